Background: an optimization exercise with open tools, aiming at small area and a short achievable clock period. Do not read the settings as production practice.
RTL that was checked went through simulation tests only; none was proved equivalent to the original.
Runs are listed by start time; runs that overlapped did not see each other's results, and the first one shown may already differ from the original design.
Some runs may be left out. An edit can pass the tests and still lose a function that they never use.
The RTL of runs 2, 3, 6, 7 and 12 was laid out without a check of its function.
Power figures rest on the tool's default switching activity, not on a simulated workload.

==> flow/design.v <==
`timescale 1ns / 10ps
`timescale 1ns / 10ps
module PC1(
       clk,
		 rst,       
		 nextPC,		 
		 currPC);
		 input clk,rst;		 
		 input [5 - 1:0]nextPC;		  
		 output reg [5 - 1:0]currPC;
		always @(posedge clk)
	 begin
    	if (rst) begin
       	 	currPC <= 0;
    	end else begin
        	 currPC <= nextPC+1; 
    end
	end
endmodule	
`timescale 1ns / 10ps
`timescale 1ns / 1ps
module IF_ID_stage(
    clk,
    rst,
    instruction_in,
    instruction_out
    );
    input clk,rst;
    input [32-1:0] instruction_in;
    output reg [32-1:0] instruction_out;
    always @(posedge clk)
    begin
        if(rst)
            begin
                instruction_out<=0;
            end
     else
        begin
            instruction_out<=instruction_in;
        end
     end
endmodule
`timescale 1ns / 10ps
module control(
  input [5:0] inst_cntrl, 
  output reg wen_cntrl,
  output reg alusrc_cntrl,
  output reg regdst_cntrl,
  output reg [2:0] aluop_cntrl
  );
  always@(inst_cntrl)
  begin
    case(inst_cntrl)
			6'b000000: begin
					wen_cntrl=1;
					alusrc_cntrl=0;
					regdst_cntrl=1;
					aluop_cntrl=inst_cntrl[2:0];
			end
        6'b000001: begin
                wen_cntrl=1;
					 alusrc_cntrl=0;
					 regdst_cntrl=1;
                aluop_cntrl=inst_cntrl[2:0];
        end
        6'b000010: begin
                wen_cntrl=1;
					 alusrc_cntrl=0;
					 regdst_cntrl=1;
                aluop_cntrl=inst_cntrl[2:0];
        end
        6'b000011: begin
                wen_cntrl=1;
					 alusrc_cntrl=0;
					 regdst_cntrl=1;
                aluop_cntrl=inst_cntrl[2:0];
        end
        6'b000100: begin
                wen_cntrl=1;
					 alusrc_cntrl=0;
					 regdst_cntrl=1;
                aluop_cntrl=inst_cntrl[2:0];
        end
        6'b000101: begin
                wen_cntrl=1;
					 alusrc_cntrl=0;
					 regdst_cntrl=1;
                aluop_cntrl=inst_cntrl[2:0];
			end
		6'b000110: begin
                wen_cntrl=1;
					 alusrc_cntrl=1;
					 regdst_cntrl=0;
                aluop_cntrl=inst_cntrl[2:0];
        end
		default: begin
				wen_cntrl=1; 
				alusrc_cntrl=0;
				regdst_cntrl=1;
				aluop_cntrl=inst_cntrl[2:0];
		end	
    endcase
  end
endmodule
`timescale 1ns / 10ps
`timescale 1ns / 1ps
module regfile (
	clk,
	rst,
	wen,
	raddr1, 
	raddr2, 
	waddr, 
	wdata, 
	rdata1,
	rdata2
	);
	input clk;
	input rst;
	input wen;
	input [5-1:0] raddr1; 
	input [5-1:0] raddr2; 
	input [5-1:0] waddr; 
	input [32-1:0] wdata; 
	output [32-1:0] rdata1;
	output [32-1:0] rdata2;
	reg [32-1:0] regdata [0:32-1];
integer i;
	always@(posedge clk)
		begin
			if(rst)
				begin
					for (i=0; i<32; i=i+1)
					regdata[i] <=0;
					regdata[8] <=5; 
					regdata[3] <=2;
				end
			else
				regdata[waddr] <= (wen == 1) ? wdata : regdata[waddr]; 
		end
	assign rdata1 = ((wen) && (waddr == raddr1)) ? wdata : regdata[raddr1]; 
	assign rdata2 = ((wen) && (waddr == raddr2)) ? wdata : regdata[raddr2];
endmodule 
`timescale 1ns / 1ps
module signextender(
    input [15:0] input_16,
    output reg [31:0] output_32
);
always @(*) begin
    if (input_16[15] == 1'b1)  
        output_32 = {16'b11111111_11111111, input_16};  
    else  
        output_32 = {16'b00000000_00000000, input_16};  
end
endmodule
`timescale 1ns / 10ps
module ID_EXE_stage (
clk,  rst, aluop_cntrl,rdata1,rdata2,signextender, waddr, aluop_cntrl_out, alusrc_cntrl, 
alusrc_cntrl_out,
rdata1_out , rdata2_out, signextender_out, waddr_out 
);
    input clk, rst;
    input [2:0] aluop_cntrl;
    input [0:0] alusrc_cntrl;
    input [32-1:0] rdata1;
    input [32-1:0] rdata2;
    input [32-1:0] signextender;
    input [5-1:0] waddr;
    output reg [2:0] aluop_cntrl_out;
    output reg [0:0] alusrc_cntrl_out;
    output reg [32-1:0] rdata1_out;
    output reg [32-1:0] rdata2_out;
    output reg [32-1:0] signextender_out; 
    output reg [5-1:0] waddr_out;
always @(posedge clk)
    begin
        if(rst)
            begin
                aluop_cntrl_out <=0;
                alusrc_cntrl_out <=0;
                rdata1_out <=0;
                rdata2_out <=0;
                signextender_out <=0;
                waddr_out <=0;
            end
     else
        begin
            aluop_cntrl_out <=aluop_cntrl;
            alusrc_cntrl_out <=alusrc_cntrl;
            rdata1_out <=rdata1;
            rdata2_out <=rdata2;
            signextender_out <=signextender;
            waddr_out <=waddr;
        end
     end
endmodule
`timescale 1ns / 10ps
module alu(
   a,    
   b,    
   op,    
   out    
   );
   input [32-1:0] a, b;
   input [2:0] op;
   output reg [32-1:0] out;
always @(a or b or op )
begin
   case(op)
       6'b000000: out = a+b;
       6'b000001: out = a - b;
       6'b000010: out = a & b;
       6'b000011:  out = a^b;
       6'b000100: out = a<=b;
       6'b000101: out = a*b;
       6'b000110: out = a+b;
default: out = 0;  
   endcase
end
endmodule
`timescale 1ns / 10ps
`timescale 1ns / 1ps
module ID_IMEM_stage(
    clk,
    rst,
    waddr,
    alures,
    waddr_out,
    alures_out
    );
    input clk,rst;
    input [5-1:0] waddr;
    input [32-1:0] alures;
    output reg [5-1:0] waddr_out;
    output reg [32-1:0] alures_out;
    always @(posedge clk)
    begin
        if(rst)
            begin
                waddr_out<=0;
                alures_out<=0;
            end
     else
        begin
            waddr_out<=waddr;
            alures_out<=alures;
        end
     end
endmodule
`timescale 1ns / 10ps
`timescale 1ns / 1ps
module datapath_mux (
	clk,
	rst,
	inst,
	aluout2
);
input		  clk;
input		  rst;
input  [32-1:0] inst;
output  [32-1:0] aluout2;
wire [2:0]	aluop;
wire alusrc;
wire [2:0]	aluop_output;
wire alusrc_output;
wire regDST;
wire wen;
wire [32-1:0] rdata1;
wire [32-1:0] rdata2;
wire [32-1:0] wdata_out_in;
wire [32-1:0] rdata1_output;
wire [32-1:0] rdata2_output;
wire [32-1:0] wdata_out;
wire [5-1:0] waddr_out;
wire [5-1:0] waddr2_out;
wire [15:0] signextend_input = inst[15:0];
wire [31:0] signextend_output;
wire [31:0] signextend2_output;
wire [32-1:0] aluout;
wire [32-1:0]rdata2_imm=alusrc_output ? signextend2_output : rdata2_output; 
wire [5-1:0]waddr_regDST=regDST ? inst[15:11] : inst[20:16]; 
control C0
(.inst_cntrl(inst[31:26]),.wen_cntrl(wen),.alusrc_cntrl(alusrc),.regdst_cntrl(regDST),.aluop_cntrl(aluop));
regfile RF0
(.clk(clk),.rst(rst),.wen(wen),.raddr1(inst[25:21]),.raddr2(inst[20:16]),.waddr(waddr2_out),.wdata(aluout2),.rdata1(rdata1),.rdata2(rdata2));
signextender S0(
     .input_16(signextend_input),
     .output_32(signextend_output)
);
ID_EXE_stage IE0 (
.clk(clk),  .rst(rst), .aluop_cntrl(aluop),.rdata1(rdata1),.rdata2(rdata2),.signextender(signextend_output), .waddr(waddr_regDST), .aluop_cntrl_out(aluop_output), .alusrc_cntrl(alusrc), 
.alusrc_cntrl_out(alusrc_output),
.rdata1_out(rdata1_output) , .rdata2_out(rdata2_output), .signextender_out(signextend2_output), .waddr_out(waddr_out) 
);
alu ALU0
(.a(rdata1_output),.b(rdata2_imm),.op(aluop_output),.out(aluout));
ID_IMEM_stage IM0(
    .clk(clk),
    .rst(rst),
    .waddr(waddr_out),
    .alures(aluout),
    .waddr_out(waddr2_out),
    .alures_out(aluout2)
    );
endmodule  
`timescale 1ns / 1ps
`timescale 1ns / 10ps
module pipelined_4stage(clk, rst, imem_addr, imem_data, aluout);
input clk;				
input rst;
output [32-1:0] aluout;
output [5-1:0] imem_addr;	 
input  [32-1:0] imem_data;	 
wire [5-1:0] PCount;
wire [32-1:0] Mem_data_output;
wire [32-1:0] IFID_output;
PC1 PC0(
       .clk(clk),
		 .rst(rst),       
		 .nextPC(PCount),		 
		 .currPC(PCount)
		 );
assign imem_addr = PCount;
assign Mem_data_output = imem_data;
IF_ID_stage ID0(
    .clk(clk),
    .rst(rst),
    .instruction_in(Mem_data_output),
    .instruction_out(IFID_output)
    );
datapath_mux D0(
	.clk(clk),
	.rst(rst),
	.inst(IFID_output),
	.aluout2(aluout)
);
endmodule
==> flow/run.sh <==
#!/bin/bash
# synth_recipe.tcl (not shown) runs the flow's synth.tcl, then flattens the netlist and writes it again
# the make line also repeats each setting of config.mk as NAME=value (left out here)
make -C /OpenROAD-flow-scripts/flow DESIGN_CONFIG=/design/flow/config.mk WORK_HOME=/design/flow/orfs CLKGATE_MAP_FILE= SYNTH_SCRIPT=/design/flow/synth_recipe.tcl finish
==> flow/config.mk <==
export PLATFORM = sky130hd
export DESIGN_NAME = pipelined_4stage
export DESIGN_NICKNAME = pipelined_4stage
export VERILOG_FILES = /design/flow/design.v
export SDC_FILE = /design/flow/constraint.sdc
export NUM_CORES = 4
export LEC_CHECK = 0
export CAP_MARGIN = 20
export CORE_MARGIN = 2
export CORE_UTILIZATION = 40
export SLEW_MARGIN = 20
==> flow/constraint.sdc <==
create_clock -name core_clock -period 10.0 [get_ports {clk}]
set_input_delay 2.0000 -clock core_clock [delete_from_list [all_inputs] [get_ports {clk}]]
set_output_delay 2.0000 -clock core_clock [all_outputs]
set_load 0.01 [all_outputs]
==> run_results.csv, run 1 <==
group,metric,value,unit
outcome,outcome,"no timing/DRC/antenna violations",
synthesis,yosysUniqueCellTypes,91,
routing,ant_nets,0,
critical_path,cp-start-kind,"register",
synthesis,synthCells,6070,
critical_path,worst_r2r_path_depth,29,
finish,layout.nets,6574,
synthesis,yosys_warnings,8,
critical_path,r2r-start,"D0.IE0.alusrc_cntrl_out",
timing,final-hold-violation-count,0,
timing,slew_viol_final,0,
timing,max-slew-margin-rel,21.3,%
placement,io_buffers,70,
clock_network,cts_max_level,4,
synthesis,syn_area,76900,um2
finish,fillers,17251,
timing,finalSetupTns,0,ns
timing,finalCritPeriodShare,87.5,%
global_routing,grt_pass1_wl,372000,um
synthesis,synth.yosys.seq_area_share,44.2,%
timing,setup_viol,0,
critical_path,path_class,"reg2reg",
critical_path,crit_path_max_fanout,19,
synthesis,synthArstFlopShare,0,%
routing,dr.pass1.iters,6,
routing,drc,0,
placement,place_hpwl,165000,um
critical_path,cp.arrival,9.44,ns
flow_run,max_cap_viol_count,0,
routing,wl_met1,95000,um
critical_path,cp_common_cell,"fa_1",
clock_network,cts_tree,"yes",
min_path,hp-class,"reg2reg",
clock_network,clockBufferDepth,3,
finish,drive_above_1_share,19.1,%
power_and_ir_drop,vdd_drop_max,0.176,mV
floorplan,row_count,160,
routing,top_layer,"met5",
routing,met2WireLength,125000,um
routing,via_per_inst,6.03,
clock_network,clk_latency,0.78,ns
global_routing,grt_pass1_vias,53129,
floorplan,die_area,196000,um2
clock_network,clkTransAtPathRegs,0.06,ns
placement,globalplace.congestion,0.958,
floorplan,coreArea,191000,um2
global_routing,antenna_found_initial,14,
clock_network,cts_setup_buffers,0,
synthesis,synth_edf_count,1024,
routing,wire_per_inst,30.0,um
critical_path,r2r_end,"D0.IM0.alures_out[31]",
timing,skew,0.0232,ns
timing,max_slew.worst_pin.slew,1.18,ns
finish,design_area,84600,um2
clock_network,cts_hold_repair.buffers,0,
clock_network,cts-root-buf,"clkbuf_16",
floorplan,start_util,40.3,%
floorplan,die_h,442,um
routing,routed-via-count,51594,
clock_network,cts_resized,0,
critical_path,crit_required,10.69,ns
finish,synthToLayoutAreaGrowth,10.0,%
power_and_ir_drop,leakage,30.4,nW
routing,met3_length,26400,um
timing,rsz0062_at_grt,"no",
clock_network,cts_buffers,133,
floorplan,fp.dieW,442,um
global_routing,grt_overflow_total,0,
critical_path,cp-end-kind,"register",
synthesis,syn_nets,6702,
critical_path,crit_slowest_cell,"dfxtp_2",
routing,drt_iter0_drc,6151,
synthesis,synth-main-ff-cell,"edfxtp_1",
critical_path,crit_end,"D0.IM0.alures_out[31]",
clock_network,cts_sinks,1187,
synthesis,synth.avg_cell_area,12.7,um2
critical_path,critPathMaxStageDelay,0.65,ns
timing,worst_hold_slack,0.439,ns
routing,wirelength,257000,um
power_and_ir_drop,powerDensity,174,nW/um2
timing,layout_min_cycle_time,8.75,ns
global_routing,grt_max_degree,111,
global_routing,grt_usage,26.2,%
min_path,hold_path_startpoint,"ID0.instruction_out[7]",
timing,timing.fmax,114,MHz
critical_path,regToRegSetupSlack,1.25,ns
critical_path,cp-startpoint,"D0.IE0.alusrc_cntrl_out",
floorplan,pin_count,71,
placement,placed_cell_area,80200,um2
synthesis,ys_seq_elements,1187,
==> cell families after synthesis <==
| family | after synthesis | share of synthesized area [%] |
|---|---|---|
| buf+inv | 956 | 4.83 |
| simple gates | 2026 | 11.6 |
| xor+xnor | 120 | 1.40 |
| compound gates | 437 | 3.97 |
| fa+ha+maj | 598 | 13.7 |
| mux | 746 | 20.3 |
| flops | 1187 | 44.2 |
==> critical path: cells and delay by family, from the launching register on <==
family,cells,cell delay (ns)
AOI/OAI and AO/OA,8,1.78
xor gates and xnor gates,1,0.17
adders and majority gates,9,3.88
buffers and inverters,8,1.27
DFF,1,0.65
muxes,1,0.36
and+or+nand+nor,2,0.52
==> registers in the layout, summed over array words and instances (netlist names), 16 cells and up <==
| name | cells |
|---|---|
| D0.IE0.signextender_out | 16 |
| D0.IM0.alures_out | 32 |
| ID0.instruction_out | 32 |
| D0.IE0.rdata2_out | 32 |
| D0.IE0.rdata1_out | 32 |
| D0.RF0.regdata | 1024 |
==> through the flow <==
step | std cells | utilization (%) | worst slack (ns) | power (mW)
CTS | 8558 | 44.4 | 1.33 | 14.7
finish | 8562 | 44.4 | 1.25 | 14.7
floorplan | 6070 | - | 2.55 | 8.47
detailed placement | 8318 | 42.1 | 1.39 | 9.81
global route | 8558 | 44.4 | 0.857 | 15.3
global placement | 8318 | 42.1 | 1.51 | 9.79
==> layer usage <==
metal	vias to the layer above	global-route usage, %
li1	21271	-
met1	26750	33.6
met2	2968	43.5
met3	589	5.81
met4	16	9.97
met5	-	0
==> cells in the mapped netlist (8+ instances only) <==
library cell  instances  area, um2
and2_1              282       1760
a21o_1               29        218
o32ai_1               8       70.1
edfxtp_1           1024      30700
nor2_1             1195       4490
mux2i_1              91        911
clkbuf_1            331       1240
fa_1                410       8210
inv_1               437       1640
mux4_2              640      14400
buf_2                61        305
buf_1               100        375
o211ai_1              9       67.6
a21oi_1             101        505
nand4_1              12       75.1
ha_1                188       2350
xor2_1               33        289
nand2b_1             77        482
nor2b_1              70        438
a21oi_4              13        211
dfxtp_1             163       3260
o22ai_1              13       81.3
o21bai_1              9       67.6
nand2_1             313       1170
o21ai_0              63        315
a31oi_1              27        169
a221oi_1             11       96.3
nor3_1               25        125
xnor2_1              85        744
a211oi_1             75        563
inv_2                19       71.3
a22oi_1              10       75.1
nand3_1              18       90.1
==> layout by cell type, fill, tap and decap left out, types with 27 or more instances in the layout <==
cell type | synthesis | final
xnor2_1 | 85 | 85
nand2_2 | 1 | 33
o21ai_0 | 63 | 63
mux4_2 | 640 | 640
clkbuf_16 | 0 | 141
clkdlybuf4s50_1 | 0 | 69
a211oi_1 | 75 | 75
edfxtp_1 | 1024 | 1024
nor2_1 | 1195 | 1194
xor2_1 | 33 | 33
nand2b_1 | 77 | 44
ha_1 | 188 | 188
a31oi_1 | 27 | 27
a21oi_1 | 101 | 101
nor2b_1 | 70 | 69
mux2i_1 | 91 | 91
dfxtp_1 | 163 | 144
buf_4 | 0 | 162
inv_1 | 437 | 436
nand2_1 | 313 | 281
and2_1 | 282 | 282
fa_1 | 410 | 410
a21o_1 | 29 | 29
==> worst min path at each step <==
stage                                  to  slack, ns  cells after the start
2_1_floorplan  D0.IE0.signextender_out[0]       0.41                      1
3_3_place_gp          D0.IM0.waddr_out[2]       0.43                      1
3_5_place_dp          D0.IM0.waddr_out[1]       0.42                      1
4_1_cts        D0.IE0.signextender_out[5]       0.44                      1
5_1_grt               D0.IM0.waddr_out[1]       0.46                      1
6_report       D0.IE0.signextender_out[7]       0.44                      1
==> power breakdown <==
part           internal [mW]  switching (mW)
Sequential              5.60           0.303
Combinational           1.57            2.32
Clock                   2.85            2.06
Total                   10.0            4.68
==> area by class of cell <==
type                       instances  area, um2  share of cell area, %
sequential                      1187      34100                   40.3
clock inverter                    67        617                  0.729
antenna                            4       10.0                 0.0118
clock buffer                     173       3710                   4.38
timing repair buffer             233       1940                   2.29
multi-input combinational       3927      39400                   46.5
inverter                         460       1740                   2.05
tap                             2511       3140                   3.71
==> inputs of run 2 (changes only) <==
==> flow/design.v (replaced) <==
module regfile (clk, rst, waddr, wdata, sel1, sel2, rdata1, rdata2);
  input         clk, rst;
  input  [4:0]  waddr;
  input  [31:0] wdata;
  input  [31:0] sel1, sel2;
  output [31:0] rdata1, rdata2;
  wire [31:0] t1 [0:32];
  wire [31:0] t2 [0:32];
  assign t1[0] = 32'd0;
  assign t2[0] = 32'd0;
  genvar g;
  generate
    for (g = 0; g < 32; g = g + 1) begin : R
      reg [31:0] r;
      wire        we = rst | (waddr == g);
      wire [31:0] d  = rst ? ((g == 3) ? 32'd2 : (g == 8) ? 32'd5 : 32'd0) : wdata;
      always @(posedge clk)
        if (we) r <= d;
      assign t1[g + 1] = t1[g] | ({32{sel1[g]}} & r);
      assign t2[g + 1] = t2[g] | ({32{sel2[g]}} & r);
    end
  endgenerate
  assign rdata1 = t1[32];
  assign rdata2 = t2[32];
endmodule
module exec (a, b, op, prod, y);
  input  [31:0] a, b, prod;
  input  [2:0]  op;
  output reg [31:0] y;
  wire        sub  = (op == 3'd1);
  wire [31:0] sum  = a + (sub ? ~b : b) + {31'd0, sub};
  wire        le   = (a <= b);
  always @(*)
    case (op)
      3'd0, 3'd1, 3'd6: y = sum;
      3'd2: y = a & b;
      3'd3: y = a ^ b;
      3'd4: y = {31'd0, le};
      3'd5: y = prod;
      default: y = 32'd0;
    endcase
endmodule
module mulpipe (clk, a, b, p);
  input         clk;
  input  [31:0] a, b;
  output [31:0] p;
  wire   [31:0] s, c;
  wire pp0_0 = a[0] & b[0];
  wire pp0_1 = a[0] & b[1];
  wire pp0_2 = a[0] & b[2];
  wire pp0_3 = a[0] & b[3];
  wire pp0_4 = a[0] & b[4];
  wire pp0_5 = a[0] & b[5];
  wire pp0_6 = a[0] & b[6];
  wire pp0_7 = a[0] & b[7];
  wire pp0_8 = a[0] & b[8];
  wire pp0_9 = a[0] & b[9];
  wire pp0_10 = a[0] & b[10];
  wire pp0_11 = a[0] & b[11];
  wire pp0_12 = a[0] & b[12];
  wire pp0_13 = a[0] & b[13];
  wire pp0_14 = a[0] & b[14];
  wire pp0_15 = a[0] & b[15];
  wire pp0_16 = a[0] & b[16];
  wire pp0_17 = a[0] & b[17];
  wire pp0_18 = a[0] & b[18];
  wire pp0_19 = a[0] & b[19];
  wire pp0_20 = a[0] & b[20];
  wire pp0_21 = a[0] & b[21];
  wire pp0_22 = a[0] & b[22];
  wire pp0_23 = a[0] & b[23];
  wire pp0_24 = a[0] & b[24];
  wire pp0_25 = a[0] & b[25];
  wire pp0_26 = a[0] & b[26];
  wire pp0_27 = a[0] & b[27];
  wire pp0_28 = a[0] & b[28];
  wire pp0_29 = a[0] & b[29];
  wire pp0_30 = a[0] & b[30];
  wire pp0_31 = a[0] & b[31];
  wire pp1_0 = a[1] & b[0];
  wire pp1_1 = a[1] & b[1];
  wire pp1_2 = a[1] & b[2];
  wire pp1_3 = a[1] & b[3];
  wire pp1_4 = a[1] & b[4];
  wire pp1_5 = a[1] & b[5];
  wire pp1_6 = a[1] & b[6];
  wire pp1_7 = a[1] & b[7];
  wire pp1_8 = a[1] & b[8];
  wire pp1_9 = a[1] & b[9];
  wire pp1_10 = a[1] & b[10];
  wire pp1_11 = a[1] & b[11];
  wire pp1_12 = a[1] & b[12];
  wire pp1_13 = a[1] & b[13];
  wire pp1_14 = a[1] & b[14];
  wire pp1_15 = a[1] & b[15];
  wire pp1_16 = a[1] & b[16];
  wire pp1_17 = a[1] & b[17];
  wire pp1_18 = a[1] & b[18];
  wire pp1_19 = a[1] & b[19];
  wire pp1_20 = a[1] & b[20];
  wire pp1_21 = a[1] & b[21];
  wire pp1_22 = a[1] & b[22];
  wire pp1_23 = a[1] & b[23];
  wire pp1_24 = a[1] & b[24];
  wire pp1_25 = a[1] & b[25];
  wire pp1_26 = a[1] & b[26];
  wire pp1_27 = a[1] & b[27];
  wire pp1_28 = a[1] & b[28];
  wire pp1_29 = a[1] & b[29];
  wire pp1_30 = a[1] & b[30];
  wire pp2_0 = a[2] & b[0];
  wire pp2_1 = a[2] & b[1];
  wire pp2_2 = a[2] & b[2];
  wire pp2_3 = a[2] & b[3];
  wire pp2_4 = a[2] & b[4];
  wire pp2_5 = a[2] & b[5];
  wire pp2_6 = a[2] & b[6];
  wire pp2_7 = a[2] & b[7];
  wire pp2_8 = a[2] & b[8];
  wire pp2_9 = a[2] & b[9];
  wire pp2_10 = a[2] & b[10];
  wire pp2_11 = a[2] & b[11];
  wire pp2_12 = a[2] & b[12];
  wire pp2_13 = a[2] & b[13];
  wire pp2_14 = a[2] & b[14];
  wire pp2_15 = a[2] & b[15];
  wire pp2_16 = a[2] & b[16];
  wire pp2_17 = a[2] & b[17];
  wire pp2_18 = a[2] & b[18];
  wire pp2_19 = a[2] & b[19];
  wire pp2_20 = a[2] & b[20];
  wire pp2_21 = a[2] & b[21];
  wire pp2_22 = a[2] & b[22];
  wire pp2_23 = a[2] & b[23];
  wire pp2_24 = a[2] & b[24];
  wire pp2_25 = a[2] & b[25];
  wire pp2_26 = a[2] & b[26];
  wire pp2_27 = a[2] & b[27];
  wire pp2_28 = a[2] & b[28];
  wire pp2_29 = a[2] & b[29];
  wire pp3_0 = a[3] & b[0];
  wire pp3_1 = a[3] & b[1];
  wire pp3_2 = a[3] & b[2];
  wire pp3_3 = a[3] & b[3];
  wire pp3_4 = a[3] & b[4];
  wire pp3_5 = a[3] & b[5];
  wire pp3_6 = a[3] & b[6];
  wire pp3_7 = a[3] & b[7];
  wire pp3_8 = a[3] & b[8];
  wire pp3_9 = a[3] & b[9];
  wire pp3_10 = a[3] & b[10];
  wire pp3_11 = a[3] & b[11];
  wire pp3_12 = a[3] & b[12];
  wire pp3_13 = a[3] & b[13];
  wire pp3_14 = a[3] & b[14];
  wire pp3_15 = a[3] & b[15];
  wire pp3_16 = a[3] & b[16];
  wire pp3_17 = a[3] & b[17];
  wire pp3_18 = a[3] & b[18];
  wire pp3_19 = a[3] & b[19];
  wire pp3_20 = a[3] & b[20];
  wire pp3_21 = a[3] & b[21];
  wire pp3_22 = a[3] & b[22];
  wire pp3_23 = a[3] & b[23];
  wire pp3_24 = a[3] & b[24];
  wire pp3_25 = a[3] & b[25];
  wire pp3_26 = a[3] & b[26];
  wire pp3_27 = a[3] & b[27];
  wire pp3_28 = a[3] & b[28];
  wire pp4_0 = a[4] & b[0];
  wire pp4_1 = a[4] & b[1];
  wire pp4_2 = a[4] & b[2];
  wire pp4_3 = a[4] & b[3];
  wire pp4_4 = a[4] & b[4];
  wire pp4_5 = a[4] & b[5];
  wire pp4_6 = a[4] & b[6];
  wire pp4_7 = a[4] & b[7];
  wire pp4_8 = a[4] & b[8];
  wire pp4_9 = a[4] & b[9];
  wire pp4_10 = a[4] & b[10];
  wire pp4_11 = a[4] & b[11];
  wire pp4_12 = a[4] & b[12];
  wire pp4_13 = a[4] & b[13];
  wire pp4_14 = a[4] & b[14];
  wire pp4_15 = a[4] & b[15];
  wire pp4_16 = a[4] & b[16];
  wire pp4_17 = a[4] & b[17];
  wire pp4_18 = a[4] & b[18];
  wire pp4_19 = a[4] & b[19];
  wire pp4_20 = a[4] & b[20];
  wire pp4_21 = a[4] & b[21];
  wire pp4_22 = a[4] & b[22];
  wire pp4_23 = a[4] & b[23];
  wire pp4_24 = a[4] & b[24];
  wire pp4_25 = a[4] & b[25];
  wire pp4_26 = a[4] & b[26];
  wire pp4_27 = a[4] & b[27];
  wire pp5_0 = a[5] & b[0];
  wire pp5_1 = a[5] & b[1];
  wire pp5_2 = a[5] & b[2];
  wire pp5_3 = a[5] & b[3];
  wire pp5_4 = a[5] & b[4];
  wire pp5_5 = a[5] & b[5];
  wire pp5_6 = a[5] & b[6];
  wire pp5_7 = a[5] & b[7];
  wire pp5_8 = a[5] & b[8];
  wire pp5_9 = a[5] & b[9];
  wire pp5_10 = a[5] & b[10];
  wire pp5_11 = a[5] & b[11];
  wire pp5_12 = a[5] & b[12];
  wire pp5_13 = a[5] & b[13];
  wire pp5_14 = a[5] & b[14];
  wire pp5_15 = a[5] & b[15];
  wire pp5_16 = a[5] & b[16];
  wire pp5_17 = a[5] & b[17];
  wire pp5_18 = a[5] & b[18];
  wire pp5_19 = a[5] & b[19];
  wire pp5_20 = a[5] & b[20];
  wire pp5_21 = a[5] & b[21];
  wire pp5_22 = a[5] & b[22];
  wire pp5_23 = a[5] & b[23];
  wire pp5_24 = a[5] & b[24];
  wire pp5_25 = a[5] & b[25];
  wire pp5_26 = a[5] & b[26];
  wire pp6_0 = a[6] & b[0];
  wire pp6_1 = a[6] & b[1];
  wire pp6_2 = a[6] & b[2];
  wire pp6_3 = a[6] & b[3];
  wire pp6_4 = a[6] & b[4];
  wire pp6_5 = a[6] & b[5];
  wire pp6_6 = a[6] & b[6];
  wire pp6_7 = a[6] & b[7];
  wire pp6_8 = a[6] & b[8];
  wire pp6_9 = a[6] & b[9];
  wire pp6_10 = a[6] & b[10];
  wire pp6_11 = a[6] & b[11];
  wire pp6_12 = a[6] & b[12];
  wire pp6_13 = a[6] & b[13];
  wire pp6_14 = a[6] & b[14];
  wire pp6_15 = a[6] & b[15];
  wire pp6_16 = a[6] & b[16];
  wire pp6_17 = a[6] & b[17];
  wire pp6_18 = a[6] & b[18];
  wire pp6_19 = a[6] & b[19];
  wire pp6_20 = a[6] & b[20];
  wire pp6_21 = a[6] & b[21];
  wire pp6_22 = a[6] & b[22];
  wire pp6_23 = a[6] & b[23];
  wire pp6_24 = a[6] & b[24];
  wire pp6_25 = a[6] & b[25];
  wire pp7_0 = a[7] & b[0];
  wire pp7_1 = a[7] & b[1];
  wire pp7_2 = a[7] & b[2];
  wire pp7_3 = a[7] & b[3];
  wire pp7_4 = a[7] & b[4];
  wire pp7_5 = a[7] & b[5];
  wire pp7_6 = a[7] & b[6];
  wire pp7_7 = a[7] & b[7];
  wire pp7_8 = a[7] & b[8];
  wire pp7_9 = a[7] & b[9];
  wire pp7_10 = a[7] & b[10];
  wire pp7_11 = a[7] & b[11];
  wire pp7_12 = a[7] & b[12];
  wire pp7_13 = a[7] & b[13];
  wire pp7_14 = a[7] & b[14];
  wire pp7_15 = a[7] & b[15];
  wire pp7_16 = a[7] & b[16];
  wire pp7_17 = a[7] & b[17];
  wire pp7_18 = a[7] & b[18];
  wire pp7_19 = a[7] & b[19];
  wire pp7_20 = a[7] & b[20];
  wire pp7_21 = a[7] & b[21];
  wire pp7_22 = a[7] & b[22];
  wire pp7_23 = a[7] & b[23];
  wire pp7_24 = a[7] & b[24];
  wire pp8_0 = a[8] & b[0];
  wire pp8_1 = a[8] & b[1];
  wire pp8_2 = a[8] & b[2];
  wire pp8_3 = a[8] & b[3];
  wire pp8_4 = a[8] & b[4];
  wire pp8_5 = a[8] & b[5];
  wire pp8_6 = a[8] & b[6];
  wire pp8_7 = a[8] & b[7];
  wire pp8_8 = a[8] & b[8];
  wire pp8_9 = a[8] & b[9];
  wire pp8_10 = a[8] & b[10];
  wire pp8_11 = a[8] & b[11];
  wire pp8_12 = a[8] & b[12];
  wire pp8_13 = a[8] & b[13];
  wire pp8_14 = a[8] & b[14];
  wire pp8_15 = a[8] & b[15];
  wire pp8_16 = a[8] & b[16];
  wire pp8_17 = a[8] & b[17];
  wire pp8_18 = a[8] & b[18];
  wire pp8_19 = a[8] & b[19];
  wire pp8_20 = a[8] & b[20];
  wire pp8_21 = a[8] & b[21];
  wire pp8_22 = a[8] & b[22];
  wire pp8_23 = a[8] & b[23];
  wire pp9_0 = a[9] & b[0];
  wire pp9_1 = a[9] & b[1];
  wire pp9_2 = a[9] & b[2];
  wire pp9_3 = a[9] & b[3];
  wire pp9_4 = a[9] & b[4];
  wire pp9_5 = a[9] & b[5];
  wire pp9_6 = a[9] & b[6];
  wire pp9_7 = a[9] & b[7];
  wire pp9_8 = a[9] & b[8];
  wire pp9_9 = a[9] & b[9];
  wire pp9_10 = a[9] & b[10];
  wire pp9_11 = a[9] & b[11];
  wire pp9_12 = a[9] & b[12];
  wire pp9_13 = a[9] & b[13];
  wire pp9_14 = a[9] & b[14];
  wire pp9_15 = a[9] & b[15];
  wire pp9_16 = a[9] & b[16];
  wire pp9_17 = a[9] & b[17];
  wire pp9_18 = a[9] & b[18];
  wire pp9_19 = a[9] & b[19];
  wire pp9_20 = a[9] & b[20];
  wire pp9_21 = a[9] & b[21];
  wire pp9_22 = a[9] & b[22];
  wire pp10_0 = a[10] & b[0];
  wire pp10_1 = a[10] & b[1];
  wire pp10_2 = a[10] & b[2];
  wire pp10_3 = a[10] & b[3];
  wire pp10_4 = a[10] & b[4];
  wire pp10_5 = a[10] & b[5];
  wire pp10_6 = a[10] & b[6];
  wire pp10_7 = a[10] & b[7];
  wire pp10_8 = a[10] & b[8];
  wire pp10_9 = a[10] & b[9];
  wire pp10_10 = a[10] & b[10];
  wire pp10_11 = a[10] & b[11];
  wire pp10_12 = a[10] & b[12];
  wire pp10_13 = a[10] & b[13];
  wire pp10_14 = a[10] & b[14];
  wire pp10_15 = a[10] & b[15];
  wire pp10_16 = a[10] & b[16];
  wire pp10_17 = a[10] & b[17];
  wire pp10_18 = a[10] & b[18];
  wire pp10_19 = a[10] & b[19];
  wire pp10_20 = a[10] & b[20];
  wire pp10_21 = a[10] & b[21];
  wire pp11_0 = a[11] & b[0];
  wire pp11_1 = a[11] & b[1];
  wire pp11_2 = a[11] & b[2];
  wire pp11_3 = a[11] & b[3];
  wire pp11_4 = a[11] & b[4];
  wire pp11_5 = a[11] & b[5];
  wire pp11_6 = a[11] & b[6];
  wire pp11_7 = a[11] & b[7];
  wire pp11_8 = a[11] & b[8];
  wire pp11_9 = a[11] & b[9];
  wire pp11_10 = a[11] & b[10];
  wire pp11_11 = a[11] & b[11];
  wire pp11_12 = a[11] & b[12];
  wire pp11_13 = a[11] & b[13];
  wire pp11_14 = a[11] & b[14];
  wire pp11_15 = a[11] & b[15];
  wire pp11_16 = a[11] & b[16];
  wire pp11_17 = a[11] & b[17];
  wire pp11_18 = a[11] & b[18];
  wire pp11_19 = a[11] & b[19];
  wire pp11_20 = a[11] & b[20];
  wire pp12_0 = a[12] & b[0];
  wire pp12_1 = a[12] & b[1];
  wire pp12_2 = a[12] & b[2];
  wire pp12_3 = a[12] & b[3];
  wire pp12_4 = a[12] & b[4];
  wire pp12_5 = a[12] & b[5];
  wire pp12_6 = a[12] & b[6];
  wire pp12_7 = a[12] & b[7];
  wire pp12_8 = a[12] & b[8];
  wire pp12_9 = a[12] & b[9];
  wire pp12_10 = a[12] & b[10];
  wire pp12_11 = a[12] & b[11];
  wire pp12_12 = a[12] & b[12];
  wire pp12_13 = a[12] & b[13];
  wire pp12_14 = a[12] & b[14];
  wire pp12_15 = a[12] & b[15];
  wire pp12_16 = a[12] & b[16];
  wire pp12_17 = a[12] & b[17];
  wire pp12_18 = a[12] & b[18];
  wire pp12_19 = a[12] & b[19];
  wire pp13_0 = a[13] & b[0];
  wire pp13_1 = a[13] & b[1];
  wire pp13_2 = a[13] & b[2];
  wire pp13_3 = a[13] & b[3];
  wire pp13_4 = a[13] & b[4];
  wire pp13_5 = a[13] & b[5];
  wire pp13_6 = a[13] & b[6];
  wire pp13_7 = a[13] & b[7];
  wire pp13_8 = a[13] & b[8];
  wire pp13_9 = a[13] & b[9];
  wire pp13_10 = a[13] & b[10];
  wire pp13_11 = a[13] & b[11];
  wire pp13_12 = a[13] & b[12];
  wire pp13_13 = a[13] & b[13];
  wire pp13_14 = a[13] & b[14];
  wire pp13_15 = a[13] & b[15];
  wire pp13_16 = a[13] & b[16];
  wire pp13_17 = a[13] & b[17];
  wire pp13_18 = a[13] & b[18];
  wire pp14_0 = a[14] & b[0];
  wire pp14_1 = a[14] & b[1];
  wire pp14_2 = a[14] & b[2];
  wire pp14_3 = a[14] & b[3];
  wire pp14_4 = a[14] & b[4];
  wire pp14_5 = a[14] & b[5];
  wire pp14_6 = a[14] & b[6];
  wire pp14_7 = a[14] & b[7];
  wire pp14_8 = a[14] & b[8];
  wire pp14_9 = a[14] & b[9];
  wire pp14_10 = a[14] & b[10];
  wire pp14_11 = a[14] & b[11];
  wire pp14_12 = a[14] & b[12];
  wire pp14_13 = a[14] & b[13];
  wire pp14_14 = a[14] & b[14];
  wire pp14_15 = a[14] & b[15];
  wire pp14_16 = a[14] & b[16];
  wire pp14_17 = a[14] & b[17];
  wire pp15_0 = a[15] & b[0];
  wire pp15_1 = a[15] & b[1];
  wire pp15_2 = a[15] & b[2];
  wire pp15_3 = a[15] & b[3];
  wire pp15_4 = a[15] & b[4];
  wire pp15_5 = a[15] & b[5];
  wire pp15_6 = a[15] & b[6];
  wire pp15_7 = a[15] & b[7];
  wire pp15_8 = a[15] & b[8];
  wire pp15_9 = a[15] & b[9];
  wire pp15_10 = a[15] & b[10];
  wire pp15_11 = a[15] & b[11];
  wire pp15_12 = a[15] & b[12];
  wire pp15_13 = a[15] & b[13];
  wire pp15_14 = a[15] & b[14];
  wire pp15_15 = a[15] & b[15];
  wire pp15_16 = a[15] & b[16];
  wire pp16_0 = a[16] & b[0];
  wire pp16_1 = a[16] & b[1];
  wire pp16_2 = a[16] & b[2];
  wire pp16_3 = a[16] & b[3];
  wire pp16_4 = a[16] & b[4];
  wire pp16_5 = a[16] & b[5];
  wire pp16_6 = a[16] & b[6];
  wire pp16_7 = a[16] & b[7];
  wire pp16_8 = a[16] & b[8];
  wire pp16_9 = a[16] & b[9];
  wire pp16_10 = a[16] & b[10];
  wire pp16_11 = a[16] & b[11];
  wire pp16_12 = a[16] & b[12];
  wire pp16_13 = a[16] & b[13];
  wire pp16_14 = a[16] & b[14];
  wire pp16_15 = a[16] & b[15];
  wire pp17_0 = a[17] & b[0];
  wire pp17_1 = a[17] & b[1];
  wire pp17_2 = a[17] & b[2];
  wire pp17_3 = a[17] & b[3];
  wire pp17_4 = a[17] & b[4];
  wire pp17_5 = a[17] & b[5];
  wire pp17_6 = a[17] & b[6];
  wire pp17_7 = a[17] & b[7];
  wire pp17_8 = a[17] & b[8];
  wire pp17_9 = a[17] & b[9];
  wire pp17_10 = a[17] & b[10];
  wire pp17_11 = a[17] & b[11];
  wire pp17_12 = a[17] & b[12];
  wire pp17_13 = a[17] & b[13];
  wire pp17_14 = a[17] & b[14];
  wire pp18_0 = a[18] & b[0];
  wire pp18_1 = a[18] & b[1];
  wire pp18_2 = a[18] & b[2];
  wire pp18_3 = a[18] & b[3];
  wire pp18_4 = a[18] & b[4];
  wire pp18_5 = a[18] & b[5];
  wire pp18_6 = a[18] & b[6];
  wire pp18_7 = a[18] & b[7];
  wire pp18_8 = a[18] & b[8];
  wire pp18_9 = a[18] & b[9];
  wire pp18_10 = a[18] & b[10];
  wire pp18_11 = a[18] & b[11];
  wire pp18_12 = a[18] & b[12];
  wire pp18_13 = a[18] & b[13];
  wire pp19_0 = a[19] & b[0];
  wire pp19_1 = a[19] & b[1];
  wire pp19_2 = a[19] & b[2];
  wire pp19_3 = a[19] & b[3];
  wire pp19_4 = a[19] & b[4];
  wire pp19_5 = a[19] & b[5];
  wire pp19_6 = a[19] & b[6];
  wire pp19_7 = a[19] & b[7];
  wire pp19_8 = a[19] & b[8];
  wire pp19_9 = a[19] & b[9];
  wire pp19_10 = a[19] & b[10];
  wire pp19_11 = a[19] & b[11];
  wire pp19_12 = a[19] & b[12];
  wire pp20_0 = a[20] & b[0];
  wire pp20_1 = a[20] & b[1];
  wire pp20_2 = a[20] & b[2];
  wire pp20_3 = a[20] & b[3];
  wire pp20_4 = a[20] & b[4];
  wire pp20_5 = a[20] & b[5];
  wire pp20_6 = a[20] & b[6];
  wire pp20_7 = a[20] & b[7];
  wire pp20_8 = a[20] & b[8];
  wire pp20_9 = a[20] & b[9];
  wire pp20_10 = a[20] & b[10];
  wire pp20_11 = a[20] & b[11];
  wire pp21_0 = a[21] & b[0];
  wire pp21_1 = a[21] & b[1];
  wire pp21_2 = a[21] & b[2];
  wire pp21_3 = a[21] & b[3];
  wire pp21_4 = a[21] & b[4];
  wire pp21_5 = a[21] & b[5];
  wire pp21_6 = a[21] & b[6];
  wire pp21_7 = a[21] & b[7];
  wire pp21_8 = a[21] & b[8];
  wire pp21_9 = a[21] & b[9];
  wire pp21_10 = a[21] & b[10];
  wire pp22_0 = a[22] & b[0];
  wire pp22_1 = a[22] & b[1];
  wire pp22_2 = a[22] & b[2];
  wire pp22_3 = a[22] & b[3];
  wire pp22_4 = a[22] & b[4];
  wire pp22_5 = a[22] & b[5];
  wire pp22_6 = a[22] & b[6];
  wire pp22_7 = a[22] & b[7];
  wire pp22_8 = a[22] & b[8];
  wire pp22_9 = a[22] & b[9];
  wire pp23_0 = a[23] & b[0];
  wire pp23_1 = a[23] & b[1];
  wire pp23_2 = a[23] & b[2];
  wire pp23_3 = a[23] & b[3];
  wire pp23_4 = a[23] & b[4];
  wire pp23_5 = a[23] & b[5];
  wire pp23_6 = a[23] & b[6];
  wire pp23_7 = a[23] & b[7];
  wire pp23_8 = a[23] & b[8];
  wire pp24_0 = a[24] & b[0];
  wire pp24_1 = a[24] & b[1];
  wire pp24_2 = a[24] & b[2];
  wire pp24_3 = a[24] & b[3];
  wire pp24_4 = a[24] & b[4];
  wire pp24_5 = a[24] & b[5];
  wire pp24_6 = a[24] & b[6];
  wire pp24_7 = a[24] & b[7];
  wire pp25_0 = a[25] & b[0];
  wire pp25_1 = a[25] & b[1];
  wire pp25_2 = a[25] & b[2];
  wire pp25_3 = a[25] & b[3];
  wire pp25_4 = a[25] & b[4];
  wire pp25_5 = a[25] & b[5];
  wire pp25_6 = a[25] & b[6];
  wire pp26_0 = a[26] & b[0];
  wire pp26_1 = a[26] & b[1];
  wire pp26_2 = a[26] & b[2];
  wire pp26_3 = a[26] & b[3];
  wire pp26_4 = a[26] & b[4];
  wire pp26_5 = a[26] & b[5];
  wire pp27_0 = a[27] & b[0];
  wire pp27_1 = a[27] & b[1];
  wire pp27_2 = a[27] & b[2];
  wire pp27_3 = a[27] & b[3];
  wire pp27_4 = a[27] & b[4];
  wire pp28_0 = a[28] & b[0];
  wire pp28_1 = a[28] & b[1];
  wire pp28_2 = a[28] & b[2];
  wire pp28_3 = a[28] & b[3];
  wire pp29_0 = a[29] & b[0];
  wire pp29_1 = a[29] & b[1];
  wire pp29_2 = a[29] & b[2];
  wire pp30_0 = a[30] & b[0];
  wire pp30_1 = a[30] & b[1];
  wire pp31_0 = a[31] & b[0];
  wire hs1, hc2;
  ha uhs1 (.a(pp0_2), .b(pp1_1), .s(hs1), .co(hc2));
  wire fs3, fc4;
  fa ufs3 (.a(pp0_3), .b(pp1_2), .c(pp2_1), .s(fs3), .co(fc4));
  wire hs5, hc6;
  ha uhs5 (.a(pp3_0), .b(hc2), .s(hs5), .co(hc6));
  wire fs7, fc8;
  fa ufs7 (.a(pp0_4), .b(pp1_3), .c(pp2_2), .s(fs7), .co(fc8));
  wire fs9, fc10;
  fa ufs9 (.a(pp3_1), .b(pp4_0), .c(hc6), .s(fs9), .co(fc10));
  wire hs11, hc12;
  ha uhs11 (.a(fc4), .b(fs7), .s(hs11), .co(hc12));
  wire fs13, fc14;
  fa ufs13 (.a(pp0_5), .b(pp1_4), .c(pp2_3), .s(fs13), .co(fc14));
  wire fs15, fc16;
  fa ufs15 (.a(pp3_2), .b(pp4_1), .c(pp5_0), .s(fs15), .co(fc16));
  wire fs17, fc18;
  fa ufs17 (.a(fc8), .b(fs13), .c(fs15), .s(fs17), .co(fc18));
  wire hs19, hc20;
  ha uhs19 (.a(hc12), .b(fc10), .s(hs19), .co(hc20));
  wire fs21, fc22;
  fa ufs21 (.a(pp0_6), .b(pp1_5), .c(pp2_4), .s(fs21), .co(fc22));
  wire fs23, fc24;
  fa ufs23 (.a(pp3_3), .b(pp4_2), .c(pp5_1), .s(fs23), .co(fc24));
  wire fs25, fc26;
  fa ufs25 (.a(pp6_0), .b(fc14), .c(fc16), .s(fs25), .co(fc26));
  wire fs27, fc28;
  fa ufs27 (.a(fs21), .b(fs23), .c(hc20), .s(fs27), .co(fc28));
  wire hs29, hc30;
  ha uhs29 (.a(fc18), .b(fs25), .s(hs29), .co(hc30));
  wire fs31, fc32;
  fa ufs31 (.a(pp0_7), .b(pp1_6), .c(pp2_5), .s(fs31), .co(fc32));
  wire fs33, fc34;
  fa ufs33 (.a(pp3_4), .b(pp4_3), .c(pp5_2), .s(fs33), .co(fc34));
  wire fs35, fc36;
  fa ufs35 (.a(pp6_1), .b(pp7_0), .c(fc22), .s(fs35), .co(fc36));
  wire fs37, fc38;
  fa ufs37 (.a(fc24), .b(fs31), .c(fs33), .s(fs37), .co(fc38));
  wire fs39, fc40;
  fa ufs39 (.a(fc26), .b(fs35), .c(fs37), .s(fs39), .co(fc40));
  wire hs41, hc42;
  ha uhs41 (.a(hc30), .b(fc28), .s(hs41), .co(hc42));
  wire fs43, fc44;
  fa ufs43 (.a(pp0_8), .b(pp1_7), .c(pp2_6), .s(fs43), .co(fc44));
  wire fs45, fc46;
  fa ufs45 (.a(pp3_5), .b(pp4_4), .c(pp5_3), .s(fs45), .co(fc46));
  wire fs47, fc48;
  fa ufs47 (.a(pp6_2), .b(pp7_1), .c(pp8_0), .s(fs47), .co(fc48));
  wire fs49, fc50;
  fa ufs49 (.a(fc32), .b(fc34), .c(fs43), .s(fs49), .co(fc50));
  wire fs51, fc52;
  fa ufs51 (.a(fs45), .b(fs47), .c(fc36), .s(fs51), .co(fc52));
  wire fs53, fc54;
  fa ufs53 (.a(fc38), .b(fs49), .c(fs51), .s(fs53), .co(fc54));
  wire hs55, hc56;
  ha uhs55 (.a(fc40), .b(hc42), .s(hs55), .co(hc56));
  wire fs57, fc58;
  fa ufs57 (.a(pp0_9), .b(pp1_8), .c(pp2_7), .s(fs57), .co(fc58));
  wire fs59, fc60;
  fa ufs59 (.a(pp3_6), .b(pp4_5), .c(pp5_4), .s(fs59), .co(fc60));
  wire fs61, fc62;
  fa ufs61 (.a(pp6_3), .b(pp7_2), .c(pp8_1), .s(fs61), .co(fc62));
  wire fs63, fc64;
  fa ufs63 (.a(pp9_0), .b(fc44), .c(fc46), .s(fs63), .co(fc64));
  wire fs65, fc66;
  fa ufs65 (.a(fc48), .b(fs57), .c(fs59), .s(fs65), .co(fc66));
  wire fs67, fc68;
  fa ufs67 (.a(fs61), .b(fc50), .c(fs63), .s(fs67), .co(fc68));
  wire fs69, fc70;
  fa ufs69 (.a(fs65), .b(fc52), .c(fs67), .s(fs69), .co(fc70));
  wire fs71, fc72;
  fa ufs71 (.a(pp0_10), .b(pp1_9), .c(pp2_8), .s(fs71), .co(fc72));
  wire fs73, fc74;
  fa ufs73 (.a(pp3_7), .b(pp4_6), .c(pp5_5), .s(fs73), .co(fc74));
  wire fs75, fc76;
  fa ufs75 (.a(pp6_4), .b(pp7_3), .c(pp8_2), .s(fs75), .co(fc76));
  wire fs77, fc78;
  fa ufs77 (.a(pp9_1), .b(pp10_0), .c(fc58), .s(fs77), .co(fc78));
  wire fs79, fc80;
  fa ufs79 (.a(fc60), .b(fc62), .c(fs71), .s(fs79), .co(fc80));
  wire fs81, fc82;
  fa ufs81 (.a(fs73), .b(fs75), .c(fc64), .s(fs81), .co(fc82));
  wire fs83, fc84;
  fa ufs83 (.a(fc66), .b(fs77), .c(fs79), .s(fs83), .co(fc84));
  wire fs85, fc86;
  fa ufs85 (.a(fc68), .b(fs81), .c(fs83), .s(fs85), .co(fc86));
  wire fs87, fc88;
  fa ufs87 (.a(pp0_11), .b(pp1_10), .c(pp2_9), .s(fs87), .co(fc88));
  wire fs89, fc90;
  fa ufs89 (.a(pp3_8), .b(pp4_7), .c(pp5_6), .s(fs89), .co(fc90));
  wire fs91, fc92;
  fa ufs91 (.a(pp6_5), .b(pp7_4), .c(pp8_3), .s(fs91), .co(fc92));
  wire fs93, fc94;
  fa ufs93 (.a(pp9_2), .b(pp10_1), .c(pp11_0), .s(fs93), .co(fc94));
  wire fs95, fc96;
  fa ufs95 (.a(fc72), .b(fc74), .c(fc76), .s(fs95), .co(fc96));
  wire fs97, fc98;
  fa ufs97 (.a(fs87), .b(fs89), .c(fs91), .s(fs97), .co(fc98));
  wire fs99, fc100;
  fa ufs99 (.a(fs93), .b(fc78), .c(fc80), .s(fs99), .co(fc100));
  wire fs101, fc102;
  fa ufs101 (.a(fs95), .b(fs97), .c(fc82), .s(fs101), .co(fc102));
  wire fs103, fc104;
  fa ufs103 (.a(pp0_12), .b(pp1_11), .c(pp2_10), .s(fs103), .co(fc104));
  wire fs105, fc106;
  fa ufs105 (.a(pp3_9), .b(pp4_8), .c(pp5_7), .s(fs105), .co(fc106));
  wire fs107, fc108;
  fa ufs107 (.a(pp6_6), .b(pp7_5), .c(pp8_4), .s(fs107), .co(fc108));
  wire fs109, fc110;
  fa ufs109 (.a(pp9_3), .b(pp10_2), .c(pp11_1), .s(fs109), .co(fc110));
  wire fs111, fc112;
  fa ufs111 (.a(pp12_0), .b(fc88), .c(fc90), .s(fs111), .co(fc112));
  wire fs113, fc114;
  fa ufs113 (.a(fc92), .b(fc94), .c(fs103), .s(fs113), .co(fc114));
  wire fs115, fc116;
  fa ufs115 (.a(fs105), .b(fs107), .c(fs109), .s(fs115), .co(fc116));
  wire fs117, fc118;
  fa ufs117 (.a(fc96), .b(fc98), .c(fs111), .s(fs117), .co(fc118));
  wire fs119, fc120;
  fa ufs119 (.a(fs113), .b(fs115), .c(fc100), .s(fs119), .co(fc120));
  wire hs121, hc122;
  ha uhs121 (.a(fs117), .b(fc102), .s(hs121), .co(hc122));
  wire fs123, fc124;
  fa ufs123 (.a(pp0_13), .b(pp1_12), .c(pp2_11), .s(fs123), .co(fc124));
  wire fs125, fc126;
  fa ufs125 (.a(pp3_10), .b(pp4_9), .c(pp5_8), .s(fs125), .co(fc126));
  wire fs127, fc128;
  fa ufs127 (.a(pp6_7), .b(pp7_6), .c(pp8_5), .s(fs127), .co(fc128));
  wire fs129, fc130;
  fa ufs129 (.a(pp9_4), .b(pp10_3), .c(pp11_2), .s(fs129), .co(fc130));
  wire fs131, fc132;
  fa ufs131 (.a(pp12_1), .b(pp13_0), .c(fc104), .s(fs131), .co(fc132));
  wire fs133, fc134;
  fa ufs133 (.a(fc106), .b(fc108), .c(fc110), .s(fs133), .co(fc134));
  wire fs135, fc136;
  fa ufs135 (.a(fs123), .b(fs125), .c(fs127), .s(fs135), .co(fc136));
  wire fs137, fc138;
  fa ufs137 (.a(fs129), .b(fc112), .c(fc114), .s(fs137), .co(fc138));
  wire fs139, fc140;
  fa ufs139 (.a(fc116), .b(fs131), .c(fs133), .s(fs139), .co(fc140));
  wire fs141, fc142;
  fa ufs141 (.a(fs135), .b(fc118), .c(fs137), .s(fs141), .co(fc142));
  wire fs143, fc144;
  fa ufs143 (.a(pp0_14), .b(pp1_13), .c(pp2_12), .s(fs143), .co(fc144));
  wire fs145, fc146;
  fa ufs145 (.a(pp3_11), .b(pp4_10), .c(pp5_9), .s(fs145), .co(fc146));
  wire fs147, fc148;
  fa ufs147 (.a(pp6_8), .b(pp7_7), .c(pp8_6), .s(fs147), .co(fc148));
  wire fs149, fc150;
  fa ufs149 (.a(pp9_5), .b(pp10_4), .c(pp11_3), .s(fs149), .co(fc150));
  wire fs151, fc152;
  fa ufs151 (.a(pp12_2), .b(pp13_1), .c(pp14_0), .s(fs151), .co(fc152));
  wire fs153, fc154;
  fa ufs153 (.a(fc124), .b(fc126), .c(fc128), .s(fs153), .co(fc154));
  wire fs155, fc156;
  fa ufs155 (.a(fc130), .b(fs143), .c(fs145), .s(fs155), .co(fc156));
  wire fs157, fc158;
  fa ufs157 (.a(fs147), .b(fs149), .c(fs151), .s(fs157), .co(fc158));
  wire fs159, fc160;
  fa ufs159 (.a(fc132), .b(fc134), .c(fc136), .s(fs159), .co(fc160));
  wire fs161, fc162;
  fa ufs161 (.a(fs153), .b(fs155), .c(fs157), .s(fs161), .co(fc162));
  wire fs163, fc164;
  fa ufs163 (.a(fc138), .b(fc140), .c(fs159), .s(fs163), .co(fc164));
  wire fs165, fc166;
  fa ufs165 (.a(pp0_15), .b(pp1_14), .c(pp2_13), .s(fs165), .co(fc166));
  wire fs167, fc168;
  fa ufs167 (.a(pp3_12), .b(pp4_11), .c(pp5_10), .s(fs167), .co(fc168));
  wire fs169, fc170;
  fa ufs169 (.a(pp6_9), .b(pp7_8), .c(pp8_7), .s(fs169), .co(fc170));
  wire fs171, fc172;
  fa ufs171 (.a(pp9_6), .b(pp10_5), .c(pp11_4), .s(fs171), .co(fc172));
  wire fs173, fc174;
  fa ufs173 (.a(pp12_3), .b(pp13_2), .c(pp14_1), .s(fs173), .co(fc174));
  wire fs175, fc176;
  fa ufs175 (.a(pp15_0), .b(fc144), .c(fc146), .s(fs175), .co(fc176));
  wire fs177, fc178;
  fa ufs177 (.a(fc148), .b(fc150), .c(fc152), .s(fs177), .co(fc178));
  wire fs179, fc180;
  fa ufs179 (.a(fs165), .b(fs167), .c(fs169), .s(fs179), .co(fc180));
  wire fs181, fc182;
  fa ufs181 (.a(fs171), .b(fs173), .c(fc154), .s(fs181), .co(fc182));
  wire fs183, fc184;
  fa ufs183 (.a(fc156), .b(fc158), .c(fs175), .s(fs183), .co(fc184));
  wire fs185, fc186;
  fa ufs185 (.a(fs177), .b(fs179), .c(fc160), .s(fs185), .co(fc186));
  wire fs187, fc188;
  fa ufs187 (.a(fs181), .b(fc162), .c(fs183), .s(fs187), .co(fc188));
  wire fs189, fc190;
  fa ufs189 (.a(pp0_16), .b(pp1_15), .c(pp2_14), .s(fs189), .co(fc190));
  wire fs191, fc192;
  fa ufs191 (.a(pp3_13), .b(pp4_12), .c(pp5_11), .s(fs191), .co(fc192));
  wire fs193, fc194;
  fa ufs193 (.a(pp6_10), .b(pp7_9), .c(pp8_8), .s(fs193), .co(fc194));
  wire fs195, fc196;
  fa ufs195 (.a(pp9_7), .b(pp10_6), .c(pp11_5), .s(fs195), .co(fc196));
  wire fs197, fc198;
  fa ufs197 (.a(pp12_4), .b(pp13_3), .c(pp14_2), .s(fs197), .co(fc198));
  wire fs199, fc200;
  fa ufs199 (.a(pp15_1), .b(pp16_0), .c(fc166), .s(fs199), .co(fc200));
  wire fs201, fc202;
  fa ufs201 (.a(fc168), .b(fc170), .c(fc172), .s(fs201), .co(fc202));
  wire fs203, fc204;
  fa ufs203 (.a(fc174), .b(fs189), .c(fs191), .s(fs203), .co(fc204));
  wire fs205, fc206;
  fa ufs205 (.a(fs193), .b(fs195), .c(fs197), .s(fs205), .co(fc206));
  wire fs207, fc208;
  fa ufs207 (.a(fc176), .b(fc178), .c(fc180), .s(fs207), .co(fc208));
  wire fs209, fc210;
  fa ufs209 (.a(fs199), .b(fs201), .c(fs203), .s(fs209), .co(fc210));
  wire fs211, fc212;
  fa ufs211 (.a(fs205), .b(fc182), .c(fc184), .s(fs211), .co(fc212));
  wire fs213, fc214;
  fa ufs213 (.a(pp0_17), .b(pp1_16), .c(pp2_15), .s(fs213), .co(fc214));
  wire fs215, fc216;
  fa ufs215 (.a(pp3_14), .b(pp4_13), .c(pp5_12), .s(fs215), .co(fc216));
  wire fs217, fc218;
  fa ufs217 (.a(pp6_11), .b(pp7_10), .c(pp8_9), .s(fs217), .co(fc218));
  wire fs219, fc220;
  fa ufs219 (.a(pp9_8), .b(pp10_7), .c(pp11_6), .s(fs219), .co(fc220));
  wire fs221, fc222;
  fa ufs221 (.a(pp12_5), .b(pp13_4), .c(pp14_3), .s(fs221), .co(fc222));
  wire fs223, fc224;
  fa ufs223 (.a(pp15_2), .b(pp16_1), .c(pp17_0), .s(fs223), .co(fc224));
  wire fs225, fc226;
  fa ufs225 (.a(fc190), .b(fc192), .c(fc194), .s(fs225), .co(fc226));
  wire fs227, fc228;
  fa ufs227 (.a(fc196), .b(fc198), .c(fs213), .s(fs227), .co(fc228));
  wire fs229, fc230;
  fa ufs229 (.a(fs215), .b(fs217), .c(fs219), .s(fs229), .co(fc230));
  wire fs231, fc232;
  fa ufs231 (.a(fs221), .b(fs223), .c(fc200), .s(fs231), .co(fc232));
  wire fs233, fc234;
  fa ufs233 (.a(fc202), .b(fc204), .c(fc206), .s(fs233), .co(fc234));
  wire fs235, fc236;
  fa ufs235 (.a(fs225), .b(fs227), .c(fs229), .s(fs235), .co(fc236));
  wire fs237, fc238;
  fa ufs237 (.a(fc208), .b(fs231), .c(fc210), .s(fs237), .co(fc238));
  wire fs239, fc240;
  fa ufs239 (.a(pp0_18), .b(pp1_17), .c(pp2_16), .s(fs239), .co(fc240));
  wire fs241, fc242;
  fa ufs241 (.a(pp3_15), .b(pp4_14), .c(pp5_13), .s(fs241), .co(fc242));
  wire fs243, fc244;
  fa ufs243 (.a(pp6_12), .b(pp7_11), .c(pp8_10), .s(fs243), .co(fc244));
  wire fs245, fc246;
  fa ufs245 (.a(pp9_9), .b(pp10_8), .c(pp11_7), .s(fs245), .co(fc246));
  wire fs247, fc248;
  fa ufs247 (.a(pp12_6), .b(pp13_5), .c(pp14_4), .s(fs247), .co(fc248));
  wire fs249, fc250;
  fa ufs249 (.a(pp15_3), .b(pp16_2), .c(pp17_1), .s(fs249), .co(fc250));
  wire fs251, fc252;
  fa ufs251 (.a(pp18_0), .b(fc214), .c(fc216), .s(fs251), .co(fc252));
  wire fs253, fc254;
  fa ufs253 (.a(fc218), .b(fc220), .c(fc222), .s(fs253), .co(fc254));
  wire fs255, fc256;
  fa ufs255 (.a(fc224), .b(fs239), .c(fs241), .s(fs255), .co(fc256));
  wire fs257, fc258;
  fa ufs257 (.a(fs243), .b(fs245), .c(fs247), .s(fs257), .co(fc258));
  wire fs259, fc260;
  fa ufs259 (.a(fs249), .b(fc226), .c(fc228), .s(fs259), .co(fc260));
  wire fs261, fc262;
  fa ufs261 (.a(fc230), .b(fs251), .c(fs253), .s(fs261), .co(fc262));
  wire fs263, fc264;
  fa ufs263 (.a(fs255), .b(fs257), .c(fc232), .s(fs263), .co(fc264));
  wire fs265, fc266;
  fa ufs265 (.a(fc234), .b(fc236), .c(fs259), .s(fs265), .co(fc266));
  wire fs267, fc268;
  fa ufs267 (.a(pp0_19), .b(pp1_18), .c(pp2_17), .s(fs267), .co(fc268));
  wire fs269, fc270;
  fa ufs269 (.a(pp3_16), .b(pp4_15), .c(pp5_14), .s(fs269), .co(fc270));
  wire fs271, fc272;
  fa ufs271 (.a(pp6_13), .b(pp7_12), .c(pp8_11), .s(fs271), .co(fc272));
  wire fs273, fc274;
  fa ufs273 (.a(pp9_10), .b(pp10_9), .c(pp11_8), .s(fs273), .co(fc274));
  wire fs275, fc276;
  fa ufs275 (.a(pp12_7), .b(pp13_6), .c(pp14_5), .s(fs275), .co(fc276));
  wire fs277, fc278;
  fa ufs277 (.a(pp15_4), .b(pp16_3), .c(pp17_2), .s(fs277), .co(fc278));
  wire fs279, fc280;
  fa ufs279 (.a(pp18_1), .b(pp19_0), .c(fc240), .s(fs279), .co(fc280));
  wire fs281, fc282;
  fa ufs281 (.a(fc242), .b(fc244), .c(fc246), .s(fs281), .co(fc282));
  wire fs283, fc284;
  fa ufs283 (.a(fc248), .b(fc250), .c(fs267), .s(fs283), .co(fc284));
  wire fs285, fc286;
  fa ufs285 (.a(fs269), .b(fs271), .c(fs273), .s(fs285), .co(fc286));
  wire fs287, fc288;
  fa ufs287 (.a(fs275), .b(fs277), .c(fc252), .s(fs287), .co(fc288));
  wire fs289, fc290;
  fa ufs289 (.a(fc254), .b(fc256), .c(fc258), .s(fs289), .co(fc290));
  wire fs291, fc292;
  fa ufs291 (.a(fs279), .b(fs281), .c(fs283), .s(fs291), .co(fc292));
  wire fs293, fc294;
  fa ufs293 (.a(fs285), .b(fc260), .c(fc262), .s(fs293), .co(fc294));
  wire fs295, fc296;
  fa ufs295 (.a(fs287), .b(fs289), .c(fs291), .s(fs295), .co(fc296));
  wire fs297, fc298;
  fa ufs297 (.a(pp0_20), .b(pp1_19), .c(pp2_18), .s(fs297), .co(fc298));
  wire fs299, fc300;
  fa ufs299 (.a(pp3_17), .b(pp4_16), .c(pp5_15), .s(fs299), .co(fc300));
  wire fs301, fc302;
  fa ufs301 (.a(pp6_14), .b(pp7_13), .c(pp8_12), .s(fs301), .co(fc302));
  wire fs303, fc304;
  fa ufs303 (.a(pp9_11), .b(pp10_10), .c(pp11_9), .s(fs303), .co(fc304));
  wire fs305, fc306;
  fa ufs305 (.a(pp12_8), .b(pp13_7), .c(pp14_6), .s(fs305), .co(fc306));
  wire fs307, fc308;
  fa ufs307 (.a(pp15_5), .b(pp16_4), .c(pp17_3), .s(fs307), .co(fc308));
  wire fs309, fc310;
  fa ufs309 (.a(pp18_2), .b(pp19_1), .c(pp20_0), .s(fs309), .co(fc310));
  wire fs311, fc312;
  fa ufs311 (.a(fc268), .b(fc270), .c(fc272), .s(fs311), .co(fc312));
  wire fs313, fc314;
  fa ufs313 (.a(fc274), .b(fc276), .c(fc278), .s(fs313), .co(fc314));
  wire fs315, fc316;
  fa ufs315 (.a(fs297), .b(fs299), .c(fs301), .s(fs315), .co(fc316));
  wire fs317, fc318;
  fa ufs317 (.a(fs303), .b(fs305), .c(fs307), .s(fs317), .co(fc318));
  wire fs319, fc320;
  fa ufs319 (.a(fs309), .b(fc280), .c(fc282), .s(fs319), .co(fc320));
  wire fs321, fc322;
  fa ufs321 (.a(fc284), .b(fc286), .c(fs311), .s(fs321), .co(fc322));
  wire fs323, fc324;
  fa ufs323 (.a(fs313), .b(fs315), .c(fs317), .s(fs323), .co(fc324));
  wire fs325, fc326;
  fa ufs325 (.a(fc288), .b(fc290), .c(fs319), .s(fs325), .co(fc326));
  wire fs327, fc328;
  fa ufs327 (.a(fc292), .b(fs321), .c(fs323), .s(fs327), .co(fc328));
  wire fs329, fc330;
  fa ufs329 (.a(pp0_21), .b(pp1_20), .c(pp2_19), .s(fs329), .co(fc330));
  wire fs331, fc332;
  fa ufs331 (.a(pp3_18), .b(pp4_17), .c(pp5_16), .s(fs331), .co(fc332));
  wire fs333, fc334;
  fa ufs333 (.a(pp6_15), .b(pp7_14), .c(pp8_13), .s(fs333), .co(fc334));
  wire fs335, fc336;
  fa ufs335 (.a(pp9_12), .b(pp10_11), .c(pp11_10), .s(fs335), .co(fc336));
  wire fs337, fc338;
  fa ufs337 (.a(pp12_9), .b(pp13_8), .c(pp14_7), .s(fs337), .co(fc338));
  wire fs339, fc340;
  fa ufs339 (.a(pp15_6), .b(pp16_5), .c(pp17_4), .s(fs339), .co(fc340));
  wire fs341, fc342;
  fa ufs341 (.a(pp18_3), .b(pp19_2), .c(pp20_1), .s(fs341), .co(fc342));
  wire fs343, fc344;
  fa ufs343 (.a(pp21_0), .b(fc298), .c(fc300), .s(fs343), .co(fc344));
  wire fs345, fc346;
  fa ufs345 (.a(fc302), .b(fc304), .c(fc306), .s(fs345), .co(fc346));
  wire fs347, fc348;
  fa ufs347 (.a(fc308), .b(fc310), .c(fs329), .s(fs347), .co(fc348));
  wire fs349, fc350;
  fa ufs349 (.a(fs331), .b(fs333), .c(fs335), .s(fs349), .co(fc350));
  wire fs351, fc352;
  fa ufs351 (.a(fs337), .b(fs339), .c(fs341), .s(fs351), .co(fc352));
  wire fs353, fc354;
  fa ufs353 (.a(fc312), .b(fc314), .c(fc316), .s(fs353), .co(fc354));
  wire fs355, fc356;
  fa ufs355 (.a(fc318), .b(fs343), .c(fs345), .s(fs355), .co(fc356));
  wire fs357, fc358;
  fa ufs357 (.a(fs347), .b(fs349), .c(fs351), .s(fs357), .co(fc358));
  wire fs359, fc360;
  fa ufs359 (.a(fc320), .b(fc322), .c(fc324), .s(fs359), .co(fc360));
  wire fs361, fc362;
  fa ufs361 (.a(fs353), .b(fs355), .c(fs357), .s(fs361), .co(fc362));
  wire fs363, fc364;
  fa ufs363 (.a(pp0_22), .b(pp1_21), .c(pp2_20), .s(fs363), .co(fc364));
  wire fs365, fc366;
  fa ufs365 (.a(pp3_19), .b(pp4_18), .c(pp5_17), .s(fs365), .co(fc366));
  wire fs367, fc368;
  fa ufs367 (.a(pp6_16), .b(pp7_15), .c(pp8_14), .s(fs367), .co(fc368));
  wire fs369, fc370;
  fa ufs369 (.a(pp9_13), .b(pp10_12), .c(pp11_11), .s(fs369), .co(fc370));
  wire fs371, fc372;
  fa ufs371 (.a(pp12_10), .b(pp13_9), .c(pp14_8), .s(fs371), .co(fc372));
  wire fs373, fc374;
  fa ufs373 (.a(pp15_7), .b(pp16_6), .c(pp17_5), .s(fs373), .co(fc374));
  wire fs375, fc376;
  fa ufs375 (.a(pp18_4), .b(pp19_3), .c(pp20_2), .s(fs375), .co(fc376));
  wire fs377, fc378;
  fa ufs377 (.a(pp21_1), .b(pp22_0), .c(fc330), .s(fs377), .co(fc378));
  wire fs379, fc380;
  fa ufs379 (.a(fc332), .b(fc334), .c(fc336), .s(fs379), .co(fc380));
  wire fs381, fc382;
  fa ufs381 (.a(fc338), .b(fc340), .c(fc342), .s(fs381), .co(fc382));
  wire fs383, fc384;
  fa ufs383 (.a(fs363), .b(fs365), .c(fs367), .s(fs383), .co(fc384));
  wire fs385, fc386;
  fa ufs385 (.a(fs369), .b(fs371), .c(fs373), .s(fs385), .co(fc386));
  wire fs387, fc388;
  fa ufs387 (.a(fs375), .b(fc344), .c(fc346), .s(fs387), .co(fc388));
  wire fs389, fc390;
  fa ufs389 (.a(fc348), .b(fc350), .c(fc352), .s(fs389), .co(fc390));
  wire fs391, fc392;
  fa ufs391 (.a(fs377), .b(fs379), .c(fs381), .s(fs391), .co(fc392));
  wire fs393, fc394;
  fa ufs393 (.a(fs383), .b(fs385), .c(fc354), .s(fs393), .co(fc394));
  wire fs395, fc396;
  fa ufs395 (.a(fc356), .b(fs387), .c(fc358), .s(fs395), .co(fc396));
  wire fs397, fc398;
  fa ufs397 (.a(pp0_23), .b(pp1_22), .c(pp2_21), .s(fs397), .co(fc398));
  wire fs399, fc400;
  fa ufs399 (.a(pp3_20), .b(pp4_19), .c(pp5_18), .s(fs399), .co(fc400));
  wire fs401, fc402;
  fa ufs401 (.a(pp6_17), .b(pp7_16), .c(pp8_15), .s(fs401), .co(fc402));
  wire fs403, fc404;
  fa ufs403 (.a(pp9_14), .b(pp10_13), .c(pp11_12), .s(fs403), .co(fc404));
  wire fs405, fc406;
  fa ufs405 (.a(pp12_11), .b(pp13_10), .c(pp14_9), .s(fs405), .co(fc406));
  wire fs407, fc408;
  fa ufs407 (.a(pp15_8), .b(pp16_7), .c(pp17_6), .s(fs407), .co(fc408));
  wire fs409, fc410;
  fa ufs409 (.a(pp18_5), .b(pp19_4), .c(pp20_3), .s(fs409), .co(fc410));
  wire fs411, fc412;
  fa ufs411 (.a(pp21_2), .b(pp22_1), .c(pp23_0), .s(fs411), .co(fc412));
  wire fs413, fc414;
  fa ufs413 (.a(fc364), .b(fc366), .c(fc368), .s(fs413), .co(fc414));
  wire fs415, fc416;
  fa ufs415 (.a(fc370), .b(fc372), .c(fc374), .s(fs415), .co(fc416));
  wire fs417, fc418;
  fa ufs417 (.a(fc376), .b(fs397), .c(fs399), .s(fs417), .co(fc418));
  wire fs419, fc420;
  fa ufs419 (.a(fs401), .b(fs403), .c(fs405), .s(fs419), .co(fc420));
  wire fs421, fc422;
  fa ufs421 (.a(fs407), .b(fs409), .c(fs411), .s(fs421), .co(fc422));
  wire fs423, fc424;
  fa ufs423 (.a(fc378), .b(fc380), .c(fc382), .s(fs423), .co(fc424));
  wire fs425, fc426;
  fa ufs425 (.a(fc384), .b(fc386), .c(fs413), .s(fs425), .co(fc426));
  wire fs427, fc428;
  fa ufs427 (.a(fs415), .b(fs417), .c(fs419), .s(fs427), .co(fc428));
  wire fs429, fc430;
  fa ufs429 (.a(fs421), .b(fc388), .c(fc390), .s(fs429), .co(fc430));
  wire fs431, fc432;
  fa ufs431 (.a(fc392), .b(fs423), .c(fs425), .s(fs431), .co(fc432));
  wire fs433, fc434;
  fa ufs433 (.a(pp0_24), .b(pp1_23), .c(pp2_22), .s(fs433), .co(fc434));
  wire fs435, fc436;
  fa ufs435 (.a(pp3_21), .b(pp4_20), .c(pp5_19), .s(fs435), .co(fc436));
  wire fs437, fc438;
  fa ufs437 (.a(pp6_18), .b(pp7_17), .c(pp8_16), .s(fs437), .co(fc438));
  wire fs439, fc440;
  fa ufs439 (.a(pp9_15), .b(pp10_14), .c(pp11_13), .s(fs439), .co(fc440));
  wire fs441, fc442;
  fa ufs441 (.a(pp12_12), .b(pp13_11), .c(pp14_10), .s(fs441), .co(fc442));
  wire fs443, fc444;
  fa ufs443 (.a(pp15_9), .b(pp16_8), .c(pp17_7), .s(fs443), .co(fc444));
  wire fs445, fc446;
  fa ufs445 (.a(pp18_6), .b(pp19_5), .c(pp20_4), .s(fs445), .co(fc446));
  wire fs447, fc448;
  fa ufs447 (.a(pp21_3), .b(pp22_2), .c(pp23_1), .s(fs447), .co(fc448));
  wire fs449, fc450;
  fa ufs449 (.a(pp24_0), .b(fc398), .c(fc400), .s(fs449), .co(fc450));
  wire fs451, fc452;
  fa ufs451 (.a(fc402), .b(fc404), .c(fc406), .s(fs451), .co(fc452));
  wire fs453, fc454;
  fa ufs453 (.a(fc408), .b(fc410), .c(fc412), .s(fs453), .co(fc454));
  wire fs455, fc456;
  fa ufs455 (.a(fs433), .b(fs435), .c(fs437), .s(fs455), .co(fc456));
  wire fs457, fc458;
  fa ufs457 (.a(fs439), .b(fs441), .c(fs443), .s(fs457), .co(fc458));
  wire fs459, fc460;
  fa ufs459 (.a(fs445), .b(fs447), .c(fc414), .s(fs459), .co(fc460));
  wire fs461, fc462;
  fa ufs461 (.a(fc416), .b(fc418), .c(fc420), .s(fs461), .co(fc462));
  wire fs463, fc464;
  fa ufs463 (.a(fc422), .b(fs449), .c(fs451), .s(fs463), .co(fc464));
  wire fs465, fc466;
  fa ufs465 (.a(fs453), .b(fs455), .c(fs457), .s(fs465), .co(fc466));
  wire fs467, fc468;
  fa ufs467 (.a(fc424), .b(fc426), .c(fs459), .s(fs467), .co(fc468));
  wire fs469, fc470;
  fa ufs469 (.a(fc428), .b(fs461), .c(fs463), .s(fs469), .co(fc470));
  wire fs471, fc472;
  fa ufs471 (.a(pp0_25), .b(pp1_24), .c(pp2_23), .s(fs471), .co(fc472));
  wire fs473, fc474;
  fa ufs473 (.a(pp3_22), .b(pp4_21), .c(pp5_20), .s(fs473), .co(fc474));
  wire fs475, fc476;
  fa ufs475 (.a(pp6_19), .b(pp7_18), .c(pp8_17), .s(fs475), .co(fc476));
  wire fs477, fc478;
  fa ufs477 (.a(pp9_16), .b(pp10_15), .c(pp11_14), .s(fs477), .co(fc478));
  wire fs479, fc480;
  fa ufs479 (.a(pp12_13), .b(pp13_12), .c(pp14_11), .s(fs479), .co(fc480));
  wire fs481, fc482;
  fa ufs481 (.a(pp15_10), .b(pp16_9), .c(pp17_8), .s(fs481), .co(fc482));
  wire fs483, fc484;
  fa ufs483 (.a(pp18_7), .b(pp19_6), .c(pp20_5), .s(fs483), .co(fc484));
  wire fs485, fc486;
  fa ufs485 (.a(pp21_4), .b(pp22_3), .c(pp23_2), .s(fs485), .co(fc486));
  wire fs487, fc488;
  fa ufs487 (.a(pp24_1), .b(pp25_0), .c(fc434), .s(fs487), .co(fc488));
  wire fs489, fc490;
  fa ufs489 (.a(fc436), .b(fc438), .c(fc440), .s(fs489), .co(fc490));
  wire fs491, fc492;
  fa ufs491 (.a(fc442), .b(fc444), .c(fc446), .s(fs491), .co(fc492));
  wire fs493, fc494;
  fa ufs493 (.a(fc448), .b(fs471), .c(fs473), .s(fs493), .co(fc494));
  wire fs495, fc496;
  fa ufs495 (.a(fs475), .b(fs477), .c(fs479), .s(fs495), .co(fc496));
  wire fs497, fc498;
  fa ufs497 (.a(fs481), .b(fs483), .c(fs485), .s(fs497), .co(fc498));
  wire fs499, fc500;
  fa ufs499 (.a(fc450), .b(fc452), .c(fc454), .s(fs499), .co(fc500));
  wire fs501, fc502;
  fa ufs501 (.a(fc456), .b(fc458), .c(fs487), .s(fs501), .co(fc502));
  wire fs503, fc504;
  fa ufs503 (.a(fs489), .b(fs491), .c(fs493), .s(fs503), .co(fc504));
  wire fs505, fc506;
  fa ufs505 (.a(fs495), .b(fs497), .c(fc460), .s(fs505), .co(fc506));
  wire fs507, fc508;
  fa ufs507 (.a(fc462), .b(fc464), .c(fs499), .s(fs507), .co(fc508));
  wire fs509, fc510;
  fa ufs509 (.a(fc466), .b(fs501), .c(fs503), .s(fs509), .co(fc510));
  wire fs511, fc512;
  fa ufs511 (.a(pp0_26), .b(pp1_25), .c(pp2_24), .s(fs511), .co(fc512));
  wire fs513, fc514;
  fa ufs513 (.a(pp3_23), .b(pp4_22), .c(pp5_21), .s(fs513), .co(fc514));
  wire fs515, fc516;
  fa ufs515 (.a(pp6_20), .b(pp7_19), .c(pp8_18), .s(fs515), .co(fc516));
  wire fs517, fc518;
  fa ufs517 (.a(pp9_17), .b(pp10_16), .c(pp11_15), .s(fs517), .co(fc518));
  wire fs519, fc520;
  fa ufs519 (.a(pp12_14), .b(pp13_13), .c(pp14_12), .s(fs519), .co(fc520));
  wire fs521, fc522;
  fa ufs521 (.a(pp15_11), .b(pp16_10), .c(pp17_9), .s(fs521), .co(fc522));
  wire fs523, fc524;
  fa ufs523 (.a(pp18_8), .b(pp19_7), .c(pp20_6), .s(fs523), .co(fc524));
  wire fs525, fc526;
  fa ufs525 (.a(pp21_5), .b(pp22_4), .c(pp23_3), .s(fs525), .co(fc526));
  wire fs527, fc528;
  fa ufs527 (.a(pp24_2), .b(pp25_1), .c(pp26_0), .s(fs527), .co(fc528));
  wire fs529, fc530;
  fa ufs529 (.a(fc472), .b(fc474), .c(fc476), .s(fs529), .co(fc530));
  wire fs531, fc532;
  fa ufs531 (.a(fc478), .b(fc480), .c(fc482), .s(fs531), .co(fc532));
  wire fs533, fc534;
  fa ufs533 (.a(fc484), .b(fc486), .c(fs511), .s(fs533), .co(fc534));
  wire fs535, fc536;
  fa ufs535 (.a(fs513), .b(fs515), .c(fs517), .s(fs535), .co(fc536));
  wire fs537, fc538;
  fa ufs537 (.a(fs519), .b(fs521), .c(fs523), .s(fs537), .co(fc538));
  wire fs539, fc540;
  fa ufs539 (.a(fs525), .b(fs527), .c(fc488), .s(fs539), .co(fc540));
  wire fs541, fc542;
  fa ufs541 (.a(fc490), .b(fc492), .c(fc494), .s(fs541), .co(fc542));
  wire fs543, fc544;
  fa ufs543 (.a(fc496), .b(fc498), .c(fs529), .s(fs543), .co(fc544));
  wire fs545, fc546;
  fa ufs545 (.a(fs531), .b(fs533), .c(fs535), .s(fs545), .co(fc546));
  wire fs547, fc548;
  fa ufs547 (.a(fs537), .b(fc500), .c(fc502), .s(fs547), .co(fc548));
  wire fs549, fc550;
  fa ufs549 (.a(fs539), .b(fc504), .c(fs541), .s(fs549), .co(fc550));
  wire fs551, fc552;
  fa ufs551 (.a(pp0_27), .b(pp1_26), .c(pp2_25), .s(fs551), .co(fc552));
  wire fs553, fc554;
  fa ufs553 (.a(pp3_24), .b(pp4_23), .c(pp5_22), .s(fs553), .co(fc554));
  wire fs555, fc556;
  fa ufs555 (.a(pp6_21), .b(pp7_20), .c(pp8_19), .s(fs555), .co(fc556));
  wire fs557, fc558;
  fa ufs557 (.a(pp9_18), .b(pp10_17), .c(pp11_16), .s(fs557), .co(fc558));
  wire fs559, fc560;
  fa ufs559 (.a(pp12_15), .b(pp13_14), .c(pp14_13), .s(fs559), .co(fc560));
  wire fs561, fc562;
  fa ufs561 (.a(pp15_12), .b(pp16_11), .c(pp17_10), .s(fs561), .co(fc562));
  wire fs563, fc564;
  fa ufs563 (.a(pp18_9), .b(pp19_8), .c(pp20_7), .s(fs563), .co(fc564));
  wire fs565, fc566;
  fa ufs565 (.a(pp21_6), .b(pp22_5), .c(pp23_4), .s(fs565), .co(fc566));
  wire fs567, fc568;
  fa ufs567 (.a(pp24_3), .b(pp25_2), .c(pp26_1), .s(fs567), .co(fc568));
  wire fs569, fc570;
  fa ufs569 (.a(pp27_0), .b(fc512), .c(fc514), .s(fs569), .co(fc570));
  wire fs571, fc572;
  fa ufs571 (.a(fc516), .b(fc518), .c(fc520), .s(fs571), .co(fc572));
  wire fs573, fc574;
  fa ufs573 (.a(fc522), .b(fc524), .c(fc526), .s(fs573), .co(fc574));
  wire fs575, fc576;
  fa ufs575 (.a(fc528), .b(fs551), .c(fs553), .s(fs575), .co(fc576));
  wire fs577, fc578;
  fa ufs577 (.a(fs555), .b(fs557), .c(fs559), .s(fs577), .co(fc578));
  wire fs579, fc580;
  fa ufs579 (.a(fs561), .b(fs563), .c(fs565), .s(fs579), .co(fc580));
  wire fs581, fc582;
  fa ufs581 (.a(fs567), .b(fc530), .c(fc532), .s(fs581), .co(fc582));
  wire fs583, fc584;
  fa ufs583 (.a(fc534), .b(fc536), .c(fc538), .s(fs583), .co(fc584));
  wire fs585, fc586;
  fa ufs585 (.a(fs569), .b(fs571), .c(fs573), .s(fs585), .co(fc586));
  wire fs587, fc588;
  fa ufs587 (.a(fs575), .b(fs577), .c(fs579), .s(fs587), .co(fc588));
  wire fs589, fc590;
  fa ufs589 (.a(fc540), .b(fc542), .c(fc544), .s(fs589), .co(fc590));
  wire fs591, fc592;
  fa ufs591 (.a(fs581), .b(fc546), .c(fs583), .s(fs591), .co(fc592));
  wire fs593, fc594;
  fa ufs593 (.a(pp0_28), .b(pp1_27), .c(pp2_26), .s(fs593), .co(fc594));
  wire fs595, fc596;
  fa ufs595 (.a(pp3_25), .b(pp4_24), .c(pp5_23), .s(fs595), .co(fc596));
  wire fs597, fc598;
  fa ufs597 (.a(pp6_22), .b(pp7_21), .c(pp8_20), .s(fs597), .co(fc598));
  wire fs599, fc600;
  fa ufs599 (.a(pp9_19), .b(pp10_18), .c(pp11_17), .s(fs599), .co(fc600));
  wire fs601, fc602;
  fa ufs601 (.a(pp12_16), .b(pp13_15), .c(pp14_14), .s(fs601), .co(fc602));
  wire fs603, fc604;
  fa ufs603 (.a(pp15_13), .b(pp16_12), .c(pp17_11), .s(fs603), .co(fc604));
  wire fs605, fc606;
  fa ufs605 (.a(pp18_10), .b(pp19_9), .c(pp20_8), .s(fs605), .co(fc606));
  wire fs607, fc608;
  fa ufs607 (.a(pp21_7), .b(pp22_6), .c(pp23_5), .s(fs607), .co(fc608));
  wire fs609, fc610;
  fa ufs609 (.a(pp24_4), .b(pp25_3), .c(pp26_2), .s(fs609), .co(fc610));
  wire fs611, fc612;
  fa ufs611 (.a(pp27_1), .b(pp28_0), .c(fc552), .s(fs611), .co(fc612));
  wire fs613, fc614;
  fa ufs613 (.a(fc554), .b(fc556), .c(fc558), .s(fs613), .co(fc614));
  wire fs615, fc616;
  fa ufs615 (.a(fc560), .b(fc562), .c(fc564), .s(fs615), .co(fc616));
  wire fs617, fc618;
  fa ufs617 (.a(fc566), .b(fc568), .c(fs593), .s(fs617), .co(fc618));
  wire fs619, fc620;
  fa ufs619 (.a(fs595), .b(fs597), .c(fs599), .s(fs619), .co(fc620));
  wire fs621, fc622;
  fa ufs621 (.a(fs601), .b(fs603), .c(fs605), .s(fs621), .co(fc622));
  wire fs623, fc624;
  fa ufs623 (.a(fs607), .b(fs609), .c(fc570), .s(fs623), .co(fc624));
  wire fs625, fc626;
  fa ufs625 (.a(fc572), .b(fc574), .c(fc576), .s(fs625), .co(fc626));
  wire fs627, fc628;
  fa ufs627 (.a(fc578), .b(fc580), .c(fs611), .s(fs627), .co(fc628));
  wire fs629, fc630;
  fa ufs629 (.a(fs613), .b(fs615), .c(fs617), .s(fs629), .co(fc630));
  wire fs631, fc632;
  fa ufs631 (.a(fs619), .b(fs621), .c(fc582), .s(fs631), .co(fc632));
  wire fs633, fc634;
  fa ufs633 (.a(fc584), .b(fc586), .c(fs623), .s(fs633), .co(fc634));
  wire fs635, fc636;
  fa ufs635 (.a(fc588), .b(fs625), .c(fs627), .s(fs635), .co(fc636));
  wire fs637, fc638;
  fa ufs637 (.a(pp0_29), .b(pp1_28), .c(pp2_27), .s(fs637), .co(fc638));
  wire fs639, fc640;
  fa ufs639 (.a(pp3_26), .b(pp4_25), .c(pp5_24), .s(fs639), .co(fc640));
  wire fs641, fc642;
  fa ufs641 (.a(pp6_23), .b(pp7_22), .c(pp8_21), .s(fs641), .co(fc642));
  wire fs643, fc644;
  fa ufs643 (.a(pp9_20), .b(pp10_19), .c(pp11_18), .s(fs643), .co(fc644));
  wire fs645, fc646;
  fa ufs645 (.a(pp12_17), .b(pp13_16), .c(pp14_15), .s(fs645), .co(fc646));
  wire fs647, fc648;
  fa ufs647 (.a(pp15_14), .b(pp16_13), .c(pp17_12), .s(fs647), .co(fc648));
  wire fs649, fc650;
  fa ufs649 (.a(pp18_11), .b(pp19_10), .c(pp20_9), .s(fs649), .co(fc650));
  wire fs651, fc652;
  fa ufs651 (.a(pp21_8), .b(pp22_7), .c(pp23_6), .s(fs651), .co(fc652));
  wire fs653, fc654;
  fa ufs653 (.a(pp24_5), .b(pp25_4), .c(pp26_3), .s(fs653), .co(fc654));
  wire fs655, fc656;
  fa ufs655 (.a(pp27_2), .b(pp28_1), .c(pp29_0), .s(fs655), .co(fc656));
  wire fs657, fc658;
  fa ufs657 (.a(fc594), .b(fc596), .c(fc598), .s(fs657), .co(fc658));
  wire fs659, fc660;
  fa ufs659 (.a(fc600), .b(fc602), .c(fc604), .s(fs659), .co(fc660));
  wire fs661, fc662;
  fa ufs661 (.a(fc606), .b(fc608), .c(fc610), .s(fs661), .co(fc662));
  wire fs663, fc664;
  fa ufs663 (.a(fs637), .b(fs639), .c(fs641), .s(fs663), .co(fc664));
  wire fs665, fc666;
  fa ufs665 (.a(fs643), .b(fs645), .c(fs647), .s(fs665), .co(fc666));
  wire fs667, fc668;
  fa ufs667 (.a(fs649), .b(fs651), .c(fs653), .s(fs667), .co(fc668));
  wire fs669, fc670;
  fa ufs669 (.a(fs655), .b(fc612), .c(fc614), .s(fs669), .co(fc670));
  wire fs671, fc672;
  fa ufs671 (.a(fc616), .b(fc618), .c(fc620), .s(fs671), .co(fc672));
  wire fs673, fc674;
  fa ufs673 (.a(fc622), .b(fs657), .c(fs659), .s(fs673), .co(fc674));
  wire fs675, fc676;
  fa ufs675 (.a(fs661), .b(fs663), .c(fs665), .s(fs675), .co(fc676));
  wire fs677, fc678;
  fa ufs677 (.a(fs667), .b(fc624), .c(fc626), .s(fs677), .co(fc678));
  wire fs679, fc680;
  fa ufs679 (.a(fc628), .b(fs669), .c(fc630), .s(fs679), .co(fc680));
  wire fs681, fc682;
  fa ufs681 (.a(fs671), .b(fs673), .c(fs675), .s(fs681), .co(fc682));
  wire fs683, fc684;
  fa ufs683 (.a(pp0_30), .b(pp1_29), .c(pp2_28), .s(fs683), .co(fc684));
  wire fs685, fc686;
  fa ufs685 (.a(pp3_27), .b(pp4_26), .c(pp5_25), .s(fs685), .co(fc686));
  wire fs687, fc688;
  fa ufs687 (.a(pp6_24), .b(pp7_23), .c(pp8_22), .s(fs687), .co(fc688));
  wire fs689, fc690;
  fa ufs689 (.a(pp9_21), .b(pp10_20), .c(pp11_19), .s(fs689), .co(fc690));
  wire fs691, fc692;
  fa ufs691 (.a(pp12_18), .b(pp13_17), .c(pp14_16), .s(fs691), .co(fc692));
  wire fs693, fc694;
  fa ufs693 (.a(pp15_15), .b(pp16_14), .c(pp17_13), .s(fs693), .co(fc694));
  wire fs695, fc696;
  fa ufs695 (.a(pp18_12), .b(pp19_11), .c(pp20_10), .s(fs695), .co(fc696));
  wire fs697, fc698;
  fa ufs697 (.a(pp21_9), .b(pp22_8), .c(pp23_7), .s(fs697), .co(fc698));
  wire fs699, fc700;
  fa ufs699 (.a(pp24_6), .b(pp25_5), .c(pp26_4), .s(fs699), .co(fc700));
  wire fs701, fc702;
  fa ufs701 (.a(pp27_3), .b(pp28_2), .c(pp29_1), .s(fs701), .co(fc702));
  wire fs703, fc704;
  fa ufs703 (.a(pp30_0), .b(fc638), .c(fc640), .s(fs703), .co(fc704));
  wire fs705, fc706;
  fa ufs705 (.a(fc642), .b(fc644), .c(fc646), .s(fs705), .co(fc706));
  wire fs707, fc708;
  fa ufs707 (.a(fc648), .b(fc650), .c(fc652), .s(fs707), .co(fc708));
  wire fs709, fc710;
  fa ufs709 (.a(fc654), .b(fc656), .c(fs683), .s(fs709), .co(fc710));
  wire fs711, fc712;
  fa ufs711 (.a(fs685), .b(fs687), .c(fs689), .s(fs711), .co(fc712));
  wire fs713, fc714;
  fa ufs713 (.a(fs691), .b(fs693), .c(fs695), .s(fs713), .co(fc714));
  wire fs715, fc716;
  fa ufs715 (.a(fs697), .b(fs699), .c(fs701), .s(fs715), .co(fc716));
  wire fs717, fc718;
  fa ufs717 (.a(fc658), .b(fc660), .c(fc662), .s(fs717), .co(fc718));
  wire fs719, fc720;
  fa ufs719 (.a(fc664), .b(fc666), .c(fc668), .s(fs719), .co(fc720));
  wire fs721, fc722;
  fa ufs721 (.a(fs703), .b(fs705), .c(fs707), .s(fs721), .co(fc722));
  wire fs723, fc724;
  fa ufs723 (.a(fs709), .b(fs711), .c(fs713), .s(fs723), .co(fc724));
  wire fs725, fc726;
  fa ufs725 (.a(fs715), .b(fc670), .c(fc672), .s(fs725), .co(fc726));
  wire fs727, fc728;
  fa ufs727 (.a(fc674), .b(fs717), .c(fc676), .s(fs727), .co(fc728));
  wire fs729, fc730;
  fa ufs729 (.a(fs719), .b(fs721), .c(fs723), .s(fs729), .co(fc730));
  wire x731 = pp0_31 ^ pp1_30;
  wire x732 = pp2_29 ^ pp3_28;
  wire x733 = pp4_27 ^ pp5_26;
  wire x734 = pp6_25 ^ pp7_24;
  wire x735 = pp8_23 ^ pp9_22;
  wire x736 = pp10_21 ^ pp11_20;
  wire x737 = pp12_19 ^ pp13_18;
  wire x738 = pp14_17 ^ pp15_16;
  wire x739 = pp16_15 ^ pp17_14;
  wire x740 = pp18_13 ^ pp19_12;
  wire x741 = pp20_11 ^ pp21_10;
  wire x742 = pp22_9 ^ pp23_8;
  wire x743 = pp24_7 ^ pp25_6;
  wire x744 = pp26_5 ^ pp27_4;
  wire x745 = pp28_3 ^ pp29_2;
  wire x746 = pp30_1 ^ pp31_0;
  wire x747 = x731 ^ x732;
  wire x748 = x733 ^ x734;
  wire x749 = x735 ^ x736;
  wire x750 = x737 ^ x738;
  wire x751 = x739 ^ x740;
  wire x752 = x741 ^ x742;
  wire x753 = x743 ^ x744;
  wire x754 = x745 ^ x746;
  wire x755 = fc684 ^ fc686;
  wire x756 = fc688 ^ fc690;
  wire x757 = fc692 ^ fc694;
  wire x758 = fc696 ^ fc698;
  wire x759 = fc700 ^ fc702;
  wire x760 = x747 ^ x748;
  wire x761 = x749 ^ x750;
  wire x762 = x751 ^ x752;
  wire x763 = x753 ^ x754;
  wire x764 = x755 ^ x756;
  wire x765 = x757 ^ x758;
  wire x766 = x759 ^ x760;
  wire x767 = x761 ^ x762;
  wire x768 = x763 ^ fc704;
  wire x769 = fc706 ^ fc708;
  wire x770 = x764 ^ x765;
  wire x771 = x766 ^ x767;
  wire x772 = fc710 ^ fc712;
  wire x773 = fc714 ^ fc716;
  wire x774 = x768 ^ x769;
  wire x775 = x770 ^ x771;
  wire x776 = x772 ^ x773;
  wire x777 = fc718 ^ x774;
  wire x778 = fc720 ^ fc722;
  wire x779 = x775 ^ x776;
  wire x780 = fc724 ^ x777;
  wire x781 = x778 ^ x779;
  reg [119:0] q;
  always @(posedge clk) q <= {fc730, fc728, x781, fc726, x780, fs729, fs727, fc682, fs725, fc680, fc678, fs681, fs679, fs677, fc636, fc634, fc632, fs635, fs633, fc592, fs631, fc590, fs629, fs591, fs589, fc550, fc548, fs587, fs585, fs549, fc510, fs547, fc508, fc506, fs545, fs543, fs509, fs507, fc470, fs505, fc468, fs469, fs467, fc432, fc430, fs465, fs431, fs429, fc396, fc394, fs427, fs395, fc362, fs393, fc360, fs391, fs389, fs361, fs359, fc328, fc326, fs327, fc296, fs325, fc294, fs295, fs293, fc266, fc264, fs265, fc238, fs263, fs261, fs237, fc212, fs235, fs233, fs211, fc188, fc186, fs209, fs207, fs187, fs185, fc164, fs163, fc142, fs161, fs141, hc122, fc120, fs139, hs121, fs119, fc86, fs101, fs99, fc84, fs85, fc70, fs69, fc54, hc56, hs55, fs53, hs41, fs39, hs29, fs27, hs19, fs17, hs11, fs9, hs5, fs3, hs1, pp2_0, pp1_0, pp0_1, pp0_0};
  wire hs782, hc783;
  ha uhs782 (.a(q[17]), .b(q[18]), .s(hs782), .co(hc783));
  wire hs784, hc785;
  ha uhs784 (.a(q[20]), .b(q[21]), .s(hs784), .co(hc785));
  wire fs786, fc787;
  fa ufs786 (.a(q[22]), .b(q[23]), .c(q[24]), .s(fs786), .co(fc787));
  wire hs788, hc789;
  ha uhs788 (.a(q[25]), .b(hc785), .s(hs788), .co(hc789));
  wire fs790, fc791;
  fa ufs790 (.a(q[26]), .b(q[27]), .c(hc789), .s(fs790), .co(fc791));
  wire fs792, fc793;
  fa ufs792 (.a(q[28]), .b(q[29]), .c(q[30]), .s(fs792), .co(fc793));
  wire hs794, hc795;
  ha uhs794 (.a(q[31]), .b(fs792), .s(hs794), .co(hc795));
  wire fs796, fc797;
  fa ufs796 (.a(q[32]), .b(q[33]), .c(q[34]), .s(fs796), .co(fc797));
  wire hs798, hc799;
  ha uhs798 (.a(fc793), .b(fs796), .s(hs798), .co(hc799));
  wire fs800, fc801;
  fa ufs800 (.a(q[35]), .b(q[36]), .c(q[37]), .s(fs800), .co(fc801));
  wire hs802, hc803;
  ha uhs802 (.a(fc797), .b(fs800), .s(hs802), .co(hc803));
  wire fs804, fc805;
  fa ufs804 (.a(q[38]), .b(q[39]), .c(q[40]), .s(fs804), .co(fc805));
  wire fs806, fc807;
  fa ufs806 (.a(q[41]), .b(q[42]), .c(fc801), .s(fs806), .co(fc807));
  wire hs808, hc809;
  ha uhs808 (.a(fs804), .b(hc803), .s(hs808), .co(hc809));
  wire fs810, fc811;
  fa ufs810 (.a(q[43]), .b(q[44]), .c(q[45]), .s(fs810), .co(fc811));
  wire fs812, fc813;
  fa ufs812 (.a(q[46]), .b(fc805), .c(fs810), .s(fs812), .co(fc813));
  wire hs814, hc815;
  ha uhs814 (.a(hc809), .b(fc807), .s(hs814), .co(hc815));
  wire fs816, fc817;
  fa ufs816 (.a(q[47]), .b(q[48]), .c(q[49]), .s(fs816), .co(fc817));
  wire fs818, fc819;
  fa ufs818 (.a(q[50]), .b(fc811), .c(fs816), .s(fs818), .co(fc819));
  wire hs820, hc821;
  ha uhs820 (.a(fc813), .b(fs818), .s(hs820), .co(hc821));
  wire fs822, fc823;
  fa ufs822 (.a(q[51]), .b(q[52]), .c(q[53]), .s(fs822), .co(fc823));
  wire fs824, fc825;
  fa ufs824 (.a(q[54]), .b(fc817), .c(fs822), .s(fs824), .co(fc825));
  wire hs826, hc827;
  ha uhs826 (.a(fc819), .b(fs824), .s(hs826), .co(hc827));
  wire fs828, fc829;
  fa ufs828 (.a(q[55]), .b(q[56]), .c(q[57]), .s(fs828), .co(fc829));
  wire fs830, fc831;
  fa ufs830 (.a(q[58]), .b(fc823), .c(fs828), .s(fs830), .co(fc831));
  wire hs832, hc833;
  ha uhs832 (.a(fc825), .b(fs830), .s(hs832), .co(hc833));
  wire fs834, fc835;
  fa ufs834 (.a(q[59]), .b(q[60]), .c(q[61]), .s(fs834), .co(fc835));
  wire fs836, fc837;
  fa ufs836 (.a(q[62]), .b(fc829), .c(fs834), .s(fs836), .co(fc837));
  wire hs838, hc839;
  ha uhs838 (.a(fc831), .b(fs836), .s(hs838), .co(hc839));
  wire fs840, fc841;
  fa ufs840 (.a(q[63]), .b(q[64]), .c(q[65]), .s(fs840), .co(fc841));
  wire fs842, fc843;
  fa ufs842 (.a(q[66]), .b(q[67]), .c(q[68]), .s(fs842), .co(fc843));
  wire fs844, fc845;
  fa ufs844 (.a(fc835), .b(fs840), .c(fs842), .s(fs844), .co(fc845));
  wire hs846, hc847;
  ha uhs846 (.a(fc837), .b(fs844), .s(hs846), .co(hc847));
  wire fs848, fc849;
  fa ufs848 (.a(q[69]), .b(q[70]), .c(q[71]), .s(fs848), .co(fc849));
  wire fs850, fc851;
  fa ufs850 (.a(q[72]), .b(q[73]), .c(fc841), .s(fs850), .co(fc851));
  wire fs852, fc853;
  fa ufs852 (.a(fc843), .b(fs848), .c(fc845), .s(fs852), .co(fc853));
  wire hs854, hc855;
  ha uhs854 (.a(fs850), .b(hc847), .s(hs854), .co(hc855));
  wire fs856, fc857;
  fa ufs856 (.a(q[74]), .b(q[75]), .c(q[76]), .s(fs856), .co(fc857));
  wire fs858, fc859;
  fa ufs858 (.a(q[77]), .b(q[78]), .c(fc849), .s(fs858), .co(fc859));
  wire fs860, fc861;
  fa ufs860 (.a(fs856), .b(fc851), .c(fs858), .s(fs860), .co(fc861));
  wire hs862, hc863;
  ha uhs862 (.a(hc855), .b(fc853), .s(hs862), .co(hc863));
  wire fs864, fc865;
  fa ufs864 (.a(q[79]), .b(q[80]), .c(q[81]), .s(fs864), .co(fc865));
  wire fs866, fc867;
  fa ufs866 (.a(q[82]), .b(q[83]), .c(fc857), .s(fs866), .co(fc867));
  wire fs868, fc869;
  fa ufs868 (.a(fs864), .b(fc859), .c(fs866), .s(fs868), .co(fc869));
  wire hs870, hc871;
  ha uhs870 (.a(fc861), .b(fs868), .s(hs870), .co(hc871));
  wire fs872, fc873;
  fa ufs872 (.a(q[84]), .b(q[85]), .c(q[86]), .s(fs872), .co(fc873));
  wire fs874, fc875;
  fa ufs874 (.a(q[87]), .b(q[88]), .c(q[89]), .s(fs874), .co(fc875));
  wire fs876, fc877;
  fa ufs876 (.a(q[90]), .b(fc865), .c(fs872), .s(fs876), .co(fc877));
  wire fs878, fc879;
  fa ufs878 (.a(fs874), .b(fc867), .c(fs876), .s(fs878), .co(fc879));
  wire hs880, hc881;
  ha uhs880 (.a(fc869), .b(fs878), .s(hs880), .co(hc881));
  wire fs882, fc883;
  fa ufs882 (.a(q[91]), .b(q[92]), .c(q[93]), .s(fs882), .co(fc883));
  wire fs884, fc885;
  fa ufs884 (.a(q[94]), .b(q[95]), .c(q[96]), .s(fs884), .co(fc885));
  wire fs886, fc887;
  fa ufs886 (.a(fc873), .b(fc875), .c(fs882), .s(fs886), .co(fc887));
  wire fs888, fc889;
  fa ufs888 (.a(fs884), .b(fc877), .c(fs886), .s(fs888), .co(fc889));
  wire hs890, hc891;
  ha uhs890 (.a(fc879), .b(fs888), .s(hs890), .co(hc891));
  wire fs892, fc893;
  fa ufs892 (.a(q[97]), .b(q[98]), .c(q[99]), .s(fs892), .co(fc893));
  wire fs894, fc895;
  fa ufs894 (.a(q[100]), .b(q[101]), .c(q[102]), .s(fs894), .co(fc895));
  wire fs896, fc897;
  fa ufs896 (.a(fc883), .b(fc885), .c(fs892), .s(fs896), .co(fc897));
  wire fs898, fc899;
  fa ufs898 (.a(fs894), .b(fc887), .c(fs896), .s(fs898), .co(fc899));
  wire hs900, hc901;
  ha uhs900 (.a(fc889), .b(fs898), .s(hs900), .co(hc901));
  wire fs902, fc903;
  fa ufs902 (.a(q[103]), .b(q[104]), .c(q[105]), .s(fs902), .co(fc903));
  wire fs904, fc905;
  fa ufs904 (.a(q[106]), .b(q[107]), .c(q[108]), .s(fs904), .co(fc905));
  wire fs906, fc907;
  fa ufs906 (.a(fc893), .b(fc895), .c(fs902), .s(fs906), .co(fc907));
  wire fs908, fc909;
  fa ufs908 (.a(fs904), .b(fc897), .c(fs906), .s(fs908), .co(fc909));
  wire hs910, hc911;
  ha uhs910 (.a(fc899), .b(fs908), .s(hs910), .co(hc911));
  wire fs912, fc913;
  fa ufs912 (.a(q[109]), .b(q[110]), .c(q[111]), .s(fs912), .co(fc913));
  wire fs914, fc915;
  fa ufs914 (.a(q[112]), .b(q[113]), .c(q[114]), .s(fs914), .co(fc915));
  wire fs916, fc917;
  fa ufs916 (.a(fc903), .b(fc905), .c(fs912), .s(fs916), .co(fc917));
  wire fs918, fc919;
  fa ufs918 (.a(fs914), .b(fc907), .c(fs916), .s(fs918), .co(fc919));
  wire hs920, hc921;
  ha uhs920 (.a(fc909), .b(fs918), .s(hs920), .co(hc921));
  wire x922 = q[115] ^ q[116];
  wire x923 = q[117] ^ q[118];
  wire x924 = q[119] ^ x922;
  wire x925 = x923 ^ fc913;
  wire x926 = fc915 ^ x924;
  wire x927 = x925 ^ x926;
  wire x928 = x927 ^ fc917;
  wire x929 = x928 ^ fc919;
  assign s[0] = q[0];
  assign c[0] = 1'b0;
  assign s[1] = q[1];
  assign c[1] = q[2];
  assign s[2] = q[3];
  assign c[2] = q[4];
  assign s[3] = q[5];
  assign c[3] = q[6];
  assign s[4] = q[7];
  assign c[4] = q[8];
  assign s[5] = q[9];
  assign c[5] = q[10];
  assign s[6] = q[11];
  assign c[6] = q[12];
  assign s[7] = q[13];
  assign c[7] = q[14];
  assign s[8] = q[15];
  assign c[8] = q[16];
  assign s[9] = q[19];
  assign c[9] = hs782;
  assign s[10] = hc783;
  assign c[10] = hs784;
  assign s[11] = fs786;
  assign c[11] = hs788;
  assign s[12] = fc787;
  assign c[12] = fs790;
  assign s[13] = fc791;
  assign c[13] = hs794;
  assign s[14] = hc795;
  assign c[14] = hs798;
  assign s[15] = hc799;
  assign c[15] = hs802;
  assign s[16] = fs806;
  assign c[16] = hs808;
  assign s[17] = fs812;
  assign c[17] = hs814;
  assign s[18] = hc815;
  assign c[18] = hs820;
  assign s[19] = hc821;
  assign c[19] = hs826;
  assign s[20] = hc827;
  assign c[20] = hs832;
  assign s[21] = hc833;
  assign c[21] = hs838;
  assign s[22] = hc839;
  assign c[22] = hs846;
  assign s[23] = fs852;
  assign c[23] = hs854;
  assign s[24] = fs860;
  assign c[24] = hs862;
  assign s[25] = hc863;
  assign c[25] = hs870;
  assign s[26] = hc871;
  assign c[26] = hs880;
  assign s[27] = hc881;
  assign c[27] = hs890;
  assign s[28] = hc891;
  assign c[28] = hs900;
  assign s[29] = hc901;
  assign c[29] = hs910;
  assign s[30] = hc911;
  assign c[30] = hs920;
  assign s[31] = hc921;
  assign c[31] = x929;
  assign p = s + c;
endmodule
module fa (a, b, c, s, co);
  input a, b, c;
  output s, co;
  assign s  = a ^ b ^ c;
  assign co = (a & b) | (a & c) | (b & c);
endmodule
module ha (a, b, s, co);
  input a, b;
  output s, co;
  assign s  = a ^ b;
  assign co = a & b;
endmodule
module pipelined_4stage(clk, rst, imem_addr, imem_data, aluout);
  input         clk;
  input         rst;
  output [4:0]  imem_addr;
  input  [31:0] imem_data;
  output [31:0] aluout;
  reg rst_q, rst_qq;
  always @(posedge clk) begin
    rst_q  <= rst;
    rst_qq <= rst_q;
  end
  reg [4:0] pc;
  always @(posedge clk)
    if (rst) pc <= 5'd0;
    else     pc <= pc + 5'd1;
  assign imem_addr = pc;
  reg  [4:0] ex_wa;
  wire       f_addi = (imem_data[31:26] == 6'b000110);
  wire [4:0] f_rs   = imem_data[25:21];
  wire [4:0] f_rt   = imem_data[20:16];
  wire [4:0] f_wa   = (rst_q | rst_qq) ? 5'd0 : ex_wa;
  wire       f_fwa  = (f_rs == f_wa);
  wire       f_fwb  = (f_rt == f_wa) & ~f_addi;
  reg [31:0] id_sa, id_sb;
  reg        id_fwa, id_fwb;
  reg        id_addi;
  reg [2:0]  id_op;
  reg [4:0]  id_rt;
  reg [15:0] id_imm;
  integer k;
  always @(posedge clk) begin
    for (k = 0; k < 32; k = k + 1) begin
      id_sa[k] <= (f_rs == k) & (f_wa != k);
      id_sb[k] <= (f_rt == k) & (f_wa != k) & ~f_addi;
    end
    id_fwa  <= f_fwa;
    id_fwb  <= f_fwb;
    id_addi <= f_addi;
    id_op   <= imem_data[28:26];
    id_rt   <= f_rt;
    id_imm  <= imem_data[15:0];
  end
  reg  [31:0] wb_res;
  reg  [4:0]  wb_wa;
  wire [31:0] rf_a, rf_b;
  regfile RF (.clk(clk), .rst(rst_q), .waddr(wb_wa), .wdata(wb_res),
              .sel1(id_sa), .sel2(id_sb), .rdata1(rf_a), .rdata2(rf_b));
  wire [31:0] d_a = rf_a | ({32{id_fwa}} & wb_res);
  wire [31:0] d_b = rf_b | ({32{id_fwb}} & wb_res) | ({32{id_addi}} & {{16{id_imm[15]}}, id_imm});
  wire [4:0]  d_wa = id_addi ? id_rt : id_imm[15:11];
  reg [31:0] ex_a, ex_b;
  reg [2:0]  ex_op;
  always @(posedge clk) begin
    ex_a  <= d_a;
    ex_b  <= d_b;
    ex_op <= id_op;
    ex_wa <= d_wa;
  end
  wire [31:0] prod;
  mulpipe M (.clk(clk), .a(d_a), .b(d_b), .p(prod));
  wire [31:0] x_res;
  exec EX (.a(ex_a), .b(ex_b), .op(ex_op), .prod(prod), .y(x_res));
  wire kill = rst | rst_q | rst_qq;
  always @(posedge clk)
    if (kill) begin
      wb_res <= 32'd0; wb_wa <= 5'd0;
    end else begin
      wb_res <= x_res; wb_wa <= ex_wa;
    end
  assign aluout = wb_res;
endmodule
--- a/flow/config.mk
+++ b/flow/config.mk
@@ -10,2 +10,3 @@
 export CORE_UTILIZATION = 40
 export SLEW_MARGIN = 20
+export SYNTH_HIERARCHICAL = 1
==> run_results.csv, run 2 <==
group,metric,value,unit
outcome,outcome,"no timing/DRC/antenna violations",
power_and_ir_drop,power.share.sequential,38.1,%
timing,final-hold-violation-count,0,
power_and_ir_drop,comb_power_share,33.0,%
power_and_ir_drop,vdd_drop_max,0.258,mV
placement,placed_cell_area,72800,um2
critical_path,cp_top_family,"adder cells",
synthesis,synth_edf_count,1024,
synthesis,synthSimpleGateAreaFrac,11.6,%
critical_path,cp-start-kind,"register",
critical_path,cp-end-kind,"register",
timing,rsz0062_at_grt,"no",
routing,drt_iter0_drc,6679,
synthesis,synth_compound_area_share,15.2,%
routing,wire_per_inst,32.0,um
synthesis,synthTopCellsByCount,"a22oi_1, edfxtp_1, and2_1",
finish,largest_reg_flops,1024,
routing,drc,0,
floorplan,start_util,40.3,%
clock_network,clk_latency,0.80,ns
floorplan,coreArea,172000,um2
critical_path,cp_common_cell,"xnor2_1",
timing,finalSetupTns,0,ns
timing,timing.fmax,184,MHz
clock_network,cts_setup_buffers,0,
synthesis,yosys_warnings,10,
clock_network,cts_max_level,4,
timing,skew,0.0476,ns
synthesis,synth.most_common_cell,"a22oi_1",
critical_path,critPathMaxStageDelay,0.68,ns
finish,mostFrequentLayoutCells,"a22oi_1, edfxtp_1, and2_1",
floorplan,row_count,152,
finish,fillers,15362,
clock_network,cts_resized,0,
placement,globalplace.congestion,0.937,
global_routing,grt_overflow_total,0,
power_and_ir_drop,p_int,12.0,mW
routing,wirelength,248000,um
synthesis,synth.avg_cell_area,13.1,um2
global_routing,grt_pass1_vias,49659,
critical_path,crit_path_max_fanout,19,
synthesis,synth_top_family_by_area,"compound AO/OA/AOI/OAI gates",
floorplan,fp.dieW,420,um
routing,via_per_inst,6.35,
synthesis,synthAdderAreaFrac,14.7,%
global_routing,grt_pass1_wl,353000,um
finish,regMostFlops,"RF.R.r",
critical_path,path_class,"reg2reg",
clock_network,clkTransAtPathRegs,0.07,ns
synthesis,yosysUniqueCellTypes,93,
synthesis,syn_area,69200,um2
finish,layout.nets,5914,
critical_path,path_cells,"buf_4, a22oi_1, nand4_1, or4_1, a221o_1, buf_4, buf_4, and2_1, fa_1, fa_1, fa_1, xnor2_1, xnor2_1, xnor2_1, xnor2_1, xnor2_1, xnor2_1",
min_path,hp-class,"reg2reg",
placement,io_buffers,70,
clock_network,cts_hold_repair.buffers,0,
clock_network,cts_sinks,1351,
critical_path,crit_required,10.67,ns
placement,place_hpwl,158000,um
synthesis,ys_seq_elements,1351,
power_and_ir_drop,leakage,29.1,nW
global_routing,grt_max_degree,69,
global_routing,antenna_found_initial,24,
synthesis,synth-main-ff-cell,"edfxtp_1",
clock_network,cts_buffers,142,
synthesis,synthArstFlopShare,0,%
critical_path,crit_slowest_cell,"or4_1",
synthesis,synth_area_leaders,"edfxtp_1, fa_1, a22oi_1, dfxtp_1, and2_1",
synthesis,synth.yosys.seq_area_share,53.9,%
finish,largest_registers,"RF.R.r: 1024 flops, M.q: 120 flops",
finish,synthToLayoutAreaGrowth,11.9,%
clock_network,clockBufferDepth,3,
timing,max_slew.worst_pin.slew,1.25,ns
global_routing,grt_usage,27.9,%
timing,finalCritPeriodShare,54.2,%
critical_path,critPathBufInv,3,
timing,slew_viol_final,0,
synthesis,synth_top_area_share,44.4,%
synthesis,synthCells,5288,
flow_run,max_cap_viol_count,0,
synthesis,synthXorXnorAreaFrac,1.91,%
synthesis,yosysTopAreaCell,"edfxtp_1",
synthesis,syn_nets,5891,
finish,drive_above_1_share,8.92,%
power_and_ir_drop,p_sw,6.28,mW
floorplan,pin_count,71,
finish,design_area,77500,um2
critical_path,cp.arrival,6.09,ns
power_and_ir_drop,clockPowerShare,28.9,%
floorplan,die_h,420,um
clock_network,cts-root-buf,"clkbuf_16",
routing,dr.pass1.iters,8,
routing,ant_nets,0,
finish,final_common_cell,"a22oi_1",
clock_network,cts_tree,"yes",
power_and_ir_drop,swShare,34.4,%
floorplan,die_area,176000,um2
timing,max-slew-margin-rel,16.3,%
timing,layout_min_cycle_time,5.42,ns
routing,routed-via-count,49125,
synthesis,muxShareOfSynthArea,0.240,%
timing,setup_viol,0,
power_and_ir_drop,powerDensity,236,nW/um2
-- run 2: Yosys stat by module, one instance, submodules excluded --
module / cells / copies in the design / flip-flops and latches
regfile: 2687 / 1 / 1024
fa: 1 / 406 / 0
exec: 607 / 1 / 0
ha: 1 / 29 / 0
pipelined_4stage: 556 / 1 / 207
mulpipe: 1003 / 1 / 120
-- run 2: cell type report --
type / count / area (um2) / share of cell area [%]
diodes: 8 / 20.0 / 0.0258
clock buffers: 185 / 3830 / 4.94
clock inverters: 71 / 767 / 0.990
inverters: 57 / 214 / 0.276
multi-input cells: 3532 / 30600 / 39.4
flip-flops and latches: 1351 / 37300 / 48.2
well taps: 2310 / 2890 / 3.73
repair buffers: 227 / 1880 / 2.43
-- run 2: power by group through the flow --
stage	registers [mW]	clock network, mW	logic [mW]
global route	7.00	5.55	6.58
detailed placement	7.06	0	5.94
finish	6.95	5.28	6.02
CTS	6.95	5.34	6.00
global placement	7.05	0	5.89
floorplan	6.93	0	3.94
-- run 2: metrics by stage --
stage               power, mW  setup slack (ns)  util, %  std cells  hold WS [ns]
global route             19.1              4.41     45.1       7733         0.334
global placement         12.9              4.61     42.4       7477         0.314
floorplan                10.9              5.86        -       5288         0.310
finish                   18.3              4.58     45.1       7741         0.326
detailed placement       13.0              4.73     42.4       7477         0.312
CTS                      18.3              4.70     45.1       7733         0.326
-- run 2: cells by family (layout without fill, tap and decap cells) --
group,count (synthesis),count (layout)
adders and majority gates,569,569
AOI/OAI and AO/OA,1429,1429
xor gates and xnor gates,151,151
muxes,16,16
DFF,1351,1351
buffers and inverters,405,540
other,0,8
and+or+nand+nor,1367,1367
-- run 2: final timing paths --
path	start	end	slack (ns)	depth (start not counted)
setup / recovery	id_sb[30]	M.q[117]	4.58	17
hold / removal	id_op[0]	ex_op[0]	0.33	0
setup reg to reg	id_sb[30]	M.q[117]	4.58	17
hold reg to reg	id_op[0]	ex_op[0]	0.33	0
-- run 2: layer usage --
metal	track usage [%]	part of all wire (%)	vias up
met4	12.1	5.1	12
li1	-	-	20376
met3	7.98	11	733
met1	36.1	39	24987
met5	0	0.030	-
met2	43.7	45	3017
==> inputs of run 3 (changes only) <==
==> flow/design.v (replaced) <==
module regfile (clk, rst, waddr, wdata, sel1, sel2, rdata1, rdata2);
  input         clk, rst;
  input  [4:0]  waddr;
  input  [31:0] wdata;
  input  [31:0] sel1, sel2;
  output [31:0] rdata1, rdata2;
  wire [31:0] t1 [0:32];
  wire [31:0] t2 [0:32];
  assign t1[0] = 32'd0;
  assign t2[0] = 32'd0;
  genvar g;
  generate
    for (g = 0; g < 32; g = g + 1) begin : R
      reg [31:0] r;
      wire        we = rst | (waddr == g);
      wire [31:0] d  = rst ? ((g == 3) ? 32'd2 : (g == 8) ? 32'd5 : 32'd0) : wdata;
      always @(posedge clk)
        if (we) r <= d;
      assign t1[g + 1] = t1[g] | ({32{sel1[g]}} & r);
      assign t2[g + 1] = t2[g] | ({32{sel2[g]}} & r);
    end
  endgenerate
  assign rdata1 = t1[32];
  assign rdata2 = t2[32];
endmodule
module exec (a, b, op, prod, y);
  input  [31:0] a, b, prod;
  input  [2:0]  op;
  output reg [31:0] y;
  wire        sub  = (op == 3'd1);
  wire [31:0] sum  = a + (sub ? ~b : b) + {31'd0, sub};
  wire        le   = (a <= b);
  always @(*)
    case (op)
      3'd0, 3'd1, 3'd6: y = sum;
      3'd2: y = a & b;
      3'd3: y = a ^ b;
      3'd4: y = {31'd0, le};
      3'd5: y = prod;
      default: y = 32'd0;
    endcase
endmodule
module mulpipe (clk, a, b, p);
  input         clk;
  input  [31:0] a, b;
  output [31:0] p;
  wire   [31:0] s, c;
  wire pp0_0 = a[0] & b[0];
  wire pp0_1 = a[0] & b[1];
  wire pp0_2 = a[0] & b[2];
  wire pp0_3 = a[0] & b[3];
  wire pp0_4 = a[0] & b[4];
  wire pp0_5 = a[0] & b[5];
  wire pp0_6 = a[0] & b[6];
  wire pp0_7 = a[0] & b[7];
  wire pp0_8 = a[0] & b[8];
  wire pp0_9 = a[0] & b[9];
  wire pp0_10 = a[0] & b[10];
  wire pp0_11 = a[0] & b[11];
  wire pp0_12 = a[0] & b[12];
  wire pp0_13 = a[0] & b[13];
  wire pp0_14 = a[0] & b[14];
  wire pp0_15 = a[0] & b[15];
  wire pp0_16 = a[0] & b[16];
  wire pp0_17 = a[0] & b[17];
  wire pp0_18 = a[0] & b[18];
  wire pp0_19 = a[0] & b[19];
  wire pp0_20 = a[0] & b[20];
  wire pp0_21 = a[0] & b[21];
  wire pp0_22 = a[0] & b[22];
  wire pp0_23 = a[0] & b[23];
  wire pp0_24 = a[0] & b[24];
  wire pp0_25 = a[0] & b[25];
  wire pp0_26 = a[0] & b[26];
  wire pp0_27 = a[0] & b[27];
  wire pp0_28 = a[0] & b[28];
  wire pp0_29 = a[0] & b[29];
  wire pp0_30 = a[0] & b[30];
  wire pp0_31 = a[0] & b[31];
  wire pp1_0 = a[1] & b[0];
  wire pp1_1 = a[1] & b[1];
  wire pp1_2 = a[1] & b[2];
  wire pp1_3 = a[1] & b[3];
  wire pp1_4 = a[1] & b[4];
  wire pp1_5 = a[1] & b[5];
  wire pp1_6 = a[1] & b[6];
  wire pp1_7 = a[1] & b[7];
  wire pp1_8 = a[1] & b[8];
  wire pp1_9 = a[1] & b[9];
  wire pp1_10 = a[1] & b[10];
  wire pp1_11 = a[1] & b[11];
  wire pp1_12 = a[1] & b[12];
  wire pp1_13 = a[1] & b[13];
  wire pp1_14 = a[1] & b[14];
  wire pp1_15 = a[1] & b[15];
  wire pp1_16 = a[1] & b[16];
  wire pp1_17 = a[1] & b[17];
  wire pp1_18 = a[1] & b[18];
  wire pp1_19 = a[1] & b[19];
  wire pp1_20 = a[1] & b[20];
  wire pp1_21 = a[1] & b[21];
  wire pp1_22 = a[1] & b[22];
  wire pp1_23 = a[1] & b[23];
  wire pp1_24 = a[1] & b[24];
  wire pp1_25 = a[1] & b[25];
  wire pp1_26 = a[1] & b[26];
  wire pp1_27 = a[1] & b[27];
  wire pp1_28 = a[1] & b[28];
  wire pp1_29 = a[1] & b[29];
  wire pp1_30 = a[1] & b[30];
  wire pp2_0 = a[2] & b[0];
  wire pp2_1 = a[2] & b[1];
  wire pp2_2 = a[2] & b[2];
  wire pp2_3 = a[2] & b[3];
  wire pp2_4 = a[2] & b[4];
  wire pp2_5 = a[2] & b[5];
  wire pp2_6 = a[2] & b[6];
  wire pp2_7 = a[2] & b[7];
  wire pp2_8 = a[2] & b[8];
  wire pp2_9 = a[2] & b[9];
  wire pp2_10 = a[2] & b[10];
  wire pp2_11 = a[2] & b[11];
  wire pp2_12 = a[2] & b[12];
  wire pp2_13 = a[2] & b[13];
  wire pp2_14 = a[2] & b[14];
  wire pp2_15 = a[2] & b[15];
  wire pp2_16 = a[2] & b[16];
  wire pp2_17 = a[2] & b[17];
  wire pp2_18 = a[2] & b[18];
  wire pp2_19 = a[2] & b[19];
  wire pp2_20 = a[2] & b[20];
  wire pp2_21 = a[2] & b[21];
  wire pp2_22 = a[2] & b[22];
  wire pp2_23 = a[2] & b[23];
  wire pp2_24 = a[2] & b[24];
  wire pp2_25 = a[2] & b[25];
  wire pp2_26 = a[2] & b[26];
  wire pp2_27 = a[2] & b[27];
  wire pp2_28 = a[2] & b[28];
  wire pp2_29 = a[2] & b[29];
  wire pp3_0 = a[3] & b[0];
  wire pp3_1 = a[3] & b[1];
  wire pp3_2 = a[3] & b[2];
  wire pp3_3 = a[3] & b[3];
  wire pp3_4 = a[3] & b[4];
  wire pp3_5 = a[3] & b[5];
  wire pp3_6 = a[3] & b[6];
  wire pp3_7 = a[3] & b[7];
  wire pp3_8 = a[3] & b[8];
  wire pp3_9 = a[3] & b[9];
  wire pp3_10 = a[3] & b[10];
  wire pp3_11 = a[3] & b[11];
  wire pp3_12 = a[3] & b[12];
  wire pp3_13 = a[3] & b[13];
  wire pp3_14 = a[3] & b[14];
  wire pp3_15 = a[3] & b[15];
  wire pp3_16 = a[3] & b[16];
  wire pp3_17 = a[3] & b[17];
  wire pp3_18 = a[3] & b[18];
  wire pp3_19 = a[3] & b[19];
  wire pp3_20 = a[3] & b[20];
  wire pp3_21 = a[3] & b[21];
  wire pp3_22 = a[3] & b[22];
  wire pp3_23 = a[3] & b[23];
  wire pp3_24 = a[3] & b[24];
  wire pp3_25 = a[3] & b[25];
  wire pp3_26 = a[3] & b[26];
  wire pp3_27 = a[3] & b[27];
  wire pp3_28 = a[3] & b[28];
  wire pp4_0 = a[4] & b[0];
  wire pp4_1 = a[4] & b[1];
  wire pp4_2 = a[4] & b[2];
  wire pp4_3 = a[4] & b[3];
  wire pp4_4 = a[4] & b[4];
  wire pp4_5 = a[4] & b[5];
  wire pp4_6 = a[4] & b[6];
  wire pp4_7 = a[4] & b[7];
  wire pp4_8 = a[4] & b[8];
  wire pp4_9 = a[4] & b[9];
  wire pp4_10 = a[4] & b[10];
  wire pp4_11 = a[4] & b[11];
  wire pp4_12 = a[4] & b[12];
  wire pp4_13 = a[4] & b[13];
  wire pp4_14 = a[4] & b[14];
  wire pp4_15 = a[4] & b[15];
  wire pp4_16 = a[4] & b[16];
  wire pp4_17 = a[4] & b[17];
  wire pp4_18 = a[4] & b[18];
  wire pp4_19 = a[4] & b[19];
  wire pp4_20 = a[4] & b[20];
  wire pp4_21 = a[4] & b[21];
  wire pp4_22 = a[4] & b[22];
  wire pp4_23 = a[4] & b[23];
  wire pp4_24 = a[4] & b[24];
  wire pp4_25 = a[4] & b[25];
  wire pp4_26 = a[4] & b[26];
  wire pp4_27 = a[4] & b[27];
  wire pp5_0 = a[5] & b[0];
  wire pp5_1 = a[5] & b[1];
  wire pp5_2 = a[5] & b[2];
  wire pp5_3 = a[5] & b[3];
  wire pp5_4 = a[5] & b[4];
  wire pp5_5 = a[5] & b[5];
  wire pp5_6 = a[5] & b[6];
  wire pp5_7 = a[5] & b[7];
  wire pp5_8 = a[5] & b[8];
  wire pp5_9 = a[5] & b[9];
  wire pp5_10 = a[5] & b[10];
  wire pp5_11 = a[5] & b[11];
  wire pp5_12 = a[5] & b[12];
  wire pp5_13 = a[5] & b[13];
  wire pp5_14 = a[5] & b[14];
  wire pp5_15 = a[5] & b[15];
  wire pp5_16 = a[5] & b[16];
  wire pp5_17 = a[5] & b[17];
  wire pp5_18 = a[5] & b[18];
  wire pp5_19 = a[5] & b[19];
  wire pp5_20 = a[5] & b[20];
  wire pp5_21 = a[5] & b[21];
  wire pp5_22 = a[5] & b[22];
  wire pp5_23 = a[5] & b[23];
  wire pp5_24 = a[5] & b[24];
  wire pp5_25 = a[5] & b[25];
  wire pp5_26 = a[5] & b[26];
  wire pp6_0 = a[6] & b[0];
  wire pp6_1 = a[6] & b[1];
  wire pp6_2 = a[6] & b[2];
  wire pp6_3 = a[6] & b[3];
  wire pp6_4 = a[6] & b[4];
  wire pp6_5 = a[6] & b[5];
  wire pp6_6 = a[6] & b[6];
  wire pp6_7 = a[6] & b[7];
  wire pp6_8 = a[6] & b[8];
  wire pp6_9 = a[6] & b[9];
  wire pp6_10 = a[6] & b[10];
  wire pp6_11 = a[6] & b[11];
  wire pp6_12 = a[6] & b[12];
  wire pp6_13 = a[6] & b[13];
  wire pp6_14 = a[6] & b[14];
  wire pp6_15 = a[6] & b[15];
  wire pp6_16 = a[6] & b[16];
  wire pp6_17 = a[6] & b[17];
  wire pp6_18 = a[6] & b[18];
  wire pp6_19 = a[6] & b[19];
  wire pp6_20 = a[6] & b[20];
  wire pp6_21 = a[6] & b[21];
  wire pp6_22 = a[6] & b[22];
  wire pp6_23 = a[6] & b[23];
  wire pp6_24 = a[6] & b[24];
  wire pp6_25 = a[6] & b[25];
  wire pp7_0 = a[7] & b[0];
  wire pp7_1 = a[7] & b[1];
  wire pp7_2 = a[7] & b[2];
  wire pp7_3 = a[7] & b[3];
  wire pp7_4 = a[7] & b[4];
  wire pp7_5 = a[7] & b[5];
  wire pp7_6 = a[7] & b[6];
  wire pp7_7 = a[7] & b[7];
  wire pp7_8 = a[7] & b[8];
  wire pp7_9 = a[7] & b[9];
  wire pp7_10 = a[7] & b[10];
  wire pp7_11 = a[7] & b[11];
  wire pp7_12 = a[7] & b[12];
  wire pp7_13 = a[7] & b[13];
  wire pp7_14 = a[7] & b[14];
  wire pp7_15 = a[7] & b[15];
  wire pp7_16 = a[7] & b[16];
  wire pp7_17 = a[7] & b[17];
  wire pp7_18 = a[7] & b[18];
  wire pp7_19 = a[7] & b[19];
  wire pp7_20 = a[7] & b[20];
  wire pp7_21 = a[7] & b[21];
  wire pp7_22 = a[7] & b[22];
  wire pp7_23 = a[7] & b[23];
  wire pp7_24 = a[7] & b[24];
  wire pp8_0 = a[8] & b[0];
  wire pp8_1 = a[8] & b[1];
  wire pp8_2 = a[8] & b[2];
  wire pp8_3 = a[8] & b[3];
  wire pp8_4 = a[8] & b[4];
  wire pp8_5 = a[8] & b[5];
  wire pp8_6 = a[8] & b[6];
  wire pp8_7 = a[8] & b[7];
  wire pp8_8 = a[8] & b[8];
  wire pp8_9 = a[8] & b[9];
  wire pp8_10 = a[8] & b[10];
  wire pp8_11 = a[8] & b[11];
  wire pp8_12 = a[8] & b[12];
  wire pp8_13 = a[8] & b[13];
  wire pp8_14 = a[8] & b[14];
  wire pp8_15 = a[8] & b[15];
  wire pp8_16 = a[8] & b[16];
  wire pp8_17 = a[8] & b[17];
  wire pp8_18 = a[8] & b[18];
  wire pp8_19 = a[8] & b[19];
  wire pp8_20 = a[8] & b[20];
  wire pp8_21 = a[8] & b[21];
  wire pp8_22 = a[8] & b[22];
  wire pp8_23 = a[8] & b[23];
  wire pp9_0 = a[9] & b[0];
  wire pp9_1 = a[9] & b[1];
  wire pp9_2 = a[9] & b[2];
  wire pp9_3 = a[9] & b[3];
  wire pp9_4 = a[9] & b[4];
  wire pp9_5 = a[9] & b[5];
  wire pp9_6 = a[9] & b[6];
  wire pp9_7 = a[9] & b[7];
  wire pp9_8 = a[9] & b[8];
  wire pp9_9 = a[9] & b[9];
  wire pp9_10 = a[9] & b[10];
  wire pp9_11 = a[9] & b[11];
  wire pp9_12 = a[9] & b[12];
  wire pp9_13 = a[9] & b[13];
  wire pp9_14 = a[9] & b[14];
  wire pp9_15 = a[9] & b[15];
  wire pp9_16 = a[9] & b[16];
  wire pp9_17 = a[9] & b[17];
  wire pp9_18 = a[9] & b[18];
  wire pp9_19 = a[9] & b[19];
  wire pp9_20 = a[9] & b[20];
  wire pp9_21 = a[9] & b[21];
  wire pp9_22 = a[9] & b[22];
  wire pp10_0 = a[10] & b[0];
  wire pp10_1 = a[10] & b[1];
  wire pp10_2 = a[10] & b[2];
  wire pp10_3 = a[10] & b[3];
  wire pp10_4 = a[10] & b[4];
  wire pp10_5 = a[10] & b[5];
  wire pp10_6 = a[10] & b[6];
  wire pp10_7 = a[10] & b[7];
  wire pp10_8 = a[10] & b[8];
  wire pp10_9 = a[10] & b[9];
  wire pp10_10 = a[10] & b[10];
  wire pp10_11 = a[10] & b[11];
  wire pp10_12 = a[10] & b[12];
  wire pp10_13 = a[10] & b[13];
  wire pp10_14 = a[10] & b[14];
  wire pp10_15 = a[10] & b[15];
  wire pp10_16 = a[10] & b[16];
  wire pp10_17 = a[10] & b[17];
  wire pp10_18 = a[10] & b[18];
  wire pp10_19 = a[10] & b[19];
  wire pp10_20 = a[10] & b[20];
  wire pp10_21 = a[10] & b[21];
  wire pp11_0 = a[11] & b[0];
  wire pp11_1 = a[11] & b[1];
  wire pp11_2 = a[11] & b[2];
  wire pp11_3 = a[11] & b[3];
  wire pp11_4 = a[11] & b[4];
  wire pp11_5 = a[11] & b[5];
  wire pp11_6 = a[11] & b[6];
  wire pp11_7 = a[11] & b[7];
  wire pp11_8 = a[11] & b[8];
  wire pp11_9 = a[11] & b[9];
  wire pp11_10 = a[11] & b[10];
  wire pp11_11 = a[11] & b[11];
  wire pp11_12 = a[11] & b[12];
  wire pp11_13 = a[11] & b[13];
  wire pp11_14 = a[11] & b[14];
  wire pp11_15 = a[11] & b[15];
  wire pp11_16 = a[11] & b[16];
  wire pp11_17 = a[11] & b[17];
  wire pp11_18 = a[11] & b[18];
  wire pp11_19 = a[11] & b[19];
  wire pp11_20 = a[11] & b[20];
  wire pp12_0 = a[12] & b[0];
  wire pp12_1 = a[12] & b[1];
  wire pp12_2 = a[12] & b[2];
  wire pp12_3 = a[12] & b[3];
  wire pp12_4 = a[12] & b[4];
  wire pp12_5 = a[12] & b[5];
  wire pp12_6 = a[12] & b[6];
  wire pp12_7 = a[12] & b[7];
  wire pp12_8 = a[12] & b[8];
  wire pp12_9 = a[12] & b[9];
  wire pp12_10 = a[12] & b[10];
  wire pp12_11 = a[12] & b[11];
  wire pp12_12 = a[12] & b[12];
  wire pp12_13 = a[12] & b[13];
  wire pp12_14 = a[12] & b[14];
  wire pp12_15 = a[12] & b[15];
  wire pp12_16 = a[12] & b[16];
  wire pp12_17 = a[12] & b[17];
  wire pp12_18 = a[12] & b[18];
  wire pp12_19 = a[12] & b[19];
  wire pp13_0 = a[13] & b[0];
  wire pp13_1 = a[13] & b[1];
  wire pp13_2 = a[13] & b[2];
  wire pp13_3 = a[13] & b[3];
  wire pp13_4 = a[13] & b[4];
  wire pp13_5 = a[13] & b[5];
  wire pp13_6 = a[13] & b[6];
  wire pp13_7 = a[13] & b[7];
  wire pp13_8 = a[13] & b[8];
  wire pp13_9 = a[13] & b[9];
  wire pp13_10 = a[13] & b[10];
  wire pp13_11 = a[13] & b[11];
  wire pp13_12 = a[13] & b[12];
  wire pp13_13 = a[13] & b[13];
  wire pp13_14 = a[13] & b[14];
  wire pp13_15 = a[13] & b[15];
  wire pp13_16 = a[13] & b[16];
  wire pp13_17 = a[13] & b[17];
  wire pp13_18 = a[13] & b[18];
  wire pp14_0 = a[14] & b[0];
  wire pp14_1 = a[14] & b[1];
  wire pp14_2 = a[14] & b[2];
  wire pp14_3 = a[14] & b[3];
  wire pp14_4 = a[14] & b[4];
  wire pp14_5 = a[14] & b[5];
  wire pp14_6 = a[14] & b[6];
  wire pp14_7 = a[14] & b[7];
  wire pp14_8 = a[14] & b[8];
  wire pp14_9 = a[14] & b[9];
  wire pp14_10 = a[14] & b[10];
  wire pp14_11 = a[14] & b[11];
  wire pp14_12 = a[14] & b[12];
  wire pp14_13 = a[14] & b[13];
  wire pp14_14 = a[14] & b[14];
  wire pp14_15 = a[14] & b[15];
  wire pp14_16 = a[14] & b[16];
  wire pp14_17 = a[14] & b[17];
  wire pp15_0 = a[15] & b[0];
  wire pp15_1 = a[15] & b[1];
  wire pp15_2 = a[15] & b[2];
  wire pp15_3 = a[15] & b[3];
  wire pp15_4 = a[15] & b[4];
  wire pp15_5 = a[15] & b[5];
  wire pp15_6 = a[15] & b[6];
  wire pp15_7 = a[15] & b[7];
  wire pp15_8 = a[15] & b[8];
  wire pp15_9 = a[15] & b[9];
  wire pp15_10 = a[15] & b[10];
  wire pp15_11 = a[15] & b[11];
  wire pp15_12 = a[15] & b[12];
  wire pp15_13 = a[15] & b[13];
  wire pp15_14 = a[15] & b[14];
  wire pp15_15 = a[15] & b[15];
  wire pp15_16 = a[15] & b[16];
  wire pp16_0 = a[16] & b[0];
  wire pp16_1 = a[16] & b[1];
  wire pp16_2 = a[16] & b[2];
  wire pp16_3 = a[16] & b[3];
  wire pp16_4 = a[16] & b[4];
  wire pp16_5 = a[16] & b[5];
  wire pp16_6 = a[16] & b[6];
  wire pp16_7 = a[16] & b[7];
  wire pp16_8 = a[16] & b[8];
  wire pp16_9 = a[16] & b[9];
  wire pp16_10 = a[16] & b[10];
  wire pp16_11 = a[16] & b[11];
  wire pp16_12 = a[16] & b[12];
  wire pp16_13 = a[16] & b[13];
  wire pp16_14 = a[16] & b[14];
  wire pp16_15 = a[16] & b[15];
  wire pp17_0 = a[17] & b[0];
  wire pp17_1 = a[17] & b[1];
  wire pp17_2 = a[17] & b[2];
  wire pp17_3 = a[17] & b[3];
  wire pp17_4 = a[17] & b[4];
  wire pp17_5 = a[17] & b[5];
  wire pp17_6 = a[17] & b[6];
  wire pp17_7 = a[17] & b[7];
  wire pp17_8 = a[17] & b[8];
  wire pp17_9 = a[17] & b[9];
  wire pp17_10 = a[17] & b[10];
  wire pp17_11 = a[17] & b[11];
  wire pp17_12 = a[17] & b[12];
  wire pp17_13 = a[17] & b[13];
  wire pp17_14 = a[17] & b[14];
  wire pp18_0 = a[18] & b[0];
  wire pp18_1 = a[18] & b[1];
  wire pp18_2 = a[18] & b[2];
  wire pp18_3 = a[18] & b[3];
  wire pp18_4 = a[18] & b[4];
  wire pp18_5 = a[18] & b[5];
  wire pp18_6 = a[18] & b[6];
  wire pp18_7 = a[18] & b[7];
  wire pp18_8 = a[18] & b[8];
  wire pp18_9 = a[18] & b[9];
  wire pp18_10 = a[18] & b[10];
  wire pp18_11 = a[18] & b[11];
  wire pp18_12 = a[18] & b[12];
  wire pp18_13 = a[18] & b[13];
  wire pp19_0 = a[19] & b[0];
  wire pp19_1 = a[19] & b[1];
  wire pp19_2 = a[19] & b[2];
  wire pp19_3 = a[19] & b[3];
  wire pp19_4 = a[19] & b[4];
  wire pp19_5 = a[19] & b[5];
  wire pp19_6 = a[19] & b[6];
  wire pp19_7 = a[19] & b[7];
  wire pp19_8 = a[19] & b[8];
  wire pp19_9 = a[19] & b[9];
  wire pp19_10 = a[19] & b[10];
  wire pp19_11 = a[19] & b[11];
  wire pp19_12 = a[19] & b[12];
  wire pp20_0 = a[20] & b[0];
  wire pp20_1 = a[20] & b[1];
  wire pp20_2 = a[20] & b[2];
  wire pp20_3 = a[20] & b[3];
  wire pp20_4 = a[20] & b[4];
  wire pp20_5 = a[20] & b[5];
  wire pp20_6 = a[20] & b[6];
  wire pp20_7 = a[20] & b[7];
  wire pp20_8 = a[20] & b[8];
  wire pp20_9 = a[20] & b[9];
  wire pp20_10 = a[20] & b[10];
  wire pp20_11 = a[20] & b[11];
  wire pp21_0 = a[21] & b[0];
  wire pp21_1 = a[21] & b[1];
  wire pp21_2 = a[21] & b[2];
  wire pp21_3 = a[21] & b[3];
  wire pp21_4 = a[21] & b[4];
  wire pp21_5 = a[21] & b[5];
  wire pp21_6 = a[21] & b[6];
  wire pp21_7 = a[21] & b[7];
  wire pp21_8 = a[21] & b[8];
  wire pp21_9 = a[21] & b[9];
  wire pp21_10 = a[21] & b[10];
  wire pp22_0 = a[22] & b[0];
  wire pp22_1 = a[22] & b[1];
  wire pp22_2 = a[22] & b[2];
  wire pp22_3 = a[22] & b[3];
  wire pp22_4 = a[22] & b[4];
  wire pp22_5 = a[22] & b[5];
  wire pp22_6 = a[22] & b[6];
  wire pp22_7 = a[22] & b[7];
  wire pp22_8 = a[22] & b[8];
  wire pp22_9 = a[22] & b[9];
  wire pp23_0 = a[23] & b[0];
  wire pp23_1 = a[23] & b[1];
  wire pp23_2 = a[23] & b[2];
  wire pp23_3 = a[23] & b[3];
  wire pp23_4 = a[23] & b[4];
  wire pp23_5 = a[23] & b[5];
  wire pp23_6 = a[23] & b[6];
  wire pp23_7 = a[23] & b[7];
  wire pp23_8 = a[23] & b[8];
  wire pp24_0 = a[24] & b[0];
  wire pp24_1 = a[24] & b[1];
  wire pp24_2 = a[24] & b[2];
  wire pp24_3 = a[24] & b[3];
  wire pp24_4 = a[24] & b[4];
  wire pp24_5 = a[24] & b[5];
  wire pp24_6 = a[24] & b[6];
  wire pp24_7 = a[24] & b[7];
  wire pp25_0 = a[25] & b[0];
  wire pp25_1 = a[25] & b[1];
  wire pp25_2 = a[25] & b[2];
  wire pp25_3 = a[25] & b[3];
  wire pp25_4 = a[25] & b[4];
  wire pp25_5 = a[25] & b[5];
  wire pp25_6 = a[25] & b[6];
  wire pp26_0 = a[26] & b[0];
  wire pp26_1 = a[26] & b[1];
  wire pp26_2 = a[26] & b[2];
  wire pp26_3 = a[26] & b[3];
  wire pp26_4 = a[26] & b[4];
  wire pp26_5 = a[26] & b[5];
  wire pp27_0 = a[27] & b[0];
  wire pp27_1 = a[27] & b[1];
  wire pp27_2 = a[27] & b[2];
  wire pp27_3 = a[27] & b[3];
  wire pp27_4 = a[27] & b[4];
  wire pp28_0 = a[28] & b[0];
  wire pp28_1 = a[28] & b[1];
  wire pp28_2 = a[28] & b[2];
  wire pp28_3 = a[28] & b[3];
  wire pp29_0 = a[29] & b[0];
  wire pp29_1 = a[29] & b[1];
  wire pp29_2 = a[29] & b[2];
  wire pp30_0 = a[30] & b[0];
  wire pp30_1 = a[30] & b[1];
  wire pp31_0 = a[31] & b[0];
  wire hs1, hc2;
  ha uhs1 (.a(pp0_2), .b(pp1_1), .s(hs1), .co(hc2));
  wire fs3, fc4;
  fa ufs3 (.a(pp0_3), .b(pp1_2), .c(pp2_1), .s(fs3), .co(fc4));
  wire hs5, hc6;
  ha uhs5 (.a(pp3_0), .b(hc2), .s(hs5), .co(hc6));
  wire fs7, fc8;
  fa ufs7 (.a(pp0_4), .b(pp1_3), .c(pp2_2), .s(fs7), .co(fc8));
  wire fs9, fc10;
  fa ufs9 (.a(pp3_1), .b(pp4_0), .c(hc6), .s(fs9), .co(fc10));
  wire hs11, hc12;
  ha uhs11 (.a(fc4), .b(fs7), .s(hs11), .co(hc12));
  wire fs13, fc14;
  fa ufs13 (.a(pp0_5), .b(pp1_4), .c(pp2_3), .s(fs13), .co(fc14));
  wire fs15, fc16;
  fa ufs15 (.a(pp3_2), .b(pp4_1), .c(pp5_0), .s(fs15), .co(fc16));
  wire fs17, fc18;
  fa ufs17 (.a(fc8), .b(fs13), .c(fs15), .s(fs17), .co(fc18));
  wire hs19, hc20;
  ha uhs19 (.a(hc12), .b(fc10), .s(hs19), .co(hc20));
  wire fs21, fc22;
  fa ufs21 (.a(pp0_6), .b(pp1_5), .c(pp2_4), .s(fs21), .co(fc22));
  wire fs23, fc24;
  fa ufs23 (.a(pp3_3), .b(pp4_2), .c(pp5_1), .s(fs23), .co(fc24));
  wire fs25, fc26;
  fa ufs25 (.a(pp6_0), .b(fc14), .c(fc16), .s(fs25), .co(fc26));
  wire fs27, fc28;
  fa ufs27 (.a(fs21), .b(fs23), .c(fc18), .s(fs27), .co(fc28));
  wire hs29, hc30;
  ha uhs29 (.a(fs25), .b(hc20), .s(hs29), .co(hc30));
  wire fs31, fc32;
  fa ufs31 (.a(pp0_7), .b(pp1_6), .c(pp2_5), .s(fs31), .co(fc32));
  wire fs33, fc34;
  fa ufs33 (.a(pp3_4), .b(pp4_3), .c(pp5_2), .s(fs33), .co(fc34));
  wire fs35, fc36;
  fa ufs35 (.a(pp6_1), .b(pp7_0), .c(fc22), .s(fs35), .co(fc36));
  wire fs37, fc38;
  fa ufs37 (.a(fc24), .b(fs31), .c(fs33), .s(fs37), .co(fc38));
  wire fs39, fc40;
  fa ufs39 (.a(fc26), .b(fs35), .c(fs37), .s(fs39), .co(fc40));
  wire hs41, hc42;
  ha uhs41 (.a(hc30), .b(fc28), .s(hs41), .co(hc42));
  wire fs43, fc44;
  fa ufs43 (.a(pp0_8), .b(pp1_7), .c(pp2_6), .s(fs43), .co(fc44));
  wire fs45, fc46;
  fa ufs45 (.a(pp3_5), .b(pp4_4), .c(pp5_3), .s(fs45), .co(fc46));
  wire fs47, fc48;
  fa ufs47 (.a(pp6_2), .b(pp7_1), .c(pp8_0), .s(fs47), .co(fc48));
  wire fs49, fc50;
  fa ufs49 (.a(fc32), .b(fc34), .c(fs43), .s(fs49), .co(fc50));
  wire fs51, fc52;
  fa ufs51 (.a(fs45), .b(fs47), .c(fc36), .s(fs51), .co(fc52));
  wire fs53, fc54;
  fa ufs53 (.a(fc38), .b(fs49), .c(fs51), .s(fs53), .co(fc54));
  wire hs55, hc56;
  ha uhs55 (.a(fc40), .b(hc42), .s(hs55), .co(hc56));
  wire fs57, fc58;
  fa ufs57 (.a(pp0_9), .b(pp1_8), .c(pp2_7), .s(fs57), .co(fc58));
  wire fs59, fc60;
  fa ufs59 (.a(pp3_6), .b(pp4_5), .c(pp5_4), .s(fs59), .co(fc60));
  wire fs61, fc62;
  fa ufs61 (.a(pp6_3), .b(pp7_2), .c(pp8_1), .s(fs61), .co(fc62));
  wire fs63, fc64;
  fa ufs63 (.a(pp9_0), .b(fc44), .c(fc46), .s(fs63), .co(fc64));
  wire fs65, fc66;
  fa ufs65 (.a(fc48), .b(fs57), .c(fs59), .s(fs65), .co(fc66));
  wire fs67, fc68;
  fa ufs67 (.a(fs61), .b(fc50), .c(fs63), .s(fs67), .co(fc68));
  wire fs69, fc70;
  fa ufs69 (.a(fs65), .b(fc52), .c(fs67), .s(fs69), .co(fc70));
  wire hs71, hc72;
  ha uhs71 (.a(hc56), .b(fc54), .s(hs71), .co(hc72));
  wire fs73, fc74;
  fa ufs73 (.a(pp0_10), .b(pp1_9), .c(pp2_8), .s(fs73), .co(fc74));
  wire fs75, fc76;
  fa ufs75 (.a(pp3_7), .b(pp4_6), .c(pp5_5), .s(fs75), .co(fc76));
  wire fs77, fc78;
  fa ufs77 (.a(pp6_4), .b(pp7_3), .c(pp8_2), .s(fs77), .co(fc78));
  wire fs79, fc80;
  fa ufs79 (.a(pp9_1), .b(pp10_0), .c(fc58), .s(fs79), .co(fc80));
  wire fs81, fc82;
  fa ufs81 (.a(fc60), .b(fc62), .c(fs73), .s(fs81), .co(fc82));
  wire fs83, fc84;
  fa ufs83 (.a(fs75), .b(fs77), .c(fc64), .s(fs83), .co(fc84));
  wire fs85, fc86;
  fa ufs85 (.a(fc66), .b(fs79), .c(fs81), .s(fs85), .co(fc86));
  wire fs87, fc88;
  fa ufs87 (.a(fc68), .b(fs83), .c(fs85), .s(fs87), .co(fc88));
  wire fs89, fc90;
  fa ufs89 (.a(pp0_11), .b(pp1_10), .c(pp2_9), .s(fs89), .co(fc90));
  wire fs91, fc92;
  fa ufs91 (.a(pp3_8), .b(pp4_7), .c(pp5_6), .s(fs91), .co(fc92));
  wire fs93, fc94;
  fa ufs93 (.a(pp6_5), .b(pp7_4), .c(pp8_3), .s(fs93), .co(fc94));
  wire fs95, fc96;
  fa ufs95 (.a(pp9_2), .b(pp10_1), .c(pp11_0), .s(fs95), .co(fc96));
  wire fs97, fc98;
  fa ufs97 (.a(fc74), .b(fc76), .c(fc78), .s(fs97), .co(fc98));
  wire fs99, fc100;
  fa ufs99 (.a(fs89), .b(fs91), .c(fs93), .s(fs99), .co(fc100));
  wire fs101, fc102;
  fa ufs101 (.a(fs95), .b(fc80), .c(fc82), .s(fs101), .co(fc102));
  wire fs103, fc104;
  fa ufs103 (.a(fs97), .b(fs99), .c(fc84), .s(fs103), .co(fc104));
  wire fs105, fc106;
  fa ufs105 (.a(pp0_12), .b(pp1_11), .c(pp2_10), .s(fs105), .co(fc106));
  wire fs107, fc108;
  fa ufs107 (.a(pp3_9), .b(pp4_8), .c(pp5_7), .s(fs107), .co(fc108));
  wire fs109, fc110;
  fa ufs109 (.a(pp6_6), .b(pp7_5), .c(pp8_4), .s(fs109), .co(fc110));
  wire fs111, fc112;
  fa ufs111 (.a(pp9_3), .b(pp10_2), .c(pp11_1), .s(fs111), .co(fc112));
  wire fs113, fc114;
  fa ufs113 (.a(pp12_0), .b(fc90), .c(fc92), .s(fs113), .co(fc114));
  wire fs115, fc116;
  fa ufs115 (.a(fc94), .b(fc96), .c(fs105), .s(fs115), .co(fc116));
  wire fs117, fc118;
  fa ufs117 (.a(fs107), .b(fs109), .c(fs111), .s(fs117), .co(fc118));
  wire fs119, fc120;
  fa ufs119 (.a(fc98), .b(fc100), .c(fs113), .s(fs119), .co(fc120));
  wire fs121, fc122;
  fa ufs121 (.a(fs115), .b(fs117), .c(fc102), .s(fs121), .co(fc122));
  wire hs123, hc124;
  ha uhs123 (.a(fs119), .b(fc104), .s(hs123), .co(hc124));
  wire fs125, fc126;
  fa ufs125 (.a(pp0_13), .b(pp1_12), .c(pp2_11), .s(fs125), .co(fc126));
  wire fs127, fc128;
  fa ufs127 (.a(pp3_10), .b(pp4_9), .c(pp5_8), .s(fs127), .co(fc128));
  wire fs129, fc130;
  fa ufs129 (.a(pp6_7), .b(pp7_6), .c(pp8_5), .s(fs129), .co(fc130));
  wire fs131, fc132;
  fa ufs131 (.a(pp9_4), .b(pp10_3), .c(pp11_2), .s(fs131), .co(fc132));
  wire fs133, fc134;
  fa ufs133 (.a(pp12_1), .b(pp13_0), .c(fc106), .s(fs133), .co(fc134));
  wire fs135, fc136;
  fa ufs135 (.a(fc108), .b(fc110), .c(fc112), .s(fs135), .co(fc136));
  wire fs137, fc138;
  fa ufs137 (.a(fs125), .b(fs127), .c(fs129), .s(fs137), .co(fc138));
  wire fs139, fc140;
  fa ufs139 (.a(fs131), .b(fc114), .c(fc116), .s(fs139), .co(fc140));
  wire fs141, fc142;
  fa ufs141 (.a(fc118), .b(fs133), .c(fs135), .s(fs141), .co(fc142));
  wire fs143, fc144;
  fa ufs143 (.a(fs137), .b(fc120), .c(fs139), .s(fs143), .co(fc144));
  wire fs145, fc146;
  fa ufs145 (.a(pp0_14), .b(pp1_13), .c(pp2_12), .s(fs145), .co(fc146));
  wire fs147, fc148;
  fa ufs147 (.a(pp3_11), .b(pp4_10), .c(pp5_9), .s(fs147), .co(fc148));
  wire fs149, fc150;
  fa ufs149 (.a(pp6_8), .b(pp7_7), .c(pp8_6), .s(fs149), .co(fc150));
  wire fs151, fc152;
  fa ufs151 (.a(pp9_5), .b(pp10_4), .c(pp11_3), .s(fs151), .co(fc152));
  wire fs153, fc154;
  fa ufs153 (.a(pp12_2), .b(pp13_1), .c(pp14_0), .s(fs153), .co(fc154));
  wire fs155, fc156;
  fa ufs155 (.a(fc126), .b(fc128), .c(fc130), .s(fs155), .co(fc156));
  wire fs157, fc158;
  fa ufs157 (.a(fc132), .b(fs145), .c(fs147), .s(fs157), .co(fc158));
  wire fs159, fc160;
  fa ufs159 (.a(fs149), .b(fs151), .c(fs153), .s(fs159), .co(fc160));
  wire fs161, fc162;
  fa ufs161 (.a(fc134), .b(fc136), .c(fc138), .s(fs161), .co(fc162));
  wire fs163, fc164;
  fa ufs163 (.a(fs155), .b(fs157), .c(fs159), .s(fs163), .co(fc164));
  wire fs165, fc166;
  fa ufs165 (.a(fc140), .b(fc142), .c(fs161), .s(fs165), .co(fc166));
  wire fs167, fc168;
  fa ufs167 (.a(pp0_15), .b(pp1_14), .c(pp2_13), .s(fs167), .co(fc168));
  wire fs169, fc170;
  fa ufs169 (.a(pp3_12), .b(pp4_11), .c(pp5_10), .s(fs169), .co(fc170));
  wire fs171, fc172;
  fa ufs171 (.a(pp6_9), .b(pp7_8), .c(pp8_7), .s(fs171), .co(fc172));
  wire fs173, fc174;
  fa ufs173 (.a(pp9_6), .b(pp10_5), .c(pp11_4), .s(fs173), .co(fc174));
  wire fs175, fc176;
  fa ufs175 (.a(pp12_3), .b(pp13_2), .c(pp14_1), .s(fs175), .co(fc176));
  wire fs177, fc178;
  fa ufs177 (.a(pp15_0), .b(fc146), .c(fc148), .s(fs177), .co(fc178));
  wire fs179, fc180;
  fa ufs179 (.a(fc150), .b(fc152), .c(fc154), .s(fs179), .co(fc180));
  wire fs181, fc182;
  fa ufs181 (.a(fs167), .b(fs169), .c(fs171), .s(fs181), .co(fc182));
  wire fs183, fc184;
  fa ufs183 (.a(fs173), .b(fs175), .c(fc156), .s(fs183), .co(fc184));
  wire fs185, fc186;
  fa ufs185 (.a(fc158), .b(fc160), .c(fs177), .s(fs185), .co(fc186));
  wire fs187, fc188;
  fa ufs187 (.a(fs179), .b(fs181), .c(fc162), .s(fs187), .co(fc188));
  wire fs189, fc190;
  fa ufs189 (.a(fs183), .b(fc164), .c(fs185), .s(fs189), .co(fc190));
  wire fs191, fc192;
  fa ufs191 (.a(pp0_16), .b(pp1_15), .c(pp2_14), .s(fs191), .co(fc192));
  wire fs193, fc194;
  fa ufs193 (.a(pp3_13), .b(pp4_12), .c(pp5_11), .s(fs193), .co(fc194));
  wire fs195, fc196;
  fa ufs195 (.a(pp6_10), .b(pp7_9), .c(pp8_8), .s(fs195), .co(fc196));
  wire fs197, fc198;
  fa ufs197 (.a(pp9_7), .b(pp10_6), .c(pp11_5), .s(fs197), .co(fc198));
  wire fs199, fc200;
  fa ufs199 (.a(pp12_4), .b(pp13_3), .c(pp14_2), .s(fs199), .co(fc200));
  wire fs201, fc202;
  fa ufs201 (.a(pp15_1), .b(pp16_0), .c(fc168), .s(fs201), .co(fc202));
  wire fs203, fc204;
  fa ufs203 (.a(fc170), .b(fc172), .c(fc174), .s(fs203), .co(fc204));
  wire fs205, fc206;
  fa ufs205 (.a(fc176), .b(fs191), .c(fs193), .s(fs205), .co(fc206));
  wire fs207, fc208;
  fa ufs207 (.a(fs195), .b(fs197), .c(fs199), .s(fs207), .co(fc208));
  wire fs209, fc210;
  fa ufs209 (.a(fc178), .b(fc180), .c(fc182), .s(fs209), .co(fc210));
  wire fs211, fc212;
  fa ufs211 (.a(fs201), .b(fs203), .c(fs205), .s(fs211), .co(fc212));
  wire fs213, fc214;
  fa ufs213 (.a(fs207), .b(fc184), .c(fc186), .s(fs213), .co(fc214));
  wire fs215, fc216;
  fa ufs215 (.a(pp0_17), .b(pp1_16), .c(pp2_15), .s(fs215), .co(fc216));
  wire fs217, fc218;
  fa ufs217 (.a(pp3_14), .b(pp4_13), .c(pp5_12), .s(fs217), .co(fc218));
  wire fs219, fc220;
  fa ufs219 (.a(pp6_11), .b(pp7_10), .c(pp8_9), .s(fs219), .co(fc220));
  wire fs221, fc222;
  fa ufs221 (.a(pp9_8), .b(pp10_7), .c(pp11_6), .s(fs221), .co(fc222));
  wire fs223, fc224;
  fa ufs223 (.a(pp12_5), .b(pp13_4), .c(pp14_3), .s(fs223), .co(fc224));
  wire fs225, fc226;
  fa ufs225 (.a(pp15_2), .b(pp16_1), .c(pp17_0), .s(fs225), .co(fc226));
  wire fs227, fc228;
  fa ufs227 (.a(fc192), .b(fc194), .c(fc196), .s(fs227), .co(fc228));
  wire fs229, fc230;
  fa ufs229 (.a(fc198), .b(fc200), .c(fs215), .s(fs229), .co(fc230));
  wire fs231, fc232;
  fa ufs231 (.a(fs217), .b(fs219), .c(fs221), .s(fs231), .co(fc232));
  wire fs233, fc234;
  fa ufs233 (.a(fs223), .b(fs225), .c(fc202), .s(fs233), .co(fc234));
  wire fs235, fc236;
  fa ufs235 (.a(fc204), .b(fc206), .c(fc208), .s(fs235), .co(fc236));
  wire fs237, fc238;
  fa ufs237 (.a(fs227), .b(fs229), .c(fs231), .s(fs237), .co(fc238));
  wire fs239, fc240;
  fa ufs239 (.a(fc210), .b(fs233), .c(fc212), .s(fs239), .co(fc240));
  wire fs241, fc242;
  fa ufs241 (.a(pp0_18), .b(pp1_17), .c(pp2_16), .s(fs241), .co(fc242));
  wire fs243, fc244;
  fa ufs243 (.a(pp3_15), .b(pp4_14), .c(pp5_13), .s(fs243), .co(fc244));
  wire fs245, fc246;
  fa ufs245 (.a(pp6_12), .b(pp7_11), .c(pp8_10), .s(fs245), .co(fc246));
  wire fs247, fc248;
  fa ufs247 (.a(pp9_9), .b(pp10_8), .c(pp11_7), .s(fs247), .co(fc248));
  wire fs249, fc250;
  fa ufs249 (.a(pp12_6), .b(pp13_5), .c(pp14_4), .s(fs249), .co(fc250));
  wire fs251, fc252;
  fa ufs251 (.a(pp15_3), .b(pp16_2), .c(pp17_1), .s(fs251), .co(fc252));
  wire fs253, fc254;
  fa ufs253 (.a(pp18_0), .b(fc216), .c(fc218), .s(fs253), .co(fc254));
  wire fs255, fc256;
  fa ufs255 (.a(fc220), .b(fc222), .c(fc224), .s(fs255), .co(fc256));
  wire fs257, fc258;
  fa ufs257 (.a(fc226), .b(fs241), .c(fs243), .s(fs257), .co(fc258));
  wire fs259, fc260;
  fa ufs259 (.a(fs245), .b(fs247), .c(fs249), .s(fs259), .co(fc260));
  wire fs261, fc262;
  fa ufs261 (.a(fs251), .b(fc228), .c(fc230), .s(fs261), .co(fc262));
  wire fs263, fc264;
  fa ufs263 (.a(fc232), .b(fs253), .c(fs255), .s(fs263), .co(fc264));
  wire fs265, fc266;
  fa ufs265 (.a(fs257), .b(fs259), .c(fc234), .s(fs265), .co(fc266));
  wire fs267, fc268;
  fa ufs267 (.a(fc236), .b(fc238), .c(fs261), .s(fs267), .co(fc268));
  wire fs269, fc270;
  fa ufs269 (.a(pp0_19), .b(pp1_18), .c(pp2_17), .s(fs269), .co(fc270));
  wire fs271, fc272;
  fa ufs271 (.a(pp3_16), .b(pp4_15), .c(pp5_14), .s(fs271), .co(fc272));
  wire fs273, fc274;
  fa ufs273 (.a(pp6_13), .b(pp7_12), .c(pp8_11), .s(fs273), .co(fc274));
  wire fs275, fc276;
  fa ufs275 (.a(pp9_10), .b(pp10_9), .c(pp11_8), .s(fs275), .co(fc276));
  wire fs277, fc278;
  fa ufs277 (.a(pp12_7), .b(pp13_6), .c(pp14_5), .s(fs277), .co(fc278));
  wire fs279, fc280;
  fa ufs279 (.a(pp15_4), .b(pp16_3), .c(pp17_2), .s(fs279), .co(fc280));
  wire fs281, fc282;
  fa ufs281 (.a(pp18_1), .b(pp19_0), .c(fc242), .s(fs281), .co(fc282));
  wire fs283, fc284;
  fa ufs283 (.a(fc244), .b(fc246), .c(fc248), .s(fs283), .co(fc284));
  wire fs285, fc286;
  fa ufs285 (.a(fc250), .b(fc252), .c(fs269), .s(fs285), .co(fc286));
  wire fs287, fc288;
  fa ufs287 (.a(fs271), .b(fs273), .c(fs275), .s(fs287), .co(fc288));
  wire fs289, fc290;
  fa ufs289 (.a(fs277), .b(fs279), .c(fc254), .s(fs289), .co(fc290));
  wire fs291, fc292;
  fa ufs291 (.a(fc256), .b(fc258), .c(fc260), .s(fs291), .co(fc292));
  wire fs293, fc294;
  fa ufs293 (.a(fs281), .b(fs283), .c(fs285), .s(fs293), .co(fc294));
  wire fs295, fc296;
  fa ufs295 (.a(fs287), .b(fc262), .c(fc264), .s(fs295), .co(fc296));
  wire fs297, fc298;
  fa ufs297 (.a(fs289), .b(fs291), .c(fs293), .s(fs297), .co(fc298));
  wire fs299, fc300;
  fa ufs299 (.a(pp0_20), .b(pp1_19), .c(pp2_18), .s(fs299), .co(fc300));
  wire fs301, fc302;
  fa ufs301 (.a(pp3_17), .b(pp4_16), .c(pp5_15), .s(fs301), .co(fc302));
  wire fs303, fc304;
  fa ufs303 (.a(pp6_14), .b(pp7_13), .c(pp8_12), .s(fs303), .co(fc304));
  wire fs305, fc306;
  fa ufs305 (.a(pp9_11), .b(pp10_10), .c(pp11_9), .s(fs305), .co(fc306));
  wire fs307, fc308;
  fa ufs307 (.a(pp12_8), .b(pp13_7), .c(pp14_6), .s(fs307), .co(fc308));
  wire fs309, fc310;
  fa ufs309 (.a(pp15_5), .b(pp16_4), .c(pp17_3), .s(fs309), .co(fc310));
  wire fs311, fc312;
  fa ufs311 (.a(pp18_2), .b(pp19_1), .c(pp20_0), .s(fs311), .co(fc312));
  wire fs313, fc314;
  fa ufs313 (.a(fc270), .b(fc272), .c(fc274), .s(fs313), .co(fc314));
  wire fs315, fc316;
  fa ufs315 (.a(fc276), .b(fc278), .c(fc280), .s(fs315), .co(fc316));
  wire fs317, fc318;
  fa ufs317 (.a(fs299), .b(fs301), .c(fs303), .s(fs317), .co(fc318));
  wire fs319, fc320;
  fa ufs319 (.a(fs305), .b(fs307), .c(fs309), .s(fs319), .co(fc320));
  wire fs321, fc322;
  fa ufs321 (.a(fs311), .b(fc282), .c(fc284), .s(fs321), .co(fc322));
  wire fs323, fc324;
  fa ufs323 (.a(fc286), .b(fc288), .c(fs313), .s(fs323), .co(fc324));
  wire fs325, fc326;
  fa ufs325 (.a(fs315), .b(fs317), .c(fs319), .s(fs325), .co(fc326));
  wire fs327, fc328;
  fa ufs327 (.a(fc290), .b(fc292), .c(fs321), .s(fs327), .co(fc328));
  wire fs329, fc330;
  fa ufs329 (.a(fc294), .b(fs323), .c(fs325), .s(fs329), .co(fc330));
  wire fs331, fc332;
  fa ufs331 (.a(pp0_21), .b(pp1_20), .c(pp2_19), .s(fs331), .co(fc332));
  wire fs333, fc334;
  fa ufs333 (.a(pp3_18), .b(pp4_17), .c(pp5_16), .s(fs333), .co(fc334));
  wire fs335, fc336;
  fa ufs335 (.a(pp6_15), .b(pp7_14), .c(pp8_13), .s(fs335), .co(fc336));
  wire fs337, fc338;
  fa ufs337 (.a(pp9_12), .b(pp10_11), .c(pp11_10), .s(fs337), .co(fc338));
  wire fs339, fc340;
  fa ufs339 (.a(pp12_9), .b(pp13_8), .c(pp14_7), .s(fs339), .co(fc340));
  wire fs341, fc342;
  fa ufs341 (.a(pp15_6), .b(pp16_5), .c(pp17_4), .s(fs341), .co(fc342));
  wire fs343, fc344;
  fa ufs343 (.a(pp18_3), .b(pp19_2), .c(pp20_1), .s(fs343), .co(fc344));
  wire fs345, fc346;
  fa ufs345 (.a(pp21_0), .b(fc300), .c(fc302), .s(fs345), .co(fc346));
  wire fs347, fc348;
  fa ufs347 (.a(fc304), .b(fc306), .c(fc308), .s(fs347), .co(fc348));
  wire fs349, fc350;
  fa ufs349 (.a(fc310), .b(fc312), .c(fs331), .s(fs349), .co(fc350));
  wire fs351, fc352;
  fa ufs351 (.a(fs333), .b(fs335), .c(fs337), .s(fs351), .co(fc352));
  wire fs353, fc354;
  fa ufs353 (.a(fs339), .b(fs341), .c(fs343), .s(fs353), .co(fc354));
  wire fs355, fc356;
  fa ufs355 (.a(fc314), .b(fc316), .c(fc318), .s(fs355), .co(fc356));
  wire fs357, fc358;
  fa ufs357 (.a(fc320), .b(fs345), .c(fs347), .s(fs357), .co(fc358));
  wire fs359, fc360;
  fa ufs359 (.a(fs349), .b(fs351), .c(fs353), .s(fs359), .co(fc360));
  wire fs361, fc362;
  fa ufs361 (.a(fc322), .b(fc324), .c(fc326), .s(fs361), .co(fc362));
  wire fs363, fc364;
  fa ufs363 (.a(fs355), .b(fs357), .c(fs359), .s(fs363), .co(fc364));
  wire fs365, fc366;
  fa ufs365 (.a(pp0_22), .b(pp1_21), .c(pp2_20), .s(fs365), .co(fc366));
  wire fs367, fc368;
  fa ufs367 (.a(pp3_19), .b(pp4_18), .c(pp5_17), .s(fs367), .co(fc368));
  wire fs369, fc370;
  fa ufs369 (.a(pp6_16), .b(pp7_15), .c(pp8_14), .s(fs369), .co(fc370));
  wire fs371, fc372;
  fa ufs371 (.a(pp9_13), .b(pp10_12), .c(pp11_11), .s(fs371), .co(fc372));
  wire fs373, fc374;
  fa ufs373 (.a(pp12_10), .b(pp13_9), .c(pp14_8), .s(fs373), .co(fc374));
  wire fs375, fc376;
  fa ufs375 (.a(pp15_7), .b(pp16_6), .c(pp17_5), .s(fs375), .co(fc376));
  wire fs377, fc378;
  fa ufs377 (.a(pp18_4), .b(pp19_3), .c(pp20_2), .s(fs377), .co(fc378));
  wire fs379, fc380;
  fa ufs379 (.a(pp21_1), .b(pp22_0), .c(fc332), .s(fs379), .co(fc380));
  wire fs381, fc382;
  fa ufs381 (.a(fc334), .b(fc336), .c(fc338), .s(fs381), .co(fc382));
  wire fs383, fc384;
  fa ufs383 (.a(fc340), .b(fc342), .c(fc344), .s(fs383), .co(fc384));
  wire fs385, fc386;
  fa ufs385 (.a(fs365), .b(fs367), .c(fs369), .s(fs385), .co(fc386));
  wire fs387, fc388;
  fa ufs387 (.a(fs371), .b(fs373), .c(fs375), .s(fs387), .co(fc388));
  wire fs389, fc390;
  fa ufs389 (.a(fs377), .b(fc346), .c(fc348), .s(fs389), .co(fc390));
  wire fs391, fc392;
  fa ufs391 (.a(fc350), .b(fc352), .c(fc354), .s(fs391), .co(fc392));
  wire fs393, fc394;
  fa ufs393 (.a(fs379), .b(fs381), .c(fs383), .s(fs393), .co(fc394));
  wire fs395, fc396;
  fa ufs395 (.a(fs385), .b(fs387), .c(fc356), .s(fs395), .co(fc396));
  wire fs397, fc398;
  fa ufs397 (.a(fc358), .b(fs389), .c(fc360), .s(fs397), .co(fc398));
  wire fs399, fc400;
  fa ufs399 (.a(pp0_23), .b(pp1_22), .c(pp2_21), .s(fs399), .co(fc400));
  wire fs401, fc402;
  fa ufs401 (.a(pp3_20), .b(pp4_19), .c(pp5_18), .s(fs401), .co(fc402));
  wire fs403, fc404;
  fa ufs403 (.a(pp6_17), .b(pp7_16), .c(pp8_15), .s(fs403), .co(fc404));
  wire fs405, fc406;
  fa ufs405 (.a(pp9_14), .b(pp10_13), .c(pp11_12), .s(fs405), .co(fc406));
  wire fs407, fc408;
  fa ufs407 (.a(pp12_11), .b(pp13_10), .c(pp14_9), .s(fs407), .co(fc408));
  wire fs409, fc410;
  fa ufs409 (.a(pp15_8), .b(pp16_7), .c(pp17_6), .s(fs409), .co(fc410));
  wire fs411, fc412;
  fa ufs411 (.a(pp18_5), .b(pp19_4), .c(pp20_3), .s(fs411), .co(fc412));
  wire fs413, fc414;
  fa ufs413 (.a(pp21_2), .b(pp22_1), .c(pp23_0), .s(fs413), .co(fc414));
  wire fs415, fc416;
  fa ufs415 (.a(fc366), .b(fc368), .c(fc370), .s(fs415), .co(fc416));
  wire fs417, fc418;
  fa ufs417 (.a(fc372), .b(fc374), .c(fc376), .s(fs417), .co(fc418));
  wire fs419, fc420;
  fa ufs419 (.a(fc378), .b(fs399), .c(fs401), .s(fs419), .co(fc420));
  wire fs421, fc422;
  fa ufs421 (.a(fs403), .b(fs405), .c(fs407), .s(fs421), .co(fc422));
  wire fs423, fc424;
  fa ufs423 (.a(fs409), .b(fs411), .c(fs413), .s(fs423), .co(fc424));
  wire fs425, fc426;
  fa ufs425 (.a(fc380), .b(fc382), .c(fc384), .s(fs425), .co(fc426));
  wire fs427, fc428;
  fa ufs427 (.a(fc386), .b(fc388), .c(fs415), .s(fs427), .co(fc428));
  wire fs429, fc430;
  fa ufs429 (.a(fs417), .b(fs419), .c(fs421), .s(fs429), .co(fc430));
  wire fs431, fc432;
  fa ufs431 (.a(fs423), .b(fc390), .c(fc392), .s(fs431), .co(fc432));
  wire fs433, fc434;
  fa ufs433 (.a(fc394), .b(fs425), .c(fs427), .s(fs433), .co(fc434));
  wire fs435, fc436;
  fa ufs435 (.a(pp0_24), .b(pp1_23), .c(pp2_22), .s(fs435), .co(fc436));
  wire fs437, fc438;
  fa ufs437 (.a(pp3_21), .b(pp4_20), .c(pp5_19), .s(fs437), .co(fc438));
  wire fs439, fc440;
  fa ufs439 (.a(pp6_18), .b(pp7_17), .c(pp8_16), .s(fs439), .co(fc440));
  wire fs441, fc442;
  fa ufs441 (.a(pp9_15), .b(pp10_14), .c(pp11_13), .s(fs441), .co(fc442));
  wire fs443, fc444;
  fa ufs443 (.a(pp12_12), .b(pp13_11), .c(pp14_10), .s(fs443), .co(fc444));
  wire fs445, fc446;
  fa ufs445 (.a(pp15_9), .b(pp16_8), .c(pp17_7), .s(fs445), .co(fc446));
  wire fs447, fc448;
  fa ufs447 (.a(pp18_6), .b(pp19_5), .c(pp20_4), .s(fs447), .co(fc448));
  wire fs449, fc450;
  fa ufs449 (.a(pp21_3), .b(pp22_2), .c(pp23_1), .s(fs449), .co(fc450));
  wire fs451, fc452;
  fa ufs451 (.a(pp24_0), .b(fc400), .c(fc402), .s(fs451), .co(fc452));
  wire fs453, fc454;
  fa ufs453 (.a(fc404), .b(fc406), .c(fc408), .s(fs453), .co(fc454));
  wire fs455, fc456;
  fa ufs455 (.a(fc410), .b(fc412), .c(fc414), .s(fs455), .co(fc456));
  wire fs457, fc458;
  fa ufs457 (.a(fs435), .b(fs437), .c(fs439), .s(fs457), .co(fc458));
  wire fs459, fc460;
  fa ufs459 (.a(fs441), .b(fs443), .c(fs445), .s(fs459), .co(fc460));
  wire fs461, fc462;
  fa ufs461 (.a(fs447), .b(fs449), .c(fc416), .s(fs461), .co(fc462));
  wire fs463, fc464;
  fa ufs463 (.a(fc418), .b(fc420), .c(fc422), .s(fs463), .co(fc464));
  wire fs465, fc466;
  fa ufs465 (.a(fc424), .b(fs451), .c(fs453), .s(fs465), .co(fc466));
  wire fs467, fc468;
  fa ufs467 (.a(fs455), .b(fs457), .c(fs459), .s(fs467), .co(fc468));
  wire fs469, fc470;
  fa ufs469 (.a(fc426), .b(fc428), .c(fs461), .s(fs469), .co(fc470));
  wire fs471, fc472;
  fa ufs471 (.a(fc430), .b(fs463), .c(fs465), .s(fs471), .co(fc472));
  wire fs473, fc474;
  fa ufs473 (.a(pp0_25), .b(pp1_24), .c(pp2_23), .s(fs473), .co(fc474));
  wire fs475, fc476;
  fa ufs475 (.a(pp3_22), .b(pp4_21), .c(pp5_20), .s(fs475), .co(fc476));
  wire fs477, fc478;
  fa ufs477 (.a(pp6_19), .b(pp7_18), .c(pp8_17), .s(fs477), .co(fc478));
  wire fs479, fc480;
  fa ufs479 (.a(pp9_16), .b(pp10_15), .c(pp11_14), .s(fs479), .co(fc480));
  wire fs481, fc482;
  fa ufs481 (.a(pp12_13), .b(pp13_12), .c(pp14_11), .s(fs481), .co(fc482));
  wire fs483, fc484;
  fa ufs483 (.a(pp15_10), .b(pp16_9), .c(pp17_8), .s(fs483), .co(fc484));
  wire fs485, fc486;
  fa ufs485 (.a(pp18_7), .b(pp19_6), .c(pp20_5), .s(fs485), .co(fc486));
  wire fs487, fc488;
  fa ufs487 (.a(pp21_4), .b(pp22_3), .c(pp23_2), .s(fs487), .co(fc488));
  wire fs489, fc490;
  fa ufs489 (.a(pp24_1), .b(pp25_0), .c(fc436), .s(fs489), .co(fc490));
  wire fs491, fc492;
  fa ufs491 (.a(fc438), .b(fc440), .c(fc442), .s(fs491), .co(fc492));
  wire fs493, fc494;
  fa ufs493 (.a(fc444), .b(fc446), .c(fc448), .s(fs493), .co(fc494));
  wire fs495, fc496;
  fa ufs495 (.a(fc450), .b(fs473), .c(fs475), .s(fs495), .co(fc496));
  wire fs497, fc498;
  fa ufs497 (.a(fs477), .b(fs479), .c(fs481), .s(fs497), .co(fc498));
  wire fs499, fc500;
  fa ufs499 (.a(fs483), .b(fs485), .c(fs487), .s(fs499), .co(fc500));
  wire fs501, fc502;
  fa ufs501 (.a(fc452), .b(fc454), .c(fc456), .s(fs501), .co(fc502));
  wire fs503, fc504;
  fa ufs503 (.a(fc458), .b(fc460), .c(fs489), .s(fs503), .co(fc504));
  wire fs505, fc506;
  fa ufs505 (.a(fs491), .b(fs493), .c(fs495), .s(fs505), .co(fc506));
  wire fs507, fc508;
  fa ufs507 (.a(fs497), .b(fs499), .c(fc462), .s(fs507), .co(fc508));
  wire fs509, fc510;
  fa ufs509 (.a(fc464), .b(fc466), .c(fs501), .s(fs509), .co(fc510));
  wire fs511, fc512;
  fa ufs511 (.a(fc468), .b(fs503), .c(fs505), .s(fs511), .co(fc512));
  wire fs513, fc514;
  fa ufs513 (.a(pp0_26), .b(pp1_25), .c(pp2_24), .s(fs513), .co(fc514));
  wire fs515, fc516;
  fa ufs515 (.a(pp3_23), .b(pp4_22), .c(pp5_21), .s(fs515), .co(fc516));
  wire fs517, fc518;
  fa ufs517 (.a(pp6_20), .b(pp7_19), .c(pp8_18), .s(fs517), .co(fc518));
  wire fs519, fc520;
  fa ufs519 (.a(pp9_17), .b(pp10_16), .c(pp11_15), .s(fs519), .co(fc520));
  wire fs521, fc522;
  fa ufs521 (.a(pp12_14), .b(pp13_13), .c(pp14_12), .s(fs521), .co(fc522));
  wire fs523, fc524;
  fa ufs523 (.a(pp15_11), .b(pp16_10), .c(pp17_9), .s(fs523), .co(fc524));
  wire fs525, fc526;
  fa ufs525 (.a(pp18_8), .b(pp19_7), .c(pp20_6), .s(fs525), .co(fc526));
  wire fs527, fc528;
  fa ufs527 (.a(pp21_5), .b(pp22_4), .c(pp23_3), .s(fs527), .co(fc528));
  wire fs529, fc530;
  fa ufs529 (.a(pp24_2), .b(pp25_1), .c(pp26_0), .s(fs529), .co(fc530));
  wire fs531, fc532;
  fa ufs531 (.a(fc474), .b(fc476), .c(fc478), .s(fs531), .co(fc532));
  wire fs533, fc534;
  fa ufs533 (.a(fc480), .b(fc482), .c(fc484), .s(fs533), .co(fc534));
  wire fs535, fc536;
  fa ufs535 (.a(fc486), .b(fc488), .c(fs513), .s(fs535), .co(fc536));
  wire fs537, fc538;
  fa ufs537 (.a(fs515), .b(fs517), .c(fs519), .s(fs537), .co(fc538));
  wire fs539, fc540;
  fa ufs539 (.a(fs521), .b(fs523), .c(fs525), .s(fs539), .co(fc540));
  wire fs541, fc542;
  fa ufs541 (.a(fs527), .b(fs529), .c(fc490), .s(fs541), .co(fc542));
  wire fs543, fc544;
  fa ufs543 (.a(fc492), .b(fc494), .c(fc496), .s(fs543), .co(fc544));
  wire fs545, fc546;
  fa ufs545 (.a(fc498), .b(fc500), .c(fs531), .s(fs545), .co(fc546));
  wire fs547, fc548;
  fa ufs547 (.a(fs533), .b(fs535), .c(fs537), .s(fs547), .co(fc548));
  wire fs549, fc550;
  fa ufs549 (.a(fs539), .b(fc502), .c(fc504), .s(fs549), .co(fc550));
  wire fs551, fc552;
  fa ufs551 (.a(fs541), .b(fc506), .c(fs543), .s(fs551), .co(fc552));
  wire fs553, fc554;
  fa ufs553 (.a(pp0_27), .b(pp1_26), .c(pp2_25), .s(fs553), .co(fc554));
  wire fs555, fc556;
  fa ufs555 (.a(pp3_24), .b(pp4_23), .c(pp5_22), .s(fs555), .co(fc556));
  wire fs557, fc558;
  fa ufs557 (.a(pp6_21), .b(pp7_20), .c(pp8_19), .s(fs557), .co(fc558));
  wire fs559, fc560;
  fa ufs559 (.a(pp9_18), .b(pp10_17), .c(pp11_16), .s(fs559), .co(fc560));
  wire fs561, fc562;
  fa ufs561 (.a(pp12_15), .b(pp13_14), .c(pp14_13), .s(fs561), .co(fc562));
  wire fs563, fc564;
  fa ufs563 (.a(pp15_12), .b(pp16_11), .c(pp17_10), .s(fs563), .co(fc564));
  wire fs565, fc566;
  fa ufs565 (.a(pp18_9), .b(pp19_8), .c(pp20_7), .s(fs565), .co(fc566));
  wire fs567, fc568;
  fa ufs567 (.a(pp21_6), .b(pp22_5), .c(pp23_4), .s(fs567), .co(fc568));
  wire fs569, fc570;
  fa ufs569 (.a(pp24_3), .b(pp25_2), .c(pp26_1), .s(fs569), .co(fc570));
  wire fs571, fc572;
  fa ufs571 (.a(pp27_0), .b(fc514), .c(fc516), .s(fs571), .co(fc572));
  wire fs573, fc574;
  fa ufs573 (.a(fc518), .b(fc520), .c(fc522), .s(fs573), .co(fc574));
  wire fs575, fc576;
  fa ufs575 (.a(fc524), .b(fc526), .c(fc528), .s(fs575), .co(fc576));
  wire fs577, fc578;
  fa ufs577 (.a(fc530), .b(fs553), .c(fs555), .s(fs577), .co(fc578));
  wire fs579, fc580;
  fa ufs579 (.a(fs557), .b(fs559), .c(fs561), .s(fs579), .co(fc580));
  wire fs581, fc582;
  fa ufs581 (.a(fs563), .b(fs565), .c(fs567), .s(fs581), .co(fc582));
  wire fs583, fc584;
  fa ufs583 (.a(fs569), .b(fc532), .c(fc534), .s(fs583), .co(fc584));
  wire fs585, fc586;
  fa ufs585 (.a(fc536), .b(fc538), .c(fc540), .s(fs585), .co(fc586));
  wire fs587, fc588;
  fa ufs587 (.a(fs571), .b(fs573), .c(fs575), .s(fs587), .co(fc588));
  wire fs589, fc590;
  fa ufs589 (.a(fs577), .b(fs579), .c(fs581), .s(fs589), .co(fc590));
  wire fs591, fc592;
  fa ufs591 (.a(fc542), .b(fc544), .c(fc546), .s(fs591), .co(fc592));
  wire fs593, fc594;
  fa ufs593 (.a(fs583), .b(fc548), .c(fs585), .s(fs593), .co(fc594));
  wire fs595, fc596;
  fa ufs595 (.a(pp0_28), .b(pp1_27), .c(pp2_26), .s(fs595), .co(fc596));
  wire fs597, fc598;
  fa ufs597 (.a(pp3_25), .b(pp4_24), .c(pp5_23), .s(fs597), .co(fc598));
  wire fs599, fc600;
  fa ufs599 (.a(pp6_22), .b(pp7_21), .c(pp8_20), .s(fs599), .co(fc600));
  wire fs601, fc602;
  fa ufs601 (.a(pp9_19), .b(pp10_18), .c(pp11_17), .s(fs601), .co(fc602));
  wire fs603, fc604;
  fa ufs603 (.a(pp12_16), .b(pp13_15), .c(pp14_14), .s(fs603), .co(fc604));
  wire fs605, fc606;
  fa ufs605 (.a(pp15_13), .b(pp16_12), .c(pp17_11), .s(fs605), .co(fc606));
  wire fs607, fc608;
  fa ufs607 (.a(pp18_10), .b(pp19_9), .c(pp20_8), .s(fs607), .co(fc608));
  wire fs609, fc610;
  fa ufs609 (.a(pp21_7), .b(pp22_6), .c(pp23_5), .s(fs609), .co(fc610));
  wire fs611, fc612;
  fa ufs611 (.a(pp24_4), .b(pp25_3), .c(pp26_2), .s(fs611), .co(fc612));
  wire fs613, fc614;
  fa ufs613 (.a(pp27_1), .b(pp28_0), .c(fc554), .s(fs613), .co(fc614));
  wire fs615, fc616;
  fa ufs615 (.a(fc556), .b(fc558), .c(fc560), .s(fs615), .co(fc616));
  wire fs617, fc618;
  fa ufs617 (.a(fc562), .b(fc564), .c(fc566), .s(fs617), .co(fc618));
  wire fs619, fc620;
  fa ufs619 (.a(fc568), .b(fc570), .c(fs595), .s(fs619), .co(fc620));
  wire fs621, fc622;
  fa ufs621 (.a(fs597), .b(fs599), .c(fs601), .s(fs621), .co(fc622));
  wire fs623, fc624;
  fa ufs623 (.a(fs603), .b(fs605), .c(fs607), .s(fs623), .co(fc624));
  wire fs625, fc626;
  fa ufs625 (.a(fs609), .b(fs611), .c(fc572), .s(fs625), .co(fc626));
  wire fs627, fc628;
  fa ufs627 (.a(fc574), .b(fc576), .c(fc578), .s(fs627), .co(fc628));
  wire fs629, fc630;
  fa ufs629 (.a(fc580), .b(fc582), .c(fs613), .s(fs629), .co(fc630));
  wire fs631, fc632;
  fa ufs631 (.a(fs615), .b(fs617), .c(fs619), .s(fs631), .co(fc632));
  wire fs633, fc634;
  fa ufs633 (.a(fs621), .b(fs623), .c(fc584), .s(fs633), .co(fc634));
  wire fs635, fc636;
  fa ufs635 (.a(fc586), .b(fc588), .c(fs625), .s(fs635), .co(fc636));
  wire fs637, fc638;
  fa ufs637 (.a(fc590), .b(fs627), .c(fs629), .s(fs637), .co(fc638));
  wire fs639, fc640;
  fa ufs639 (.a(pp0_29), .b(pp1_28), .c(pp2_27), .s(fs639), .co(fc640));
  wire fs641, fc642;
  fa ufs641 (.a(pp3_26), .b(pp4_25), .c(pp5_24), .s(fs641), .co(fc642));
  wire fs643, fc644;
  fa ufs643 (.a(pp6_23), .b(pp7_22), .c(pp8_21), .s(fs643), .co(fc644));
  wire fs645, fc646;
  fa ufs645 (.a(pp9_20), .b(pp10_19), .c(pp11_18), .s(fs645), .co(fc646));
  wire fs647, fc648;
  fa ufs647 (.a(pp12_17), .b(pp13_16), .c(pp14_15), .s(fs647), .co(fc648));
  wire fs649, fc650;
  fa ufs649 (.a(pp15_14), .b(pp16_13), .c(pp17_12), .s(fs649), .co(fc650));
  wire fs651, fc652;
  fa ufs651 (.a(pp18_11), .b(pp19_10), .c(pp20_9), .s(fs651), .co(fc652));
  wire fs653, fc654;
  fa ufs653 (.a(pp21_8), .b(pp22_7), .c(pp23_6), .s(fs653), .co(fc654));
  wire fs655, fc656;
  fa ufs655 (.a(pp24_5), .b(pp25_4), .c(pp26_3), .s(fs655), .co(fc656));
  wire fs657, fc658;
  fa ufs657 (.a(pp27_2), .b(pp28_1), .c(pp29_0), .s(fs657), .co(fc658));
  wire fs659, fc660;
  fa ufs659 (.a(fc596), .b(fc598), .c(fc600), .s(fs659), .co(fc660));
  wire fs661, fc662;
  fa ufs661 (.a(fc602), .b(fc604), .c(fc606), .s(fs661), .co(fc662));
  wire fs663, fc664;
  fa ufs663 (.a(fc608), .b(fc610), .c(fc612), .s(fs663), .co(fc664));
  wire fs665, fc666;
  fa ufs665 (.a(fs639), .b(fs641), .c(fs643), .s(fs665), .co(fc666));
  wire fs667, fc668;
  fa ufs667 (.a(fs645), .b(fs647), .c(fs649), .s(fs667), .co(fc668));
  wire fs669, fc670;
  fa ufs669 (.a(fs651), .b(fs653), .c(fs655), .s(fs669), .co(fc670));
  wire fs671, fc672;
  fa ufs671 (.a(fs657), .b(fc614), .c(fc616), .s(fs671), .co(fc672));
  wire fs673, fc674;
  fa ufs673 (.a(fc618), .b(fc620), .c(fc622), .s(fs673), .co(fc674));
  wire fs675, fc676;
  fa ufs675 (.a(fc624), .b(fs659), .c(fs661), .s(fs675), .co(fc676));
  wire fs677, fc678;
  fa ufs677 (.a(fs663), .b(fs665), .c(fs667), .s(fs677), .co(fc678));
  wire fs679, fc680;
  fa ufs679 (.a(fs669), .b(fc626), .c(fc628), .s(fs679), .co(fc680));
  wire fs681, fc682;
  fa ufs681 (.a(fc630), .b(fs671), .c(fc632), .s(fs681), .co(fc682));
  wire fs683, fc684;
  fa ufs683 (.a(fs673), .b(fs675), .c(fs677), .s(fs683), .co(fc684));
  wire fs685, fc686;
  fa ufs685 (.a(pp0_30), .b(pp1_29), .c(pp2_28), .s(fs685), .co(fc686));
  wire fs687, fc688;
  fa ufs687 (.a(pp3_27), .b(pp4_26), .c(pp5_25), .s(fs687), .co(fc688));
  wire fs689, fc690;
  fa ufs689 (.a(pp6_24), .b(pp7_23), .c(pp8_22), .s(fs689), .co(fc690));
  wire fs691, fc692;
  fa ufs691 (.a(pp9_21), .b(pp10_20), .c(pp11_19), .s(fs691), .co(fc692));
  wire fs693, fc694;
  fa ufs693 (.a(pp12_18), .b(pp13_17), .c(pp14_16), .s(fs693), .co(fc694));
  wire fs695, fc696;
  fa ufs695 (.a(pp15_15), .b(pp16_14), .c(pp17_13), .s(fs695), .co(fc696));
  wire fs697, fc698;
  fa ufs697 (.a(pp18_12), .b(pp19_11), .c(pp20_10), .s(fs697), .co(fc698));
  wire fs699, fc700;
  fa ufs699 (.a(pp21_9), .b(pp22_8), .c(pp23_7), .s(fs699), .co(fc700));
  wire fs701, fc702;
  fa ufs701 (.a(pp24_6), .b(pp25_5), .c(pp26_4), .s(fs701), .co(fc702));
  wire fs703, fc704;
  fa ufs703 (.a(pp27_3), .b(pp28_2), .c(pp29_1), .s(fs703), .co(fc704));
  wire fs705, fc706;
  fa ufs705 (.a(pp30_0), .b(fc640), .c(fc642), .s(fs705), .co(fc706));
  wire fs707, fc708;
  fa ufs707 (.a(fc644), .b(fc646), .c(fc648), .s(fs707), .co(fc708));
  wire fs709, fc710;
  fa ufs709 (.a(fc650), .b(fc652), .c(fc654), .s(fs709), .co(fc710));
  wire fs711, fc712;
  fa ufs711 (.a(fc656), .b(fc658), .c(fs685), .s(fs711), .co(fc712));
  wire fs713, fc714;
  fa ufs713 (.a(fs687), .b(fs689), .c(fs691), .s(fs713), .co(fc714));
  wire fs715, fc716;
  fa ufs715 (.a(fs693), .b(fs695), .c(fs697), .s(fs715), .co(fc716));
  wire fs717, fc718;
  fa ufs717 (.a(fs699), .b(fs701), .c(fs703), .s(fs717), .co(fc718));
  wire fs719, fc720;
  fa ufs719 (.a(fc660), .b(fc662), .c(fc664), .s(fs719), .co(fc720));
  wire fs721, fc722;
  fa ufs721 (.a(fc666), .b(fc668), .c(fc670), .s(fs721), .co(fc722));
  wire fs723, fc724;
  fa ufs723 (.a(fs705), .b(fs707), .c(fs709), .s(fs723), .co(fc724));
  wire fs725, fc726;
  fa ufs725 (.a(fs711), .b(fs713), .c(fs715), .s(fs725), .co(fc726));
  wire fs727, fc728;
  fa ufs727 (.a(fs717), .b(fc672), .c(fc674), .s(fs727), .co(fc728));
  wire fs729, fc730;
  fa ufs729 (.a(fc676), .b(fs719), .c(fc678), .s(fs729), .co(fc730));
  wire fs731, fc732;
  fa ufs731 (.a(fs721), .b(fs723), .c(fs725), .s(fs731), .co(fc732));
  wire x733 = pp0_31 ^ pp1_30;
  wire x734 = pp2_29 ^ pp3_28;
  wire x735 = pp4_27 ^ pp5_26;
  wire x736 = pp6_25 ^ pp7_24;
  wire x737 = pp8_23 ^ pp9_22;
  wire x738 = pp10_21 ^ pp11_20;
  wire x739 = pp12_19 ^ pp13_18;
  wire x740 = pp14_17 ^ pp15_16;
  wire x741 = pp16_15 ^ pp17_14;
  wire x742 = pp18_13 ^ pp19_12;
  wire x743 = pp20_11 ^ pp21_10;
  wire x744 = pp22_9 ^ pp23_8;
  wire x745 = pp24_7 ^ pp25_6;
  wire x746 = pp26_5 ^ pp27_4;
  wire x747 = pp28_3 ^ pp29_2;
  wire x748 = pp30_1 ^ pp31_0;
  wire x749 = x733 ^ x734;
  wire x750 = x735 ^ x736;
  wire x751 = x737 ^ x738;
  wire x752 = x739 ^ x740;
  wire x753 = x741 ^ x742;
  wire x754 = x743 ^ x744;
  wire x755 = x745 ^ x746;
  wire x756 = x747 ^ x748;
  wire x757 = x749 ^ x750;
  wire x758 = x751 ^ x752;
  wire x759 = x753 ^ x754;
  wire x760 = x755 ^ x756;
  wire x761 = fc686 ^ fc688;
  wire x762 = fc690 ^ fc692;
  wire x763 = fc694 ^ fc696;
  wire x764 = fc698 ^ fc700;
  wire x765 = fc702 ^ fc704;
  wire x766 = x757 ^ x758;
  wire x767 = x759 ^ x760;
  wire x768 = x761 ^ x762;
  wire x769 = x763 ^ x764;
  wire x770 = x765 ^ x766;
  wire x771 = x767 ^ x768;
  wire x772 = x769 ^ fc706;
  wire x773 = fc708 ^ fc710;
  wire x774 = fc712 ^ fc714;
  wire x775 = fc716 ^ fc718;
  wire x776 = x770 ^ x771;
  wire x777 = x772 ^ x773;
  wire x778 = x774 ^ x775;
  wire x779 = x776 ^ x777;
  wire x780 = fc720 ^ x778;
  wire x781 = fc722 ^ fc724;
  wire x782 = fc726 ^ x779;
  wire x783 = x780 ^ x781;
  wire x784 = x782 ^ x783;
  wire x785 = fc728 ^ fc730;
  reg [117:0] q;
  always @(posedge clk) q <= {x785, x784, fc732, fs731, fs729, fc684, fs727, fc682, fc680, fs683, fs681, fs679, fc638, fc636, fc634, fs637, fs635, fc594, fs633, fc592, fs631, fs593, fs591, fc552, fc550, fs589, fs587, fs551, fc512, fs549, fc510, fc508, fs547, fs545, fs511, fs509, fc472, fs507, fc470, fs471, fs469, fc434, fc432, fs467, fs433, fs431, fc398, fc396, fs429, fs397, fc364, fs395, fc362, fs393, fs391, fs363, fs361, fc330, fc328, fs329, fc298, fs327, fc296, fs297, fs295, fc268, fc266, fs267, fc240, fs265, fs263, fs239, fc214, fs237, fs235, fs213, fc190, fc188, fs211, fs209, fs189, fs187, fc166, fs165, fc144, fs163, hc124, fs143, fc122, fs141, hs123, fs121, fc88, fs103, fs101, fc86, hc72, fs87, fc70, hs71, fs69, hs55, fs53, hs41, fs39, hs29, fs27, hs19, fs17, hs11, fs9, hs5, fs3, hs1, pp2_0, pp1_0, pp0_1, pp0_0};
  wire hs786, hc787;
  ha uhs786 (.a(q[19]), .b(q[20]), .s(hs786), .co(hc787));
  wire fs788, fc789;
  fa ufs788 (.a(q[22]), .b(q[23]), .c(q[24]), .s(fs788), .co(fc789));
  wire hs790, hc791;
  ha uhs790 (.a(q[25]), .b(hc787), .s(hs790), .co(hc791));
  wire fs792, fc793;
  fa ufs792 (.a(q[26]), .b(q[27]), .c(hc791), .s(fs792), .co(fc793));
  wire fs794, fc795;
  fa ufs794 (.a(q[28]), .b(q[29]), .c(q[30]), .s(fs794), .co(fc795));
  wire hs796, hc797;
  ha uhs796 (.a(q[31]), .b(fs794), .s(hs796), .co(hc797));
  wire fs798, fc799;
  fa ufs798 (.a(q[32]), .b(q[33]), .c(q[34]), .s(fs798), .co(fc799));
  wire hs800, hc801;
  ha uhs800 (.a(fc795), .b(fs798), .s(hs800), .co(hc801));
  wire fs802, fc803;
  fa ufs802 (.a(q[35]), .b(q[36]), .c(q[37]), .s(fs802), .co(fc803));
  wire hs804, hc805;
  ha uhs804 (.a(fc799), .b(fs802), .s(hs804), .co(hc805));
  wire fs806, fc807;
  fa ufs806 (.a(q[38]), .b(q[39]), .c(q[40]), .s(fs806), .co(fc807));
  wire fs808, fc809;
  fa ufs808 (.a(q[41]), .b(q[42]), .c(fc803), .s(fs808), .co(fc809));
  wire hs810, hc811;
  ha uhs810 (.a(fs806), .b(hc805), .s(hs810), .co(hc811));
  wire fs812, fc813;
  fa ufs812 (.a(q[43]), .b(q[44]), .c(q[45]), .s(fs812), .co(fc813));
  wire fs814, fc815;
  fa ufs814 (.a(q[46]), .b(fc807), .c(fs812), .s(fs814), .co(fc815));
  wire hs816, hc817;
  ha uhs816 (.a(fc809), .b(hc811), .s(hs816), .co(hc817));
  wire fs818, fc819;
  fa ufs818 (.a(q[47]), .b(q[48]), .c(q[49]), .s(fs818), .co(fc819));
  wire fs820, fc821;
  fa ufs820 (.a(q[50]), .b(fc813), .c(fs818), .s(fs820), .co(fc821));
  wire hs822, hc823;
  ha uhs822 (.a(fc815), .b(fs820), .s(hs822), .co(hc823));
  wire fs824, fc825;
  fa ufs824 (.a(q[51]), .b(q[52]), .c(q[53]), .s(fs824), .co(fc825));
  wire fs826, fc827;
  fa ufs826 (.a(q[54]), .b(fc819), .c(fs824), .s(fs826), .co(fc827));
  wire hs828, hc829;
  ha uhs828 (.a(fc821), .b(fs826), .s(hs828), .co(hc829));
  wire fs830, fc831;
  fa ufs830 (.a(q[55]), .b(q[56]), .c(q[57]), .s(fs830), .co(fc831));
  wire fs832, fc833;
  fa ufs832 (.a(q[58]), .b(fc825), .c(fs830), .s(fs832), .co(fc833));
  wire hs834, hc835;
  ha uhs834 (.a(fc827), .b(fs832), .s(hs834), .co(hc835));
  wire fs836, fc837;
  fa ufs836 (.a(q[59]), .b(q[60]), .c(q[61]), .s(fs836), .co(fc837));
  wire fs838, fc839;
  fa ufs838 (.a(q[62]), .b(fc831), .c(fs836), .s(fs838), .co(fc839));
  wire hs840, hc841;
  ha uhs840 (.a(fc833), .b(fs838), .s(hs840), .co(hc841));
  wire fs842, fc843;
  fa ufs842 (.a(q[63]), .b(q[64]), .c(q[65]), .s(fs842), .co(fc843));
  wire fs844, fc845;
  fa ufs844 (.a(q[66]), .b(q[67]), .c(q[68]), .s(fs844), .co(fc845));
  wire fs846, fc847;
  fa ufs846 (.a(fc837), .b(fs842), .c(fs844), .s(fs846), .co(fc847));
  wire hs848, hc849;
  ha uhs848 (.a(fc839), .b(fs846), .s(hs848), .co(hc849));
  wire fs850, fc851;
  fa ufs850 (.a(q[69]), .b(q[70]), .c(q[71]), .s(fs850), .co(fc851));
  wire fs852, fc853;
  fa ufs852 (.a(q[72]), .b(q[73]), .c(fc843), .s(fs852), .co(fc853));
  wire fs854, fc855;
  fa ufs854 (.a(fc845), .b(fs850), .c(fc847), .s(fs854), .co(fc855));
  wire hs856, hc857;
  ha uhs856 (.a(fs852), .b(hc849), .s(hs856), .co(hc857));
  wire fs858, fc859;
  fa ufs858 (.a(q[74]), .b(q[75]), .c(q[76]), .s(fs858), .co(fc859));
  wire fs860, fc861;
  fa ufs860 (.a(q[77]), .b(q[78]), .c(fc851), .s(fs860), .co(fc861));
  wire fs862, fc863;
  fa ufs862 (.a(fs858), .b(fc853), .c(fs860), .s(fs862), .co(fc863));
  wire hs864, hc865;
  ha uhs864 (.a(fc855), .b(hc857), .s(hs864), .co(hc865));
  wire fs866, fc867;
  fa ufs866 (.a(q[79]), .b(q[80]), .c(q[81]), .s(fs866), .co(fc867));
  wire fs868, fc869;
  fa ufs868 (.a(q[82]), .b(q[83]), .c(fc859), .s(fs868), .co(fc869));
  wire fs870, fc871;
  fa ufs870 (.a(fs866), .b(fc861), .c(fs868), .s(fs870), .co(fc871));
  wire hs872, hc873;
  ha uhs872 (.a(fc863), .b(fs870), .s(hs872), .co(hc873));
  wire fs874, fc875;
  fa ufs874 (.a(q[84]), .b(q[85]), .c(q[86]), .s(fs874), .co(fc875));
  wire fs876, fc877;
  fa ufs876 (.a(q[87]), .b(q[88]), .c(q[89]), .s(fs876), .co(fc877));
  wire fs878, fc879;
  fa ufs878 (.a(q[90]), .b(fc867), .c(fs874), .s(fs878), .co(fc879));
  wire fs880, fc881;
  fa ufs880 (.a(fs876), .b(fc869), .c(fs878), .s(fs880), .co(fc881));
  wire hs882, hc883;
  ha uhs882 (.a(fc871), .b(fs880), .s(hs882), .co(hc883));
  wire fs884, fc885;
  fa ufs884 (.a(q[91]), .b(q[92]), .c(q[93]), .s(fs884), .co(fc885));
  wire fs886, fc887;
  fa ufs886 (.a(q[94]), .b(q[95]), .c(q[96]), .s(fs886), .co(fc887));
  wire fs888, fc889;
  fa ufs888 (.a(fc875), .b(fc877), .c(fs884), .s(fs888), .co(fc889));
  wire fs890, fc891;
  fa ufs890 (.a(fs886), .b(fc879), .c(fs888), .s(fs890), .co(fc891));
  wire hs892, hc893;
  ha uhs892 (.a(fc881), .b(fs890), .s(hs892), .co(hc893));
  wire fs894, fc895;
  fa ufs894 (.a(q[97]), .b(q[98]), .c(q[99]), .s(fs894), .co(fc895));
  wire fs896, fc897;
  fa ufs896 (.a(q[100]), .b(q[101]), .c(q[102]), .s(fs896), .co(fc897));
  wire fs898, fc899;
  fa ufs898 (.a(fc885), .b(fc887), .c(fs894), .s(fs898), .co(fc899));
  wire fs900, fc901;
  fa ufs900 (.a(fs896), .b(fc889), .c(fs898), .s(fs900), .co(fc901));
  wire hs902, hc903;
  ha uhs902 (.a(fc891), .b(fs900), .s(hs902), .co(hc903));
  wire fs904, fc905;
  fa ufs904 (.a(q[103]), .b(q[104]), .c(q[105]), .s(fs904), .co(fc905));
  wire fs906, fc907;
  fa ufs906 (.a(q[106]), .b(q[107]), .c(q[108]), .s(fs906), .co(fc907));
  wire fs908, fc909;
  fa ufs908 (.a(fc895), .b(fc897), .c(fs904), .s(fs908), .co(fc909));
  wire fs910, fc911;
  fa ufs910 (.a(fs906), .b(fc899), .c(fs908), .s(fs910), .co(fc911));
  wire hs912, hc913;
  ha uhs912 (.a(fc901), .b(fs910), .s(hs912), .co(hc913));
  wire fs914, fc915;
  fa ufs914 (.a(q[109]), .b(q[110]), .c(q[111]), .s(fs914), .co(fc915));
  wire fs916, fc917;
  fa ufs916 (.a(q[112]), .b(q[113]), .c(q[114]), .s(fs916), .co(fc917));
  wire fs918, fc919;
  fa ufs918 (.a(fc905), .b(fc907), .c(fs914), .s(fs918), .co(fc919));
  wire fs920, fc921;
  fa ufs920 (.a(fs916), .b(fc909), .c(fs918), .s(fs920), .co(fc921));
  wire hs922, hc923;
  ha uhs922 (.a(fc911), .b(fs920), .s(hs922), .co(hc923));
  wire x924 = q[115] ^ q[116];
  wire x925 = q[117] ^ x924;
  wire x926 = x925 ^ fc915;
  wire x927 = fc917 ^ x926;
  wire x928 = x927 ^ fc919;
  wire x929 = x928 ^ fc921;
  assign s[0] = q[0];
  assign c[0] = 1'b0;
  assign s[1] = q[1];
  assign c[1] = q[2];
  assign s[2] = q[3];
  assign c[2] = q[4];
  assign s[3] = q[5];
  assign c[3] = q[6];
  assign s[4] = q[7];
  assign c[4] = q[8];
  assign s[5] = q[9];
  assign c[5] = q[10];
  assign s[6] = q[11];
  assign c[6] = q[12];
  assign s[7] = q[13];
  assign c[7] = q[14];
  assign s[8] = q[15];
  assign c[8] = q[16];
  assign s[9] = q[17];
  assign c[9] = q[18];
  assign s[10] = q[21];
  assign c[10] = hs786;
  assign s[11] = fs788;
  assign c[11] = hs790;
  assign s[12] = fc789;
  assign c[12] = fs792;
  assign s[13] = fc793;
  assign c[13] = hs796;
  assign s[14] = hc797;
  assign c[14] = hs800;
  assign s[15] = hc801;
  assign c[15] = hs804;
  assign s[16] = fs808;
  assign c[16] = hs810;
  assign s[17] = fs814;
  assign c[17] = hs816;
  assign s[18] = hc817;
  assign c[18] = hs822;
  assign s[19] = hc823;
  assign c[19] = hs828;
  assign s[20] = hc829;
  assign c[20] = hs834;
  assign s[21] = hc835;
  assign c[21] = hs840;
  assign s[22] = hc841;
  assign c[22] = hs848;
  assign s[23] = fs854;
  assign c[23] = hs856;
  assign s[24] = fs862;
  assign c[24] = hs864;
  assign s[25] = hc865;
  assign c[25] = hs872;
  assign s[26] = hc873;
  assign c[26] = hs882;
  assign s[27] = hc883;
  assign c[27] = hs892;
  assign s[28] = hc893;
  assign c[28] = hs902;
  assign s[29] = hc903;
  assign c[29] = hs912;
  assign s[30] = hc913;
  assign c[30] = hs922;
  assign s[31] = hc923;
  assign c[31] = x929;
  assign p = s + c;
endmodule
module fa (a, b, c, s, co);
  input a, b, c;
  output s, co;
  assign s  = a ^ b ^ c;
  assign co = (a & b) | (a & c) | (b & c);
endmodule
module ha (a, b, s, co);
  input a, b;
  output s, co;
  assign s  = a ^ b;
  assign co = a & b;
endmodule
module pipelined_4stage(clk, rst, imem_addr, imem_data, aluout);
  input         clk;
  input         rst;
  output [4:0]  imem_addr;
  input  [31:0] imem_data;
  output [31:0] aluout;
  reg rst_q, rst_qq;
  always @(posedge clk) begin
    rst_q  <= rst;
    rst_qq <= rst_q;
  end
  wire kill = rst | rst_q | rst_qq;
  reg [4:0] pc;
  always @(posedge clk)
    if (rst) pc <= 5'd0;
    else     pc <= pc + 5'd1;
  assign imem_addr = pc;
  reg  [31:0] wb_res;
  reg  [4:0]  wb_wa;
  reg  [4:0]  ex_wa;
  wire       f_addi = (imem_data[31:26] == 6'b000110);
  wire [4:0] f_rs   = imem_data[25:21];
  wire [4:0] f_rt   = imem_data[20:16];
  wire [4:0] f_wa   = f_addi ? f_rt : imem_data[15:11];
  wire [31:0] f_imm = {{16{imem_data[15]}}, imem_data[15:0]};
  wire f_fa1 = (f_rs == wb_wa);
  wire f_fb1 = (f_rt == wb_wa) & ~f_addi;
  wire [4:0] f_wa2 = kill ? 5'd0 : ex_wa;
  wire f_fa2 = (f_rs == f_wa2);
  wire f_fb2 = (f_rt == f_wa2) & ~f_addi;
  reg [31:0] f_s1, f_s2;
  integer k;
  always @(*)
    for (k = 0; k < 32; k = k + 1) begin
      f_s1[k] = (f_rs == k) & (wb_wa != k);
      f_s2[k] = (f_rt == k) & (wb_wa != k) & ~f_addi;
    end
  wire [31:0] rf_a, rf_b;
  regfile RF (.clk(clk), .rst(rst), .waddr(wb_wa), .wdata(wb_res),
              .sel1(f_s1), .sel2(f_s2), .rdata1(rf_a), .rdata2(rf_b));
  wire [31:0] f_a = rf_a | ({32{f_fa1}} & wb_res);
  wire [31:0] f_b = rf_b | ({32{f_fb1}} & wb_res) | ({32{f_addi}} & f_imm);
  reg [31:0] id_a, id_b;
  reg        id_fa, id_fb;
  reg [2:0]  id_op;
  reg [4:0]  id_wa;
  always @(posedge clk) begin
    id_a  <= f_a;
    id_b  <= f_b;
    id_fa <= f_fa2;
    id_fb <= f_fb2;
    id_op <= imem_data[28:26];
    id_wa <= f_wa;
  end
  wire [31:0] d_a = id_fa ? wb_res : id_a;
  wire [31:0] d_b = id_fb ? wb_res : id_b;
  reg [31:0] ex_a, ex_b;
  reg [2:0]  ex_op;
  always @(posedge clk) begin
    ex_a  <= d_a;
    ex_b  <= d_b;
    ex_op <= id_op;
    ex_wa <= id_wa;
  end
  wire [31:0] prod;
  mulpipe M (.clk(clk), .a(d_a), .b(d_b), .p(prod));
  wire [31:0] x_res;
  exec EX (.a(ex_a), .b(ex_b), .op(ex_op), .prod(prod), .y(x_res));
  always @(posedge clk)
    if (kill) begin
      wb_res <= 32'd0; wb_wa <= 5'd0;
    end else begin
      wb_res <= x_res; wb_wa <= ex_wa;
    end
  assign aluout = wb_res;
endmodule
==> flow/flow/run.sh (new file) <==
#!/bin/bash
set -euo pipefail
export SETUP_SLACK_MARGIN=${MARGIN:-6.5}
bash standard.sh finish > flow_make.log 2>&1
==> flow/standard.sh (new file) <==
#!/bin/bash
# synth_recipe.tcl (not shown) runs the flow's synth.tcl, then flattens the netlist and writes it again
# the make line also repeats each setting of config.mk as NAME=value (left out here)
make -C /OpenROAD-flow-scripts/flow DESIGN_CONFIG=/design/flow/config.mk WORK_HOME=/design/flow/orfs CLKGATE_MAP_FILE= SYNTH_SCRIPT=/design/flow/synth_recipe.tcl "${@:-finish}"
removed: flow/run.sh
==> run_results.csv, run 3 <==
group,metric,value,unit
power_and_ir_drop,vdd_drop_max,0.355,mV
clock_network,clockBufferDepth,3,
clock_network,cts_tree,"yes",
timing,slew_viol_final,0,
global_routing,grt_overflow_total,0,
synthesis,synthCells,5307,
finish,synthToLayoutAreaGrowth,24.9,%
timing,max_slew.worst_pin.slew,0.926,ns
power_and_ir_drop,leakage,32.5,nW
routing,drt_iter0_drc,8725,
synthesis,synthArstFlopShare,0,%
critical_path,critPathMaxStageDelay,0.69,ns
synthesis,yosys_warnings,10,
routing,dr.pass1.iters,9,
routing,ant_nets,0,
global_routing,grt_usage,30.6,%
critical_path,cp-end-kind,"register",
floorplan,die_h,421,um
timing,max-slew-margin-rel,38.3,%
timing,layout_min_cycle_time,4.28,ns
routing,wirelength,298000,um
floorplan,start_util,40.2,%
placement,globalplace.congestion,0.920,
routing,routed-via-count,54489,
placement,place_hpwl,160000,um
global_routing,grt_pass1_vias,52645,
timing,finalCritPeriodShare,42.8,%
global_routing,grt_pass1_wl,390000,um
finish,mostFrequentLayoutCells,"edfxtp_1, a22oi_1, and2_1",
floorplan,coreArea,173000,um2
critical_path,path_cells,"dlygate4sd2_1, nor3_4, buf_12, buf_6, or3_4, buf_6, nor3_4, buf_6, a22oi_2, nand4_1, or4_1, a211o_1",
routing,via_per_inst,6.63,
timing,finalSetupTns,0,ns
clock_network,cts_hold_repair.buffers,0,
finish,largest_registers,"RF.R.r: 1024 flops, M.q: 118 flops",
synthesis,synth.most_common_cell,"a22oi_1",
synthesis,synth_edf_count,1024,
synthesis,synth.avg_cell_area,13.1,um2
placement,place_inst,7493,
clock_network,clk_latency,0.83,ns
synthesis,yosysTopAreaCell,"edfxtp_1",
timing,rsz0062_at_grt,"yes",
routing,wire_per_inst,36.2,um
routing,drc,0,
clock_network,cts-root-buf,"clkbuf_16",
synthesis,syn_nets,5910,
synthesis,yosysUniqueCellTypes,96,
clock_network,cts_sinks,1332,
floorplan,die_area,178000,um2
finish,multi_input_area,34500,um2
flow_run,max_cap_viol_count,0,
timing,timing.fmax,234,MHz
power_and_ir_drop,p_total,19.4,mW
critical_path,crit_required,10.72,ns
critical_path,critPathBufInv,5,
critical_path,cp_top_family,"simple AND/OR/NAND/NOR gates",
finish,finalNonFillerCells,8216,
finish,regMostFlops,"RF.R.r",
clock_network,clkTransAtPathRegs,0.06,ns
critical_path,crit_path_max_fanout,7,
floorplan,pin_count,71,
synthesis,synth_top_area_share,44.1,%
timing,setup_viol,0,
synthesis,synth.yosys.seq_area_share,52.9,%
finish,largest_reg_flops,1024,
synthesis,ys_seq_elements,1332,
synthesis,synthTopCellsByCount,"a22oi_1, edfxtp_1, and2_1",
clock_network,cts_max_level,4,
finish,drive_above_1_share,27.3,%
finish,seq_area,37000,um2
finish,fillers,14627,
global_routing,antenna_found_initial,24,
global_routing,grt_max_degree,59,
critical_path,cp-start-kind,"input pin",
finish,layout.nets,6352,
synthesis,synth-main-ff-cell,"edfxtp_1",
critical_path,path_class,"in2reg",
critical_path,cp_common_cell,"buf_6",
timing,skew,0.0520,ns
synthesis,syn_area,69700,um2
floorplan,fp.dieW,421,um
synthesis,synth_area_leaders,"edfxtp_1, fa_1, a22oi_1, dfxtp_1, and2_1",
placement,io_buffers,70,
finish,final_common_cell,"edfxtp_1",
min_path,hp-class,"reg2reg",
clock_network,cts_buffers,146,
critical_path,cp.arrival,5.00,ns
timing,final-hold-violation-count,0,
outcome,outcome,"no timing/DRC/antenna violations",
power_and_ir_drop,powerDensity,223,nW/um2
floorplan,row_count,153,
critical_path,crit_slowest_cell,"or4_1",
## run 3: changes by cell type after synthesis, moves of 10 or more
cell,previous run,this run
a211o_1,3,17
a21oi_1,108,84
buf_2,61,71
clkbuf_1,264,254
dfxtp_1,327,308
mux2_2,5,60
nand2_1,121,101
nor2_1,112,94
nor3_1,75,91
## run 3: timing repair
item,in CTS,in global routing
pin swaps,200,248
cloned,30,34
endpoints found under the setup margin,800,414
resized for setup,790,378
hold endpoints to repair,0,0
buffers inserted,184,185
## run 3: modules after synthesis, one instance, submodules excluded
module,area (um2),flip-flops and latches
regfile,42200,1024
mulpipe,8050,118
pipelined_4stage,6770,190
exec,4210,0
fa,20.0,0
ha,12.5,0
## run 3: through the flow
stage	instance area [um2]	hold slack, ns	worst slack (ns)	utilization [%]
after floorplan	70700	0.310	5.81	-
after global placement	73800	0.311	4.31	42.6
after detailed placement	73900	0.312	4.27	42.6
after CTS	83400	0.327	5.79	48.1
after global routing	87100	0.331	5.66	50.2
final	87100	0.327	5.72	50.2
## run 3: where the power goes
| part | switching (mW) | internal, mW |
|---|---|---|
| logic | 4.02 | 3.06 |
| registers | 0.365 | 6.55 |
| clock network | 2.38 | 3.05 |
## run 3: path summary, 6_finish.rpt
| check | from | to | slack [ns] | cells after the start |
|---|---|---|---|---|
| worst max register to register | M.q[53] | wb_res[31] | 5.81 | 16 |
| worst min register to register | id_wa[1] | ex_wa[1] | 0.33 | 0 |
| worst max-delay path | imem_data[31] | id_b[31] | 5.72 | 12 |
| worst min-delay path | id_wa[1] | ex_wa[1] | 0.33 | 0 |
## run 3: layout make-up
type	count	area share [%]
multi-input cells	3568	39.6
inverters	59	0.254
clock inverters	79	0.876
diodes	17	0.0488
flip-flops and latches	1332	42.5
repair buffers	642	8.74
well taps	2325	3.34
clock buffers	194	4.59
## run 3: cell families (layout without fill, tap and decap cells)
group | count (synthesis) | count (layout) | share of synthesized area (%)
AOI/OAI and AO/OA | 1403 | 1403 | 15.0
xor gates and xnor gates | 163 | 163 | 2.05
adders and majority gates | 569 | 569 | 14.6
buffers and inverters | 416 | 974 | 2.63
DFF | 1332 | 1332 | 52.9
muxes | 79 | 88 | 1.26
other | 0 | 17 | 0
and+or+nand+nor | 1345 | 1345 | 11.5
## run 3: layer usage
layer / global-route usage, % / part of all wire [%]
met3: 9.88 / 14
met1: 38.1 / 34
met4: 18.3 / 8.0
met2: 46.5 / 44
met5: 0.833 / 0.13
==> inputs of run 4 (changes only) <==
--- a/flow/design.v
+++ b/flow/design.v
@@ -24,19 +24,19 @@
   assign rdata2 = t2[32];
 endmodule
-module exec (a, b, op, prod, y);
-  input  [31:0] a, b, prod;
+module alu_simple (a, b, op, y);
+  input  [31:0] a, b;
   input  [2:0]  op;
   output reg [31:0] y;
-  wire        sub  = (op == 3'd1);
-  wire [31:0] sum  = a + (sub ? ~b : b) + {31'd0, sub};
-  wire        le   = (a <= b);
+  wire        sub = (op == 3'd1) | (op == 3'd4);
+  wire [32:0] sum = {1'b0, a} + {1'b0, sub ? ~b : b} + {32'd0, sub};
+  wire [31:0] x   = a ^ b;
+  wire        le  = ~sum[32] | (x == 32'd0);
   always @(*)
     case (op)
-      3'd0, 3'd1, 3'd6: y = sum;
-      3'd2: y = a & b;
-      3'd3: y = a ^ b;
-      3'd4: y = {31'd0, le};
-      3'd5: y = prod;
-      default: y = 32'd0;
+      3'd2:    y = a & b;
+      3'd3:    y = x;
+      3'd4:    y = {31'd0, le};
+      3'd7:    y = 32'd0;
+      default: y = sum[31:0];
     endcase
 endmodule
@@ -1639,16 +1639,16 @@
   wire [31:0] d_a = id_fa ? wb_res : id_a;
   wire [31:0] d_b = id_fb ? wb_res : id_b;
-  reg [31:0] ex_a, ex_b;
-  reg [2:0]  ex_op;
+  wire [31:0] d_alu;
+  alu_simple AL (.a(d_a), .b(d_b), .op(id_op), .y(d_alu));
+  reg [31:0] ex_alu;
+  reg        ex_mul;
   always @(posedge clk) begin
-    ex_a  <= d_a;
-    ex_b  <= d_b;
-    ex_op <= id_op;
-    ex_wa <= id_wa;
+    ex_alu <= d_alu;
+    ex_mul <= (id_op == 3'd5);
+    ex_wa  <= id_wa;
   end
   wire [31:0] prod;
   mulpipe M (.clk(clk), .a(d_a), .b(d_b), .p(prod));
-  wire [31:0] x_res;
-  exec EX (.a(ex_a), .b(ex_b), .op(ex_op), .prod(prod), .y(x_res));
+  wire [31:0] x_res = ex_mul ? prod : ex_alu;
   always @(posedge clk)
     if (kill) begin
==> flow/flow/run.sh (replaced) <==
#!/bin/bash
set -euo pipefail
export SETUP_SLACK_MARGIN=6.0
bash standard.sh finish > flow_make.log 2>&1
--- a/flow/config.mk
+++ b/flow/config.mk
@@ -8,5 +8,6 @@
 export CAP_MARGIN = 20
 export CORE_MARGIN = 2
-export CORE_UTILIZATION = 40
+export CORE_UTILIZATION = 55
 export SLEW_MARGIN = 20
 export SYNTH_HIERARCHICAL = 1
+export TNS_END_PERCENT = 0
==> run_results.csv, run 4 <==
group,metric,value,unit
power_and_ir_drop,p_total,18.6,mW
min_path,hp-class,"reg2reg",
clock_network,cts_buffers,142,
critical_path,path_cells,"dlygate4sd2_1, or3_1, nor3_4, buf_6, a22oi_1, nand4_1, or4_1, a221o_1",
routing,ant_nets,0,
timing,skew,0.0493,ns
finish,synthToLayoutAreaGrowth,13.8,%
finish,largest_reg_flops,1024,
critical_path,crit_slowest_cell,"dlygate4sd2_1",
synthesis,yosysTopAreaCell,"edfxtp_1",
synthesis,ys_seq_elements,1298,
synthesis,yosysUniqueCellTypes,97,
finish,mostFrequentLayoutCells,"edfxtp_1, a22oi_1, and2_1",
global_routing,grt_overflow_total,0,
placement,io_buffers,70,
global_routing,grt_pass1_wl,382000,um
power_and_ir_drop,powerDensity,239,nW/um2
placement,place_hpwl,168000,um
timing,layout_min_cycle_time,4.36,ns
critical_path,cp-start-kind,"input pin",
synthesis,synthTopCellsByCount,"a22oi_1, edfxtp_1, and2_1",
critical_path,cp.arrival,5.06,ns
placement,globalplace.congestion,1.08,
timing,finalCritPeriodShare,43.6,%
timing,finalSetupTns,0,ns
finish,regMostFlops,"RF.R.r",
timing,slew_viol_final,0,
global_routing,antenna_found_initial,15,
flow_run,max_cap_viol_count,0,
synthesis,synth-main-ff-cell,"edfxtp_1",
clock_network,clk_latency,0.81,ns
critical_path,crit_path_max_fanout,24,
finish,final_common_cell,"edfxtp_1",
clock_network,cts_max_level,4,
floorplan,start_util,55.4,%
synthesis,synth.yosys.seq_area_share,53.0,%
outcome,outcome,"no timing/DRC/antenna violations",
timing,setup_viol,0,
synthesis,synth_edf_count,1024,
floorplan,coreArea,123000,um2
critical_path,critPathBufInv,2,
power_and_ir_drop,vdd_drop_max,0.277,mV
routing,dr.pass1.iters,7,
global_routing,grt_usage,43.2,%
synthesis,yosys_warnings,10,
critical_path,cp_top_family,"simple AND/OR/NAND/NOR gates",
floorplan,die_h,357,um
synthesis,synthCells,5158,
routing,drt_iter0_drc,7611,
synthesis,synth.avg_cell_area,13.3,um2
critical_path,cp-end-kind,"register",
routing,wirelength,276000,um
finish,design_area,77800,um2
placement,placed_cell_area,71500,um2
routing,drc,0,
synthesis,syn_area,68400,um2
timing,final-hold-violation-count,0,
clock_network,cts-root-buf,"clkbuf_16",
timing,max_slew.worst_pin.slew,1.14,ns
global_routing,grt_pass1_vias,51170,
timing,timing.fmax,229,MHz
floorplan,die_area,127000,um2
synthesis,syn_nets,5723,
critical_path,critPathMaxStageDelay,0.64,ns
clock_network,clockBufferDepth,3,
floorplan,fp.dieW,357,um
timing,max-slew-margin-rel,23.5,%
floorplan,row_count,129,
floorplan,pin_count,71,
power_and_ir_drop,leakage,29.5,nW
global_routing,grt_max_degree,63,
clock_network,cts_tree,"yes",
clock_network,cts_sinks,1298,
routing,wire_per_inst,39.4,um
finish,layout.nets,5809,
critical_path,path_class,"in2reg",
critical_path,crit_required,10.69,ns
clock_network,clkTransAtPathRegs,0.06,ns
timing,rsz0062_at_grt,"yes",
routing,via_per_inst,7.43,
synthesis,synth_top_area_share,45.0,%
finish,drive_above_1_share,13.7,%
finish,largest_registers,"RF.R.r: 1024 flops, M.q: 118 flops",
synthesis,synthArstFlopShare,0,%
routing,routed-via-count,51988,
finish,fillers,9268,
synthesis,synth.most_common_cell,"a22oi_1",
synthesis,synth_area_leaders,"edfxtp_1, fa_1, a22oi_1, dfxtp_1, and2_1",
run 4: cell type report:
| class | count | area [um2] | area share (%) |
|---|---|---|---|
| sequential | 1298 | 36300 | 46.6 |
| multi-input combinational | 3484 | 31700 | 40.7 |
| clock buffer | 189 | 3990 | 5.12 |
| timing repair buffer | 297 | 3010 | 3.86 |
| tap | 1637 | 2050 | 2.63 |
| clock inverter | 69 | 783 | 1.01 |
| inverter | 21 | 78.8 | 0.101 |
| antenna | 5 | 12.5 | 0.0161 |
run 4: cells by family after synthesis:
logic type	Yosys count	synth area share, %
xor+xnor	156	2.01
mux	133	2.07
fa+ha+maj	531	14.2
buf+inv	376	2.39
flops	1298	53.0
simple gates	1322	11.6
compound gates	1342	14.8
run 4: power breakdown:
part	total, mW	internal (mW)	leakage (nW)	switching [mW]
clock network	5.36	3.09	2.32	2.27
registers	6.87	6.49	12.9	0.375
logic	6.35	2.45	14.3	3.90
total	18.6	12.0	29.5	6.55
run 4: Yosys stat by module (local to each module, per instance):
| module | flip-flops and latches | copies in the design |
|---|---|---|
| fa | 0 | 406 |
| alu_simple | 0 | 1 |
| ha | 0 | 29 |
| regfile | 1024 | 1 |
| mulpipe | 118 | 1 |
| pipelined_4stage | 156 | 1 |
run 4: path summary, 6_finish.rpt:
path	startpoint	endpoint	slack, ns	depth (start not counted)
setup reg to reg	M.q[66]	wb_res[31]	5.80	15
hold reg to reg	id_wa[2]	ex_wa[2]	0.33	0
hold / removal	id_wa[2]	ex_wa[2]	0.33	0
setup / recovery	imem_data[20]	id_b[0]	5.64	8
run 4: through the flow:
| stage | util [%] | hold WS (ns) | cells | setup WS, ns |
|---|---|---|---|---|
| 2_1_floorplan | - | 0.310 | 5158 | 5.75 |
| 3_3_place_gp | 57.8 | 0.313 | 6665 | 3.97 |
| 3_5_place_dp | 57.9 | 0.317 | 6667 | 3.94 |
| 4_1_cts | 62.7 | 0.327 | 6988 | 5.77 |
| 5_1_grt | 63.0 | 0.330 | 6995 | 5.66 |
| 6_report | 63.0 | 0.327 | 7000 | 5.64 |
run 4: repair_timing:
item / 4_1_cts / 5_1_grt
gates resized for setup: 110 / 68
buffers inserted: 53 / 7
pin swaps: 21 / 27
cloned: 10 / 0
hold buffers: 0 / 0
endpoints found under the setup margin: 181 / 125
run 4: per-layer routing:
| metal | vias up | GRT usage (%) | wire (um) |
|---|---|---|---|
| met3 | 1233 | 14.6 | 38400 |
| li1 | 20235 | - | - |
| met1 | 26026 | 54.6 | 96700 |
| met4 | 12 | 26.3 | 21000 |
| met2 | 4482 | 64.7 | 119000 |
| met5 | - | 0 | 78 |
==> inputs of run 5 (changes only) <==
==> flow/flow/run.sh (replaced) <==
#!/bin/bash
set -euo pipefail
export SETUP_SLACK_MARGIN=${MARGIN:-6.5}
bash standard.sh finish > flow_make.log 2>&1
--- a/flow/config.mk
+++ b/flow/config.mk
@@ -8,6 +8,5 @@
 export CAP_MARGIN = 20
 export CORE_MARGIN = 2
-export CORE_UTILIZATION = 55
+export CORE_UTILIZATION = 40
 export SLEW_MARGIN = 20
 export SYNTH_HIERARCHICAL = 1
-export TNS_END_PERCENT = 0
==> run_results.csv, run 5 <==
group,metric,value,unit
routing,routed-via-count,54270,
placement,place_hpwl,153000,um
clock_network,cts_hold_repair.buffers,0,
clock_network,clkTransAtPathRegs,0.06,ns
synthesis,synth.avg_cell_area,13.3,um2
synthesis,synth_top_area_share,45.0,%
timing,skew,0.0488,ns
timing,worst_hold_slack,0.327,ns
critical_path,path_class,"in2reg",
routing,dr.pass1.iters,8,
finish,layout.nets,6144,
min_path,hold_path_startpoint,"id_wa[3]",
clock_network,cts_tree,"yes",
synthesis,syn_area,68400,um2
synthesis,synthCells,5158,
synthesis,yosysTopAreaCell,"edfxtp_1",
placement,globalplace.congestion,0.928,
critical_path,r2r_end,"M.q[116]",
min_path,worstHoldEndpoint,"ex_wa[3]",
critical_path,r2r-start,"id_fb",
global_routing,grt_usage,32.3,%
clock_network,cts_max_level,4,
timing,timing.fmax,239,MHz
power_and_ir_drop,clockPowerShare,25.9,%
routing,drt_iter0_drc,8379,
timing,final-hold-violation-count,0,
floorplan,pin_count,71,
floorplan,die_area,174000,um2
power_and_ir_drop,vdd_drop_max,0.310,mV
critical_path,worst_r2r_path_depth,13,
finish,fillers,14147,
synthesis,synth-main-ff-cell,"edfxtp_1",
timing,layout_min_cycle_time,4.19,ns
timing,slew_viol_final,0,
global_routing,grt_max_degree,48,
timing,finalCritPeriodShare,41.9,%
routing,wire_per_inst,37.8,um
finish,drive_above_1_share,28.4,%
min_path,min_path_cells,0,
power_and_ir_drop,p_sw,7.15,mW
global_routing,grt_overflow_total,0,
floorplan,row_count,151,
floorplan,coreArea,170000,um2
synthesis,yosysUniqueCellTypes,97,
synthesis,yosys_warnings,10,
outcome,outcome,"no timing/DRC/antenna violations",
floorplan,start_util,40.3,%
timing,setup_viol,0,
min_path,hp-class,"reg2reg",
synthesis,synth.most_common_cell,"a22oi_1",
synthesis,synth.yosys.seq_area_share,53.0,%
clock_network,cts-root-buf,"clkbuf_16",
critical_path,cp-start-kind,"input pin",
clock_network,cts_buffers,139,
finish,final_common_cell,"edfxtp_1",
global_routing,antenna_found_initial,26,
critical_path,cp-end-kind,"register",
synthesis,synth_edf_count,1024,
critical_path,cp.arrival,4.85,ns
global_routing,grt_pass1_vias,52052,
clock_network,clockBufferDepth,3,
floorplan,die_h,417,um
flow_run,max_cap_viol_count,0,
routing,via_per_inst,6.84,
clock_network,cts_sinks,1298,
power_and_ir_drop,swShare,35.7,%
timing,rsz0062_at_grt,"yes",
power_and_ir_drop,leakage,31.7,nW
synthesis,synthArstFlopShare,0,%
global_routing,grt_pass1_wl,396000,um
timing,max_slew.worst_pin.slew,1.03,ns
finish,largest_registers,"RF.R.r: 1024 flops, M.q: 118 flops",
critical_path,regToRegSetupSlack,5.96,ns
power_and_ir_drop,power.share.sequential,34.4,%
timing,finalSetupTns,0,ns
finish,regMostFlops,"RF.R.r",
synthesis,ys_seq_elements,1298,
routing,ant_nets,0,
finish,mostFrequentLayoutCells,"edfxtp_1, a22oi_1, and2_1",
clock_network,clk_latency,0.80,ns
power_and_ir_drop,p_int,12.9,mW
routing,drc,0,
synthesis,syn_nets,5723,
routing,wirelength,300000,um
finish,synthToLayoutAreaGrowth,25.1,%
synthesis,synthTopCellsByCount,"a22oi_1, edfxtp_1, and2_1",
placement,io_buffers,70,
power_and_ir_drop,comb_power_share,39.7,%
power_and_ir_drop,powerDensity,234,nW/um2
critical_path,crit_required,10.67,ns
synthesis,synth_area_leaders,"edfxtp_1, fa_1, a22oi_1, dfxtp_1, and2_1",
floorplan,fp.dieW,417,um
critical_path,crit_path_max_fanout,32,
finish,largest_reg_flops,1024,
timing,max-slew-margin-rel,31.3,%
## run 5: cell families (layout without fill, tap and decap cells)
logic type	Yosys count	in the layout	share of synthesized area [%]
AO/OA/AOI/OAI	1342	1342	14.8
XOR/XNOR	156	156	2.01
adder cells (fa/ha/maj)	531	531	14.2
buffers and inverters	376	884	2.39
flip-flops	1298	1298	53.0
multiplexers	133	158	2.07
other	0	23	0
AND/OR/NAND/NOR	1322	1322	11.6
## run 5: cell type report
cell class	count	area [um2]	area share, %
Tap cell	2218	2780	3.24
Timing Repair Buffer	610	7250	8.47
Inverter	21	78.8	0.0921
Multi-Input combinational cell	3509	34500	40.4
Sequential cell	1298	36300	42.5
Clock inverter	70	694	0.812
Antenna cell	23	57.6	0.0673
Clock buffer	183	3830	4.47
## run 5: repair_timing
item / CTS / global route
cloned: 50 / 31
pin swaps: 159 / 291
buffers inserted: 186 / 152
resized for setup: 727 / 493
setup endpoints to repair: 243 / 302
## run 5: worst max path at each step
stage	startpoint	endpoint	slack, ns	cells past startpoint
after floorplan	imem_data[29]	id_b[10]	5.75	9
after global placement	imem_data[26]	id_b[14]	4.19	11
after detailed placement	imem_data[26]	id_b[5]	4.11	11
after CTS	id_fa	M.q[116]	5.97	15
after global routing	imem_data[26]	id_b[5]	5.83	12
final	imem_data[26]	id_b[5]	5.81	12
## run 5: metrics by stage
| step | std cells | setup WS (ns) | util (%) | area (um2) | power (mW) |
|---|---|---|---|---|---|
| finish | 7932 | 5.81 | 50.4 | 85500 | 20.0 |
| global route | 7911 | 5.83 | 50.4 | 85500 | 20.7 |
| CTS | 7726 | 5.97 | 48.2 | 81800 | 18.9 |
| detailed placement | 7237 | 4.11 | 42.6 | 72300 | 12.9 |
| global placement | 7237 | 4.19 | 42.6 | 72300 | 12.8 |
| floorplan | 5158 | 5.75 | - | 68900 | 10.8 |
## run 5: routing by layer
layer / GRT usage [%] / part of all wire [%] / vias up
li1: - / - / 20989
met1: 39.5 / 34 / 27327
met2: 48.2 / 43 / 4642
met3: 10.8 / 14 / 1298
met4: 22.3 / 8.8 / 14
met5: 0 / 0.027 / -
## run 5: power by group through the flow
stage	logic [mW]	clock network (mW)	registers [mW]
after floorplan	4.01	0	6.81
after detailed placement	5.94	0	6.94
after CTS	6.90	5.19	6.84
after global routing	8.35	5.42	6.93
after global placement	5.88	0	6.93
final	7.94	5.19	6.88
## run 5: Yosys stat by module, one instance, submodules excluded
module,times used,flops+latches,cells
alu_simple,1,0,449
pipelined_4stage,1,156,601
regfile,1,1024,2687
mulpipe,1,118,986
fa,406,0,1
ha,29,0,1
## run 5: worst max-delay path, stage by stage
cell and delay (ns):
buf_6 0.09, nand4bb_4 0.22, nor3_4 0.19, buf_12 0.17, or3b_4 0.19, buf_4 0.16
nor3_2 0.06, buf_12 0.20, a22oi_2 0.18, nand4_1 0.46, or4_1 0.64, a221o_1 0.27
--- run 6: outline of the changes from run 5 ---
flow/design.v: 1660 -> 1661 lines; modules unchanged: 5
  mulpipe: edited, 1530 -> 1531 lines, shown in part
==> module mulpipe as of run 6, first 57 of 1531 lines <==
module mulpipe (clk, a, b, p);
  input         clk;
  input  [31:0] a, b;
  output [31:0] p;
  wire   [31:0] s, c;
  wire pn0_0 = ~(a[0] & b[0]);
  wire pn0_1 = ~(a[0] & b[1]);
  wire pn0_2 = ~(a[0] & b[2]);
  wire pn0_3 = ~(a[0] & b[3]);
  wire pn0_4 = ~(a[0] & b[4]);
  wire pn0_5 = ~(a[0] & b[5]);
  wire pn0_6 = ~(a[0] & b[6]);
  wire pn0_7 = ~(a[0] & b[7]);
  wire pn0_8 = ~(a[0] & b[8]);
  wire pn0_9 = ~(a[0] & b[9]);
  wire pn0_10 = ~(a[0] & b[10]);
  wire pn0_11 = ~(a[0] & b[11]);
  wire pn0_12 = ~(a[0] & b[12]);
  wire pn0_13 = ~(a[0] & b[13]);
  wire pn0_14 = ~(a[0] & b[14]);
  wire pn0_15 = ~(a[0] & b[15]);
  wire pn0_16 = ~(a[0] & b[16]);
  wire pn0_17 = ~(a[0] & b[17]);
  wire pn0_18 = ~(a[0] & b[18]);
  wire pn0_19 = ~(a[0] & b[19]);
  wire pn0_20 = ~(a[0] & b[20]);
  wire pn0_21 = ~(a[0] & b[21]);
  wire pn0_22 = ~(a[0] & b[22]);
  wire pn0_23 = ~(a[0] & b[23]);
  wire pn0_24 = ~(a[0] & b[24]);
  wire pn0_25 = ~(a[0] & b[25]);
  wire pn0_26 = ~(a[0] & b[26]);
  wire pn0_27 = ~(a[0] & b[27]);
  wire pn0_28 = ~(a[0] & b[28]);
  wire pn0_29 = ~(a[0] & b[29]);
  wire pn0_30 = ~(a[0] & b[30]);
  wire pn0_31 = ~(a[0] & b[31]);
  wire pn1_0 = ~(a[1] & b[0]);
  wire pn1_1 = ~(a[1] & b[1]);
  wire pn1_2 = ~(a[1] & b[2]);
  wire pn1_3 = ~(a[1] & b[3]);
  wire pn1_4 = ~(a[1] & b[4]);
  wire pn1_5 = ~(a[1] & b[5]);
  wire pn1_6 = ~(a[1] & b[6]);
  wire pn1_7 = ~(a[1] & b[7]);
  wire pn1_8 = ~(a[1] & b[8]);
  wire pn1_9 = ~(a[1] & b[9]);
  wire pn1_10 = ~(a[1] & b[10]);
  wire pn1_11 = ~(a[1] & b[11]);
  wire pn1_12 = ~(a[1] & b[12]);
  wire pn1_13 = ~(a[1] & b[13]);
  wire pn1_14 = ~(a[1] & b[14]);
  wire pn1_15 = ~(a[1] & b[15]);
  wire pn1_16 = ~(a[1] & b[16]);
  wire pn1_17 = ~(a[1] & b[17]);
  wire pn1_18 = ~(a[1] & b[18]);
  wire pn1_19 = ~(a[1] & b[19]);
==> flow/flow/run.sh (replaced) <==
#!/bin/bash
set -euo pipefail
export SETUP_SLACK_MARGIN=6.0
export BUFFER_PORTS_ARGS="-buffer_cell sky130_fd_sc_hd__buf_4"
bash standard.sh finish > flow_make.log 2>&1
--- a/flow/config.mk
+++ b/flow/config.mk
@@ -8,5 +8,7 @@
 export CAP_MARGIN = 20
 export CORE_MARGIN = 2
-export CORE_UTILIZATION = 40
+export CORE_UTILIZATION = 55
+export CTS_BUF_LIST = sky130_fd_sc_hd__clkbuf_4 sky130_fd_sc_hd__clkbuf_8
 export SLEW_MARGIN = 20
 export SYNTH_HIERARCHICAL = 1
+export TNS_END_PERCENT = 0
==> run_results.csv, run 6 <==
group,metric,value,unit
synthesis,yosysTopAreaCell,"edfxtp_1",
critical_path,crit_end,"id_b[23]",
routing,drt_iter0_drc,7275,
timing,max_slew.worst_pin.slew,1.23,ns
routing,met3_length,38000,um
finish,final_common_cell,"edfxtp_1",
finish,largest_registers,"RF.R.r: 1024 flops, M.q: 119 flops",
routing,ant_nets,0,
synthesis,yosysUniqueCellTypes,89,
global_routing,grt_pass1_wl,358000,um
global_routing,grt_usage,40.0,%
timing,max-slew-margin-rel,17.7,%
global_routing,antenna_found_initial,20,
floorplan,die_h,354,um
synthesis,synth_compound_area_share,14.9,%
synthesis,ys_seq_elements,1299,
synthesis,synthAdderAreaFrac,14.4,%
critical_path,crit_path_max_fanout,21,
clock_network,cts_tree,"yes",
outcome,outcome,"no timing/DRC/antenna violations",
finish,finalNonFillerCells,7191,
synthesis,syn_nets,5832,
synthesis,yosys_warnings,10,
placement,globalplace.congestion,0.931,
placement,io_buffers,70,
critical_path,r2r_end,"M.q[118]",
floorplan,die_area,125000,um2
clock_network,cts_hold_repair.buffers,0,
finish,drive_above_1_share,16.5,%
placement,place_inst,6738,
synthesis,synthCells,5267,
clock_network,clockBufferDepth,3,
critical_path,cp-end-kind,"register",
clock_network,cts_sinks,1299,
synthesis,synthArstFlopShare,0,%
critical_path,path_cells,"buf_4, nand4bb_4, nor3_4, buf_12, or3b_4, buf_4, nor3_4, buf_6, a22oi_1, nand4_1, or4_1, a211o_1",
synthesis,synth.yosys.seq_area_share,53.7,%
timing,worst_hold_slack,0.328,ns
critical_path,cp-start-kind,"input pin",
routing,top_layer,"met5",
timing,setup_viol,0,
global_routing,grt_pass1_vias,50555,
synthesis,syn_area,67500,um2
synthesis,synth.most_common_cell,"a22oi_1",
placement,place_hpwl,155000,um
floorplan,fp.dieW,354,um
clock_network,cts_max_level,4,
synthesis,synth_edf_count,1024,
timing,timing.fmax,239,MHz
power_and_ir_drop,powerDensity,240,nW/um2
timing,skew,0.0394,ns
synthesis,synth.avg_cell_area,12.8,um2
critical_path,cp.arrival,5.01,ns
routing,wl_met1,90900,um
clock_network,cts-root-buf,"clkbuf_8",
finish,layout.nets,5952,
finish,regMostFlops,"RF.R.r",
critical_path,path_class,"in2reg",
power_and_ir_drop,leakage,26.0,nW
placement,place_ws,4.31,ns
min_path,hp-class,"reg2reg",
clock_network,clk_latency,0.96,ns
finish,post-route-util,62.5,%
clock_network,clkTransAtPathRegs,0.06,ns
critical_path,cp-startpoint,"imem_data[29]",
timing,slew_viol_final,0,
routing,drc,0,
routing,wire_per_inst,35.7,um
routing,via_per_inst,7.10,
critical_path,regToRegSetupSlack,5.89,ns
global_routing,grt_max_degree,50,
routing,met2WireLength,112000,um
floorplan,row_count,128,
routing,routed-via-count,51050,
floorplan,pin_count,71,
power_and_ir_drop,vdd_drop_max,0.277,mV
floorplan,coreArea,122000,um2
finish,mostFrequentLayoutCells,"edfxtp_1, a22oi_1, nand2_1",
synthesis,synthSimpleGateAreaFrac,9.83,%
timing,rsz0062_at_grt,"yes",
critical_path,worst_r2r_path_depth,12,
critical_path,critPathMaxStageDelay,0.62,ns
synthesis,muxShareOfSynthArea,2.12,%
critical_path,crit_required,10.82,ns
routing,dr.pass1.iters,6,
synthesis,synth-main-ff-cell,"edfxtp_1",
timing,layout_min_cycle_time,4.19,ns
routing,wirelength,256000,um
synthesis,synth_area_leaders,"edfxtp_1, fa_1, a22oi_1, dfxtp_1, nand2_1",
timing,finalCritPeriodShare,41.9,%
finish,largest_reg_flops,1024,
finish,synthToLayoutAreaGrowth,12.8,%
floorplan,start_util,55.4,%
critical_path,r2r-start,"wb_res[22]",
synthesis,synth_top_family_by_area,"compound AO/OA/AOI/OAI gates",
synthesis,synthXorXnorAreaFrac,2.05,%
clock_network,cts_buffers,211,
synthesis,synthTopCellsByCount,"a22oi_1, edfxtp_1, nand2_1",
global_routing,grt_overflow_total,0,
timing,finalSetupTns,0,ns
timing,final.setup.worst_slack,5.81,ns
flow_run,max_cap_viol_count,0,
synthesis,synth_top_area_share,45.6,%
timing,final-hold-violation-count,0,
critical_path,crit_slowest_cell,"or4_1",
==> run 6: cell types whose count changed after synthesis, sizes merged, moves of 4 or more <==
cell,change
nand3,-5
clkbuf,+14
a21o,+4
and2,-493
nand2,+495
nor3,-4
nor2,+15
o21bai,-5
inv,+69
and3,-4
buf,+10
o21a,+4
o21ai,+5
==> run 6: per-stage QoR <==
step	power [mW]	instance area (um2)
finish	18.2	76100
global route	19.0	76100
CTS	17.9	75100
detailed placement	13.0	70200
global placement	13.0	70200
floorplan	11.0	67500
==> run 6: routing by layer <==
layer / global-route usage (%) / up-vias
met2: 59.4 / 4172
met5: 0 / -
met4: 21.3 / 20
met3: 15.2 / 1027
li1: - / 20536
met1: 51.0 / 25295
==> run 6: cell type report <==
type                       instances  area (um2)
antenna                            5        12.5
clock buffer                     314        3870
clock inverter                    73         539
fill                            9399       45600
inverter                          90         338
multi-input combinational       3501       30300
sequential                      1299       36300
tap                             1625        2030
timing repair buffer             284        2690
==> run 6: worst min path at each step <==
| stage | startpoint | end | slack, ns | cells after the start |
|---|---|---|---|---|
| detailed placement | id_wa[3] | ex_wa[3] | 0.31 | 0 |
| global route | id_wa[3] | ex_wa[3] | 0.33 | 0 |
| finish | id_wa[3] | ex_wa[3] | 0.33 | 0 |
| floorplan | id_wa[0] | ex_wa[0] | 0.31 | 0 |
| global placement | id_wa[2] | ex_wa[2] | 0.31 | 0 |
| CTS | id_wa[3] | ex_wa[3] | 0.33 | 0 |
==> run 6: repair_timing <==
action / CTS / global route
setup buffers: 10 / 41
setup endpoints to repair: 134 / 62
gates resized for setup: 99 / 110
gates cloned: 2 / 6
hold endpoints to repair: 0 / 0
pin swaps: 9 / 24
==> run 6: critical path, delay by kind of cell <==
kind,cells,cell delay [ns]
AO/OA/AOI/OAI,2,0.48
AND/OR/NAND/NOR,6,1.82
buffers and inverters,4,0.69
==> run 6: where the power goes <==
part / switching, mW / internal (mW) / leakage (nW)
sequential: 0.384 / 6.50 / 12.9
combinational: 3.97 / 2.51 / 10.7
clock: 2.22 / 2.65 / 2.35
total: 6.57 / 11.7 / 26.0
==> run 6: per-module statistics from Yosys, one instance, submodules excluded <==
module	copies in the design	cells inside	cell area (um2)
regfile	1	2687	42200
alu_simple	1	449	3350
pipelined_4stage	1	601	6280
mulpipe	1	1124	7490
fa	406	1	20.0
==> run 6: kinds of logic after synthesis <==
family                   after synthesis
buffers and inverters                469
XOR/XNOR                             157
flip-flops                          1299
adder cells (fa/ha/maj)              531
multiplexers                         134
AND/OR/NAND/NOR                     1326
AO/OA/AOI/OAI                       1351
## Run 7: large edit since run 6, in outline
flow/design.v: 1661 -> 1657 lines; modules unchanged: 3
  alu_simple: edited, 17 -> 10 lines
  mulpipe: edited, 1531 -> 1530 lines, shown in part
  pipelined_4stage: edited, 76 -> 80 lines
==> module alu_simple as of run 7 <==
module alu_simple (a, b, sub, sel_add, sel_and, sel_xor, sel_le, y);
  input  [31:0] a, b;
  input         sub, sel_add, sel_and, sel_xor, sel_le;
  output [31:0] y;
  wire [32:0] sum = {1'b0, a} + {1'b0, b ^ {32{sub}}} + {32'd0, sub};
  wire [31:0] x   = a ^ b;
  wire        le  = ~sum[32] | (x == 32'd0);
  assign y = ({32{sel_add}} & sum[31:0]) | ({32{sel_and}} & (a & b)) |
             ({32{sel_xor}} & x) | {31'd0, sel_le & le};
endmodule
==> module mulpipe, changes in run 7, first 38 of 1469 lines <==
@@ -602,638 +602,638 @@
   wire fs69, fc70;
   fa ufs69 (.a(fs65), .b(fc52), .c(fs67), .s(fs69), .co(fc70));
-  wire fs71, fc72;
-  fa ufs71 (.a(pn0_10), .b(pn1_9), .c(pn2_8), .s(fs71), .co(fc72));
+  wire hs71 = hc56 ^ fc54;
+  wire hc72 = hc56 | fc54;
   wire fs73, fc74;
-  fa ufs73 (.a(pn3_7), .b(pn4_6), .c(pn5_5), .s(fs73), .co(fc74));
+  fa ufs73 (.a(pn0_10), .b(pn1_9), .c(pn2_8), .s(fs73), .co(fc74));
   wire fs75, fc76;
-  fa ufs75 (.a(pn6_4), .b(pn7_3), .c(pn8_2), .s(fs75), .co(fc76));
+  fa ufs75 (.a(pn3_7), .b(pn4_6), .c(pn5_5), .s(fs75), .co(fc76));
   wire fs77, fc78;
-  fa ufs77 (.a(pn9_1), .b(pn10_0), .c(fc58), .s(fs77), .co(fc78));
+  fa ufs77 (.a(pn6_4), .b(pn7_3), .c(pn8_2), .s(fs77), .co(fc78));
   wire fs79, fc80;
-  fa ufs79 (.a(fc60), .b(fc62), .c(fs71), .s(fs79), .co(fc80));
+  fa ufs79 (.a(pn9_1), .b(pn10_0), .c(fc58), .s(fs79), .co(fc80));
   wire fs81, fc82;
-  fa ufs81 (.a(fs73), .b(fs75), .c(fc64), .s(fs81), .co(fc82));
+  fa ufs81 (.a(fc60), .b(fc62), .c(fs73), .s(fs81), .co(fc82));
   wire fs83, fc84;
-  fa ufs83 (.a(fc66), .b(fs77), .c(fs79), .s(fs83), .co(fc84));
+  fa ufs83 (.a(fs75), .b(fs77), .c(fc64), .s(fs83), .co(fc84));
   wire fs85, fc86;
-  fa ufs85 (.a(fs81), .b(fc68), .c(fs83), .s(fs85), .co(fc86));
+  fa ufs85 (.a(fc66), .b(fs79), .c(fs81), .s(fs85), .co(fc86));
   wire fs87, fc88;
-  fa ufs87 (.a(pn0_11), .b(pn1_10), .c(pn2_9), .s(fs87), .co(fc88));
-  wire fs89, fc90;
-  fa ufs89 (.a(pn3_8), .b(pn4_7), .c(pn5_6), .s(fs89), .co(fc90));
+  fa ufs87 (.a(fs83), .b(fc68), .c(fs85), .s(fs87), .co(fc88));
+  wire hs89 = fc70 ^ hc72;
+  wire hc90 = fc70 | hc72;
   wire fs91, fc92;
-  fa ufs91 (.a(pn6_5), .b(pn7_4), .c(pn8_3), .s(fs91), .co(fc92));
+  fa ufs91 (.a(pn0_11), .b(pn1_10), .c(pn2_9), .s(fs91), .co(fc92));
==> module pipelined_4stage as of run 7 <==
module pipelined_4stage(clk, rst, imem_addr, imem_data, aluout);
  input         clk;
  input         rst;
  output [4:0]  imem_addr;
  input  [31:0] imem_data;
  output [31:0] aluout;
  reg rst_q, rst_qq;
  always @(posedge clk) begin
    rst_q  <= rst;
    rst_qq <= rst_q;
  end
  wire kill = rst | rst_q | rst_qq;
  reg [4:0] pc;
  always @(posedge clk)
    if (rst) pc <= 5'd0;
    else     pc <= pc + 5'd1;
  assign imem_addr = pc;
  reg  [31:0] wb_res;
  reg  [4:0]  wb_wa;
  reg  [4:0]  ex_wa;
  wire       f_addi = (imem_data[31:26] == 6'b000110);
  wire [4:0] f_rs   = imem_data[25:21];
  wire [4:0] f_rt   = imem_data[20:16];
  wire [4:0] f_wa   = f_addi ? f_rt : imem_data[15:11];
  wire [31:0] f_imm = {{16{imem_data[15]}}, imem_data[15:0]};
  wire f_fa1 = (f_rs == wb_wa);
  wire f_fb1 = (f_rt == wb_wa) & ~f_addi;
  wire [4:0] f_wa2 = kill ? 5'd0 : ex_wa;
  wire f_fa2 = (f_rs == f_wa2);
  wire f_fb2 = (f_rt == f_wa2) & ~f_addi;
  reg [31:0] f_s1, f_s2;
  integer k;
  always @(*)
    for (k = 0; k < 32; k = k + 1) begin
      f_s1[k] = (f_rs == k) & (wb_wa != k);
      f_s2[k] = (f_rt == k) & (wb_wa != k) & ~f_addi;
    end
  wire [31:0] rf_a, rf_b;
  regfile RF (.clk(clk), .rst(rst), .waddr(wb_wa), .wdata(wb_res),
              .sel1(f_s1), .sel2(f_s2), .rdata1(rf_a), .rdata2(rf_b));
  wire [31:0] f_a = rf_a | ({32{f_fa1}} & wb_res);
  wire [31:0] f_b = rf_b | ({32{f_fb1}} & wb_res) | ({32{f_addi}} & f_imm);
  wire [31:0] x_wb;
  wire [2:0] f_op = imem_data[28:26];
  reg [31:0] id_a, id_b;
  reg        id_sub, id_add, id_and, id_xor, id_le, id_mul;
  reg [4:0]  id_wa;
  always @(posedge clk) begin
    id_a   <= f_fa2 ? x_wb : f_a;
    id_b   <= f_fb2 ? x_wb : f_b;
    id_sub <= (f_op == 3'd1) | (f_op == 3'd4);
    id_add <= (f_op == 3'd0) | (f_op == 3'd1) | (f_op == 3'd6);
    id_and <= (f_op == 3'd2);
    id_xor <= (f_op == 3'd3);
    id_le  <= (f_op == 3'd4);
    id_mul <= (f_op == 3'd5);
    id_wa  <= f_wa;
  end
  wire [31:0] d_a = id_a;
  wire [31:0] d_b = id_b;
  wire [31:0] d_alu;
  alu_simple AL (.a(d_a), .b(d_b), .sub(id_sub), .sel_add(id_add), .sel_and(id_and),
                 .sel_xor(id_xor), .sel_le(id_le), .y(d_alu));
  reg [31:0] ex_alu;
  reg        ex_mul;
  always @(posedge clk) begin
    ex_alu <= d_alu;
    ex_mul <= id_mul;
    ex_wa  <= id_wa;
  end
  wire [31:0] prod;
  mulpipe M (.clk(clk), .a(d_a), .b(d_b), .p(prod));
  wire [31:0] x_res = ex_mul ? prod : ex_alu;
  assign x_wb = kill ? 32'd0 : x_res;
  always @(posedge clk) begin
    wb_res <= x_wb;
    wb_wa  <= kill ? 5'd0 : ex_wa;
  end
  assign aluout = wb_res;
endmodule
==> run_results.csv, run 7 <==
group,metric,value,unit
outcome,outcome,"no timing/DRC/antenna violations",
routing,ant_nets,0,
clock_network,cts_max_level,4,
placement,place_hpwl,154000,um
timing,finalCritPeriodShare,42.0,%
synthesis,syn_nets,5835,
finish,synthToLayoutAreaGrowth,11.7,%
synthesis,syn_area,67000,um2
power_and_ir_drop,vdd_drop_max,0.192,mV
timing,skew,0.0659,ns
timing,rsz0062_at_grt,"yes",
global_routing,top_usage_layer,"met2",
timing,layout_min_cycle_time,4.20,ns
global_routing,antenna_found_initial,15,
critical_path,crit_required,10.87,ns
floorplan,die_area,125000,um2
floorplan,coreArea,121000,um2
finish,fillers,9594,
critical_path,worst_r2r_path_depth,13,
min_path,min_path_cells,0,
clock_network,cts_tree,"yes",
synthesis,synth_area_leaders,"edfxtp_1, fa_1, a22oi_1, dfxtp_1, nand2_1",
critical_path,cp-end-kind,"register",
critical_path,crit_path_max_fanout,23,
clock_network,cts_hold_repair.buffers,0,
power_and_ir_drop,p_sw,6.03,mW
finish,final_common_cell,"edfxtp_1",
synthesis,synth_edf_count,1024,
synthesis,synth.yosys.seq_area_share,53.4,%
critical_path,r2r-start,"M.q[63]",
global_routing,use_met2,62.4,%
power_and_ir_drop,leakage,25.4,nW
routing,wirelength,250000,um
power_and_ir_drop,power.share.sequential,39.8,%
critical_path,path_cells,"buf_4, or3_1, nor3_2, buf_4, a22oi_1, nand4_1, or4_1, a21oi_1, mux2i_1",
global_routing,globalRouteMet1Util,51.1,%
critical_path,crit_end,"id_a[28]",
critical_path,critPathBufInv,2,
timing,max-slew-margin-rel,19.2,%
global_routing,grt_usage,39.8,%
min_path,hold_path_startpoint,"id_wa[2]",
floorplan,die_h,353,um
synthesis,synthArstFlopShare,0,%
synthesis,synthTopCellsByCount,"a22oi_1, edfxtp_1, nand2_1",
routing,drt_iter0_drc,7023,
finish,mostFrequentLayoutCells,"edfxtp_1, a22oi_1, nand2_1",
finish,drive_above_1_share,15.3,%
timing,max_slew.worst_pin.slew,1.21,ns
synthesis,yosysUniqueCellTypes,91,
critical_path,crit_slowest_cell,"nor3_2",
floorplan,pin_count,71,
timing,setup_viol,0,
floorplan,row_count,128,
floorplan,fp.dieW,353,um
finish,layout.nets,5914,
clock_network,cts_sinks,1277,
synthesis,synth.most_common_cell,"a22oi_1",
global_routing,grt_max_degree,53,
timing,finalSetupTns,0,ns
finish,seq_area,35800,um2
clock_network,clockBufferDepth,3,
timing,worst_hold_slack,0.327,ns
placement,io_buffers,70,
finish,largest_reg_flops,1024,
finish,largest_registers,"RF.R.r: 1024 flops, M.q: 96 flops",
min_path,hp-class,"reg2reg",
floorplan,start_util,55.2,%
global_routing,grt_pass1_vias,50196,
critical_path,cp.arrival,5.07,ns
routing,drc,0,
critical_path,cp-start-kind,"input pin",
flow_run,max_cap_viol_count,0,
routing,via_per_inst,7.04,
finish,regMostFlops,"RF.R.r",
critical_path,critPathMaxStageDelay,0.88,ns
routing,dr.pass1.iters,6,
synthesis,synth_top_area_share,45.9,%
timing,timing.fmax,238,MHz
power_and_ir_drop,powerDensity,227,nW/um2
global_routing,grt_pass1_wl,356000,um
synthesis,yosys_warnings,9,
global_routing,use_met3,11.6,%
synthesis,synth-main-ff-cell,"edfxtp_1",
critical_path,regToRegSetupSlack,6.03,ns
synthesis,synth.avg_cell_area,12.7,um2
power_and_ir_drop,swShare,35.5,%
clock_network,clk_latency,0.96,ns
synthesis,synthCells,5262,
clock_network,cts-root-buf,"clkbuf_8",
timing,slew_viol_final,0,
clock_network,clkTransAtPathRegs,0.06,ns
placement,globalplace.congestion,0.966,
critical_path,crit_cells,9,
clock_network,cts_buffers,204,
critical_path,cp-startpoint,"imem_data[23]",
routing,wire_per_inst,35.0,um
critical_path,path_class,"in2reg",
global_routing,grt_overflow_total,0,
critical_path,r2r_end,"id_a[31]",
synthesis,ys_seq_elements,1277,
synthesis,yosysTopAreaCell,"edfxtp_1",
finish,multi_input_area,29900,um2
critical_path,cp_common_cell,"buf_4",
timing,final-hold-violation-count,0,
routing,routed-via-count,50259,
power_and_ir_drop,clockPowerShare,28.5,%
critical_path,cp_top_family,"simple AND/OR/NAND/NOR gates",
power_and_ir_drop,comb_power_share,31.6,%
power_and_ir_drop,p_int,11.0,mW
## run 7: cell type report
cell class / instances / area share, %
flip-flops and latches: 1277 / 47.8
multi-input cells: 3480 / 39.9
clock buffers: 280 / 4.63
repair buffers: 245 / 3.00
well taps: 1625 / 2.71
clock inverters: 92 / 1.21
inverters: 133 / 0.667
diodes: 6 / 0.0200
## run 7: power groups by stage
stage | registers [mW] | clock network [mW] | logic (mW)
6_report | 6.77 | 4.85 | 5.37
3_5_place_dp | 6.85 | 0 | 5.21
3_3_place_gp | 6.85 | 0 | 5.19
5_1_grt | 6.81 | 5.10 | 5.81
2_1_floorplan | 6.65 | 0 | 3.44
4_1_cts | 6.75 | 4.88 | 5.27
## run 7: worst min-delay path by stage
stage	end	slack, ns
finish	ex_wa[2]	0.33
global route	ex_wa[0]	0.33
CTS	ex_wa[2]	0.33
detailed placement	ex_wa[2]	0.31
global placement	ex_wa[1]	0.31
floorplan	ex_mul	0.31
## run 7: modules after synthesis, one instance, submodules excluded
module / cells / flops+latches
regfile: 2687 / 1024
mulpipe: 1119 / 96
pipelined_4stage: 627 / 157
alu_simple: 423 / 0
fa: 1 / 0
## run 7: per-layer routing
layer / up-vias / wire, um
li1: 20363 / -
met1: 25195 / 90400
met2: 3763 / 114000
met3: 928 / 31500
met4: 10 / 14000
met5: - / 63
## run 7: cells by family (layout without fill, tap and decap cells)
kind of cell | Yosys count | after routing | synth area share (%)
flops | 1277 | 1277 | 53.4
simple gates | 1311 | 1311 | 9.78
other cells | 0 | 6 | 0
buf+inv | 505 | 750 | 3.37
compound gates | 1361 | 1361 | 15.0
mux | 104 | 104 | 1.64
fa+ha+maj | 539 | 539 | 14.6
xor+xnor | 165 | 165 | 2.18
## run 7: metrics by stage
stage | instance area, um2 | instances | util, % | power [mW] | setup WS [ns]
final | 74900 | 7138 | 61.7 | 17.0 | 5.80
after global routing | 74900 | 7133 | 61.7 | 17.7 | 5.84
after CTS | 74700 | 7131 | 61.5 | 16.9 | 5.92
after detailed placement | 69600 | 6742 | 57.4 | 12.1 | 4.28
after global placement | 69600 | 6742 | 57.4 | 12.0 | 4.33
after floorplan | 67000 | 5262 | - | 10.1 | 5.63
## run 7: what timing repair did
item | in CTS | in global routing
pin swaps | 36 | 32
setup buffers | 12 | 1
setup endpoints to repair | 35 | 56
gates cloned | 5 | 0
gates resized for setup | 92 | 37
==> inputs of run 8 (changes only) <==
--- a/flow/design.v
+++ b/flow/design.v
@@ -1610,12 +1610,12 @@
   always @(*)
     for (k = 0; k < 32; k = k + 1) begin
-      f_s1[k] = (f_rs == k) & (wb_wa != k);
-      f_s2[k] = (f_rt == k) & (wb_wa != k) & ~f_addi;
+      f_s1[k] = (f_rs == k);
+      f_s2[k] = (f_rt == k);
     end
   wire [31:0] rf_a, rf_b;
   regfile RF (.clk(clk), .rst(rst), .waddr(wb_wa), .wdata(wb_res),
               .sel1(f_s1), .sel2(f_s2), .rdata1(rf_a), .rdata2(rf_b));
-  wire [31:0] f_a = rf_a | ({32{f_fa1}} & wb_res);
-  wire [31:0] f_b = rf_b | ({32{f_fb1}} & wb_res) | ({32{f_addi}} & f_imm);
+  wire [31:0] f_a = f_fa1 ? wb_res : rf_a;
+  wire [31:0] f_b = f_addi ? f_imm : f_fb1 ? wb_res : rf_b;
   wire [31:0] x_wb;
   wire [2:0] f_op = imem_data[28:26];
--- a/flow/config.mk
+++ b/flow/config.mk
@@ -8,6 +8,7 @@
 export CAP_MARGIN = 20
 export CORE_MARGIN = 2
-export CORE_UTILIZATION = 55
-export CTS_BUF_LIST = sky130_fd_sc_hd__clkbuf_4 sky130_fd_sc_hd__clkbuf_8
+export CORE_UTILIZATION = 65
+export CTS_CLUSTER_DIAMETER = 60
+export CTS_CLUSTER_SIZE = 24
 export SLEW_MARGIN = 20
 export SYNTH_HIERARCHICAL = 1
==> run_results.csv, run 8 <==
group,metric,value,unit
synthesis,synth_top_area_share,45.9,%
clock_network,cts_hold_repair.buffers,0,
placement,place_inst,6467,
floorplan,die_area,106000,um2
floorplan,coreArea,102000,um2
synthesis,synthTopCellsByCount,"a22oi_1, edfxtp_1, nand2_1",
floorplan,row_count,117,
synthesis,yosysTopAreaCell,"edfxtp_1",
critical_path,critPathBufInv,2,
synthesis,synthArstFlopShare,0,%
flow_run,max_cap_viol_count,0,
routing,wire_per_inst,36.7,um
timing,final-hold-violation-count,0,
finish,largest_registers,"RF.R.r: 1024 flops, M.q: 96 flops",
routing,drc,0,
synthesis,syn_nets,5859,
finish,synthToLayoutAreaGrowth,11.0,%
timing,slew_viol_final,0,
routing,ant_nets,0,
critical_path,cp-end-kind,"register",
timing,rsz0062_at_grt,"yes",
clock_network,clkTransAtPathRegs,0.09,ns
power_and_ir_drop,p_total,16.6,mW
routing,via_per_inst,7.65,
floorplan,pin_count,71,
critical_path,path_class,"in2reg",
routing,top_layer,"met5",
timing,finalCritPeriodShare,42.1,%
critical_path,crit_slowest_cell,"or4_4",
timing,skew,0.0464,ns
routing,wl_met1,79700,um
synthesis,syn_area,67000,um2
synthesis,synth-main-ff-cell,"edfxtp_1",
clock_network,cts_tree,"yes",
finish,layout.nets,5864,
finish,mostFrequentLayoutCells,"a22oi_1, edfxtp_1, nand2_1",
global_routing,grt_pass1_wl,350000,um
synthesis,synth.yosys.seq_area_share,53.4,%
routing,wirelength,248000,um
synthesis,synth.most_common_cell,"a22oi_1",
routing,met3_length,40500,um
synthesis,ys_seq_elements,1277,
global_routing,grt_overflow_total,0,
synthesis,synth_area_leaders,"edfxtp_1, fa_1, a22oi_1, dfxtp_1, nand2_1",
critical_path,crit_path_max_fanout,32,
floorplan,die_h,325,um
critical_path,crit_required,10.61,ns
finish,drive_above_1_share,13.1,%
outcome,outcome,"no timing/DRC/antenna violations",
placement,globalplace.congestion,1.00,
synthesis,yosysUniqueCellTypes,91,
timing,max-slew-margin-rel,13.5,%
timing,layout_min_cycle_time,4.21,ns
routing,dr.pass1.iters,8,
critical_path,cp-start-kind,"input pin",
placement,place_hpwl,153000,um
critical_path,cp_top_family,"simple AND/OR/NAND/NOR gates",
placement,io_buffers,70,
global_routing,grt_pass1_vias,51153,
power_and_ir_drop,vdd_drop_max,0.257,mV
clock_network,clk_latency,0.76,ns
floorplan,start_util,65.7,%
min_path,hp-class,"reg2reg",
critical_path,critPathMaxStageDelay,0.64,ns
timing,timing.fmax,238,MHz
finish,regMostFlops,"RF.R.r",
routing,routed-via-count,51701,
timing,finalSetupTns,0,ns
routing,met2WireLength,107000,um
synthesis,synth_edf_count,1024,
finish,fillers,6723,
global_routing,antenna_found_initial,18,
clock_network,cts_max_level,3,
finish,finalNonFillerCells,6756,
global_routing,grt_max_degree,49,
finish,final_common_cell,"a22oi_1",
global_routing,grt_usage,46.0,%
clock_network,cts_sinks,1277,
critical_path,path_cells,"buf_4, nand2b_4, nor2_4, buf_4, a22oi_1, nand4_1, or4_4, mux2_1, mux2_1",
power_and_ir_drop,leakage,25.3,nW
power_and_ir_drop,powerDensity,224,nW/um2
critical_path,cp.arrival,4.82,ns
clock_network,cts_buffers,103,
timing,worst_hold_slack,0.321,ns
clock_network,clockBufferDepth,3,
timing,setup_viol,0,
synthesis,synthCells,5286,
synthesis,yosys_warnings,9,
floorplan,fp.dieW,325,um
finish,largest_reg_flops,1024,
synthesis,synth.avg_cell_area,12.7,um2
routing,drt_iter0_drc,8642,
timing,max_slew.worst_pin.slew,1.30,ns
clock_network,cts-root-buf,"clkbuf_16",
-- run 8: area by class of cell --
class,instances,area (um2),area share [%]
Antenna cell,8,20.0,0.0269
Clock buffer,108,2620,3.52
Clock inverter,86,1130,1.53
Inverter,123,462,0.621
Multi-Input combinational cell,3522,30200,40.6
Sequential cell,1277,35900,48.2
Tap cell,1368,1710,2.30
Timing Repair Buffer,264,2370,3.19
-- run 8: final timing paths --
check / cells after the start / slack [ns] / to / startpoint
max: 9 / 5.79 / id_a[5] / imem_data[21]
min: 0 / 0.32 / ex_wa[4] / id_wa[4]
max reg2reg: 12 / 5.94 / M.q[90] / id_a[14]
min reg2reg: 0 / 0.32 / ex_wa[4] / id_wa[4]
-- run 8: kinds of logic after synthesis --
logic type / synth area share (%)
AOI/OAI and AO/OA: 15.2
and+or+nand+nor: 9.55
DFF: 53.4
adders and majority gates: 14.6
buffers and inverters: 3.19
xor gates and xnor gates: 2.18
muxes: 1.82
-- run 8: stage by stage --
| stage | setup slack [ns] | util, % | cell area (um2) |
|---|---|---|---|
| finish | 5.79 | 72.9 | 74400 |
| global route | 5.88 | 72.9 | 74400 |
| CTS | 5.89 | 72.1 | 73500 |
| detailed placement | 4.69 | 68.1 | 69500 |
| global placement | 4.74 | 67.8 | 69200 |
| floorplan | 5.95 | - | 67000 |
-- run 8: timing repair --
action / in CTS / in global routing
pin swaps: 13 / 31
setup buffers: 16 / 52
endpoints found under the setup margin: 65 / 70
resized for setup: 25 / 59
gates cloned: 9 / 7
-- run 8: per-layer routing --
metal | vias to the layer above | track usage [%]
met5 | - | 0
met4 | 19 | 28.4
met3 | 1342 | 18.4
met2 | 4878 | 68.1
met1 | 25190 | 56.9
li1 | 20272 | -
-- run 8: report_power, final --
part	internal [mW]	switching [mW]	leakage (nW)
registers	6.32	0.478	12.7
logic	2.04	3.34	10.7
clock network	2.14	2.31	1.80
total	10.5	6.13	25.3
-- run 8: modules after synthesis, one instance, submodules excluded --
module	cells inside	area (um2)	times used	flops+latches
fa	1	20.0	406	0
mulpipe	1119	7140	1	96
alu_simple	420	3160	1	0
pipelined_4stage	654	6390	1	157
regfile	2687	42200	1	1024
==> inputs of run 9 (changes only) <==
--- a/flow/config.mk
+++ b/flow/config.mk
@@ -8,5 +8,5 @@
 export CAP_MARGIN = 20
 export CORE_MARGIN = 2
-export CORE_UTILIZATION = 65
+export CORE_UTILIZATION = 55
 export CTS_CLUSTER_DIAMETER = 60
 export CTS_CLUSTER_SIZE = 24
==> run_results.csv, run 9 <==
group,metric,value,unit
outcome,outcome,"no timing/DRC/antenna violations",
floorplan,fp.dieW,353,um
clock_network,clockBufferDepth,3,
synthesis,yosysTopAreaCell,"edfxtp_1",
synthesis,yosysUniqueCellTypes,91,
placement,globalplace.congestion,0.956,
finish,largest_reg_flops,1024,
finish,layout.nets,5860,
synthesis,synthTopCellsByCount,"a22oi_1, edfxtp_1, nand2_1",
synthesis,ys_seq_elements,1277,
critical_path,cp-end-kind,"register",
clock_network,cts-root-buf,"clkbuf_16",
routing,dr.pass1.iters,8,
critical_path,r2r-start,"id_a[0]",
routing,wire_per_inst,36.8,um
power_and_ir_drop,powerDensity,225,nW/um2
timing,finalSetupTns,0,ns
floorplan,pin_count,71,
timing,setup_viol,0,
timing,finalCritPeriodShare,41.8,%
routing,drc,0,
timing,max-slew-margin-rel,16.0,%
min_path,hp-class,"reg2reg",
synthesis,synthCells,5286,
clock_network,cts_hold_repair.buffers,0,
routing,wirelength,258000,um
flow_run,max_cap_viol_count,0,
global_routing,grt_max_degree,64,
floorplan,start_util,55.2,%
power_and_ir_drop,p_total,16.9,mW
clock_network,cts_tree,"yes",
routing,drt_iter0_drc,7272,
finish,largest_registers,"RF.R.r: 1024 flops, M.q: 96 flops",
clock_network,cts_buffers,109,
clock_network,cts_sinks,1277,
synthesis,synth_edf_count,1024,
timing,layout_min_cycle_time,4.18,ns
synthesis,yosys_warnings,9,
clock_network,cts_max_level,3,
floorplan,row_count,128,
synthesis,synth.most_common_cell,"a22oi_1",
synthesis,synth-main-ff-cell,"edfxtp_1",
critical_path,cp-start-kind,"input pin",
global_routing,antenna_found_initial,15,
power_and_ir_drop,leakage,25.4,nW
synthesis,syn_nets,5859,
critical_path,crit_path_max_fanout,32,
floorplan,coreArea,121000,um2
floorplan,die_area,125000,um2
routing,ant_nets,0,
synthesis,synthArstFlopShare,0,%
global_routing,grt_overflow_total,0,
placement,io_buffers,70,
routing,via_per_inst,7.25,
finish,mostFrequentLayoutCells,"a22oi_1, edfxtp_1, nand2_1",
finish,regMostFlops,"RF.R.r",
synthesis,syn_area,67000,um2
placement,place_inst,6743,
global_routing,grt_usage,40.8,%
finish,synthToLayoutAreaGrowth,11.6,%
timing,slew_viol_final,0,
global_routing,grt_pass1_vias,50201,
finish,drive_above_1_share,12.7,%
critical_path,path_class,"in2reg",
timing,skew,0.0719,ns
timing,timing.fmax,239,MHz
timing,worst_hold_slack,0.331,ns
timing,max_slew.worst_pin.slew,1.26,ns
synthesis,synth_top_area_share,45.9,%
timing,final-hold-violation-count,0,
floorplan,die_h,353,um
synthesis,synth.avg_cell_area,12.7,um2
critical_path,crit_required,10.64,ns
finish,finalNonFillerCells,7012,
clock_network,clk_latency,0.77,ns
min_path,hold_path_startpoint,"id_wa[2]",
power_and_ir_drop,vdd_drop_max,0.192,mV
timing,rsz0062_at_grt,"yes",
critical_path,cp.arrival,4.82,ns
finish,final_common_cell,"a22oi_1",
routing,routed-via-count,50826,
critical_path,cp-startpoint,"imem_data[21]",
global_routing,grt_pass1_wl,362000,um
finish,fillers,9490,
clock_network,clkTransAtPathRegs,0.07,ns
synthesis,synth_area_leaders,"edfxtp_1, fa_1, a22oi_1, dfxtp_1, nand2_1",
placement,place_hpwl,163000,um
synthesis,synth.yosys.seq_area_share,53.4,%
run 9: cells by family (layout without fill, tap and decap cells):
logic type      count (synthesis)  after routing  share of synthesized area (%)
flops                        1277           1277                           53.4
buf+inv                       503            592                           3.19
fa+ha+maj                     539            539                           14.6
compound gates               1384           1384                           15.2
mux                           114            114                           1.82
other cells                     0              6                              0
simple gates                 1304           1310                           9.55
xor+xnor                      165            165                           2.18
run 9: path summary, 6_finish.rpt:
check | to | slack (ns) | depth (start not counted)
max | id_a[6] | 5.82 | 10
min | ex_wa[2] | 0.33 | 0
max reg2reg | M.q[90] | 6.03 | 12
min reg2reg | ex_wa[2] | 0.33 | 0
run 9: per-layer routing:
metal	wire (um)	GRT usage (%)
met1	91700	52.0
met2	115000	61.9
met3	34400	13.1
met4	17400	22.8
met5	46	0
run 9: area by class of cell:
class,count,area [um2],area share [%]
Multi-Input combinational cell,3512,30200,40.3
Tap cell,1625,2030,2.72
Antenna cell,6,15.0,0.0201
Timing Repair Buffer,264,2400,3.21
Clock inverter,87,1090,1.46
Inverter,123,462,0.617
Sequential cell,1277,35800,47.9
Clock buffer,118,2840,3.79
run 9: power breakdown:
part           leakage [nW]  internal (mW)  switching, mW  total (mW)
sequential             12.7           6.32          0.390        6.71
combinational          10.8           2.03           3.49        5.52
clock                  1.90           2.36           2.29        4.65
run 9: stage by stage:
stage / util, % / setup WS [ns] / area (um2)
after floorplan: - / 5.95 / 67000
after global placement: 57.4 / 4.73 / 69700
after detailed placement: 57.7 / 4.72 / 70100
after CTS: 61.1 / 5.88 / 74100
after global routing: 61.6 / 5.88 / 74800
final: 61.6 / 5.82 / 74800
run 9: what timing repair did:
action / 4_1_cts / 5_1_grt
pin swaps: 4 / 17
setup endpoints to repair: 385 / 129
buffers inserted: 3 / 48
cloned: 4 / 2
resized for setup: 18 / 45
run 9: modules after synthesis, one instance, submodules excluded:
module,cells,times used,area (um2),flops+latches
regfile,2687,1,42200,1024
mulpipe,1119,1,7140,96
pipelined_4stage,654,1,6390,157
alu_simple,420,1,3160,0
fa,1,406,20.0,0
run 9: worst max-delay path, stage by stage:
cell	delay [ns]
buf_4	0.22
nand2b_4	0.27
buf_4	0.16
nor2_4	0.03
buf_4	0.32
a22oi_1	0.24
nand4_1	0.19
or4_1	0.72
mux2_1	0.36
mux2_1	0.29
==> inputs of run 10 (changes only) <==
--- a/flow/config.mk
+++ b/flow/config.mk
@@ -9,6 +9,6 @@
 export CORE_MARGIN = 2
 export CORE_UTILIZATION = 55
-export CTS_CLUSTER_DIAMETER = 60
-export CTS_CLUSTER_SIZE = 24
+export CTS_CLUSTER_DIAMETER = 70
+export CTS_CLUSTER_SIZE = 32
 export SLEW_MARGIN = 20
 export SYNTH_HIERARCHICAL = 1
==> run_results.csv, run 10 <==
group,metric,value,unit
synthesis,yosysTopAreaCell,"edfxtp_1",
synthesis,syn_nets,5859,
timing,max_slew.worst_pin.slew,1.25,ns
synthesis,synth-main-ff-cell,"edfxtp_1",
clock_network,clkTransAtPathRegs,0.09,ns
timing,setup_viol,0,
timing,worst_hold_slack,0.335,ns
finish,drive_above_1_share,12.2,%
placement,place_hpwl,163000,um
synthesis,synthArstFlopShare,0,%
finish,largest_reg_flops,1024,
synthesis,synth.yosys.seq_area_share,53.4,%
finish,mostFrequentLayoutCells,"a22oi_1, edfxtp_1, nand2_1",
clock_network,cts_hold_repair.buffers,0,
clock_network,cts_sinks,1277,
global_routing,grt_usage,40.7,%
floorplan,start_util,55.2,%
synthesis,ys_seq_elements,1277,
global_routing,grt_max_degree,64,
floorplan,die_area,125000,um2
synthesis,syn_area,67000,um2
synthesis,yosysUniqueCellTypes,91,
routing,routed-via-count,50583,
outcome,outcome,"no timing/DRC/antenna violations",
routing,wire_per_inst,37.0,um
synthesis,synth_area_leaders,"edfxtp_1, fa_1, a22oi_1, dfxtp_1, nand2_1",
synthesis,synthCells,5286,
critical_path,path_class,"in2reg",
min_path,hp-class,"reg2reg",
synthesis,synth_edf_count,1024,
timing,slew_viol_final,0,
routing,drc,0,
floorplan,row_count,128,
timing,final-hold-violation-count,0,
clock_network,cts_max_level,3,
global_routing,grt_pass1_wl,360000,um
routing,via_per_inst,7.26,
floorplan,coreArea,121000,um2
timing,max-slew-margin-rel,16.3,%
clock_network,cts-root-buf,"clkbuf_16",
power_and_ir_drop,leakage,25.1,nW
synthesis,synthTopCellsByCount,"a22oi_1, edfxtp_1, nand2_1",
synthesis,yosys_warnings,9,
timing,finalSetupTns,0,ns
synthesis,synth_top_area_share,45.9,%
placement,io_buffers,70,
timing,final.setup.worst_slack,5.88,ns
synthesis,synth.most_common_cell,"a22oi_1",
clock_network,clockBufferDepth,3,
flow_run,max_cap_viol_count,0,
finish,final_common_cell,"a22oi_1",
global_routing,grt_overflow_total,0,
routing,ant_nets,0,
clock_network,cts_buffers,88,
finish,regMostFlops,"RF.R.r",
routing,dr.pass1.iters,8,
global_routing,antenna_found_initial,16,
global_routing,grt_pass1_vias,49910,
critical_path,crit_required,10.67,ns
timing,layout_min_cycle_time,4.12,ns
finish,design_area,74200,um2
power_and_ir_drop,vdd_drop_max,0.221,mV
timing,finalCritPeriodShare,41.2,%
finish,layout.nets,5842,
finish,post-route-util,61.1,%
finish,largest_registers,"RF.R.r: 1024 flops, M.q: 96 flops",
placement,globalplace.congestion,0.956,
routing,wirelength,258000,um
critical_path,cp-end-kind,"register",
placement,place_ws,4.72,ns
clock_network,cts_tree,"yes",
floorplan,fp.dieW,353,um
critical_path,cp.arrival,4.79,ns
power_and_ir_drop,powerDensity,220,nW/um2
critical_path,crit_path_max_fanout,22,
timing,rsz0062_at_grt,"yes",
clock_network,clk_latency,0.76,ns
floorplan,die_h,353,um
timing,skew,0.0616,ns
critical_path,cp-start-kind,"input pin",
floorplan,pin_count,71,
timing,timing.fmax,243,MHz
synthesis,synth.avg_cell_area,12.7,um2
routing,drt_iter0_drc,7388,
placement,placed_cell_area,70100,um2
finish,synthToLayoutAreaGrowth,10.7,%
-- run 10: cell counts after synthesis --
No cell type changed its count.
-- run 10: area by class of cell --
class / instances / area, um2
Antenna cell: 3 / 7.51
Clock buffer: 94 / 2280
Clock inverter: 70 / 1030
Fill cell: 9506 / 47200
Inverter: 123 / 462
Multi-Input combinational cell: 3514 / 30200
Sequential cell: 1277 / 35800
Tap cell: 1625 / 2030
Timing Repair Buffer: 265 / 2400
-- run 10: path summary, 6_finish.rpt --
check,startpoint,slack (ns),to,depth (start not counted)
worst min register to register,id_wa[2],0.33,ex_wa[2],0
worst max register to register,id_a[0],5.99,M.q[90],12
worst min-delay path,id_wa[2],0.33,ex_wa[2],0
worst max-delay path,imem_data[18],5.88,id_b[13],10
-- run 10: power breakdown --
part | switching (mW) | internal [mW]
sequential | 0.389 | 6.31
clock | 2.27 | 1.88
combinational | 3.47 | 2.02
total | 6.14 | 10.2
-- run 10: critical path: stages --
cell and delay [ns]:
buf_4 0.27, or3b_4 0.53, nor2_4 0.39, buf_4 0.52, a22oi_1 0.18, nand4_1 0.14, or4_1 0.28, o21ai_0 0.14
a21oi_1 0.15, mux2_1 0.15
-- run 10: per-stage QoR --
stage,cells,power (mW)
after global placement,6728,12.1
final,6971,16.4
after detailed placement,6743,12.1
after global routing,6969,17.1
after floorplan,5286,10.1
after CTS,6917,16.2
-- run 10: kinds of logic (layout without fill, tap and decap cells) --
family	Yosys count	in the layout	share of synthesized area [%]
fa+ha+maj	539	539	14.6
flops	1277	1277	53.4
buf+inv	503	552	3.19
other cells	0	3	0
compound gates	1384	1384	15.2
mux	114	114	1.82
xor+xnor	165	165	2.18
simple gates	1304	1312	9.55
-- run 10: per-module statistics from Yosys, one instance, submodules excluded --
module	cells	flops+latches
mulpipe	1119	96
fa	1	0
alu_simple	420	0
regfile	2687	1024
pipelined_4stage	654	157
-- run 10: repair_timing --
item	in CTS	in global routing
endpoints found under the setup margin	417	167
setup buffers	6	46
gates resized for setup	18	42
pin swaps	4	16
endpoints found under the hold margin	0	0
cloned	4	4
-- run 10: metal layers --
metal / GRT usage, % / up-vias / part of all wire [%] / routed length (um)
met5: 0 / - / 0.024 / 63
met4: 23.1 / 10 / 7.3 / 18700
met3: 13.6 / 1038 / 14 / 35200
met2: 61.6 / 4004 / 44 / 113000
met1: 51.5 / 25329 / 35 / 90300
li1: - / 20202 / - / -
==> inputs of run 11 (changes only) <==
--- a/flow/design.v
+++ b/flow/design.v
@@ -1,12 +1,10 @@
-module regfile (clk, rst, waddr, wdata, sel1, sel2, rdata1, rdata2);
-  input         clk, rst;
-  input  [4:0]  waddr;
-  input  [31:0] wdata;
-  input  [31:0] sel1, sel2;
-  output [31:0] rdata1, rdata2;
-  wire [31:0] t1 [0:32];
-  wire [31:0] t2 [0:32];
-  assign t1[0] = 32'd0;
-  assign t2[0] = 32'd0;
+module regfile (clk, rst, waddr, wdata, sel1, sel2, rn1, rn2);
+  input          clk, rst;
+  input  [4:0]   waddr;
+  input  [31:0]  wdata;
+  input  [31:0]  sel1, sel2;
+  output [127:0] rn1, rn2;
+  wire [31:0] t1 [1:32];
+  wire [31:0] t2 [1:32];
   genvar g;
   generate
@@ -17,10 +15,17 @@
       always @(posedge clk)
         if (we) r <= d;
-      assign t1[g + 1] = t1[g] | ({32{sel1[g]}} & r);
-      assign t2[g + 1] = t2[g] | ({32{sel2[g]}} & r);
+      if (g % 8 == 0) begin : first
+        assign t1[g + 1] = {32{sel1[g]}} & r;
+        assign t2[g + 1] = {32{sel2[g]}} & r;
+      end else begin : next
+        assign t1[g + 1] = t1[g] | ({32{sel1[g]}} & r);
+        assign t2[g + 1] = t2[g] | ({32{sel2[g]}} & r);
+      end
+    end
+    for (g = 0; g < 4; g = g + 1) begin : P
+      assign rn1[32 * g +: 32] = ~t1[8 * g + 8];
+      assign rn2[32 * g +: 32] = ~t2[8 * g + 8];
     end
   endgenerate
-  assign rdata1 = t1[32];
-  assign rdata2 = t2[32];
 endmodule
 module alu_simple (a, b, sub, sel_add, sel_and, sel_xor, sel_le, y);
@@ -1602,20 +1607,24 @@
   wire [31:0] f_imm = {{16{imem_data[15]}}, imem_data[15:0]};
   wire f_fa1 = (f_rs == wb_wa);
-  wire f_fb1 = (f_rt == wb_wa) & ~f_addi;
-  wire [4:0] f_wa2 = kill ? 5'd0 : ex_wa;
+  wire f_fb1 = (f_rt == wb_wa);
+  wire [4:0] f_wa2 = (rst_q | rst_qq) ? 5'd0 : ex_wa;
   wire f_fa2 = (f_rs == f_wa2);
-  wire f_fb2 = (f_rt == f_wa2) & ~f_addi;
+  wire f_fb2 = (f_rt == f_wa2);
   reg [31:0] f_s1, f_s2;
   integer k;
   always @(*)
     for (k = 0; k < 32; k = k + 1) begin
-      f_s1[k] = (f_rs == k);
-      f_s2[k] = (f_rt == k);
+      f_s1[k] = (f_rs == k) & (wb_wa != k) & (f_wa2 != k);
+      f_s2[k] = (f_rt == k) & (wb_wa != k) & (f_wa2 != k);
     end
-  wire [31:0] rf_a, rf_b;
+  wire [127:0] rn_a, rn_b;
   regfile RF (.clk(clk), .rst(rst), .waddr(wb_wa), .wdata(wb_res),
-              .sel1(f_s1), .sel2(f_s2), .rdata1(rf_a), .rdata2(rf_b));
-  wire [31:0] f_a = f_fa1 ? wb_res : rf_a;
-  wire [31:0] f_b = f_addi ? f_imm : f_fb1 ? wb_res : rf_b;
+              .sel1(f_s1), .sel2(f_s2), .rn1(rn_a), .rn2(rn_b));
+  wire [31:0] rf_a = ~(rn_a[31:0] & rn_a[63:32] & rn_a[95:64] & rn_a[127:96]);
+  wire [31:0] rf_b = ~(rn_b[31:0] & rn_b[63:32] & rn_b[95:64] & rn_b[127:96]);
+  wire f_xa = f_fa2;
+  wire f_wba = f_fa1 & ~f_fa2;
+  wire f_xb = f_fb2 & ~f_addi;
+  wire f_wbb = f_fb1 & ~f_fb2 & ~f_addi;
   wire [31:0] x_wb;
   wire [2:0] f_op = imem_data[28:26];
@@ -1624,6 +1633,6 @@
   reg [4:0]  id_wa;
   always @(posedge clk) begin
-    id_a   <= f_fa2 ? x_wb : f_a;
-    id_b   <= f_fb2 ? x_wb : f_b;
+    id_a   <= rf_a | ({32{f_wba}} & wb_res) | ({32{f_xa}} & x_wb);
+    id_b   <= ({32{~f_addi}} & rf_b) | ({32{f_wbb}} & wb_res) | ({32{f_xb}} & x_wb) | ({32{f_addi}} & f_imm);
     id_sub <= (f_op == 3'd1) | (f_op == 3'd4);
     id_add <= (f_op == 3'd0) | (f_op == 3'd1) | (f_op == 3'd6);
==> run_results.csv, run 11 <==
group,metric,value,unit
outcome,outcome,"no timing/DRC/antenna violations",
placement,globalplace.congestion,0.959,
finish,largest_reg_flops,1024,
synthesis,ys_seq_elements,1277,
min_path,hp-class,"reg2reg",
critical_path,cp_top_family,"adder cells",
critical_path,cp-startpoint,"M.q[39]",
timing,timing.fmax,250,MHz
routing,wire_per_inst,36.0,um
timing,final.setup.worst_slack,6.01,ns
placement,place_ws,5.21,ns
critical_path,worst_r2r_path_depth,16,
timing,finalCritPeriodShare,39.9,%
synthesis,synth.yosys.seq_area_share,53.1,%
timing,rsz0062_at_grt,"yes",
clock_network,clk_latency,0.75,ns
finish,synthToLayoutAreaGrowth,8.92,%
global_routing,grt_overflow_total,0,
clock_network,cts-root-buf,"clkbuf_16",
synthesis,synth.most_common_cell,"a22oi_1",
timing,setup_viol,0,
finish,fillers,9556,
routing,via_per_inst,7.22,
routing,routed-via-count,49559,
timing,layout_min_cycle_time,3.99,ns
power_and_ir_drop,powerDensity,222,nW/um2
finish,largest_registers,"RF.R.r: 1024 flops, M.q: 96 flops",
synthesis,synthCells,5224,
clock_network,cts_max_level,3,
synthesis,synth-main-ff-cell,"edfxtp_1",
clock_network,clockBufferDepth,3,
timing,final-hold-violation-count,0,
critical_path,path_cells,"fa_1, inv_1, ha_1, ha_1, inv_1, nor2_1, o211ai_1, a21oi_1, a2111oi_4, nor3_2, a221oi_2, and2b_1, xnor2_1, mux2i_1, nor2_1, a221o_1",
power_and_ir_drop,p_total,16.3,mW
placement,io_buffers,70,
critical_path,crit_slowest_cell,"fa_1",
synthesis,yosysUniqueCellTypes,90,
critical_path,regToRegSetupSlack,6.01,ns
synthesis,syn_nets,5797,
finish,post-route-util,60.3,%
synthesis,yosysTopAreaCell,"edfxtp_1",
synthesis,synthArstFlopShare,0,%
finish,regMostFlops,"RF.R.r",
global_routing,grt_pass1_vias,49658,
routing,ant_nets,0,
routing,wirelength,247000,um
critical_path,crit_path_max_fanout,4,
power_and_ir_drop,leakage,22.9,nW
finish,layout.nets,5735,
synthesis,synthTopCellsByCount,"a22oi_1, edfxtp_1, nand2_1",
synthesis,yosys_warnings,9,
timing,finalSetupTns,0,ns
routing,drc,0,
global_routing,antenna_found_initial,10,
critical_path,crit_required,10.69,ns
finish,drive_above_1_share,10.8,%
timing,slew_viol_final,0,
synthesis,synth_top_area_share,45.6,%
power_and_ir_drop,vdd_drop_max,0.239,mV
global_routing,grt_pass1_wl,352000,um
timing,max-slew-margin-rel,20.8,%
finish,seq_area,35800,um2
critical_path,cp-start-kind,"register",
floorplan,die_area,125000,um2
critical_path,cp-end-kind,"register",
critical_path,crit_end,"id_b[29]",
floorplan,row_count,128,
floorplan,pin_count,71,
routing,dr.pass1.iters,7,
synthesis,synth_edf_count,1024,
synthesis,synth_area_leaders,"edfxtp_1, fa_1, a22oi_1, dfxtp_1, and4_1",
placement,place_hpwl,152000,um
global_routing,grt_max_degree,53,
floorplan,die_h,354,um
floorplan,fp.dieW,354,um
finish,final_common_cell,"a22oi_1",
timing,worst_hold_slack,0.337,ns
timing,max_slew.worst_pin.slew,1.19,ns
clock_network,cts_hold_repair.buffers,0,
flow_run,max_cap_viol_count,0,
critical_path,cp.arrival,4.68,ns
critical_path,path_class,"reg2reg",
synthesis,synth.avg_cell_area,12.9,um2
global_routing,grt_usage,39.1,%
finish,mostFrequentLayoutCells,"a22oi_1, edfxtp_1, nand2_1",
clock_network,cts_buffers,86,
clock_network,cts_sinks,1277,
clock_network,cts_tree,"yes",
synthesis,syn_area,67400,um2
finish,multi_input_area,30200,um2
critical_path,r2r-start,"M.q[39]",
floorplan,coreArea,122000,um2
routing,drt_iter0_drc,6988,
critical_path,crit_cells,16,
floorplan,start_util,55.4,%
critical_path,critPathMaxStageDelay,0.53,ns
clock_network,clkTransAtPathRegs,0.10,ns
critical_path,r2r_end,"id_b[29]",
critical_path,critPathBufInv,2,
timing,skew,0.0528,ns
==> run 11: changes by cell type after synthesis, sizes merged, moves of 58 or more <==
cell,change
a221o,+63
and4,+286
buf,+115
clkbuf,-114
nand4,-218
nor3,+58
or4,-64
==> run 11: timing repair <==
action | CTS | global route
gates resized for setup | 0 | 5
endpoints found under the setup margin | 0 | 40
setup buffers | 0 | 0
==> run 11: worst min-delay path by stage <==
stage | startpoint | endpoint | slack [ns] | depth (start not counted)
2_1_floorplan | id_mul | ex_mul | 0.31 | 0
3_3_place_gp | id_wa[1] | ex_wa[1] | 0.31 | 0
3_5_place_dp | id_wa[3] | ex_wa[3] | 0.31 | 0
4_1_cts | id_wa[3] | ex_wa[3] | 0.34 | 0
5_1_grt | id_wa[3] | ex_wa[3] | 0.34 | 0
6_report | id_wa[3] | ex_wa[3] | 0.34 | 0
==> run 11: area by class of cell <==
class | count | share of cell area (%)
antenna | 2 | 0.00682
tap | 1625 | 2.77
clock buffer | 93 | 3.04
timing repair buffer | 231 | 2.37
multi-input combinational | 3473 | 41.1
inverter | 93 | 0.475
clock inverter | 66 | 1.48
sequential | 1277 | 48.8
==> run 11: logic make-up after synthesis <==
| kind of cell | Yosys count | share of synthesized area [%] |
|---|---|---|
| AOI/OAI and AO/OA | 1425 | 15.8 |
| buffers and inverters | 474 | 3.16 |
| xor gates and xnor gates | 164 | 2.13 |
| and+or+nand+nor | 1304 | 10.6 |
| DFF | 1277 | 53.1 |
| adders and majority gates | 539 | 14.5 |
| muxes | 41 | 0.620 |
==> run 11: where the power goes <==
| part | total, mW | leakage (nW) | internal [mW] | switching [mW] |
|---|---|---|---|---|
| clock network | 4.12 | 1.58 | 1.87 | 2.25 |
| registers | 6.74 | 12.7 | 6.32 | 0.412 |
| logic | 5.43 | 8.62 | 2.01 | 3.42 |
| total | 16.3 | 22.9 | 10.2 | 6.08 |
==> run 11: modules after synthesis (local to each module, per instance) <==
module	cells	flops+latches	copies in the design
alu_simple	425	0	1
fa	1	0	406
mulpipe	1075	96	1
pipelined_4stage	695	157	1
regfile	2623	1024	1
==> run 11: routing by layer <==
metal	GRT usage, %	wire [um]	up-vias
li1	-	-	20042
met1	50.7	89100	25058
met2	60.1	110000	3663
met3	12.1	34000	790
met4	19.1	13800	6
met5	0	41	-
==> run 11: worst register-to-register path, stage by stage, from the launching register on <==
cell       delay [ns]
dfxtp_1          0.33
fa_1             0.53
inv_1            0.05
ha_1             0.28
ha_1             0.35
inv_1            0.08
nor2_1           0.12
o211ai_1         0.09
a21oi_1          0.45
a2111oi_4        0.14
nor3_2           0.25
a221oi_2         0.06
and2b_1          0.18
xnor2_1          0.38
mux2i_1          0.15
nor2_1           0.30
a221o_1          0.21
==> run 11: per-stage QoR <==
step	instances	cell area [um2]
final	6860	73400
after global routing	6858	73400
after CTS	6857	73400
after detailed placement	6698	70000
after global placement	6698	70000
after floorplan	5224	67400
==> inputs of run 12 (changes only) <==
--- a/flow/design.v
+++ b/flow/design.v
@@ -1398,109 +1398,109 @@
   wire x825 = x820 ^ x821;
   wire x826 = x822 ^ x823;
-  wire x827 = x824 ^ x825;
-  wire x828 = fc766 ^ x826;
-  wire x829 = fc768 ^ fc770;
-  wire x830 = fc772 ^ x827;
-  wire x831 = x828 ^ x829;
-  reg [95:0] q;
-  always @(posedge clk) q <= {fc780, fc778, fc776, fc774, x831, x830, fs779, fc730, fs777, fc728, fs775, fc682, fs729, fc680, fs727, fs725, fc678, fs681, fc634, fs679, fc632, fs633, fc588, fs631, fc586, fs587, fc544, fs585, fc542, fs543, fc502, fs541, fs539, fs501, fc462, fs499, fs497, fc424, fs461, fc422, fs459, fc420, fs423, fc386, fs421, fs385, fc350, fs383, fs349, fc316, fs347, fs315, fc284, fs313, fs283, fc254, fs281, fs253, fc226, fs251, fc200, fs225, fs223, fc198, fs199, fc174, fs173, fc150, fs149, fc128, fs127, fc108, fs107, hc90, fc88, hs89, fs87, hs71, fs69, hs55, fs53, hs41, fs39, hs29, fs27, hs19, fs17, hs11, fs9, hs5, fs3, hs1, pn2_0, pn1_0, pn0_1, pn0_0};
-  wire hs832 = q[21] ^ q[22];
-  wire hc833 = q[21] | q[22];
-  wire hs834 = q[24] ^ q[25];
-  wire hc835 = q[24] | q[25];
-  wire hs836 = q[26] ^ q[27];
-  wire hc837 = q[26] | q[27];
-  wire hs838 = q[28] ^ q[29];
-  wire hc839 = q[28] | q[29];
-  wire hs840 = q[30] ^ q[31];
-  wire hc841 = q[30] | q[31];
-  wire fs842, fc843;
-  fa ufs842 (.a(q[32]), .b(q[33]), .c(q[34]), .s(fs842), .co(fc843));
-  wire hs844 = q[35] ^ hc841;
-  wire hc845 = q[35] | hc841;
-  wire fs846, fc847;
-  fa ufs846 (.a(q[36]), .b(q[37]), .c(q[38]), .s(fs846), .co(fc847));
-  wire hs848 = hc845 ^ fc843;
-  wire hc849 = hc845 | fc843;
-  wire fs850, fc851;
-  fa ufs850 (.a(q[39]), .b(q[40]), .c(q[41]), .s(fs850), .co(fc851));
-  wire hs852 = fc847 ^ fs850;
-  wire hc853 = fc847 | fs850;
-  wire fs854, fc855;
-  fa ufs854 (.a(q[42]), .b(q[43]), .c(q[44]), .s(fs854), .co(fc855));
-  wire hs856 = fc851 ^ fs854;
-  wire hc857 = fc851 | fs854;
-  wire fs858, fc859;
-  fa ufs858 (.a(q[45]), .b(q[46]), .c(q[47]), .s(fs858), .co(fc859));
-  wire hs860 = fc855 ^ fs858;
-  wire hc861 = fc855 | fs858;
-  wire fs862, fc863;
-  fa ufs862 (.a(q[48]), .b(q[49]), .c(q[50]), .s(fs862), .co(fc863));
-  wire hs864 = fc859 ^ fs862;
-  wire hc865 = fc859 | fs862;
-  wire fs866, fc867;
-  fa ufs866 (.a(q[51]), .b(q[52]), .c(q[53]), .s(fs866), .co(fc867));
-  wire hs868 = fc863 ^ fs866;
-  wire hc869 = fc863 | fs866;
-  wire fs870, fc871;
-  fa ufs870 (.a(q[54]), .b(q[55]), .c(q[56]), .s(fs870), .co(fc871));
-  wire fs872, fc873;
-  fa ufs872 (.a(q[57]), .b(q[58]), .c(fc867), .s(fs872), .co(fc873));
-  wire hs874 = fs870 ^ hc869;
-  wire hc875 = fs870 | hc869;
-  wire fs876, fc877;
-  fa ufs876 (.a(q[59]), .b(q[60]), .c(q[61]), .s(fs876), .co(fc877));
-  wire fs878, fc879;
-  fa ufs878 (.a(q[62]), .b(fc871), .c(fs876), .s(fs878), .co(fc879));
-  wire hs880 = fc873 ^ hc875;
-  wire hc881 = fc873 | hc875;
-  wire fs882, fc883;
-  fa ufs882 (.a(q[63]), .b(q[64]), .c(q[65]), .s(fs882), .co(fc883));
-  wire fs884, fc885;
-  fa ufs884 (.a(q[66]), .b(fc877), .c(fs882), .s(fs884), .co(fc885));
-  wire hs886 = fc879 ^ fs884;
-  wire hc887 = fc879 | fs884;
-  wire fs888, fc889;
-  fa ufs888 (.a(q[67]), .b(q[68]), .c(q[69]), .s(fs888), .co(fc889));
-  wire fs890, fc891;
-  fa ufs890 (.a(q[70]), .b(fc883), .c(fs888), .s(fs890), .co(fc891));
-  wire hs892 = fc885 ^ fs890;
-  wire hc893 = fc885 | fs890;
-  wire fs894, fc895;
-  fa ufs894 (.a(q[71]), .b(q[72]), .c(q[73]), .s(fs894), .co(fc895));
-  wire fs896, fc897;
-  fa ufs896 (.a(q[74]), .b(fc889), .c(fs894), .s(fs896), .co(fc897));
-  wire hs898 = fc891 ^ fs896;
-  wire hc899 = fc891 | fs896;
-  wire fs900, fc901;
-  fa ufs900 (.a(q[75]), .b(q[76]), .c(q[77]), .s(fs900), .co(fc901));
-  wire fs902, fc903;
-  fa ufs902 (.a(q[78]), .b(fc895), .c(fs900), .s(fs902), .co(fc903));
-  wire hs904 = fc897 ^ fs902;
-  wire hc905 = fc897 | fs902;
-  wire fs906, fc907;
-  fa ufs906 (.a(q[79]), .b(q[80]), .c(q[81]), .s(fs906), .co(fc907));
-  wire fs908, fc909;
-  fa ufs908 (.a(q[82]), .b(q[83]), .c(q[84]), .s(fs908), .co(fc909));
-  wire fs910, fc911;
-  fa ufs910 (.a(fc901), .b(fs906), .c(fs908), .s(fs910), .co(fc911));
-  wire hs912 = fc903 ^ fs910;
-  wire hc913 = fc903 | fs910;
-  wire fs914, fc915;
-  fa ufs914 (.a(q[85]), .b(q[86]), .c(q[87]), .s(fs914), .co(fc915));
-  wire fs916, fc917;
-  fa ufs916 (.a(q[88]), .b(q[89]), .c(fc907), .s(fs916), .co(fc917));
-  wire fs918, fc919;
-  fa ufs918 (.a(fc909), .b(fs914), .c(fc911), .s(fs918), .co(fc919));
-  wire hs920 = fs916 ^ hc913;
-  wire hc921 = fs916 | hc913;
-  wire x922 = q[90] ^ q[91];
-  wire x923 = q[92] ^ q[93];
-  wire x924 = q[94] ^ q[95];
+  reg [100:0] q;
+  always @(posedge clk) q <= {fc780, fc778, fc776, fc774, fc772, fc770, fc768, x826, fc766, x825, x824, fs779, fc730, fs777, fc728, fs775, fc682, fs729, fc680, fs727, fs725, fc678, fs681, fc634, fs679, fc632, fs633, fc588, fs631, fc586, fs587, fc544, fs585, fc542, fs543, fc502, fs541, fs539, fs501, fc462, fs499, fs497, fc424, fs461, fc422, fs459, fc420, fs423, fc386, fs421, fs385, fc350, fs383, fs349, fc316, fs347, fs315, fc284, fs313, fs283, fc254, fs281, fs253, fc226, fs251, fc200, fs225, fs223, fc198, fs199, fc174, fs173, fc150, fs149, fc128, fs127, fc108, fs107, hc90, fc88, hs89, fs87, hs71, fs69, hs55, fs53, hs41, fs39, hs29, fs27, hs19, fs17, hs11, fs9, hs5, fs3, hs1, pn2_0, pn1_0, pn0_1, pn0_0};
+  wire hs827 = q[21] ^ q[22];
+  wire hc828 = q[21] | q[22];
+  wire hs829 = q[24] ^ q[25];
+  wire hc830 = q[24] | q[25];
+  wire hs831 = q[26] ^ q[27];
+  wire hc832 = q[26] | q[27];
+  wire hs833 = q[28] ^ q[29];
+  wire hc834 = q[28] | q[29];
+  wire hs835 = q[30] ^ q[31];
+  wire hc836 = q[30] | q[31];
+  wire fs837, fc838;
+  fa ufs837 (.a(q[32]), .b(q[33]), .c(q[34]), .s(fs837), .co(fc838));
+  wire hs839 = q[35] ^ hc836;
+  wire hc840 = q[35] | hc836;
+  wire fs841, fc842;
+  fa ufs841 (.a(q[36]), .b(q[37]), .c(q[38]), .s(fs841), .co(fc842));
+  wire hs843 = hc840 ^ fc838;
+  wire hc844 = hc840 | fc838;
+  wire fs845, fc846;
+  fa ufs845 (.a(q[39]), .b(q[40]), .c(q[41]), .s(fs845), .co(fc846));
+  wire hs847 = fc842 ^ fs845;
+  wire hc848 = fc842 | fs845;
+  wire fs849, fc850;
+  fa ufs849 (.a(q[42]), .b(q[43]), .c(q[44]), .s(fs849), .co(fc850));
+  wire hs851 = fc846 ^ fs849;
+  wire hc852 = fc846 | fs849;
+  wire fs853, fc854;
+  fa ufs853 (.a(q[45]), .b(q[46]), .c(q[47]), .s(fs853), .co(fc854));
+  wire hs855 = fc850 ^ fs853;
+  wire hc856 = fc850 | fs853;
+  wire fs857, fc858;
+  fa ufs857 (.a(q[48]), .b(q[49]), .c(q[50]), .s(fs857), .co(fc858));
+  wire hs859 = fc854 ^ fs857;
+  wire hc860 = fc854 | fs857;
+  wire fs861, fc862;
+  fa ufs861 (.a(q[51]), .b(q[52]), .c(q[53]), .s(fs861), .co(fc862));
+  wire hs863 = fc858 ^ fs861;
+  wire hc864 = fc858 | fs861;
+  wire fs865, fc866;
+  fa ufs865 (.a(q[54]), .b(q[55]), .c(q[56]), .s(fs865), .co(fc866));
+  wire fs867, fc868;
+  fa ufs867 (.a(q[57]), .b(q[58]), .c(fc862), .s(fs867), .co(fc868));
+  wire hs869 = fs865 ^ hc864;
+  wire hc870 = fs865 | hc864;
+  wire fs871, fc872;
+  fa ufs871 (.a(q[59]), .b(q[60]), .c(q[61]), .s(fs871), .co(fc872));
+  wire fs873, fc874;
+  fa ufs873 (.a(q[62]), .b(fc866), .c(fs871), .s(fs873), .co(fc874));
+  wire hs875 = fc868 ^ hc870;
+  wire hc876 = fc868 | hc870;
+  wire fs877, fc878;
+  fa ufs877 (.a(q[63]), .b(q[64]), .c(q[65]), .s(fs877), .co(fc878));
+  wire fs879, fc880;
+  fa ufs879 (.a(q[66]), .b(fc872), .c(fs877), .s(fs879), .co(fc880));
+  wire hs881 = fc874 ^ fs879;
+  wire hc882 = fc874 | fs879;
+  wire fs883, fc884;
+  fa ufs883 (.a(q[67]), .b(q[68]), .c(q[69]), .s(fs883), .co(fc884));
+  wire fs885, fc886;
+  fa ufs885 (.a(q[70]), .b(fc878), .c(fs883), .s(fs885), .co(fc886));
+  wire hs887 = fc880 ^ fs885;
+  wire hc888 = fc880 | fs885;
+  wire fs889, fc890;
+  fa ufs889 (.a(q[71]), .b(q[72]), .c(q[73]), .s(fs889), .co(fc890));
+  wire fs891, fc892;
+  fa ufs891 (.a(q[74]), .b(fc884), .c(fs889), .s(fs891), .co(fc892));
+  wire hs893 = fc886 ^ fs891;
+  wire hc894 = fc886 | fs891;
+  wire fs895, fc896;
+  fa ufs895 (.a(q[75]), .b(q[76]), .c(q[77]), .s(fs895), .co(fc896));
+  wire fs897, fc898;
+  fa ufs897 (.a(q[78]), .b(fc890), .c(fs895), .s(fs897), .co(fc898));
+  wire hs899 = fc892 ^ fs897;
+  wire hc900 = fc892 | fs897;
+  wire fs901, fc902;
+  fa ufs901 (.a(q[79]), .b(q[80]), .c(q[81]), .s(fs901), .co(fc902));
+  wire fs903, fc904;
+  fa ufs903 (.a(q[82]), .b(q[83]), .c(q[84]), .s(fs903), .co(fc904));
+  wire fs905, fc906;
+  fa ufs905 (.a(fc896), .b(fs901), .c(fs903), .s(fs905), .co(fc906));
+  wire hs907 = fc898 ^ fs905;
+  wire hc908 = fc898 | fs905;
+  wire fs909, fc910;
+  fa ufs909 (.a(q[85]), .b(q[86]), .c(q[87]), .s(fs909), .co(fc910));
+  wire fs911, fc912;
+  fa ufs911 (.a(q[88]), .b(q[89]), .c(fc902), .s(fs911), .co(fc912));
+  wire fs913, fc914;
+  fa ufs913 (.a(fc904), .b(fs909), .c(fc906), .s(fs913), .co(fc914));
+  wire hs915 = fs911 ^ hc908;
+  wire hc916 = fs911 | hc908;
+  wire x917 = q[90] ^ q[91];
+  wire x918 = q[92] ^ q[93];
+  wire x919 = q[94] ^ q[95];
+  wire x920 = q[96] ^ q[97];
+  wire x921 = q[98] ^ q[99];
+  wire x922 = q[100] ^ x917;
+  wire x923 = x918 ^ x919;
+  wire x924 = x920 ^ x921;
   wire x925 = x922 ^ x923;
-  wire x926 = x924 ^ x925;
-  wire x927 = fc915 ^ x926;
-  wire x928 = x927 ^ fc917;
-  wire x929 = x928 ^ fc919;
+  wire x926 = x924 ^ fc910;
+  wire x927 = x925 ^ x926;
+  wire x928 = x927 ^ fc912;
+  wire x929 = x928 ^ fc914;
   assign s[0] = ~q[0];
   assign c[0] = 1'b0;
@@ -1526,44 +1526,44 @@
   assign c[10] = q[20];
   assign s[11] = ~q[23];
-  assign c[11] = hs832;
-  assign s[12] = ~hc833;
-  assign c[12] = hs834;
-  assign s[13] = ~hc835;
-  assign c[13] = hs836;
-  assign s[14] = ~hc837;
-  assign c[14] = hs838;
-  assign s[15] = ~hc839;
-  assign c[15] = hs840;
-  assign s[16] = ~fs842;
-  assign c[16] = hs844;
-  assign s[17] = ~fs846;
-  assign c[17] = hs848;
-  assign s[18] = ~hc849;
-  assign c[18] = hs852;
-  assign s[19] = ~hc853;
-  assign c[19] = hs856;
-  assign s[20] = ~hc857;
-  assign c[20] = hs860;
-  assign s[21] = ~hc861;
-  assign c[21] = hs864;
-  assign s[22] = ~hc865;
-  assign c[22] = hs868;
-  assign s[23] = ~fs872;
-  assign c[23] = hs874;
-  assign s[24] = ~fs878;
-  assign c[24] = hs880;
-  assign s[25] = ~hc881;
-  assign c[25] = hs886;
-  assign s[26] = ~hc887;
-  assign c[26] = hs892;
-  assign s[27] = ~hc893;
-  assign c[27] = hs898;
-  assign s[28] = ~hc899;
-  assign c[28] = hs904;
-  assign s[29] = ~hc905;
-  assign c[29] = hs912;
-  assign s[30] = ~fs918;
-  assign c[30] = hs920;
-  assign s[31] = ~hc921;
+  assign c[11] = hs827;
+  assign s[12] = ~hc828;
+  assign c[12] = hs829;
+  assign s[13] = ~hc830;
+  assign c[13] = hs831;
+  assign s[14] = ~hc832;
+  assign c[14] = hs833;
+  assign s[15] = ~hc834;
+  assign c[15] = hs835;
+  assign s[16] = ~fs837;
+  assign c[16] = hs839;
+  assign s[17] = ~fs841;
+  assign c[17] = hs843;
+  assign s[18] = ~hc844;
+  assign c[18] = hs847;
+  assign s[19] = ~hc848;
+  assign c[19] = hs851;
+  assign s[20] = ~hc852;
+  assign c[20] = hs855;
+  assign s[21] = ~hc856;
+  assign c[21] = hs859;
+  assign s[22] = ~hc860;
+  assign c[22] = hs863;
+  assign s[23] = ~fs867;
+  assign c[23] = hs869;
+  assign s[24] = ~fs873;
+  assign c[24] = hs875;
+  assign s[25] = ~hc876;
+  assign c[25] = hs881;
+  assign s[26] = ~hc882;
+  assign c[26] = hs887;
+  assign s[27] = ~hc888;
+  assign c[27] = hs893;
+  assign s[28] = ~hc894;
+  assign c[28] = hs899;
+  assign s[29] = ~hc900;
+  assign c[29] = hs907;
+  assign s[30] = ~fs913;
+  assign c[30] = hs915;
+  assign s[31] = ~hc916;
   assign c[31] = x929;
   assign p = s + c;
@@ -1627,5 +1627,8 @@
   wire f_xb = f_fb2 & ~f_addi;
   wire f_wbb = f_fb1 & ~f_fb2 & ~f_addi;
-  wire [31:0] x_wb;
+  wire [31:0] x_wb, prod;
+  wire        s_p, s_l;
+  reg  [31:0] ex_alu;
+  reg         ex_mul;
   wire [2:0] f_op = imem_data[28:26];
   reg [31:0] id_a, id_b;
@@ -1633,6 +1636,7 @@
   reg [4:0]  id_wa;
   always @(posedge clk) begin
-    id_a   <= rf_a | ({32{f_wba}} & wb_res) | ({32{f_xa}} & x_wb);
-    id_b   <= ({32{~f_addi}} & rf_b) | ({32{f_wbb}} & wb_res) | ({32{f_xb}} & x_wb) | ({32{f_addi}} & f_imm);
+    id_a   <= rf_a | ({32{f_wba}} & wb_res) | ({32{f_xa & s_p}} & prod) | ({32{f_xa & s_l}} & ex_alu);
+    id_b   <= ({32{~f_addi}} & rf_b) | ({32{f_wbb}} & wb_res) | ({32{f_xb & s_p}} & prod) |
+              ({32{f_xb & s_l}} & ex_alu) | ({32{f_addi}} & f_imm);
     id_sub <= (f_op == 3'd1) | (f_op == 3'd4);
     id_add <= (f_op == 3'd0) | (f_op == 3'd1) | (f_op == 3'd6);
@@ -1648,6 +1652,4 @@
   alu_simple AL (.a(d_a), .b(d_b), .sub(id_sub), .sel_add(id_add), .sel_and(id_and),
                  .sel_xor(id_xor), .sel_le(id_le), .y(d_alu));
-  reg [31:0] ex_alu;
-  reg        ex_mul;
   always @(posedge clk) begin
     ex_alu <= d_alu;
@@ -1655,8 +1657,8 @@
     ex_wa  <= id_wa;
   end
-  wire [31:0] prod;
   mulpipe M (.clk(clk), .a(d_a), .b(d_b), .p(prod));
-  wire [31:0] x_res = ex_mul ? prod : ex_alu;
-  assign x_wb = kill ? 32'd0 : x_res;
+  assign s_p = ex_mul & ~kill;
+  assign s_l = ~kill;
+  assign x_wb = ({32{s_p}} & prod) | ({32{s_l}} & ex_alu);
   always @(posedge clk) begin
     wb_res <= x_wb;
==> run_results.csv, run 12 <==
group,metric,value,unit
outcome,outcome,"no timing/DRC/antenna violations",
critical_path,cp-end-kind,"register",
power_and_ir_drop,p_sw,6.19,mW
synthesis,syn_nets,5855,
routing,dr.pass1.iters,9,
critical_path,crit_path_max_fanout,7,
power_and_ir_drop,power.share.sequential,41.0,%
timing,finalSetupTns,0,ns
finish,mostFrequentLayoutCells,"a22oi_1, edfxtp_1, nand2_1",
critical_path,crit_slowest_cell,"fa_1",
power_and_ir_drop,p_int,10.3,mW
power_and_ir_drop,clockPowerShare,24.8,%
floorplan,coreArea,122000,um2
synthesis,synth.yosys.seq_area_share,53.1,%
finish,largest_reg_flops,1024,
timing,max_slew.worst_pin.slew,1.07,ns
global_routing,globalRouteMet1Util,49.9,%
synthesis,synth.avg_cell_area,12.8,um2
timing,skew,0.0521,ns
clock_network,cts_tree,"yes",
routing,routed-via-count,50476,
global_routing,top_usage_layer,"met2",
min_path,min_path_cells,0,
clock_network,cts_hold_repair.buffers,0,
timing,slew_viol_final,0,
clock_network,cts-root-buf,"clkbuf_16",
clock_network,cts_sinks,1282,
placement,place_hpwl,159000,um
global_routing,use_met2,62.9,%
synthesis,syn_area,67600,um2
clock_network,clockBufferDepth,3,
floorplan,pin_count,71,
routing,wire_per_inst,36.8,um
critical_path,r2r_end,"id_b[25]",
synthesis,synth.most_common_cell,"a22oi_1",
min_path,hold_path_startpoint,"id_wa[4]",
synthesis,synth-main-ff-cell,"edfxtp_1",
power_and_ir_drop,leakage,23.1,nW
synthesis,yosysTopAreaCell,"edfxtp_1",
critical_path,critPathBufInv,1,
floorplan,die_area,126000,um2
critical_path,cp.arrival,4.59,ns
timing,finalCritPeriodShare,39.9,%
placement,io_buffers,70,
global_routing,grt_pass1_wl,359000,um
critical_path,cp_top_family,"compound AO/OA/AOI/OAI gates",
finish,final_common_cell,"a22oi_1",
finish,regMostFlops,"RF.R.r",
min_path,hp-class,"reg2reg",
power_and_ir_drop,comb_power_share,34.1,%
finish,fillers,9500,
global_routing,grt_overflow_total,0,
synthesis,synth_area_leaders,"edfxtp_1, fa_1, a22oi_1, dfxtp_1, and4_1",
synthesis,synth_top_area_share,45.5,%
synthesis,synthArstFlopShare,0,%
critical_path,regToRegSetupSlack,6.01,ns
power_and_ir_drop,powerDensity,224,nW/um2
floorplan,row_count,128,
flow_run,max_cap_viol_count,0,
power_and_ir_drop,p_total,16.5,mW
clock_network,cts_buffers,85,
placement,globalplace.congestion,0.979,
clock_network,clk_latency,0.75,ns
timing,timing.fmax,250,MHz
timing,setup_viol,0,
power_and_ir_drop,swShare,37.5,%
routing,drc,0,
power_and_ir_drop,vdd_drop_max,0.235,mV
synthesis,ys_seq_elements,1282,
clock_network,clkTransAtPathRegs,0.11,ns
finish,synthToLayoutAreaGrowth,9.10,%
floorplan,fp.dieW,355,um
synthesis,yosysUniqueCellTypes,91,
finish,drive_above_1_share,11.3,%
timing,final-hold-violation-count,0,
finish,largest_registers,"RF.R.r: 1024 flops, M.q: 101 flops",
floorplan,die_h,355,um
critical_path,path_cells,"fa_1, inv_1, ha_1, ha_1, a21o_1, a21o_1, a21oi_1, o21a_1, o31a_1, o21ai_0, xor2_1, a21oi_1, nor2_1, a221o_1",
critical_path,cp-start-kind,"register",
finish,layout.nets,5794,
synthesis,yosys_warnings,9,
critical_path,critPathMaxStageDelay,0.53,ns
timing,layout_min_cycle_time,3.99,ns
synthesis,synthCells,5282,
clock_network,cts_max_level,3,
critical_path,r2r-start,"M.q[39]",
global_routing,grt_pass1_vias,50194,
global_routing,antenna_found_initial,10,
timing,rsz0062_at_grt,"yes",
min_path,worstHoldEndpoint,"ex_wa[4]",
routing,via_per_inst,7.29,
routing,drt_iter0_drc,6774,
floorplan,start_util,55.5,%
timing,max-slew-margin-rel,28.5,%
critical_path,worst_r2r_path_depth,14,
synthesis,synthTopCellsByCount,"a22oi_1, edfxtp_1, nand2_1",
synthesis,synth_edf_count,1024,
critical_path,path_class,"reg2reg",
global_routing,grt_usage,40.2,%
critical_path,crit_required,10.59,ns
global_routing,use_met3,12.6,%
global_routing,grt_max_degree,67,
routing,wirelength,255000,um
routing,ant_nets,0,
run 12: cell types whose count changed after synthesis, sizes merged, moves of 4 or more:
cell    before  now
nand4       50   55
nor2       116  106
a211o        1    6
a31oi        8   12
nand2b      16   12
dfxtp      253  258
mux2i       35    2
xnor2       93   84
nand2      584  597
clkbuf     138  153
xor2        71   79
o21ai       55   61
a21oi       86  125
run 12: kinds of logic (layout without fill, tap and decap cells):
group                      count (synthesis)  count (layout)  synth area share [%]
AOI/OAI and AO/OA                       1482            1482                  16.2
xor gates and xnor gates                 163             163                  2.14
adders and majority gates                539             539                  14.5
buffers and inverters                    493             505                  3.27
DFF                                     1282            1282                  53.1
muxes                                      8               8                 0.129
other                                      0               9                     0
and+or+nand+nor                         1315            1315                  10.6
run 12: worst max path at each step:
stage / from / to / slack, ns / cells past startpoint
2_1_floorplan: imem_data[19] / id_b[0] / 6.07 / 9
3_3_place_gp: imem_data[26] / id_b[26] / 5.37 / 7
3_5_place_dp: imem_data[17] / id_b[21] / 5.43 / 9
4_1_cts: M.q[68] / id_b[30] / 5.95 / 14
5_1_grt: M.q[60] / id_b[30] / 5.91 / 16
6_report: M.q[39] / id_b[25] / 6.01 / 14
run 12: cell type report:
cell class | instances | area [um2] | share of cell area (%)
sequential | 1282 | 35900 | 48.7
multi-input combinational | 3507 | 30200 | 41.0
clock buffer | 87 | 2170 | 2.94
tap | 1625 | 2030 | 2.76
timing repair buffer | 251 | 1900 | 2.58
clock inverter | 73 | 1140 | 1.55
inverter | 94 | 353 | 0.478
antenna | 9 | 22.5 | 0.0305
run 12: repair_timing:
action,4_1_cts,5_1_grt
gates resized for setup,6,12
endpoints found under the setup margin,10,43
buffers inserted,2,3
pin swaps,1,3
run 12: Yosys stat by module (local to each module, per instance):
module | times used | cell area, um2
regfile | 1 | 42500
pipelined_4stage | 1 | 6630
alu_simple | 1 | 3160
fa | 406 | 20.0
mulpipe | 1 | 7240
run 12: power by group through the flow:
stage               clock network [mW]  registers (mW)  logic [mW]
finish                            4.10            6.78        5.64
global route                      4.33            6.82        6.14
CTS                               4.14            6.76        5.48
detailed placement                   0            6.88        5.43
global placement                     0            6.87        5.36
floorplan                            0            6.68        3.68
run 12: per-layer routing:
metal / part of all wire, % / vias up
met1: 35 / 25429
met5: 0.013 / -
met4: 6.5 / 6
li1: - / 20278
met3: 13 / 955
met2: 45 / 3808
run 12: per-stage QoR:
step	util, %	instances	setup WS (ns)	instance area (um2)	hold slack [ns]
after floorplan	-	5282	6.07	67600	0.310
after global placement	57.6	6753	5.37	70300	0.311
after detailed placement	57.7	6754	5.43	70300	0.312
after CTS	60.4	6916	5.95	73600	0.331
after global routing	60.5	6919	5.91	73800	0.347
final	60.5	6928	6.01	73800	0.329
==> inputs of run 13 (changes only) <==
==> flow/design.v: back to that of run 11 <==
--- a/flow/config.mk
+++ b/flow/config.mk
@@ -13,3 +13,3 @@
 export SLEW_MARGIN = 20
 export SYNTH_HIERARCHICAL = 1
-export TNS_END_PERCENT = 0
+export TNS_END_PERCENT = 10
==> run_results.csv, run 13 <==
group,metric,value,unit
outcome,outcome,"no timing/DRC/antenna violations",
global_routing,grt_max_degree,53,
finish,layout.nets,5735,
timing,rsz0062_at_grt,"yes",
synthesis,synth_area_leaders,"edfxtp_1, fa_1, a22oi_1, dfxtp_1, and4_1",
finish,mostFrequentLayoutCells,"a22oi_1, edfxtp_1, nand2_1",
floorplan,die_h,354,um
synthesis,synth.most_common_cell,"a22oi_1",
min_path,hp-class,"reg2reg",
synthesis,syn_nets,5797,
critical_path,cp.arrival,4.70,ns
clock_network,clockBufferDepth,3,
clock_network,cts_setup_buffers,0,
power_and_ir_drop,powerDensity,222,nW/um2
routing,wirelength,247000,um
synthesis,syn_area,67400,um2
routing,drc,0,
global_routing,grt_pass1_vias,49658,
timing,final.setup.worst_slack,6.00,ns
timing,max_slew.worst_pin.slew,1.17,ns
synthesis,ys_seq_elements,1277,
clock_network,clk_latency,0.75,ns
timing,timing.fmax,250,MHz
routing,wire_per_inst,36.0,um
placement,place_ws,5.21,ns
routing,routed-via-count,49741,
finish,largest_reg_flops,1024,
floorplan,row_count,128,
critical_path,cp-end-kind,"register",
global_routing,grt_overflow_total,0,
floorplan,pin_count,71,
timing,max-slew-margin-rel,21.7,%
routing,drt_iter0_drc,7104,
flow_run,max_cap_viol_count,0,
critical_path,crit_required,10.69,ns
finish,drive_above_1_share,10.8,%
synthesis,yosysUniqueCellTypes,90,
floorplan,fp.dieW,354,um
clock_network,cts_sinks,1277,
global_routing,grt_usage,39.1,%
routing,ant_nets,0,
timing,final-hold-violation-count,0,
timing,finalCritPeriodShare,40.0,%
placement,place_hpwl,152000,um
routing,via_per_inst,7.25,
power_and_ir_drop,leakage,22.9,nW
clock_network,cts_tree,"yes",
floorplan,start_util,55.4,%
synthesis,synth.yosys.seq_area_share,53.1,%
synthesis,synth_edf_count,1024,
timing,worst_hold_slack,0.339,ns
global_routing,grt_pass1_wl,352000,um
finish,synthToLayoutAreaGrowth,8.93,%
finish,regMostFlops,"RF.R.r",
synthesis,yosysTopAreaCell,"edfxtp_1",
timing,setup_viol,0,
synthesis,synthTopCellsByCount,"a22oi_1, edfxtp_1, nand2_1",
finish,largest_registers,"RF.R.r: 1024 flops, M.q: 96 flops",
timing,finalSetupTns,0,ns
clock_network,cts_max_level,3,
synthesis,synthCells,5224,
critical_path,crit_path_max_fanout,4,
critical_path,cp-start-kind,"register",
clock_network,cts-root-buf,"clkbuf_16",
routing,dr.pass1.iters,9,
power_and_ir_drop,vdd_drop_max,0.239,mV
floorplan,die_area,125000,um2
synthesis,synth.avg_cell_area,12.9,um2
synthesis,synth_top_area_share,45.6,%
synthesis,yosys_warnings,9,
clock_network,clkTransAtPathRegs,0.10,ns
placement,io_buffers,70,
finish,final_common_cell,"a22oi_1",
synthesis,synthArstFlopShare,0,%
global_routing,antenna_found_initial,10,
floorplan,coreArea,122000,um2
placement,globalplace.congestion,0.959,
timing,slew_viol_final,0,
timing,layout_min_cycle_time,4.00,ns
critical_path,path_class,"reg2reg",
synthesis,synth-main-ff-cell,"edfxtp_1",
timing,skew,0.0518,ns
clock_network,cts_buffers,86,
==> run 13: cell count changes after synthesis, moves of 9 or more <==
cell	previous run	this run
a21oi_1	124	85
mux2i_1	2	35
nand2_1	597	584
clkbuf_1	149	138
xnor2_1	83	93
nor2_1	105	114
==> run 13: Yosys stat by module, one instance, submodules excluded <==
module,area (um2),cells,times used,flip-flops and latches
regfile,42500,2623,1,1024
pipelined_4stage,6740,695,1,157
fa,20.0,1,406,0
alu_simple,3160,425,1,0
mulpipe,6910,1075,1,96
==> run 13: worst max-delay path: stages (launching register included) <==
cell and delay (ns):
dfxtp_1 0.33, fa_1 0.53, inv_1 0.05, ha_1 0.28, ha_1 0.35, inv_1 0.08, nor2_1 0.12, o211ai_1 0.09
a21oi_1 0.46, a2111oi_4 0.14, nor3_2 0.24, a221oi_2 0.06, and2b_1 0.17, xnor2_1 0.38, mux2i_1 0.15, nor2_1 0.30
a221o_1 0.21
==> run 13: path summary, 6_finish.rpt <==
kind	start	end	slack, ns	depth (start not counted)
worst min-delay path	id_wa[1]	ex_wa[1]	0.34	0
worst min register to register	id_wa[1]	ex_wa[1]	0.34	0
worst max-delay path	M.q[39]	id_b[29]	6.00	16
worst max register to register	M.q[39]	id_b[29]	6.00	16
==> run 13: layout make-up <==
class / instances / area, um2
Clock buffer: 93 / 2230
Timing Repair Buffer: 231 / 1740
Antenna cell: 2 / 5.00
Sequential cell: 1277 / 35800
Inverter: 93 / 349
Multi-Input combinational cell: 3473 / 30200
Clock inverter: 66 / 1090
Tap cell: 1625 / 2030
Fill cell: 9558 / 48300
==> run 13: repair_timing <==
action,CTS,global route
hold buffers,0,0
resized for setup,0,6
setup endpoints to repair,0,40
==> run 13: cell families after synthesis <==
| family | after synthesis | synth area share, % |
|---|---|---|
| AO/OA/AOI/OAI | 1425 | 15.8 |
| AND/OR/NAND/NOR | 1304 | 10.6 |
| flip-flops | 1277 | 53.1 |
| adder cells (fa/ha/maj) | 539 | 14.5 |
| buffers and inverters | 474 | 3.16 |
| XOR/XNOR | 164 | 2.13 |
| multiplexers | 41 | 0.620 |
==> run 13: through the flow <==
stage / util, % / power [mW] / instance area, um2 / std cells
floorplan: - / 10.1 / 67400 / 5224
global placement: 57.5 / 12.0 / 70000 / 6698
detailed placement: 57.5 / 12.1 / 70000 / 6698
CTS: 60.3 / 16.2 / 73400 / 6857
global route: 60.3 / 17.0 / 73400 / 6858
finish: 60.3 / 16.3 / 73400 / 6860
==> run 13: where the power goes <==
group | internal (mW) | total [mW] | switching, mW
Combinational | 2.01 | 5.42 | 3.41
Sequential | 6.32 | 6.74 | 0.412
Clock | 1.87 | 4.12 | 2.25
==> run 13: per-layer routing <==
| layer | vias up | global-route usage [%] | part of all wire (%) |
|---|---|---|---|
| met5 | - | 0 | 0.014 |
| met2 | 3581 | 60.1 | 45 |
| li1 | 20043 | - | - |
| met3 | 805 | 12.1 | 13 |
| met1 | 25306 | 50.7 | 36 |
| met4 | 6 | 19.1 | 5.6 |
==> inputs of run 14 (changes only) <==
--- a/flow/config.mk
+++ b/flow/config.mk
@@ -8,8 +8,8 @@
 export CAP_MARGIN = 20
 export CORE_MARGIN = 2
-export CORE_UTILIZATION = 55
+export CORE_UTILIZATION = 62
 export CTS_CLUSTER_DIAMETER = 70
 export CTS_CLUSTER_SIZE = 32
 export SLEW_MARGIN = 20
 export SYNTH_HIERARCHICAL = 1
-export TNS_END_PERCENT = 10
+export TNS_END_PERCENT = 0
==> run_results.csv, run 14 <==
group,metric,value,unit
synthesis,yosysUniqueCellTypes,90,
finish,finalNonFillerCells,6601,
synthesis,synth_edf_count,1024,
critical_path,path_class,"in2reg",
finish,largest_reg_flops,1024,
clock_network,cts_sinks,1277,
synthesis,yosys_warnings,9,
placement,io_buffers,70,
timing,setup_viol,0,
power_and_ir_drop,p_int,9.99,mW
synthesis,synth.yosys.seq_area_share,53.1,%
critical_path,cp-end-kind,"register",
timing,timing.fmax,250,MHz
critical_path,crit_slowest_cell,"or3_1",
synthesis,syn_area,67400,um2
placement,globalplace.congestion,0.982,
synthesis,synth_area_leaders,"edfxtp_1, fa_1, a22oi_1, dfxtp_1, and4_1",
critical_path,critPathMaxStageDelay,0.51,ns
clock_network,cts_buffers,73,
global_routing,grt_overflow_total,0,
critical_path,crit_path_max_fanout,32,
routing,drt_iter0_drc,7000,
global_routing,grt_max_degree,62,
finish,post-route-util,67.6,%
floorplan,fp.dieW,334,um
synthesis,synth.avg_cell_area,12.9,um2
critical_path,cp.arrival,4.64,ns
routing,wirelength,235000,um
floorplan,die_h,334,um
routing,wire_per_inst,35.6,um
power_and_ir_drop,vdd_drop_max,0.202,mV
synthesis,synth-main-ff-cell,"edfxtp_1",
synthesis,synthCells,5224,
timing,final-hold-violation-count,0,
synthesis,syn_nets,5797,
finish,drive_above_1_share,10.1,%
clock_network,clockBufferDepth,3,
synthesis,ys_seq_elements,1277,
floorplan,start_util,62.7,%
timing,max-slew-margin-rel,21.1,%
power_and_ir_drop,leakage,22.7,nW
clock_network,clk_latency,0.71,ns
synthesis,synth.most_common_cell,"a22oi_1",
timing,layout_min_cycle_time,4.00,ns
timing,max_slew.worst_pin.slew,1.18,ns
floorplan,coreArea,108000,um2
critical_path,crit_required,10.64,ns
global_routing,grt_usage,42.1,%
clock_network,cts_setup_buffers,0,
flow_run,max_cap_viol_count,0,
power_and_ir_drop,clockPowerShare,24.1,%
finish,synthToLayoutAreaGrowth,7.81,%
clock_network,cts_tree,"yes",
power_and_ir_drop,p_sw,5.88,mW
routing,routed-via-count,49734,
outcome,outcome,"no timing/DRC/antenna violations",
placement,place_inst,6465,
routing,drc,0,
synthesis,synthArstFlopShare,0,%
clock_network,clkTransAtPathRegs,0.10,ns
timing,slew_viol_final,0,
global_routing,grt_pass1_wl,337000,um
timing,finalCritPeriodShare,40.0,%
placement,place_ws,5.42,ns
finish,layout.nets,5710,
floorplan,pin_count,71,
power_and_ir_drop,comb_power_share,33.2,%
synthesis,yosysTopAreaCell,"edfxtp_1",
power_and_ir_drop,swShare,37.1,%
timing,finalSetupTns,0,ns
timing,final.setup.worst_slack,6.00,ns
routing,dr.pass1.iters,7,
power_and_ir_drop,powerDensity,218,nW/um2
timing,rsz0062_at_grt,"yes",
floorplan,die_area,111000,um2
critical_path,regToRegSetupSlack,6.04,ns
min_path,hp-class,"reg2reg",
finish,largest_registers,"RF.R.r: 1024 flops, M.q: 96 flops",
global_routing,antenna_found_initial,11,
finish,regMostFlops,"RF.R.r",
critical_path,path_cells,"buf_4, or3_1, nor4b_4, buf_4, a22oi_1, and4_1, and4_1, a21oi_1, a221o_1",
clock_network,cts-root-buf,"clkbuf_16",
routing,ant_nets,0,
power_and_ir_drop,power.share.sequential,42.7,%
timing,skew,0.0448,ns
finish,final_common_cell,"a22oi_1",
routing,via_per_inst,7.53,
critical_path,cp-start-kind,"input pin",
clock_network,cts_max_level,3,
global_routing,grt_pass1_vias,49358,
placement,place_hpwl,147000,um
floorplan,row_count,120,
synthesis,synthTopCellsByCount,"a22oi_1, edfxtp_1, nand2_1",
synthesis,synth_top_area_share,45.6,%
finish,mostFrequentLayoutCells,"a22oi_1, edfxtp_1, nand2_1",
## run 14: what timing repair did
action	4_1_cts	5_1_grt
resized for setup	1	1
cloned	0	0
endpoints found under the setup margin	2	10
hold buffers	0	0
## run 14: path summary, 6_finish.rpt
check,startpoint,end,cells after the start
worst max-delay path,imem_data[18],id_b[12],9
worst min-delay path,id_wa[4],ex_wa[4],0
worst max register to register,id_a[18],M.q[90],11
worst min register to register,id_wa[4],ex_wa[4],0
## run 14: per-layer routing
metal  share of wire [%]  GRT usage (%)
met1                  35           54.4
met2                  45           64.9
met3                  15           13.1
met4                 5.9           20.5
met5               0.021         0.0434
## run 14: through the flow
step | hold slack (ns) | power (mW) | area (um2)
after global routing | 0.343 | 16.5 | 72700
after floorplan | 0.310 | 10.1 | 67400
final | 0.335 | 15.9 | 72700
after global placement | 0.310 | 11.9 | 69600
after CTS | 0.334 | 15.8 | 72600
after detailed placement | 0.312 | 12.0 | 69700
## run 14: cell type report
cell class,count,area (um2)
diodes,1,2.50
flip-flops and latches,1277,35800
inverters,93,349
fillers,7722,34800
repair buffers,219,1650
multi-input cells,3473,30100
clock inverters,60,1090
clock buffers,75,1880
well taps,1403,1760
## run 14: Yosys stat by module (local to each module, per instance)
module / times used / flops+latches / area [um2] / cells
pipelined_4stage: 1 / 157 / 6740 / 695
regfile: 1 / 1024 / 42500 / 2623
mulpipe: 1 / 96 / 6910 / 1075
alu_simple: 1 / 0 / 3160 / 425
fa: 406 / 0 / 20.0 / 1
## run 14: power by group through the flow
| stage | clock (mW) | sequential (mW) | combinational, mW |
|---|---|---|---|
| CTS | 3.84 | 6.76 | 5.17 |
| finish | 3.83 | 6.77 | 5.27 |
| global placement | 0 | 6.86 | 5.05 |
| floorplan | 0 | 6.67 | 3.42 |
| global route | 4.03 | 6.82 | 5.69 |
| detailed placement | 0 | 6.87 | 5.11 |
## run 14: cells by family (layout without fill, tap and decap cells)
| group | Yosys count | in the layout | synth area share [%] |
|---|---|---|---|
| AOI/OAI and AO/OA | 1425 | 1425 | 15.8 |
| xor gates and xnor gates | 164 | 164 | 2.13 |
| adders and majority gates | 539 | 539 | 14.5 |
| buffers and inverters | 474 | 447 | 3.16 |
| DFF | 1277 | 1277 | 53.1 |
| muxes | 41 | 41 | 0.620 |
| other | 0 | 1 | 0 |
| and+or+nand+nor | 1304 | 1304 | 10.6 |
## run 14: worst max-delay path, delay by kind of cell
kind	cells	cell delay, ns
simple gates	4	1.23
compound gates	3	0.68
buf+inv	2	0.68
==> inputs of run 15 (changes only) <==
--- a/flow/config.mk
+++ b/flow/config.mk
@@ -8,7 +8,8 @@
 export CAP_MARGIN = 20
 export CORE_MARGIN = 2
-export CORE_UTILIZATION = 62
+export CORE_UTILIZATION = 55
 export CTS_CLUSTER_DIAMETER = 70
 export CTS_CLUSTER_SIZE = 32
+export PLACE_DENSITY = 0.75
 export SLEW_MARGIN = 20
 export SYNTH_HIERARCHICAL = 1
==> run_results.csv, run 15 <==
group,metric,value,unit
routing,dr.pass1.iters,9,
finish,multi_input_area,30100,um2
routing,via_per_inst,7.52,
synthesis,syn_area,67400,um2
routing,met2WireLength,105000,um
power_and_ir_drop,powerDensity,216,nW/um2
synthesis,syn_nets,5797,
clock_network,cts_sinks,1277,
clock_network,cts-root-buf,"clkbuf_16",
min_path,hold_path_startpoint,"id_mul",
placement,globalplace.congestion,0.970,
timing,timing.fmax,242,MHz
finish,mostFrequentLayoutCells,"a22oi_1, edfxtp_1, nand2_1",
timing,max_slew.worst_pin.slew,1.18,ns
clock_network,clk_latency,0.75,ns
clock_network,clkTransAtPathRegs,0.12,ns
synthesis,synth.yosys.seq_area_share,53.1,%
routing,ant_nets,0,
routing,routed-via-count,51553,
clock_network,cts_max_level,3,
power_and_ir_drop,vdd_drop_max,0.287,mV
critical_path,cp.arrival,4.78,ns
floorplan,die_area,125000,um2
timing,finalSetupTns,0,ns
clock_network,cts_tree,"yes",
floorplan,coreArea,122000,um2
global_routing,antenna_found_initial,9,
finish,regMostFlops,"RF.R.r",
floorplan,pin_count,71,
flow_run,max_cap_viol_count,0,
routing,drc,0,
routing,wl_met1,77600,um
global_routing,grt_pass1_wl,349000,um
placement,place_ws,5.17,ns
global_routing,grt_usage,38.6,%
synthesis,synth_area_leaders,"edfxtp_1, fa_1, a22oi_1, dfxtp_1, and4_1",
synthesis,synthCells,5224,
floorplan,die_h,354,um
timing,layout_min_cycle_time,4.13,ns
power_and_ir_drop,p_total,15.8,mW
timing,rsz0062_at_grt,"yes",
critical_path,cp-startpoint,"M.q[21]",
finish,final_common_cell,"a22oi_1",
finish,seq_area,35800,um2
floorplan,row_count,128,
finish,drive_above_1_share,10.6,%
global_routing,grt_overflow_total,0,
synthesis,synth_edf_count,1024,
critical_path,crit_path_max_fanout,5,
placement,place_hpwl,148000,um
power_and_ir_drop,leakage,22.8,nW
synthesis,synth.avg_cell_area,12.9,um2
finish,largest_registers,"RF.R.r: 1024 flops, M.q: 96 flops",
clock_network,cts_buffers,74,
critical_path,cp-start-kind,"register",
synthesis,ys_seq_elements,1277,
routing,wirelength,244000,um
clock_network,clockBufferDepth,3,
floorplan,fp.dieW,354,um
finish,fillers,9263,
synthesis,synth-main-ff-cell,"edfxtp_1",
critical_path,cp-end-kind,"register",
routing,wire_per_inst,35.6,um
floorplan,start_util,55.4,%
finish,synthToLayoutAreaGrowth,8.26,%
timing,finalCritPeriodShare,41.3,%
routing,drt_iter0_drc,7838,
timing,skew,0.0735,ns
synthesis,yosys_warnings,9,
timing,setup_viol,0,
clock_network,cts_setup_buffers,0,
routing,top_layer,"met5",
routing,met3_length,39200,um
global_routing,grt_max_degree,63,
outcome,outcome,"no timing/DRC/antenna violations",
synthesis,synth_top_area_share,45.6,%
critical_path,r2r-start,"M.q[21]",
critical_path,crit_required,10.64,ns
critical_path,path_class,"reg2reg",
timing,final-hold-violation-count,0,
synthesis,synthArstFlopShare,0,%
timing,slew_viol_final,0,
global_routing,grt_pass1_vias,51952,
synthesis,synth.most_common_cell,"a22oi_1",
synthesis,yosysTopAreaCell,"edfxtp_1",
placement,io_buffers,70,
min_path,hp-class,"reg2reg",
timing,final.setup.worst_slack,5.87,ns
timing,max-slew-margin-rel,21.1,%
finish,layout.nets,5740,
synthesis,yosysUniqueCellTypes,90,
finish,largest_reg_flops,1024,
synthesis,synthTopCellsByCount,"a22oi_1, edfxtp_1, nand2_1",
-- run 15: worst max-delay path, cell delays in order, from the launching register on --
cell,delay (ns)
dfxtp_1,0.31
inv_1,0.04
ha_1,0.28
ha_1,0.35
a21o_1,0.18
a21o_1,0.18
a21o_1,0.24
a211oi_1,0.50
o21ai_1,0.26
o21ai_0,0.37
o21ai_0,0.18
xor2_1,0.18
mux2i_2,0.48
nor2_1,0.17
a221o_1,0.37
-- run 15: cell families after synthesis --
family | after synthesis | share of synthesized area [%]
AOI/OAI and AO/OA | 1425 | 15.8
xor gates and xnor gates | 164 | 2.13
adders and majority gates | 539 | 14.5
buffers and inverters | 474 | 3.16
DFF | 1277 | 53.1
muxes | 41 | 0.620
and+or+nand+nor | 1304 | 10.6
-- run 15: power by group --
| group | total [mW] | switching (mW) | internal [mW] | leakage [nW] |
|---|---|---|---|---|
| Combinational | 5.31 | 3.30 | 2.01 | 8.72 |
| Sequential | 6.76 | 0.438 | 6.32 | 12.7 |
| Clock | 3.68 | 2.03 | 1.65 | 1.32 |
| Total | 15.8 | 5.77 | 9.99 | 22.8 |
-- run 15: timing repair --
action                                  4_1_cts  5_1_grt
pin swaps                                     0        1
hold endpoints to repair                      0        0
hold buffers                                  0        0
endpoints found under the setup margin       41       86
resized for setup                             3       15
-- run 15: worst paths after layout --
check,cells past startpoint,slack [ns],to
max,14,5.87,id_a[26]
min,0,0.33,ex_mul
max reg2reg,14,5.87,id_a[26]
min reg2reg,0,0.33,ex_mul
-- run 15: final cells by class --
class,instances,area share [%]
Antenna cell,5,0.0171
Clock buffer,79,2.59
Clock inverter,56,1.18
Inverter,93,0.478
Multi-Input combinational cell,3473,41.3
Sequential cell,1277,49.1
Tap cell,1625,2.79
Timing Repair Buffer,248,2.57
-- run 15: Yosys stat by module, one instance, submodules excluded --
module / cell area, um2 / cells
pipelined_4stage: 6740 / 695
alu_simple: 3160 / 425
mulpipe: 6910 / 1075
fa: 20.0 / 1
regfile: 42500 / 2623
-- run 15: per-stage QoR --
stage	area, um2	utilization (%)	hold slack [ns]	std cells
2_1_floorplan	67400	-	0.310	5224
3_5_place_dp	70100	57.6	0.316	6714
3_3_place_gp	70100	57.6	0.310	6713
5_1_grt	73000	60.0	0.340	6851
4_1_cts	72900	59.9	0.338	6849
6_report	73000	60.0	0.333	6856
-- run 15: routing by layer --
layer,global-route usage [%],vias up
li1,-,20032
met1,46.2,25099
met2,57.4,4974
met3,14.5,1436
met4,27.8,12
met5,0.0377,-

what the ideal ports hide:
The flow's constraints put no driver on any port. The routed layouts listed below were extracted and timed again, unchanged, in two steps.
Step 1 sets driving cells, clkbuf_16 on the clock port and buf_2 on the other inputs (assumed; they add their load-dependent delay and slew).
Step 2, shift: input delay + t, output delay - t, t = (earliest + latest rising clock arrival at the registers) / 2. This alone moves slack from input paths to output paths.
Three values: no drivers, after step 1, after step 2; two values: the first two.
run	shift t [ns]	setup WS [ns]	cell pins on the clock port's net
run 1	0.851	1.252 / 1.252 / 1.252	1
run 2	0.854	4.578 / 4.578 / 4.578	1
run 3	0.891	5.719 / 5.769 / 4.879	1
run 4	0.860	5.636 / 5.670 / 4.810	1
run 5	0.865	5.814 / 5.872 / 5.006	1
run 6	1.012	5.809 / 5.853 / 4.841	1
run 7	0.998	5.795 / 5.843 / 4.846	1
run 8	0.815	5.792 / 5.746 / 4.931	1
run 9	0.827	5.819 / 5.807 / 4.980	1
run 10	0.811	5.881 / 5.871 / 5.060	1
run 11	0.814	6.005 / 6.005 / 5.329	1
run 12	0.803	6.007 / 6.007 / 5.274	1
run 13	0.817	5.997 / 5.997 / 5.313	1
run 14	0.768	6.001 / 6.040 / 5.292	1
run 15	0.784	5.866 / 5.866 / 5.205	1
After both steps setup and hold are still met in every run listed. For run 6, which loses most, drivers alone change the setup slack by +0.044 ns; drivers and shift together by -0.968 ns.
